This is an optimization exercise on Yosys and OpenROAD, whose aim is small area, a short achievable clock period and few clock cycles per item, not a production implementation. RTL that was checked went through simulation tests only; none was proved equivalent to the original. Order is by start time. A run may have started before the one above it ended, and the first run may already hold edits. The series may have gaps, and a smaller design here may also do less where the tests do not look. For runs 7, 9, 10, 16 to 19 and 21, only the layout was checked, not whether the RTL still works.

**flow/design.v**
```verilog
module alu (
    input wire clk,          
    input wire en,           
    input wire rst,          
    input wire [7:0] a,       
    input wire [7:0] b,       
    input wire [31:0] int_result, 
    output wire [31:0] out    
);
wire [31:0] c;
assign c = a * b;
assign out = c  + int_result ;
endmodule
module conv3x3(
    input wire clk,
    input wire rst,
    input wire en,
    input wire [7:0] pixel1,
    input wire [7:0] pixel2,
    input wire [7:0] pixel3,
    input wire [7:0] pixel4,
    input wire [7:0] pixel5,
    input wire [7:0] pixel6,
    input wire [7:0] pixel7,
    input wire [7:0] pixel8,
    input wire [7:0] pixel9,
    input wire [7:0] filter1,
    input wire [7:0] filter2,
    input wire [7:0] filter3,
    input wire [7:0] filter4,
    input wire [7:0] filter5,
    input wire [7:0] filter6,
    input wire [7:0] filter7,
    input wire [7:0] filter8,
    input wire [7:0] filter9,
    output wire [31:0] result,
    output wire done
);
reg [7:0] input_reg;
reg [7:0] filter_reg;
reg [31:0] int_result;
reg [31:0] result_reg;
wire [31:0] result1;
reg [3:0] counter;
reg [3:0] current_state;
reg fin;
reg done_reg;
alu alu1(
    .clk(clk),
    .rst(rst),
    .en(en),
    .a(input_reg),
    .b(filter_reg),
    .int_result(int_result),
    .out(result1)
);
assign result = result_reg;
assign done = done_reg;
parameter 
    IDLE = 0,
    Stage1 = 1,
    Stage2 = 2,
    Stage3 = 3,
    Stage4 = 4,
    Stage5 = 5,
    Stage6 = 6,
    Stage7 = 7,
    Stage8 = 8,
    Stage9 = 9;
always @ (posedge clk or posedge rst) begin
    if (rst) begin
        current_state <= IDLE;
        fin <= 1'b0;
        done_reg <= 1'b0;
    end
    else begin
        case (current_state)
            IDLE: begin
                if (fin)
                    result_reg <= result1;
                done_reg <= fin;
                fin <= 1'b0;
                if (en)
                    current_state <= Stage1;
                else
                    current_state <= IDLE;
            end
            Stage1: begin
                done_reg <= 1'b0;
                input_reg <= pixel1;
                filter_reg <= filter1;
                int_result <= 0;
                result_reg <= result1;
                current_state <= Stage2;
            end
            Stage2: begin
                input_reg <= pixel2;
                filter_reg <= filter2;
                int_result <= result1;
                result_reg <= result1;
                current_state <= Stage3;
            end
            Stage3: begin
                input_reg <= pixel3;
                filter_reg <= filter3;
                int_result <= result1;
                result_reg <= result1;
                current_state <= Stage4;
            end
            Stage4: begin
                input_reg <= pixel4;
                filter_reg <= filter4;
                int_result <= result1;
                result_reg <= result1;
                current_state <= Stage5;
            end
            Stage5: begin
                input_reg <= pixel5;
                filter_reg <= filter5;
                int_result <= result1;
                result_reg <= result1;
                current_state <= Stage6;
            end
            Stage6: begin
                input_reg <= pixel6;
                filter_reg <= filter6;
                int_result <= result1;
                result_reg <= result1;
                current_state <= Stage7;
            end
            Stage7: begin
                input_reg <= pixel7;
                filter_reg <= filter7;
                int_result <= result1;
                result_reg <= result1;
                current_state <= Stage8;
            end
            Stage8: begin
                input_reg <= pixel8;
                filter_reg <= filter8;
                int_result <= result1;
                result_reg <= result1;
                current_state <= Stage9;
            end
            Stage9: begin
                input_reg <= pixel9;
                filter_reg <= filter9;
                int_result <= result1;
                result_reg <= result1;
                fin <= 1'b1;
                current_state <= IDLE;
            end
        endcase
    end
end
endmodule
```
**flow/run.sh**
```bash
#!/bin/bash
# synth_recipe.tcl (not shown) runs the flow's synth.tcl, then flattens the netlist and writes it again
# the make line also repeats each setting of config.mk as NAME=value (left out here)
make -C /OpenROAD-flow-scripts/flow DESIGN_CONFIG=/design/flow/config.mk WORK_HOME=/design/flow/orfs CLKGATE_MAP_FILE= SYNTH_SCRIPT=/design/flow/synth_recipe.tcl finish
```
**flow/config.mk**
```make
export PLATFORM = sky130hd
export DESIGN_NAME = conv3x3
export DESIGN_NICKNAME = conv3x3
export VERILOG_FILES = /design/flow/design.v
export SDC_FILE = /design/flow/constraint.sdc
export NUM_CORES = 4
export LEC_CHECK = 0
export CAP_MARGIN = 20
export CORE_MARGIN = 2
export CORE_UTILIZATION = 40
export SLEW_MARGIN = 20
```
**flow/constraint.sdc**
```tcl
create_clock -name core_clock -period 10.0 [get_ports {clk}]
set_input_delay 2.0000 -clock core_clock [delete_from_list [all_inputs] [get_ports {clk}]]
set_output_delay 2.0000 -clock core_clock [all_outputs]
set_load 0.01 [all_outputs]
```
==> flow_summary.ini, run 1 <==
[yosys]
synth_edf_count = 80
synth.cells.most_frequent = edfxtp_1, and2_1, inv_1
async_reset_ff_share_pct = 6.977
ys.warnings.count = 1
syn-instance-count = 688
syn_area_um2 = 7049
synth-main-ff-cell = edfxtp_1
synth_area_leaders = edfxtp_1, fa_1, ha_1
syn_area_per_cell_um2 = 10.25
synth_seq_cells = 86
synth_top_area_cell = edfxtp_1
ys_types = 57
synth.most_common_cell = edfxtp_1
synth_top_area_share_pct = 34.08
synth-seq-area-share_pct = 36.21

[clock_network]
hold_buffers = 0
path_clk_slew_ns = 0.07
cts_sinks = 86
cts_root_buf = clkbuf_16
ctsResizeCount = 0
cts.path.max_buffers = 2
cts-htree-levels = 3
clock_latency_ns = 0.35
cts_tree = built
post_cts_buffers = 0
cts_buffers = 9

[critical_path]
worstSetupEndpointType = flip-flop
r2r_end = int_result[16]$_SDFFCE_PP0P_
required_ns = 10.11
cp_top_family = adder cells
path_cells = and2_1, fa_1, fa_1, inv_1, fa_1, fa_1, inv_1, ha_1, inv_1, o31ai_1, nor4_1, nor2_1, a21oi_1, xnor2_1, ha_1, and4_1, a211o_1, a31o_1, o31ai_2, xnor2_1, and2_1
worst_ep_arrival_time_ns = 6.72
max_stage_delay_ns = 0.79
path_buf_inv = 3
startpoint = input_reg[1]$_DFFE_PP_
cp_max_fo = 14
cpMostUsedCell = fa_1
reg2reg_from = input_reg[1]$_DFFE_PP_
endpoint = int_result[16]$_SDFFCE_PP0P_
crit_type = reg2reg
path_depth = 21
r2r_slack_ns = 3.39
r2r_cells = 21
cp_slowest_cell = o31ai_2
crit_path_start_kind = flip-flop

[sta]
whs_ns = 0.5866
max_slew_margin_pct = 34.31
period_share_pct = 66.13
setup_tns_ns = 0
rsz0062_at_grt = no
final-max-slew-violation-count = 0
finalSetupViolCount = 0
worstMarginPinSlew_ns = 0.9795
skew_ns = 0.01308
fmax_mhz = 151.2
fin_crit_ns = 6.613
hold_viol = 0

[global_routing]
grt_usage_pct = 21.03
grt_pass1_wl_mm = 30.17
overflow = 0
grt_max_degree = 33
grt_pass1_vias = 5997
antenna_found_initial = 0

[hold_path]
hold_class = reg2reg

[drt]
antenna_left = 0
wire_per_inst_um = 17.93
totalWireLength_mm = 19.58
viasPerCell = 5.554
drc = 0
via_count = 6065
drt_iter0_drc = 390
first_pass_iters = 6

[run]
cap_violations = 0

[floorplanning]
ios = 180
die_h_um = 136.8
start_util_pct = 40.90
die_w_um = 136.8
core_um2 = 17240
rows = 48
die_area_um2 = 18700

[placed_design]
place_area_um2 = 9105
gp_congestion = 0.8713
dpl.hpwl_mm = 15.57
io_buffer_count = 179

[cells_and_area]
drive_gt1_share_pct = 4.960
diodes = 0
final_area_um2 = 9414
nNetsFinal = 1100
syn_to_final_growth_pct = 33.55

[outcome]
status = no timing/DRC/antenna violations
## routing by layer
layer / share of wire (%) / routed length [um] / vias to the layer above / global-route usage [%]
met3: 5.1 / 997 / 24 / 4.481
met2: 49 / 9576 / 192 / 33.94
met5: 0 / 0 / - / 0
li1: - / - / 2885 / -
met4: 1.8 / 357 / 0 / 7.523
met1: 44 / 8644 / 2964 / 27.89
## through the flow
step	util (%)	worst slack (ns)	cells
after CTS	54.44	3.419	1091
after global routing	54.62	2.940	1092
after floorplan	-	4.279	688
after detailed placement	52.82	3.436	1075
after global placement	52.76	3.564	1075
final	54.62	3.387	1092
## area by class of cell
| class | instances | area [um^2] |
|---|---|---|
| Fill cell | 1521 | 7823 |
| Multi-Input combinational cell | 523 | 4254 |
| Sequential cell | 86 | 2552 |
| Timing Repair Buffer | 184 | 1829 |
| Tap cell | 225 | 281.5 |
| Clock buffer | 10 | 229.0 |
| Inverter | 58 | 217.7 |
| Clock inverter | 6 | 50.05 |
## how the worst min path moves through the flow
| stage | from | to | slack, ns | depth (start not counted) |
|---|---|---|---|---|
| floorplan | fin$_DFFE_PP0P_ | fin$_DFFE_PP0P_ | 0.52 | 2 |
| global placement | fin$_DFFE_PP0P_ | fin$_DFFE_PP0P_ | 0.55 | 2 |
| detailed placement | done_reg$_DFFE_PP0P_ | done_reg$_DFFE_PP0P_ | 0.56 | 2 |
| CTS | fin$_DFFE_PP0P_ | fin$_DFFE_PP0P_ | 0.58 | 2 |
| global route | int_result[0]$_SDFFCE_PP0P_ | result_reg[0]$_DFFE_PP_ | 0.63 | 1 |
| finish | fin$_DFFE_PP0P_ | fin$_DFFE_PP0P_ | 0.59 | 2 |
## worst register-to-register path, cell delays in order, from the launching register on
cell	delay (ns)
edfxtp_1	0.49
and2_1	0.23
fa_1	0.44
fa_1	0.54
inv_1	0.05
fa_1	0.46
fa_1	0.55
inv_1	0.04
ha_1	0.32
inv_1	0.07
o31ai_1	0.43
nor4_1	0.13
nor2_1	0.14
a21oi_1	0.09
xnor2_1	0.14
ha_1	0.37
and4_1	0.20
a211o_1	0.29
a31o_1	0.22
o31ai_2	0.79
xnor2_1	0.20
and2_1	0.20
## layout by cell type (no fill, tap or decap), drive strengths merged, types with 6 or more instances in the layout
| cell type | instances |
|---|---|
| a21oi | 34 |
| a221o | 16 |
| a222oi | 16 |
| a22oi | 33 |
| and2 | 70 |
| clkbuf | 10 |
| clkdlybuf4s50 | 179 |
| dfrtp | 6 |
| edfxtp | 80 |
| fa | 37 |
| ha | 54 |
| inv | 62 |
| mux2i | 7 |
| nand2 | 46 |
| nand3 | 26 |
| nand4 | 7 |
| nor2 | 31 |
| nor2b | 7 |
| nor3 | 15 |
| o21a | 6 |
| o21ai | 20 |
| o31ai | 8 |
| or2 | 7 |
| xnor2 | 18 |
| xor2 | 15 |
## logic make-up (layout without fill, tap and decap cells)
logic type               count (synthesis)  count (layout)  synth area share [%]
flip-flops                              86              86                 36.21
AND/OR/NAND/NOR                        237             237                 18.05
multiplexers                             7               7                0.9940
AO/OA/AOI/OAI                          155             155                 16.17
XOR/XNOR                                33              33                 4.100
adder cells (fa/ha/maj)                 91              91                 20.09
buffers and inverters                   79             258                 4.384
Testbench counts, summed over its fixed seeds: cycles 17,608, items 1,600.
Power of run 1 is left out: the tool's default activity adds up to more than one toggle a clock period on the data nets, which glitch-free logic cannot reach.
## Run 2: large edit since run 1, in outline
flow/design.v: 156 -> 1863 lines; modules unchanged: 0
  alu: edited, 13 -> 1731 lines, shown in part
  fa: new, 4 lines
  ha: new, 4 lines
  conv3x3: edited, 143 -> 124 lines
==> module alu, changes in run 2, first 52 of 1742 lines <==
@@ -1,13 +1,1731 @@
 module alu (
-    input wire clk,          
-    input wire en,           
-    input wire rst,          
-    input wire [7:0] a,       
-    input wire [7:0] b,       
-    input wire [31:0] int_result, 
-    output wire [31:0] out    
+    input wire [7:0] pixel1,
+    input wire [7:0] pixel2,
+    input wire [7:0] pixel3,
+    input wire [7:0] pixel4,
+    input wire [7:0] pixel5,
+    input wire [7:0] pixel6,
+    input wire [7:0] pixel7,
+    input wire [7:0] pixel8,
+    input wire [7:0] pixel9,
+    input wire [7:0] filter1,
+    input wire [7:0] filter2,
+    input wire [7:0] filter3,
+    input wire [7:0] filter4,
+    input wire [7:0] filter5,
+    input wire [7:0] filter6,
+    input wire [7:0] filter7,
+    input wire [7:0] filter8,
+    input wire [7:0] filter9,
+    output wire [48:0] cs
 );
-wire [31:0] c;
-assign c = a * b;
-assign out = c  + int_result ;
+wire pp1_0_0 = ~(pixel1[0] & filter1[0]);
+wire pp1_0_1 = ~(pixel1[0] & filter1[1]);
+wire pp1_0_2 = ~(pixel1[0] & filter1[2]);
+wire pp1_0_3 = ~(pixel1[0] & filter1[3]);
+wire pp1_0_4 = ~(pixel1[0] & filter1[4]);
+wire pp1_0_5 = ~(pixel1[0] & filter1[5]);
+wire pp1_0_6 = ~(pixel1[0] & filter1[6]);
+wire pp1_0_7 = ~(pixel1[0] & filter1[7]);
+wire pp1_1_0 = ~(pixel1[1] & filter1[0]);
+wire pp1_1_1 = ~(pixel1[1] & filter1[1]);
+wire pp1_1_2 = ~(pixel1[1] & filter1[2]);
+wire pp1_1_3 = ~(pixel1[1] & filter1[3]);
+wire pp1_1_4 = ~(pixel1[1] & filter1[4]);
+wire pp1_1_5 = ~(pixel1[1] & filter1[5]);
+wire pp1_1_6 = ~(pixel1[1] & filter1[6]);
+wire pp1_1_7 = ~(pixel1[1] & filter1[7]);
+wire pp1_2_0 = ~(pixel1[2] & filter1[0]);
+wire pp1_2_1 = ~(pixel1[2] & filter1[1]);
+wire pp1_2_2 = ~(pixel1[2] & filter1[2]);
+wire pp1_2_3 = ~(pixel1[2] & filter1[3]);
==> module fa as of run 2 <==
module fa (input wire a, input wire b, input wire c, output wire s, output wire co);
assign s = a ^ b ^ c;
assign co = (a & b) | (a & c) | (b & c);
endmodule
==> module ha as of run 2 <==
module ha (input wire a, input wire b, output wire s, output wire co);
assign s = a ^ b;
assign co = a & b;
endmodule
==> module conv3x3 as of run 2 <==
module conv3x3(
    input wire clk,
    input wire rst,
    input wire en,
    input wire [7:0] pixel1,
    input wire [7:0] pixel2,
    input wire [7:0] pixel3,
    input wire [7:0] pixel4,
    input wire [7:0] pixel5,
    input wire [7:0] pixel6,
    input wire [7:0] pixel7,
    input wire [7:0] pixel8,
    input wire [7:0] pixel9,
    input wire [7:0] filter1,
    input wire [7:0] filter2,
    input wire [7:0] filter3,
    input wire [7:0] filter4,
    input wire [7:0] filter5,
    input wire [7:0] filter6,
    input wire [7:0] filter7,
    input wire [7:0] filter8,
    input wire [7:0] filter9,
    output wire [31:0] result,
    output wire done
);
wire [48:0] cs;
reg [48:0] cs_reg;
reg done_reg;
alu alu1(
    .pixel1(pixel1),
    .pixel2(pixel2),
    .pixel3(pixel3),
    .pixel4(pixel4),
    .pixel5(pixel5),
    .pixel6(pixel6),
    .pixel7(pixel7),
    .pixel8(pixel8),
    .pixel9(pixel9),
    .filter1(filter1),
    .filter2(filter2),
    .filter3(filter3),
    .filter4(filter4),
    .filter5(filter5),
    .filter6(filter6),
    .filter7(filter7),
    .filter8(filter8),
    .filter9(filter9),
    .cs(cs)
);
always @ (posedge clk)
    cs_reg <= cs;
always @ (posedge clk or posedge rst) begin
    if (rst)
        done_reg <= 1'b0;
    else
        done_reg <= en;
end
wire bhs0, bhc0;
ha bha0 (.a(cs_reg[5]), .b(cs_reg[6]), .s(bhs0), .co(bhc0));
wire bhs1, bhc1;
ha bha1 (.a(cs_reg[8]), .b(cs_reg[9]), .s(bhs1), .co(bhc1));
wire bs537, bc537;
fa bfa537 (.a(cs_reg[10]), .b(cs_reg[11]), .c(cs_reg[12]), .s(bs537), .co(bc537));
wire bhs2, bhc2;
ha bha2 (.a(cs_reg[13]), .b(bhc1), .s(bhs2), .co(bhc2));
wire bs538, bc538;
fa bfa538 (.a(cs_reg[14]), .b(cs_reg[15]), .c(cs_reg[16]), .s(bs538), .co(bc538));
wire bhs3, bhc3;
ha bha3 (.a(bc537), .b(bs538), .s(bhs3), .co(bhc3));
wire bs539, bc539;
fa bfa539 (.a(cs_reg[17]), .b(cs_reg[18]), .c(cs_reg[19]), .s(bs539), .co(bc539));
wire bs540, bc540;
fa bfa540 (.a(cs_reg[20]), .b(cs_reg[21]), .c(bc538), .s(bs540), .co(bc540));
wire bhs4, bhc4;
ha bha4 (.a(bs539), .b(bhc3), .s(bhs4), .co(bhc4));
wire bs541, bc541;
fa bfa541 (.a(cs_reg[22]), .b(cs_reg[23]), .c(cs_reg[24]), .s(bs541), .co(bc541));
wire bs542, bc542;
fa bfa542 (.a(cs_reg[25]), .b(bc539), .c(bs541), .s(bs542), .co(bc542));
wire bhs5, bhc5;
ha bha5 (.a(bc540), .b(bs542), .s(bhs5), .co(bhc5));
wire bs543, bc543;
fa bfa543 (.a(cs_reg[26]), .b(cs_reg[27]), .c(cs_reg[28]), .s(bs543), .co(bc543));
wire bs544, bc544;
fa bfa544 (.a(cs_reg[29]), .b(bc541), .c(bs543), .s(bs544), .co(bc544));
wire bhs6, bhc6;
ha bha6 (.a(bc542), .b(bs544), .s(bhs6), .co(bhc6));
wire bs545, bc545;
fa bfa545 (.a(cs_reg[30]), .b(cs_reg[31]), .c(cs_reg[32]), .s(bs545), .co(bc545));
wire bs546, bc546;
fa bfa546 (.a(cs_reg[33]), .b(bc543), .c(bs545), .s(bs546), .co(bc546));
wire bhs7, bhc7;
ha bha7 (.a(bc544), .b(bs546), .s(bhs7), .co(bhc7));
wire bs547, bc547;
fa bfa547 (.a(cs_reg[34]), .b(cs_reg[35]), .c(cs_reg[36]), .s(bs547), .co(bc547));
wire bs548, bc548;
fa bfa548 (.a(cs_reg[37]), .b(bc545), .c(bs547), .s(bs548), .co(bc548));
wire bhs8, bhc8;
ha bha8 (.a(bc546), .b(bs548), .s(bhs8), .co(bhc8));
wire bs549, bc549;
fa bfa549 (.a(cs_reg[38]), .b(cs_reg[39]), .c(cs_reg[40]), .s(bs549), .co(bc549));
wire bs550, bc550;
fa bfa550 (.a(cs_reg[41]), .b(bc547), .c(bs549), .s(bs550), .co(bc550));
wire bhs9, bhc9;
ha bha9 (.a(bc548), .b(bs550), .s(bhs9), .co(bhc9));
wire bs551, bc551;
fa bfa551 (.a(cs_reg[42]), .b(cs_reg[43]), .c(bc549), .s(bs551), .co(bc551));
wire bhs10, bhc10;
ha bha10 (.a(bc550), .b(bs551), .s(bhs10), .co(bhc10));
wire bs552, bc552;
fa bfa552 (.a(cs_reg[44]), .b(cs_reg[45]), .c(cs_reg[46]), .s(bs552), .co(bc552));
wire bhs11, bhc11;
ha bha11 (.a(bs552), .b(bc551), .s(bhs11), .co(bhc11));
wire bhs12, bhc12;
ha bha12 (.a(cs_reg[47]), .b(bc552), .s(bhs12), .co(bhc12));
wire bhs13, bhc13;
assign bhs13 = ~cs_reg[48];
assign bhc13 = cs_reg[48];
wire [19:0] rowa = {bhc13, bhc12, bhc11, bhc10, bhc9, bhc8, bhc7, bhc6, bhc5, bhc4, bs540, bhc2, bs537, bhc0, cs_reg[7], cs_reg[4], cs_reg[3], cs_reg[2], cs_reg[1], cs_reg[0]};
wire [19:0] rowb = {1'b0, bhs13, bhs12, bhs11, bhs10, bhs9, bhs8, bhs7, bhs6, bhs5, bhs4, bhs3, bhs2, bhs1, bhs0, 1'b0, 1'b0, 1'b0, 1'b0, 1'b0};
wire [19:0] sum = rowa + rowb;
assign result = {12'd0, ~sum};
assign done = done_reg;
endmodule
--- a/flow/config.mk
+++ b/flow/config.mk
@@ -10,2 +10,4 @@
 export CORE_UTILIZATION = 40
+export SETUP_SLACK_MARGIN = 4
 export SLEW_MARGIN = 20
+export SYNTH_HIERARCHICAL = 1
==> run 2 against run 1 <==
Net effect:
- still clean on timing, DRC and antenna
- via count up 86%
- routed wire length grew to 2.8 times the previous value
- non-clock buffer count decreased by 17
- core utilization fell by 12 points
- sequential cell count shrank 36
- first-iteration DRC count grew to 2.8 times the previous value
- critical path depth decreased by 12
- critical path type is now in2reg
- critical endpoint is now cs_reg[25]$_DFF_P_
- largest cell class unchanged
==> flow_summary.ini, run 2 <==
[yosys]
synth_top_area_cell = fa_1
synth_seq_cells = 50
ys.warnings.count = 7
synth.most_common_cell = nand2_1
syn-instance-count = 1507
synthMuxAreaShare_pct = 0.1533
syn_area_um2 = 16330
synthAdderAreaFrac_pct = 69.53
ys_types = 40
async_reset_ff_share_pct = 2.000
syn_area_per_cell_um2 = 10.83
synth_edf_count = 0
synth-main-ff-cell = dfxtp_1
synth_top_family_by_area = adder cells
synth-seq-area-share_pct = 6.161
synth-xor-area-share_pct = 0.5364
synth-compound-area-share_pct = 1.747
synth_area_leaders = fa_1, nand2_1, dfxtp_1
yosys.area_share.simple_pct = 14.19
synth.cells.most_frequent = nand2_1, fa_1, buf_2
synth_top_area_share_pct = 66.70

[clock_network]
hold_buffers = 0
cts_buffers = 5
cts_root_buf = clkbuf_16
cts.path.max_buffers = 2
cts-htree-levels = 2
path_clk_slew_ns = 0.07
cts_sinks = 50
post_cts_buffers = 0
cts_tree = built

[global_routing]
grt_max_degree = 17
antenna_found_initial = 0
grt_pass1_vias = 12510
overflow = 0
grt_usage_pct = 27.21
grt_pass1_wl_mm = 81.29

[critical_path]
cp_max_fo = 8
worstSetupEndpointType = flip-flop
worst_ep_arrival_time_ns = 6.14
startpoint = filter7[4]
crit_path_start_kind = input pin
crit_type = in2reg
required_ns = 10.20

[sta]
fmax_mhz = 168.3
setup_tns_ns = 0
final-max-slew-violation-count = 0
rsz0062_at_grt = yes
worst_slack_ns = 4.057
fin_crit_ns = 5.943
worstMarginPinSlew_ns = 0.6357
max_slew_margin_pct = 57.62
finalSetupViolCount = 0
hold_viol = 0
period_share_pct = 59.43

[floorplanning]
core_um2 = 40550
die_h_um = 206.0
ios = 180
die_w_um = 206.0
start_util_pct = 40.26
rows = 74
die_area_um2 = 42450

[drt]
viasPerCell = 5.550
via_count = 11280
totalWireLength_mm = 54.56
drc = 0
wire_per_inst_um = 26.84
first_pass_iters = 5
drt_iter0_drc = 1086
antenna_left = 0

[placed_design]
dp.cells = 2024
io_buffer_count = 167
dpl.hpwl_mm = 49.25
gp_congestion = 0.9481
pre_cts_ws_ns = 3.248

[hold_path]
hold_class = in2async

[cells_and_area]
drive_gt1_share_pct = 6.733
final_cells = 2033
multi_input_area_um2 = 14140
final_cell_mix = nand2_1, fa_1, clkbuf_2, dfxtp_1, dlygate4sd2_1
num-fill-cells = 3976
syn_to_final_growth_pct = 6.850
final_common_cell = nand2_1
largest_reg_flops = 49
nNetsFinal = 2227
ff_latch_area_um2 = 1006

[outcome]
status = no timing/DRC/antenna violations

[run]
cap_violations = 0
run 2: changes by cell type after synthesis, sizes merged, moves of 22 or more:
| cell | previous run | this run |
|---|---|---|
| nand2 | 46 | 571 |
| fa | 37 | 544 |
| buf | 5 | 193 |
| edfxtp | 80 | 0 |
| and2 | 70 | 16 |
| dfxtp | 0 | 49 |
| a22oi | 33 | 0 |
| nor2 | 31 | 2 |
| a21oi | 34 | 11 |
| inv | 58 | 35 |
| nand3 | 26 | 4 |
run 2: kinds of logic (layout without fill, tap and decap cells):
logic type | after synthesis | after routing
flops | 50 | 50
compound gates | 35 | 35
other cells | 1 | 13
buf+inv | 228 | 210
simple gates | 600 | 600
xor+xnor | 10 | 10
mux | 2 | 2
fa+ha+maj | 581 | 581
run 2: repair_timing:
| item | in CTS | in global routing |
|---|---|---|
| setup endpoints to repair | 36 | 20 |
| gates resized for setup | 177 | 161 |
| pin swaps | 0 | 1 |
run 2: worst max path at each step:
| stage | cells after the start | slack, ns | endpoint |
|---|---|---|---|
| after CTS | 9 | 3.95 | cs_reg[25]$_DFF_P_ |
| after detailed placement | 9 | 3.25 | cs_reg[25]$_DFF_P_ |
| after global placement | 9 | 3.26 | cs_reg[29]$_DFF_P_ |
| final | 9 | 4.06 | cs_reg[25]$_DFF_P_ |
| after floorplan | 10 | 4.18 | cs_reg[29]$_DFF_P_ |
| after global routing | 9 | 3.99 | cs_reg[25]$_DFF_P_ |
run 2: layer usage:
| layer | vias to the layer above | global-route usage [%] | part of all wire (%) |
|---|---|---|---|
| met3 | 104 | 4.841 | 9.8 |
| met5 | - | 0 | 0 |
| li1 | 4376 | - | - |
| met1 | 6088 | 37.23 | 38 |
| met2 | 716 | 43.82 | 48 |
| met4 | 0 | 9.668 | 3.8 |
run 2: layout make-up:
type | count | area share (%)
Sequential cell | 50 | 5.766
Antenna cell | 1 | 0.01434
Clock inverter | 3 | 0.3944
Clock buffer | 5 | 0.7172
Inverter | 35 | 0.7530
Tap cell | 532 | 3.815
Multi-Input combinational cell | 1240 | 81.02
Timing Repair Buffer | 167 | 7.516
run 2: per-module statistics from Yosys, one instance, submodules excluded:
module / cells inside / flops+latches
fa: 1 / 0
conv3x3: 163 / 50
alu: 788 / 0
ha: 1 / 0
run 2: through the flow:
step / hold slack (ns) / utilization (%) / instance area [um^2]
floorplan: 1.729 / - / 16370
global route: 1.820 / 43.01 / 17440
finish: 1.821 / 43.02 / 17450
CTS: 1.810 / 43.51 / 17650
global placement: 2.144 / 43.37 / 17590
detailed placement: 2.145 / 43.37 / 17590
run 2: critical path: stages:
cell             delay [ns]
clkdlybuf4s15_1        0.46
nand2_1                0.16
fa_1                   0.47
fa_1                   0.49
fa_1                   0.51
fa_1                   0.48
fa_1                   0.56
fa_1                   0.59
fa_1                   0.41
Testbench counts for the RTL of run 2, summed over its fixed seeds: cycles 1,608, items 1,600.
Power of run 2 is not shown: the default activity estimate is doubtful for this run.
==> run 3, diff against run 2 <==
==> flow/flow/run.sh (new file) <==
#!/bin/bash
set -o pipefail
bash standard.sh "BUFFER_PORTS_ARGS=-buffer_cell sky130_fd_sc_hd__buf_2" finish > standard_flow.log 2>&1
==> flow/standard.sh (new file) <==
#!/bin/bash
# synth_recipe.tcl (not shown) runs the flow's synth.tcl, then flattens the netlist and writes it again
# the make line also repeats each setting of config.mk as NAME=value (left out here)
make -C /OpenROAD-flow-scripts/flow DESIGN_CONFIG=/design/flow/config.mk WORK_HOME=/design/flow/orfs CLKGATE_MAP_FILE= SYNTH_SCRIPT=/design/flow/synth_recipe.tcl "${@:-finish}"
--- a/flow/config.mk
+++ b/flow/config.mk
@@ -10,3 +10,3 @@
 export CORE_UTILIZATION = 40
-export SETUP_SLACK_MARGIN = 4
+export SETUP_SLACK_MARGIN = 4.5
 export SLEW_MARGIN = 20
removed: flow/run.sh
==> run 3 against run 2 <==
Net effect:
- synthesized cell count unchanged
- clock-buffer cell count is 1 higher
- global-route usage rose by 0.078 points
==> flow_summary.ini, run 3 <==
[run]
cap_violations = 0

[global_routing]
overflow = 0
antenna_found_initial = 0
grt_pass1_vias = 12760
grt_usage_pct = 27.29
grtUsageMet1_pct = 36.26
grt_use_met3_pct = 4.715
grt_use_met2_pct = 45.05
grt-busiest-layer = met2
grt_pass1_wl_mm = 81.83
grt_max_degree = 16

[yosys]
ys.warnings.count = 7
synth_seq_cells = 50
synth.cells.most_frequent = nand2_1, fa_1, buf_2
syn_area_um2 = 16330
async_reset_ff_share_pct = 2.000
synth_top_area_cell = fa_1
synth_top_area_share_pct = 66.70
synth_area_leaders = fa_1, nand2_1, dfxtp_1
syn_area_per_cell_um2 = 10.83
syn-instance-count = 1507
synth_edf_count = 0
synth.most_common_cell = nand2_1
ys_types = 40
synth-main-ff-cell = dfxtp_1
synth-seq-area-share_pct = 6.161

[cells_and_area]
drive_gt1_share_pct = 33.91
diodes = 0
nNetsFinal = 2231
num-fill-cells = 3774
syn_to_final_growth_pct = 14.75
final_cell_mix = nand2_1, fa_1, fa_2, nand2_2, buf_6
largest_reg_flops = 49
final_common_cell = nand2_1

[drt]
antenna_left = 0
drt_iter0_drc = 961
first_pass_iters = 5
viasPerCell = 5.468
wire_per_inst_um = 26.35
drc = 0
totalWireLength_mm = 53.65
via_count = 11130

[placed_design]
io_buffer_count = 167
dpl.hpwl_mm = 48.45
gp_congestion = 0.9418

[sta]
worstMarginPinSlew_ns = 0.5399
setup_tns_ns = 0
final-max-slew-violation-count = 0
fmax_mhz = 182.5
period_share_pct = 54.80
hold_viol = 0
rsz0062_at_grt = yes
fin_crit_ns = 5.480
max_slew_margin_pct = 63.54
finalSetupViolCount = 0

[critical_path]
crit_type = in2reg
worstSetupEndpointType = flip-flop
cp_max_fo = 8
path_cells = buf_4, nand2_1, fa_1, fa_2, fa_2, fa_2, fa_1, fa_1, fa_2
path_buf_inv = 1
required_ns = 10.26
cpMostUsedCell = fa_2
worst_ep_arrival_time_ns = 5.74
cp_top_family = adder cells
cp_slowest_cell = fa_2
max_stage_delay_ns = 0.63
crit_path_start_kind = input pin

[clock_network]
cts_tree = built
cts.path.max_buffers = 2
path_clk_slew_ns = 0.08
hold_buffers = 0
cts_sinks = 50
cts_buffers = 5
cts_root_buf = clkbuf_16
cts-htree-levels = 2

[outcome]
status = no timing/DRC/antenna violations

[floorplanning]
rows = 74
die_area_um2 = 42450
die_w_um = 206.0
core_um2 = 40550
start_util_pct = 40.26
ios = 180
die_h_um = 206.0

[hold_path]
hold_class = in2async
## run 3: cell counts after synthesis
Identical to the previous run, type by type.
## run 3: layout make-up
type / count / area (um^2) / share of cell area (%)
timing repair buffer: 171 / 1698 / 9.062
tap: 532 / 665.6 / 3.553
clock inverter: 2 / 37.54 / 0.2003
clock buffer: 6 / 128.9 / 0.6878
sequential: 50 / 1007 / 5.376
inverter: 35 / 131.4 / 0.7012
multi-input combinational: 1240 / 15070 / 80.42
## run 3: modules after synthesis (local to each module, per instance)
module | cell area (um^2) | flip-flops and latches | cells | copies in the design
alu | 3433 | 0 | 788 | 1
ha | 12.51 | 0 | 1 | 13
fa | 20.02 | 0 | 1 | 543
conv3x3 | 1862 | 50 | 163 | 1
## run 3: repair_timing
| action | CTS | global route |
|---|---|---|
| setup endpoints to repair | 21 | 21 |
| pin swaps | 4 | 58 |
| setup buffers | 0 | 4 |
| gates resized for setup | 121 | 250 |
## run 3: worst max-delay path by stage
stage / cells after the start / endpoint / slack (ns) / start
final: 9 / cs_reg[9]$_DFF_P_ / 4.52 / filter1[0]
after detailed placement: 9 / cs_reg[29]$_DFF_P_ / 4.03 / pixel7[4]
after CTS: 9 / cs_reg[29]$_DFF_P_ / 4.50 / filter6[7]
after floorplan: 10 / cs_reg[25]$_DFF_P_ / 4.32 / filter3[2]
after global placement: 9 / cs_reg[29]$_DFF_P_ / 4.05 / pixel5[2]
after global routing: 10 / result[16] / 4.41 / cs_reg[24]$_DFF_P_
## run 3: cells by family (layout without fill, tap and decap cells)
| family | Yosys count | in the layout | share of synthesized area, % |
|---|---|---|---|
| AOI/OAI and AO/OA | 35 | 35 | 1.747 |
| and+or+nand+nor | 600 | 600 | 14.19 |
| adders and majority gates | 581 | 581 | 69.53 |
| muxes | 2 | 2 | 0.1532 |
| buffers and inverters | 228 | 214 | 7.655 |
| other | 1 | 12 | 0.02297 |
| DFF | 50 | 50 | 6.161 |
| xor gates and xnor gates | 10 | 10 | 0.5364 |
## run 3: routing by layer
layer | routed length, um | up-vias
met5 | 0 | -
met4 | 2423 | 0
met3 | 5201 | 118
met2 | 26260 | 705
met1 | 19770 | 5920
li1 | - | 4389
## run 3: stage by stage
stage	hold WS (ns)	std cells	utilization [%]	worst slack [ns]	cell area (um^2)
2_1_floorplan	1.729	1518	-	4.316	17620
3_3_place_gp	1.832	2024	42.97	4.048	17430
3_5_place_dp	1.836	2024	42.97	4.033	17430
4_1_cts	1.503	2032	44.18	4.500	17910
5_1_grt	1.506	2036	46.20	4.409	18740
6_report	1.504	2036	46.20	4.520	18740
Power of run 3 is not shown: the default activity estimate is doubtful for this run.
==> run 4, diff against run 3 <==
--- a/flow/config.mk
+++ b/flow/config.mk
@@ -10,3 +10,3 @@
 export CORE_UTILIZATION = 40
-export SETUP_SLACK_MARGIN = 4.5
+export SETUP_SLACK_MARGIN = 4
 export SLEW_MARGIN = 20
==> run 4 against run 3 <==
Net effect:
- synthesized cell count is the same
- routed wire length is 1.2% higher
- core utilization decreased by 4.5 points
- non-clock buffer count down 4
- still clean on timing, DRC and antenna
- critical endpoint is now cs_reg[25]$_DFF_P_
- sequential cell count is the same
- first-iteration DRC count increased by 4.5%
==> flow_summary.ini, run 4 <==
[outcome]
status = no timing/DRC/antenna violations

[cells_and_area]
drive_gt1_share_pct = 12.33
syn_to_final_growth_pct = 3.655
final_common_cell = nand2_1
diodes = 0
num-fill-cells = 3963
nNetsFinal = 2227
largest_reg_flops = 49
final_area_um2 = 16930
final_cell_mix = nand2_1, fa_1, buf_2, dfxtp_1, ha_1

[yosys]
synth-seq-area-share_pct = 6.161
syn_area_per_cell_um2 = 10.83
synth_top_area_cell = fa_1
synth.most_common_cell = nand2_1
synth_seq_cells = 50
synth-main-ff-cell = dfxtp_1
syn_area_um2 = 16330
synth.cells.most_frequent = nand2_1, fa_1, buf_2
async_reset_ff_share_pct = 2.000
synth_edf_count = 0
synth_area_leaders = fa_1, nand2_1, dfxtp_1
ys.warnings.count = 7
syn-instance-count = 1507
synth_top_area_share_pct = 66.70
ys_types = 40

[sta]
rsz0062_at_grt = no
worst_slack_ns = 4.215
fmax_mhz = 172.9
finalSetupViolCount = 0
hold_viol = 0
final-max-slew-violation-count = 0
worstMarginPinSlew_ns = 0.5916
setup_tns_ns = 0
period_share_pct = 57.85
fin_crit_ns = 5.785
max_slew_margin_pct = 60.05

[drt]
viasPerCell = 5.495
first_pass_iters = 5
drc = 0
wire_per_inst_um = 26.72
totalWireLength_mm = 54.30
via_count = 11170
antenna_left = 0
drt_iter0_drc = 1004

[clock_network]
ctsResizeCount = 0
post_cts_buffers = 0
cts_sinks = 50
cts_root_buf = clkbuf_16
hold_buffers = 0
cts-htree-levels = 2
path_clk_slew_ns = 0.07
cts_buffers = 5
cts.path.max_buffers = 2
cts_tree = built

[critical_path]
crit_path_start_kind = input pin
required_ns = 10.17
worst_ep_arrival_time_ns = 5.95
worstSetupEndpointType = flip-flop
crit_type = in2reg
cp_max_fo = 8

[floorplanning]
die_area_um2 = 42450
start_util_pct = 40.26
die_w_um = 206.0
ios = 180
die_h_um = 206.0
core_um2 = 40550
rows = 74

[placed_design]
pre_cts_ws_ns = 3.879
io_buffer_count = 167
place_area_um2 = 16750
gp_congestion = 0.9313
dpl.hpwl_mm = 49.83

[hold_path]
hold_class = in2async

[run]
cap_violations = 0

[global_routing]
antenna_found_initial = 0
grt_pass1_wl_mm = 81.66
grt_usage_pct = 27.26
grt_max_degree = 18
grt_pass1_vias = 12410
overflow = 0
[run 4: final timing paths]
kind / cells past startpoint / from / slack, ns / end
max: 9 / filter8[3] / 4.22 / cs_reg[25]$_DFF_P_
min: 2 / rst / 1.51 / done_reg$_DFF_PP0_
max in group asynchronous: 2 / rst / 8.40 / done_reg$_DFF_PP0_
min in group core_clock: 1 / en / 1.79 / done_reg$_DFF_PP0_
[run 4: worst max-delay path: stages]
cell and delay (ns):
buf_2 0.26, nand2_1 0.13, fa_1 0.47, fa_1 0.53
fa_1 0.49, fa_1 0.59, fa_1 0.44, fa_1 0.54
fa_1 0.48
[run 4: routing by layer]
metal | vias to the layer above | routed length, um | GRT usage [%]
met5 | - | 0 | 0
met1 | 6004 | 21200 | 38.03
met3 | 98 | 5451 | 4.857
li1 | 4372 | - | -
met4 | 0 | 2039 | 9.209
met2 | 691 | 25620 | 43.22
[run 4: area by class of cell]
type,count,area [um^2],area share [%]
multi-input combinational,1240,14110,83.39
sequential,50,1006,5.944
timing repair buffer,167,835.8,4.938
tap,532,665.6,3.933
inverter,35,131.4,0.7762
clock buffer,5,125.1,0.7393
clock inverter,3,47.55,0.2809
[run 4: cells by family after synthesis]
logic type | after synthesis | share of synthesized area [%]
and+or+nand+nor | 600 | 14.19
xor gates and xnor gates | 10 | 0.5364
buffers and inverters | 228 | 7.655
other | 1 | 0.02297
muxes | 2 | 0.1532
AOI/OAI and AO/OA | 35 | 1.747
adders and majority gates | 581 | 69.53
DFF | 50 | 6.161
[run 4: modules after synthesis (local to each module, per instance)]
module | flip-flops and latches | cells
conv3x3 | 50 | 163
alu | 0 | 788
fa | 0 | 1
ha | 0 | 1
[run 4: stage by stage]
| stage | std cells | hold WS, ns | utilization, % |
|---|---|---|---|
| finish | 2032 | 1.510 | 41.73 |
| global route | 2032 | 1.508 | 41.73 |
| CTS | 2032 | 1.502 | 41.73 |
| detailed placement | 2024 | 1.838 | 41.31 |
| global placement | 2024 | 1.833 | 41.31 |
| floorplan | 1518 | 1.729 | - |
Power of run 4 is not shown: the default activity estimate is doubtful for this run.
==> run 5, diff against run 4 <==
--- a/flow/config.mk
+++ b/flow/config.mk
@@ -10,3 +10,2 @@
 export CORE_UTILIZATION = 40
-export SETUP_SLACK_MARGIN = 4
 export SLEW_MARGIN = 20
==> run 5 against run 4 <==
Net effect:
- final cell count did not move
- still clean on timing, DRC and antenna
- critical path type unchanged
- first-iteration DRC count did not move
- critical path depth did not move
- clock-buffer cell count did not move
- area after synthesis did not move
- critical endpoint unchanged
- maximum frequency did not move
- sequential cell count did not move
- global-route usage did not move
==> flow_summary.ini, run 5 <==
[outcome]
status = no timing/DRC/antenna violations

[floorplanning]
rows = 74
start_util_pct = 40.26
core_um2 = 40550
die_w_um = 206.0
die_area_um2 = 42450
ios = 180
die_h_um = 206.0

[clock_network]
cts_buffers = 5
cts_sinks = 50
post_cts_buffers = 0
cts-htree-levels = 2
ctsResizeCount = 0
hold_buffers = 0
cts_tree = built
path_clk_slew_ns = 0.07
cts_root_buf = clkbuf_16
cts.path.max_buffers = 2

[drt]
drc = 0
drt_iter0_drc = 1004
totalWireLength_mm = 54.30
first_pass_iters = 5
antenna_left = 0
wire_per_inst_um = 26.72
viasPerCell = 5.495
via_count = 11170

[yosys]
synth_top_area_cell = fa_1
synth-seq-area-share_pct = 6.161
synth_area_leaders = fa_1, nand2_1, dfxtp_1
async_reset_ff_share_pct = 2.000
synth-main-ff-cell = dfxtp_1
synth.cells.most_frequent = nand2_1, fa_1, buf_2
ys_types = 40
syn_area_per_cell_um2 = 10.83
synth.most_common_cell = nand2_1
synth_top_area_share_pct = 66.70
syn_area_um2 = 16330
synth_seq_cells = 50
synth_edf_count = 0
ys.warnings.count = 7
syn-instance-count = 1507

[cells_and_area]
syn_to_final_growth_pct = 3.655
final_common_cell = nand2_1
diodes = 0
nNetsFinal = 2227
drive_gt1_share_pct = 12.33
final_cell_mix = nand2_1, fa_1, buf_2, dfxtp_1, ha_1
num-fill-cells = 3963
largest_reg_flops = 49

[critical_path]
crit_type = in2reg
worstSetupEndpointType = flip-flop
required_ns = 10.17
cp_max_fo = 8
crit_path_start_kind = input pin
worst_ep_arrival_time_ns = 5.95

[sta]
hold_viol = 0
rsz0062_at_grt = no
max_slew_margin_pct = 60.05
worstMarginPinSlew_ns = 0.5916
setup_tns_ns = 0
fmax_mhz = 172.9
finalSetupViolCount = 0
period_share_pct = 57.85
final-max-slew-violation-count = 0
fin_crit_ns = 5.785

[global_routing]
overflow = 0
grt_pass1_vias = 12410
grt_usage_pct = 27.26
grt_max_degree = 18
grt_pass1_wl_mm = 81.66
antenna_found_initial = 0

[hold_path]
hold_class = in2async

[placed_design]
io_buffer_count = 167
gp_congestion = 0.9313
dpl.hpwl_mm = 49.83

[run]
cap_violations = 0
==> run 5: cell counts after synthesis <==
No cell type changed its count.
==> run 5: critical path: stages <==
cell,delay [ns]
buf_2,0.26
nand2_1,0.13
fa_1,0.47
fa_1,0.53
fa_1,0.49
fa_1,0.59
fa_1,0.44
fa_1,0.54
fa_1,0.48
==> run 5: layer usage <==
| metal | global-route usage [%] | wire [um] |
|---|---|---|
| met1 | 38.03 | 21200 |
| met2 | 43.22 | 25620 |
| met3 | 4.857 | 5451 |
| met4 | 9.209 | 2039 |
| met5 | 0 | 0 |
==> run 5: logic make-up (layout without fill, tap and decap cells) <==
family	Yosys count	in the layout	synth area share [%]
AND/OR/NAND/NOR	600	600	14.19
adder cells (fa/ha/maj)	581	581	69.53
buffers and inverters	228	210	7.655
flip-flops	50	50	6.161
AO/OA/AOI/OAI	35	35	1.747
XOR/XNOR	10	10	0.5364
multiplexers	2	2	0.1532
other	1	12	0.02297
==> run 5: area by class of cell <==
cell class	instances	area (um^2)	share of cell area (%)
multi-input cells	1240	14110	83.39
flip-flops and latches	50	1006	5.944
repair buffers	167	835.8	4.938
well taps	532	665.6	3.933
inverters	35	131.4	0.7762
clock buffers	5	125.1	0.7393
clock inverters	3	47.55	0.2809
==> run 5: modules after synthesis, one instance, submodules excluded <==
module / cells / flip-flops and latches / cell area, um^2 / copies in the design
alu: 788 / 0 / 3433 / 1
conv3x3: 163 / 50 / 1862 / 1
fa: 1 / 0 / 20.02 / 543
ha: 1 / 0 / 12.51 / 13
==> run 5: metrics by stage <==
stage / util [%] / setup WS (ns) / cells / area [um^2] / hold WS [ns]
floorplan: - / 4.181 / 1518 / 16370 / 1.729
global placement: 41.31 / 3.903 / 2024 / 16750 / 1.833
detailed placement: 41.31 / 3.879 / 2024 / 16750 / 1.838
CTS: 41.73 / 4.220 / 2032 / 16930 / 1.502
global route: 41.73 / 4.111 / 2032 / 16930 / 1.508
finish: 41.73 / 4.215 / 2032 / 16930 / 1.510
==> run 5: worst max path at each step <==
stage                     from            endpoint  slack (ns)  cells after the start
floorplan            pixel4[2]  cs_reg[29]$_DFF_P_        4.18                     10
global placement     pixel4[3]  cs_reg[25]$_DFF_P_        3.90                      9
detailed placement   pixel4[3]  cs_reg[25]$_DFF_P_        3.88                      9
CTS                  pixel4[3]  cs_reg[25]$_DFF_P_        4.22                      9
global route         pixel4[3]  cs_reg[25]$_DFF_P_        4.11                      9
finish              filter8[3]  cs_reg[25]$_DFF_P_        4.22                      9
Power of run 5 is not shown: the default activity estimate is doubtful for this run.
==> run 6, diff against run 5 <==
==> flow/flow/run.sh (replaced) <==
#!/bin/bash
set -o pipefail
bash standard.sh "BUFFER_PORTS_ARGS=-buffer_cell sky130_fd_sc_hd__buf_1" finish > standard_flow.log 2>&1
==> run 6 against run 5 <==
Net effect:
- core utilization fell by 0.45 points
- global-route usage barely moved
- sequential share of layout area rose by 0.065 points
- critical path type unchanged
- still clean
- maximum frequency fell by 5.0%
- critical path depth did not move
- die area did not move
- area after synthesis did not move
- first-iteration DRC count fell by 0.50%
- non-clock buffer count did not move
- synthesized cell count did not move
==> flow_summary.ini, run 6 <==
[yosys]
synth.most_common_cell = nand2_1
ys_types = 40
synth-seq-area-share_pct = 6.161
synth_top_family_by_area = adder cells
syn_area_um2 = 16330
ys.warnings.count = 7
synth-main-ff-cell = dfxtp_1
synthAdderAreaFrac_pct = 69.53
synth_seq_cells = 50
synth-compound-area-share_pct = 1.747
syn_area_per_cell_um2 = 10.83
synth-xor-area-share_pct = 0.5364
synth_edf_count = 0
async_reset_ff_share_pct = 2.000
yosys.area_share.simple_pct = 14.19
synth_area_leaders = fa_1, nand2_1, dfxtp_1
synth_top_area_share_pct = 66.70
synth_top_area_cell = fa_1
synthMuxAreaShare_pct = 0.1533
synth.cells.most_frequent = nand2_1, fa_1, buf_2
syn-instance-count = 1507

[cells_and_area]
largest_reg_flops = 49
diodes = 0
drive_gt1_share_pct = 1.200
final_cell_mix = nand2_1, fa_1, buf_1, dfxtp_1, ha_1
num-fill-cells = 3982
final_common_cell = nand2_1
nNetsFinal = 2227
multi_input_area_um2 = 14110
syn_to_final_growth_pct = 2.536
ff_latch_area_um2 = 1006

[critical_path]
path_cells = buf_1, nand2_1, fa_1, fa_1, fa_1, fa_1, fa_1, fa_1, fa_1
cp_max_fo = 8
worstSetupEndpointType = flip-flop
worst_ep_arrival_time_ns = 6.29
cp_slowest_cell = fa_1
cpMostUsedCell = fa_1
required_ns = 10.20
crit_type = in2reg
max_stage_delay_ns = 0.64
crit_path_start_kind = input pin

[sta]
rsz0062_at_grt = no
final-max-slew-violation-count = 0
worstMarginPinSlew_ns = 0.8428
period_share_pct = 60.91
setup_tns_ns = 0
whs_ns = 1.480
fmax_mhz = 164.2
hold_viol = 0
max_slew_margin_pct = 43.82
fin_crit_ns = 6.091
finalSetupViolCount = 0

[placed_design]
io_buffer_count = 167
dpl.hpwl_mm = 49.64
gp_congestion = 0.9556

[floorplanning]
die_h_um = 206.0
die_w_um = 206.0
die_area_um2 = 42450
start_util_pct = 40.26
ios = 180
core_um2 = 40550
rows = 74

[run]
cap_violations = 0

[clock_network]
hold_buffers = 0
cts_root_buf = clkbuf_16
cts-htree-levels = 2
cts.path.max_buffers = 2
cts_buffers = 5
ctsResizeCount = 0
cts_sinks = 50
cts_tree = built
post_cts_buffers = 0
path_clk_slew_ns = 0.08

[drt]
viasPerCell = 5.516
via_count = 11210
drt_iter0_drc = 999
antenna_left = 0
wire_per_inst_um = 26.86
first_pass_iters = 5
drc = 0
totalWireLength_mm = 54.57

[global_routing]
grt_pass1_vias = 12500
overflow = 0
antenna_found_initial = 0
grt_usage_pct = 27.26
grt_use_met2_pct = 42.39
grt_pass1_wl_mm = 80.98
grt-busiest-layer = met2
grt_use_met3_pct = 6.607
grt_max_degree = 16
grtUsageMet1_pct = 36.58

[hold_path]
hold_class = in2async

[outcome]
status = no timing/DRC/antenna violations
[run 6: cells by family (layout without fill, tap and decap cells)]
kind of cell             Yosys count  in the layout
flip-flops                        50             50
AND/OR/NAND/NOR                  600            600
multiplexers                       2              2
adder cells (fa/ha/maj)          581            581
AO/OA/AOI/OAI                     35             35
other                              1             12
XOR/XNOR                          10             10
buffers and inverters            228            210
[run 6: Yosys stat by module, one instance, submodules excluded]
module   flops+latches  times used  cells inside  cell area [um^2]
alu                  0           1           788              3433
ha                   0          13             1             12.51
conv3x3             50           1           163              1862
fa                   0         543             1             20.02
[run 6: layer usage]
metal / share of wire [%] / vias up
li1: - / 4374
met1: 38 / 5950
met2: 46 / 765
met3: 11 / 119
met4: 4.8 / 0
met5: 0 / -
[run 6: path summary, 6_finish.rpt]
kind | start | to | slack (ns) | depth (start not counted)
worst min-delay path | rst | done_reg$_DFF_PP0_ | 1.48 | 2
min in group core_clock | en | done_reg$_DFF_PP0_ | 1.79 | 1
worst max-delay path | pixel4[2] | cs_reg[20]$_DFF_P_ | 3.91 | 9
max in group asynchronous | rst | done_reg$_DFF_PP0_ | 8.43 | 2
[run 6: worst max-delay path: cells and delay by family]
kind	cells	cell delay (ns)
buffers and inverters	1	0.52
and+or+nand+nor	1	0.17
adders and majority gates	7	3.58
[run 6: through the flow]
stage | area [um^2] | util, % | setup WS [ns] | instances
after floorplan | 16370 | - | 4.181 | 1518
after global placement | 16540 | 40.79 | 3.591 | 2024
after detailed placement | 16540 | 40.79 | 3.598 | 2024
after CTS | 16740 | 41.28 | 3.945 | 2032
after global routing | 16740 | 41.28 | 3.766 | 2032
final | 16740 | 41.28 | 3.909 | 2032
[run 6: final cells by class]
class	instances	area share, %
sequential	50	6.008
timing repair buffer	167	3.744
clock inverter	2	0.3587
clock buffer	6	0.8295
inverter	35	0.7847
multi-input combinational	1240	84.30
tap	532	3.976
Power of run 6 is not shown: the default activity estimate is doubtful for this run.
==> run 7, diff against run 6 <==
--- a/flow/design.v
+++ b/flow/design.v
@@ -19,3 +19,3 @@
     input wire [7:0] filter9,
-    output wire [48:0] cs
+    output wire [49:0] cs
 );
@@ -1673,2 +1673,4 @@
 fa afa533 (.a(ac525), .b(ac526), .c(as532), .s(as533), .co(ac533));
+wire ahs0, ahc0;
+ha aha0 (.a(ac527), .b(as533), .s(ahs0), .co(ahc0));
 wire as534, ac534;
@@ -1681,2 +1683,5 @@
 assign ac536 = ac534 | ac535;
+wire ahs1, ahc1;
+assign ahs1 = ~ac536;
+assign ahc1 = ac536;
 assign cs[0] = as3;   
@@ -1723,9 +1728,10 @@
 assign cs[41] = ac513;   
-assign cs[42] = ac527;   
-assign cs[43] = as533;   
-assign cs[44] = ac532;   
-assign cs[45] = as535;   
-assign cs[46] = ac533;   
+assign cs[42] = ahs0;   
+assign cs[43] = ac532;   
+assign cs[44] = as535;   
+assign cs[45] = ac533;   
+assign cs[46] = ahc0;   
 assign cs[47] = as536;   
-assign cs[48] = ac536;   
+assign cs[48] = ahs1;   
+assign cs[49] = ahc1;   
 endmodule
@@ -1764,4 +1770,4 @@
 );
-wire [48:0] cs;
-reg [48:0] cs_reg;
+wire [49:0] cs;
+reg [49:0] cs_reg;
 reg done_reg;
@@ -1796,14 +1802,14 @@
 end
-wire bhs0, bhc0;
-ha bha0 (.a(cs_reg[5]), .b(cs_reg[6]), .s(bhs0), .co(bhc0));
-wire bhs1, bhc1;
-ha bha1 (.a(cs_reg[8]), .b(cs_reg[9]), .s(bhs1), .co(bhc1));
+wire bhs2, bhc2;
+ha bha2 (.a(cs_reg[5]), .b(cs_reg[6]), .s(bhs2), .co(bhc2));
+wire bhs3, bhc3;
+ha bha3 (.a(cs_reg[8]), .b(cs_reg[9]), .s(bhs3), .co(bhc3));
 wire bs537, bc537;
 fa bfa537 (.a(cs_reg[10]), .b(cs_reg[11]), .c(cs_reg[12]), .s(bs537), .co(bc537));
-wire bhs2, bhc2;
-ha bha2 (.a(cs_reg[13]), .b(bhc1), .s(bhs2), .co(bhc2));
+wire bhs4, bhc4;
+ha bha4 (.a(cs_reg[13]), .b(bhc3), .s(bhs4), .co(bhc4));
 wire bs538, bc538;
 fa bfa538 (.a(cs_reg[14]), .b(cs_reg[15]), .c(cs_reg[16]), .s(bs538), .co(bc538));
-wire bhs3, bhc3;
-ha bha3 (.a(bc537), .b(bs538), .s(bhs3), .co(bhc3));
+wire bhs5, bhc5;
+ha bha5 (.a(bc537), .b(bs538), .s(bhs5), .co(bhc5));
 wire bs539, bc539;
@@ -1812,4 +1818,4 @@
 fa bfa540 (.a(cs_reg[20]), .b(cs_reg[21]), .c(bc538), .s(bs540), .co(bc540));
-wire bhs4, bhc4;
-ha bha4 (.a(bs539), .b(bhc3), .s(bhs4), .co(bhc4));
+wire bhs6, bhc6;
+ha bha6 (.a(bs539), .b(bhc5), .s(bhs6), .co(bhc6));
 wire bs541, bc541;
@@ -1818,4 +1824,4 @@
 fa bfa542 (.a(cs_reg[25]), .b(bc539), .c(bs541), .s(bs542), .co(bc542));
-wire bhs5, bhc5;
-ha bha5 (.a(bc540), .b(bs542), .s(bhs5), .co(bhc5));
+wire bhs7, bhc7;
+ha bha7 (.a(bc540), .b(bs542), .s(bhs7), .co(bhc7));
 wire bs543, bc543;
@@ -1824,4 +1830,4 @@
 fa bfa544 (.a(cs_reg[29]), .b(bc541), .c(bs543), .s(bs544), .co(bc544));
-wire bhs6, bhc6;
-ha bha6 (.a(bc542), .b(bs544), .s(bhs6), .co(bhc6));
+wire bhs8, bhc8;
+ha bha8 (.a(bc542), .b(bs544), .s(bhs8), .co(bhc8));
 wire bs545, bc545;
@@ -1830,4 +1836,4 @@
 fa bfa546 (.a(cs_reg[33]), .b(bc543), .c(bs545), .s(bs546), .co(bc546));
-wire bhs7, bhc7;
-ha bha7 (.a(bc544), .b(bs546), .s(bhs7), .co(bhc7));
+wire bhs9, bhc9;
+ha bha9 (.a(bc544), .b(bs546), .s(bhs9), .co(bhc9));
 wire bs547, bc547;
@@ -1836,4 +1842,4 @@
 fa bfa548 (.a(cs_reg[37]), .b(bc545), .c(bs547), .s(bs548), .co(bc548));
-wire bhs8, bhc8;
-ha bha8 (.a(bc546), .b(bs548), .s(bhs8), .co(bhc8));
+wire bhs10, bhc10;
+ha bha10 (.a(bc546), .b(bs548), .s(bhs10), .co(bhc10));
 wire bs549, bc549;
@@ -1842,19 +1848,14 @@
 fa bfa550 (.a(cs_reg[41]), .b(bc547), .c(bs549), .s(bs550), .co(bc550));
-wire bhs9, bhc9;
-ha bha9 (.a(bc548), .b(bs550), .s(bhs9), .co(bhc9));
+wire bhs11, bhc11;
+ha bha11 (.a(bc548), .b(bs550), .s(bhs11), .co(bhc11));
 wire bs551, bc551;
-fa bfa551 (.a(cs_reg[42]), .b(cs_reg[43]), .c(bc549), .s(bs551), .co(bc551));
-wire bhs10, bhc10;
-ha bha10 (.a(bc550), .b(bs551), .s(bhs10), .co(bhc10));
+fa bfa551 (.a(cs_reg[42]), .b(bc549), .c(bc550), .s(bs551), .co(bc551));
 wire bs552, bc552;
-fa bfa552 (.a(cs_reg[44]), .b(cs_reg[45]), .c(cs_reg[46]), .s(bs552), .co(bc552));
-wire bhs11, bhc11;
-ha bha11 (.a(bs552), .b(bc551), .s(bhs11), .co(bhc11));
+fa bfa552 (.a(cs_reg[43]), .b(cs_reg[44]), .c(cs_reg[45]), .s(bs552), .co(bc552));
 wire bhs12, bhc12;
-ha bha12 (.a(cs_reg[47]), .b(bc552), .s(bhs12), .co(bhc12));
+ha bha12 (.a(cs_reg[46]), .b(bs552), .s(bhs12), .co(bhc12));
 wire bhs13, bhc13;
-assign bhs13 = ~cs_reg[48];
-assign bhc13 = cs_reg[48];
-wire [19:0] rowa = {bhc13, bhc12, bhc11, bhc10, bhc9, bhc8, bhc7, bhc6, bhc5, bhc4, bs540, bhc2, bs537, bhc0, cs_reg[7], cs_reg[4], cs_reg[3], cs_reg[2], cs_reg[1], cs_reg[0]};
-wire [19:0] rowb = {1'b0, bhs13, bhs12, bhs11, bhs10, bhs9, bhs8, bhs7, bhs6, bhs5, bhs4, bhs3, bhs2, bhs1, bhs0, 1'b0, 1'b0, 1'b0, 1'b0, 1'b0};
+ha bha13 (.a(cs_reg[47]), .b(bc552), .s(bhs13), .co(bhc13));
+wire [19:0] rowa = {cs_reg[49], cs_reg[48], bhc12, bc551, bhc11, bhc10, bhc9, bhc8, bhc7, bhc6, bs540, bhc4, bs537, bhc2, cs_reg[7], cs_reg[4], cs_reg[3], cs_reg[2], cs_reg[1], cs_reg[0]};
+wire [19:0] rowb = {1'b0, bhc13, bhs13, bhs12, bs551, bhs11, bhs10, bhs9, bhs8, bhs7, bhs6, bhs5, bhs4, bhs3, bhs2, 1'b0, 1'b0, 1'b0, 1'b0, 1'b0};
 wire [19:0] sum = rowa + rowb;
==> flow/flow/run.sh (replaced) <==
#!/bin/bash
set -o pipefail
bash standard.sh "BUFFER_PORTS_ARGS=-buffer_cell sky130_fd_sc_hd__buf_2" finish > standard_flow.log 2>&1
==> run 7 against run 6 <==
Net effect:
- maximum frequency increased by 4.6%
- routed wire length decreased by 0.29%
- critical path type is now reg2out
- final cell count about the same
- first-iteration DRC count increased by 14%
- highest routed layer unchanged
==> flow_summary.ini, run 7 <==
[outcome]
status = no timing/DRC/antenna violations

[run]
cap_violations = 0

[sta]
hold_viol = 0
finalSetupViolCount = 0
fmax_mhz = 171.7
rsz0062_at_grt = no
final-max-slew-violation-count = 0
worstMarginPinSlew_ns = 0.8876
setup_tns_ns = 0
max_slew_margin_pct = 40.20
fin_crit_ns = 5.826
period_share_pct = 58.26

[clock_network]
cts_root_buf = clkbuf_16
cts_sinks = 51
hold_buffers = 0
ctsResizeCount = 0
cts_buffers = 5
cts.path.max_buffers = 2
path_clk_slew_ns = 0.07
cts-htree-levels = 2
post_cts_buffers = 0
cts_tree = built

[global_routing]
overflow = 0
grt_usage_pct = 27.05
grt_pass1_vias = 12250
antenna_found_initial = 0
grt_pass1_wl_mm = 80.47
grt_max_degree = 17

[yosys]
synth-seq-area-share_pct = 6.289
synth_top_area_cell = fa_1
synth_edf_count = 0
synth_area_leaders = fa_1, nand2_1, dfxtp_1
async_reset_ff_share_pct = 1.961
syn_area_per_cell_um2 = 10.78
ys_types = 39
syn_area_um2 = 16310
synth.cells.most_frequent = nand2_1, fa_1, buf_2
synth_seq_cells = 51
synth-main-ff-cell = dfxtp_1
ys.warnings.count = 7
syn-instance-count = 1513
synth.most_common_cell = nand2_1
synth_top_area_share_pct = 66.76

[floorplanning]
die_h_um = 205.9
ios = 180
start_util_pct = 40.78
die_area_um2 = 42410
core_um2 = 40010
die_w_um = 205.9
rows = 73

[critical_path]
crit_type = reg2out
startpoint = cs_reg[22]$_DFF_P_
endpoint = result[16]
worstSetupEndpointType = primary output
crit_path_start_kind = flip-flop
worst_ep_arrival_time_ns = 3.83
cp_max_fo = 5
required_ns = 8.00

[placed_design]
gp_congestion = 0.9667
dpl.hpwl_mm = 49.97
io_buffer_count = 167

[cells_and_area]
drive_gt1_share_pct = 11.89
diodes = 0
syn_to_final_growth_pct = 3.459
final_common_cell = nand2_1
nNetsFinal = 2233
final_cell_mix = nand2_1, fa_1, buf_2, dfxtp_1, ha_1
largest_reg_flops = 50

[hold_path]
hold_class = in2async

[drt]
drt_iter0_drc = 1135
antenna_left = 0
drc = 0
viasPerCell = 5.511
first_pass_iters = 5
via_count = 11190
totalWireLength_mm = 54.42
wire_per_inst_um = 26.81
run 7: cell types whose count changed after synthesis, sizes merged, moves of 2 or more:
cell     change
a2111oi      -2
nor2         +3
inv          -2
nor3         -2
nand4        +3
a21oi        +2
run 7: cell type report:
| class | instances | area, um^2 |
|---|---|---|
| fill | 3871 | 23130 |
| inverter | 33 | 123.9 |
| clock inverter | 2 | 16.27 |
| multi-input combinational | 1246 | 14080 |
| sequential | 51 | 1026 |
| clock buffer | 6 | 138.9 |
| timing repair buffer | 167 | 835.8 |
| tap | 525 | 656.9 |
run 7: logic make-up (layout without fill, tap and decap cells):
kind of cell | after synthesis | after routing | share of synthesized area [%]
AND/OR/NAND/NOR | 608 | 608 | 14.42
adder cells (fa/ha/maj) | 582 | 582 | 69.67
buffers and inverters | 227 | 208 | 7.655
AO/OA/AOI/OAI | 34 | 34 | 1.404
other | 1 | 12 | 0.02299
flip-flops | 51 | 51 | 6.289
XOR/XNOR | 10 | 10 | 0.5369
run 7: routing by layer:
layer,part of all wire (%),wire (um),GRT usage [%]
met2,48,26200,43.77
met1,38,20900,37.34
met4,4.4,2382,10.00
met5,0,0,0
met3,9.1,4942,3.800
run 7: critical path: stages, from the launching register on:
cell and delay (ns):
dfxtp_1 0.32, fa_1 0.54, fa_1 0.41, ha_1 0.29, ha_1 0.44, inv_1 0.20, o21ai_0 0.74, nor4_1 0.11
a211oi_1 0.26, buf_2 0.17
run 7: worst min-delay path by stage:
stage	from	endpoint	slack (ns)	cells after the start
6_report	rst	done_reg$_DFF_PP0_	1.50	2
3_5_place_dp	rst	done_reg$_DFF_PP0_	1.84	2
4_1_cts	rst	done_reg$_DFF_PP0_	1.49	2
3_3_place_gp	rst	done_reg$_DFF_PP0_	1.83	2
2_1_floorplan	rst	done_reg$_DFF_PP0_	1.73	1
5_1_grt	rst	done_reg$_DFF_PP0_	1.50	2
run 7: Yosys stat by module, one instance, submodules excluded:
module,flops+latches,copies in the design,cells,area (um^2)
ha,0,13,1,12.51
alu,0,1,790,3453
fa,0,543,1,20.02
conv3x3,51,1,167,1827
run 7: metrics by stage:
| step | hold WS (ns) | cell area (um^2) | instances | util, % | worst slack [ns] |
|---|---|---|---|---|---|
| floorplan | 1.729 | 16350 | 1524 | - | 4.109 |
| global placement | 1.832 | 16720 | 2022 | 41.80 | 3.961 |
| detailed placement | 1.836 | 16720 | 2022 | 41.80 | 3.934 |
| CTS | 1.495 | 16880 | 2030 | 42.19 | 4.270 |
| global route | 1.499 | 16880 | 2030 | 42.19 | 4.065 |
| finish | 1.502 | 16880 | 2030 | 42.19 | 4.174 |
Power of run 7 is not shown: the default activity estimate is doubtful for this run.
==> run 8, diff against run 7 <==
==> flow/design.v: back to that of run 2 <==
--- a/flow/config.mk
+++ b/flow/config.mk
@@ -7,2 +7,3 @@
 export LEC_CHECK = 0
+export ABC_CLOCK_PERIOD_IN_PS = 2000
 export CAP_MARGIN = 20
==> run 8 against run 7 <==
Net effect:
- sequential cell count decreased by 1
- first-iteration DRC count decreased by 12%
- still clean on timing, DRC and antenna
- worst setup slack improved by 0.041 ns
==> flow_summary.ini, run 8 <==
[sta]
fmax_mhz = 172.9
max_slew_margin_pct = 60.05
fin_crit_ns = 5.785
worstMarginPinSlew_ns = 0.5916
rsz0062_at_grt = no
final-max-slew-violation-count = 0
finalSetupViolCount = 0
period_share_pct = 57.85
hold_viol = 0
setup_tns_ns = 0
whs_ns = 1.510
worst_slack_ns = 4.215

[cells_and_area]
diodes = 0
largest_reg_flops = 49
multi_input_area_um2 = 14110
final_common_cell = nand2_1
drive_gt1_share_pct = 12.33
num-fill-cells = 3963
ff_latch_area_um2 = 1006
nNetsFinal = 2227
syn_to_final_growth_pct = 3.655
final_cell_mix = nand2_1, fa_1, buf_2, dfxtp_1, ha_1

[yosys]
synth-compound-area-share_pct = 1.747
synth_top_family_by_area = adder cells
synth.cells.most_frequent = nand2_1, fa_1, buf_2
synth-main-ff-cell = dfxtp_1
synthMuxAreaShare_pct = 0.1533
async_reset_ff_share_pct = 2.000
synth_edf_count = 0
synth-xor-area-share_pct = 0.5364
ys.warnings.count = 7
synth.most_common_cell = nand2_1
syn-instance-count = 1507
synthAdderAreaFrac_pct = 69.53
syn_area_per_cell_um2 = 10.83
yosys.area_share.simple_pct = 14.19
ys_types = 40
synth-seq-area-share_pct = 6.161
synth_seq_cells = 50
synth_top_area_cell = fa_1
synth_top_area_share_pct = 66.70
synth_area_leaders = fa_1, nand2_1, dfxtp_1
syn_area_um2 = 16330

[floorplanning]
core_um2 = 40550
die_area_um2 = 42450
start_util_pct = 40.26
die_h_um = 206.0
die_w_um = 206.0
ios = 180
rows = 74

[critical_path]
required_ns = 10.17
crit_type = in2reg
crit_path_start_kind = input pin
worst_ep_arrival_time_ns = 5.95
cp_max_fo = 8
worstSetupEndpointType = flip-flop

[clock_network]
cts_root_buf = clkbuf_16
ctsResizeCount = 0
cts-htree-levels = 2
path_clk_slew_ns = 0.07
cts.path.max_buffers = 2
cts_tree = built
hold_buffers = 0
cts_buffers = 5
cts_sinks = 50
post_cts_buffers = 0

[placed_design]
pre_cts_ws_ns = 3.879
dpl.hpwl_mm = 49.83
gp_congestion = 0.9313
io_buffer_count = 167

[drt]
drt_iter0_drc = 1004
first_pass_iters = 5
wire_per_inst_um = 26.72
totalWireLength_mm = 54.30
viasPerCell = 5.495
via_count = 11170
antenna_left = 0
drc = 0

[hold_path]
hold_class = in2async

[global_routing]
overflow = 0
grt_usage_pct = 27.26
grt_pass1_wl_mm = 81.66
antenna_found_initial = 0
grt_max_degree = 18
grt_pass1_vias = 12410

[outcome]
status = no timing/DRC/antenna violations

[run]
cap_violations = 0
## run 8: changes by cell type after synthesis, moves of 2 or more
| cell | before | now |
|---|---|---|
| nand2_1 | 572 | 570 |
| a21oi_2 | 1 | 3 |
| nor2_1 | 5 | 2 |
| nand4_1 | 3 | 0 |
| inv_1 | 33 | 35 |
| a21oi_1 | 12 | 8 |
| nor3_1 | 2 | 4 |
## run 8: worst max path at each step
stage,startpoint,end
4_1_cts,pixel4[3],cs_reg[25]$_DFF_P_
3_3_place_gp,pixel4[3],cs_reg[25]$_DFF_P_
2_1_floorplan,pixel4[2],cs_reg[29]$_DFF_P_
3_5_place_dp,pixel4[3],cs_reg[25]$_DFF_P_
5_1_grt,pixel4[3],cs_reg[25]$_DFF_P_
6_report,filter8[3],cs_reg[25]$_DFF_P_
## run 8: cell type report
cell class | instances | share of cell area [%]
clock buffer | 5 | 0.7393
timing repair buffer | 167 | 4.938
clock inverter | 3 | 0.2809
sequential | 50 | 5.944
inverter | 35 | 0.7762
tap | 532 | 3.933
multi-input combinational | 1240 | 83.39
## run 8: worst max-delay path, cell delays in order
cell	delay [ns]
buf_2	0.26
nand2_1	0.13
fa_1	0.47
fa_1	0.53
fa_1	0.49
fa_1	0.59
fa_1	0.44
fa_1	0.54
fa_1	0.48
## run 8: cell families after synthesis
kind of cell,Yosys count
AO/OA/AOI/OAI,35
flip-flops,50
buffers and inverters,228
AND/OR/NAND/NOR,600
multiplexers,2
XOR/XNOR,10
adder cells (fa/ha/maj),581
other,1
## run 8: metal layers
layer | track usage, % | wire length [um]
met1 | 38.03 | 21200
met4 | 9.209 | 2039
met3 | 4.857 | 5451
met5 | 0 | 0
met2 | 43.22 | 25620
## run 8: stage by stage
| stage | cells | utilization, % | cell area, um^2 |
|---|---|---|---|
| 4_1_cts | 2032 | 41.73 | 16930 |
| 5_1_grt | 2032 | 41.73 | 16930 |
| 3_3_place_gp | 2024 | 41.31 | 16750 |
| 2_1_floorplan | 1518 | - | 16370 |
| 6_report | 2032 | 41.73 | 16930 |
| 3_5_place_dp | 2024 | 41.31 | 16750 |
## run 8: Yosys stat by module, one instance, submodules excluded
module,flops+latches,copies in the design
alu,0,1
conv3x3,50,1
fa,0,543
ha,0,13
Testbench counts for the RTL of run 8, summed over its fixed seeds: cycles 1,608, items 1,600.
Power of run 8 is not shown: the default activity estimate is doubtful for this run.
==> run 9, diff against run 8 <==
--- a/flow/design.v
+++ b/flow/design.v
@@ -1796,66 +1796,8 @@
 end
-wire bhs0, bhc0;
-ha bha0 (.a(cs_reg[5]), .b(cs_reg[6]), .s(bhs0), .co(bhc0));
-wire bhs1, bhc1;
-ha bha1 (.a(cs_reg[8]), .b(cs_reg[9]), .s(bhs1), .co(bhc1));
-wire bs537, bc537;
-fa bfa537 (.a(cs_reg[10]), .b(cs_reg[11]), .c(cs_reg[12]), .s(bs537), .co(bc537));
-wire bhs2, bhc2;
-ha bha2 (.a(cs_reg[13]), .b(bhc1), .s(bhs2), .co(bhc2));
-wire bs538, bc538;
-fa bfa538 (.a(cs_reg[14]), .b(cs_reg[15]), .c(cs_reg[16]), .s(bs538), .co(bc538));
-wire bhs3, bhc3;
-ha bha3 (.a(bc537), .b(bs538), .s(bhs3), .co(bhc3));
-wire bs539, bc539;
-fa bfa539 (.a(cs_reg[17]), .b(cs_reg[18]), .c(cs_reg[19]), .s(bs539), .co(bc539));
-wire bs540, bc540;
-fa bfa540 (.a(cs_reg[20]), .b(cs_reg[21]), .c(bc538), .s(bs540), .co(bc540));
-wire bhs4, bhc4;
-ha bha4 (.a(bs539), .b(bhc3), .s(bhs4), .co(bhc4));
-wire bs541, bc541;
-fa bfa541 (.a(cs_reg[22]), .b(cs_reg[23]), .c(cs_reg[24]), .s(bs541), .co(bc541));
-wire bs542, bc542;
-fa bfa542 (.a(cs_reg[25]), .b(bc539), .c(bs541), .s(bs542), .co(bc542));
-wire bhs5, bhc5;
-ha bha5 (.a(bc540), .b(bs542), .s(bhs5), .co(bhc5));
-wire bs543, bc543;
-fa bfa543 (.a(cs_reg[26]), .b(cs_reg[27]), .c(cs_reg[28]), .s(bs543), .co(bc543));
-wire bs544, bc544;
-fa bfa544 (.a(cs_reg[29]), .b(bc541), .c(bs543), .s(bs544), .co(bc544));
-wire bhs6, bhc6;
-ha bha6 (.a(bc542), .b(bs544), .s(bhs6), .co(bhc6));
-wire bs545, bc545;
-fa bfa545 (.a(cs_reg[30]), .b(cs_reg[31]), .c(cs_reg[32]), .s(bs545), .co(bc545));
-wire bs546, bc546;
-fa bfa546 (.a(cs_reg[33]), .b(bc543), .c(bs545), .s(bs546), .co(bc546));
-wire bhs7, bhc7;
-ha bha7 (.a(bc544), .b(bs546), .s(bhs7), .co(bhc7));
-wire bs547, bc547;
-fa bfa547 (.a(cs_reg[34]), .b(cs_reg[35]), .c(cs_reg[36]), .s(bs547), .co(bc547));
-wire bs548, bc548;
-fa bfa548 (.a(cs_reg[37]), .b(bc545), .c(bs547), .s(bs548), .co(bc548));
-wire bhs8, bhc8;
-ha bha8 (.a(bc546), .b(bs548), .s(bhs8), .co(bhc8));
-wire bs549, bc549;
-fa bfa549 (.a(cs_reg[38]), .b(cs_reg[39]), .c(cs_reg[40]), .s(bs549), .co(bc549));
-wire bs550, bc550;
-fa bfa550 (.a(cs_reg[41]), .b(bc547), .c(bs549), .s(bs550), .co(bc550));
-wire bhs9, bhc9;
-ha bha9 (.a(bc548), .b(bs550), .s(bhs9), .co(bhc9));
-wire bs551, bc551;
-fa bfa551 (.a(cs_reg[42]), .b(cs_reg[43]), .c(bc549), .s(bs551), .co(bc551));
-wire bhs10, bhc10;
-ha bha10 (.a(bc550), .b(bs551), .s(bhs10), .co(bhc10));
-wire bs552, bc552;
-fa bfa552 (.a(cs_reg[44]), .b(cs_reg[45]), .c(cs_reg[46]), .s(bs552), .co(bc552));
-wire bhs11, bhc11;
-ha bha11 (.a(bs552), .b(bc551), .s(bhs11), .co(bhc11));
-wire bhs12, bhc12;
-ha bha12 (.a(cs_reg[47]), .b(bc552), .s(bhs12), .co(bhc12));
-wire bhs13, bhc13;
-assign bhs13 = ~cs_reg[48];
-assign bhc13 = cs_reg[48];
-wire [19:0] rowa = {bhc13, bhc12, bhc11, bhc10, bhc9, bhc8, bhc7, bhc6, bhc5, bhc4, bs540, bhc2, bs537, bhc0, cs_reg[7], cs_reg[4], cs_reg[3], cs_reg[2], cs_reg[1], cs_reg[0]};
-wire [19:0] rowb = {1'b0, bhs13, bhs12, bhs11, bhs10, bhs9, bhs8, bhs7, bhs6, bhs5, bhs4, bhs3, bhs2, bhs1, bhs0, 1'b0, 1'b0, 1'b0, 1'b0, 1'b0};
-wire [19:0] sum = rowa + rowb;
+wire [19:0] row0 = {1'b0, cs_reg[48], cs_reg[47], cs_reg[44], cs_reg[42], cs_reg[38], cs_reg[34], cs_reg[30], cs_reg[26], cs_reg[22], cs_reg[17], cs_reg[14], cs_reg[10], cs_reg[8], cs_reg[5], cs_reg[4], cs_reg[3], cs_reg[2], cs_reg[1], cs_reg[0]};
+wire [19:0] row1 = {1'b0, 1'b1, 1'b0, cs_reg[45], cs_reg[43], cs_reg[39], cs_reg[35], cs_reg[31], cs_reg[27], cs_reg[23], cs_reg[18], cs_reg[15], cs_reg[11], cs_reg[9], cs_reg[6], 1'b0, 1'b0, 1'b0, 1'b0, 1'b0};
+wire [19:0] row2 = {1'b0, 1'b0, 1'b0, cs_reg[46], 1'b0, cs_reg[40], cs_reg[36], cs_reg[32], cs_reg[28], cs_reg[24], cs_reg[19], cs_reg[16], cs_reg[12], 1'b0, cs_reg[7], 1'b0, 1'b0, 1'b0, 1'b0, 1'b0};
+wire [19:0] row3 = {1'b0, 1'b0, 1'b0, 1'b0, 1'b0, cs_reg[41], cs_reg[37], cs_reg[33], cs_reg[29], cs_reg[25], cs_reg[20], 1'b0, cs_reg[13], 1'b0, 1'b0, 1'b0, 1'b0, 1'b0, 1'b0, 1'b0};
+wire [19:0] row4 = {1'b0, 1'b0, 1'b0, 1'b0, 1'b0, 1'b0, 1'b0, 1'b0, 1'b0, 1'b0, cs_reg[21], 1'b0, 1'b0, 1'b0, 1'b0, 1'b0, 1'b0, 1'b0, 1'b0, 1'b0};
+wire [19:0] sum = row0 + row1 + row2 + row3 + row4;
 assign result = {12'd0, ~sum};
--- a/flow/config.mk
+++ b/flow/config.mk
@@ -7,3 +7,2 @@
 export LEC_CHECK = 0
-export ABC_CLOCK_PERIOD_IN_PS = 2000
 export CAP_MARGIN = 20
@@ -11,2 +10,3 @@
 export CORE_UTILIZATION = 40
+export SETUP_SLACK_MARGIN = 4
 export SLEW_MARGIN = 20
==> run 9 against run 8 <==
Net effect:
- first-iteration DRC count fell by 3.4%
- area after synthesis barely moved
- via count fell by 1.2%
- worst setup slack got worse by 0.021 ns
==> flow_summary.ini, run 9 <==
[floorplanning]
die_area_um2 = 42430
die_w_um = 206.0
rows = 73
start_util_pct = 40.79
core_um2 = 40010
die_h_um = 206.0
ios = 180

[critical_path]
crit_path_start_kind = input pin
worst_ep_arrival_time_ns = 5.99
crit_type = in2reg
required_ns = 10.18
cp_max_fo = 8
startpoint = filter4[7]
worstSetupEndpointType = flip-flop

[cells_and_area]
largest_reg_flops = 49
syn_to_final_growth_pct = 3.780
drive_gt1_share_pct = 12.23
diodes = 0
nNetsFinal = 2252
num-fill-cells = 3900
final_common_cell = nand2_1
final_cell_mix = nand2_1, fa_1, buf_2, inv_1, dfxtp_1

[global_routing]
grt_max_degree = 19
grt_pass1_vias = 12470
grt_usage_pct = 26.40
antenna_found_initial = 0
grt_pass1_wl_mm = 79.03
overflow = 0

[yosys]
ys.warnings.count = 7
synth_edf_count = 0
syn_area_um2 = 16320
synth_seq_cells = 50
synth.most_common_cell = nand2_1
synth_area_leaders = fa_1, nand2_1, dfxtp_1
async_reset_ff_share_pct = 2.000
synth_top_area_share_pct = 66.98
synth-seq-area-share_pct = 6.165
syn-instance-count = 1525
syn_area_per_cell_um2 = 10.70
synth.cells.most_frequent = nand2_1, fa_1, buf_2
ys_types = 29
synth-main-ff-cell = dfxtp_1
synth_top_area_cell = fa_1

[clock_network]
cts.path.max_buffers = 2
cts_root_buf = clkbuf_16
cts_tree = built
cts_sinks = 50
cts_buffers = 5
path_clk_slew_ns = 0.07
cts-htree-levels = 2

[outcome]
status = no timing/DRC/antenna violations

[drt]
via_count = 11030
first_pass_iters = 5
totalWireLength_mm = 52.17
antenna_left = 0
viasPerCell = 5.389
drt_iter0_drc = 970
drc = 0
wire_per_inst_um = 25.50

[sta]
period_share_pct = 58.06
rsz0062_at_grt = no
final-max-slew-violation-count = 0
finalSetupViolCount = 0
hold_viol = 0
fin_crit_ns = 5.806
fmax_mhz = 172.3
whs_ns = 1.498
setup_tns_ns = 0

[run]
cap_violations = 0

[placed_design]
io_buffer_count = 167
dpl.hpwl_mm = 48.44
gp_congestion = 0.9976

[hold_path]
hold_class = in2async
## run 9: cell types whose count changed after synthesis, sizes merged, moves of 2 or more
cell,previous run,this run
o211ai,2,0
nor3,4,0
fa,544,546
a21oi,11,6
ha,37,39
inv,35,79
nand2,571,564
xnor2,6,4
and3,2,0
a21o,4,1
## run 9: critical path, cell delays in order
cell and delay [ns]:
buf_2 0.22, nand2_1 0.18, fa_1 0.55, fa_1 0.47
fa_1 0.53, fa_1 0.47, fa_1 0.58, fa_1 0.45
fa_1 0.53
## run 9: kinds of logic (layout without fill, tap and decap cells)
logic type / count (synthesis) / count (layout) / share of synthesized area, %
buf+inv: 271 / 256 / 8.641
compound gates: 20 / 20 / 0.8511
fa+ha+maj: 585 / 585 / 69.97
simple gates: 589 / 589 / 13.86
flops: 50 / 50 / 6.165
xor+xnor: 9 / 9 / 0.4830
other cells: 1 / 12 / 0.02298
## run 9: layout make-up
| class | instances | area (um^2) | share of cell area (%) |
|---|---|---|---|
| Clock buffer | 5 | 125.1 | 0.7388 |
| Sequential cell | 50 | 1007 | 5.948 |
| Inverter | 79 | 296.5 | 1.751 |
| Multi-Input combinational cell | 1215 | 13970 | 82.50 |
| Clock inverter | 3 | 26.28 | 0.1552 |
| Tap cell | 525 | 656.9 | 3.879 |
| Timing Repair Buffer | 169 | 850.8 | 5.024 |
## run 9: per-layer routing
| metal | global-route usage [%] | vias up | wire, um |
|---|---|---|---|
| li1 | - | 4361 | - |
| met1 | 35.60 | 5841 | 19830 |
| met2 | 43.43 | 740 | 24940 |
| met3 | 4.825 | 84 | 5521 |
| met4 | 8.444 | 0 | 1874 |
| met5 | 0 | - | 0 |
## run 9: what timing repair did
item	4_1_cts	5_1_grt
setup endpoints to repair	0	5
hold buffers	0	0
setup buffers	0	2
gates resized for setup	0	7
## run 9: per-stage QoR
step / instances / setup slack [ns] / util [%] / area (um^2)
6_report: 2046 / 4.194 / 42.33 / 16940
5_1_grt: 2046 / 4.001 / 42.33 / 16940
4_1_cts: 2044 / 4.023 / 42.22 / 16890
3_5_place_dp: 2036 / 3.901 / 41.84 / 16740
3_3_place_gp: 2036 / 3.926 / 41.84 / 16740
2_1_floorplan: 1536 / 4.181 / - / 16360
## run 9: modules after synthesis, one instance, submodules excluded
module   cell area [um^2]  times used  cells inside  flip-flops and latches
alu                  3433           1           788                       0
fa                  20.02         527             1                       0
conv3x3              2335           1           210                      50
## run 9: final timing paths
path | endpoint | slack, ns
min in group core_clock | done_reg$_DFF_PP0_ | 1.78
max in group asynchronous | done_reg$_DFF_PP0_ | 8.41
worst max-delay path | cs_reg[29]$_DFF_P_ | 4.19
worst min-delay path | done_reg$_DFF_PP0_ | 1.50
Power of run 9 is not shown: the default activity estimate is doubtful for this run.
==> run 10, diff against run 9 <==
--- a/flow/design.v
+++ b/flow/design.v
@@ -19,3 +19,3 @@
     input wire [7:0] filter9,
-    output wire [48:0] cs
+    output wire [49:0] cs
 );
@@ -1673,2 +1673,4 @@
 fa afa533 (.a(ac525), .b(ac526), .c(as532), .s(as533), .co(ac533));
+wire ahs0, ahc0;
+ha aha0 (.a(ac527), .b(as533), .s(ahs0), .co(ahc0));
 wire as534, ac534;
@@ -1681,2 +1683,5 @@
 assign ac536 = ac534 | ac535;
+wire ahs1, ahc1;
+assign ahs1 = ~ac536;
+assign ahc1 = ac536;
 assign cs[0] = as3;   
@@ -1723,9 +1728,10 @@
 assign cs[41] = ac513;   
-assign cs[42] = ac527;   
-assign cs[43] = as533;   
-assign cs[44] = ac532;   
-assign cs[45] = as535;   
-assign cs[46] = ac533;   
+assign cs[42] = ahs0;   
+assign cs[43] = ac532;   
+assign cs[44] = as535;   
+assign cs[45] = ac533;   
+assign cs[46] = ahc0;   
 assign cs[47] = as536;   
-assign cs[48] = ac536;   
+assign cs[48] = ahs1;   
+assign cs[49] = ahc1;   
 endmodule
@@ -1764,4 +1770,4 @@
 );
-wire [48:0] cs;
-reg [48:0] cs_reg;
+wire [49:0] cs;
+reg [49:0] cs_reg;
 reg done_reg;
@@ -1796,6 +1802,6 @@
 end
-wire [19:0] row0 = {1'b0, cs_reg[48], cs_reg[47], cs_reg[44], cs_reg[42], cs_reg[38], cs_reg[34], cs_reg[30], cs_reg[26], cs_reg[22], cs_reg[17], cs_reg[14], cs_reg[10], cs_reg[8], cs_reg[5], cs_reg[4], cs_reg[3], cs_reg[2], cs_reg[1], cs_reg[0]};
-wire [19:0] row1 = {1'b0, 1'b1, 1'b0, cs_reg[45], cs_reg[43], cs_reg[39], cs_reg[35], cs_reg[31], cs_reg[27], cs_reg[23], cs_reg[18], cs_reg[15], cs_reg[11], cs_reg[9], cs_reg[6], 1'b0, 1'b0, 1'b0, 1'b0, 1'b0};
-wire [19:0] row2 = {1'b0, 1'b0, 1'b0, cs_reg[46], 1'b0, cs_reg[40], cs_reg[36], cs_reg[32], cs_reg[28], cs_reg[24], cs_reg[19], cs_reg[16], cs_reg[12], 1'b0, cs_reg[7], 1'b0, 1'b0, 1'b0, 1'b0, 1'b0};
-wire [19:0] row3 = {1'b0, 1'b0, 1'b0, 1'b0, 1'b0, cs_reg[41], cs_reg[37], cs_reg[33], cs_reg[29], cs_reg[25], cs_reg[20], 1'b0, cs_reg[13], 1'b0, 1'b0, 1'b0, 1'b0, 1'b0, 1'b0, 1'b0};
+wire [19:0] row0 = {cs_reg[49], cs_reg[48], cs_reg[47], cs_reg[43], cs_reg[42], cs_reg[38], cs_reg[34], cs_reg[30], cs_reg[26], cs_reg[22], cs_reg[17], cs_reg[14], cs_reg[10], cs_reg[8], cs_reg[5], cs_reg[4], cs_reg[3], cs_reg[2], cs_reg[1], cs_reg[0]};
+wire [19:0] row1 = {1'b0, 1'b0, 1'b0, cs_reg[44], 1'b0, cs_reg[39], cs_reg[35], cs_reg[31], cs_reg[27], cs_reg[23], cs_reg[18], cs_reg[15], cs_reg[11], cs_reg[9], cs_reg[6], 1'b0, 1'b0, 1'b0, 1'b0, 1'b0};
+wire [19:0] row2 = {1'b0, 1'b0, 1'b0, cs_reg[45], 1'b0, cs_reg[40], cs_reg[36], cs_reg[32], cs_reg[28], cs_reg[24], cs_reg[19], cs_reg[16], cs_reg[12], 1'b0, cs_reg[7], 1'b0, 1'b0, 1'b0, 1'b0, 1'b0};
+wire [19:0] row3 = {1'b0, 1'b0, 1'b0, cs_reg[46], 1'b0, cs_reg[41], cs_reg[37], cs_reg[33], cs_reg[29], cs_reg[25], cs_reg[20], 1'b0, cs_reg[13], 1'b0, 1'b0, 1'b0, 1'b0, 1'b0, 1'b0, 1'b0};
 wire [19:0] row4 = {1'b0, 1'b0, 1'b0, 1'b0, 1'b0, 1'b0, 1'b0, 1'b0, 1'b0, 1'b0, cs_reg[21], 1'b0, 1'b0, 1'b0, 1'b0, 1'b0, 1'b0, 1'b0, 1'b0, 1'b0};
==> run 10 against run 9 <==
Net effect:
- first-iteration DRC count is 3.4% higher
- synthesized cell count is essentially flat
- worst setup slack worse by 0.073 ns
- clock-buffer cell count grew 1
- area after synthesis grew 0.23%
- critical path type is now reg2out
- critical endpoint is now result[18]
- largest cell class unchanged
- highest routed layer unchanged
==> flow_summary.ini, run 10 <==
[cells_and_area]
final_common_cell = nand2_1
largest_reg_flops = 50
syn_to_final_growth_pct = 3.993
nNetsFinal = 2252
diodes = 0
final_area_um2 = 17010
final_cell_mix = nand2_1, fa_1, buf_2, inv_1, dfxtp_1
drive_gt1_share_pct = 12.24

[sta]
rsz0062_at_grt = yes
whs_ns = 1.504
period_share_pct = 58.79
setup_tns_ns = 0
final-max-slew-violation-count = 0
hold_viol = 0
fmax_mhz = 170.1
fin_crit_ns = 5.879
finalSetupViolCount = 0

[drt]
first_pass_iters = 6
antenna_left = 0
via_count = 10920
totalWireLength_mm = 52.60
drt_iter0_drc = 1003
wire_per_inst_um = 25.63
drc = 0
viasPerCell = 5.321

[clock_network]
cts.path.max_buffers = 2
cts_buffers = 5
path_clk_slew_ns = 0.07
cts_tree = built
cts_root_buf = clkbuf_16
cts_sinks = 51
hold_buffers = 0
cts-htree-levels = 2

[yosys]
ys.warnings.count = 7
synth_top_area_cell = fa_1
synth.most_common_cell = nand2_1
ys_types = 29
synth_top_area_share_pct = 66.83
synth-main-ff-cell = dfxtp_1
syn_area_um2 = 16360
synth_edf_count = 0
synth_seq_cells = 51
synth-seq-area-share_pct = 6.273
syn-instance-count = 1526
async_reset_ff_share_pct = 1.961
synth.cells.most_frequent = nand2_1, fa_1, buf_2
syn_area_per_cell_um2 = 10.72
synth_area_leaders = fa_1, nand2_1, dfxtp_1

[global_routing]
grt_usage_pct = 26.79
grt_pass1_wl_mm = 80.15
grt_max_degree = 17
grt_pass1_vias = 12540
antenna_found_initial = 0
overflow = 0

[floorplanning]
die_area_um2 = 42520
die_h_um = 206.2
ios = 180
core_um2 = 40550
rows = 74
start_util_pct = 40.33
die_w_um = 206.2

[critical_path]
cpMostUsedCell = fa_1
path_depth = 12
crit_type = reg2out
path_cells = inv_2, fa_1, fa_1, inv_2, fa_1, fa_2, a211oi_4, o21ai_4, a2111oi_2, or3_1, xor2_1, buf_2
cp_max_fo = 3
cp_slowest_cell = fa_1
path_buf_inv = 3
crit_path_start_kind = flip-flop
max_stage_delay_ns = 0.53
worst_ep_arrival_time_ns = 3.88
required_ns = 8.00
cp_top_family = adder cells
worstSetupEndpointType = primary output

[run]
cap_violations = 0

[placed_design]
io_buffer_count = 167
gp_congestion = 0.9764
place_area_um2 = 16780
dpl.hpwl_mm = 48.48

[outcome]
status = no timing/DRC/antenna violations

[hold_path]
hold_class = in2async
-- run 10: worst paths after layout --
check | from | to | slack [ns]
max | cs_reg[19]$_DFF_P_ | result[18] | 4.12
min | rst | done_reg$_DFF_PP0_ | 1.50
max in group asynchronous | rst | done_reg$_DFF_PP0_ | 8.40
min in group core_clock | en | done_reg$_DFF_PP0_ | 1.79
-- run 10: final cells by class --
type | count | area, um^2
Fill cell | 3927 | 23550
Multi-Input combinational cell | 1217 | 14020
Sequential cell | 51 | 1027
Timing Repair Buffer | 168 | 843.3
Tap cell | 532 | 665.6
Inverter | 76 | 285.3
Clock buffer | 6 | 128.9
Clock inverter | 2 | 37.54
-- run 10: modules after synthesis, one instance, submodules excluded --
module	cells	cell area, um^2
ha	1	12.51
conv3x3	208	2340
alu	790	3453
fa	1	20.02
-- run 10: cells by family after synthesis --
| logic type | after synthesis | synth area share, % |
|---|---|---|
| buf+inv | 269 | 8.599 |
| fa+ha+maj | 586 | 69.89 |
| compound gates | 20 | 0.8492 |
| simple gates | 589 | 13.83 |
| xor+xnor | 10 | 0.5355 |
| flops | 51 | 6.273 |
| other cells | 1 | 0.02293 |
-- run 10: metrics by stage --
stage	cells	utilization, %	worst slack, ns
floorplan	1537	-	4.109
global placement	2043	41.37	3.945
detailed placement	2043	41.37	3.939
CTS	2051	41.80	4.013
global route	2052	41.94	3.935
finish	2052	41.94	4.121
-- run 10: what timing repair did --
item                       in CTS  in global routing
setup buffers                   0                  1
pin swaps                       0                  8
setup endpoints to repair       1                  5
gates cloned                    0                  0
gates resized for setup         1                 11
-- run 10: per-layer routing --
layer | track usage (%) | share of wire [%]
met1 | 35.93 | 39
met2 | 45.17 | 49
met3 | 3.721 | 8.7
met4 | 8.571 | 4.1
met5 | 0 | 0
Power of run 10 is not shown: the default activity estimate is doubtful for this run.
==> run 11, diff against run 10 <==
==> flow/design.v: back to that of run 2 <==
--- a/flow/config.mk
+++ b/flow/config.mk
@@ -9,4 +9,3 @@
 export CORE_MARGIN = 2
-export CORE_UTILIZATION = 40
-export SETUP_SLACK_MARGIN = 4
+export CORE_UTILIZATION = 65
 export SLEW_MARGIN = 20
==> run 11 against run 10 <==
Net effect:
- global-route usage is 14 points higher
- core utilization is 25 points higher
- clock-buffer cell count is 1 lower
- highest routed layer unchanged
- via count is 3.9% higher
==> flow_summary.ini, run 11 <==
[yosys]
synth-main-ff-cell = dfxtp_1
synth_area_leaders = fa_1, nand2_1, dfxtp_1
async_reset_ff_share_pct = 2.000
synth_top_area_cell = fa_1
synth_edf_count = 0
synth-seq-area-share_pct = 6.161
synth_seq_cells = 50
ys_types = 40
syn-instance-count = 1507
syn_area_um2 = 16330
synth.cells.most_frequent = nand2_1, fa_1, buf_2
synth_top_area_share_pct = 66.70
syn_area_per_cell_um2 = 10.83
ys.warnings.count = 7
synth.most_common_cell = nand2_1

[global_routing]
grt_pass1_vias = 12480
antenna_found_initial = 0
grt_pass1_wl_mm = 75.67
grt_max_degree = 17
grt_usage_pct = 40.89
overflow = 0

[sta]
max_slew_margin_pct = 63.78
worstMarginPinSlew_ns = 0.5363
finalSetupViolCount = 0
final-max-slew-violation-count = 0
fmax_mhz = 173.2
whs_ns = 1.495
period_share_pct = 57.75
hold_viol = 0
fin_crit_ns = 5.775
rsz0062_at_grt = no
setup_tns_ns = 0

[hold_path]
hold_class = in2async

[floorplanning]
rows = 58
die_area_um2 = 26400
die_w_um = 162.5
die_h_um = 162.5
core_um2 = 24890
start_util_pct = 65.60
ios = 180

[drt]
drt_iter0_drc = 1205
viasPerCell = 6.201
drc = 0
via_count = 11350
first_pass_iters = 5
wire_per_inst_um = 27.29
totalWireLength_mm = 49.94
antenna_left = 0

[outcome]
status = no timing/DRC/antenna violations

[placed_design]
io_buffer_count = 167
gp_congestion = 0.9804
dpl.hpwl_mm = 45.07

[cells_and_area]
utilization_pct = 66.87
nNetsFinal = 2227
drive_gt1_share_pct = 12.33
final_common_cell = nand2_1
multi_input_area_um2 = 14110
largest_reg_flops = 49
final_cell_mix = nand2_1, fa_1, buf_2, dfxtp_1, ha_1
syn_to_final_growth_pct = 1.947
ff_latch_area_um2 = 1006
num-fill-cells = 2002
diodes = 0

[clock_network]
post_cts_buffers = 0
cts.path.max_buffers = 2
path_clk_slew_ns = 0.09
cts_root_buf = clkbuf_16
ctsResizeCount = 0
cts_buffers = 5
cts_sinks = 50
cts_tree = built
hold_buffers = 0
cts-htree-levels = 2

[critical_path]
cp_slowest_cell = fa_1
cpMostUsedCell = fa_1
crit_path_start_kind = input pin
worst_ep_arrival_time_ns = 5.94
cp_max_fo = 8
worstSetupEndpointType = flip-flop
path_buf_inv = 1
required_ns = 10.16
path_cells = buf_2, nand2_1, fa_1, fa_1, fa_1, fa_1, fa_1, fa_1, fa_1
max_stage_delay_ns = 0.56
cp_top_family = adder cells
crit_type = in2reg

[run]
cap_violations = 0
[run 11: metrics by stage]
stage / cells / area (um^2) / setup WS, ns
after floorplan: 1518 / 16370 / 4.181
after global placement: 1822 / 16500 / 3.952
after detailed placement: 1822 / 16500 / 3.909
after CTS: 1830 / 16650 / 4.224
after global routing: 1830 / 16650 / 4.156
final: 1830 / 16650 / 4.225
[run 11: worst max-delay path by stage]
stage                     slack, ns            endpoint       start  cells past startpoint
after global routing           4.16  cs_reg[25]$_DFF_P_   pixel4[3]                      9
after CTS                      4.22  cs_reg[25]$_DFF_P_   pixel4[3]                      9
after floorplan                4.18  cs_reg[29]$_DFF_P_   pixel4[2]                     10
after detailed placement       3.91  cs_reg[25]$_DFF_P_   pixel4[3]                      9
final                          4.23  cs_reg[25]$_DFF_P_  filter4[4]                      9
after global placement         3.95  cs_reg[25]$_DFF_P_  filter4[4]                      9
[run 11: per-module statistics from Yosys (local to each module, per instance)]
module / cells inside / cell area (um^2) / copies in the design
alu: 788 / 3433 / 1
conv3x3: 163 / 1862 / 1
fa: 1 / 20.02 / 543
ha: 1 / 12.51 / 13
[run 11: cell type report]
type | instances | area share (%)
clock buffer | 5 | 0.7517
clock inverter | 3 | 0.1278
inverter | 35 | 0.7892
multi-input combinational | 1240 | 84.79
sequential | 50 | 6.043
tap | 330 | 2.480
timing repair buffer | 167 | 5.021
[run 11: cells by family (layout without fill, tap and decap cells)]
logic type,after synthesis,after routing,share of synthesized area [%]
buf+inv,228,210,7.655
other cells,1,12,0.02297
mux,2,2,0.1532
fa+ha+maj,581,581,69.53
xor+xnor,10,10,0.5364
flops,50,50,6.161
compound gates,35,35,1.747
simple gates,600,600,14.19
[run 11: layer usage]
metal	vias to the layer above	routed length, um	global-route usage, %
li1	4377	-	-
met1	5912	16760	54.84
met2	890	23720	64.20
met3	169	5787	6.825
met4	0	3676	24.09
met5	-	0	0
Testbench counts for the RTL of run 11, summed over its fixed seeds: cycles 1,608, items 1,600.
Power of run 11 is not shown: the default activity estimate is doubtful for this run.
==> run 12, diff against run 11 <==
--- a/flow/config.mk
+++ b/flow/config.mk
@@ -10,2 +10,3 @@
 export CORE_UTILIZATION = 65
+export GPL_TIMING_DRIVEN = 1
 export SLEW_MARGIN = 20
==> run 12 against run 11 <==
Net effect:
- still clean
- core utilization unchanged
- critical path depth stayed put
- final area unchanged
- area after synthesis is the same
- worst setup slack unchanged
- first-iteration DRC count is the same
- routed wire length unchanged
- die area stayed put
- final cell count is the same
- sequential cell count stayed put
- worst hold slack unchanged
- non-clock buffer count is the same
- critical endpoint unchanged
==> flow_summary.ini, run 12 <==
[floorplanning]
die_w_um = 162.5
rows = 58
core_um2 = 24890
ios = 180
start_util_pct = 65.60
die_area_um2 = 26400
die_h_um = 162.5

[critical_path]
worst_ep_arrival_time_ns = 5.94
crit_type = in2reg
worstSetupEndpointType = flip-flop
cp_max_fo = 8
crit_path_start_kind = input pin
required_ns = 10.16

[yosys]
synth_top_area_share_pct = 66.70
synth-seq-area-share_pct = 6.161
async_reset_ff_share_pct = 2.000
synth_seq_cells = 50
synth-main-ff-cell = dfxtp_1
ys_types = 40
synth.cells.most_frequent = nand2_1, fa_1, buf_2
syn-instance-count = 1507
synth_area_leaders = fa_1, nand2_1, dfxtp_1
syn_area_per_cell_um2 = 10.83
synth_top_area_cell = fa_1
synth_edf_count = 0
ys.warnings.count = 7
synth.most_common_cell = nand2_1
syn_area_um2 = 16330

[clock_network]
cts_sinks = 50
ctsResizeCount = 0
path_clk_slew_ns = 0.09
cts-htree-levels = 2
cts.path.max_buffers = 2
cts_root_buf = clkbuf_16
cts_tree = built
cts_buffers = 5
post_cts_buffers = 0
hold_buffers = 0

[sta]
fin_crit_ns = 5.775
final-max-slew-violation-count = 0
period_share_pct = 57.75
fmax_mhz = 173.2
max_slew_margin_pct = 63.78
rsz0062_at_grt = no
setup_tns_ns = 0
worstMarginPinSlew_ns = 0.5363
finalSetupViolCount = 0
hold_viol = 0

[global_routing]
overflow = 0
grt_max_degree = 17
antenna_found_initial = 0
grt_pass1_wl_mm = 75.67
grt_pass1_vias = 12480
grt_usage_pct = 40.89

[drt]
drc = 0
drt_iter0_drc = 1205
via_count = 11350
first_pass_iters = 5
totalWireLength_mm = 49.94
antenna_left = 0
wire_per_inst_um = 27.29
viasPerCell = 6.201

[hold_path]
hold_class = in2async

[cells_and_area]
syn_to_final_growth_pct = 1.947
final_cell_mix = nand2_1, fa_1, buf_2, dfxtp_1, ha_1
final_cells = 1830
final_common_cell = nand2_1
drive_gt1_share_pct = 12.33
nNetsFinal = 2227
largest_reg_flops = 49
diodes = 0

[run]
cap_violations = 0

[placed_design]
gp_congestion = 0.9804
dp.cells = 1822
dpl.hpwl_mm = 45.07
io_buffer_count = 167

[outcome]
status = no timing/DRC/antenna violations
run 12: cell counts after synthesis:
No cell type changed its count.
run 12: how the worst max path moves through the flow:
stage	start	endpoint	slack, ns	depth (start not counted)
detailed placement	pixel4[3]	cs_reg[25]$_DFF_P_	3.91	9
finish	filter4[4]	cs_reg[25]$_DFF_P_	4.23	9
CTS	pixel4[3]	cs_reg[25]$_DFF_P_	4.22	9
floorplan	pixel4[2]	cs_reg[29]$_DFF_P_	4.18	10
global route	pixel4[3]	cs_reg[25]$_DFF_P_	4.16	9
global placement	filter4[4]	cs_reg[25]$_DFF_P_	3.95	9
run 12: logic make-up (layout without fill, tap and decap cells):
group,after synthesis,after routing,share of synthesized area (%)
flip-flops,50,50,6.161
AND/OR/NAND/NOR,600,600,14.19
adder cells (fa/ha/maj),581,581,69.53
multiplexers,2,2,0.1532
buffers and inverters,228,210,7.655
AO/OA/AOI/OAI,35,35,1.747
other,1,12,0.02297
XOR/XNOR,10,10,0.5364
run 12: Yosys stat by module, one instance, submodules excluded:
| module | cells inside | times used |
|---|---|---|
| fa | 1 | 543 |
| alu | 788 | 1 |
| conv3x3 | 163 | 1 |
| ha | 1 | 13 |
run 12: area by class of cell:
type                    count  area [um^2]
multi-input cells        1240        14110
inverters                  35        131.4
fillers                  2002         8245
clock inverters             3        21.27
repair buffers            167        835.8
clock buffers               5        125.1
flip-flops and latches     50         1006
well taps                 330        412.9
run 12: metal layers:
metal / vias to the layer above / track usage [%] / wire length [um]
met5: - / 0 / 0
met4: 0 / 24.09 / 3676
met3: 169 / 6.825 / 5787
met2: 890 / 64.20 / 23720
met1: 5912 / 54.84 / 16760
li1: 4377 / - / -
run 12: critical path, stage by stage:
cell and delay [ns]:
buf_2 0.25, nand2_1 0.12, fa_1 0.53, fa_1 0.56, fa_1 0.47, fa_1 0.47
fa_1 0.52, fa_1 0.55, fa_1 0.47
run 12: per-stage QoR:
step | hold slack, ns | utilization, % | area [um^2] | setup slack, ns
after detailed placement | 1.835 | 66.29 | 16500 | 3.909
after floorplan | 1.729 | - | 16370 | 4.181
after CTS | 1.492 | 66.87 | 16650 | 4.224
after global routing | 1.490 | 66.87 | 16650 | 4.156
after global placement | 1.832 | 66.29 | 16500 | 3.952
final | 1.495 | 66.87 | 16650 | 4.225
Power of run 12 is not shown: the default activity estimate is doubtful for this run.
==> run 13, diff against run 12 <==
--- a/flow/config.mk
+++ b/flow/config.mk
@@ -10,3 +10,3 @@
 export CORE_UTILIZATION = 65
-export GPL_TIMING_DRIVEN = 1
+export SETUP_SLACK_MARGIN = 4.4
 export SLEW_MARGIN = 20
==> run 13 against run 12 <==
Net effect:
- core utilization grew 3.0 points
- via count is 0.48% lower
- global-route usage is 0.25 points lower
- area after synthesis is the same
- routed wire length shrank 0.47%
- synthesized cell count is the same
- still clean
- final area rose by 4.4%
- final cell count up 0.11%
- highest routed layer unchanged
- critical endpoint unchanged
==> flow_summary.ini, run 13 <==
[clock_network]
cts_tree = built
cts_sinks = 50
path_clk_slew_ns = 0.09
cts_buffers = 5
hold_buffers = 0
cts.path.max_buffers = 2
cts-htree-levels = 2
cts_root_buf = clkbuf_16

[sta]
final-max-slew-violation-count = 0
fmax_mhz = 178.4
setup_tns_ns = 0
hold_viol = 0
whs_ns = 1.496
worstMarginPinSlew_ns = 0.5322
fin_crit_ns = 5.604
finalSetupViolCount = 0
max_slew_margin_pct = 64.05
period_share_pct = 56.04
rsz0062_at_grt = yes

[floorplanning]
die_area_um2 = 26400
ios = 180
rows = 58
start_util_pct = 65.60
core_um2 = 24890
die_w_um = 162.5
die_h_um = 162.5

[critical_path]
crit_path_start_kind = input pin
crit_type = in2reg
cp_slowest_cell = fa_1
required_ns = 10.16
cp_max_fo = 8
cpMostUsedCell = fa_1
worst_ep_arrival_time_ns = 5.76
path_cells = buf_4, nand2_1, fa_1, fa_2, fa_2, fa_1, fa_2, fa_1, fa_1
worstSetupEndpointType = flip-flop
max_stage_delay_ns = 0.63

[yosys]
synth_edf_count = 0
synth-seq-area-share_pct = 6.161
syn_area_um2 = 16330
synth_top_area_share_pct = 66.70
synth_area_leaders = fa_1, nand2_1, dfxtp_1
synth-main-ff-cell = dfxtp_1
ys.warnings.count = 7
synth_top_area_cell = fa_1
synth_seq_cells = 50
async_reset_ff_share_pct = 2.000
syn-instance-count = 1507
synth.cells.most_frequent = nand2_1, fa_1, buf_2
synth.most_common_cell = nand2_1
syn_area_per_cell_um2 = 10.83
ys_types = 40

[cells_and_area]
largest_reg_flops = 49
utilization_pct = 69.83
nNetsFinal = 2229
diodes = 0
final_common_cell = nand2_1
final_cell_mix = nand2_1, fa_1, fa_2, clkbuf_4, buf_2
syn_to_final_growth_pct = 6.452
drive_gt1_share_pct = 22.84

[drt]
viasPerCell = 6.165
wire_per_inst_um = 27.13
totalWireLength_mm = 49.71
drt_iter0_drc = 1049
drc = 0
via_count = 11290
antenna_left = 0
first_pass_iters = 7

[global_routing]
grt_pass1_wl_mm = 75.29
antenna_found_initial = 0
grt_max_degree = 17
grt_usage_pct = 40.64
grt_pass1_vias = 12400
overflow = 0

[run]
cap_violations = 0

[placed_design]
io_buffer_count = 167
dpl.hpwl_mm = 44.90
gp_congestion = 1.025

[outcome]
status = no timing/DRC/antenna violations

[hold_path]
hold_class = in2async
[run 13: cell counts after synthesis]
No cell type changed its count.
[run 13: cells by family after synthesis]
group	count (synthesis)	share of synthesized area, %
buf+inv	228	7.655
flops	50	6.161
mux	2	0.1532
fa+ha+maj	581	69.53
xor+xnor	10	0.5364
compound gates	35	1.747
other cells	1	0.02297
simple gates	600	14.19
[run 13: metal layers]
| layer | global-route usage (%) | share of wire [%] | wire (um) |
|---|---|---|---|
| met1 | 55.26 | 34 | 16880 |
| met2 | 62.30 | 47 | 23270 |
| met3 | 5.679 | 11 | 5332 |
| met4 | 27.23 | 8.5 | 4219 |
| met5 | 0 | 0 | 0 |
[run 13: worst paths after layout]
kind	startpoint	end	depth (start not counted)
setup / recovery	pixel8[4]	cs_reg[25]$_DFF_P_	9
max in group asynchronous	rst	done_reg$_DFF_PP0_	2
hold / removal	rst	done_reg$_DFF_PP0_	2
min in group core_clock	en	done_reg$_DFF_PP0_	1
[run 13: critical path, delay by kind of cell]
kind | cells | cell delay [ns]
adders and majority gates | 7 | 3.48
and+or+nand+nor | 1 | 0.10
buffers and inverters | 1 | 0.17
[run 13: per-module statistics from Yosys (local to each module, per instance)]
module | copies in the design | cell area, um^2 | flops+latches | cells
fa | 543 | 20.02 | 0 | 1
conv3x3 | 1 | 1862 | 50 | 163
ha | 13 | 12.51 | 0 | 1
alu | 1 | 3433 | 0 | 788
[run 13: layout make-up]
type,count,area [um^2]
Clock buffer,6,128.9
Timing Repair Buffer,169,1136
Sequential cell,50,1006
Inverter,35,131.4
Fill cell,1915,7510
Clock inverter,2,15.01
Multi-Input combinational cell,1240,14550
Tap cell,330,412.9
[run 13: what timing repair did]
item | in CTS | in global routing
endpoints found under the setup margin | 5 | 15
pin swaps | 2 | 14
buffers inserted | 0 | 2
resized for setup | 31 | 124
[run 13: per-stage QoR]
| step | cells | worst slack, ns | cell area, um^2 |
|---|---|---|---|
| 2_1_floorplan | 1518 | 4.291 | 16970 |
| 3_3_place_gp | 1822 | 3.999 | 16820 |
| 3_5_place_dp | 1822 | 3.969 | 16820 |
| 4_1_cts | 1830 | 4.386 | 17050 |
| 5_1_grt | 1832 | 4.338 | 17380 |
| 6_report | 1832 | 4.396 | 17380 |
Power of run 13 is not shown: the default activity estimate is doubtful for this run.
==> run 14, diff against run 13 <==
--- a/flow/config.mk
+++ b/flow/config.mk
@@ -10,3 +10,3 @@
 export CORE_UTILIZATION = 65
-export SETUP_SLACK_MARGIN = 4.4
+export SETUP_SLACK_MARGIN = 4.5
 export SLEW_MARGIN = 20
==> run 14 against run 13 <==
Net effect:
- still clean
- largest cell class unchanged
- sequential cell count unchanged
- worst hold slack better by 0.014 ns
- worst setup slack better by 0.14 ns
- critical path depth unchanged
- first-iteration DRC count up 15%
- global-route usage up 0.73 points
- critical endpoint is now cs_reg[13]$_DFF_P_
- synthesized cell count unchanged
- routed wire length up 1.3%
- sequential share of layout area down 0.21 points
- core utilization up 2.6 points
==> flow_summary.ini, run 14 <==
[clock_network]
cts_sinks = 50
path_clk_slew_ns = 0.07
cts-htree-levels = 2
post_cts_buffers = 0
cts_buffers = 5
cts_tree = built
cts_root_buf = clkbuf_16
cts.path.max_buffers = 2

[cells_and_area]
largest_reg_flops = 49
diodes = 0
num-fill-cells = 1759
nNetsFinal = 2227
drive_gt1_share_pct = 31.93
final_cell_mix = nand2_1, fa_1, fa_2, nand2_2, buf_4
syn_to_final_growth_pct = 10.42
final_common_cell = nand2_1

[placed_design]
gp_congestion = 1.009
dpl.hpwl_mm = 45.04
pre_cts_ws_ns = 4.043
io_buffer_count = 167

[sta]
worst_slack_ns = 4.533
fin_crit_ns = 5.467
fmax_mhz = 182.9
rsz0062_at_grt = yes
setup_tns_ns = 0
final-max-slew-violation-count = 0
hold_viol = 0
worstMarginPinSlew_ns = 0.5865
period_share_pct = 54.67
max_slew_margin_pct = 60.90
finalSetupViolCount = 0

[yosys]
async_reset_ff_share_pct = 2.000
synth_top_family_by_area = adder cells
syn-instance-count = 1507
yosys.area_share.simple_pct = 14.19
synthAdderAreaFrac_pct = 69.53
synth-compound-area-share_pct = 1.747
syn_area_um2 = 16330
synth-main-ff-cell = dfxtp_1
synth_top_area_cell = fa_1
synth-xor-area-share_pct = 0.5364
ys_types = 40
synth.cells.most_frequent = nand2_1, fa_1, buf_2
syn_area_per_cell_um2 = 10.83
synth.most_common_cell = nand2_1
synth_seq_cells = 50
synth-seq-area-share_pct = 6.161
synth_area_leaders = fa_1, nand2_1, dfxtp_1
synthMuxAreaShare_pct = 0.1533
synth_edf_count = 0
synth_top_area_share_pct = 66.70
ys.warnings.count = 7

[global_routing]
grt_pass1_vias = 12450
grt_usage_pct = 41.37
grt_pass1_wl_mm = 76.16
antenna_found_initial = 0
overflow = 0
grt_max_degree = 16

[critical_path]
cp_slowest_cell = fa_1
crit_path_start_kind = input pin
cp_max_fo = 8
worstSetupEndpointType = flip-flop
crit_type = in2reg
required_ns = 10.17
max_stage_delay_ns = 0.61
path_cells = clkbuf_4, nand2_1, fa_2, fa_1, fa_2, fa_2, fa_1, fa_1, fa_1
worst_ep_arrival_time_ns = 5.64
cpMostUsedCell = fa_1
path_buf_inv = 1
cp_top_family = adder cells

[floorplanning]
rows = 58
die_h_um = 162.5
die_w_um = 162.5
start_util_pct = 65.60
core_um2 = 24890
ios = 180
die_area_um2 = 26400

[run]
cap_violations = 0

[drt]
wire_per_inst_um = 27.52
antenna_left = 0
drc = 0
via_count = 11270
viasPerCell = 6.158
first_pass_iters = 5
drt_iter0_drc = 1205
totalWireLength_mm = 50.36

[hold_path]
hold_class = in2async

[outcome]
status = no timing/DRC/antenna violations
[run 14: changes by cell type in the layout (fill, tap and decap cells not counted), moves of 2 or more]
cell	before	now
buf_4	29	64
fa_2	134	212
nand2_4	3	10
nand2_1	552	495
buf_2	53	29
clkbuf_4	87	31
fa_1	410	332
ha_4	2	4
nand2_2	16	66
buf_6	0	43
[run 14: per-stage QoR]
stage	std cells	utilization, %	hold WS (ns)	instance area [um^2]
after detailed placement	1822	69.00	1.835	17180
after global placement	1822	69.00	1.833	17180
final	1830	72.43	1.510	18030
after floorplan	1518	-	1.729	17620
after global routing	1830	72.43	1.505	18030
after CTS	1830	70.33	1.505	17510
[run 14: Yosys stat by module (local to each module, per instance)]
module	times used	cells	flip-flops and latches	cell area, um^2
fa	543	1	0	20.02
conv3x3	1	163	50	1862
ha	13	1	0	12.51
alu	1	788	0	3433
[run 14: worst max-delay path by stage]
stage / end / depth (start not counted) / startpoint
after global placement: cs_reg[13]$_DFF_P_ / 9 / pixel7[4]
after global routing: result[16] / 10 / cs_reg[22]$_DFF_P_
final: cs_reg[13]$_DFF_P_ / 9 / pixel7[1]
after detailed placement: cs_reg[9]$_DFF_P_ / 9 / pixel7[4]
after floorplan: cs_reg[25]$_DFF_P_ / 10 / filter3[2]
after CTS: result[16] / 10 / cs_reg[22]$_DFF_P_
[run 14: final cells by class]
class                           instances  area, um^2  area share, %
Clock inverter                          2       37.54         0.2082
Inverter                               35       131.4         0.7287
Clock buffer                            6       128.9         0.7148
Timing Repair Buffer                  167        1343          7.446
Multi-Input combinational cell       1240       14970          83.03
Tap cell                              330       412.9          2.290
Sequential cell                        50        1006          5.579
[run 14: logic make-up (layout without fill, tap and decap cells)]
logic type,Yosys count,after routing
AND/OR/NAND/NOR,600,600
other,1,12
flip-flops,50,50
XOR/XNOR,10,10
buffers and inverters,228,210
adder cells (fa/ha/maj),581,581
AO/OA/AOI/OAI,35,35
multiplexers,2,2
[run 14: layer usage]
layer	wire length (um)	track usage (%)	share of wire [%]	up-vias
met4	3384	20.39	6.7	0
met5	0	0	0	-
met2	24730	68.16	49	864
met1	16900	54.90	34	5856
li1	-	-	-	4382
met3	5348	6.035	11	168
[run 14: repair_timing]
| action | 4_1_cts | 5_1_grt |
|---|---|---|
| endpoints found under the setup margin | 11 | 20 |
| pin swaps | 1 | 52 |
| gates resized for setup | 62 | 225 |
| cloned | 0 | 0 |
| hold buffers | 0 | 0 |
Power of run 14 is not shown: the default activity estimate is doubtful for this run.
==> run 15, diff against run 14 <==
--- a/flow/config.mk
+++ b/flow/config.mk
@@ -10,3 +10,3 @@
 export CORE_UTILIZATION = 65
-export SETUP_SLACK_MARGIN = 4.5
+export SETUP_SLACK_MARGIN = 4.3
 export SLEW_MARGIN = 20
==> run 15 against run 14 <==
Net effect:
- still clean on timing, DRC and antenna
- clock-buffer cell count down 1
- core utilization is 4.6 points lower
- global-route usage is 0.29 points higher
- synthesized cell count is the same
- via count rose by 1.9%
- area after synthesis is the same
- die area is the same
- first-iteration DRC count grew 9.3%
- worst hold slack lost 0.014 ns
- routed wire length up 1.5%
- sequential cell count unchanged
==> flow_summary.ini, run 15 <==
[global_routing]
overflow = 0
grt_usage_pct = 41.66
antenna_found_initial = 0
grt_pass1_wl_mm = 77.02
grt_pass1_vias = 12390
grt_max_degree = 18

[yosys]
syn_area_um2 = 16330
syn_area_per_cell_um2 = 10.83
synth.cells.most_frequent = nand2_1, fa_1, buf_2
ys.warnings.count = 7
async_reset_ff_share_pct = 2.000
synth-main-ff-cell = dfxtp_1
synth_area_leaders = fa_1, nand2_1, dfxtp_1
synth.most_common_cell = nand2_1
synth_edf_count = 0
ys_types = 40
syn-instance-count = 1507
synth_top_area_share_pct = 66.70
synth_seq_cells = 50
synth_top_area_cell = fa_1
synth-seq-area-share_pct = 6.161

[critical_path]
path_cells = clkbuf_4, nand2_1, fa_1, fa_2, fa_2, fa_2, fa_1, fa_1, fa_1
worst_ep_arrival_time_ns = 5.83
crit_type = in2reg
path_buf_inv = 1
cp_max_fo = 8
required_ns = 10.18
cpMostUsedCell = fa_1
cp_slowest_cell = fa_2
max_stage_delay_ns = 0.64
cp_top_family = adder cells
crit_path_start_kind = input pin
worstSetupEndpointType = flip-flop

[floorplanning]
start_util_pct = 65.60
die_w_um = 162.5
core_um2 = 24890
die_area_um2 = 26400
rows = 58
ios = 180
die_h_um = 162.5

[sta]
setup_tns_ns = 0
hold_viol = 0
worstMarginPinSlew_ns = 0.5373
final-max-slew-violation-count = 0
fmax_mhz = 177.1
rsz0062_at_grt = yes
period_share_pct = 56.48
max_slew_margin_pct = 63.71
fin_crit_ns = 5.648
finalSetupViolCount = 0

[cells_and_area]
final_cell_mix = nand2_1, fa_1, buf_2, fa_2, dfxtp_1
largest_reg_flops = 49
syn_to_final_growth_pct = 3.425
nNetsFinal = 2227
final_common_cell = nand2_1
drive_gt1_share_pct = 16.87
diodes = 0

[clock_network]
cts_root_buf = clkbuf_16
cts_sinks = 50
cts_tree = built
cts.path.max_buffers = 2
cts_buffers = 5
path_clk_slew_ns = 0.08
cts-htree-levels = 2

[drt]
drc = 0
antenna_left = 0
wire_per_inst_um = 27.94
totalWireLength_mm = 51.14
viasPerCell = 6.275
via_count = 11480
drt_iter0_drc = 1317
first_pass_iters = 5

[outcome]
status = no timing/DRC/antenna violations

[hold_path]
hold_class = in2async

[run]
cap_violations = 0

[placed_design]
dpl.hpwl_mm = 45.59
io_buffer_count = 167
gp_congestion = 1.002
==> run 15: layout make-up <==
type	instances	area, um^2
clock inverters	3	47.55
clock buffers	5	125.1
fillers	2002	8004
multi-input cells	1240	14290
well taps	330	412.9
inverters	35	131.4
repair buffers	167	870.8
flip-flops and latches	50	1006
==> run 15: final timing paths <==
path | slack [ns] | depth (start not counted) | startpoint | end
min | 1.50 | 2 | rst | done_reg$_DFF_PP0_
min in group core_clock | 1.79 | 1 | en | done_reg$_DFF_PP0_
max | 4.35 | 9 | filter5[4] | cs_reg[29]$_DFF_P_
max in group asynchronous | 8.41 | 2 | rst | done_reg$_DFF_PP0_
==> run 15: cells by family after synthesis <==
kind of cell	synth area share [%]
flip-flops	6.161
buffers and inverters	7.655
other	0.02297
adder cells (fa/ha/maj)	69.53
AO/OA/AOI/OAI	1.747
AND/OR/NAND/NOR	14.19
XOR/XNOR	0.5364
multiplexers	0.1532
==> run 15: routing by layer <==
metal | up-vias | GRT usage [%] | wire length, um
li1 | 4379 | - | -
met1 | 6019 | 57.77 | 17950
met2 | 923 | 65.45 | 24410
met3 | 162 | 5.551 | 5364
met4 | 0 | 22.57 | 3418
met5 | - | 0 | 0
==> run 15: per-stage QoR <==
stage	setup WS (ns)	utilization [%]	hold slack, ns	std cells	area [um^2]
2_1_floorplan	4.285	-	1.729	1518	16650
3_3_place_gp	4.015	66.90	1.833	1822	16650
3_5_place_dp	4.011	66.90	1.838	1822	16650
4_1_cts	4.309	67.59	1.497	1830	16820
5_1_grt	4.296	67.84	1.498	1830	16890
6_report	4.352	67.84	1.496	1830	16890
==> run 15: repair_timing <==
item                                    in CTS  in global routing
endpoints found under the hold margin        0                  0
buffers inserted                             0                  0
endpoints found under the setup margin       0                  5
gates resized for setup                      0                 23
hold buffers                                 0                  0
==> run 15: modules after synthesis (local to each module, per instance) <==
module   cells  flip-flops and latches  area, um^2
alu        788                       0        3433
ha           1                       0       12.51
conv3x3    163                      50        1862
fa           1                       0       20.02
Power of run 15 is not shown: the default activity estimate is doubtful for this run.
==> run 16, diff against run 15 <==
--- a/flow/design.v
+++ b/flow/design.v
@@ -1859,3 +1859,210 @@
 wire [19:0] rowb = {1'b0, bhs13, bhs12, bhs11, bhs10, bhs9, bhs8, bhs7, bhs6, bhs5, bhs4, bhs3, bhs2, bhs1, bhs0, 1'b0, 1'b0, 1'b0, 1'b0, 1'b0};
-wire [19:0] sum = rowa + rowb;
+wire [19:0] g0 = rowa & rowb;
+wire [19:0] t0 = rowa | rowb;
+wire [19:0] g1, t1;
+assign g1[0] = g0[0];
+assign t1[0] = t0[0];
+assign g1[1] = g0[1] | (t0[1] & g0[0]);
+assign t1[1] = t0[1] & t0[0];
+assign g1[2] = g0[2];
+assign t1[2] = t0[2];
+assign g1[3] = g0[3] | (t0[3] & g0[2]);
+assign t1[3] = t0[3] & t0[2];
+assign g1[4] = g0[4];
+assign t1[4] = t0[4];
+assign g1[5] = g0[5] | (t0[5] & g0[4]);
+assign t1[5] = t0[5] & t0[4];
+assign g1[6] = g0[6];
+assign t1[6] = t0[6];
+assign g1[7] = g0[7] | (t0[7] & g0[6]);
+assign t1[7] = t0[7] & t0[6];
+assign g1[8] = g0[8];
+assign t1[8] = t0[8];
+assign g1[9] = g0[9] | (t0[9] & g0[8]);
+assign t1[9] = t0[9] & t0[8];
+assign g1[10] = g0[10];
+assign t1[10] = t0[10];
+assign g1[11] = g0[11] | (t0[11] & g0[10]);
+assign t1[11] = t0[11] & t0[10];
+assign g1[12] = g0[12];
+assign t1[12] = t0[12];
+assign g1[13] = g0[13] | (t0[13] & g0[12]);
+assign t1[13] = t0[13] & t0[12];
+assign g1[14] = g0[14];
+assign t1[14] = t0[14];
+assign g1[15] = g0[15] | (t0[15] & g0[14]);
+assign t1[15] = t0[15] & t0[14];
+assign g1[16] = g0[16];
+assign t1[16] = t0[16];
+assign g1[17] = g0[17] | (t0[17] & g0[16]);
+assign t1[17] = t0[17] & t0[16];
+assign g1[18] = g0[18];
+assign t1[18] = t0[18];
+assign g1[19] = g0[19] | (t0[19] & g0[18]);
+assign t1[19] = t0[19] & t0[18];
+wire [19:0] g2, t2;
+assign g2[0] = g1[0];
+assign t2[0] = t1[0];
+assign g2[1] = g1[1];
+assign t2[1] = t1[1];
+assign g2[2] = g1[2] | (t1[2] & g1[1]);
+assign t2[2] = t1[2] & t1[1];
+assign g2[3] = g1[3] | (t1[3] & g1[1]);
+assign t2[3] = t1[3] & t1[1];
+assign g2[4] = g1[4];
+assign t2[4] = t1[4];
+assign g2[5] = g1[5];
+assign t2[5] = t1[5];
+assign g2[6] = g1[6] | (t1[6] & g1[5]);
+assign t2[6] = t1[6] & t1[5];
+assign g2[7] = g1[7] | (t1[7] & g1[5]);
+assign t2[7] = t1[7] & t1[5];
+assign g2[8] = g1[8];
+assign t2[8] = t1[8];
+assign g2[9] = g1[9];
+assign t2[9] = t1[9];
+assign g2[10] = g1[10] | (t1[10] & g1[9]);
+assign t2[10] = t1[10] & t1[9];
+assign g2[11] = g1[11] | (t1[11] & g1[9]);
+assign t2[11] = t1[11] & t1[9];
+assign g2[12] = g1[12];
+assign t2[12] = t1[12];
+assign g2[13] = g1[13];
+assign t2[13] = t1[13];
+assign g2[14] = g1[14] | (t1[14] & g1[13]);
+assign t2[14] = t1[14] & t1[13];
+assign g2[15] = g1[15] | (t1[15] & g1[13]);
+assign t2[15] = t1[15] & t1[13];
+assign g2[16] = g1[16];
+assign t2[16] = t1[16];
+assign g2[17] = g1[17];
+assign t2[17] = t1[17];
+assign g2[18] = g1[18] | (t1[18] & g1[17]);
+assign t2[18] = t1[18] & t1[17];
+assign g2[19] = g1[19] | (t1[19] & g1[17]);
+assign t2[19] = t1[19] & t1[17];
+wire [19:0] g3, t3;
+assign g3[0] = g2[0];
+assign t3[0] = t2[0];
+assign g3[1] = g2[1];
+assign t3[1] = t2[1];
+assign g3[2] = g2[2];
+assign t3[2] = t2[2];
+assign g3[3] = g2[3];
+assign t3[3] = t2[3];
+assign g3[4] = g2[4] | (t2[4] & g2[3]);
+assign t3[4] = t2[4] & t2[3];
+assign g3[5] = g2[5] | (t2[5] & g2[3]);
+assign t3[5] = t2[5] & t2[3];
+assign g3[6] = g2[6] | (t2[6] & g2[3]);
+assign t3[6] = t2[6] & t2[3];
+assign g3[7] = g2[7] | (t2[7] & g2[3]);
+assign t3[7] = t2[7] & t2[3];
+assign g3[8] = g2[8];
+assign t3[8] = t2[8];
+assign g3[9] = g2[9];
+assign t3[9] = t2[9];
+assign g3[10] = g2[10];
+assign t3[10] = t2[10];
+assign g3[11] = g2[11];
+assign t3[11] = t2[11];
+assign g3[12] = g2[12] | (t2[12] & g2[11]);
+assign t3[12] = t2[12] & t2[11];
+assign g3[13] = g2[13] | (t2[13] & g2[11]);
+assign t3[13] = t2[13] & t2[11];
+assign g3[14] = g2[14] | (t2[14] & g2[11]);
+assign t3[14] = t2[14] & t2[11];
+assign g3[15] = g2[15] | (t2[15] & g2[11]);
+assign t3[15] = t2[15] & t2[11];
+assign g3[16] = g2[16];
+assign t3[16] = t2[16];
+assign g3[17] = g2[17];
+assign t3[17] = t2[17];
+assign g3[18] = g2[18];
+assign t3[18] = t2[18];
+assign g3[19] = g2[19];
+assign t3[19] = t2[19];
+wire [19:0] g4, t4;
+assign g4[0] = g3[0];
+assign t4[0] = t3[0];
+assign g4[1] = g3[1];
+assign t4[1] = t3[1];
+assign g4[2] = g3[2];
+assign t4[2] = t3[2];
+assign g4[3] = g3[3];
+assign t4[3] = t3[3];
+assign g4[4] = g3[4];
+assign t4[4] = t3[4];
+assign g4[5] = g3[5];
+assign t4[5] = t3[5];
+assign g4[6] = g3[6];
+assign t4[6] = t3[6];
+assign g4[7] = g3[7];
+assign t4[7] = t3[7];
+assign g4[8] = g3[8] | (t3[8] & g3[7]);
+assign t4[8] = t3[8] & t3[7];
+assign g4[9] = g3[9] | (t3[9] & g3[7]);
+assign t4[9] = t3[9] & t3[7];
+assign g4[10] = g3[10] | (t3[10] & g3[7]);
+assign t4[10] = t3[10] & t3[7];
+assign g4[11] = g3[11] | (t3[11] & g3[7]);
+assign t4[11] = t3[11] & t3[7];
+assign g4[12] = g3[12] | (t3[12] & g3[7]);
+assign t4[12] = t3[12] & t3[7];
+assign g4[13] = g3[13] | (t3[13] & g3[7]);
+assign t4[13] = t3[13] & t3[7];
+assign g4[14] = g3[14] | (t3[14] & g3[7]);
+assign t4[14] = t3[14] & t3[7];
+assign g4[15] = g3[15] | (t3[15] & g3[7]);
+assign t4[15] = t3[15] & t3[7];
+assign g4[16] = g3[16];
+assign t4[16] = t3[16];
+assign g4[17] = g3[17];
+assign t4[17] = t3[17];
+assign g4[18] = g3[18];
+assign t4[18] = t3[18];
+assign g4[19] = g3[19];
+assign t4[19] = t3[19];
+wire [19:0] g5, t5;
+assign g5[0] = g4[0];
+assign t5[0] = t4[0];
+assign g5[1] = g4[1];
+assign t5[1] = t4[1];
+assign g5[2] = g4[2];
+assign t5[2] = t4[2];
+assign g5[3] = g4[3];
+assign t5[3] = t4[3];
+assign g5[4] = g4[4];
+assign t5[4] = t4[4];
+assign g5[5] = g4[5];
+assign t5[5] = t4[5];
+assign g5[6] = g4[6];
+assign t5[6] = t4[6];
+assign g5[7] = g4[7];
+assign t5[7] = t4[7];
+assign g5[8] = g4[8];
+assign t5[8] = t4[8];
+assign g5[9] = g4[9];
+assign t5[9] = t4[9];
+assign g5[10] = g4[10];
+assign t5[10] = t4[10];
+assign g5[11] = g4[11];
+assign t5[11] = t4[11];
+assign g5[12] = g4[12];
+assign t5[12] = t4[12];
+assign g5[13] = g4[13];
+assign t5[13] = t4[13];
+assign g5[14] = g4[14];
+assign t5[14] = t4[14];
+assign g5[15] = g4[15];
+assign t5[15] = t4[15];
+assign g5[16] = g4[16] | (t4[16] & g4[15]);
+assign t5[16] = t4[16] & t4[15];
+assign g5[17] = g4[17] | (t4[17] & g4[15]);
+assign t5[17] = t4[17] & t4[15];
+assign g5[18] = g4[18] | (t4[18] & g4[15]);
+assign t5[18] = t4[18] & t4[15];
+assign g5[19] = g4[19] | (t4[19] & g4[15]);
+assign t5[19] = t4[19] & t4[15];
+wire [19:0] sum = rowa ^ rowb ^ {g5[18:0], 1'b0};
 assign result = {12'd0, ~sum};
==> run 16 against run 15 <==
Net effect:
- worst hold slack gained 0.0088 ns
- worst setup slack got worse by 0.0068 ns
- sequential share of layout area decreased by 0.070 points
- maximum frequency decreased by 0.12%
- global-route usage down 1.4 points
- synthesized cell count rose by 1.2%
- critical path type is now reg2out
- still clean
- clock-buffer cell count increased by 1
- sequential cell count is the same
==> flow_summary.ini, run 16 <==
[cells_and_area]
diodes = 0
drive_gt1_share_pct = 17.27
nNetsFinal = 2265
largest_reg_flops = 49
final_common_cell = nand2_1
syn_to_final_growth_pct = 3.835
final_cell_mix = nand2_1, fa_1, buf_2, inv_1, fa_2

[floorplanning]
die_area_um2 = 26640
rows = 58
start_util_pct = 65.81
core_um2 = 25040
ios = 180
die_h_um = 163.2
die_w_um = 163.2

[global_routing]
grt_pass1_vias = 12420
antenna_found_initial = 0
grt_max_degree = 16
grt_usage_pct = 40.23
grt_pass1_wl_mm = 75.07
overflow = 0

[drt]
totalWireLength_mm = 49.39
drt_iter0_drc = 1073
wire_per_inst_um = 26.65
drc = 0
via_count = 11330
antenna_left = 0
first_pass_iters = 8
viasPerCell = 6.116

[clock_network]
cts_tree = built
cts-htree-levels = 2
cts.path.max_buffers = 2
cts_buffers = 5
cts_root_buf = clkbuf_16
cts_sinks = 50
path_clk_slew_ns = 0.08

[yosys]
syn-instance-count = 1525
synthAdderAreaFrac_pct = 70.13
synth-seq-area-share_pct = 6.105
synth_edf_count = 0
synth_top_area_share_pct = 66.34
synth_top_family_by_area = adder cells
synth-xor-area-share_pct = 0.5847
synth.cells.most_frequent = nand2_1, fa_1, buf_2
synthMuxAreaShare_pct = 0
ys_types = 30
ys.warnings.count = 7
syn_area_per_cell_um2 = 10.80
synth_area_leaders = fa_1, nand2_1, dfxtp_1
async_reset_ff_share_pct = 2.000
synth_top_area_cell = fa_1
syn_area_um2 = 16480
synth_seq_cells = 50
synth.most_common_cell = nand2_1
yosys.area_share.simple_pct = 13.87
synth-compound-area-share_pct = 1.040
synth-main-ff-cell = dfxtp_1

[critical_path]
cp_max_fo = 3
required_ns = 8.00
startpoint = cs_reg[40]$_DFF_P_
crit_type = reg2out
path_cells = fa_1, fa_1, ha_4, inv_2, ha_4, nor2_2, a221oi_4, o41ai_2, a21oi_2, o21bai_1, fa_2, inv_1, buf_2
endpoint = result[16]
cp_slowest_cell = fa_1
worstSetupEndpointType = primary output
worst_ep_arrival_time_ns = 3.65
max_stage_delay_ns = 0.58
crit_path_start_kind = flip-flop

[hold_path]
hold_class = in2async

[sta]
period_share_pct = 56.55
finalSetupViolCount = 0
hold_viol = 0
fin_crit_ns = 5.655
rsz0062_at_grt = yes
final-max-slew-violation-count = 0
fmax_mhz = 176.8
setup_tns_ns = 0

[placed_design]
dpl.hpwl_mm = 44.79
io_buffer_count = 167
gp_congestion = 0.9886

[outcome]
status = no timing/DRC/antenna violations

[run]
cap_violations = 0
==> run 16: cell types whose count changed in the layout (fill, tap and decap cells not counted), moves of 5 or more <==
cell	previous run	this run
nand2_1	564	556
ha_1	34	45
buf_2	153	159
o21bai_1	0	5
inv_1	35	61
clkbuf_4	14	8
==> run 16: modules after synthesis (local to each module, per instance) <==
module	area (um^2)	flip-flops and latches
fa	20.02	0
ha	12.51	0
conv3x3	2011	50
alu	3433	0
==> run 16: logic make-up (layout without fill, tap and decap cells) <==
family          count (synthesis)  in the layout
buf+inv                       257            244
xor+xnor                       11             11
fa+ha+maj                     596            596
other cells                     1             12
compound gates                 19             19
simple gates                  591            591
flops                          50             50
==> run 16: worst max-delay path: cells and delay by family, from the launching register on <==
kind	cells	cell delay, ns
compound gates	4	0.75
flops	1	0.33
buf+inv	3	0.21
fa+ha+maj	5	1.98
simple gates	1	0.06
==> run 16: per-layer routing <==
layer	wire length, um	GRT usage (%)
met5	0	0
met4	3841	24.58
met3	5308	6.044
met2	23400	62.04
met1	16840	54.94
==> run 16: what timing repair did <==
action                     CTS  global route
setup endpoints to repair    2             5
pin swaps                    1             6
hold buffers                 0             0
gates resized for setup      7            19
setup buffers                2             2
==> run 16: final cells by class <==
type,count,area (um^2)
well taps,330,412.9
repair buffers,171,885.9
clock inverters,2,37.54
multi-input cells,1229,14390
inverters,65,244.0
flip-flops and latches,50,1007
fillers,1955,7928
clock buffers,6,128.9
==> run 16: stage by stage <==
| step | instance area [um^2] | hold WS, ns | instances | util (%) | setup WS [ns] |
|---|---|---|---|---|---|
| 2_1_floorplan | 16800 | 1.729 | 1536 | - | 4.285 |
| 3_3_place_gp | 16810 | 1.832 | 1841 | 67.13 | 4.044 |
| 3_5_place_dp | 16810 | 1.837 | 1841 | 67.13 | 4.040 |
| 4_1_cts | 17030 | 1.510 | 1851 | 68.03 | 4.323 |
| 5_1_grt | 17110 | 1.513 | 1853 | 68.34 | 4.273 |
| 6_report | 17110 | 1.505 | 1853 | 68.34 | 4.345 |
==> run 16: worst min-delay path by stage <==
stage / slack [ns] / to / start
after floorplan: 1.73 / done_reg$_DFF_PP0_ / rst
after global placement: 1.83 / done_reg$_DFF_PP0_ / rst
after detailed placement: 1.84 / done_reg$_DFF_PP0_ / rst
after CTS: 1.51 / done_reg$_DFF_PP0_ / rst
after global routing: 1.51 / done_reg$_DFF_PP0_ / rst
final: 1.50 / done_reg$_DFF_PP0_ / rst
Power of run 16 is not shown: the default activity estimate is doubtful for this run.
==> run 17, diff against run 16 <==
--- a/flow/design.v
+++ b/flow/design.v
@@ -19,3 +19,3 @@
     input wire [7:0] filter9,
-    output wire [48:0] cs
+    output wire [49:0] cs
 );
@@ -1681,2 +1681,5 @@
 assign ac536 = ac534 | ac535;
+wire ahs0, ahc0;
+assign ahs0 = ~ac536;
+assign ahc0 = ac536;
 assign cs[0] = as3;   
@@ -1729,3 +1732,4 @@
 assign cs[47] = as536;   
-assign cs[48] = ac536;   
+assign cs[48] = ahs0;   
+assign cs[49] = ahc0;   
 endmodule
@@ -1764,4 +1768,4 @@
 );
-wire [48:0] cs;
-reg [48:0] cs_reg;
+wire [49:0] cs;
+reg [49:0] cs_reg;
 reg done_reg;
@@ -1796,14 +1800,14 @@
 end
-wire bhs0, bhc0;
-ha bha0 (.a(cs_reg[5]), .b(cs_reg[6]), .s(bhs0), .co(bhc0));
 wire bhs1, bhc1;
-ha bha1 (.a(cs_reg[8]), .b(cs_reg[9]), .s(bhs1), .co(bhc1));
+ha bha1 (.a(cs_reg[5]), .b(cs_reg[6]), .s(bhs1), .co(bhc1));
+wire bhs2, bhc2;
+ha bha2 (.a(cs_reg[8]), .b(cs_reg[9]), .s(bhs2), .co(bhc2));
 wire bs537, bc537;
 fa bfa537 (.a(cs_reg[10]), .b(cs_reg[11]), .c(cs_reg[12]), .s(bs537), .co(bc537));
-wire bhs2, bhc2;
-ha bha2 (.a(cs_reg[13]), .b(bhc1), .s(bhs2), .co(bhc2));
+wire bhs3, bhc3;
+ha bha3 (.a(cs_reg[13]), .b(bhc2), .s(bhs3), .co(bhc3));
 wire bs538, bc538;
 fa bfa538 (.a(cs_reg[14]), .b(cs_reg[15]), .c(cs_reg[16]), .s(bs538), .co(bc538));
-wire bhs3, bhc3;
-ha bha3 (.a(bc537), .b(bs538), .s(bhs3), .co(bhc3));
+wire bhs4, bhc4;
+ha bha4 (.a(bc537), .b(bs538), .s(bhs4), .co(bhc4));
 wire bs539, bc539;
@@ -1812,4 +1816,4 @@
 fa bfa540 (.a(cs_reg[20]), .b(cs_reg[21]), .c(bc538), .s(bs540), .co(bc540));
-wire bhs4, bhc4;
-ha bha4 (.a(bs539), .b(bhc3), .s(bhs4), .co(bhc4));
+wire bhs5, bhc5;
+ha bha5 (.a(bs539), .b(bhc4), .s(bhs5), .co(bhc5));
 wire bs541, bc541;
@@ -1818,4 +1822,4 @@
 fa bfa542 (.a(cs_reg[25]), .b(bc539), .c(bs541), .s(bs542), .co(bc542));
-wire bhs5, bhc5;
-ha bha5 (.a(bc540), .b(bs542), .s(bhs5), .co(bhc5));
+wire bhs6, bhc6;
+ha bha6 (.a(bc540), .b(bs542), .s(bhs6), .co(bhc6));
 wire bs543, bc543;
@@ -1824,4 +1828,4 @@
 fa bfa544 (.a(cs_reg[29]), .b(bc541), .c(bs543), .s(bs544), .co(bc544));
-wire bhs6, bhc6;
-ha bha6 (.a(bc542), .b(bs544), .s(bhs6), .co(bhc6));
+wire bhs7, bhc7;
+ha bha7 (.a(bc542), .b(bs544), .s(bhs7), .co(bhc7));
 wire bs545, bc545;
@@ -1830,4 +1834,4 @@
 fa bfa546 (.a(cs_reg[33]), .b(bc543), .c(bs545), .s(bs546), .co(bc546));
-wire bhs7, bhc7;
-ha bha7 (.a(bc544), .b(bs546), .s(bhs7), .co(bhc7));
+wire bhs8, bhc8;
+ha bha8 (.a(bc544), .b(bs546), .s(bhs8), .co(bhc8));
 wire bs547, bc547;
@@ -1836,4 +1840,4 @@
 fa bfa548 (.a(cs_reg[37]), .b(bc545), .c(bs547), .s(bs548), .co(bc548));
-wire bhs8, bhc8;
-ha bha8 (.a(bc546), .b(bs548), .s(bhs8), .co(bhc8));
+wire bhs9, bhc9;
+ha bha9 (.a(bc546), .b(bs548), .s(bhs9), .co(bhc9));
 wire bs549, bc549;
@@ -1842,227 +1846,17 @@
 fa bfa550 (.a(cs_reg[41]), .b(bc547), .c(bs549), .s(bs550), .co(bc550));
-wire bhs9, bhc9;
-ha bha9 (.a(bc548), .b(bs550), .s(bhs9), .co(bhc9));
+wire bhs10, bhc10;
+ha bha10 (.a(bc548), .b(bs550), .s(bhs10), .co(bhc10));
 wire bs551, bc551;
 fa bfa551 (.a(cs_reg[42]), .b(cs_reg[43]), .c(bc549), .s(bs551), .co(bc551));
-wire bhs10, bhc10;
-ha bha10 (.a(bc550), .b(bs551), .s(bhs10), .co(bhc10));
+wire bhs11, bhc11;
+ha bha11 (.a(bc550), .b(bs551), .s(bhs11), .co(bhc11));
 wire bs552, bc552;
 fa bfa552 (.a(cs_reg[44]), .b(cs_reg[45]), .c(cs_reg[46]), .s(bs552), .co(bc552));
-wire bhs11, bhc11;
-ha bha11 (.a(bs552), .b(bc551), .s(bhs11), .co(bhc11));
 wire bhs12, bhc12;
-ha bha12 (.a(cs_reg[47]), .b(bc552), .s(bhs12), .co(bhc12));
+ha bha12 (.a(bs552), .b(bc551), .s(bhs12), .co(bhc12));
 wire bhs13, bhc13;
-assign bhs13 = ~cs_reg[48];
-assign bhc13 = cs_reg[48];
-wire [19:0] rowa = {bhc13, bhc12, bhc11, bhc10, bhc9, bhc8, bhc7, bhc6, bhc5, bhc4, bs540, bhc2, bs537, bhc0, cs_reg[7], cs_reg[4], cs_reg[3], cs_reg[2], cs_reg[1], cs_reg[0]};
-wire [19:0] rowb = {1'b0, bhs13, bhs12, bhs11, bhs10, bhs9, bhs8, bhs7, bhs6, bhs5, bhs4, bhs3, bhs2, bhs1, bhs0, 1'b0, 1'b0, 1'b0, 1'b0, 1'b0};
-wire [19:0] g0 = rowa & rowb;
-wire [19:0] t0 = rowa | rowb;
-wire [19:0] g1, t1;
-assign g1[0] = g0[0];
-assign t1[0] = t0[0];
-assign g1[1] = g0[1] | (t0[1] & g0[0]);
-assign t1[1] = t0[1] & t0[0];
-assign g1[2] = g0[2];
-assign t1[2] = t0[2];
-assign g1[3] = g0[3] | (t0[3] & g0[2]);
-assign t1[3] = t0[3] & t0[2];
-assign g1[4] = g0[4];
-assign t1[4] = t0[4];
-assign g1[5] = g0[5] | (t0[5] & g0[4]);
-assign t1[5] = t0[5] & t0[4];
-assign g1[6] = g0[6];
-assign t1[6] = t0[6];
-assign g1[7] = g0[7] | (t0[7] & g0[6]);
-assign t1[7] = t0[7] & t0[6];
-assign g1[8] = g0[8];
-assign t1[8] = t0[8];
-assign g1[9] = g0[9] | (t0[9] & g0[8]);
-assign t1[9] = t0[9] & t0[8];
-assign g1[10] = g0[10];
-assign t1[10] = t0[10];
-assign g1[11] = g0[11] | (t0[11] & g0[10]);
-assign t1[11] = t0[11] & t0[10];
-assign g1[12] = g0[12];
-assign t1[12] = t0[12];
-assign g1[13] = g0[13] | (t0[13] & g0[12]);
-assign t1[13] = t0[13] & t0[12];
-assign g1[14] = g0[14];
-assign t1[14] = t0[14];
-assign g1[15] = g0[15] | (t0[15] & g0[14]);
-assign t1[15] = t0[15] & t0[14];
-assign g1[16] = g0[16];
-assign t1[16] = t0[16];
-assign g1[17] = g0[17] | (t0[17] & g0[16]);
-assign t1[17] = t0[17] & t0[16];
-assign g1[18] = g0[18];
-assign t1[18] = t0[18];
-assign g1[19] = g0[19] | (t0[19] & g0[18]);
-assign t1[19] = t0[19] & t0[18];
-wire [19:0] g2, t2;
-assign g2[0] = g1[0];
-assign t2[0] = t1[0];
-assign g2[1] = g1[1];
-assign t2[1] = t1[1];
-assign g2[2] = g1[2] | (t1[2] & g1[1]);
-assign t2[2] = t1[2] & t1[1];
-assign g2[3] = g1[3] | (t1[3] & g1[1]);
-assign t2[3] = t1[3] & t1[1];
-assign g2[4] = g1[4];
-assign t2[4] = t1[4];
-assign g2[5] = g1[5];
-assign t2[5] = t1[5];
-assign g2[6] = g1[6] | (t1[6] & g1[5]);
-assign t2[6] = t1[6] & t1[5];
-assign g2[7] = g1[7] | (t1[7] & g1[5]);
-assign t2[7] = t1[7] & t1[5];
-assign g2[8] = g1[8];
-assign t2[8] = t1[8];
-assign g2[9] = g1[9];
-assign t2[9] = t1[9];
-assign g2[10] = g1[10] | (t1[10] & g1[9]);
-assign t2[10] = t1[10] & t1[9];
-assign g2[11] = g1[11] | (t1[11] & g1[9]);
-assign t2[11] = t1[11] & t1[9];
-assign g2[12] = g1[12];
-assign t2[12] = t1[12];
-assign g2[13] = g1[13];
-assign t2[13] = t1[13];
-assign g2[14] = g1[14] | (t1[14] & g1[13]);
-assign t2[14] = t1[14] & t1[13];
-assign g2[15] = g1[15] | (t1[15] & g1[13]);
-assign t2[15] = t1[15] & t1[13];
-assign g2[16] = g1[16];
-assign t2[16] = t1[16];
-assign g2[17] = g1[17];
-assign t2[17] = t1[17];
-assign g2[18] = g1[18] | (t1[18] & g1[17]);
-assign t2[18] = t1[18] & t1[17];
-assign g2[19] = g1[19] | (t1[19] & g1[17]);
-assign t2[19] = t1[19] & t1[17];
-wire [19:0] g3, t3;
-assign g3[0] = g2[0];
-assign t3[0] = t2[0];
-assign g3[1] = g2[1];
-assign t3[1] = t2[1];
-assign g3[2] = g2[2];
-assign t3[2] = t2[2];
-assign g3[3] = g2[3];
-assign t3[3] = t2[3];
-assign g3[4] = g2[4] | (t2[4] & g2[3]);
-assign t3[4] = t2[4] & t2[3];
-assign g3[5] = g2[5] | (t2[5] & g2[3]);
-assign t3[5] = t2[5] & t2[3];
-assign g3[6] = g2[6] | (t2[6] & g2[3]);
-assign t3[6] = t2[6] & t2[3];
-assign g3[7] = g2[7] | (t2[7] & g2[3]);
-assign t3[7] = t2[7] & t2[3];
-assign g3[8] = g2[8];
-assign t3[8] = t2[8];
-assign g3[9] = g2[9];
-assign t3[9] = t2[9];
-assign g3[10] = g2[10];
-assign t3[10] = t2[10];
-assign g3[11] = g2[11];
-assign t3[11] = t2[11];
-assign g3[12] = g2[12] | (t2[12] & g2[11]);
-assign t3[12] = t2[12] & t2[11];
-assign g3[13] = g2[13] | (t2[13] & g2[11]);
-assign t3[13] = t2[13] & t2[11];
-assign g3[14] = g2[14] | (t2[14] & g2[11]);
-assign t3[14] = t2[14] & t2[11];
-assign g3[15] = g2[15] | (t2[15] & g2[11]);
-assign t3[15] = t2[15] & t2[11];
-assign g3[16] = g2[16];
-assign t3[16] = t2[16];
-assign g3[17] = g2[17];
-assign t3[17] = t2[17];
-assign g3[18] = g2[18];
-assign t3[18] = t2[18];
-assign g3[19] = g2[19];
-assign t3[19] = t2[19];
-wire [19:0] g4, t4;
-assign g4[0] = g3[0];
-assign t4[0] = t3[0];
-assign g4[1] = g3[1];
-assign t4[1] = t3[1];
-assign g4[2] = g3[2];
-assign t4[2] = t3[2];
-assign g4[3] = g3[3];
-assign t4[3] = t3[3];
-assign g4[4] = g3[4];
-assign t4[4] = t3[4];
-assign g4[5] = g3[5];
-assign t4[5] = t3[5];
-assign g4[6] = g3[6];
-assign t4[6] = t3[6];
-assign g4[7] = g3[7];
-assign t4[7] = t3[7];
-assign g4[8] = g3[8] | (t3[8] & g3[7]);
-assign t4[8] = t3[8] & t3[7];
-assign g4[9] = g3[9] | (t3[9] & g3[7]);
-assign t4[9] = t3[9] & t3[7];
-assign g4[10] = g3[10] | (t3[10] & g3[7]);
-assign t4[10] = t3[10] & t3[7];
-assign g4[11] = g3[11] | (t3[11] & g3[7]);
-assign t4[11] = t3[11] & t3[7];
-assign g4[12] = g3[12] | (t3[12] & g3[7]);
-assign t4[12] = t3[12] & t3[7];
-assign g4[13] = g3[13] | (t3[13] & g3[7]);
-assign t4[13] = t3[13] & t3[7];
-assign g4[14] = g3[14] | (t3[14] & g3[7]);
-assign t4[14] = t3[14] & t3[7];
-assign g4[15] = g3[15] | (t3[15] & g3[7]);
-assign t4[15] = t3[15] & t3[7];
-assign g4[16] = g3[16];
-assign t4[16] = t3[16];
-assign g4[17] = g3[17];
-assign t4[17] = t3[17];
-assign g4[18] = g3[18];
-assign t4[18] = t3[18];
-assign g4[19] = g3[19];
-assign t4[19] = t3[19];
-wire [19:0] g5, t5;
-assign g5[0] = g4[0];
-assign t5[0] = t4[0];
-assign g5[1] = g4[1];
-assign t5[1] = t4[1];
-assign g5[2] = g4[2];
-assign t5[2] = t4[2];
-assign g5[3] = g4[3];
-assign t5[3] = t4[3];
-assign g5[4] = g4[4];
-assign t5[4] = t4[4];
-assign g5[5] = g4[5];
-assign t5[5] = t4[5];
-assign g5[6] = g4[6];
-assign t5[6] = t4[6];
-assign g5[7] = g4[7];
-assign t5[7] = t4[7];
-assign g5[8] = g4[8];
-assign t5[8] = t4[8];
-assign g5[9] = g4[9];
-assign t5[9] = t4[9];
-assign g5[10] = g4[10];
-assign t5[10] = t4[10];
-assign g5[11] = g4[11];
-assign t5[11] = t4[11];
-assign g5[12] = g4[12];
-assign t5[12] = t4[12];
-assign g5[13] = g4[13];
-assign t5[13] = t4[13];
-assign g5[14] = g4[14];
-assign t5[14] = t4[14];
-assign g5[15] = g4[15];
-assign t5[15] = t4[15];
-assign g5[16] = g4[16] | (t4[16] & g4[15]);
-assign t5[16] = t4[16] & t4[15];
-assign g5[17] = g4[17] | (t4[17] & g4[15]);
-assign t5[17] = t4[17] & t4[15];
-assign g5[18] = g4[18] | (t4[18] & g4[15]);
-assign t5[18] = t4[18] & t4[15];
-assign g5[19] = g4[19] | (t4[19] & g4[15]);
-assign t5[19] = t4[19] & t4[15];
-wire [19:0] sum = rowa ^ rowb ^ {g5[18:0], 1'b0};
+ha bha13 (.a(cs_reg[47]), .b(bc552), .s(bhs13), .co(bhc13));
+wire [19:0] rowa = {cs_reg[49], cs_reg[48], bhc12, bhc11, bhc10, bhc9, bhc8, bhc7, bhc6, bhc5, bs540, bhc3, bs537, bhc1, cs_reg[7], cs_reg[4], cs_reg[3], cs_reg[2], cs_reg[1], cs_reg[0]};
+wire [19:0] rowb = {1'b0, bhc13, bhs13, bhs12, bhs11, bhs10, bhs9, bhs8, bhs7, bhs6, bhs5, bhs4, bhs3, bhs2, bhs1, 1'b0, 1'b0, 1'b0, 1'b0, 1'b0};
+wire [19:0] sum = rowa + rowb;
 assign result = {12'd0, ~sum};
==> run 17 against run 16 <==
Net effect:
- sequential share of layout area up 0.21 points
- final cell count is 1.3% lower
- core utilization grew 0.43 points
- routed wire length shrank 1.4%
- still clean
==> flow_summary.ini, run 17 <==
[outcome]
status = no timing/DRC/antenna violations

[placed_design]
dpl.hpwl_mm = 44.35
io_buffer_count = 167
place_area_um2 = 16620
gp_congestion = 1.010

[sta]
fin_crit_ns = 5.630
hold_viol = 0
whs_ns = 1.511
rsz0062_at_grt = yes
final-max-slew-violation-count = 0
setup_tns_ns = 0
max_slew_margin_pct = 64.21
worstMarginPinSlew_ns = 0.5333
fmax_mhz = 177.6
period_share_pct = 56.30
finalSetupViolCount = 0

[clock_network]
cts_tree = built
ctsResizeCount = 1
cts_sinks = 51
cts_buffers = 5
cts-htree-levels = 2
cts_root_buf = clkbuf_16
path_clk_slew_ns = 0.08
post_cts_buffers = 0
cts.path.max_buffers = 2
hold_buffers = 0

[critical_path]
crit_type = in2reg
endpoint = cs_reg[29]$_DFF_P_
worstSetupEndpointType = flip-flop
cp_max_fo = 8
startpoint = filter1[7]
crit_path_start_kind = input pin
required_ns = 10.18
worst_ep_arrival_time_ns = 5.81

[drt]
wire_per_inst_um = 26.63
antenna_left = 0
first_pass_iters = 5
totalWireLength_mm = 48.71
via_count = 11400
viasPerCell = 6.232
drc = 0
drt_iter0_drc = 1169

[floorplanning]
core_um2 = 24460
die_h_um = 162.4
die_w_um = 162.4
ios = 180
start_util_pct = 66.69
die_area_um2 = 26380
rows = 57

[cells_and_area]
final_area_um2 = 16820
drive_gt1_share_pct = 16.35
final_cell_mix = nand2_1, fa_1, buf_2, fa_2, dfxtp_1
nNetsFinal = 2233
final_common_cell = nand2_1
largest_reg_flops = 50
diodes = 0
syn_to_final_growth_pct = 3.114

[yosys]
syn-instance-count = 1513
synth-main-ff-cell = dfxtp_1
synth_top_area_cell = fa_1
syn_area_um2 = 16310
ys.warnings.count = 7
synth_seq_cells = 51
syn_area_per_cell_um2 = 10.78
synth_top_area_share_pct = 66.76
synth.most_common_cell = nand2_1
synth-seq-area-share_pct = 6.289
synth_area_leaders = fa_1, nand2_1, dfxtp_1
ys_types = 39
synth_edf_count = 0
async_reset_ff_share_pct = 1.961
synth.cells.most_frequent = nand2_1, fa_1, buf_2

[hold_path]
hold_class = in2async

[global_routing]
grtUsageMet1_pct = 53.29
grt_pass1_wl_mm = 75.13
antenna_found_initial = 0
grt_usage_pct = 40.62
grt_pass1_vias = 12690
grt_use_met2_pct = 63.97
grt_max_degree = 17
grt_use_met3_pct = 6.061
overflow = 0
grt-busiest-layer = met2

[run]
cap_violations = 0
==> run 17: cell count changes in the layout (fill, tap and decap cells not counted), sizes merged, moves of 3 or more <==
cell    previous run  this run
nand4              0         3
nand3              0         4
a21o               0         5
nand2            562       572
a21oi              5        13
inv               65        33
nor2               8         5
o21bai             5         0
o21ai              1         5
ha                50        38
==> run 17: how the worst min path moves through the flow <==
stage               slack, ns            endpoint  cells past startpoint  from
floorplan                1.73  done_reg$_DFF_PP0_                      1   rst
detailed placement       1.84  done_reg$_DFF_PP0_                      2   rst
CTS                      1.51  done_reg$_DFF_PP0_                      2   rst
finish                   1.51  done_reg$_DFF_PP0_                      2   rst
global route             1.51  done_reg$_DFF_PP0_                      2   rst
global placement         1.83  done_reg$_DFF_PP0_                      2   rst
==> run 17: cells by family after synthesis <==
family | share of synthesized area [%]
AOI/OAI and AO/OA | 1.404
adders and majority gates | 69.67
other | 0.02299
DFF | 6.289
buffers and inverters | 7.655
and+or+nand+nor | 14.42
xor gates and xnor gates | 0.5369
==> run 17: stage by stage <==
stage	instances	worst slack [ns]	utilization, %
floorplan	1524	4.285	-
CTS	1829	4.330	68.65
detailed placement	1821	3.956	67.96
finish	1829	4.370	68.76
global route	1829	4.284	68.76
global placement	1821	3.971	67.96
==> run 17: per-module statistics from Yosys (local to each module, per instance) <==
module	cells inside	flip-flops and latches	copies in the design
alu	790	0	1
conv3x3	167	51	1
fa	1	0	543
ha	1	0	13
==> run 17: final cells by class <==
type | instances | area, um^2
Inverter | 33 | 123.9
Fill cell | 1877 | 7641
Tap cell | 324 | 405.4
Clock inverter | 2 | 37.54
Clock buffer | 6 | 128.9
Sequential cell | 51 | 1026
Multi-Input combinational cell | 1246 | 14250
Timing Repair Buffer | 167 | 850.8
==> run 17: per-layer routing <==
layer  vias to the layer above  part of all wire (%)
met5                         -                     0
met2                       849                    47
li1                       4389                     -
met1                      5974                    34
met4                         0                   8.8
met3                       187                    10
==> run 17: worst max-delay path: stages <==
cell,delay [ns]
clkbuf_4,0.20
nand2_2,0.11
fa_1,0.48
fa_1,0.60
fa_1,0.48
fa_2,0.42
fa_1,0.57
fa_1,0.47
fa_1,0.47
Power of run 17 is not shown: the default activity estimate is doubtful for this run.
==> run 18, diff against run 17 <==
--- a/flow/design.v
+++ b/flow/design.v
@@ -793,3 +793,3 @@
 wire as96, ac96;
-fa afa96 (.a(as94), .b(as95), .c(ac60), .s(as96), .co(ac96));
+fa afa96 (.a(as94), .b(ac60), .c(as95), .s(as96), .co(ac96));
 wire as97, ac97;
@@ -1108,3 +1108,3 @@
 wire as252, ac252;
-fa afa252 (.a(as248), .b(ac188), .c(ac189), .s(as252), .co(ac252));
+fa afa252 (.a(ac188), .b(ac189), .c(as248), .s(as252), .co(ac252));
 wire as253, ac253;
@@ -1233,3 +1233,3 @@
 wire as314, ac314;
-fa afa314 (.a(as310), .b(as311), .c(ac252), .s(as314), .co(ac314));
+fa afa314 (.a(as310), .b(ac252), .c(as311), .s(as314), .co(ac314));
 wire as315, ac315;
@@ -1339,3 +1339,3 @@
 wire as367, ac367;
-fa afa367 (.a(as362), .b(ac308), .c(ac309), .s(as367), .co(ac367));
+fa afa367 (.a(ac308), .b(as362), .c(ac309), .s(as367), .co(ac367));
 wire as368, ac368;
@@ -1345,3 +1345,3 @@
 wire as370, ac370;
-fa afa370 (.a(ac312), .b(as367), .c(as368), .s(as370), .co(ac370));
+fa afa370 (.a(ac312), .b(as367), .c(ac313), .s(as370), .co(ac370));
 wire as371, ac371;
@@ -1433,11 +1433,11 @@
 wire as414, ac414;
-fa afa414 (.a(as409), .b(ac362), .c(as410), .s(as414), .co(ac414));
+fa afa414 (.a(as409), .b(ac362), .c(ac363), .s(as414), .co(ac414));
 wire as415, ac415;
-fa afa415 (.a(ac363), .b(ac364), .c(ac365), .s(as415), .co(ac415));
+fa afa415 (.a(as410), .b(ac364), .c(ac365), .s(as415), .co(ac415));
 wire as416, ac416;
-fa afa416 (.a(as411), .b(as412), .c(as413), .s(as416), .co(ac416));
+fa afa416 (.a(as411), .b(as412), .c(ac366), .s(as416), .co(ac416));
 wire as417, ac417;
-fa afa417 (.a(ac366), .b(as414), .c(ac367), .s(as417), .co(ac417));
+fa afa417 (.a(as413), .b(ac367), .c(as414), .s(as417), .co(ac417));
 wire as418, ac418;
-fa afa418 (.a(ac368), .b(as415), .c(as416), .s(as418), .co(ac418));
+fa afa418 (.a(ac368), .b(as415), .c(ac369), .s(as418), .co(ac418));
 wire as419, ac419;
@@ -1515,3 +1515,3 @@
 wire as455, ac455;
-fa afa455 (.a(as451), .b(ac411), .c(ac412), .s(as455), .co(ac455));
+fa afa455 (.a(ac411), .b(ac412), .c(as451), .s(as455), .co(ac455));
 wire as456, ac456;
@@ -1521,3 +1521,3 @@
 wire as458, ac458;
-fa afa458 (.a(as455), .b(as456), .c(ac416), .s(as458), .co(ac458));
+fa afa458 (.a(as455), .b(ac416), .c(as456), .s(as458), .co(ac458));
 wire as459, ac459;
@@ -1580,5 +1580,5 @@
 wire as487, ac487;
-fa afa487 (.a(as483), .b(ac451), .c(as484), .s(as487), .co(ac487));
+fa afa487 (.a(as483), .b(ac451), .c(ac452), .s(as487), .co(ac487));
 wire as488, ac488;
-fa afa488 (.a(ac452), .b(ac453), .c(as485), .s(as488), .co(ac488));
+fa afa488 (.a(ac453), .b(as484), .c(as485), .s(as488), .co(ac488));
 wire as489, ac489;
@@ -1586,3 +1586,3 @@
 wire as490, ac490;
-fa afa490 (.a(as487), .b(ac456), .c(as488), .s(as490), .co(ac490));
+fa afa490 (.a(ac456), .b(as487), .c(as488), .s(as490), .co(ac490));
 wire as491, ac491;
@@ -1628,7 +1628,7 @@
 wire as511, ac511;
-fa afa511 (.a(as508), .b(ac484), .c(as509), .s(as511), .co(ac511));
+fa afa511 (.a(as508), .b(ac484), .c(ac485), .s(as511), .co(ac511));
 wire as512, ac512;
-fa afa512 (.a(ac485), .b(ac486), .c(as510), .s(as512), .co(ac512));
+fa afa512 (.a(ac486), .b(as509), .c(as510), .s(as512), .co(ac512));
 wire as513, ac513;
-fa afa513 (.a(ac487), .b(as511), .c(ac488), .s(as513), .co(ac513));
+fa afa513 (.a(ac487), .b(ac488), .c(as511), .s(as513), .co(ac513));
 wire as514, ac514;
@@ -1670,5 +1670,5 @@
 wire as532, ac532;
-fa afa532 (.a(as530), .b(ac524), .c(as531), .s(as532), .co(ac532));
+fa afa532 (.a(as530), .b(ac524), .c(ac525), .s(as532), .co(ac532));
 wire as533, ac533;
-fa afa533 (.a(ac525), .b(ac526), .c(as532), .s(as533), .co(ac533));
+fa afa533 (.a(as531), .b(ac526), .c(as532), .s(as533), .co(ac533));
 wire as534, ac534;
@@ -1690,4 +1690,4 @@
 assign cs[5] = as139;   
-assign cs[6] = as140;   
-assign cs[7] = ac96;   
+assign cs[6] = ac96;   
+assign cs[7] = as140;   
 assign cs[8] = ac140;   
@@ -1701,8 +1701,8 @@
 assign cs[16] = as315;   
-assign cs[17] = ac313;   
-assign cs[18] = as369;   
-assign cs[19] = ac314;   
-assign cs[20] = as370;   
-assign cs[21] = ac315;   
-assign cs[22] = ac369;   
+assign cs[17] = as368;   
+assign cs[18] = ac314;   
+assign cs[19] = as369;   
+assign cs[20] = ac315;   
+assign cs[21] = as370;   
+assign cs[22] = as416;   
 assign cs[23] = as417;   
@@ -1724,4 +1724,4 @@
 assign cs[39] = ac512;   
-assign cs[40] = as527;   
-assign cs[41] = ac513;   
+assign cs[40] = ac513;   
+assign cs[41] = as527;   
 assign cs[42] = ac527;   
==> run 18 against run 17 <==
Net effect:
- area after synthesis did not move
- final cell count did not move
- first-iteration DRC count is 9.3% higher
- synthesized cell count is the same
- maximum frequency down 0.18%
- sequential cell count is the same
- routed wire length up 0.11%
- non-clock buffer count is the same
- core utilization about the same
- clock-buffer cell count did not move
- final area about the same
==> flow_summary.ini, run 18 <==
[sta]
setup_tns_ns = 0
rsz0062_at_grt = no
hold_viol = 0
period_share_pct = 56.40
fmax_mhz = 177.3
final-max-slew-violation-count = 0
max_slew_margin_pct = 52.98
worstMarginPinSlew_ns = 0.6979
finalSetupViolCount = 0
fin_crit_ns = 5.640

[yosys]
synth_top_area_share_pct = 66.76
syn_area_per_cell_um2 = 10.78
synth-seq-area-share_pct = 6.289
synth_edf_count = 0
ys_types = 39
async_reset_ff_share_pct = 1.961
synth_seq_cells = 51
synth_area_leaders = fa_1, nand2_1, dfxtp_1
syn-instance-count = 1513
synth.most_common_cell = nand2_1
syn_area_um2 = 16310
ys.warnings.count = 7
synth.cells.most_frequent = nand2_1, fa_1, buf_2
synth-main-ff-cell = dfxtp_1
synth_top_area_cell = fa_1

[cells_and_area]
drive_gt1_share_pct = 15.81
syn_to_final_growth_pct = 3.168
utilization_pct = 68.80
final_common_cell = nand2_1
final_cell_mix = nand2_1, fa_1, buf_2, fa_2, dfxtp_1
diodes = 0
final_area_um2 = 16830
final_cells = 1829
ff_latch_area_um2 = 1026
multi_input_area_um2 = 14230
nNetsFinal = 2233
largest_reg_flops = 50
num-fill-cells = 1925

[global_routing]
antenna_found_initial = 0
grt_max_degree = 17
overflow = 0
grt_pass1_wl_mm = 74.41
grt_pass1_vias = 12350
grt_usage_pct = 40.17

[placed_design]
dpl.hpwl_mm = 44.50
io_buffer_count = 167
gp_congestion = 1.019
dp.cells = 1821
place_area_um2 = 16610

[floorplanning]
rows = 57
core_um2 = 24460
die_area_um2 = 26380
die_h_um = 162.4
start_util_pct = 66.69
die_w_um = 162.4
ios = 180

[drt]
viasPerCell = 6.197
drt_iter0_drc = 1278
antenna_left = 0
first_pass_iters = 5
wire_per_inst_um = 26.66
via_count = 11340
drc = 0
totalWireLength_mm = 48.76

[critical_path]
max_stage_delay_ns = 0.63
crit_path_start_kind = input pin
cp_slowest_cell = fa_1
cp_max_fo = 8
required_ns = 10.17
cp_top_family = adder cells
worstSetupEndpointType = flip-flop
worst_ep_arrival_time_ns = 5.81
cpMostUsedCell = fa_1
path_buf_inv = 1
path_cells = buf_2, nand2_1, fa_1, fa_1, fa_1, fa_2, fa_1, fa_1, fa_1
crit_type = in2reg

[clock_network]
cts_tree = built
path_clk_slew_ns = 0.10
cts.path.max_buffers = 2
cts_buffers = 5
cts-htree-levels = 2
cts_sinks = 51
hold_buffers = 0
cts_root_buf = clkbuf_16

[run]
cap_violations = 0

[outcome]
status = no timing/DRC/antenna violations

[hold_path]
hold_class = in2async
## run 18: cell counts after synthesis
Identical to the previous run, type by type.
## run 18: repair_timing
action / CTS / global route
buffers inserted: 0 / 0
endpoints found under the setup margin: 0 / 3
resized for setup: 0 / 21
## run 18: through the flow
stage / hold WS, ns / setup WS, ns
finish: 1.485 / 4.360
global route: 1.488 / 4.301
CTS: 1.484 / 4.327
detailed placement: 1.837 / 4.023
global placement: 1.833 / 4.027
floorplan: 1.729 / 4.286
## run 18: final cells by class
type | instances | area share, %
clock buffers | 6 | 0.7657
clock inverters | 2 | 0.2230
inverters | 33 | 0.7360
multi-input cells | 1246 | 84.55
flip-flops and latches | 51 | 6.096
well taps | 324 | 2.409
repair buffers | 167 | 5.219
## run 18: logic make-up after synthesis
| logic type | synth area share, % |
|---|---|
| xor+xnor | 0.5369 |
| compound gates | 1.404 |
| flops | 6.289 |
| other cells | 0.02299 |
| fa+ha+maj | 69.67 |
| buf+inv | 7.655 |
| simple gates | 14.42 |
## run 18: worst max path at each step
stage | startpoint | to | cells past startpoint
3_3_place_gp | pixel2[3] | cs_reg[25]$_DFF_P_ | 10
6_report | pixel8[0] | cs_reg[25]$_DFF_P_ | 9
2_1_floorplan | filter3[4] | cs_reg[25]$_DFF_P_ | 10
3_5_place_dp | pixel2[3] | cs_reg[25]$_DFF_P_ | 10
5_1_grt | pixel7[2] | cs_reg[25]$_DFF_P_ | 9
4_1_cts | pixel2[3] | cs_reg[25]$_DFF_P_ | 10
## run 18: per-module statistics from Yosys, one instance, submodules excluded
module | cells | cell area (um^2) | flops+latches | times used
alu | 790 | 3453 | 0 | 1
conv3x3 | 167 | 1827 | 51 | 1
fa | 1 | 20.02 | 0 | 543
ha | 1 | 12.51 | 0 | 13
## run 18: metal layers
layer / global-route usage, % / wire [um]
met4: 26.03 / 3959
met3: 7.156 / 5692
met5: 0 / 0
met1: 53.60 / 16380
met2: 62.01 / 22720
Power of run 18 is not shown: the default activity estimate is doubtful for this run.
==> run 19: too many edits to list; what changed since run 18 <==
flow/design.v: 1864 -> 1850 lines; modules unchanged: 2
  alu: edited, 1735 -> 1709 lines, shown in part
  conv3x3: edited, 121 -> 133 lines
==> module alu, changes in run 19, first 41 of 1708 lines <==
@@ -19,3 +19,3 @@
     input wire [7:0] filter9,
-    output wire [49:0] cs
+    output wire [46:0] cs
 );
@@ -606,702 +606,701 @@
 wire as4, ac4;
-assign as4 = ~(pp1_0_1 ^ pp1_1_0);
-assign ac4 = pp1_0_1 | pp1_1_0;
+fa afa4 (.a(pp1_0_1), .b(pp1_1_0), .c(pp2_0_1), .s(as4), .co(ac4));
 wire as5, ac5;
-fa afa5 (.a(pp2_0_1), .b(pp2_1_0), .c(pp3_0_1), .s(as5), .co(ac5));
+fa afa5 (.a(pp2_1_0), .b(pp3_0_1), .c(pp3_1_0), .s(as5), .co(ac5));
 wire as6, ac6;
-fa afa6 (.a(pp3_1_0), .b(pp4_0_1), .c(pp4_1_0), .s(as6), .co(ac6));
+fa afa6 (.a(pp4_0_1), .b(pp4_1_0), .c(pp5_0_1), .s(as6), .co(ac6));
 wire as7, ac7;
-fa afa7 (.a(pp5_0_1), .b(pp5_1_0), .c(pp6_0_1), .s(as7), .co(ac7));
+fa afa7 (.a(pp5_1_0), .b(pp6_0_1), .c(pp6_1_0), .s(as7), .co(ac7));
 wire as8, ac8;
-fa afa8 (.a(pp6_1_0), .b(pp7_0_1), .c(pp7_1_0), .s(as8), .co(ac8));
+fa afa8 (.a(pp7_0_1), .b(pp7_1_0), .c(pp8_0_1), .s(as8), .co(ac8));
 wire as9, ac9;
-fa afa9 (.a(pp8_0_1), .b(pp8_1_0), .c(pp9_0_1), .s(as9), .co(ac9));
+fa afa9 (.a(pp8_1_0), .b(pp9_0_1), .c(pp9_1_0), .s(as9), .co(ac9));
 wire as10, ac10;
-fa afa10 (.a(pp9_1_0), .b(ac0), .c(ac1), .s(as10), .co(ac10));
+fa afa10 (.a(ac0), .b(ac1), .c(ac2), .s(as10), .co(ac10));
 wire as11, ac11;
-fa afa11 (.a(ac2), .b(as4), .c(as5), .s(as11), .co(ac11));
+fa afa11 (.a(as4), .b(as5), .c(as6), .s(as11), .co(ac11));
 wire as12, ac12;
-fa afa12 (.a(as6), .b(as7), .c(as8), .s(as12), .co(ac12));
+fa afa12 (.a(as7), .b(as8), .c(as9), .s(as12), .co(ac12));
 wire as13, ac13;
-fa afa13 (.a(as9), .b(ac3), .c(as10), .s(as13), .co(ac13));
+fa afa13 (.a(ac3), .b(as10), .c(as11), .s(as13), .co(ac13));
+wire ahs0, ahc0;
+ha aha0 (.a(as12), .b(as13), .s(ahs0), .co(ahc0));
 wire as14, ac14;
-fa afa14 (.a(as11), .b(as12), .c(as13), .s(as14), .co(ac14));
==> module conv3x3 as of run 19 <==
module conv3x3(
    input wire clk,
    input wire rst,
    input wire en,
    input wire [7:0] pixel1,
    input wire [7:0] pixel2,
    input wire [7:0] pixel3,
    input wire [7:0] pixel4,
    input wire [7:0] pixel5,
    input wire [7:0] pixel6,
    input wire [7:0] pixel7,
    input wire [7:0] pixel8,
    input wire [7:0] pixel9,
    input wire [7:0] filter1,
    input wire [7:0] filter2,
    input wire [7:0] filter3,
    input wire [7:0] filter4,
    input wire [7:0] filter5,
    input wire [7:0] filter6,
    input wire [7:0] filter7,
    input wire [7:0] filter8,
    input wire [7:0] filter9,
    output wire [31:0] result,
    output wire done
);
wire [46:0] cs;
reg [46:0] cs_reg;
reg done_reg;
alu alu1(
    .pixel1(pixel1),
    .pixel2(pixel2),
    .pixel3(pixel3),
    .pixel4(pixel4),
    .pixel5(pixel5),
    .pixel6(pixel6),
    .pixel7(pixel7),
    .pixel8(pixel8),
    .pixel9(pixel9),
    .filter1(filter1),
    .filter2(filter2),
    .filter3(filter3),
    .filter4(filter4),
    .filter5(filter5),
    .filter6(filter6),
    .filter7(filter7),
    .filter8(filter8),
    .filter9(filter9),
    .cs(cs)
);
always @ (posedge clk)
    cs_reg <= cs;
always @ (posedge clk or posedge rst) begin
    if (rst)
        done_reg <= 1'b0;
    else
        done_reg <= en;
end
wire bhs3, bhc3;
ha bha3 (.a(cs_reg[5]), .b(cs_reg[6]), .s(bhs3), .co(bhc3));
wire bs529, bc529;
fa bfa529 (.a(cs_reg[7]), .b(cs_reg[8]), .c(cs_reg[9]), .s(bs529), .co(bc529));
wire bhs4, bhc4;
ha bha4 (.a(bhc3), .b(bs529), .s(bhs4), .co(bhc4));
wire bs530, bc530;
fa bfa530 (.a(cs_reg[10]), .b(cs_reg[11]), .c(cs_reg[12]), .s(bs530), .co(bc530));
wire bs531, bc531;
fa bfa531 (.a(cs_reg[13]), .b(bc529), .c(bs530), .s(bs531), .co(bc531));
wire bhs5, bhc5;
ha bha5 (.a(bhc4), .b(bs531), .s(bhs5), .co(bhc5));
wire bs532, bc532;
fa bfa532 (.a(cs_reg[14]), .b(cs_reg[15]), .c(cs_reg[16]), .s(bs532), .co(bc532));
wire bs533, bc533;
fa bfa533 (.a(bc530), .b(bs532), .c(bc531), .s(bs533), .co(bc533));
wire bhs6, bhc6;
ha bha6 (.a(bhc5), .b(bs533), .s(bhs6), .co(bhc6));
wire bs534, bc534;
fa bfa534 (.a(cs_reg[17]), .b(cs_reg[18]), .c(cs_reg[19]), .s(bs534), .co(bc534));
wire bs535, bc535;
fa bfa535 (.a(cs_reg[20]), .b(bc532), .c(bs534), .s(bs535), .co(bc535));
wire bhs7, bhc7;
ha bha7 (.a(bs535), .b(bc533), .s(bhs7), .co(bhc7));
wire bs536, bc536;
fa bfa536 (.a(cs_reg[21]), .b(cs_reg[22]), .c(cs_reg[23]), .s(bs536), .co(bc536));
wire bs537, bc537;
fa bfa537 (.a(cs_reg[24]), .b(bc534), .c(bs536), .s(bs537), .co(bc537));
wire bhs8, bhc8;
ha bha8 (.a(bc535), .b(bs537), .s(bhs8), .co(bhc8));
wire bs538, bc538;
fa bfa538 (.a(cs_reg[25]), .b(cs_reg[26]), .c(cs_reg[27]), .s(bs538), .co(bc538));
wire bs539, bc539;
fa bfa539 (.a(cs_reg[28]), .b(bc536), .c(bs538), .s(bs539), .co(bc539));
wire bhs9, bhc9;
ha bha9 (.a(bc537), .b(bs539), .s(bhs9), .co(bhc9));
wire bs540, bc540;
fa bfa540 (.a(cs_reg[29]), .b(cs_reg[30]), .c(cs_reg[31]), .s(bs540), .co(bc540));
wire bs541, bc541;
fa bfa541 (.a(cs_reg[32]), .b(cs_reg[33]), .c(bc538), .s(bs541), .co(bc541));
wire bs542, bc542;
fa bfa542 (.a(bs540), .b(bc539), .c(bs541), .s(bs542), .co(bc542));
wire bhs10, bhc10;
ha bha10 (.a(bhc9), .b(bs542), .s(bhs10), .co(bhc10));
wire bs543, bc543;
fa bfa543 (.a(cs_reg[34]), .b(cs_reg[35]), .c(cs_reg[36]), .s(bs543), .co(bc543));
wire bs544, bc544;
fa bfa544 (.a(bc540), .b(bs543), .c(bc541), .s(bs544), .co(bc544));
wire bhs11, bhc11;
ha bha11 (.a(bc542), .b(bs544), .s(bhs11), .co(bhc11));
wire bs545, bc545;
fa bfa545 (.a(cs_reg[37]), .b(cs_reg[38]), .c(cs_reg[39]), .s(bs545), .co(bc545));
wire bs546, bc546;
fa bfa546 (.a(cs_reg[40]), .b(bc543), .c(bs545), .s(bs546), .co(bc546));
wire bhs12, bhc12;
ha bha12 (.a(bs546), .b(bc544), .s(bhs12), .co(bhc12));
wire bs547, bc547;
fa bfa547 (.a(cs_reg[41]), .b(cs_reg[42]), .c(bc545), .s(bs547), .co(bc547));
wire bhs13, bhc13;
ha bha13 (.a(bc546), .b(bs547), .s(bhs13), .co(bhc13));
wire bs548, bc548;
fa bfa548 (.a(cs_reg[43]), .b(cs_reg[44]), .c(bc547), .s(bs548), .co(bc548));
wire bhs14, bhc14;
ha bha14 (.a(bhc13), .b(bs548), .s(bhs14), .co(bhc14));
wire bs549, bc549;
fa bfa549 (.a(cs_reg[45]), .b(cs_reg[46]), .c(bc548), .s(bs549), .co(bc549));
wire bhs15, bhc15;
ha bha15 (.a(bhc14), .b(bs549), .s(bhs15), .co(bhc15));
wire bhs16, bhc16;
ha bha16 (.a(bc549), .b(bhc15), .s(bhs16), .co(bhc16));
wire [19:0] rowa = {bhc16, 1'b1, 1'b1, 1'b1, bhc12, bhc11, bhc10, 1'b1, bhc8, bhc7, bhc6, 1'b1, 1'b1, 1'b1, 1'b1, cs_reg[4], cs_reg[3], cs_reg[2], cs_reg[1], cs_reg[0]};
wire [19:0] rowb = {1'b0, bhs16, bhs15, bhs14, bhs13, bhs12, bhs11, bhs10, bhs9, bhs8, bhs7, bhs6, bhs5, bhs4, bhs3, 1'b1, 1'b0, 1'b1, 1'b1, 1'b0};
wire [19:0] sum = rowa + rowb;
assign result = {12'd0, ~sum};
assign done = done_reg;
endmodule
==> run 19 against run 18 <==
Net effect:
- still clean on timing, DRC and antenna
- clock-buffer cell count is the same
- final cell count shrank 1.6%
- final area shrank 1.2%
- critical endpoint is now result[19]
==> flow_summary.ini, run 19 <==
[drt]
drt_iter0_drc = 946
via_count = 10740
wire_per_inst_um = 25.30
antenna_left = 0
viasPerCell = 5.967
totalWireLength_mm = 45.53
drc = 0
first_pass_iters = 5

[sta]
max_slew_margin_pct = 61.85
worstMarginPinSlew_ns = 0.5671
worst_slack_ns = 4.250
fmax_mhz = 173.9
hold_viol = 0
period_share_pct = 57.50
final-max-slew-violation-count = 0
finalSetupViolCount = 0
fin_crit_ns = 5.750
rsz0062_at_grt = yes
setup_tns_ns = 0

[yosys]
synth.most_common_cell = nand2_1
synth_area_leaders = fa_1, nand2_1, buf_6
synth_seq_cells = 48
synth.cells.most_frequent = nand2_1, fa_1, buf_6
synth-xor-area-share_pct = 0.8230
ys.warnings.count = 7
synth-compound-area-share_pct = 1.058
synthAdderAreaFrac_pct = 66.43
syn_area_um2 = 17030
yosys.area_share.simple_pct = 13.59
synth-main-ff-cell = dfxtp_1
synth_top_family_by_area = adder cells
syn-instance-count = 1484
synth-seq-area-share_pct = 5.673
synth_edf_count = 0
async_reset_ff_share_pct = 2.083
synth_top_area_cell = fa_1
syn_area_per_cell_um2 = 11.47
ys_types = 37
synthMuxAreaShare_pct = 0
synth_top_area_share_pct = 64.66

[critical_path]
crit_path_start_kind = flip-flop
worstSetupEndpointType = primary output
cp_max_fo = 2
worst_ep_arrival_time_ns = 3.75
crit_type = reg2out
required_ns = 8.00

[cells_and_area]
nNetsFinal = 2185
largest_reg_flops = 47
final_area_um2 = 16630
drive_gt1_share_pct = 15.43
syn_to_final_growth_pct = -2.307
final_cell_mix = nand2_1, fa_1, buf_2, dfxtp_1, fa_2
final_common_cell = nand2_1
diodes = 0

[placed_design]
io_buffer_count = 167
place_area_um2 = 16300
pre_cts_ws_ns = 3.986
dpl.hpwl_mm = 42.52
gp_congestion = 0.9778

[hold_path]
hold_class = in2async

[floorplanning]
core_um2 = 25910
ios = 180
die_area_um2 = 27510
start_util_pct = 65.72
die_h_um = 165.9
rows = 59
die_w_um = 165.9

[global_routing]
overflow = 0
grt_pass1_vias = 11920
antenna_found_initial = 0
grt_pass1_wl_mm = 72.05
grt_max_degree = 16
grt_usage_pct = 36.07

[run]
cap_violations = 0

[clock_network]
cts_root_buf = clkbuf_16
path_clk_slew_ns = 0.08
cts_buffers = 5
cts_sinks = 48
cts_tree = built
cts.path.max_buffers = 2
cts-htree-levels = 2

[outcome]
status = no timing/DRC/antenna violations
## run 19: cell count changes after synthesis, sizes merged, moves of 3 or more
cell   change
and2      -16
buf       +11
nand4      -3
inv       -24
xnor2      +7
fa         +6
ha        -14
a21o       -5
a21oi      -9
dfxtp      -3
nand2     +11
## run 19: Yosys stat by module (local to each module, per instance)
module	flops+latches	cell area [um^2]	times used	cells inside
ha	0	12.51	17	1
conv3x3	48	1665	1	150
fa	0	20.02	550	1
alu	0	4139	1	767
## run 19: worst paths after layout
| path | from | cells after the start | end |
|---|---|---|---|
| setup / recovery | cs_reg[39]$_DFF_P_ | 10 | result[19] |
| hold / removal | rst | 2 | done_reg$_DFF_PP0_ |
| max in group asynchronous | rst | 2 | done_reg$_DFF_PP0_ |
| min in group core_clock | en | 1 | done_reg$_DFF_PP0_ |
## run 19: cell families (layout without fill, tap and decap cells)
family	count (synthesis)	in the layout
AOI/OAI and AO/OA	26	26
other	1	12
DFF	48	48
adders and majority gates	574	574
buffers and inverters	215	185
xor gates and xnor gates	16	16
and+or+nand+nor	604	604
## run 19: layout make-up
type,count,area [um^2]
clock buffers,6,138.9
clock inverters,2,38.79
fillers,2140,9276
inverters,9,33.78
multi-input cells,1232,14150
flip-flops and latches,48,967.2
well taps,335,419.2
repair buffers,168,885.9
## run 19: stage by stage
stage                     hold WS [ns]  std cells  util, %
after floorplan                  1.729       1495        -
after global placement           1.831       1791    62.90
after detailed placement         1.837       1791    62.90
after CTS                        1.522       1799    63.71
after global routing             1.529       1800    64.20
final                            1.518       1800    64.20
## run 19: worst max-delay path: stages (launching register included)
cell      delay [ns]
dfxtp_2         0.33
fa_2            0.38
fa_2            0.34
fa_2            0.34
fa_2            0.57
ha_4            0.21
or3_4           0.37
or2_4           0.24
or3_4           0.35
o211ai_1        0.17
buf_2           0.15
## run 19: layer usage
metal / part of all wire (%) / wire (um) / up-vias / GRT usage, %
met5: 0 / 0 / - / 0
met4: 6.1 / 2798 / 0 / 16.75
met3: 9.8 / 4485 / 98 / 4.957
met2: 47 / 21540 / 694 / 57.24
met1: 37 / 16710 / 5668 / 50.54
li1: - / - / 4281 / -
## run 19: repair_timing
item                       4_1_cts  5_1_grt
buffers inserted                 0        1
hold buffers                     0        0
hold endpoints to repair         0        0
pin swaps                        4        7
gates resized for setup          7       38
setup endpoints to repair        4       12
Power of run 19 is not shown: the default activity estimate is doubtful for this run.
==> run 20, diff against run 19 <==
--- a/flow/design.v
+++ b/flow/design.v
@@ -1661,2 +1661,4 @@
 fa afa528 (.a(ac524), .b(as527), .c(ac525), .s(as528), .co(ac528));
+wire ahs3, ahc3;
+ha aha3 (.a(ac527), .b(ac528), .s(ahs3), .co(ahc3));
 assign cs[0] = as3;   
@@ -1706,4 +1708,4 @@
 assign cs[44] = as528;   
-assign cs[45] = ac527;   
-assign cs[46] = ac528;   
+assign cs[45] = ahs3;   
+assign cs[46] = ahc3;   
 endmodule
@@ -1774,8 +1776,8 @@
 end
-wire bhs3, bhc3;
-ha bha3 (.a(cs_reg[5]), .b(cs_reg[6]), .s(bhs3), .co(bhc3));
+wire bhs4, bhc4;
+ha bha4 (.a(cs_reg[5]), .b(cs_reg[6]), .s(bhs4), .co(bhc4));
 wire bs529, bc529;
 fa bfa529 (.a(cs_reg[7]), .b(cs_reg[8]), .c(cs_reg[9]), .s(bs529), .co(bc529));
-wire bhs4, bhc4;
-ha bha4 (.a(bhc3), .b(bs529), .s(bhs4), .co(bhc4));
+wire bhs5, bhc5;
+ha bha5 (.a(bhc4), .b(bs529), .s(bhs5), .co(bhc5));
 wire bs530, bc530;
@@ -1784,4 +1786,4 @@
 fa bfa531 (.a(cs_reg[13]), .b(bc529), .c(bs530), .s(bs531), .co(bc531));
-wire bhs5, bhc5;
-ha bha5 (.a(bhc4), .b(bs531), .s(bhs5), .co(bhc5));
+wire bhs6, bhc6;
+ha bha6 (.a(bhc5), .b(bs531), .s(bhs6), .co(bhc6));
 wire bs532, bc532;
@@ -1790,4 +1792,4 @@
 fa bfa533 (.a(bc530), .b(bs532), .c(bc531), .s(bs533), .co(bc533));
-wire bhs6, bhc6;
-ha bha6 (.a(bhc5), .b(bs533), .s(bhs6), .co(bhc6));
+wire bhs7, bhc7;
+ha bha7 (.a(bhc6), .b(bs533), .s(bhs7), .co(bhc7));
 wire bs534, bc534;
@@ -1796,4 +1798,4 @@
 fa bfa535 (.a(cs_reg[20]), .b(bc532), .c(bs534), .s(bs535), .co(bc535));
-wire bhs7, bhc7;
-ha bha7 (.a(bs535), .b(bc533), .s(bhs7), .co(bhc7));
+wire bhs8, bhc8;
+ha bha8 (.a(bs535), .b(bc533), .s(bhs8), .co(bhc8));
 wire bs536, bc536;
@@ -1802,4 +1804,4 @@
 fa bfa537 (.a(cs_reg[24]), .b(bc534), .c(bs536), .s(bs537), .co(bc537));
-wire bhs8, bhc8;
-ha bha8 (.a(bc535), .b(bs537), .s(bhs8), .co(bhc8));
+wire bhs9, bhc9;
+ha bha9 (.a(bc535), .b(bs537), .s(bhs9), .co(bhc9));
 wire bs538, bc538;
@@ -1808,4 +1810,4 @@
 fa bfa539 (.a(cs_reg[28]), .b(bc536), .c(bs538), .s(bs539), .co(bc539));
-wire bhs9, bhc9;
-ha bha9 (.a(bc537), .b(bs539), .s(bhs9), .co(bhc9));
+wire bhs10, bhc10;
+ha bha10 (.a(bc537), .b(bs539), .s(bhs10), .co(bhc10));
 wire bs540, bc540;
@@ -1816,4 +1818,4 @@
 fa bfa542 (.a(bs540), .b(bc539), .c(bs541), .s(bs542), .co(bc542));
-wire bhs10, bhc10;
-ha bha10 (.a(bhc9), .b(bs542), .s(bhs10), .co(bhc10));
+wire bhs11, bhc11;
+ha bha11 (.a(bhc10), .b(bs542), .s(bhs11), .co(bhc11));
 wire bs543, bc543;
@@ -1822,4 +1824,4 @@
 fa bfa544 (.a(bc540), .b(bs543), .c(bc541), .s(bs544), .co(bc544));
-wire bhs11, bhc11;
-ha bha11 (.a(bc542), .b(bs544), .s(bhs11), .co(bhc11));
+wire bhs12, bhc12;
+ha bha12 (.a(bc542), .b(bs544), .s(bhs12), .co(bhc12));
 wire bs545, bc545;
@@ -1828,20 +1830,18 @@
 fa bfa546 (.a(cs_reg[40]), .b(bc543), .c(bs545), .s(bs546), .co(bc546));
-wire bhs12, bhc12;
-ha bha12 (.a(bs546), .b(bc544), .s(bhs12), .co(bhc12));
+wire bhs13, bhc13;
+ha bha13 (.a(bs546), .b(bc544), .s(bhs13), .co(bhc13));
 wire bs547, bc547;
 fa bfa547 (.a(cs_reg[41]), .b(cs_reg[42]), .c(bc545), .s(bs547), .co(bc547));
-wire bhs13, bhc13;
-ha bha13 (.a(bc546), .b(bs547), .s(bhs13), .co(bhc13));
+wire bhs14, bhc14;
+ha bha14 (.a(bc546), .b(bs547), .s(bhs14), .co(bhc14));
 wire bs548, bc548;
 fa bfa548 (.a(cs_reg[43]), .b(cs_reg[44]), .c(bc547), .s(bs548), .co(bc548));
-wire bhs14, bhc14;
-ha bha14 (.a(bhc13), .b(bs548), .s(bhs14), .co(bhc14));
-wire bs549, bc549;
-fa bfa549 (.a(cs_reg[45]), .b(cs_reg[46]), .c(bc548), .s(bs549), .co(bc549));
 wire bhs15, bhc15;
-ha bha15 (.a(bhc14), .b(bs549), .s(bhs15), .co(bhc15));
+ha bha15 (.a(bhc14), .b(bs548), .s(bhs15), .co(bhc15));
+wire bs549, bc549;
+fa bfa549 (.a(cs_reg[45]), .b(bc548), .c(bhc15), .s(bs549), .co(bc549));
 wire bhs16, bhc16;
-ha bha16 (.a(bc549), .b(bhc15), .s(bhs16), .co(bhc16));
-wire [19:0] rowa = {bhc16, 1'b1, 1'b1, 1'b1, bhc12, bhc11, bhc10, 1'b1, bhc8, bhc7, bhc6, 1'b1, 1'b1, 1'b1, 1'b1, cs_reg[4], cs_reg[3], cs_reg[2], cs_reg[1], cs_reg[0]};
-wire [19:0] rowb = {1'b0, bhs16, bhs15, bhs14, bhs13, bhs12, bhs11, bhs10, bhs9, bhs8, bhs7, bhs6, bhs5, bhs4, bhs3, 1'b1, 1'b0, 1'b1, 1'b1, 1'b0};
+ha bha16 (.a(cs_reg[46]), .b(bc549), .s(bhs16), .co(bhc16));
+wire [19:0] rowa = {bhc16, 1'b1, 1'b1, 1'b1, bhc13, bhc12, bhc11, 1'b1, bhc9, bhc8, bhc7, 1'b1, 1'b1, 1'b1, 1'b1, cs_reg[4], cs_reg[3], cs_reg[2], cs_reg[1], cs_reg[0]};
+wire [19:0] rowb = {1'b0, bhs16, bs549, bhs15, bhs14, bhs13, bhs12, bhs11, bhs10, bhs9, bhs8, bhs7, bhs6, bhs5, bhs4, 1'b1, 1'b0, 1'b1, 1'b1, 1'b0};
 wire [19:0] sum = rowa + rowb;
==> run 20 against run 19 <==
Net effect:
- sequential share of layout area barely moved
- final area is 0.52% lower
- core utilization down 0.33 points
- worst setup slack better by 0.085 ns
- largest cell class unchanged
- highest routed layer unchanged
==> flow_summary.ini, run 20 <==
[outcome]
status = no timing/DRC/antenna violations

[floorplanning]
rows = 59
start_util_pct = 65.72
die_w_um = 165.9
core_um2 = 25910
die_h_um = 165.9
die_area_um2 = 27510
ios = 180

[sta]
max_slew_margin_pct = 61.27
rsz0062_at_grt = yes
final-max-slew-violation-count = 0
setup_tns_ns = 0
hold_viol = 0
finalSetupViolCount = 0
worstMarginPinSlew_ns = 0.5749
fin_crit_ns = 5.665
period_share_pct = 56.65
worst_slack_ns = 4.335
fmax_mhz = 176.5

[clock_network]
cts_buffers = 5
cts-htree-levels = 2
cts_root_buf = clkbuf_16
cts_tree = built
cts_sinks = 48
hold_buffers = 0
cts.path.max_buffers = 2
path_clk_slew_ns = 0.08

[hold_path]
hold_class = in2async

[critical_path]
worstSetupEndpointType = primary output
startpoint = cs_reg[39]$_DFF_P_
path_cells = fa_2, fa_2, fa_1, ha_2, fa_1, or3_4, or2_4, or3_1, o211ai_1, buf_2
worst_ep_arrival_time_ns = 3.67
cp_max_fo = 2
crit_path_start_kind = flip-flop
crit_type = reg2out
required_ns = 8.00
max_stage_delay_ns = 0.49
cp_slowest_cell = fa_1

[yosys]
ys.warnings.count = 7
synth-main-ff-cell = dfxtp_1
syn-instance-count = 1484
synth_top_area_share_pct = 64.66
synth_edf_count = 0
syn_area_per_cell_um2 = 11.47
syn_area_um2 = 17030
synth.most_common_cell = nand2_1
synth_seq_cells = 48
ys_types = 37
synth_area_leaders = fa_1, nand2_1, buf_6
async_reset_ff_share_pct = 2.083
synth.cells.most_frequent = nand2_1, fa_1, buf_6
synth_top_area_cell = fa_1
synth-seq-area-share_pct = 5.673

[global_routing]
overflow = 0
grt_usage_pct = 35.32
antenna_found_initial = 0
grt_pass1_vias = 11430
grt_max_degree = 18
grt_pass1_wl_mm = 70.40

[drt]
drt_iter0_drc = 1094
totalWireLength_mm = 45.18
via_count = 10710
viasPerCell = 5.949
antenna_left = 0
wire_per_inst_um = 25.10
drc = 0
first_pass_iters = 5

[cells_and_area]
final_area_um2 = 16550
num-fill-cells = 2142
utilization_pct = 63.87
final_common_cell = nand2_1
largest_reg_flops = 47
nNetsFinal = 2185
diodes = 0
drive_gt1_share_pct = 14.61
syn_to_final_growth_pct = -2.814
final_cell_mix = nand2_1, fa_1, buf_2, dfxtp_1, fa_2

[placed_design]
gp_congestion = 0.9877
pre_cts_ws_ns = 4.024
io_buffer_count = 167
dpl.hpwl_mm = 42.18
place_area_um2 = 16300

[run]
cap_violations = 0
[run 20: cell counts after synthesis]
No cell type changed its count.
[run 20: layout make-up]
type                       instances  area, um^2  area share (%)
inverter                           9       33.78          0.2041
tap                              335       419.2           2.533
clock inverter                     3       50.05          0.3024
multi-input combinational       1232       14100           85.23
timing repair buffer             168       848.3           5.126
clock buffer                       5       125.1          0.7561
sequential                        48       967.2           5.845
[run 20: worst max path at each step]
stage                     cells past startpoint                 end  slack, ns
after floorplan                              10  cs_reg[28]$_DFF_P_       4.29
after global placement                        9   cs_reg[6]$_DFF_P_       4.02
after detailed placement                      9   cs_reg[6]$_DFF_P_       4.02
after CTS                                    10          result[19]       4.29
after global routing                         10          result[19]       4.21
final                                        10          result[19]       4.33
[run 20: worst max-delay path: cells and delay by family, from the launching register on]
family,cells,cell delay [ns]
and+or+nand+nor,3,0.93
AOI/OAI and AO/OA,1,0.15
adders and majority gates,5,1.80
DFF,1,0.33
buffers and inverters,1,0.15
[run 20: logic make-up (layout without fill, tap and decap cells)]
logic type                 count (synthesis)  after routing  share of synthesized area [%]
xor gates and xnor gates                  16             16                         0.8230
buffers and inverters                    215            185                          12.41
other                                      1             12                        0.02202
DFF                                       48             48                          5.673
AOI/OAI and AO/OA                         26             26                          1.058
adders and majority gates                574            574                          66.43
and+or+nand+nor                          604            604                          13.59
[run 20: routing by layer]
layer | vias to the layer above | global-route usage, % | wire, um
met5 | - | 0 | 0
met4 | 0 | 14.06 | 2256
met3 | 88 | 4.266 | 4437
met2 | 697 | 55.01 | 21570
met1 | 5642 | 51.96 | 16910
li1 | 4282 | - | -
[run 20: per-module statistics from Yosys, one instance, submodules excluded]
module	cells inside	area, um^2	copies in the design	flip-flops and latches
conv3x3	150	1665	1	48
fa	1	20.02	550	0
ha	1	12.51	17	0
alu	767	4139	1	0
[run 20: through the flow]
step                instances  hold slack (ns)
detailed placement       1791            1.834
global placement         1791            1.831
CTS                      1800            1.513
finish                   1800            1.521
floorplan                1495            1.729
global route             1800            1.522
[run 20: timing repair]
item	CTS	global route
pin swaps	3	3
setup buffers	1	0
endpoints found under the setup margin	4	10
hold endpoints to repair	0	0
resized for setup	6	12
Testbench counts for the RTL of run 20, summed over its fixed seeds: cycles 1,608, items 1,600.
Power of run 20 is not shown: the default activity estimate is doubtful for this run.
==> run 21, diff against run 20 <==
--- a/flow/design.v
+++ b/flow/design.v
@@ -19,3 +19,3 @@
     input wire [7:0] filter9,
-    output wire [46:0] cs
+    output wire [41:0] cs
 );
@@ -790,3 +790,3 @@
 wire ahs2, ahc2;
-ha aha2 (.a(as93), .b(ac58), .s(ahs2), .co(ahc2));
+ha aha2 (.a(ac58), .b(as93), .s(ahs2), .co(ahc2));
 wire as94, ac94;
@@ -978,3 +978,3 @@
 wire as187, ac187;
-fa afa187 (.a(as183), .b(as184), .c(ac133), .s(as187), .co(ac187));
+fa afa187 (.a(as183), .b(ac133), .c(as184), .s(as187), .co(ac187));
 wire as188, ac188;
@@ -1098,3 +1098,3 @@
 wire as247, ac247;
-fa afa247 (.a(as243), .b(ac184), .c(ac185), .s(as247), .co(ac247));
+fa afa247 (.a(ac184), .b(as243), .c(ac185), .s(as247), .co(ac247));
 wire as248, ac248;
@@ -1104,561 +1104,571 @@
 wire as250, ac250;
-fa afa250 (.a(pp1_1_7), .b(pp1_2_6), .c(pp1_3_5), .s(as250), .co(ac250));
+fa afa250 (.a(ac188), .b(as248), .c(ac189), .s(as250), .co(ac250));
 wire as251, ac251;
-fa afa251 (.a(pp1_4_4), .b(pp1_5_3), .c(pp1_6_2), .s(as251), .co(ac251));
+fa afa251 (.a(pp1_1_7), .b(pp1_2_6), .c(pp1_3_5), .s(as251), .co(ac251));
 wire as252, ac252;
-fa afa252 (.a(pp1_7_1), .b(pp2_1_7), .c(pp2_2_6), .s(as252), .co(ac252));
+fa afa252 (.a(pp1_4_4), .b(pp1_5_3), .c(pp1_6_2), .s(as252), .co(ac252));
 wire as253, ac253;
-fa afa253 (.a(pp2_3_5), .b(pp2_4_4), .c(pp2_5_3), .s(as253), .co(ac253));
+fa afa253 (.a(pp1_7_1), .b(pp2_1_7), .c(pp2_2_6), .s(as253), .co(ac253));
 wire as254, ac254;
-fa afa254 (.a(pp2_6_2), .b(pp2_7_1), .c(pp3_1_7), .s(as254), .co(ac254));
+fa afa254 (.a(pp2_3_5), .b(pp2_4_4), .c(pp2_5_3), .s(as254), .co(ac254));
 wire as255, ac255;
-fa afa255 (.a(pp3_2_6), .b(pp3_3_5), .c(pp3_4_4), .s(as255), .co(ac255));
+fa afa255 (.a(pp2_6_2), .b(pp2_7_1), .c(pp3_1_7), .s(as255), .co(ac255));
 wire as256, ac256;
-fa afa256 (.a(pp3_5_3), .b(pp3_6_2), .c(pp3_7_1), .s(as256), .co(ac256));
+fa afa256 (.a(pp3_2_6), .b(pp3_3_5), .c(pp3_4_4), .s(as256), .co(ac256));
 wire as257, ac257;
-fa afa257 (.a(pp4_1_7), .b(pp4_2_6), .c(pp4_3_5), .s(as257), .co(ac257));
+fa afa257 (.a(pp3_5_3), .b(pp3_6_2), .c(pp3_7_1), .s(as257), .co(ac257));
 wire as258, ac258;
-fa afa258 (.a(pp4_4_4), .b(pp4_5_3), .c(pp4_6_2), .s(as258), .co(ac258));
+fa afa258 (.a(pp4_1_7), .b(pp4_2_6), .c(pp4_3_5), .s(as258), .co(ac258));
 wire as259, ac259;
-fa afa259 (.a(pp4_7_1), .b(pp5_1_7), .c(pp5_2_6), .s(as259), .co(ac259));
+fa afa259 (.a(pp4_4_4), .b(pp4_5_3), .c(pp4_6_2), .s(as259), .co(ac259));
 wire as260, ac260;
-fa afa260 (.a(pp5_3_5), .b(pp5_4_4), .c(pp5_5_3), .s(as260), .co(ac260));
+fa afa260 (.a(pp4_7_1), .b(pp5_1_7), .c(pp5_2_6), .s(as260), .co(ac260));
 wire as261, ac261;
-fa afa261 (.a(pp5_6_2), .b(pp5_7_1), .c(pp6_1_7), .s(as261), .co(ac261));
+fa afa261 (.a(pp5_3_5), .b(pp5_4_4), .c(pp5_5_3), .s(as261), .co(ac261));
 wire as262, ac262;
-fa afa262 (.a(pp6_2_6), .b(pp6_3_5), .c(pp6_4_4), .s(as262), .co(ac262));
+fa afa262 (.a(pp5_6_2), .b(pp5_7_1), .c(pp6_1_7), .s(as262), .co(ac262));
 wire as263, ac263;
-fa afa263 (.a(pp6_5_3), .b(pp6_6_2), .c(pp6_7_1), .s(as263), .co(ac263));
+fa afa263 (.a(pp6_2_6), .b(pp6_3_5), .c(pp6_4_4), .s(as263), .co(ac263));
 wire as264, ac264;
-fa afa264 (.a(pp7_1_7), .b(pp7_2_6), .c(pp7_3_5), .s(as264), .co(ac264));
+fa afa264 (.a(pp6_5_3), .b(pp6_6_2), .c(pp6_7_1), .s(as264), .co(ac264));
 wire as265, ac265;
-fa afa265 (.a(pp7_4_4), .b(pp7_5_3), .c(pp7_6_2), .s(as265), .co(ac265));
+fa afa265 (.a(pp7_1_7), .b(pp7_2_6), .c(pp7_3_5), .s(as265), .co(ac265));
 wire as266, ac266;
-fa afa266 (.a(pp7_7_1), .b(pp8_1_7), .c(pp8_2_6), .s(as266), .co(ac266));
+fa afa266 (.a(pp7_4_4), .b(pp7_5_3), .c(pp7_6_2), .s(as266), .co(ac266));
 wire as267, ac267;
-fa afa267 (.a(pp8_3_5), .b(pp8_4_4), .c(pp8_5_3), .s(as267), .co(ac267));
+fa afa267 (.a(pp7_7_1), .b(pp8_1_7), .c(pp8_2_6), .s(as267), .co(ac267));
 wire as268, ac268;
-fa afa268 (.a(pp8_6_2), .b(pp8_7_1), .c(pp9_1_7), .s(as268), .co(ac268));
+fa afa268 (.a(pp8_3_5), .b(pp8_4_4), .c(pp8_5_3), .s(as268), .co(ac268));
 wire as269, ac269;
-fa afa269 (.a(pp9_2_6), .b(pp9_3_5), .c(pp9_4_4), .s(as269), .co(ac269));
+fa afa269 (.a(pp8_6_2), .b(pp8_7_1), .c(pp9_1_7), .s(as269), .co(ac269));
 wire as270, ac270;
-fa afa270 (.a(pp9_5_3), .b(pp9_6_2), .c(pp9_7_1), .s(as270), .co(ac270));
+fa afa270 (.a(pp9_2_6), .b(pp9_3_5), .c(pp9_4_4), .s(as270), .co(ac270));
 wire as271, ac271;
-fa afa271 (.a(ac190), .b(ac191), .c(ac192), .s(as271), .co(ac271));
+fa afa271 (.a(pp9_5_3), .b(pp9_6_2), .c(pp9_7_1), .s(as271), .co(ac271));
 wire as272, ac272;
-fa afa272 (.a(ac193), .b(ac194), .c(ac195), .s(as272), .co(ac272));
+fa afa272 (.a(ac190), .b(ac191), .c(ac192), .s(as272), .co(ac272));
 wire as273, ac273;
-fa afa273 (.a(ac196), .b(ac197), .c(ac198), .s(as273), .co(ac273));
+fa afa273 (.a(ac193), .b(ac194), .c(ac195), .s(as273), .co(ac273));
 wire as274, ac274;
-fa afa274 (.a(ac199), .b(ac200), .c(ac201), .s(as274), .co(ac274));
+fa afa274 (.a(ac196), .b(ac197), .c(ac198), .s(as274), .co(ac274));
 wire as275, ac275;
-fa afa275 (.a(ac202), .b(ac203), .c(ac204), .s(as275), .co(ac275));
+fa afa275 (.a(ac199), .b(ac200), .c(ac201), .s(as275), .co(ac275));
 wire as276, ac276;
-fa afa276 (.a(ac205), .b(ac206), .c(ac207), .s(as276), .co(ac276));
+fa afa276 (.a(ac202), .b(ac203), .c(ac204), .s(as276), .co(ac276));
 wire as277, ac277;
-fa afa277 (.a(ac208), .b(ac209), .c(ac210), .s(as277), .co(ac277));
+fa afa277 (.a(ac205), .b(ac206), .c(ac207), .s(as277), .co(ac277));
 wire as278, ac278;
-fa afa278 (.a(ac211), .b(ac212), .c(ac213), .s(as278), .co(ac278));
+fa afa278 (.a(ac208), .b(ac209), .c(ac210), .s(as278), .co(ac278));
 wire as279, ac279;
-fa afa279 (.a(as250), .b(as251), .c(as252), .s(as279), .co(ac279));
+fa afa279 (.a(ac211), .b(ac212), .c(ac213), .s(as279), .co(ac279));
 wire as280, ac280;
-fa afa280 (.a(as253), .b(as254), .c(as255), .s(as280), .co(ac280));
+fa afa280 (.a(as251), .b(as252), .c(as253), .s(as280), .co(ac280));
 wire as281, ac281;
-fa afa281 (.a(as256), .b(as257), .c(as258), .s(as281), .co(ac281));
+fa afa281 (.a(as254), .b(as255), .c(as256), .s(as281), .co(ac281));
 wire as282, ac282;
-fa afa282 (.a(as259), .b(as260), .c(as261), .s(as282), .co(ac282));
+fa afa282 (.a(as257), .b(as258), .c(as259), .s(as282), .co(ac282));
 wire as283, ac283;
-fa afa283 (.a(as262), .b(as263), .c(as264), .s(as283), .co(ac283));
+fa afa283 (.a(as260), .b(as261), .c(as262), .s(as283), .co(ac283));
 wire as284, ac284;
-fa afa284 (.a(as265), .b(as266), .c(as267), .s(as284), .co(ac284));
+fa afa284 (.a(as263), .b(as264), .c(as265), .s(as284), .co(ac284));
 wire as285, ac285;
-fa afa285 (.a(as268), .b(as269), .c(as270), .s(as285), .co(ac285));
+fa afa285 (.a(as266), .b(as267), .c(as268), .s(as285), .co(ac285));
 wire as286, ac286;
-fa afa286 (.a(ac214), .b(ac215), .c(ac216), .s(as286), .co(ac286));
+fa afa286 (.a(as269), .b(as270), .c(as271), .s(as286), .co(ac286));
 wire as287, ac287;
-fa afa287 (.a(ac217), .b(ac218), .c(ac219), .s(as287), .co(ac287));
+fa afa287 (.a(ac214), .b(ac215), .c(ac216), .s(as287), .co(ac287));
 wire as288, ac288;
-fa afa288 (.a(ac220), .b(ac221), .c(ac222), .s(as288), .co(ac288));
+fa afa288 (.a(ac217), .b(ac218), .c(ac219), .s(as288), .co(ac288));
 wire as289, ac289;
-fa afa289 (.a(ac223), .b(ac224), .c(ac225), .s(as289), .co(ac289));
+fa afa289 (.a(ac220), .b(ac221), .c(ac222), .s(as289), .co(ac289));
 wire as290, ac290;
-fa afa290 (.a(ac226), .b(ac227), .c(ac228), .s(as290), .co(ac290));
+fa afa290 (.a(ac223), .b(ac224), .c(ac225), .s(as290), .co(ac290));
 wire as291, ac291;
-fa afa291 (.a(as271), .b(as272), .c(as273), .s(as291), .co(ac291));
+fa afa291 (.a(ac226), .b(ac227), .c(ac228), .s(as291), .co(ac291));
 wire as292, ac292;
-fa afa292 (.a(as274), .b(as275), .c(as276), .s(as292), .co(ac292));
+fa afa292 (.a(as272), .b(as273), .c(as274), .s(as292), .co(ac292));
 wire as293, ac293;
-fa afa293 (.a(as277), .b(as278), .c(as279), .s(as293), .co(ac293));
+fa afa293 (.a(as275), .b(as276), .c(as277), .s(as293), .co(ac293));
 wire as294, ac294;
-fa afa294 (.a(as280), .b(as281), .c(as282), .s(as294), .co(ac294));
+fa afa294 (.a(as278), .b(as279), .c(as280), .s(as294), .co(ac294));
 wire as295, ac295;
-fa afa295 (.a(as283), .b(as284), .c(as285), .s(as295), .co(ac295));
+fa afa295 (.a(as281), .b(as282), .c(as283), .s(as295), .co(ac295));
 wire as296, ac296;
-fa afa296 (.a(ac229), .b(ac230), .c(ac231), .s(as296), .co(ac296));
+fa afa296 (.a(as284), .b(as285), .c(as286), .s(as296), .co(ac296));
 wire as297, ac297;
-fa afa297 (.a(ac232), .b(ac233), .c(ac234), .s(as297), .co(ac297));
+fa afa297 (.a(ac229), .b(ac230), .c(ac231), .s(as297), .co(ac297));
 wire as298, ac298;
-fa afa298 (.a(as286), .b(as287), .c(ac235), .s(as298), .co(ac298));
+fa afa298 (.a(ac232), .b(ac233), .c(ac234), .s(as298), .co(ac298));
 wire as299, ac299;
-fa afa299 (.a(ac236), .b(ac237), .c(as288), .s(as299), .co(ac299));
+fa afa299 (.a(as287), .b(as288), .c(ac235), .s(as299), .co(ac299));
 wire as300, ac300;
-fa afa300 (.a(as289), .b(as290), .c(as291), .s(as300), .co(ac300));
+fa afa300 (.a(ac236), .b(ac237), .c(as289), .s(as300), .co(ac300));
 wire as301, ac301;
-fa afa301 (.a(as292), .b(as293), .c(as294), .s(as301), .co(ac301));
+fa afa301 (.a(as290), .b(as291), .c(as292), .s(as301), .co(ac301));
 wire as302, ac302;
-fa afa302 (.a(as295), .b(ac238), .c(ac239), .s(as302), .co(ac302));
+fa afa302 (.a(as293), .b(as294), .c(as295), .s(as302), .co(ac302));
 wire as303, ac303;
-fa afa303 (.a(ac240), .b(ac241), .c(ac242), .s(as303), .co(ac303));
+fa afa303 (.a(as296), .b(ac238), .c(ac239), .s(as303), .co(ac303));
 wire as304, ac304;
-fa afa304 (.a(as296), .b(as297), .c(ac243), .s(as304), .co(ac304));
+fa afa304 (.a(ac240), .b(ac241), .c(ac242), .s(as304), .co(ac304));
 wire as305, ac305;
-fa afa305 (.a(as298), .b(as299), .c(as300), .s(as305), .co(ac305));
+fa afa305 (.a(as297), .b(as298), .c(ac243), .s(as305), .co(ac305));
 wire as306, ac306;
-fa afa306 (.a(as301), .b(as302), .c(ac244), .s(as306), .co(ac306));
+fa afa306 (.a(as299), .b(as300), .c(as301), .s(as306), .co(ac306));
 wire as307, ac307;
-fa afa307 (.a(ac245), .b(ac246), .c(as303), .s(as307), .co(ac307));
+fa afa307 (.a(as302), .b(ac244), .c(as303), .s(as307), .co(ac307));
 wire as308, ac308;
-fa afa308 (.a(as304), .b(as305), .c(ac247), .s(as308), .co(ac308));
+fa afa308 (.a(ac245), .b(ac246), .c(as304), .s(as308), .co(ac308));
 wire as309, ac309;
-fa afa309 (.a(as306), .b(as307), .c(ac248), .s(as309), .co(ac309));
+fa afa309 (.a(as305), .b(as306), .c(ac247), .s(as309), .co(ac309));
 wire as310, ac310;
-fa afa310 (.a(pp1_2_7), .b(pp1_3_6), .c(pp1_4_5), .s(as310), .co(ac310));
+fa afa310 (.a(as307), .b(ac248), .c(as308), .s(as310), .co(ac310));
 wire as311, ac311;
-fa afa311 (.a(pp1_5_4), .b(pp1_6_3), .c(pp1_7_2), .s(as311), .co(ac311));
+fa afa311 (.a(pp1_2_7), .b(pp1_3_6), .c(pp1_4_5), .s(as311), .co(ac311));
 wire as312, ac312;
-fa afa312 (.a(pp2_2_7), .b(pp2_3_6), .c(pp2_4_5), .s(as312), .co(ac312));
+fa afa312 (.a(pp1_5_4), .b(pp1_6_3), .c(pp1_7_2), .s(as312), .co(ac312));
 wire as313, ac313;
-fa afa313 (.a(pp2_5_4), .b(pp2_6_3), .c(pp2_7_2), .s(as313), .co(ac313));
+fa afa313 (.a(pp2_2_7), .b(pp2_3_6), .c(pp2_4_5), .s(as313), .co(ac313));
 wire as314, ac314;
-fa afa314 (.a(pp3_2_7), .b(pp3_3_6), .c(pp3_4_5), .s(as314), .co(ac314));
+fa afa314 (.a(pp2_5_4), .b(pp2_6_3), .c(pp2_7_2), .s(as314), .co(ac314));
 wire as315, ac315;
-fa afa315 (.a(pp3_5_4), .b(pp3_6_3), .c(pp3_7_2), .s(as315), .co(ac315));
+fa afa315 (.a(pp3_2_7), .b(pp3_3_6), .c(pp3_4_5), .s(as315), .co(ac315));
 wire as316, ac316;
-fa afa316 (.a(pp4_2_7), .b(pp4_3_6), .c(pp4_4_5), .s(as316), .co(ac316));
+fa afa316 (.a(pp3_5_4), .b(pp3_6_3), .c(pp3_7_2), .s(as316), .co(ac316));
 wire as317, ac317;
-fa afa317 (.a(pp4_5_4), .b(pp4_6_3), .c(pp4_7_2), .s(as317), .co(ac317));
+fa afa317 (.a(pp4_2_7), .b(pp4_3_6), .c(pp4_4_5), .s(as317), .co(ac317));
 wire as318, ac318;
-fa afa318 (.a(pp5_2_7), .b(pp5_3_6), .c(pp5_4_5), .s(as318), .co(ac318));
+fa afa318 (.a(pp4_5_4), .b(pp4_6_3), .c(pp4_7_2), .s(as318), .co(ac318));
 wire as319, ac319;
-fa afa319 (.a(pp5_5_4), .b(pp5_6_3), .c(pp5_7_2), .s(as319), .co(ac319));
+fa afa319 (.a(pp5_2_7), .b(pp5_3_6), .c(pp5_4_5), .s(as319), .co(ac319));
 wire as320, ac320;
-fa afa320 (.a(pp6_2_7), .b(pp6_3_6), .c(pp6_4_5), .s(as320), .co(ac320));
+fa afa320 (.a(pp5_5_4), .b(pp5_6_3), .c(pp5_7_2), .s(as320), .co(ac320));
 wire as321, ac321;
-fa afa321 (.a(pp6_5_4), .b(pp6_6_3), .c(pp6_7_2), .s(as321), .co(ac321));
+fa afa321 (.a(pp6_2_7), .b(pp6_3_6), .c(pp6_4_5), .s(as321), .co(ac321));
 wire as322, ac322;
-fa afa322 (.a(pp7_2_7), .b(pp7_3_6), .c(pp7_4_5), .s(as322), .co(ac322));
+fa afa322 (.a(pp6_5_4), .b(pp6_6_3), .c(pp6_7_2), .s(as322), .co(ac322));
 wire as323, ac323;
-fa afa323 (.a(pp7_5_4), .b(pp7_6_3), .c(pp7_7_2), .s(as323), .co(ac323));
+fa afa323 (.a(pp7_2_7), .b(pp7_3_6), .c(pp7_4_5), .s(as323), .co(ac323));
 wire as324, ac324;
-fa afa324 (.a(pp8_2_7), .b(pp8_3_6), .c(pp8_4_5), .s(as324), .co(ac324));
+fa afa324 (.a(pp7_5_4), .b(pp7_6_3), .c(pp7_7_2), .s(as324), .co(ac324));
 wire as325, ac325;
-fa afa325 (.a(pp8_5_4), .b(pp8_6_3), .c(pp8_7_2), .s(as325), .co(ac325));
+fa afa325 (.a(pp8_2_7), .b(pp8_3_6), .c(pp8_4_5), .s(as325), .co(ac325));
 wire as326, ac326;
-fa afa326 (.a(pp9_2_7), .b(pp9_3_6), .c(pp9_4_5), .s(as326), .co(ac326));
+fa afa326 (.a(pp8_5_4), .b(pp8_6_3), .c(pp8_7_2), .s(as326), .co(ac326));
 wire as327, ac327;
-fa afa327 (.a(pp9_5_4), .b(pp9_6_3), .c(pp9_7_2), .s(as327), .co(ac327));
+fa afa327 (.a(pp9_2_7), .b(pp9_3_6), .c(pp9_4_5), .s(as327), .co(ac327));
 wire as328, ac328;
-fa afa328 (.a(ac250), .b(ac251), .c(ac252), .s(as328), .co(ac328));
+fa afa328 (.a(pp9_5_4), .b(pp9_6_3), .c(pp9_7_2), .s(as328), .co(ac328));
 wire as329, ac329;
-fa afa329 (.a(ac253), .b(ac254), .c(ac255), .s(as329), .co(ac329));
+fa afa329 (.a(ac251), .b(ac252), .c(ac253), .s(as329), .co(ac329));
 wire as330, ac330;
-fa afa330 (.a(ac256), .b(ac257), .c(ac258), .s(as330), .co(ac330));
+fa afa330 (.a(ac254), .b(ac255), .c(ac256), .s(as330), .co(ac330));
 wire as331, ac331;
-fa afa331 (.a(ac259), .b(ac260), .c(ac261), .s(as331), .co(ac331));
+fa afa331 (.a(ac257), .b(ac258), .c(ac259), .s(as331), .co(ac331));
 wire as332, ac332;
-fa afa332 (.a(ac262), .b(ac263), .c(ac264), .s(as332), .co(ac332));
+fa afa332 (.a(ac260), .b(ac261), .c(ac262), .s(as332), .co(ac332));
 wire as333, ac333;
-fa afa333 (.a(ac265), .b(ac266), .c(ac267), .s(as333), .co(ac333));
+fa afa333 (.a(ac263), .b(ac264), .c(ac265), .s(as333), .co(ac333));
 wire as334, ac334;
-fa afa334 (.a(ac268), .b(ac269), .c(ac270), .s(as334), .co(ac334));
+fa afa334 (.a(ac266), .b(ac267), .c(ac268), .s(as334), .co(ac334));
 wire as335, ac335;
-fa afa335 (.a(as310), .b(as311), .c(as312), .s(as335), .co(ac335));
+fa afa335 (.a(ac269), .b(ac270), .c(ac271), .s(as335), .co(ac335));
 wire as336, ac336;
-fa afa336 (.a(as313), .b(as314), .c(as315), .s(as336), .co(ac336));
+fa afa336 (.a(as311), .b(as312), .c(as313), .s(as336), .co(ac336));
 wire as337, ac337;
-fa afa337 (.a(as316), .b(as317), .c(as318), .s(as337), .co(ac337));
+fa afa337 (.a(as314), .b(as315), .c(as316), .s(as337), .co(ac337));
 wire as338, ac338;
-fa afa338 (.a(as319), .b(as320), .c(as321), .s(as338), .co(ac338));
+fa afa338 (.a(as317), .b(as318), .c(as319), .s(as338), .co(ac338));
 wire as339, ac339;
-fa afa339 (.a(as322), .b(as323), .c(as324), .s(as339), .co(ac339));
+fa afa339 (.a(as320), .b(as321), .c(as322), .s(as339), .co(ac339));
 wire as340, ac340;
-fa afa340 (.a(as325), .b(as326), .c(as327), .s(as340), .co(ac340));
+fa afa340 (.a(as323), .b(as324), .c(as325), .s(as340), .co(ac340));
 wire as341, ac341;
-fa afa341 (.a(ac271), .b(ac272), .c(ac273), .s(as341), .co(ac341));
+fa afa341 (.a(as326), .b(as327), .c(as328), .s(as341), .co(ac341));
 wire as342, ac342;
-fa afa342 (.a(ac274), .b(ac275), .c(ac276), .s(as342), .co(ac342));
+fa afa342 (.a(ac272), .b(ac273), .c(ac274), .s(as342), .co(ac342));
 wire as343, ac343;
-fa afa343 (.a(ac277), .b(ac278), .c(ac279), .s(as343), .co(ac343));
+fa afa343 (.a(ac275), .b(ac276), .c(ac277), .s(as343), .co(ac343));
 wire as344, ac344;
-fa afa344 (.a(ac280), .b(ac281), .c(ac282), .s(as344), .co(ac344));
+fa afa344 (.a(ac278), .b(ac279), .c(ac280), .s(as344), .co(ac344));
 wire as345, ac345;
-fa afa345 (.a(ac283), .b(ac284), .c(ac285), .s(as345), .co(ac345));
+fa afa345 (.a(ac281), .b(ac282), .c(ac283), .s(as345), .co(ac345));
 wire as346, ac346;
-fa afa346 (.a(as328), .b(as329), .c(as330), .s(as346), .co(ac346));
+fa afa346 (.a(ac284), .b(ac285), .c(ac286), .s(as346), .co(ac346));
 wire as347, ac347;
-fa afa347 (.a(as331), .b(as332), .c(as333), .s(as347), .co(ac347));
+fa afa347 (.a(as329), .b(as330), .c(as331), .s(as347), .co(ac347));
 wire as348, ac348;
-fa afa348 (.a(as334), .b(as335), .c(as336), .s(as348), .co(ac348));
+fa afa348 (.a(as332), .b(as333), .c(as334), .s(as348), .co(ac348));
 wire as349, ac349;
-fa afa349 (.a(as337), .b(as338), .c(as339), .s(as349), .co(ac349));
+fa afa349 (.a(as335), .b(as336), .c(as337), .s(as349), .co(ac349));
 wire as350, ac350;
-fa afa350 (.a(as340), .b(ac286), .c(ac287), .s(as350), .co(ac350));
+fa afa350 (.a(as338), .b(as339), .c(as340), .s(as350), .co(ac350));
 wire as351, ac351;
-fa afa351 (.a(ac288), .b(ac289), .c(ac290), .s(as351), .co(ac351));
+fa afa351 (.a(as341), .b(ac287), .c(ac288), .s(as351), .co(ac351));
 wire as352, ac352;
-fa afa352 (.a(ac291), .b(ac292), .c(as341), .s(as352), .co(ac352));
+fa afa352 (.a(ac289), .b(ac290), .c(ac291), .s(as352), .co(ac352));
 wire as353, ac353;
-fa afa353 (.a(as342), .b(ac293), .c(ac294), .s(as353), .co(ac353));
+fa afa353 (.a(ac292), .b(ac293), .c(as342), .s(as353), .co(ac353));
 wire as354, ac354;
-fa afa354 (.a(ac295), .b(as343), .c(as344), .s(as354), .co(ac354));
+fa afa354 (.a(as343), .b(ac294), .c(ac295), .s(as354), .co(ac354));
 wire as355, ac355;
-fa afa355 (.a(as345), .b(as346), .c(as347), .s(as355), .co(ac355));
+fa afa355 (.a(ac296), .b(as344), .c(as345), .s(as355), .co(ac355));
 wire as356, ac356;
-fa afa356 (.a(as348), .b(as349), .c(ac296), .s(as356), .co(ac356));
+fa afa356 (.a(as346), .b(as347), .c(as348), .s(as356), .co(ac356));
 wire as357, ac357;
-fa afa357 (.a(ac297), .b(as350), .c(ac298), .s(as357), .co(ac357));
+fa afa357 (.a(as349), .b(as350), .c(ac297), .s(as357), .co(ac357));
 wire as358, ac358;
-fa afa358 (.a(ac299), .b(ac300), .c(as351), .s(as358), .co(ac358));
+fa afa358 (.a(ac298), .b(as351), .c(ac299), .s(as358), .co(ac358));
 wire as359, ac359;
-fa afa359 (.a(as352), .b(ac301), .c(as353), .s(as359), .co(ac359));
+fa afa359 (.a(ac300), .b(ac301), .c(as352), .s(as359), .co(ac359));
 wire as360, ac360;
-fa afa360 (.a(as354), .b(as355), .c(ac302), .s(as360), .co(ac360));
+fa afa360 (.a(as353), .b(ac302), .c(as354), .s(as360), .co(ac360));
 wire as361, ac361;
-fa afa361 (.a(as356), .b(ac303), .c(ac304), .s(as361), .co(ac361));
+fa afa361 (.a(as355), .b(as356), .c(ac303), .s(as361), .co(ac361));
 wire as362, ac362;
-fa afa362 (.a(ac305), .b(as357), .c(as358), .s(as362), .co(ac362));
+fa afa362 (.a(ac304), .b(as357), .c(ac305), .s(as362), .co(ac362));
 wire as363, ac363;
-fa afa363 (.a(as359), .b(as360), .c(ac306), .s(as363), .co(ac363));
+fa afa363 (.a(ac306), .b(as358), .c(as359), .s(as363), .co(ac363));
 wire as364, ac364;
-fa afa364 (.a(ac307), .b(as361), .c(as362), .s(as364), .co(ac364));
+fa afa364 (.a(as360), .b(ac307), .c(as361), .s(as364), .co(ac364));
 wire as365, ac365;
-fa afa365 (.a(pp1_3_7), .b(pp1_4_6), .c(pp1_5_5), .s(as365), .co(ac365));
+fa afa365 (.a(ac308), .b(as362), .c(as363), .s(as365), .co(ac365));
 wire as366, ac366;
-fa afa366 (.a(pp1_6_4), .b(pp1_7_3), .c(pp2_3_7), .s(as366), .co(ac366));
+fa afa366 (.a(ac309), .b(as364), .c(ac310), .s(as366), .co(ac366));
 wire as367, ac367;
-fa afa367 (.a(pp2_4_6), .b(pp2_5_5), .c(pp2_6_4), .s(as367), .co(ac367));
+fa afa367 (.a(pp1_3_7), .b(pp1_4_6), .c(pp1_5_5), .s(as367), .co(ac367));
 wire as368, ac368;
-fa afa368 (.a(pp2_7_3), .b(pp3_3_7), .c(pp3_4_6), .s(as368), .co(ac368));
+fa afa368 (.a(pp1_6_4), .b(pp1_7_3), .c(pp2_3_7), .s(as368), .co(ac368));
 wire as369, ac369;
-fa afa369 (.a(pp3_5_5), .b(pp3_6_4), .c(pp3_7_3), .s(as369), .co(ac369));
+fa afa369 (.a(pp2_4_6), .b(pp2_5_5), .c(pp2_6_4), .s(as369), .co(ac369));
 wire as370, ac370;
-fa afa370 (.a(pp4_3_7), .b(pp4_4_6), .c(pp4_5_5), .s(as370), .co(ac370));
+fa afa370 (.a(pp2_7_3), .b(pp3_3_7), .c(pp3_4_6), .s(as370), .co(ac370));
 wire as371, ac371;
-fa afa371 (.a(pp4_6_4), .b(pp4_7_3), .c(pp5_3_7), .s(as371), .co(ac371));
+fa afa371 (.a(pp3_5_5), .b(pp3_6_4), .c(pp3_7_3), .s(as371), .co(ac371));
 wire as372, ac372;
-fa afa372 (.a(pp5_4_6), .b(pp5_5_5), .c(pp5_6_4), .s(as372), .co(ac372));
+fa afa372 (.a(pp4_3_7), .b(pp4_4_6), .c(pp4_5_5), .s(as372), .co(ac372));
 wire as373, ac373;
-fa afa373 (.a(pp5_7_3), .b(pp6_3_7), .c(pp6_4_6), .s(as373), .co(ac373));
+fa afa373 (.a(pp4_6_4), .b(pp4_7_3), .c(pp5_3_7), .s(as373), .co(ac373));
 wire as374, ac374;
-fa afa374 (.a(pp6_5_5), .b(pp6_6_4), .c(pp6_7_3), .s(as374), .co(ac374));
+fa afa374 (.a(pp5_4_6), .b(pp5_5_5), .c(pp5_6_4), .s(as374), .co(ac374));
 wire as375, ac375;
-fa afa375 (.a(pp7_3_7), .b(pp7_4_6), .c(pp7_5_5), .s(as375), .co(ac375));
+fa afa375 (.a(pp5_7_3), .b(pp6_3_7), .c(pp6_4_6), .s(as375), .co(ac375));
 wire as376, ac376;
-fa afa376 (.a(pp7_6_4), .b(pp7_7_3), .c(pp8_3_7), .s(as376), .co(ac376));
+fa afa376 (.a(pp6_5_5), .b(pp6_6_4), .c(pp6_7_3), .s(as376), .co(ac376));
 wire as377, ac377;
-fa afa377 (.a(pp8_4_6), .b(pp8_5_5), .c(pp8_6_4), .s(as377), .co(ac377));
+fa afa377 (.a(pp7_3_7), .b(pp7_4_6), .c(pp7_5_5), .s(as377), .co(ac377));
 wire as378, ac378;
-fa afa378 (.a(pp8_7_3), .b(pp9_3_7), .c(pp9_4_6), .s(as378), .co(ac378));
+fa afa378 (.a(pp7_6_4), .b(pp7_7_3), .c(pp8_3_7), .s(as378), .co(ac378));
 wire as379, ac379;
-fa afa379 (.a(pp9_5_5), .b(pp9_6_4), .c(pp9_7_3), .s(as379), .co(ac379));
+fa afa379 (.a(pp8_4_6), .b(pp8_5_5), .c(pp8_6_4), .s(as379), .co(ac379));
 wire as380, ac380;
-fa afa380 (.a(ac310), .b(ac311), .c(ac312), .s(as380), .co(ac380));
+fa afa380 (.a(pp8_7_3), .b(pp9_3_7), .c(pp9_4_6), .s(as380), .co(ac380));
 wire as381, ac381;
-fa afa381 (.a(ac313), .b(ac314), .c(ac315), .s(as381), .co(ac381));
+fa afa381 (.a(pp9_5_5), .b(pp9_6_4), .c(pp9_7_3), .s(as381), .co(ac381));
 wire as382, ac382;
-fa afa382 (.a(ac316), .b(ac317), .c(ac318), .s(as382), .co(ac382));
+fa afa382 (.a(ac311), .b(ac312), .c(ac313), .s(as382), .co(ac382));
 wire as383, ac383;
-fa afa383 (.a(ac319), .b(ac320), .c(ac321), .s(as383), .co(ac383));
+fa afa383 (.a(ac314), .b(ac315), .c(ac316), .s(as383), .co(ac383));
 wire as384, ac384;
-fa afa384 (.a(ac322), .b(ac323), .c(ac324), .s(as384), .co(ac384));
+fa afa384 (.a(ac317), .b(ac318), .c(ac319), .s(as384), .co(ac384));
 wire as385, ac385;
-fa afa385 (.a(ac325), .b(ac326), .c(ac327), .s(as385), .co(ac385));
+fa afa385 (.a(ac320), .b(ac321), .c(ac322), .s(as385), .co(ac385));
 wire as386, ac386;
-fa afa386 (.a(as365), .b(as366), .c(as367), .s(as386), .co(ac386));
+fa afa386 (.a(ac323), .b(ac324), .c(ac325), .s(as386), .co(ac386));
 wire as387, ac387;
-fa afa387 (.a(as368), .b(as369), .c(as370), .s(as387), .co(ac387));
+fa afa387 (.a(ac326), .b(ac327), .c(ac328), .s(as387), .co(ac387));
 wire as388, ac388;
-fa afa388 (.a(as371), .b(as372), .c(as373), .s(as388), .co(ac388));
+fa afa388 (.a(as367), .b(as368), .c(as369), .s(as388), .co(ac388));
 wire as389, ac389;
-fa afa389 (.a(as374), .b(as375), .c(as376), .s(as389), .co(ac389));
+fa afa389 (.a(as370), .b(as371), .c(as372), .s(as389), .co(ac389));
 wire as390, ac390;
-fa afa390 (.a(as377), .b(as378), .c(as379), .s(as390), .co(ac390));
+fa afa390 (.a(as373), .b(as374), .c(as375), .s(as390), .co(ac390));
 wire as391, ac391;
-fa afa391 (.a(ac328), .b(ac329), .c(ac330), .s(as391), .co(ac391));
+fa afa391 (.a(as376), .b(as377), .c(as378), .s(as391), .co(ac391));
 wire as392, ac392;
-fa afa392 (.a(ac331), .b(ac332), .c(ac333), .s(as392), .co(ac392));
+fa afa392 (.a(as379), .b(as380), .c(as381), .s(as392), .co(ac392));
 wire as393, ac393;
-fa afa393 (.a(ac334), .b(ac335), .c(ac336), .s(as393), .co(ac393));
+fa afa393 (.a(ac329), .b(ac330), .c(ac331), .s(as393), .co(ac393));
 wire as394, ac394;
-fa afa394 (.a(ac337), .b(ac338), .c(ac339), .s(as394), .co(ac394));
+fa afa394 (.a(ac332), .b(ac333), .c(ac334), .s(as394), .co(ac394));
 wire as395, ac395;
-fa afa395 (.a(ac340), .b(as380), .c(as381), .s(as395), .co(ac395));
+fa afa395 (.a(ac335), .b(ac336), .c(ac337), .s(as395), .co(ac395));
 wire as396, ac396;
-fa afa396 (.a(as382), .b(as383), .c(as384), .s(as396), .co(ac396));
+fa afa396 (.a(ac338), .b(ac339), .c(ac340), .s(as396), .co(ac396));
 wire as397, ac397;
-fa afa397 (.a(as385), .b(as386), .c(as387), .s(as397), .co(ac397));
+fa afa397 (.a(ac341), .b(as382), .c(as383), .s(as397), .co(ac397));
 wire as398, ac398;
-fa afa398 (.a(as388), .b(as389), .c(as390), .s(as398), .co(ac398));
+fa afa398 (.a(as384), .b(as385), .c(as386), .s(as398), .co(ac398));
 wire as399, ac399;
-fa afa399 (.a(ac341), .b(ac342), .c(ac343), .s(as399), .co(ac399));
+fa afa399 (.a(as387), .b(as388), .c(as389), .s(as399), .co(ac399));
 wire as400, ac400;
-fa afa400 (.a(ac344), .b(ac345), .c(ac346), .s(as400), .co(ac400));
+fa afa400 (.a(as390), .b(as391), .c(as392), .s(as400), .co(ac400));
 wire as401, ac401;
-fa afa401 (.a(ac347), .b(as391), .c(as392), .s(as401), .co(ac401));
+fa afa401 (.a(ac342), .b(ac343), .c(ac344), .s(as401), .co(ac401));
 wire as402, ac402;
-fa afa402 (.a(ac348), .b(ac349), .c(as393), .s(as402), .co(ac402));
+fa afa402 (.a(ac345), .b(ac346), .c(ac347), .s(as402), .co(ac402));
 wire as403, ac403;
-fa afa403 (.a(as394), .b(as395), .c(as396), .s(as403), .co(ac403));
+fa afa403 (.a(ac348), .b(as393), .c(as394), .s(as403), .co(ac403));
 wire as404, ac404;
-fa afa404 (.a(as397), .b(as398), .c(ac350), .s(as404), .co(ac404));
+fa afa404 (.a(ac349), .b(ac350), .c(as395), .s(as404), .co(ac404));
 wire as405, ac405;
-fa afa405 (.a(ac351), .b(ac352), .c(ac353), .s(as405), .co(ac405));
+fa afa405 (.a(as396), .b(as397), .c(as398), .s(as405), .co(ac405));
 wire as406, ac406;
-fa afa406 (.a(ac354), .b(ac355), .c(as399), .s(as406), .co(ac406));
+fa afa406 (.a(as399), .b(as400), .c(ac351), .s(as406), .co(ac406));
 wire as407, ac407;
-fa afa407 (.a(as400), .b(as401), .c(as402), .s(as407), .co(ac407));
+fa afa407 (.a(ac352), .b(ac353), .c(ac354), .s(as407), .co(ac407));
 wire as408, ac408;
-fa afa408 (.a(as403), .b(ac356), .c(as404), .s(as408), .co(ac408));
+fa afa408 (.a(ac355), .b(ac356), .c(as401), .s(as408), .co(ac408));
 wire as409, ac409;
-fa afa409 (.a(ac357), .b(ac358), .c(ac359), .s(as409), .co(ac409));
+fa afa409 (.a(as402), .b(as403), .c(as404), .s(as409), .co(ac409));
 wire as410, ac410;
-fa afa410 (.a(as405), .b(as406), .c(as407), .s(as410), .co(ac410));
+fa afa410 (.a(as405), .b(ac357), .c(as406), .s(as410), .co(ac410));
 wire as411, ac411;
-fa afa411 (.a(ac360), .b(as408), .c(ac361), .s(as411), .co(ac411));
+fa afa411 (.a(ac358), .b(ac359), .c(ac360), .s(as411), .co(ac411));
 wire as412, ac412;
-fa afa412 (.a(ac362), .b(as409), .c(as410), .s(as412), .co(ac412));
+fa afa412 (.a(as407), .b(as408), .c(as409), .s(as412), .co(ac412));
 wire as413, ac413;
-fa afa413 (.a(pp1_4_7), .b(pp1_5_6), .c(pp1_6_5), .s(as413), .co(ac413));
+fa afa413 (.a(ac361), .b(as410), .c(ac362), .s(as413), .co(ac413));
 wire as414, ac414;
-fa afa414 (.a(pp1_7_4), .b(pp2_4_7), .c(pp2_5_6), .s(as414), .co(ac414));
+fa afa414 (.a(ac363), .b(as411), .c(as412), .s(as414), .co(ac414));
 wire as415, ac415;
-fa afa415 (.a(pp2_6_5), .b(pp2_7_4), .c(pp3_4_7), .s(as415), .co(ac415));
+fa afa415 (.a(ac364), .b(ac365), .c(as413), .s(as415), .co(ac415));
 wire as416, ac416;
-fa afa416 (.a(pp3_5_6), .b(pp3_6_5), .c(pp3_7_4), .s(as416), .co(ac416));
+fa afa416 (.a(pp1_4_7), .b(pp1_5_6), .c(pp1_6_5), .s(as416), .co(ac416));
 wire as417, ac417;
-fa afa417 (.a(pp4_4_7), .b(pp4_5_6), .c(pp4_6_5), .s(as417), .co(ac417));
+fa afa417 (.a(pp1_7_4), .b(pp2_4_7), .c(pp2_5_6), .s(as417), .co(ac417));
 wire as418, ac418;
-fa afa418 (.a(pp4_7_4), .b(pp5_4_7), .c(pp5_5_6), .s(as418), .co(ac418));
+fa afa418 (.a(pp2_6_5), .b(pp2_7_4), .c(pp3_4_7), .s(as418), .co(ac418));
 wire as419, ac419;
-fa afa419 (.a(pp5_6_5), .b(pp5_7_4), .c(pp6_4_7), .s(as419), .co(ac419));
+fa afa419 (.a(pp3_5_6), .b(pp3_6_5), .c(pp3_7_4), .s(as419), .co(ac419));
 wire as420, ac420;
-fa afa420 (.a(pp6_5_6), .b(pp6_6_5), .c(pp6_7_4), .s(as420), .co(ac420));
+fa afa420 (.a(pp4_4_7), .b(pp4_5_6), .c(pp4_6_5), .s(as420), .co(ac420));
 wire as421, ac421;
-fa afa421 (.a(pp7_4_7), .b(pp7_5_6), .c(pp7_6_5), .s(as421), .co(ac421));
+fa afa421 (.a(pp4_7_4), .b(pp5_4_7), .c(pp5_5_6), .s(as421), .co(ac421));
 wire as422, ac422;
-fa afa422 (.a(pp7_7_4), .b(pp8_4_7), .c(pp8_5_6), .s(as422), .co(ac422));
+fa afa422 (.a(pp5_6_5), .b(pp5_7_4), .c(pp6_4_7), .s(as422), .co(ac422));
 wire as423, ac423;
-fa afa423 (.a(pp8_6_5), .b(pp8_7_4), .c(pp9_4_7), .s(as423), .co(ac423));
+fa afa423 (.a(pp6_5_6), .b(pp6_6_5), .c(pp6_7_4), .s(as423), .co(ac423));
 wire as424, ac424;
-fa afa424 (.a(pp9_5_6), .b(pp9_6_5), .c(pp9_7_4), .s(as424), .co(ac424));
+fa afa424 (.a(pp7_4_7), .b(pp7_5_6), .c(pp7_6_5), .s(as424), .co(ac424));
 wire as425, ac425;
-fa afa425 (.a(ac365), .b(ac366), .c(ac367), .s(as425), .co(ac425));
+fa afa425 (.a(pp7_7_4), .b(pp8_4_7), .c(pp8_5_6), .s(as425), .co(ac425));
 wire as426, ac426;
-fa afa426 (.a(ac368), .b(ac369), .c(ac370), .s(as426), .co(ac426));
+fa afa426 (.a(pp8_6_5), .b(pp8_7_4), .c(pp9_4_7), .s(as426), .co(ac426));
 wire as427, ac427;
-fa afa427 (.a(ac371), .b(ac372), .c(ac373), .s(as427), .co(ac427));
+fa afa427 (.a(pp9_5_6), .b(pp9_6_5), .c(pp9_7_4), .s(as427), .co(ac427));
 wire as428, ac428;
-fa afa428 (.a(ac374), .b(ac375), .c(ac376), .s(as428), .co(ac428));
+fa afa428 (.a(ac367), .b(ac368), .c(ac369), .s(as428), .co(ac428));
 wire as429, ac429;
-fa afa429 (.a(ac377), .b(ac378), .c(ac379), .s(as429), .co(ac429));
+fa afa429 (.a(ac370), .b(ac371), .c(ac372), .s(as429), .co(ac429));
 wire as430, ac430;
-fa afa430 (.a(as413), .b(as414), .c(as415), .s(as430), .co(ac430));
+fa afa430 (.a(ac373), .b(ac374), .c(ac375), .s(as430), .co(ac430));
 wire as431, ac431;
-fa afa431 (.a(as416), .b(as417), .c(as418), .s(as431), .co(ac431));
+fa afa431 (.a(ac376), .b(ac377), .c(ac378), .s(as431), .co(ac431));
 wire as432, ac432;
-fa afa432 (.a(as419), .b(as420), .c(as421), .s(as432), .co(ac432));
+fa afa432 (.a(ac379), .b(ac380), .c(ac381), .s(as432), .co(ac432));
 wire as433, ac433;
-fa afa433 (.a(as422), .b(as423), .c(as424), .s(as433), .co(ac433));
+fa afa433 (.a(as416), .b(as417), .c(as418), .s(as433), .co(ac433));
 wire as434, ac434;
-fa afa434 (.a(ac380), .b(ac381), .c(ac382), .s(as434), .co(ac434));
+fa afa434 (.a(as419), .b(as420), .c(as421), .s(as434), .co(ac434));
 wire as435, ac435;
-fa afa435 (.a(ac383), .b(ac384), .c(ac385), .s(as435), .co(ac435));
+fa afa435 (.a(as422), .b(as423), .c(as424), .s(as435), .co(ac435));
 wire as436, ac436;
-fa afa436 (.a(ac386), .b(ac387), .c(ac388), .s(as436), .co(ac436));
+fa afa436 (.a(as425), .b(as426), .c(as427), .s(as436), .co(ac436));
 wire as437, ac437;
-fa afa437 (.a(ac389), .b(ac390), .c(as425), .s(as437), .co(ac437));
+fa afa437 (.a(ac382), .b(ac383), .c(ac384), .s(as437), .co(ac437));
 wire as438, ac438;
-fa afa438 (.a(as426), .b(as427), .c(as428), .s(as438), .co(ac438));
+fa afa438 (.a(ac385), .b(ac386), .c(ac387), .s(as438), .co(ac438));
 wire as439, ac439;
-fa afa439 (.a(as429), .b(as430), .c(as431), .s(as439), .co(ac439));
+fa afa439 (.a(ac388), .b(ac389), .c(ac390), .s(as439), .co(ac439));
 wire as440, ac440;
-fa afa440 (.a(as432), .b(as433), .c(ac391), .s(as440), .co(ac440));
+fa afa440 (.a(ac391), .b(ac392), .c(as428), .s(as440), .co(ac440));
 wire as441, ac441;
-fa afa441 (.a(ac392), .b(ac393), .c(ac394), .s(as441), .co(ac441));
+fa afa441 (.a(as429), .b(as430), .c(as431), .s(as441), .co(ac441));
 wire as442, ac442;
-fa afa442 (.a(ac395), .b(ac396), .c(as434), .s(as442), .co(ac442));
+fa afa442 (.a(as432), .b(as433), .c(as434), .s(as442), .co(ac442));
 wire as443, ac443;
-fa afa443 (.a(as435), .b(ac397), .c(ac398), .s(as443), .co(ac443));
+fa afa443 (.a(as435), .b(as436), .c(ac393), .s(as443), .co(ac443));
 wire as444, ac444;
-fa afa444 (.a(as436), .b(as437), .c(as438), .s(as444), .co(ac444));
+fa afa444 (.a(ac394), .b(ac395), .c(ac396), .s(as444), .co(ac444));
 wire as445, ac445;
-fa afa445 (.a(as439), .b(ac399), .c(ac400), .s(as445), .co(ac445));
+fa afa445 (.a(ac397), .b(ac398), .c(as437), .s(as445), .co(ac445));
 wire as446, ac446;
-fa afa446 (.a(ac401), .b(as440), .c(ac402), .s(as446), .co(ac446));
+fa afa446 (.a(as438), .b(ac399), .c(ac400), .s(as446), .co(ac446));
 wire as447, ac447;
-fa afa447 (.a(ac403), .b(as441), .c(as442), .s(as447), .co(ac447));
+fa afa447 (.a(as439), .b(as440), .c(as441), .s(as447), .co(ac447));
 wire as448, ac448;
-fa afa448 (.a(as443), .b(as444), .c(ac404), .s(as448), .co(ac448));
+fa afa448 (.a(as442), .b(ac401), .c(ac402), .s(as448), .co(ac448));
 wire as449, ac449;
-fa afa449 (.a(as445), .b(ac405), .c(ac406), .s(as449), .co(ac449));
+fa afa449 (.a(ac403), .b(as443), .c(ac404), .s(as449), .co(ac449));
 wire as450, ac450;
-fa afa450 (.a(ac407), .b(as446), .c(as447), .s(as450), .co(ac450));
+fa afa450 (.a(ac405), .b(as444), .c(as445), .s(as450), .co(ac450));
 wire as451, ac451;
-fa afa451 (.a(ac408), .b(as448), .c(ac409), .s(as451), .co(ac451));
+fa afa451 (.a(as446), .b(as447), .c(ac406), .s(as451), .co(ac451));
 wire as452, ac452;
-fa afa452 (.a(as449), .b(as450), .c(ac410), .s(as452), .co(ac452));
+fa afa452 (.a(ac407), .b(ac408), .c(as448), .s(as452), .co(ac452));
 wire as453, ac453;
-fa afa453 (.a(pp1_5_7), .b(pp1_6_6), .c(pp1_7_5), .s(as453), .co(ac453));
+fa afa453 (.a(ac409), .b(as449), .c(as450), .s(as453), .co(ac453));
 wire as454, ac454;
-fa afa454 (.a(pp2_5_7), .b(pp2_6_6), .c(pp2_7_5), .s(as454), .co(ac454));
+fa afa454 (.a(ac410), .b(as451), .c(ac411), .s(as454), .co(ac454));
 wire as455, ac455;
-fa afa455 (.a(pp3_5_7), .b(pp3_6_6), .c(pp3_7_5), .s(as455), .co(ac455));
+fa afa455 (.a(as452), .b(ac412), .c(as453), .s(as455), .co(ac455));
 wire as456, ac456;
-fa afa456 (.a(pp4_5_7), .b(pp4_6_6), .c(pp4_7_5), .s(as456), .co(ac456));
+fa afa456 (.a(pp1_5_7), .b(pp1_6_6), .c(pp1_7_5), .s(as456), .co(ac456));
 wire as457, ac457;
-fa afa457 (.a(pp5_5_7), .b(pp5_6_6), .c(pp5_7_5), .s(as457), .co(ac457));
+fa afa457 (.a(pp2_5_7), .b(pp2_6_6), .c(pp2_7_5), .s(as457), .co(ac457));
 wire as458, ac458;
-fa afa458 (.a(pp6_5_7), .b(pp6_6_6), .c(pp6_7_5), .s(as458), .co(ac458));
+fa afa458 (.a(pp3_5_7), .b(pp3_6_6), .c(pp3_7_5), .s(as458), .co(ac458));
 wire as459, ac459;
-fa afa459 (.a(pp7_5_7), .b(pp7_6_6), .c(pp7_7_5), .s(as459), .co(ac459));
+fa afa459 (.a(pp4_5_7), .b(pp4_6_6), .c(pp4_7_5), .s(as459), .co(ac459));
 wire as460, ac460;
-fa afa460 (.a(pp8_5_7), .b(pp8_6_6), .c(pp8_7_5), .s(as460), .co(ac460));
+fa afa460 (.a(pp5_5_7), .b(pp5_6_6), .c(pp5_7_5), .s(as460), .co(ac460));
 wire as461, ac461;
-fa afa461 (.a(pp9_5_7), .b(pp9_6_6), .c(pp9_7_5), .s(as461), .co(ac461));
+fa afa461 (.a(pp6_5_7), .b(pp6_6_6), .c(pp6_7_5), .s(as461), .co(ac461));
 wire as462, ac462;
-fa afa462 (.a(ac413), .b(ac414), .c(ac415), .s(as462), .co(ac462));
+fa afa462 (.a(pp7_5_7), .b(pp7_6_6), .c(pp7_7_5), .s(as462), .co(ac462));
 wire as463, ac463;
-fa afa463 (.a(ac416), .b(ac417), .c(ac418), .s(as463), .co(ac463));
+fa afa463 (.a(pp8_5_7), .b(pp8_6_6), .c(pp8_7_5), .s(as463), .co(ac463));
 wire as464, ac464;
-fa afa464 (.a(ac419), .b(ac420), .c(ac421), .s(as464), .co(ac464));
+fa afa464 (.a(pp9_5_7), .b(pp9_6_6), .c(pp9_7_5), .s(as464), .co(ac464));
 wire as465, ac465;
-fa afa465 (.a(ac422), .b(ac423), .c(ac424), .s(as465), .co(ac465));
+fa afa465 (.a(ac416), .b(ac417), .c(ac418), .s(as465), .co(ac465));
 wire as466, ac466;
-fa afa466 (.a(as453), .b(as454), .c(as455), .s(as466), .co(ac466));
+fa afa466 (.a(ac419), .b(ac420), .c(ac421), .s(as466), .co(ac466));
 wire as467, ac467;
-fa afa467 (.a(as456), .b(as457), .c(as458), .s(as467), .co(ac467));
+fa afa467 (.a(ac422), .b(ac423), .c(ac424), .s(as467), .co(ac467));
 wire as468, ac468;
-fa afa468 (.a(as459), .b(as460), .c(as461), .s(as468), .co(ac468));
+fa afa468 (.a(ac425), .b(ac426), .c(ac427), .s(as468), .co(ac468));
 wire as469, ac469;
-fa afa469 (.a(ac425), .b(ac426), .c(ac427), .s(as469), .co(ac469));
+fa afa469 (.a(as456), .b(as457), .c(as458), .s(as469), .co(ac469));
 wire as470, ac470;
-fa afa470 (.a(ac428), .b(ac429), .c(ac430), .s(as470), .co(ac470));
+fa afa470 (.a(as459), .b(as460), .c(as461), .s(as470), .co(ac470));
 wire as471, ac471;
-fa afa471 (.a(ac431), .b(ac432), .c(ac433), .s(as471), .co(ac471));
+fa afa471 (.a(as462), .b(as463), .c(as464), .s(as471), .co(ac471));
 wire as472, ac472;
-fa afa472 (.a(as462), .b(as463), .c(as464), .s(as472), .co(ac472));
+fa afa472 (.a(ac428), .b(ac429), .c(ac430), .s(as472), .co(ac472));
 wire as473, ac473;
-fa afa473 (.a(as465), .b(as466), .c(as467), .s(as473), .co(ac473));
+fa afa473 (.a(ac431), .b(ac432), .c(ac433), .s(as473), .co(ac473));
 wire as474, ac474;
-fa afa474 (.a(as468), .b(ac434), .c(ac435), .s(as474), .co(ac474));
+fa afa474 (.a(ac434), .b(ac435), .c(ac436), .s(as474), .co(ac474));
 wire as475, ac475;
-fa afa475 (.a(ac436), .b(ac437), .c(ac438), .s(as475), .co(ac475));
+fa afa475 (.a(as465), .b(as466), .c(as467), .s(as475), .co(ac475));
 wire as476, ac476;
-fa afa476 (.a(as469), .b(ac439), .c(as470), .s(as476), .co(ac476));
+fa afa476 (.a(as468), .b(as469), .c(as470), .s(as476), .co(ac476));
 wire as477, ac477;
-fa afa477 (.a(as471), .b(as472), .c(as473), .s(as477), .co(ac477));
+fa afa477 (.a(as471), .b(ac437), .c(ac438), .s(as477), .co(ac477));
 wire as478, ac478;
-fa afa478 (.a(ac440), .b(ac441), .c(ac442), .s(as478), .co(ac478));
+fa afa478 (.a(ac439), .b(ac440), .c(ac441), .s(as478), .co(ac478));
 wire as479, ac479;
-fa afa479 (.a(as474), .b(ac443), .c(ac444), .s(as479), .co(ac479));
+fa afa479 (.a(as472), .b(ac442), .c(as473), .s(as479), .co(ac479));
 wire as480, ac480;
-fa afa480 (.a(as475), .b(as476), .c(as477), .s(as480), .co(ac480));
+fa afa480 (.a(as474), .b(as475), .c(as476), .s(as480), .co(ac480));
 wire as481, ac481;
-fa afa481 (.a(ac445), .b(as478), .c(ac446), .s(as481), .co(ac481));
+fa afa481 (.a(ac443), .b(ac444), .c(ac445), .s(as481), .co(ac481));
 wire as482, ac482;
-fa afa482 (.a(ac447), .b(as479), .c(as480), .s(as482), .co(ac482));
+fa afa482 (.a(as477), .b(ac446), .c(ac447), .s(as482), .co(ac482));
 wire as483, ac483;
-fa afa483 (.a(ac448), .b(ac449), .c(ac450), .s(as483), .co(ac483));
+fa afa483 (.a(as478), .b(as479), .c(as480), .s(as483), .co(ac483));
 wire as484, ac484;
-fa afa484 (.a(pp1_6_7), .b(pp1_7_6), .c(pp2_6_7), .s(as484), .co(ac484));
+fa afa484 (.a(ac448), .b(ac449), .c(ac450), .s(as484), .co(ac484));
 wire as485, ac485;
-fa afa485 (.a(pp2_7_6), .b(pp3_6_7), .c(pp3_7_6), .s(as485), .co(ac485));
+fa afa485 (.a(as481), .b(as482), .c(ac451), .s(as485), .co(ac485));
 wire as486, ac486;
-fa afa486 (.a(pp4_6_7), .b(pp4_7_6), .c(pp5_6_7), .s(as486), .co(ac486));
+fa afa486 (.a(as483), .b(ac452), .c(ac453), .s(as486), .co(ac486));
 wire as487, ac487;
-fa afa487 (.a(pp5_7_6), .b(pp6_6_7), .c(pp6_7_6), .s(as487), .co(ac487));
+fa afa487 (.a(as484), .b(as485), .c(ac454), .s(as487), .co(ac487));
 wire as488, ac488;
-fa afa488 (.a(pp7_6_7), .b(pp7_7_6), .c(pp8_6_7), .s(as488), .co(ac488));
+fa afa488 (.a(pp1_6_7), .b(pp1_7_6), .c(pp2_6_7), .s(as488), .co(ac488));
 wire as489, ac489;
-fa afa489 (.a(pp8_7_6), .b(pp9_6_7), .c(pp9_7_6), .s(as489), .co(ac489));
+fa afa489 (.a(pp2_7_6), .b(pp3_6_7), .c(pp3_7_6), .s(as489), .co(ac489));
 wire as490, ac490;
-fa afa490 (.a(ac453), .b(ac454), .c(ac455), .s(as490), .co(ac490));
+fa afa490 (.a(pp4_6_7), .b(pp4_7_6), .c(pp5_6_7), .s(as490), .co(ac490));
 wire as491, ac491;
-fa afa491 (.a(ac456), .b(ac457), .c(ac458), .s(as491), .co(ac491));
+fa afa491 (.a(pp5_7_6), .b(pp6_6_7), .c(pp6_7_6), .s(as491), .co(ac491));
 wire as492, ac492;
-fa afa492 (.a(ac459), .b(ac460), .c(ac461), .s(as492), .co(ac492));
+fa afa492 (.a(pp7_6_7), .b(pp7_7_6), .c(pp8_6_7), .s(as492), .co(ac492));
 wire as493, ac493;
-fa afa493 (.a(as484), .b(as485), .c(as486), .s(as493), .co(ac493));
+fa afa493 (.a(pp8_7_6), .b(pp9_6_7), .c(pp9_7_6), .s(as493), .co(ac493));
 wire as494, ac494;
-fa afa494 (.a(as487), .b(as488), .c(as489), .s(as494), .co(ac494));
+fa afa494 (.a(ac456), .b(ac457), .c(ac458), .s(as494), .co(ac494));
 wire as495, ac495;
-fa afa495 (.a(ac462), .b(ac463), .c(ac464), .s(as495), .co(ac495));
+fa afa495 (.a(ac459), .b(ac460), .c(ac461), .s(as495), .co(ac495));
 wire as496, ac496;
-fa afa496 (.a(ac465), .b(ac466), .c(ac467), .s(as496), .co(ac496));
+fa afa496 (.a(ac462), .b(ac463), .c(ac464), .s(as496), .co(ac496));
 wire as497, ac497;
-fa afa497 (.a(ac468), .b(as490), .c(as491), .s(as497), .co(ac497));
+fa afa497 (.a(as488), .b(as489), .c(as490), .s(as497), .co(ac497));
 wire as498, ac498;
-fa afa498 (.a(as492), .b(as493), .c(as494), .s(as498), .co(ac498));
+fa afa498 (.a(as491), .b(as492), .c(as493), .s(as498), .co(ac498));
 wire as499, ac499;
-fa afa499 (.a(ac469), .b(ac470), .c(ac471), .s(as499), .co(ac499));
+fa afa499 (.a(ac465), .b(ac466), .c(ac467), .s(as499), .co(ac499));
 wire as500, ac500;
-fa afa500 (.a(ac472), .b(as495), .c(ac473), .s(as500), .co(ac500));
+fa afa500 (.a(ac468), .b(ac469), .c(ac470), .s(as500), .co(ac500));
 wire as501, ac501;
-fa afa501 (.a(as496), .b(as497), .c(as498), .s(as501), .co(ac501));
+fa afa501 (.a(ac471), .b(as494), .c(as495), .s(as501), .co(ac501));
 wire as502, ac502;
-fa afa502 (.a(ac474), .b(ac475), .c(ac476), .s(as502), .co(ac502));
+fa afa502 (.a(as496), .b(as497), .c(as498), .s(as502), .co(ac502));
 wire as503, ac503;
-fa afa503 (.a(as499), .b(ac477), .c(as500), .s(as503), .co(ac503));
+fa afa503 (.a(ac472), .b(ac473), .c(ac474), .s(as503), .co(ac503));
 wire as504, ac504;
-fa afa504 (.a(as501), .b(ac478), .c(ac479), .s(as504), .co(ac504));
+fa afa504 (.a(ac475), .b(as499), .c(ac476), .s(as504), .co(ac504));
 wire as505, ac505;
-fa afa505 (.a(as502), .b(ac480), .c(as503), .s(as505), .co(ac505));
+fa afa505 (.a(as500), .b(as501), .c(as502), .s(as505), .co(ac505));
 wire as506, ac506;
-fa afa506 (.a(ac481), .b(as504), .c(ac482), .s(as506), .co(ac506));
+fa afa506 (.a(ac477), .b(ac478), .c(ac479), .s(as506), .co(ac506));
 wire as507, ac507;
-fa afa507 (.a(pp1_7_7), .b(pp2_7_7), .c(pp3_7_7), .s(as507), .co(ac507));
+fa afa507 (.a(as503), .b(ac480), .c(as504), .s(as507), .co(ac507));
 wire as508, ac508;
-fa afa508 (.a(pp4_7_7), .b(pp5_7_7), .c(pp6_7_7), .s(as508), .co(ac508));
+fa afa508 (.a(as505), .b(ac481), .c(ac482), .s(as508), .co(ac508));
 wire as509, ac509;
-fa afa509 (.a(pp7_7_7), .b(pp8_7_7), .c(pp9_7_7), .s(as509), .co(ac509));
+fa afa509 (.a(as506), .b(ac483), .c(as507), .s(as509), .co(ac509));
 wire as510, ac510;
-fa afa510 (.a(ac484), .b(ac485), .c(ac486), .s(as510), .co(ac510));
+fa afa510 (.a(ac484), .b(as508), .c(ac485), .s(as510), .co(ac510));
 wire as511, ac511;
-fa afa511 (.a(ac487), .b(ac488), .c(ac489), .s(as511), .co(ac511));
+fa afa511 (.a(pp1_7_7), .b(pp2_7_7), .c(pp3_7_7), .s(as511), .co(ac511));
 wire as512, ac512;
-fa afa512 (.a(as507), .b(as508), .c(as509), .s(as512), .co(ac512));
+fa afa512 (.a(pp4_7_7), .b(pp5_7_7), .c(pp6_7_7), .s(as512), .co(ac512));
 wire as513, ac513;
-fa afa513 (.a(ac490), .b(ac491), .c(ac492), .s(as513), .co(ac513));
+fa afa513 (.a(pp7_7_7), .b(pp8_7_7), .c(pp9_7_7), .s(as513), .co(ac513));
 wire as514, ac514;
-fa afa514 (.a(ac493), .b(ac494), .c(as510), .s(as514), .co(ac514));
+fa afa514 (.a(ac488), .b(ac489), .c(ac490), .s(as514), .co(ac514));
 wire as515, ac515;
-fa afa515 (.a(as511), .b(as512), .c(ac495), .s(as515), .co(ac515));
+fa afa515 (.a(ac491), .b(ac492), .c(ac493), .s(as515), .co(ac515));
 wire as516, ac516;
-fa afa516 (.a(ac496), .b(ac497), .c(as513), .s(as516), .co(ac516));
+fa afa516 (.a(as511), .b(as512), .c(as513), .s(as516), .co(ac516));
 wire as517, ac517;
-fa afa517 (.a(ac498), .b(as514), .c(ac499), .s(as517), .co(ac517));
+fa afa517 (.a(ac494), .b(ac495), .c(ac496), .s(as517), .co(ac517));
 wire as518, ac518;
-fa afa518 (.a(as515), .b(ac500), .c(as516), .s(as518), .co(ac518));
+fa afa518 (.a(ac497), .b(ac498), .c(as514), .s(as518), .co(ac518));
 wire as519, ac519;
-fa afa519 (.a(ac501), .b(as517), .c(ac502), .s(as519), .co(ac519));
+fa afa519 (.a(as515), .b(as516), .c(ac499), .s(as519), .co(ac519));
 wire as520, ac520;
-fa afa520 (.a(ac503), .b(as518), .c(ac504), .s(as520), .co(ac520));
+fa afa520 (.a(ac500), .b(ac501), .c(as517), .s(as520), .co(ac520));
 wire as521, ac521;
-fa afa521 (.a(ac507), .b(ac508), .c(ac509), .s(as521), .co(ac521));
+fa afa521 (.a(ac502), .b(as518), .c(ac503), .s(as521), .co(ac521));
 wire as522, ac522;
-fa afa522 (.a(ac510), .b(ac511), .c(ac512), .s(as522), .co(ac522));
+fa afa522 (.a(as519), .b(ac504), .c(as520), .s(as522), .co(ac522));
 wire as523, ac523;
-fa afa523 (.a(as521), .b(ac513), .c(ac514), .s(as523), .co(ac523));
+fa afa523 (.a(ac505), .b(ac506), .c(as521), .s(as523), .co(ac523));
 wire as524, ac524;
-fa afa524 (.a(as522), .b(ac515), .c(ac516), .s(as524), .co(ac524));
+fa afa524 (.a(ac507), .b(as522), .c(ac508), .s(as524), .co(ac524));
 wire as525, ac525;
-fa afa525 (.a(as523), .b(ac517), .c(as524), .s(as525), .co(ac525));
+fa afa525 (.a(as523), .b(ac509), .c(as524), .s(as525), .co(ac525));
 wire as526, ac526;
-fa afa526 (.a(ac518), .b(ac519), .c(as525), .s(as526), .co(ac526));
+fa afa526 (.a(ac511), .b(ac512), .c(ac513), .s(as526), .co(ac526));
 wire as527, ac527;
-fa afa527 (.a(ac521), .b(ac522), .c(ac523), .s(as527), .co(ac527));
+fa afa527 (.a(ac514), .b(ac515), .c(ac516), .s(as527), .co(ac527));
 wire as528, ac528;
-fa afa528 (.a(ac524), .b(as527), .c(ac525), .s(as528), .co(ac528));
+fa afa528 (.a(as526), .b(ac517), .c(ac518), .s(as528), .co(ac528));
+wire as529, ac529;
+fa afa529 (.a(as527), .b(ac519), .c(ac520), .s(as529), .co(ac529));
+wire as530, ac530;
+fa afa530 (.a(as528), .b(ac521), .c(ac522), .s(as530), .co(ac530));
+wire as531, ac531;
+fa afa531 (.a(as529), .b(ac523), .c(as530), .s(as531), .co(ac531));
+wire as532, ac532;
+fa afa532 (.a(ac526), .b(ac527), .c(ac528), .s(as532), .co(ac532));
+wire as533, ac533;
+fa afa533 (.a(ac529), .b(as532), .c(ac530), .s(as533), .co(ac533));
 wire ahs3, ahc3;
-ha aha3 (.a(ac527), .b(ac528), .s(ahs3), .co(ahc3));
+ha aha3 (.a(ac531), .b(as533), .s(ahs3), .co(ahc3));
 assign cs[0] = as3;   
@@ -1673,39 +1683,34 @@
 assign cs[9] = as189;   
-assign cs[10] = ac188;   
-assign cs[11] = as248;   
-assign cs[12] = as249;   
-assign cs[13] = ac189;   
-assign cs[14] = ac249;   
-assign cs[15] = as308;   
-assign cs[16] = as309;   
-assign cs[17] = ac308;   
-assign cs[18] = as363;   
-assign cs[19] = ac309;   
-assign cs[20] = as364;   
-assign cs[21] = ac363;   
-assign cs[22] = ac364;   
-assign cs[23] = as411;   
-assign cs[24] = as412;   
-assign cs[25] = ac411;   
-assign cs[26] = as451;   
-assign cs[27] = ac412;   
-assign cs[28] = as452;   
-assign cs[29] = as481;   
-assign cs[30] = as482;   
-assign cs[31] = ac451;   
-assign cs[32] = as483;   
-assign cs[33] = ac452;   
-assign cs[34] = as505;   
-assign cs[35] = ac483;   
-assign cs[36] = as506;   
-assign cs[37] = as519;   
-assign cs[38] = ac505;   
-assign cs[39] = as520;   
-assign cs[40] = ac506;   
-assign cs[41] = ac520;   
-assign cs[42] = as526;   
-assign cs[43] = ac526;   
-assign cs[44] = as528;   
-assign cs[45] = ahs3;   
-assign cs[46] = ahc3;   
+assign cs[10] = as249;   
+assign cs[11] = as250;   
+assign cs[12] = ac249;   
+assign cs[13] = as309;   
+assign cs[14] = as310;   
+assign cs[15] = ac250;   
+assign cs[16] = as365;   
+assign cs[17] = as366;   
+assign cs[18] = as414;   
+assign cs[19] = ac366;   
+assign cs[20] = as415;   
+assign cs[21] = ac413;   
+assign cs[22] = as454;   
+assign cs[23] = ac414;   
+assign cs[24] = as455;   
+assign cs[25] = ac415;   
+assign cs[26] = ac455;   
+assign cs[27] = as486;   
+assign cs[28] = as487;   
+assign cs[29] = as509;   
+assign cs[30] = ac486;   
+assign cs[31] = as510;   
+assign cs[32] = ac487;   
+assign cs[33] = ac510;   
+assign cs[34] = as525;   
+assign cs[35] = ac524;   
+assign cs[36] = as531;   
+assign cs[37] = ac525;   
+assign cs[38] = ahs3;   
+assign cs[39] = ac532;   
+assign cs[40] = ac533;   
+assign cs[41] = ahc3;   
 endmodule
@@ -1744,4 +1749,4 @@
 );
-wire [46:0] cs;
-reg [46:0] cs_reg;
+wire [41:0] cs;
+reg [41:0] cs_reg;
 reg done_reg;
@@ -1778,70 +1783,60 @@
 ha bha4 (.a(cs_reg[5]), .b(cs_reg[6]), .s(bhs4), .co(bhc4));
-wire bs529, bc529;
-fa bfa529 (.a(cs_reg[7]), .b(cs_reg[8]), .c(cs_reg[9]), .s(bs529), .co(bc529));
-wire bhs5, bhc5;
-ha bha5 (.a(bhc4), .b(bs529), .s(bhs5), .co(bhc5));
-wire bs530, bc530;
-fa bfa530 (.a(cs_reg[10]), .b(cs_reg[11]), .c(cs_reg[12]), .s(bs530), .co(bc530));
-wire bs531, bc531;
-fa bfa531 (.a(cs_reg[13]), .b(bc529), .c(bs530), .s(bs531), .co(bc531));
-wire bhs6, bhc6;
-ha bha6 (.a(bhc5), .b(bs531), .s(bhs6), .co(bhc6));
-wire bs532, bc532;
-fa bfa532 (.a(cs_reg[14]), .b(cs_reg[15]), .c(cs_reg[16]), .s(bs532), .co(bc532));
-wire bs533, bc533;
-fa bfa533 (.a(bc530), .b(bs532), .c(bc531), .s(bs533), .co(bc533));
-wire bhs7, bhc7;
-ha bha7 (.a(bhc6), .b(bs533), .s(bhs7), .co(bhc7));
 wire bs534, bc534;
-fa bfa534 (.a(cs_reg[17]), .b(cs_reg[18]), .c(cs_reg[19]), .s(bs534), .co(bc534));
+fa bfa534 (.a(cs_reg[7]), .b(cs_reg[8]), .c(cs_reg[9]), .s(bs534), .co(bc534));
+wire bhs5, bhc5;
+ha bha5 (.a(bhc4), .b(bs534), .s(bhs5), .co(bhc5));
 wire bs535, bc535;
-fa bfa535 (.a(cs_reg[20]), .b(bc532), .c(bs534), .s(bs535), .co(bc535));
-wire bhs8, bhc8;
-ha bha8 (.a(bs535), .b(bc533), .s(bhs8), .co(bhc8));
+fa bfa535 (.a(cs_reg[10]), .b(cs_reg[11]), .c(bc534), .s(bs535), .co(bc535));
+wire bhs6, bhc6;
+ha bha6 (.a(bhc5), .b(bs535), .s(bhs6), .co(bhc6));
 wire bs536, bc536;
-fa bfa536 (.a(cs_reg[21]), .b(cs_reg[22]), .c(cs_reg[23]), .s(bs536), .co(bc536));
+fa bfa536 (.a(cs_reg[12]), .b(cs_reg[13]), .c(cs_reg[14]), .s(bs536), .co(bc536));
 wire bs537, bc537;
-fa bfa537 (.a(cs_reg[24]), .b(bc534), .c(bs536), .s(bs537), .co(bc537));
-wire bhs9, bhc9;
-ha bha9 (.a(bc535), .b(bs537), .s(bhs9), .co(bhc9));
+fa bfa537 (.a(cs_reg[15]), .b(bs536), .c(bc535), .s(bs537), .co(bc537));
+wire bhs7, bhc7;
+ha bha7 (.a(bhc6), .b(bs537), .s(bhs7), .co(bhc7));
 wire bs538, bc538;
-fa bfa538 (.a(cs_reg[25]), .b(cs_reg[26]), .c(cs_reg[27]), .s(bs538), .co(bc538));
+fa bfa538 (.a(cs_reg[16]), .b(cs_reg[17]), .c(bc536), .s(bs538), .co(bc538));
+wire bhs8, bhc8;
+ha bha8 (.a(bs538), .b(bc537), .s(bhs8), .co(bhc8));
 wire bs539, bc539;
-fa bfa539 (.a(cs_reg[28]), .b(bc536), .c(bs538), .s(bs539), .co(bc539));
-wire bhs10, bhc10;
-ha bha10 (.a(bc537), .b(bs539), .s(bhs10), .co(bhc10));
+fa bfa539 (.a(cs_reg[18]), .b(cs_reg[19]), .c(cs_reg[20]), .s(bs539), .co(bc539));
+wire bhs9, bhc9;
+ha bha9 (.a(bs539), .b(bc538), .s(bhs9), .co(bhc9));
 wire bs540, bc540;
-fa bfa540 (.a(cs_reg[29]), .b(cs_reg[30]), .c(cs_reg[31]), .s(bs540), .co(bc540));
+fa bfa540 (.a(cs_reg[21]), .b(cs_reg[22]), .c(cs_reg[23]), .s(bs540), .co(bc540));
 wire bs541, bc541;
-fa bfa541 (.a(cs_reg[32]), .b(cs_reg[33]), .c(bc538), .s(bs541), .co(bc541));
+fa bfa541 (.a(cs_reg[24]), .b(cs_reg[25]), .c(bc539), .s(bs541), .co(bc541));
+wire bhs10, bhc10;
+ha bha10 (.a(bs540), .b(bs541), .s(bhs10), .co(bhc10));
 wire bs542, bc542;
-fa bfa542 (.a(bs540), .b(bc539), .c(bs541), .s(bs542), .co(bc542));
-wire bhs11, bhc11;
-ha bha11 (.a(bhc10), .b(bs542), .s(bhs11), .co(bhc11));
+fa bfa542 (.a(cs_reg[26]), .b(cs_reg[27]), .c(cs_reg[28]), .s(bs542), .co(bc542));
 wire bs543, bc543;
-fa bfa543 (.a(cs_reg[34]), .b(cs_reg[35]), .c(cs_reg[36]), .s(bs543), .co(bc543));
+fa bfa543 (.a(bc540), .b(bs542), .c(bc541), .s(bs543), .co(bc543));
+wire bhs11, bhc11;
+ha bha11 (.a(bhc10), .b(bs543), .s(bhs11), .co(bhc11));
 wire bs544, bc544;
-fa bfa544 (.a(bc540), .b(bs543), .c(bc541), .s(bs544), .co(bc544));
-wire bhs12, bhc12;
-ha bha12 (.a(bc542), .b(bs544), .s(bhs12), .co(bhc12));
+fa bfa544 (.a(cs_reg[29]), .b(cs_reg[30]), .c(cs_reg[31]), .s(bs544), .co(bc544));
 wire bs545, bc545;
-fa bfa545 (.a(cs_reg[37]), .b(cs_reg[38]), .c(cs_reg[39]), .s(bs545), .co(bc545));
+fa bfa545 (.a(cs_reg[32]), .b(bc542), .c(bs544), .s(bs545), .co(bc545));
+wire bhs12, bhc12;
+ha bha12 (.a(bs545), .b(bc543), .s(bhs12), .co(bhc12));
 wire bs546, bc546;
-fa bfa546 (.a(cs_reg[40]), .b(bc543), .c(bs545), .s(bs546), .co(bc546));
+fa bfa546 (.a(cs_reg[33]), .b(cs_reg[34]), .c(bc544), .s(bs546), .co(bc546));
 wire bhs13, bhc13;
-ha bha13 (.a(bs546), .b(bc544), .s(bhs13), .co(bhc13));
+ha bha13 (.a(bc545), .b(bs546), .s(bhs13), .co(bhc13));
 wire bs547, bc547;
-fa bfa547 (.a(cs_reg[41]), .b(cs_reg[42]), .c(bc545), .s(bs547), .co(bc547));
+fa bfa547 (.a(cs_reg[35]), .b(cs_reg[36]), .c(cs_reg[37]), .s(bs547), .co(bc547));
 wire bhs14, bhc14;
-ha bha14 (.a(bc546), .b(bs547), .s(bhs14), .co(bhc14));
+ha bha14 (.a(bs547), .b(bc546), .s(bhs14), .co(bhc14));
 wire bs548, bc548;
-fa bfa548 (.a(cs_reg[43]), .b(cs_reg[44]), .c(bc547), .s(bs548), .co(bc548));
-wire bhs15, bhc15;
-ha bha15 (.a(bhc14), .b(bs548), .s(bhs15), .co(bhc15));
+fa bfa548 (.a(cs_reg[38]), .b(bc547), .c(bhc14), .s(bs548), .co(bc548));
 wire bs549, bc549;
-fa bfa549 (.a(cs_reg[45]), .b(bc548), .c(bhc15), .s(bs549), .co(bc549));
+fa bfa549 (.a(cs_reg[39]), .b(cs_reg[40]), .c(cs_reg[41]), .s(bs549), .co(bc549));
+wire bhs15, bhc15;
+ha bha15 (.a(bs549), .b(bc548), .s(bhs15), .co(bhc15));
 wire bhs16, bhc16;
-ha bha16 (.a(cs_reg[46]), .b(bc549), .s(bhs16), .co(bhc16));
+ha bha16 (.a(bc549), .b(bhc15), .s(bhs16), .co(bhc16));
 wire [19:0] rowa = {bhc16, 1'b1, 1'b1, 1'b1, bhc13, bhc12, bhc11, 1'b1, bhc9, bhc8, bhc7, 1'b1, 1'b1, 1'b1, 1'b1, cs_reg[4], cs_reg[3], cs_reg[2], cs_reg[1], cs_reg[0]};
-wire [19:0] rowb = {1'b0, bhs16, bs549, bhs15, bhs14, bhs13, bhs12, bhs11, bhs10, bhs9, bhs8, bhs7, bhs6, bhs5, bhs4, 1'b1, 1'b0, 1'b1, 1'b1, 1'b0};
+wire [19:0] rowb = {1'b0, bhs16, bhs15, bs548, bhs14, bhs13, bhs12, bhs11, bhs10, bhs9, bhs8, bhs7, bhs6, bhs5, bhs4, 1'b1, 1'b0, 1'b1, 1'b1, 1'b0};
 wire [19:0] sum = rowa + rowb;
==> run 21 against run 20 <==
Net effect:
- sequential cell count shrank 5
- area after synthesis shrank 0.81%
- final area is 7.0% higher
- critical path type is now in2reg
- largest cell class unchanged
- synthesized cell count down 0.67%
- final cell count is 0.61% lower
- worst hold slack better by 0.0025 ns
- routed wire length is 2.0% higher
- die area decreased by 0.79%
==> flow_summary.ini, run 21 <==
[run]
cap_violations = 0

[floorplanning]
die_area_um2 = 27290
die_h_um = 165.2
core_um2 = 25330
start_util_pct = 66.69
ios = 180
die_w_um = 165.2
rows = 58

[sta]
setup_tns_ns = 0
whs_ns = 1.523
final-max-slew-violation-count = 0
fin_crit_ns = 5.743
rsz0062_at_grt = yes
fmax_mhz = 174.1
finalSetupViolCount = 0
worstMarginPinSlew_ns = 0.5999
max_slew_margin_pct = 59.58
period_share_pct = 57.43
hold_viol = 0

[critical_path]
required_ns = 10.16
max_stage_delay_ns = 0.60
path_cells = buf_8, nand2_1, fa_1, fa_2, fa_2, fa_2, fa_2, fa_2, fa_1, fa_1
crit_path_start_kind = input pin
startpoint = pixel5[3]
cp_max_fo = 8
crit_type = in2reg
cpMostUsedCell = fa_2
cp_slowest_cell = fa_2
worstSetupEndpointType = flip-flop
path_buf_inv = 1
worst_ep_arrival_time_ns = 5.91
cp_top_family = adder cells

[cells_and_area]
final_common_cell = nand2_1
largest_reg_flops = 42
drive_gt1_share_pct = 30.16
diodes = 0
syn_to_final_growth_pct = 4.800
final_cell_mix = nand2_1, fa_1, fa_2, buf_6, buf_4
nNetsFinal = 2179

[yosys]
syn_area_um2 = 16890
synth_seq_cells = 43
async_reset_ff_share_pct = 2.326
ys_types = 37
synth-seq-area-share_pct = 5.126
synth-main-ff-cell = dfxtp_1
synth_top_area_cell = fa_1
synth_top_area_share_pct = 65.19
ys.warnings.count = 7
synth_edf_count = 0
synth_area_leaders = fa_1, nand2_1, buf_6
syn-instance-count = 1474
synth.cells.most_frequent = nand2_1, fa_1, buf_6
syn_area_per_cell_um2 = 11.46
synth.most_common_cell = nand2_1

[drt]
viasPerCell = 5.955
via_count = 10650
antenna_left = 0
drt_iter0_drc = 818
wire_per_inst_um = 25.76
drc = 0
totalWireLength_mm = 46.09
first_pass_iters = 5

[clock_network]
post_cts_buffers = 0
cts_sinks = 43
cts.path.max_buffers = 2
cts_tree = built
path_clk_slew_ns = 0.07
cts_buffers = 5
cts-htree-levels = 2
cts_root_buf = clkbuf_16

[global_routing]
grt_pass1_vias = 11690
grt_max_degree = 13
grt_pass1_wl_mm = 70.04
overflow = 0
grt_usage_pct = 36.76
antenna_found_initial = 0

[outcome]
status = no timing/DRC/antenna violations

[placed_design]
dpl.hpwl_mm = 42.17
io_buffer_count = 167
gp_congestion = 0.9473

[hold_path]
hold_class = in2async
==> run 21: cell count changes after synthesis <==
cell,previous run,this run
buf_4,60,55
dfxtp_1,47,42
==> run 21: routing by layer <==
| layer | up-vias | routed length, um | global-route usage, % |
|---|---|---|---|
| met5 | - | 0 | 0 |
| met4 | 0 | 2113 | 13.24 |
| met3 | 90 | 4752 | 6.444 |
| met2 | 696 | 22220 | 59.32 |
| met1 | 5603 | 17000 | 51.18 |
| li1 | 4264 | - | - |
==> run 21: layout make-up <==
type	count	area (um^2)
inverters	9	33.78
multi-input cells	1232	14680
repair buffers	167	1569
well taps	330	412.9
clock buffers	7	132.6
clock inverters	1	5.005
flip-flops and latches	43	865.8
fillers	1864	7626
==> run 21: worst max-delay path by stage <==
stage | slack [ns] | endpoint | cells past startpoint
detailed placement | 3.74 | cs_reg[20]$_DFF_P_ | 10
finish | 4.26 | cs_reg[20]$_DFF_P_ | 10
floorplan | 4.02 | cs_reg[20]$_DFF_P_ | 11
global route | 4.18 | cs_reg[20]$_DFF_P_ | 10
global placement | 3.74 | cs_reg[20]$_DFF_P_ | 10
CTS | 4.22 | cs_reg[20]$_DFF_P_ | 10
==> run 21: kinds of logic after synthesis <==
logic type | after synthesis | share of synthesized area, %
AOI/OAI and AO/OA | 26 | 1.067
xor gates and xnor gates | 16 | 0.8297
other | 1 | 0.02220
buffers and inverters | 210 | 12.29
adders and majority gates | 574 | 66.97
and+or+nand+nor | 604 | 13.70
DFF | 43 | 5.126
==> run 21: Yosys stat by module, one instance, submodules excluded <==
module   cells  flip-flops and latches  copies in the design  cell area (um^2)
alu        762                       0                     1              4101
fa           1                       0                   550             20.02
ha           1                       0                    17             12.51
conv3x3    145                      43                     1              1565
==> run 21: through the flow <==
stage          setup slack (ns)  instances  utilization [%]  area [um^2]
2_1_floorplan             4.020       1485                -        17350
3_3_place_gp              3.739       1781            65.31        16540
3_5_place_dp              3.741       1781            65.31        16540
4_1_cts                   4.223       1789            68.69        17400
5_1_grt                   4.180       1789            69.89        17700
6_report                  4.257       1789            69.89        17700
==> run 21: timing repair <==
action | 4_1_cts | 5_1_grt
resized for setup | 255 | 96
pin swaps | 57 | 46
hold endpoints to repair | 0 | 0
hold buffers | 0 | 0
endpoints found under the setup margin | 9 | 13
Power of run 21 is not shown: the default activity estimate is doubtful for this run.
==> run 22, diff against run 21 <==
==> flow/design.v: back to that of run 20 <==
--- a/flow/config.mk
+++ b/flow/config.mk
@@ -10,2 +10,3 @@
 export CORE_UTILIZATION = 65
+export CTS_BUF_LIST = sky130_fd_sc_hd__clkbuf_8
 export SETUP_SLACK_MARGIN = 4.3
==> run 22 against run 21 <==
Net effect:
- clock-buffer cell count decreased by 2
- worst setup slack gained 0.030 ns
- core utilization is 6.2 points lower
- critical path type is now reg2out
- sequential cell count rose by 5
- still clean
- die area rose by 0.79%
- global-route usage down 1.5 points
==> flow_summary.ini, run 22 <==
[global_routing]
grt_pass1_vias = 11400
grt_pass1_wl_mm = 70.32
antenna_found_initial = 0
grt_max_degree = 18
overflow = 0
grt_usage_pct = 35.31

[critical_path]
max_stage_delay_ns = 0.49
startpoint = cs_reg[39]$_DFF_P_
required_ns = 8.00
worstSetupEndpointType = primary output
cp_max_fo = 2
path_cells = fa_2, fa_2, fa_1, ha_2, fa_1, or3_4, or2_4, or3_1, o211ai_1, buf_2
crit_type = reg2out
worst_ep_arrival_time_ns = 3.71
cp_slowest_cell = fa_1
crit_path_start_kind = flip-flop
endpoint = result[19]

[hold_path]
hold_class = in2async

[clock_network]
path_clk_slew_ns = 0.11
cts_sinks = 48
cts_tree = built
cts-htree-levels = 2
cts_root_buf = clkbuf_8
cts_buffers = 5
hold_buffers = 0
cts.path.max_buffers = 2

[drt]
totalWireLength_mm = 45.22
wire_per_inst_um = 25.12
via_count = 10690
viasPerCell = 5.941
drt_iter0_drc = 975
antenna_left = 0
drc = 0
first_pass_iters = 6

[yosys]
ys_types = 37
synth_area_leaders = fa_1, nand2_1, buf_6
syn_area_um2 = 17030
async_reset_ff_share_pct = 2.083
synth.most_common_cell = nand2_1
synth.cells.most_frequent = nand2_1, fa_1, buf_6
synth_seq_cells = 48
ys.warnings.count = 7
synth_edf_count = 0
synth_top_area_share_pct = 64.66
syn-instance-count = 1484
synth-main-ff-cell = dfxtp_1
synth_top_area_cell = fa_1
synth-seq-area-share_pct = 5.673
syn_area_per_cell_um2 = 11.47

[outcome]
status = no timing/DRC/antenna violations

[sta]
setup_tns_ns = 0
hold_viol = 0
fin_crit_ns = 5.713
max_slew_margin_pct = 62.82
worstMarginPinSlew_ns = 0.5519
period_share_pct = 57.13
worst_slack_ns = 4.287
fmax_mhz = 175.1
final-max-slew-violation-count = 0
rsz0062_at_grt = yes
finalSetupViolCount = 0

[floorplanning]
start_util_pct = 65.72
die_w_um = 165.9
ios = 180
die_h_um = 165.9
core_um2 = 25910
rows = 59
die_area_um2 = 27510

[cells_and_area]
syn_to_final_growth_pct = -3.123
utilization_pct = 63.66
diodes = 0
final_cell_mix = nand2_1, fa_1, buf_2, dfxtp_1, fa_2
largest_reg_flops = 47
final_common_cell = nand2_1
final_area_um2 = 16500
drive_gt1_share_pct = 14.68
nNetsFinal = 2185

[placed_design]
place_area_um2 = 16300
io_buffer_count = 167
dpl.hpwl_mm = 42.18
pre_cts_ws_ns = 4.024
gp_congestion = 0.9877

[run]
cap_violations = 0
==> run 22: cell types whose count changed after synthesis, sizes merged <==
cell | previous run | this run
buf | 199 | 204
dfxtp | 42 | 47
==> run 22: cell type report <==
cell class,instances,area [um^2]
clock inverters,3,50.05
repair buffers,168,843.3
flip-flops and latches,48,968.4
well taps,335,419.2
clock buffers,5,68.82
multi-input cells,1232,14110
fillers,2144,9415
inverters,9,33.78
==> run 22: per-layer routing <==
metal	wire length (um)	up-vias	track usage [%]
li1	-	4279	-
met1	17050	5634	51.99
met2	21470	689	54.84
met3	4392	91	4.075
met4	2304	0	14.52
met5	0	-	0
==> run 22: worst min-delay path by stage <==
stage | endpoint | slack, ns | depth (start not counted)
global placement | done_reg$_DFF_PP0_ | 1.83 | 2
CTS | done_reg$_DFF_PP0_ | 1.47 | 2
global route | done_reg$_DFF_PP0_ | 1.48 | 2
floorplan | done_reg$_DFF_PP0_ | 1.73 | 1
detailed placement | done_reg$_DFF_PP0_ | 1.83 | 2
finish | done_reg$_DFF_PP0_ | 1.48 | 2
==> run 22: worst max-delay path, delay by kind of cell (launching register included) <==
kind	cells	cell delay (ns)
DFF	1	0.34
adders and majority gates	5	1.80
buffers and inverters	1	0.15
AOI/OAI and AO/OA	1	0.15
and+or+nand+nor	3	0.93
==> run 22: repair_timing <==
item	in CTS	in global routing
pin swaps	3	4
gates resized for setup	7	10
hold endpoints to repair	0	0
setup endpoints to repair	5	8
buffers inserted	1	0
==> run 22: per-stage QoR <==
step | hold WS, ns | instances
after global routing | 1.479 | 1800
final | 1.479 | 1800
after global placement | 1.831 | 1791
after detailed placement | 1.834 | 1791
after floorplan | 1.729 | 1495
after CTS | 1.473 | 1800
==> run 22: kinds of logic after synthesis <==
logic type,synth area share [%]
flops,5.673
buf+inv,12.41
other cells,0.02202
xor+xnor,0.8230
compound gates,1.058
simple gates,13.59
fa+ha+maj,66.43
==> run 22: modules after synthesis, one instance, submodules excluded <==
module   cell area, um^2  cells inside
conv3x3             1665           150
alu                 4139           767
ha                 12.51             1
fa                 20.02             1
Testbench counts for the RTL of run 22, summed over its fixed seeds: cycles 1,608, items 1,600.
Power of run 22 is not shown: the default activity estimate is doubtful for this run.
==> run 23, diff against run 22 <==
==> flow/flow/run.sh (replaced) <==
#!/bin/bash
set -o pipefail
bash standard.sh "BUFFER_PORTS_ARGS=-buffer_cell sky130_fd_sc_hd__buf_1" finish > standard_flow.log 2>&1
--- a/flow/config.mk
+++ b/flow/config.mk
@@ -10,3 +10,2 @@
 export CORE_UTILIZATION = 65
-export CTS_BUF_LIST = sky130_fd_sc_hd__clkbuf_8
 export SETUP_SLACK_MARGIN = 4.3
==> run 23 against run 22 <==
Net effect:
- area after synthesis stayed put
- clock-buffer cell count is 1 higher
- global-route usage is 0.21 points higher
- die area stayed put
- via count hardly changed
- critical path type unchanged
- core utilization is 0.34 points higher
- worst setup slack better by 0.025 ns
- critical endpoint unchanged
==> flow_summary.ini, run 23 <==
[outcome]
status = no timing/DRC/antenna violations

[sta]
setup_tns_ns = 0
fin_crit_ns = 5.687
final-max-slew-violation-count = 0
fmax_mhz = 175.8
max_slew_margin_pct = 65.17
hold_viol = 0
whs_ns = 1.496
finalSetupViolCount = 0
period_share_pct = 56.87
worstMarginPinSlew_ns = 0.5171
rsz0062_at_grt = yes

[yosys]
synth-main-ff-cell = dfxtp_1
synth.cells.most_frequent = nand2_1, fa_1, buf_6
syn-instance-count = 1484
ys.warnings.count = 7
synth_top_area_cell = fa_1
synth_edf_count = 0
syn_area_per_cell_um2 = 11.47
synth_seq_cells = 48
syn_area_um2 = 17030
async_reset_ff_share_pct = 2.083
synth_top_area_share_pct = 64.66
ys_types = 37
synth_area_leaders = fa_1, nand2_1, buf_6
synth-seq-area-share_pct = 5.673
synth.most_common_cell = nand2_1

[cells_and_area]
drive_gt1_share_pct = 13.51
final_area_um2 = 16580
diodes = 0
num-fill-cells = 2150
final_common_cell = nand2_1
final_cell_mix = nand2_1, fa_1, buf_2, dfxtp_1, fa_2
largest_reg_flops = 47
syn_to_final_growth_pct = -2.609
nNetsFinal = 2186

[critical_path]
crit_type = reg2out
cp_max_fo = 2
worstSetupEndpointType = primary output
required_ns = 8.00
worst_ep_arrival_time_ns = 3.69
crit_path_start_kind = flip-flop

[clock_network]
cts.path.max_buffers = 2
path_clk_slew_ns = 0.07
hold_buffers = 0
cts_buffers = 5
cts-htree-levels = 2
cts_sinks = 48
cts_root_buf = clkbuf_16
cts_tree = built

[global_routing]
grt_usage_pct = 35.51
grt_pass1_vias = 11640
grt_use_met3_pct = 4.314
grt_use_met2_pct = 55.51
overflow = 0
grt-busiest-layer = met2
grt_max_degree = 16
grtUsageMet1_pct = 51.95
antenna_found_initial = 0
grt_pass1_wl_mm = 70.82

[placed_design]
io_buffer_count = 167
place_area_um2 = 16090
gp_congestion = 0.9892
dpl.hpwl_mm = 42.12

[drt]
totalWireLength_mm = 45.35
via_count = 10700
first_pass_iters = 5
drt_iter0_drc = 1139
viasPerCell = 5.942
antenna_left = 0
wire_per_inst_um = 25.18
drc = 0

[hold_path]
hold_class = in2async

[floorplanning]
die_area_um2 = 27510
start_util_pct = 65.72
die_h_um = 165.9
rows = 59
ios = 180
die_w_um = 165.9
core_um2 = 25910

[run]
cap_violations = 0
[run 23: cell types whose count changed in the layout (fill, tap and decap cells not counted), moves of 4 or more]
cell,change
buf_2,-46
buf_1,+22
clkbuf_4,+13
clkbuf_2,+11
fa_1,-7
fa_2,+7
clkbuf_16,+5
clkbuf_8,-4
[run 23: cell families (layout without fill, tap and decap cells)]
kind of cell    Yosys count  after routing  synth area share (%)
simple gates            604            604                 13.59
buf+inv                 215            186                 12.41
other cells               1             12               0.02202
flops                    48             48                 5.673
fa+ha+maj               574            574                 66.43
xor+xnor                 16             16                0.8230
compound gates           26             26                 1.058
[run 23: per-module statistics from Yosys, one instance, submodules excluded]
module,copies in the design,area [um^2]
conv3x3,1,1665
alu,1,4139
fa,550,20.02
ha,17,12.51
[run 23: path summary, 6_finish.rpt]
check,end,from,cells past startpoint
worst min-delay path,done_reg$_DFF_PP0_,rst,2
max in group asynchronous,done_reg$_DFF_PP0_,rst,2
min in group core_clock,done_reg$_DFF_PP0_,en,1
worst max-delay path,result[19],cs_reg[37]$_DFF_P_,10
[run 23: per-stage QoR]
stage | worst slack, ns | util, % | instances
6_report | 4.313 | 64.00 | 1801
5_1_grt | 4.188 | 64.00 | 1801
4_1_cts | 4.228 | 63.52 | 1800
3_5_place_dp | 3.781 | 62.09 | 1791
3_3_place_gp | 3.811 | 62.09 | 1791
2_1_floorplan | 4.290 | - | 1495
[run 23: worst max-delay path, cell delays in order (launching register included)]
cell,delay (ns)
dfxtp_2,0.33
fa_2,0.38
fa_2,0.34
fa_1,0.49
ha_2,0.18
fa_1,0.43
or3_4,0.38
or2_4,0.24
or3_1,0.30
o211ai_1,0.17
buf_2,0.16
[run 23: final cells by class]
| type | count | area, um^2 | area share, % |
|---|---|---|---|
| Inverter | 9 | 33.78 | 0.2037 |
| Tap cell | 335 | 419.2 | 2.528 |
| Multi-Input combinational cell | 1232 | 14130 | 85.20 |
| Timing Repair Buffer | 169 | 855.8 | 5.161 |
| Sequential cell | 48 | 967.2 | 5.832 |
| Clock buffer | 6 | 138.9 | 0.8375 |
| Clock inverter | 2 | 38.79 | 0.2339 |
[run 23: routing by layer]
| layer | routed length (um) | up-vias |
|---|---|---|
| met5 | 0 | - |
| li1 | - | 4278 |
| met4 | 2258 | 0 |
| met3 | 4365 | 93 |
| met1 | 17090 | 5670 |
| met2 | 21630 | 661 |
[run 23: what timing repair did]
item	in CTS	in global routing
setup buffers	1	1
pin swaps	3	5
resized for setup	139	41
setup endpoints to repair	32	27
hold endpoints to repair	0	0
Power of run 23 is not shown: the default activity estimate is doubtful for this run.
==> run 24, diff against run 23 <==
==> flow/flow/run.sh (replaced) <==
#!/bin/bash
set -o pipefail
bash standard.sh "BUFFER_PORTS_ARGS=-buffer_cell sky130_fd_sc_hd__buf_2" finish > standard_flow.log 2>&1
--- a/flow/config.mk
+++ b/flow/config.mk
@@ -10,3 +10,3 @@
 export CORE_UTILIZATION = 65
-export SETUP_SLACK_MARGIN = 4.3
+export SETUP_SLACK_MARGIN = 4.4
 export SLEW_MARGIN = 20
==> run 24 against run 23 <==
Net effect:
- still clean
- critical endpoint unchanged
- area after synthesis stayed put
- critical path depth unchanged
- synthesized cell count stayed put
- final cell count unchanged
- non-clock buffer count unchanged
- worst setup slack improved by 0.019 ns
- largest cell class unchanged
- sequential share of layout area shrank 0.19 points
- routed wire length up 0.28%
- highest routed layer unchanged
==> flow_summary.ini, run 24 <==
[drt]
drt_iter0_drc = 1022
totalWireLength_mm = 45.48
first_pass_iters = 5
wire_per_inst_um = 25.25
antenna_left = 0
via_count = 10670
drc = 0
viasPerCell = 5.923

[clock_network]
cts-htree-levels = 2
cts_tree = built
cts_sinks = 48
cts.path.max_buffers = 2
path_clk_slew_ns = 0.07
cts_buffers = 5
cts_root_buf = clkbuf_16

[floorplanning]
start_util_pct = 65.72
die_area_um2 = 27510
die_w_um = 165.9
core_um2 = 25910
die_h_um = 165.9
ios = 180
rows = 59

[yosys]
synth_top_area_share_pct = 64.66
syn-instance-count = 1484
ys_types = 37
synth_edf_count = 0
synth-seq-area-share_pct = 5.673
syn_area_um2 = 17030
synth.cells.most_frequent = nand2_1, fa_1, buf_6
syn_area_per_cell_um2 = 11.47
synth_top_area_cell = fa_1
async_reset_ff_share_pct = 2.083
synth_seq_cells = 48
ys.warnings.count = 7
synth.most_common_cell = nand2_1
synth_area_leaders = fa_1, nand2_1, buf_6
synth-main-ff-cell = dfxtp_1

[critical_path]
path_buf_inv = 1
crit_path_start_kind = flip-flop
worstSetupEndpointType = primary output
required_ns = 8.00
cp_slowest_cell = fa_1
crit_type = reg2out
cpMostUsedCell = fa_2
cp_top_family = adder cells
max_stage_delay_ns = 0.49
worst_ep_arrival_time_ns = 3.67
cp_max_fo = 2
path_cells = fa_2, fa_2, fa_1, ha_2, fa_2, or3_4, or2_4, or3_1, o211ai_1, buf_2

[global_routing]
grt_pass1_wl_mm = 71.39
antenna_found_initial = 0
overflow = 0
grt_usage_pct = 35.68
grt_max_degree = 16
grt_pass1_vias = 11790

[placed_design]
dpl.hpwl_mm = 42.22
dp.cells = 1791
pre_cts_ws_ns = 4.062
io_buffer_count = 167
gp_congestion = 0.9685
place_area_um2 = 16530

[cells_and_area]
ff_latch_area_um2 = 968.4
final_cell_mix = nand2_1, fa_1, fa_2, clkbuf_4, buf_2
nNetsFinal = 2186
syn_to_final_growth_pct = 0.7125
largest_reg_flops = 47
final_cells = 1801
drive_gt1_share_pct = 22.85
final_common_cell = nand2_1
diodes = 0
final_area_um2 = 17150
num-fill-cells = 2071
multi_input_area_um2 = 14430

[hold_path]
hold_class = in2async

[sta]
fin_crit_ns = 5.668
final-max-slew-violation-count = 0
period_share_pct = 56.68
max_slew_margin_pct = 60.10
finalSetupViolCount = 0
setup_tns_ns = 0
worstMarginPinSlew_ns = 0.5931
worst_slack_ns = 4.332
rsz0062_at_grt = yes
hold_viol = 0
fmax_mhz = 176.4

[outcome]
status = no timing/DRC/antenna violations

[run]
cap_violations = 0
run 24: cell counts after synthesis:
No cell type changed its count.
run 24: metal layers:
layer	track usage, %	part of all wire [%]	vias up
met4	15.73	5.5	0
met3	4.909	9.7	86
li1	-	-	4282
met5	0	0	-
met1	50.11	37	5639
met2	56.92	48	660
run 24: area by class of cell:
cell class	instances	area share, %
tap	335	2.444
multi-input combinational	1232	84.15
sequential	48	5.647
clock buffer	5	0.7296
clock inverter	3	0.2481
inverter	9	0.1970
timing repair buffer	169	6.581
run 24: stage by stage:
step	util (%)	hold slack, ns
final	66.18	1.527
after global routing	66.18	1.524
after CTS	64.64	1.523
after detailed placement	63.79	1.835
after global placement	63.79	1.832
after floorplan	-	1.729
run 24: per-module statistics from Yosys (local to each module, per instance):
module | area [um^2] | flip-flops and latches | cells | times used
ha | 12.51 | 0 | 1 | 17
alu | 4139 | 0 | 767 | 1
fa | 20.02 | 0 | 1 | 550
conv3x3 | 1665 | 48 | 150 | 1
run 24: cell families (layout without fill, tap and decap cells):
logic type / after synthesis / in the layout / share of synthesized area [%]
adder cells (fa/ha/maj): 574 / 574 / 66.43
XOR/XNOR: 16 / 16 / 0.8230
other: 1 / 12 / 0.02202
buffers and inverters: 215 / 186 / 12.41
flip-flops: 48 / 48 / 5.673
AO/OA/AOI/OAI: 26 / 26 / 1.058
AND/OR/NAND/NOR: 604 / 604 / 13.59
run 24: what timing repair did:
item | 4_1_cts | 5_1_grt
buffers inserted | 1 | 1
hold buffers | 0 | 0
pin swaps | 8 | 33
gates resized for setup | 15 | 161
endpoints found under the setup margin | 7 | 21
run 24: worst max path at each step:
stage                       start                 end  slack (ns)  cells past startpoint
5_1_grt        cs_reg[37]$_DFF_P_          result[19]        4.20                     10
3_5_place_dp           filter1[7]  cs_reg[28]$_DFF_P_        4.06                      9
6_report       cs_reg[37]$_DFF_P_          result[19]        4.33                     10
4_1_cts        cs_reg[39]$_DFF_P_          result[19]        4.17                     10
3_3_place_gp           filter2[2]  cs_reg[24]$_DFF_P_        4.08                      9
2_1_floorplan           pixel1[2]  cs_reg[28]$_DFF_P_        4.33                     10
Power of run 24 is not shown: the default activity estimate is doubtful for this run.

[re-timing with driven ports]
How much do the figures lean on ideal ports? The routed layouts below were timed once more, with nothing changed but the port constraints.
Step 1 assumes that a clkbuf_16 drives the clock port and a buf_2 every other input.
Step 2 also shifts input and output timing later by t, the mid clock arrival at the registers, as if the neighbouring blocks saw the same clock.
a / b / c = ideal / step 1 / step 2; a / b = the first two.
| run | t, ns | slack for setup (ns) | hold WS [ns] | clock arrival spread, ns | slew at the worst register clock pin (ns) |
|---|---|---|---|---|---|
| run 1 | 0.387 | 3.387 / 3.387 / 3.387 | 0.587 / 0.587 / 0.587 | 0.013 / 0.013 | 0.07 / 0.07 |
| run 2 | 0.372 | 4.057 / 4.039 / 3.667 | 1.821 / 1.794 / 2.166 | 0.015 / 0.014 | 0.08 / 0.08 |
| run 3 | 0.354 | 4.520 / 4.509 / 4.164 | 1.504 / 1.473 / 1.827 | 0.011 / 0.011 | 0.08 / 0.08 |
| run 4 | 0.362 | 4.215 / 4.238 / 3.876 | 1.510 / 1.487 / 1.849 | 0.012 / 0.012 | 0.08 / 0.08 |
| run 5 | 0.362 | 4.215 / 4.238 / 3.876 | 1.510 / 1.487 / 1.849 | 0.012 / 0.012 | 0.08 / 0.08 |
| run 6 | 0.361 | 3.909 / 3.934 / 3.573 | 1.480 / 1.452 / 1.813 | 0.013 / 0.013 | 0.08 / 0.08 |
| run 7 | 0.356 | 4.174 / 4.126 / 3.915 | 1.502 / 1.471 / 1.827 | 0.008 / 0.008 | 0.07 / 0.07 |
| run 8 | 0.362 | 4.215 / 4.238 / 3.876 | 1.510 / 1.487 / 1.849 | 0.012 / 0.012 | 0.08 / 0.08 |
| run 9 | 0.365 | 4.194 / 4.173 / 3.847 | 1.498 / 1.474 / 1.839 | 0.010 / 0.010 | 0.08 / 0.08 |
| run 10 | 0.358 | 4.121 / 4.076 / 3.907 | 1.504 / 1.483 / 1.841 | 0.004 / 0.004 | 0.07 / 0.07 |
| run 11 | 0.358 | 4.225 / 4.247 / 3.889 | 1.495 / 1.463 / 1.821 | 0.017 / 0.016 | 0.09 / 0.09 |
| run 12 | 0.358 | 4.225 / 4.247 / 3.889 | 1.495 / 1.463 / 1.821 | 0.017 / 0.016 | 0.09 / 0.09 |
| run 13 | 0.356 | 4.396 / 4.417 / 4.061 | 1.496 / 1.463 / 1.820 | 0.021 / 0.021 | 0.09 / 0.09 |
| run 14 | 0.365 | 4.533 / 4.508 / 4.183 | 1.510 / 1.479 / 1.844 | 0.017 / 0.016 | 0.09 / 0.09 |
| run 15 | 0.367 | 4.352 / 4.360 / 4.006 | 1.496 / 1.468 / 1.835 | 0.017 / 0.017 | 0.09 / 0.09 |
| run 16 | 0.358 | 4.345 / 4.295 / 4.035 | 1.505 / 1.474 / 1.832 | 0.018 / 0.018 | 0.09 / 0.09 |
| run 17 | 0.356 | 4.370 / 4.386 / 4.030 | 1.511 / 1.483 / 1.839 | 0.014 / 0.014 | 0.08 / 0.08 |
| run 18 | 0.363 | 4.360 / 4.387 / 4.024 | 1.485 / 1.454 / 1.817 | 0.028 / 0.028 | 0.10 / 0.10 |
| run 19 | 0.338 | 4.250 / 4.206 / 4.056 | 1.518 / 1.493 / 1.830 | 0.010 / 0.009 | 0.08 / 0.08 |
| run 20 | 0.335 | 4.335 / 4.295 / 4.042 | 1.521 / 1.500 / 1.835 | 0.007 / 0.007 | 0.08 / 0.08 |
| run 21 | 0.328 | 4.257 / 4.245 / 3.918 | 1.523 / 1.504 / 1.832 | 0.009 / 0.009 | 0.07 / 0.07 |
| run 22 | 0.359 | 4.287 / 4.255 / 4.015 | 1.479 / 1.466 / 1.825 | 0.011 / 0.010 | 0.11 / 0.11 |
| run 23 | 0.339 | 4.313 / 4.271 / 4.009 | 1.496 / 1.474 / 1.812 | 0.008 / 0.009 | 0.07 / 0.07 |
| run 24 | 0.337 | 4.332 / 4.286 / 4.120 | 1.527 / 1.501 / 1.838 | 0.004 / 0.004 | 0.07 / 0.07 |
After both steps every run listed still meets setup and hold. The setup slack of run 2, which loses most, moves by -0.018 ns with the drivers and by -0.390 ns with both steps.
